This is an optimization exercise on Yosys and OpenROAD, whose aim is small area, not a production implementation.
At most, simulation tests tie the RTL to the original design; equivalence was not proved.
Order is by start time. A run may have started before the one above it ended, and the first run may already hold edits.
Not every run is shown, and edits may drop behaviour that the tests do not exercise.
Function not checked in run 1: the RTL went through the layout flow alone.

<file path="design/flow/config.mk">
export PLATFORM = sky130hd
export DESIGN_NAME = PHASEMETER_V4
export DESIGN_NICKNAME = PHASEMETER_V4
export VERILOG_FILES = /design/flow/design.v
export SDC_FILE = /design/flow/constraint.sdc
export NUM_CORES = 4
export LEC_CHECK = 0
export CAP_MARGIN = 20
export CORE_MARGIN = 2
export CORE_UTILIZATION = 45
export SLEW_MARGIN = 20
export SYNTH_MEMORY_MAX_BITS = 32768
</file>
<file path="design/flow/constraint.sdc">
create_clock -name core_clock -period 10.0 [get_ports {clk}]
set_input_delay 2.0000 -clock core_clock [delete_from_list [all_inputs] [get_ports {clk}]]
set_output_delay 2.0000 -clock core_clock [all_outputs]
set_load 0.01 [all_outputs]
</file>
<file path="design/flow/design.v">
`timescale 1ns / 1ps
module SINE_LUT_V4 (input [9:0] ADDR, output reg signed [13:0] DATA);
always @(*) begin
    case (ADDR)
    10'd0: DATA = 14'h0000;
    10'd1: DATA = 14'h0032;
    10'd2: DATA = 14'h0065;
    10'd3: DATA = 14'h0097;
    10'd4: DATA = 14'h00c9;
    10'd5: DATA = 14'h00fb;
    10'd6: DATA = 14'h012d;
    10'd7: DATA = 14'h0160;
    10'd8: DATA = 14'h0192;
    10'd9: DATA = 14'h01c4;
    10'd10: DATA = 14'h01f6;
    10'd11: DATA = 14'h0228;
    10'd12: DATA = 14'h025b;
    10'd13: DATA = 14'h028d;
    10'd14: DATA = 14'h02bf;
    10'd15: DATA = 14'h02f1;
    10'd16: DATA = 14'h0323;
    10'd17: DATA = 14'h0355;
    10'd18: DATA = 14'h0387;
    10'd19: DATA = 14'h03b9;
    10'd20: DATA = 14'h03eb;
    10'd21: DATA = 14'h041d;
    10'd22: DATA = 14'h044e;
    10'd23: DATA = 14'h0480;
    10'd24: DATA = 14'h04b2;
    10'd25: DATA = 14'h04e4;
    10'd26: DATA = 14'h0515;
    10'd27: DATA = 14'h0547;
    10'd28: DATA = 14'h0578;
    10'd29: DATA = 14'h05aa;
    10'd30: DATA = 14'h05db;
    10'd31: DATA = 14'h060d;
    10'd32: DATA = 14'h063e;
    10'd33: DATA = 14'h066f;
    10'd34: DATA = 14'h06a0;
    10'd35: DATA = 14'h06d2;
    10'd36: DATA = 14'h0703;
    10'd37: DATA = 14'h0734;
    10'd38: DATA = 14'h0765;
    10'd39: DATA = 14'h0795;
    10'd40: DATA = 14'h07c6;
    10'd41: DATA = 14'h07f7;
    10'd42: DATA = 14'h0828;
    10'd43: DATA = 14'h0858;
    10'd44: DATA = 14'h0889;
    10'd45: DATA = 14'h08b9;
    10'd46: DATA = 14'h08e9;
    10'd47: DATA = 14'h091a;
    10'd48: DATA = 14'h094a;
    10'd49: DATA = 14'h097a;
    10'd50: DATA = 14'h09aa;
    10'd51: DATA = 14'h09da;
    10'd52: DATA = 14'h0a09;
    10'd53: DATA = 14'h0a39;
    10'd54: DATA = 14'h0a69;
    10'd55: DATA = 14'h0a98;
    10'd56: DATA = 14'h0ac7;
    10'd57: DATA = 14'h0af7;
    10'd58: DATA = 14'h0b26;
    10'd59: DATA = 14'h0b55;
    10'd60: DATA = 14'h0b84;
    10'd61: DATA = 14'h0bb3;
    10'd62: DATA = 14'h0be1;
    10'd63: DATA = 14'h0c10;
    10'd64: DATA = 14'h0c3f;
    10'd65: DATA = 14'h0c6d;
    10'd66: DATA = 14'h0c9b;
    10'd67: DATA = 14'h0cc9;
    10'd68: DATA = 14'h0cf7;
    10'd69: DATA = 14'h0d25;
    10'd70: DATA = 14'h0d53;
    10'd71: DATA = 14'h0d81;
    10'd72: DATA = 14'h0dae;
    10'd73: DATA = 14'h0ddb;
    10'd74: DATA = 14'h0e09;
    10'd75: DATA = 14'h0e36;
    10'd76: DATA = 14'h0e63;
    10'd77: DATA = 14'h0e90;
    10'd78: DATA = 14'h0ebc;
    10'd79: DATA = 14'h0ee9;
    10'd80: DATA = 14'h0f15;
    10'd81: DATA = 14'h0f41;
    10'd82: DATA = 14'h0f6e;
    10'd83: DATA = 14'h0f9a;
    10'd84: DATA = 14'h0fc5;
    10'd85: DATA = 14'h0ff1;
    10'd86: DATA = 14'h101c;
    10'd87: DATA = 14'h1048;
    10'd88: DATA = 14'h1073;
    10'd89: DATA = 14'h109e;
    10'd90: DATA = 14'h10c9;
    10'd91: DATA = 14'h10f4;
    10'd92: DATA = 14'h111e;
    10'd93: DATA = 14'h1149;
    10'd94: DATA = 14'h1173;
    10'd95: DATA = 14'h119d;
    10'd96: DATA = 14'h11c7;
    10'd97: DATA = 14'h11f0;
    10'd98: DATA = 14'h121a;
    10'd99: DATA = 14'h1243;
    10'd100: DATA = 14'h126c;
    10'd101: DATA = 14'h1295;
    10'd102: DATA = 14'h12be;
    10'd103: DATA = 14'h12e7;
    10'd104: DATA = 14'h130f;
    10'd105: DATA = 14'h1338;
    10'd106: DATA = 14'h1360;
    10'd107: DATA = 14'h1388;
    10'd108: DATA = 14'h13af;
    10'd109: DATA = 14'h13d7;
    10'd110: DATA = 14'h13fe;
    10'd111: DATA = 14'h1425;
    10'd112: DATA = 14'h144c;
    10'd113: DATA = 14'h1473;
    10'd114: DATA = 14'h149a;
    10'd115: DATA = 14'h14c0;
    10'd116: DATA = 14'h14e6;
    10'd117: DATA = 14'h150c;
    10'd118: DATA = 14'h1532;
    10'd119: DATA = 14'h1557;
    10'd120: DATA = 14'h157d;
    10'd121: DATA = 14'h15a2;
    10'd122: DATA = 14'h15c7;
    10'd123: DATA = 14'h15ec;
    10'd124: DATA = 14'h1610;
    10'd125: DATA = 14'h1634;
    10'd126: DATA = 14'h1658;
    10'd127: DATA = 14'h167c;
    10'd128: DATA = 14'h16a0;
    10'd129: DATA = 14'h16c3;
    10'd130: DATA = 14'h16e7;
    10'd131: DATA = 14'h170a;
    10'd132: DATA = 14'h172c;
    10'd133: DATA = 14'h174f;
    10'd134: DATA = 14'h1771;
    10'd135: DATA = 14'h1793;
    10'd136: DATA = 14'h17b5;
    10'd137: DATA = 14'h17d7;
    10'd138: DATA = 14'h17f8;
    10'd139: DATA = 14'h1819;
    10'd140: DATA = 14'h183a;
    10'd141: DATA = 14'h185b;
    10'd142: DATA = 14'h187b;
    10'd143: DATA = 14'h189c;
    10'd144: DATA = 14'h18bc;
    10'd145: DATA = 14'h18db;
    10'd146: DATA = 14'h18fb;
    10'd147: DATA = 14'h191a;
    10'd148: DATA = 14'h1939;
    10'd149: DATA = 14'h1958;
    10'd150: DATA = 14'h1977;
    10'd151: DATA = 14'h1995;
    10'd152: DATA = 14'h19b3;
    10'd153: DATA = 14'h19d1;
    10'd154: DATA = 14'h19ee;
    10'd155: DATA = 14'h1a0c;
    10'd156: DATA = 14'h1a29;
    10'd157: DATA = 14'h1a46;
    10'd158: DATA = 14'h1a62;
    10'd159: DATA = 14'h1a7f;
    10'd160: DATA = 14'h1a9b;
    10'd161: DATA = 14'h1ab6;
    10'd162: DATA = 14'h1ad2;
    10'd163: DATA = 14'h1aed;
    10'd164: DATA = 14'h1b08;
    10'd165: DATA = 14'h1b23;
    10'd166: DATA = 14'h1b3d;
    10'd167: DATA = 14'h1b58;
    10'd168: DATA = 14'h1b72;
    10'd169: DATA = 14'h1b8b;
    10'd170: DATA = 14'h1ba5;
    10'd171: DATA = 14'h1bbe;
    10'd172: DATA = 14'h1bd7;
    10'd173: DATA = 14'h1bf0;
    10'd174: DATA = 14'h1c08;
    10'd175: DATA = 14'h1c20;
    10'd176: DATA = 14'h1c38;
    10'd177: DATA = 14'h1c4f;
    10'd178: DATA = 14'h1c67;
    10'd179: DATA = 14'h1c7e;
    10'd180: DATA = 14'h1c94;
    10'd181: DATA = 14'h1cab;
    10'd182: DATA = 14'h1cc1;
    10'd183: DATA = 14'h1cd7;
    10'd184: DATA = 14'h1ced;
    10'd185: DATA = 14'h1d02;
    10'd186: DATA = 14'h1d17;
    10'd187: DATA = 14'h1d2c;
    10'd188: DATA = 14'h1d40;
    10'd189: DATA = 14'h1d55;
    10'd190: DATA = 14'h1d68;
    10'd191: DATA = 14'h1d7c;
    10'd192: DATA = 14'h1d8f;
    10'd193: DATA = 14'h1da3;
    10'd194: DATA = 14'h1db5;
    10'd195: DATA = 14'h1dc8;
    10'd196: DATA = 14'h1dda;
    10'd197: DATA = 14'h1dec;
    10'd198: DATA = 14'h1dfe;
    10'd199: DATA = 14'h1e0f;
    10'd200: DATA = 14'h1e20;
    10'd201: DATA = 14'h1e31;
    10'd202: DATA = 14'h1e41;
    10'd203: DATA = 14'h1e52;
    10'd204: DATA = 14'h1e62;
    10'd205: DATA = 14'h1e71;
    10'd206: DATA = 14'h1e81;
    10'd207: DATA = 14'h1e90;
    10'd208: DATA = 14'h1e9e;
    10'd209: DATA = 14'h1ead;
    10'd210: DATA = 14'h1ebb;
    10'd211: DATA = 14'h1ec9;
    10'd212: DATA = 14'h1ed6;
    10'd213: DATA = 14'h1ee4;
    10'd214: DATA = 14'h1ef1;
    10'd215: DATA = 14'h1efd;
    10'd216: DATA = 14'h1f0a;
    10'd217: DATA = 14'h1f16;
    10'd218: DATA = 14'h1f21;
    10'd219: DATA = 14'h1f2d;
    10'd220: DATA = 14'h1f38;
    10'd221: DATA = 14'h1f43;
    10'd222: DATA = 14'h1f4d;
    10'd223: DATA = 14'h1f58;
    10'd224: DATA = 14'h1f62;
    10'd225: DATA = 14'h1f6b;
    10'd226: DATA = 14'h1f75;
    10'd227: DATA = 14'h1f7e;
    10'd228: DATA = 14'h1f86;
    10'd229: DATA = 14'h1f8f;
    10'd230: DATA = 14'h1f97;
    10'd231: DATA = 14'h1f9f;
    10'd232: DATA = 14'h1fa6;
    10'd233: DATA = 14'h1fae;
    10'd234: DATA = 14'h1fb4;
    10'd235: DATA = 14'h1fbb;
    10'd236: DATA = 14'h1fc1;
    10'd237: DATA = 14'h1fc7;
    10'd238: DATA = 14'h1fcd;
    10'd239: DATA = 14'h1fd2;
    10'd240: DATA = 14'h1fd8;
    10'd241: DATA = 14'h1fdc;
    10'd242: DATA = 14'h1fe1;
    10'd243: DATA = 14'h1fe5;
    10'd244: DATA = 14'h1fe9;
    10'd245: DATA = 14'h1fec;
    10'd246: DATA = 14'h1ff0;
    10'd247: DATA = 14'h1ff3;
    10'd248: DATA = 14'h1ff5;
    10'd249: DATA = 14'h1ff7;
    10'd250: DATA = 14'h1ff9;
    10'd251: DATA = 14'h1ffb;
    10'd252: DATA = 14'h1ffd;
    10'd253: DATA = 14'h1ffe;
    10'd254: DATA = 14'h1ffe;
    10'd255: DATA = 14'h1fff;
    10'd256: DATA = 14'h1fff;
    10'd257: DATA = 14'h1fff;
    10'd258: DATA = 14'h1ffe;
    10'd259: DATA = 14'h1ffe;
    10'd260: DATA = 14'h1ffd;
    10'd261: DATA = 14'h1ffb;
    10'd262: DATA = 14'h1ff9;
    10'd263: DATA = 14'h1ff7;
    10'd264: DATA = 14'h1ff5;
    10'd265: DATA = 14'h1ff3;
    10'd266: DATA = 14'h1ff0;
    10'd267: DATA = 14'h1fec;
    10'd268: DATA = 14'h1fe9;
    10'd269: DATA = 14'h1fe5;
    10'd270: DATA = 14'h1fe1;
    10'd271: DATA = 14'h1fdc;
    10'd272: DATA = 14'h1fd8;
    10'd273: DATA = 14'h1fd2;
    10'd274: DATA = 14'h1fcd;
    10'd275: DATA = 14'h1fc7;
    10'd276: DATA = 14'h1fc1;
    10'd277: DATA = 14'h1fbb;
    10'd278: DATA = 14'h1fb4;
    10'd279: DATA = 14'h1fae;
    10'd280: DATA = 14'h1fa6;
    10'd281: DATA = 14'h1f9f;
    10'd282: DATA = 14'h1f97;
    10'd283: DATA = 14'h1f8f;
    10'd284: DATA = 14'h1f86;
    10'd285: DATA = 14'h1f7e;
    10'd286: DATA = 14'h1f75;
    10'd287: DATA = 14'h1f6b;
    10'd288: DATA = 14'h1f62;
    10'd289: DATA = 14'h1f58;
    10'd290: DATA = 14'h1f4d;
    10'd291: DATA = 14'h1f43;
    10'd292: DATA = 14'h1f38;
    10'd293: DATA = 14'h1f2d;
    10'd294: DATA = 14'h1f21;
    10'd295: DATA = 14'h1f16;
    10'd296: DATA = 14'h1f0a;
    10'd297: DATA = 14'h1efd;
    10'd298: DATA = 14'h1ef1;
    10'd299: DATA = 14'h1ee4;
    10'd300: DATA = 14'h1ed6;
    10'd301: DATA = 14'h1ec9;
    10'd302: DATA = 14'h1ebb;
    10'd303: DATA = 14'h1ead;
    10'd304: DATA = 14'h1e9e;
    10'd305: DATA = 14'h1e90;
    10'd306: DATA = 14'h1e81;
    10'd307: DATA = 14'h1e71;
    10'd308: DATA = 14'h1e62;
    10'd309: DATA = 14'h1e52;
    10'd310: DATA = 14'h1e41;
    10'd311: DATA = 14'h1e31;
    10'd312: DATA = 14'h1e20;
    10'd313: DATA = 14'h1e0f;
    10'd314: DATA = 14'h1dfe;
    10'd315: DATA = 14'h1dec;
    10'd316: DATA = 14'h1dda;
    10'd317: DATA = 14'h1dc8;
    10'd318: DATA = 14'h1db5;
    10'd319: DATA = 14'h1da3;
    10'd320: DATA = 14'h1d8f;
    10'd321: DATA = 14'h1d7c;
    10'd322: DATA = 14'h1d68;
    10'd323: DATA = 14'h1d55;
    10'd324: DATA = 14'h1d40;
    10'd325: DATA = 14'h1d2c;
    10'd326: DATA = 14'h1d17;
    10'd327: DATA = 14'h1d02;
    10'd328: DATA = 14'h1ced;
    10'd329: DATA = 14'h1cd7;
    10'd330: DATA = 14'h1cc1;
    10'd331: DATA = 14'h1cab;
    10'd332: DATA = 14'h1c94;
    10'd333: DATA = 14'h1c7e;
    10'd334: DATA = 14'h1c67;
    10'd335: DATA = 14'h1c4f;
    10'd336: DATA = 14'h1c38;
    10'd337: DATA = 14'h1c20;
    10'd338: DATA = 14'h1c08;
    10'd339: DATA = 14'h1bf0;
    10'd340: DATA = 14'h1bd7;
    10'd341: DATA = 14'h1bbe;
    10'd342: DATA = 14'h1ba5;
    10'd343: DATA = 14'h1b8b;
    10'd344: DATA = 14'h1b72;
    10'd345: DATA = 14'h1b58;
    10'd346: DATA = 14'h1b3d;
    10'd347: DATA = 14'h1b23;
    10'd348: DATA = 14'h1b08;
    10'd349: DATA = 14'h1aed;
    10'd350: DATA = 14'h1ad2;
    10'd351: DATA = 14'h1ab6;
    10'd352: DATA = 14'h1a9b;
    10'd353: DATA = 14'h1a7f;
    10'd354: DATA = 14'h1a62;
    10'd355: DATA = 14'h1a46;
    10'd356: DATA = 14'h1a29;
    10'd357: DATA = 14'h1a0c;
    10'd358: DATA = 14'h19ee;
    10'd359: DATA = 14'h19d1;
    10'd360: DATA = 14'h19b3;
    10'd361: DATA = 14'h1995;
    10'd362: DATA = 14'h1977;
    10'd363: DATA = 14'h1958;
    10'd364: DATA = 14'h1939;
    10'd365: DATA = 14'h191a;
    10'd366: DATA = 14'h18fb;
    10'd367: DATA = 14'h18db;
    10'd368: DATA = 14'h18bc;
    10'd369: DATA = 14'h189c;
    10'd370: DATA = 14'h187b;
    10'd371: DATA = 14'h185b;
    10'd372: DATA = 14'h183a;
    10'd373: DATA = 14'h1819;
    10'd374: DATA = 14'h17f8;
    10'd375: DATA = 14'h17d7;
    10'd376: DATA = 14'h17b5;
    10'd377: DATA = 14'h1793;
    10'd378: DATA = 14'h1771;
    10'd379: DATA = 14'h174f;
    10'd380: DATA = 14'h172c;
    10'd381: DATA = 14'h170a;
    10'd382: DATA = 14'h16e7;
    10'd383: DATA = 14'h16c3;
    10'd384: DATA = 14'h16a0;
    10'd385: DATA = 14'h167c;
    10'd386: DATA = 14'h1658;
    10'd387: DATA = 14'h1634;
    10'd388: DATA = 14'h1610;
    10'd389: DATA = 14'h15ec;
    10'd390: DATA = 14'h15c7;
    10'd391: DATA = 14'h15a2;
    10'd392: DATA = 14'h157d;
    10'd393: DATA = 14'h1557;
    10'd394: DATA = 14'h1532;
    10'd395: DATA = 14'h150c;
    10'd396: DATA = 14'h14e6;
    10'd397: DATA = 14'h14c0;
    10'd398: DATA = 14'h149a;
    10'd399: DATA = 14'h1473;
    10'd400: DATA = 14'h144c;
    10'd401: DATA = 14'h1425;
    10'd402: DATA = 14'h13fe;
    10'd403: DATA = 14'h13d7;
    10'd404: DATA = 14'h13af;
    10'd405: DATA = 14'h1388;
    10'd406: DATA = 14'h1360;
    10'd407: DATA = 14'h1338;
    10'd408: DATA = 14'h130f;
    10'd409: DATA = 14'h12e7;
    10'd410: DATA = 14'h12be;
    10'd411: DATA = 14'h1295;
    10'd412: DATA = 14'h126c;
    10'd413: DATA = 14'h1243;
    10'd414: DATA = 14'h121a;
    10'd415: DATA = 14'h11f0;
    10'd416: DATA = 14'h11c7;
    10'd417: DATA = 14'h119d;
    10'd418: DATA = 14'h1173;
    10'd419: DATA = 14'h1149;
    10'd420: DATA = 14'h111e;
    10'd421: DATA = 14'h10f4;
    10'd422: DATA = 14'h10c9;
    10'd423: DATA = 14'h109e;
    10'd424: DATA = 14'h1073;
    10'd425: DATA = 14'h1048;
    10'd426: DATA = 14'h101c;
    10'd427: DATA = 14'h0ff1;
    10'd428: DATA = 14'h0fc5;
    10'd429: DATA = 14'h0f9a;
    10'd430: DATA = 14'h0f6e;
    10'd431: DATA = 14'h0f41;
    10'd432: DATA = 14'h0f15;
    10'd433: DATA = 14'h0ee9;
    10'd434: DATA = 14'h0ebc;
    10'd435: DATA = 14'h0e90;
    10'd436: DATA = 14'h0e63;
    10'd437: DATA = 14'h0e36;
    10'd438: DATA = 14'h0e09;
    10'd439: DATA = 14'h0ddb;
    10'd440: DATA = 14'h0dae;
    10'd441: DATA = 14'h0d81;
    10'd442: DATA = 14'h0d53;
    10'd443: DATA = 14'h0d25;
    10'd444: DATA = 14'h0cf7;
    10'd445: DATA = 14'h0cc9;
    10'd446: DATA = 14'h0c9b;
    10'd447: DATA = 14'h0c6d;
    10'd448: DATA = 14'h0c3f;
    10'd449: DATA = 14'h0c10;
    10'd450: DATA = 14'h0be1;
    10'd451: DATA = 14'h0bb3;
    10'd452: DATA = 14'h0b84;
    10'd453: DATA = 14'h0b55;
    10'd454: DATA = 14'h0b26;
    10'd455: DATA = 14'h0af7;
    10'd456: DATA = 14'h0ac7;
    10'd457: DATA = 14'h0a98;
    10'd458: DATA = 14'h0a69;
    10'd459: DATA = 14'h0a39;
    10'd460: DATA = 14'h0a09;
    10'd461: DATA = 14'h09da;
    10'd462: DATA = 14'h09aa;
    10'd463: DATA = 14'h097a;
    10'd464: DATA = 14'h094a;
    10'd465: DATA = 14'h091a;
    10'd466: DATA = 14'h08e9;
    10'd467: DATA = 14'h08b9;
    10'd468: DATA = 14'h0889;
    10'd469: DATA = 14'h0858;
    10'd470: DATA = 14'h0828;
    10'd471: DATA = 14'h07f7;
    10'd472: DATA = 14'h07c6;
    10'd473: DATA = 14'h0795;
    10'd474: DATA = 14'h0765;
    10'd475: DATA = 14'h0734;
    10'd476: DATA = 14'h0703;
    10'd477: DATA = 14'h06d2;
    10'd478: DATA = 14'h06a0;
    10'd479: DATA = 14'h066f;
    10'd480: DATA = 14'h063e;
    10'd481: DATA = 14'h060d;
    10'd482: DATA = 14'h05db;
    10'd483: DATA = 14'h05aa;
    10'd484: DATA = 14'h0578;
    10'd485: DATA = 14'h0547;
    10'd486: DATA = 14'h0515;
    10'd487: DATA = 14'h04e4;
    10'd488: DATA = 14'h04b2;
    10'd489: DATA = 14'h0480;
    10'd490: DATA = 14'h044e;
    10'd491: DATA = 14'h041d;
    10'd492: DATA = 14'h03eb;
    10'd493: DATA = 14'h03b9;
    10'd494: DATA = 14'h0387;
    10'd495: DATA = 14'h0355;
    10'd496: DATA = 14'h0323;
    10'd497: DATA = 14'h02f1;
    10'd498: DATA = 14'h02bf;
    10'd499: DATA = 14'h028d;
    10'd500: DATA = 14'h025b;
    10'd501: DATA = 14'h0228;
    10'd502: DATA = 14'h01f6;
    10'd503: DATA = 14'h01c4;
    10'd504: DATA = 14'h0192;
    10'd505: DATA = 14'h0160;
    10'd506: DATA = 14'h012d;
    10'd507: DATA = 14'h00fb;
    10'd508: DATA = 14'h00c9;
    10'd509: DATA = 14'h0097;
    10'd510: DATA = 14'h0065;
    10'd511: DATA = 14'h0032;
    10'd512: DATA = 14'h0000;
    10'd513: DATA = 14'h3fce;
    10'd514: DATA = 14'h3f9b;
    10'd515: DATA = 14'h3f69;
    10'd516: DATA = 14'h3f37;
    10'd517: DATA = 14'h3f05;
    10'd518: DATA = 14'h3ed3;
    10'd519: DATA = 14'h3ea0;
    10'd520: DATA = 14'h3e6e;
    10'd521: DATA = 14'h3e3c;
    10'd522: DATA = 14'h3e0a;
    10'd523: DATA = 14'h3dd8;
    10'd524: DATA = 14'h3da5;
    10'd525: DATA = 14'h3d73;
    10'd526: DATA = 14'h3d41;
    10'd527: DATA = 14'h3d0f;
    10'd528: DATA = 14'h3cdd;
    10'd529: DATA = 14'h3cab;
    10'd530: DATA = 14'h3c79;
    10'd531: DATA = 14'h3c47;
    10'd532: DATA = 14'h3c15;
    10'd533: DATA = 14'h3be3;
    10'd534: DATA = 14'h3bb2;
    10'd535: DATA = 14'h3b80;
    10'd536: DATA = 14'h3b4e;
    10'd537: DATA = 14'h3b1c;
    10'd538: DATA = 14'h3aeb;
    10'd539: DATA = 14'h3ab9;
    10'd540: DATA = 14'h3a88;
    10'd541: DATA = 14'h3a56;
    10'd542: DATA = 14'h3a25;
    10'd543: DATA = 14'h39f3;
    10'd544: DATA = 14'h39c2;
    10'd545: DATA = 14'h3991;
    10'd546: DATA = 14'h3960;
    10'd547: DATA = 14'h392e;
    10'd548: DATA = 14'h38fd;
    10'd549: DATA = 14'h38cc;
    10'd550: DATA = 14'h389b;
    10'd551: DATA = 14'h386b;
    10'd552: DATA = 14'h383a;
    10'd553: DATA = 14'h3809;
    10'd554: DATA = 14'h37d8;
    10'd555: DATA = 14'h37a8;
    10'd556: DATA = 14'h3777;
    10'd557: DATA = 14'h3747;
    10'd558: DATA = 14'h3717;
    10'd559: DATA = 14'h36e6;
    10'd560: DATA = 14'h36b6;
    10'd561: DATA = 14'h3686;
    10'd562: DATA = 14'h3656;
    10'd563: DATA = 14'h3626;
    10'd564: DATA = 14'h35f7;
    10'd565: DATA = 14'h35c7;
    10'd566: DATA = 14'h3597;
    10'd567: DATA = 14'h3568;
    10'd568: DATA = 14'h3539;
    10'd569: DATA = 14'h3509;
    10'd570: DATA = 14'h34da;
    10'd571: DATA = 14'h34ab;
    10'd572: DATA = 14'h347c;
    10'd573: DATA = 14'h344d;
    10'd574: DATA = 14'h341f;
    10'd575: DATA = 14'h33f0;
    10'd576: DATA = 14'h33c1;
    10'd577: DATA = 14'h3393;
    10'd578: DATA = 14'h3365;
    10'd579: DATA = 14'h3337;
    10'd580: DATA = 14'h3309;
    10'd581: DATA = 14'h32db;
    10'd582: DATA = 14'h32ad;
    10'd583: DATA = 14'h327f;
    10'd584: DATA = 14'h3252;
    10'd585: DATA = 14'h3225;
    10'd586: DATA = 14'h31f7;
    10'd587: DATA = 14'h31ca;
    10'd588: DATA = 14'h319d;
    10'd589: DATA = 14'h3170;
    10'd590: DATA = 14'h3144;
    10'd591: DATA = 14'h3117;
    10'd592: DATA = 14'h30eb;
    10'd593: DATA = 14'h30bf;
    10'd594: DATA = 14'h3092;
    10'd595: DATA = 14'h3066;
    10'd596: DATA = 14'h303b;
    10'd597: DATA = 14'h300f;
    10'd598: DATA = 14'h2fe4;
    10'd599: DATA = 14'h2fb8;
    10'd600: DATA = 14'h2f8d;
    10'd601: DATA = 14'h2f62;
    10'd602: DATA = 14'h2f37;
    10'd603: DATA = 14'h2f0c;
    10'd604: DATA = 14'h2ee2;
    10'd605: DATA = 14'h2eb7;
    10'd606: DATA = 14'h2e8d;
    10'd607: DATA = 14'h2e63;
    10'd608: DATA = 14'h2e39;
    10'd609: DATA = 14'h2e10;
    10'd610: DATA = 14'h2de6;
    10'd611: DATA = 14'h2dbd;
    10'd612: DATA = 14'h2d94;
    10'd613: DATA = 14'h2d6b;
    10'd614: DATA = 14'h2d42;
    10'd615: DATA = 14'h2d19;
    10'd616: DATA = 14'h2cf1;
    10'd617: DATA = 14'h2cc8;
    10'd618: DATA = 14'h2ca0;
    10'd619: DATA = 14'h2c78;
    10'd620: DATA = 14'h2c51;
    10'd621: DATA = 14'h2c29;
    10'd622: DATA = 14'h2c02;
    10'd623: DATA = 14'h2bdb;
    10'd624: DATA = 14'h2bb4;
    10'd625: DATA = 14'h2b8d;
    10'd626: DATA = 14'h2b66;
    10'd627: DATA = 14'h2b40;
    10'd628: DATA = 14'h2b1a;
    10'd629: DATA = 14'h2af4;
    10'd630: DATA = 14'h2ace;
    10'd631: DATA = 14'h2aa9;
    10'd632: DATA = 14'h2a83;
    10'd633: DATA = 14'h2a5e;
    10'd634: DATA = 14'h2a39;
    10'd635: DATA = 14'h2a14;
    10'd636: DATA = 14'h29f0;
    10'd637: DATA = 14'h29cc;
    10'd638: DATA = 14'h29a8;
    10'd639: DATA = 14'h2984;
    10'd640: DATA = 14'h2960;
    10'd641: DATA = 14'h293d;
    10'd642: DATA = 14'h2919;
    10'd643: DATA = 14'h28f6;
    10'd644: DATA = 14'h28d4;
    10'd645: DATA = 14'h28b1;
    10'd646: DATA = 14'h288f;
    10'd647: DATA = 14'h286d;
    10'd648: DATA = 14'h284b;
    10'd649: DATA = 14'h2829;
    10'd650: DATA = 14'h2808;
    10'd651: DATA = 14'h27e7;
    10'd652: DATA = 14'h27c6;
    10'd653: DATA = 14'h27a5;
    10'd654: DATA = 14'h2785;
    10'd655: DATA = 14'h2764;
    10'd656: DATA = 14'h2744;
    10'd657: DATA = 14'h2725;
    10'd658: DATA = 14'h2705;
    10'd659: DATA = 14'h26e6;
    10'd660: DATA = 14'h26c7;
    10'd661: DATA = 14'h26a8;
    10'd662: DATA = 14'h2689;
    10'd663: DATA = 14'h266b;
    10'd664: DATA = 14'h264d;
    10'd665: DATA = 14'h262f;
    10'd666: DATA = 14'h2612;
    10'd667: DATA = 14'h25f4;
    10'd668: DATA = 14'h25d7;
    10'd669: DATA = 14'h25ba;
    10'd670: DATA = 14'h259e;
    10'd671: DATA = 14'h2581;
    10'd672: DATA = 14'h2565;
    10'd673: DATA = 14'h254a;
    10'd674: DATA = 14'h252e;
    10'd675: DATA = 14'h2513;
    10'd676: DATA = 14'h24f8;
    10'd677: DATA = 14'h24dd;
    10'd678: DATA = 14'h24c3;
    10'd679: DATA = 14'h24a8;
    10'd680: DATA = 14'h248e;
    10'd681: DATA = 14'h2475;
    10'd682: DATA = 14'h245b;
    10'd683: DATA = 14'h2442;
    10'd684: DATA = 14'h2429;
    10'd685: DATA = 14'h2410;
    10'd686: DATA = 14'h23f8;
    10'd687: DATA = 14'h23e0;
    10'd688: DATA = 14'h23c8;
    10'd689: DATA = 14'h23b1;
    10'd690: DATA = 14'h2399;
    10'd691: DATA = 14'h2382;
    10'd692: DATA = 14'h236c;
    10'd693: DATA = 14'h2355;
    10'd694: DATA = 14'h233f;
    10'd695: DATA = 14'h2329;
    10'd696: DATA = 14'h2313;
    10'd697: DATA = 14'h22fe;
    10'd698: DATA = 14'h22e9;
    10'd699: DATA = 14'h22d4;
    10'd700: DATA = 14'h22c0;
    10'd701: DATA = 14'h22ab;
    10'd702: DATA = 14'h2298;
    10'd703: DATA = 14'h2284;
    10'd704: DATA = 14'h2271;
    10'd705: DATA = 14'h225d;
    10'd706: DATA = 14'h224b;
    10'd707: DATA = 14'h2238;
    10'd708: DATA = 14'h2226;
    10'd709: DATA = 14'h2214;
    10'd710: DATA = 14'h2202;
    10'd711: DATA = 14'h21f1;
    10'd712: DATA = 14'h21e0;
    10'd713: DATA = 14'h21cf;
    10'd714: DATA = 14'h21bf;
    10'd715: DATA = 14'h21ae;
    10'd716: DATA = 14'h219e;
    10'd717: DATA = 14'h218f;
    10'd718: DATA = 14'h217f;
    10'd719: DATA = 14'h2170;
    10'd720: DATA = 14'h2162;
    10'd721: DATA = 14'h2153;
    10'd722: DATA = 14'h2145;
    10'd723: DATA = 14'h2137;
    10'd724: DATA = 14'h212a;
    10'd725: DATA = 14'h211c;
    10'd726: DATA = 14'h210f;
    10'd727: DATA = 14'h2103;
    10'd728: DATA = 14'h20f6;
    10'd729: DATA = 14'h20ea;
    10'd730: DATA = 14'h20df;
    10'd731: DATA = 14'h20d3;
    10'd732: DATA = 14'h20c8;
    10'd733: DATA = 14'h20bd;
    10'd734: DATA = 14'h20b3;
    10'd735: DATA = 14'h20a8;
    10'd736: DATA = 14'h209e;
    10'd737: DATA = 14'h2095;
    10'd738: DATA = 14'h208b;
    10'd739: DATA = 14'h2082;
    10'd740: DATA = 14'h207a;
    10'd741: DATA = 14'h2071;
    10'd742: DATA = 14'h2069;
    10'd743: DATA = 14'h2061;
    10'd744: DATA = 14'h205a;
    10'd745: DATA = 14'h2052;
    10'd746: DATA = 14'h204c;
    10'd747: DATA = 14'h2045;
    10'd748: DATA = 14'h203f;
    10'd749: DATA = 14'h2039;
    10'd750: DATA = 14'h2033;
    10'd751: DATA = 14'h202e;
    10'd752: DATA = 14'h2028;
    10'd753: DATA = 14'h2024;
    10'd754: DATA = 14'h201f;
    10'd755: DATA = 14'h201b;
    10'd756: DATA = 14'h2017;
    10'd757: DATA = 14'h2014;
    10'd758: DATA = 14'h2010;
    10'd759: DATA = 14'h200d;
    10'd760: DATA = 14'h200b;
    10'd761: DATA = 14'h2009;
    10'd762: DATA = 14'h2007;
    10'd763: DATA = 14'h2005;
    10'd764: DATA = 14'h2003;
    10'd765: DATA = 14'h2002;
    10'd766: DATA = 14'h2002;
    10'd767: DATA = 14'h2001;
    10'd768: DATA = 14'h2001;
    10'd769: DATA = 14'h2001;
    10'd770: DATA = 14'h2002;
    10'd771: DATA = 14'h2002;
    10'd772: DATA = 14'h2003;
    10'd773: DATA = 14'h2005;
    10'd774: DATA = 14'h2007;
    10'd775: DATA = 14'h2009;
    10'd776: DATA = 14'h200b;
    10'd777: DATA = 14'h200d;
    10'd778: DATA = 14'h2010;
    10'd779: DATA = 14'h2014;
    10'd780: DATA = 14'h2017;
    10'd781: DATA = 14'h201b;
    10'd782: DATA = 14'h201f;
    10'd783: DATA = 14'h2024;
    10'd784: DATA = 14'h2028;
    10'd785: DATA = 14'h202e;
    10'd786: DATA = 14'h2033;
    10'd787: DATA = 14'h2039;
    10'd788: DATA = 14'h203f;
    10'd789: DATA = 14'h2045;
    10'd790: DATA = 14'h204c;
    10'd791: DATA = 14'h2052;
    10'd792: DATA = 14'h205a;
    10'd793: DATA = 14'h2061;
    10'd794: DATA = 14'h2069;
    10'd795: DATA = 14'h2071;
    10'd796: DATA = 14'h207a;
    10'd797: DATA = 14'h2082;
    10'd798: DATA = 14'h208b;
    10'd799: DATA = 14'h2095;
    10'd800: DATA = 14'h209e;
    10'd801: DATA = 14'h20a8;
    10'd802: DATA = 14'h20b3;
    10'd803: DATA = 14'h20bd;
    10'd804: DATA = 14'h20c8;
    10'd805: DATA = 14'h20d3;
    10'd806: DATA = 14'h20df;
    10'd807: DATA = 14'h20ea;
    10'd808: DATA = 14'h20f6;
    10'd809: DATA = 14'h2103;
    10'd810: DATA = 14'h210f;
    10'd811: DATA = 14'h211c;
    10'd812: DATA = 14'h212a;
    10'd813: DATA = 14'h2137;
    10'd814: DATA = 14'h2145;
    10'd815: DATA = 14'h2153;
    10'd816: DATA = 14'h2162;
    10'd817: DATA = 14'h2170;
    10'd818: DATA = 14'h217f;
    10'd819: DATA = 14'h218f;
    10'd820: DATA = 14'h219e;
    10'd821: DATA = 14'h21ae;
    10'd822: DATA = 14'h21bf;
    10'd823: DATA = 14'h21cf;
    10'd824: DATA = 14'h21e0;
    10'd825: DATA = 14'h21f1;
    10'd826: DATA = 14'h2202;
    10'd827: DATA = 14'h2214;
    10'd828: DATA = 14'h2226;
    10'd829: DATA = 14'h2238;
    10'd830: DATA = 14'h224b;
    10'd831: DATA = 14'h225d;
    10'd832: DATA = 14'h2271;
    10'd833: DATA = 14'h2284;
    10'd834: DATA = 14'h2298;
    10'd835: DATA = 14'h22ab;
    10'd836: DATA = 14'h22c0;
    10'd837: DATA = 14'h22d4;
    10'd838: DATA = 14'h22e9;
    10'd839: DATA = 14'h22fe;
    10'd840: DATA = 14'h2313;
    10'd841: DATA = 14'h2329;
    10'd842: DATA = 14'h233f;
    10'd843: DATA = 14'h2355;
    10'd844: DATA = 14'h236c;
    10'd845: DATA = 14'h2382;
    10'd846: DATA = 14'h2399;
    10'd847: DATA = 14'h23b1;
    10'd848: DATA = 14'h23c8;
    10'd849: DATA = 14'h23e0;
    10'd850: DATA = 14'h23f8;
    10'd851: DATA = 14'h2410;
    10'd852: DATA = 14'h2429;
    10'd853: DATA = 14'h2442;
    10'd854: DATA = 14'h245b;
    10'd855: DATA = 14'h2475;
    10'd856: DATA = 14'h248e;
    10'd857: DATA = 14'h24a8;
    10'd858: DATA = 14'h24c3;
    10'd859: DATA = 14'h24dd;
    10'd860: DATA = 14'h24f8;
    10'd861: DATA = 14'h2513;
    10'd862: DATA = 14'h252e;
    10'd863: DATA = 14'h254a;
    10'd864: DATA = 14'h2565;
    10'd865: DATA = 14'h2581;
    10'd866: DATA = 14'h259e;
    10'd867: DATA = 14'h25ba;
    10'd868: DATA = 14'h25d7;
    10'd869: DATA = 14'h25f4;
    10'd870: DATA = 14'h2612;
    10'd871: DATA = 14'h262f;
    10'd872: DATA = 14'h264d;
    10'd873: DATA = 14'h266b;
    10'd874: DATA = 14'h2689;
    10'd875: DATA = 14'h26a8;
    10'd876: DATA = 14'h26c7;
    10'd877: DATA = 14'h26e6;
    10'd878: DATA = 14'h2705;
    10'd879: DATA = 14'h2725;
    10'd880: DATA = 14'h2744;
    10'd881: DATA = 14'h2764;
    10'd882: DATA = 14'h2785;
    10'd883: DATA = 14'h27a5;
    10'd884: DATA = 14'h27c6;
    10'd885: DATA = 14'h27e7;
    10'd886: DATA = 14'h2808;
    10'd887: DATA = 14'h2829;
    10'd888: DATA = 14'h284b;
    10'd889: DATA = 14'h286d;
    10'd890: DATA = 14'h288f;
    10'd891: DATA = 14'h28b1;
    10'd892: DATA = 14'h28d4;
    10'd893: DATA = 14'h28f6;
    10'd894: DATA = 14'h2919;
    10'd895: DATA = 14'h293d;
    10'd896: DATA = 14'h2960;
    10'd897: DATA = 14'h2984;
    10'd898: DATA = 14'h29a8;
    10'd899: DATA = 14'h29cc;
    10'd900: DATA = 14'h29f0;
    10'd901: DATA = 14'h2a14;
    10'd902: DATA = 14'h2a39;
    10'd903: DATA = 14'h2a5e;
    10'd904: DATA = 14'h2a83;
    10'd905: DATA = 14'h2aa9;
    10'd906: DATA = 14'h2ace;
    10'd907: DATA = 14'h2af4;
    10'd908: DATA = 14'h2b1a;
    10'd909: DATA = 14'h2b40;
    10'd910: DATA = 14'h2b66;
    10'd911: DATA = 14'h2b8d;
    10'd912: DATA = 14'h2bb4;
    10'd913: DATA = 14'h2bdb;
    10'd914: DATA = 14'h2c02;
    10'd915: DATA = 14'h2c29;
    10'd916: DATA = 14'h2c51;
    10'd917: DATA = 14'h2c78;
    10'd918: DATA = 14'h2ca0;
    10'd919: DATA = 14'h2cc8;
    10'd920: DATA = 14'h2cf1;
    10'd921: DATA = 14'h2d19;
    10'd922: DATA = 14'h2d42;
    10'd923: DATA = 14'h2d6b;
    10'd924: DATA = 14'h2d94;
    10'd925: DATA = 14'h2dbd;
    10'd926: DATA = 14'h2de6;
    10'd927: DATA = 14'h2e10;
    10'd928: DATA = 14'h2e39;
    10'd929: DATA = 14'h2e63;
    10'd930: DATA = 14'h2e8d;
    10'd931: DATA = 14'h2eb7;
    10'd932: DATA = 14'h2ee2;
    10'd933: DATA = 14'h2f0c;
    10'd934: DATA = 14'h2f37;
    10'd935: DATA = 14'h2f62;
    10'd936: DATA = 14'h2f8d;
    10'd937: DATA = 14'h2fb8;
    10'd938: DATA = 14'h2fe4;
    10'd939: DATA = 14'h300f;
    10'd940: DATA = 14'h303b;
    10'd941: DATA = 14'h3066;
    10'd942: DATA = 14'h3092;
    10'd943: DATA = 14'h30bf;
    10'd944: DATA = 14'h30eb;
    10'd945: DATA = 14'h3117;
    10'd946: DATA = 14'h3144;
    10'd947: DATA = 14'h3170;
    10'd948: DATA = 14'h319d;
    10'd949: DATA = 14'h31ca;
    10'd950: DATA = 14'h31f7;
    10'd951: DATA = 14'h3225;
    10'd952: DATA = 14'h3252;
    10'd953: DATA = 14'h327f;
    10'd954: DATA = 14'h32ad;
    10'd955: DATA = 14'h32db;
    10'd956: DATA = 14'h3309;
    10'd957: DATA = 14'h3337;
    10'd958: DATA = 14'h3365;
    10'd959: DATA = 14'h3393;
    10'd960: DATA = 14'h33c1;
    10'd961: DATA = 14'h33f0;
    10'd962: DATA = 14'h341f;
    10'd963: DATA = 14'h344d;
    10'd964: DATA = 14'h347c;
    10'd965: DATA = 14'h34ab;
    10'd966: DATA = 14'h34da;
    10'd967: DATA = 14'h3509;
    10'd968: DATA = 14'h3539;
    10'd969: DATA = 14'h3568;
    10'd970: DATA = 14'h3597;
    10'd971: DATA = 14'h35c7;
    10'd972: DATA = 14'h35f7;
    10'd973: DATA = 14'h3626;
    10'd974: DATA = 14'h3656;
    10'd975: DATA = 14'h3686;
    10'd976: DATA = 14'h36b6;
    10'd977: DATA = 14'h36e6;
    10'd978: DATA = 14'h3717;
    10'd979: DATA = 14'h3747;
    10'd980: DATA = 14'h3777;
    10'd981: DATA = 14'h37a8;
    10'd982: DATA = 14'h37d8;
    10'd983: DATA = 14'h3809;
    10'd984: DATA = 14'h383a;
    10'd985: DATA = 14'h386b;
    10'd986: DATA = 14'h389b;
    10'd987: DATA = 14'h38cc;
    10'd988: DATA = 14'h38fd;
    10'd989: DATA = 14'h392e;
    10'd990: DATA = 14'h3960;
    10'd991: DATA = 14'h3991;
    10'd992: DATA = 14'h39c2;
    10'd993: DATA = 14'h39f3;
    10'd994: DATA = 14'h3a25;
    10'd995: DATA = 14'h3a56;
    10'd996: DATA = 14'h3a88;
    10'd997: DATA = 14'h3ab9;
    10'd998: DATA = 14'h3aeb;
    10'd999: DATA = 14'h3b1c;
    10'd1000: DATA = 14'h3b4e;
    10'd1001: DATA = 14'h3b80;
    10'd1002: DATA = 14'h3bb2;
    10'd1003: DATA = 14'h3be3;
    10'd1004: DATA = 14'h3c15;
    10'd1005: DATA = 14'h3c47;
    10'd1006: DATA = 14'h3c79;
    10'd1007: DATA = 14'h3cab;
    10'd1008: DATA = 14'h3cdd;
    10'd1009: DATA = 14'h3d0f;
    10'd1010: DATA = 14'h3d41;
    10'd1011: DATA = 14'h3d73;
    10'd1012: DATA = 14'h3da5;
    10'd1013: DATA = 14'h3dd8;
    10'd1014: DATA = 14'h3e0a;
    10'd1015: DATA = 14'h3e3c;
    10'd1016: DATA = 14'h3e6e;
    10'd1017: DATA = 14'h3ea0;
    10'd1018: DATA = 14'h3ed3;
    10'd1019: DATA = 14'h3f05;
    10'd1020: DATA = 14'h3f37;
    10'd1021: DATA = 14'h3f69;
    10'd1022: DATA = 14'h3f9b;
    10'd1023: DATA = 14'h3fce;
    default: DATA = 14'h0000;
    endcase
end
endmodule
`timescale 1ns / 1ps
module NCO_V4#
(parameter ACCUM_WIDTH = 32,
parameter PHASE_BITS = 10,
parameter AMPLITUDE_BITS = 14
)
(input clk,
input rst,
input [ACCUM_WIDTH-1:0] FREQ_WORD,
output [AMPLITUDE_BITS-1:0] SINE_WAVE,
output [AMPLITUDE_BITS-1:0] COS_WAVE);
localparam integer LUT_LENGTH = 1 << PHASE_BITS;
localparam integer COS_OFFSET = LUT_LENGTH/4;
reg [ACCUM_WIDTH-1:0] ACCUMULATOR;
wire [PHASE_BITS-1:0] PHASE;
wire [PHASE_BITS-1:0] PHASE_COS;
reg signed [AMPLITUDE_BITS-1:0] SINE;
reg signed [AMPLITUDE_BITS-1:0] COS;
wire signed [AMPLITUDE_BITS-1:0] SINE_LOOKUP;
wire signed [AMPLITUDE_BITS-1:0] COS_LOOKUP;
assign SINE_WAVE = SINE;
assign COS_WAVE = COS;
assign PHASE = ACCUMULATOR[ACCUM_WIDTH-1:ACCUM_WIDTH-PHASE_BITS];
assign PHASE_COS = ACCUMULATOR[ACCUM_WIDTH-1:ACCUM_WIDTH-PHASE_BITS]+COS_OFFSET;
SINE_LUT_V4 sine_lut (.ADDR(PHASE), .DATA(SINE_LOOKUP));
SINE_LUT_V4 cos_lut (.ADDR(PHASE_COS), .DATA(COS_LOOKUP));
always @ (posedge clk or posedge rst) begin
    if(rst) begin
        ACCUMULATOR <= 0;
        SINE <= 0;
        COS <= 0;
    end
    else begin
        ACCUMULATOR <= ACCUMULATOR + FREQ_WORD;
        SINE <= SINE_LOOKUP;
        COS <= COS_LOOKUP;
    end
end
endmodule
`timescale 1ns / 1ps
module MIXER_V4#
(parameter OUTPUT_WIDTH = 14,
parameter INPUT_WIDTH = 14
)
(input clk,
input rst,
input signed [INPUT_WIDTH-1:0] INPUT_A,
input signed [INPUT_WIDTH-1:0] INPUT_B,
output signed [OUTPUT_WIDTH-1:0] MIXED_AB);
localparam TRUNCATION_UP = OUTPUT_WIDTH - 2*INPUT_WIDTH;  
localparam TRUNCATION_DOWN = 2*INPUT_WIDTH - OUTPUT_WIDTH;
reg signed [2*INPUT_WIDTH-1:0] MIXED_REG;
reg signed [OUTPUT_WIDTH-1:0] TRUNCATED_REG;
assign MIXED_AB = TRUNCATED_REG;
always @ (posedge clk or posedge rst) begin
        if(rst) begin
            MIXED_REG <= 0;
            TRUNCATED_REG <= 0;
        end
        else begin
            MIXED_REG <= INPUT_A * INPUT_B;
            if(TRUNCATION_UP > 0) TRUNCATED_REG <= MIXED_REG <<< TRUNCATION_UP;
            else if (TRUNCATION_DOWN > 0) TRUNCATED_REG <= MIXED_REG >>> TRUNCATION_DOWN;
            else TRUNCATED_REG <= MIXED_REG;
        end
    end
endmodule
`timescale 1ns / 1ps
module CIC_V4 # (parameter N = 2, parameter R = 32, parameter INPUT_WIDTH = 14, parameter OUTPUT_WIDTH = 14)
(input clk, input rst, input signed [INPUT_WIDTH-1:0] inF, output signed [OUTPUT_WIDTH-1:0] outF, output d_clk);
reg signed [INPUT_WIDTH+N*$clog2(R):0] integratorRegs [2*N:0];
reg signed [INPUT_WIDTH+N*$clog2(R):0] subtractorRegs [2*N:0];
reg [$clog2(R)-1:0] count;
reg [OUTPUT_WIDTH-1:0] outputReg;
reg clk_d;
localparam TRUNCATION_UP = OUTPUT_WIDTH - (INPUT_WIDTH + N*$clog2(R));
localparam TRUNCATION_DOWN = (INPUT_WIDTH + N*$clog2(R)) - OUTPUT_WIDTH;
assign outF = outputReg;
assign d_clk = clk_d;
always @ (posedge clk or posedge rst) begin
    if(rst) begin
        clk_d <= 0;
        count <= 0;
    end
    else begin
        count <= count + 1;
        if(count == R-1) begin
            clk_d <= 1'b1;
            count <= 0;
        end
        else clk_d <= 1'b0;
    end
end
genvar k;
always @ (posedge clk or posedge rst) begin
    if(rst) begin
        integratorRegs[0] <= 0;
        integratorRegs[1] <= 0;
        integratorRegs[2] <= 0;
    end
    else begin
        integratorRegs[0] <= inF;
        integratorRegs[2] <= integratorRegs[1];
        integratorRegs[1] <= integratorRegs[2] + integratorRegs[0];
    end
end
generate
    for(k = 1; k < N; k = k + 1) begin : INTEGRATOR_STAGE
        always @ (posedge clk or posedge rst) begin
            if(rst) begin
                integratorRegs[2*k + 1] <= 0;
                integratorRegs[2*k + 2] <= 0;
            end
            else begin
                integratorRegs[2*k + 1] <= integratorRegs[2*k - 1] + integratorRegs[2*k + 2];
                integratorRegs[2*k + 2] <= integratorRegs[2*k + 1];
            end
        end
    end
endgenerate
always @ (posedge clk or posedge rst) begin
    if(rst) begin
        subtractorRegs[0] <= 0;
        subtractorRegs[1] <= 0;
        subtractorRegs[2] <= 0;
    end
    else if(clk_d) begin
        subtractorRegs[1] <= subtractorRegs[0];
        subtractorRegs[0] <= integratorRegs[2*N];
        subtractorRegs[2] <= subtractorRegs[0] - subtractorRegs[1];
    end
end
generate
    for(k = 1; k < N; k = k + 1) begin : SUBTRACTOR_STAGE
        always @ (posedge clk or posedge rst) begin
            if(rst) begin
                subtractorRegs[2*k + 1] <= 0;
                subtractorRegs[2*k + 2] <= 0;
            end
            else if(clk_d) begin
                subtractorRegs[2*k + 2] <= subtractorRegs[2*k] - subtractorRegs[2*k + 1];
                subtractorRegs[2*k + 1] <= subtractorRegs[2*k];
            end
        end
    end
endgenerate
always @ (posedge rst or posedge clk) begin
    if(rst) outputReg <= 0;
    else begin
        if(TRUNCATION_UP > 0) outputReg <= subtractorRegs[2*N] <<< TRUNCATION_UP;
        else if(TRUNCATION_DOWN > 0) outputReg <= subtractorRegs[2*N] >>> TRUNCATION_DOWN;
        else outputReg <= subtractorRegs[2*N];
    end
end
endmodule
`timescale 1ns / 1ps
module PIG_V4 # (parameter INPUT_WIDTH = 14, parameter OUTPUT_WIDTH = 32)(input clk, input ce, input rst, input signed [7:0] KP, input signed [7:0] KI, input signed [7:0] KG, input KGSign, input signed [INPUT_WIDTH-1:0] PV, output signed [OUTPUT_WIDTH-1:0] action);
reg signed [OUTPUT_WIDTH-1:0] error;
reg signed [OUTPUT_WIDTH-1:0] integrator;
reg signed [OUTPUT_WIDTH-1:0] sum;
reg signed [OUTPUT_WIDTH-1:0] actionReg;  
reg signed [OUTPUT_WIDTH-1:0] negSum;
assign action = actionReg;
always @ (*) begin
    if(KI >= 0) begin
        if(KP >= 0) sum = (error <<< KP) + (integrator <<< KI);
        else sum = (error >>> (~KP+1)) + (integrator <<< KI);
    end
    else begin
        if(KP >= 0) sum = (error <<< KP) + (integrator >>> (~KI+1));
        else sum = (error >>> (~KP+1)) + (integrator >>> (~KI+1));
    end
end
always @ (posedge clk or posedge rst) begin
    if(rst) begin
        integrator <= 0;
        actionReg <= 0;
        negSum <= 0;
        error <= 0;
    end
    else if(ce) begin
        error <= ~PV+1;  
        integrator <= error + integrator;  
        if(KGSign == 0) begin
            if(KG >= 0) actionReg <= sum <<< KG;
            else actionReg <= sum >>> (~KG+1);
        end
        else if(KGSign == 1) begin
            negSum <= ~sum+1;
            if(KG >= 0) actionReg <= negSum <<< KG;
            else actionReg <= negSum >>> (~KG+1);
        end
    end
end
endmodule
`timescale 1ns / 1ps
module OLINT_V4#(parameter INPUT_WIDTH = 32, parameter ACCUMULATOR_WIDTH = 32)(input signed [INPUT_WIDTH-1:0] FERROR, input clk, input ce, input rst, output signed [ACCUMULATOR_WIDTH-1:0] PERROR);
    reg signed [ACCUMULATOR_WIDTH-1:0] phaseAccum;  
    assign PERROR = phaseAccum;
    always @ (posedge clk or posedge rst) begin
        if(rst) phaseAccum <= 0;
        else if(ce) phaseAccum <= phaseAccum + FERROR;
    end
endmodule
`timescale 1ns / 1ps
module PHASEMETER_V4#
(
    parameter AXIS_TDATA_WIDTH = 32,
    parameter integer GUESS = 340161410,
    parameter integer ACCUM_WIDTH = 32,
    parameter integer PHASE_BITS = 10,
    parameter integer AMPLITUDE_BITS = 14,
    parameter MIXER_OUTPUT_WIDTH = 14,
    parameter integer CIC_OUTPUT_WIDTH = 14,
    parameter integer R = 32,
    parameter integer N = 2,
    parameter integer PI_OUTPUT_WIDTH = 32,
    parameter integer CFG_EN = 1
)
(
    input clk,
    input rst,
    input en,
    input [AXIS_TDATA_WIDTH-1:0]        S_AXIS_SOURCE_tdata,
    input                               S_AXIS_SOURCE_tvalid,
    input [AXIS_TDATA_WIDTH-1:0]        S_AXIS_PARAM_tdata,  
    input                               S_AXIS_PARAM_tvalid,
    input [AXIS_TDATA_WIDTH-1:0]        S_AXIS_GUESS_tdata,  
    input                               S_AXIS_GUESS_tvalid,
    output wire [AXIS_TDATA_WIDTH-1:0]  M_AXIS_REF_tdata,
    output wire                         M_AXIS_REF_tvalid,
    output wire [AXIS_TDATA_WIDTH-1:0]  M_AXIS_QUAD_tdata,
    output wire                         M_AXIS_QUAD_tvalid,
    output wire [AXIS_TDATA_WIDTH-1:0]  M_AXIS_MIX_tdata,
    output wire                         M_AXIS_MIX_tvalid,
    output wire [AXIS_TDATA_WIDTH-1:0]  M_AXIS_LPF_tdata,  
    output wire                         M_AXIS_LPF_tvalid,
    output wire [AXIS_TDATA_WIDTH-1:0]  M_AXIS_PI_tdata,  
    output wire                         M_AXIS_PI_tvalid,
    output wire [AXIS_TDATA_WIDTH-1:0]  M_AXIS_PE_tdata,  
    output wire                         M_AXIS_PE_tvalid);
    wire [ACCUM_WIDTH-1:0] guess = GUESS;
    reg [ACCUM_WIDTH-1:0] phase_word;
    wire signed [AMPLITUDE_BITS-1:0] NCO_sine;
    wire signed [AMPLITUDE_BITS-1:0] NCO_cos;
    reg signed [AMPLITUDE_BITS-1:0] source;
    wire signed [MIXER_OUTPUT_WIDTH-1:0] mixerOut;
    wire signed [MIXER_OUTPUT_WIDTH-1:0] mixerQuadOut;
    reg signed [MIXER_OUTPUT_WIDTH-1:0] inF;
    reg signed [MIXER_OUTPUT_WIDTH-1:0] inFQuad;
    wire signed [CIC_OUTPUT_WIDTH-1:0] lpfOut;
    wire signed [CIC_OUTPUT_WIDTH-1:0] lpfQuadOut;
    wire d_clk;
    wire d_clk_quad;
    reg signed [7:0] kp;
    reg signed [7:0] ki;
    reg signed [7:0] kg;
    reg KGSign;
    wire signed [PI_OUTPUT_WIDTH-1:0] action;
    reg signed [CIC_OUTPUT_WIDTH-1:0] PV;
    wire signed [ACCUM_WIDTH-1:0] perror;
    assign M_AXIS_REF_tvalid = 1'b1;
    assign M_AXIS_QUAD_tvalid = 1'b1;
    assign M_AXIS_MIX_tvalid = 1'b1;
    assign M_AXIS_LPF_tvalid = 1'b1;
    assign M_AXIS_PI_tvalid = 1'b1;
    assign M_AXIS_PE_tvalid = 1'b1;
    localparam NCO_TRUNCATION_UP = AXIS_TDATA_WIDTH - AMPLITUDE_BITS;
    localparam NCO_TRUNCATION_DOWN = AMPLITUDE_BITS - AXIS_TDATA_WIDTH;
    localparam MIXER_TRUNCATION_UP = AXIS_TDATA_WIDTH - MIXER_OUTPUT_WIDTH;
    localparam MIXER_TRUNCATION_DOWN = MIXER_OUTPUT_WIDTH - AXIS_TDATA_WIDTH;
    localparam CIC_TRUNCATION_UP = AXIS_TDATA_WIDTH -CIC_OUTPUT_WIDTH;
    localparam CIC_TRUNCATION_DOWN = CIC_OUTPUT_WIDTH - AXIS_TDATA_WIDTH;
    localparam PI_TRUNCATION_UP = AXIS_TDATA_WIDTH - PI_OUTPUT_WIDTH;
    localparam PI_TRUNCATION_DOWN = PI_OUTPUT_WIDTH - AXIS_TDATA_WIDTH;
    localparam PE_TRUNCATION_UP = AXIS_TDATA_WIDTH - ACCUM_WIDTH;
    localparam PE_TRUNCATION_DOWN = ACCUM_WIDTH - AXIS_TDATA_WIDTH;
    if(NCO_TRUNCATION_UP > 0) assign M_AXIS_REF_tdata = NCO_sine <<< NCO_TRUNCATION_UP;
    else if(NCO_TRUNCATION_UP < 0) assign M_AXIS_REF_tdata = NCO_sine >>> NCO_TRUNCATION_DOWN;
    else assign M_AXIS_REF_tdata = NCO_sine;
    if(MIXER_TRUNCATION_UP > 0) assign M_AXIS_MIX_tdata = mixerOut <<< MIXER_TRUNCATION_UP;
    else if(MIXER_TRUNCATION_UP < 0) assign M_AXIS_MIX_tdata = mixerOut >>> MIXER_TRUNCATION_DOWN;
    else assign M_AXIS_MIX_tdata = mixerOut;
    if(CIC_TRUNCATION_UP > 0) assign M_AXIS_LPF_tdata = lpfOut <<< CIC_TRUNCATION_UP;
    else if(CIC_TRUNCATION_UP < 0) assign M_AXIS_LPF_tdata = lpfOut >>> CIC_TRUNCATION_DOWN;
    else assign M_AXIS_LPF_tdata = lpfOut;
    if(PI_TRUNCATION_UP > 0) assign M_AXIS_PI_tdata = action <<< PI_TRUNCATION_UP;
    else if(PI_TRUNCATION_UP < 0) assign M_AXIS_PI_tdata = action >>> PI_TRUNCATION_DOWN;
    else assign M_AXIS_PI_tdata = action;
    if(PE_TRUNCATION_UP > 0) assign M_AXIS_PE_tdata = perror <<< PE_TRUNCATION_UP;
    else if(PE_TRUNCATION_UP < 0) assign M_AXIS_PE_tdata = perror >>> PE_TRUNCATION_DOWN;
    else assign M_AXIS_PE_tdata = perror;
    NCO_V4 # (.ACCUM_WIDTH(ACCUM_WIDTH), .PHASE_BITS(PHASE_BITS), .AMPLITUDE_BITS(AMPLITUDE_BITS)) refGen(.clk(clk), .rst(rst),
    .FREQ_WORD(phase_word), .SINE_WAVE(NCO_sine), .COS_WAVE(NCO_cos));
    MIXER_V4 # (.INPUT_WIDTH(AMPLITUDE_BITS), .OUTPUT_WIDTH(MIXER_OUTPUT_WIDTH)) mixer(.clk(clk),.rst(rst),.INPUT_A(source),
    .INPUT_B(NCO_sine), .MIXED_AB(mixerOut));
    CIC_V4 #(.R(R), .N(N), .INPUT_WIDTH(MIXER_OUTPUT_WIDTH), .OUTPUT_WIDTH(CIC_OUTPUT_WIDTH)) LPF(.inF(inF), .rst(rst),
    .clk(clk), .d_clk(d_clk),.outF(lpfOut));
    PIG_V4 #(.INPUT_WIDTH(CIC_OUTPUT_WIDTH), .OUTPUT_WIDTH(PI_OUTPUT_WIDTH)) controller (.clk(clk), .ce(d_clk), .rst(rst),
    .KP(kp), .KI(ki), .KG(kg), .KGSign(KGSign), .PV(PV), .action(action));
    OLINT_V4 #(.INPUT_WIDTH(PI_OUTPUT_WIDTH), .ACCUMULATOR_WIDTH(ACCUM_WIDTH)) PHASE_SUM(.clk(clk), .ce(d_clk), .rst(rst),
    .FERROR(action), .PERROR(perror));
    MIXER_V4 # (.INPUT_WIDTH(AMPLITUDE_BITS), .OUTPUT_WIDTH(MIXER_OUTPUT_WIDTH)) mixer_quad (.clk(clk),.rst(rst),.INPUT_A(source),
    .INPUT_B(NCO_cos), .MIXED_AB(mixerQuadOut));
    CIC_V4 #(.R(R), .N(N), .INPUT_WIDTH(MIXER_OUTPUT_WIDTH), .OUTPUT_WIDTH(CIC_OUTPUT_WIDTH)) LPF_quad (.inF(inFQuad), .rst(rst),
    .clk(clk), .d_clk(d_clk_quad), .outF(lpfQuadOut));
    if(MIXER_TRUNCATION_UP > 0) assign M_AXIS_QUAD_tdata = lpfQuadOut <<< MIXER_TRUNCATION_UP;
    else if(MIXER_TRUNCATION_UP < 0) assign M_AXIS_QUAD_tdata = lpfQuadOut >>> MIXER_TRUNCATION_DOWN;
    else assign M_AXIS_QUAD_tdata = lpfQuadOut;
    always @ (posedge clk) begin
        if(rst) begin
            kp <= S_AXIS_PARAM_tdata[7:0];
            ki <= S_AXIS_PARAM_tdata[15:8];
            kg <= S_AXIS_PARAM_tdata[22:16];
            KGSign <= S_AXIS_PARAM_tdata[23];
        end
    end
    always @ (posedge clk or posedge rst) begin
        if(rst) begin
            source <= 0;
            inF <= 0;
            inFQuad <= 0;
            PV <= 0;
        end
        else begin
            source <= S_AXIS_SOURCE_tdata[13:0];
            inF <= mixerOut;
            inFQuad <= mixerQuadOut;
            PV <= lpfOut;
        end
    end
    always @ (posedge clk or posedge rst) begin
            if(rst) phase_word <= guess;
            else if(d_clk && (!CFG_EN || en)) phase_word <= guess + action;
    end
endmodule
</file>
<file path="design/flow/run.sh">
#!/bin/bash
# synth_recipe.tcl (not shown) runs the flow's synth.tcl, then flattens the netlist and writes it again
# the make line also repeats each setting of config.mk as NAME=value (left out here)
make -C /OpenROAD-flow-scripts/flow DESIGN_CONFIG=/design/flow/config.mk WORK_HOME=/design/flow/orfs CLKGATE_MAP_FILE= SYNTH_SCRIPT=/design/flow/synth_recipe.tcl finish
</file>
==> flow_summary.ini, run 1 <==
[status]
status = no timing/DRC/antenna violations

[synthesis]
synth_simple_gate_area_frac = 0.1566
ys.flop_type = dfrtp_1
synth.top_cells.by_area = dfrtp_1 27%, fa_1 10%, ha_1 8.1%
synth_top_area_share = 0.2725
synth_fa_ha_area_frac = 0.1854
yosys_warnings = 9
synth.most_common_cell = nand2_1
ys_seq_area_frac = 0.2861
synth_common_cells = 1034 x nand2_1, 832 x dfrtp_1, 675 x o21ai_0
synth-edff-count = 24
synth-seq-cells = 868
syn_area_per_cell_um2 = 8.835
synthMuxAreaShare = 0.07533
synth_compound_area_frac = 0.1923
synth_top_family_by_area = compound AO/OA/AOI/OAI gates
synthArstFlopShare = 0.9724
yosys.area.top_type = dfrtp_1
synthXorXnorAreaFrac = 0.04127
syn-cell-area_um2 = 76400
synth_cells = 8648
synth_cell_types = 105

[global_routing]
track_usage = 0.3188
antenna_found_initial = 10
grt_first_pass_wirelength_um = 419400
grt_max_degree = 154
grt_pass1_vias = 64733
grt_overflow = 0

[detailed_routing]
drt_wl_total_um = 280300
drc = 0
first_pass_iters = 9
via_per_inst = 6.153
ant_nets = 0
via_count = 66804
drt_iter0_drc = 7221
wl_per_cell_um = 25.82

[flow_run]
max-cap-violations = 0

[finish]
nets = 9547
syn_to_final_growth_pct = 9.220
fin_cells = 10858
drive_gt1_frac = 0.08801
final_util = 0.4935

[placed_design]
gp_congestion = 1.042
placed_cells = 10670
io_buffer_count = 160
hpwl_um = 205100

[floorplan]
placementRows = 151
die_area_um2 = 173100
die_y_um = 416.1
start_util = 0.4518
die-width_um = 416.1
core-area_um2 = 169100
ioPinCount = 300

[clock_network]
clk_pin_slew_worst_paths_ns = 0.06
cts_tree = yes
ctsHoldBuffers = 0
post_cts_buffers = 0
cts_buffers = 99
clk_path_buf_depth = 3
cts-resized-gates = 0
insertion_delay_ns = 0.77
cts_max_level = 3
clock-sinks = 868
root_buffer = clkbuf_16

[setup_path]
endpoint_kind = register
start_kind = register
r2r_start = ki[0]
critPathMaxFanout = 14
worstPathArrival_ns = 9.34
worstSetupStartpoint = ki[0]
cpMaxStageDelayCell = a2111oi_4
cp_slowest_stage_delay_ns = 0.79
worst_ep_required_time_ns = 10.65
worstSetupPathType = register to register

[timing]
rsz0062_at_grt = no
finalSetupViolCount = 0
finalHoldViolCount = 0
fin_crit_ns = 8.693
finalMaxSlewViolations = 0
clock.fmax_mhz = 115.0
fin_skew_ns = 0.06128
tightestPinTransition_ns = 1.355
slew-limit-headroom = 0.09049
fin_crit_sh = 0.8693

[worst_hold_path]
min_from = LPF_quad.integratorRegs[3][9]
hp-class = register to register
-- registers in the layout (all words and copies together) (netlist names), 110 cells and up --
name	count
LPF.integratorRegs	110
LPF.subtractorRegs	110
LPF_quad.integratorRegs	110
LPF_quad.subtractorRegs	110
-- cell type report --
cell class / instances / area [um2]
antenna: 5 / 12.51
clock buffer: 122 / 2684
clock inverter: 61 / 800.8
fill: 15848 / 85640
inverter: 601 / 2263
multi-input combinational: 6655 / 50090
sequential: 868 / 21880
tap: 2218 / 2775
timing repair buffer: 328 / 2937
-- worst paths after layout --
kind,end,depth (start not counted),slack [ns]
max,controller.actionReg[17],28,1.31
min,LPF_quad.integratorRegs[4][9],0,0.33
max reg2reg,controller.actionReg[17],28,1.31
min reg2reg,LPF_quad.integratorRegs[4][9],0,0.33
max in group asynchronous,LPF.subtractorRegs[4][15],6,6.14
min in group asynchronous,controller.negSum[18],3,1.57
-- stage by stage --
step                setup slack (ns)  area (um2)  hold WS, ns  TNS [ns]
global route                  0.5246       83440       0.3436         0
global placement               1.388       79950       0.3310         0
detailed placement             1.441       79950       0.3347         0
floorplan                     -3.586       76690       0.3312  -2987.24
CTS                            1.397       83430       0.3317         0
finish                         1.307       83450       0.3301         0
-- placed cells by master (no fill, tap or decap), types with 113 or more instances in the layout --
cell type        instances
fa_1                   400
clkdlybuf4s50_1        159
nor2_1                 568
xnor2_1                256
mux2_2                 212
a21oi_1                552
buf_4                  161
dfrtp_1                823
inv_1                  588
and2_1                 185
mux2i_1                125
ha_1                   489
nand2_1               1033
o21ai_0                672
a211oi_1               113
nand3_1                234
a31oi_1                116
nor3_1                 152
-- worst max-delay path, delay by kind of cell, from the launching register on --
family	cells	cell delay, ns
AOI/OAI and AO/OA	14	3.95
xor gates and xnor gates	1	0.27
adders and majority gates	4	1.38
buffers and inverters	1	0.11
DFF	1	0.47
muxes	1	0.61
and+or+nand+nor	7	1.84
-- per-layer routing --
layer | share of wire | vias to the layer above | track usage
met2 | 0.43 | 2997 | 0.4788
met4 | 0.063 | 12 | 0.1760
met3 | 0.081 | 634 | 0.06154
met1 | 0.42 | 33005 | 0.4328
met5 | 0.00028 | - | 0
li1 | - | 30156 | -
-- kinds of logic after synthesis --
logic type | after synthesis
AOI/OAI and AO/OA | 2296
and+or+nand+nor | 2598
xor gates and xnor gates | 360
other | 2
DFF | 868
buffers and inverters | 1201
muxes | 431
adders and majority gates | 892
Power of run 1 is not shown: default switching activity piles up to over one toggle a cycle in this logic, so the estimate is an artifact.
==> run 2, diff against run 1 <==
==> design/flow/design.v (replaced) <==
`timescale 1ns / 1ps
module SINE_LUT_V4 (input [8:0] ADDR, output reg [12:0] DATA);
always @(*) begin
    case (ADDR)
    9'd0: DATA = 13'h0000;
    9'd1: DATA = 13'h0032;
    9'd2: DATA = 13'h0065;
    9'd3: DATA = 13'h0097;
    9'd4: DATA = 13'h00c9;
    9'd5: DATA = 13'h00fb;
    9'd6: DATA = 13'h012d;
    9'd7: DATA = 13'h0160;
    9'd8: DATA = 13'h0192;
    9'd9: DATA = 13'h01c4;
    9'd10: DATA = 13'h01f6;
    9'd11: DATA = 13'h0228;
    9'd12: DATA = 13'h025b;
    9'd13: DATA = 13'h028d;
    9'd14: DATA = 13'h02bf;
    9'd15: DATA = 13'h02f1;
    9'd16: DATA = 13'h0323;
    9'd17: DATA = 13'h0355;
    9'd18: DATA = 13'h0387;
    9'd19: DATA = 13'h03b9;
    9'd20: DATA = 13'h03eb;
    9'd21: DATA = 13'h041d;
    9'd22: DATA = 13'h044e;
    9'd23: DATA = 13'h0480;
    9'd24: DATA = 13'h04b2;
    9'd25: DATA = 13'h04e4;
    9'd26: DATA = 13'h0515;
    9'd27: DATA = 13'h0547;
    9'd28: DATA = 13'h0578;
    9'd29: DATA = 13'h05aa;
    9'd30: DATA = 13'h05db;
    9'd31: DATA = 13'h060d;
    9'd32: DATA = 13'h063e;
    9'd33: DATA = 13'h066f;
    9'd34: DATA = 13'h06a0;
    9'd35: DATA = 13'h06d2;
    9'd36: DATA = 13'h0703;
    9'd37: DATA = 13'h0734;
    9'd38: DATA = 13'h0765;
    9'd39: DATA = 13'h0795;
    9'd40: DATA = 13'h07c6;
    9'd41: DATA = 13'h07f7;
    9'd42: DATA = 13'h0828;
    9'd43: DATA = 13'h0858;
    9'd44: DATA = 13'h0889;
    9'd45: DATA = 13'h08b9;
    9'd46: DATA = 13'h08e9;
    9'd47: DATA = 13'h091a;
    9'd48: DATA = 13'h094a;
    9'd49: DATA = 13'h097a;
    9'd50: DATA = 13'h09aa;
    9'd51: DATA = 13'h09da;
    9'd52: DATA = 13'h0a09;
    9'd53: DATA = 13'h0a39;
    9'd54: DATA = 13'h0a69;
    9'd55: DATA = 13'h0a98;
    9'd56: DATA = 13'h0ac7;
    9'd57: DATA = 13'h0af7;
    9'd58: DATA = 13'h0b26;
    9'd59: DATA = 13'h0b55;
    9'd60: DATA = 13'h0b84;
    9'd61: DATA = 13'h0bb3;
    9'd62: DATA = 13'h0be1;
    9'd63: DATA = 13'h0c10;
    9'd64: DATA = 13'h0c3f;
    9'd65: DATA = 13'h0c6d;
    9'd66: DATA = 13'h0c9b;
    9'd67: DATA = 13'h0cc9;
    9'd68: DATA = 13'h0cf7;
    9'd69: DATA = 13'h0d25;
    9'd70: DATA = 13'h0d53;
    9'd71: DATA = 13'h0d81;
    9'd72: DATA = 13'h0dae;
    9'd73: DATA = 13'h0ddb;
    9'd74: DATA = 13'h0e09;
    9'd75: DATA = 13'h0e36;
    9'd76: DATA = 13'h0e63;
    9'd77: DATA = 13'h0e90;
    9'd78: DATA = 13'h0ebc;
    9'd79: DATA = 13'h0ee9;
    9'd80: DATA = 13'h0f15;
    9'd81: DATA = 13'h0f41;
    9'd82: DATA = 13'h0f6e;
    9'd83: DATA = 13'h0f9a;
    9'd84: DATA = 13'h0fc5;
    9'd85: DATA = 13'h0ff1;
    9'd86: DATA = 13'h101c;
    9'd87: DATA = 13'h1048;
    9'd88: DATA = 13'h1073;
    9'd89: DATA = 13'h109e;
    9'd90: DATA = 13'h10c9;
    9'd91: DATA = 13'h10f4;
    9'd92: DATA = 13'h111e;
    9'd93: DATA = 13'h1149;
    9'd94: DATA = 13'h1173;
    9'd95: DATA = 13'h119d;
    9'd96: DATA = 13'h11c7;
    9'd97: DATA = 13'h11f0;
    9'd98: DATA = 13'h121a;
    9'd99: DATA = 13'h1243;
    9'd100: DATA = 13'h126c;
    9'd101: DATA = 13'h1295;
    9'd102: DATA = 13'h12be;
    9'd103: DATA = 13'h12e7;
    9'd104: DATA = 13'h130f;
    9'd105: DATA = 13'h1338;
    9'd106: DATA = 13'h1360;
    9'd107: DATA = 13'h1388;
    9'd108: DATA = 13'h13af;
    9'd109: DATA = 13'h13d7;
    9'd110: DATA = 13'h13fe;
    9'd111: DATA = 13'h1425;
    9'd112: DATA = 13'h144c;
    9'd113: DATA = 13'h1473;
    9'd114: DATA = 13'h149a;
    9'd115: DATA = 13'h14c0;
    9'd116: DATA = 13'h14e6;
    9'd117: DATA = 13'h150c;
    9'd118: DATA = 13'h1532;
    9'd119: DATA = 13'h1557;
    9'd120: DATA = 13'h157d;
    9'd121: DATA = 13'h15a2;
    9'd122: DATA = 13'h15c7;
    9'd123: DATA = 13'h15ec;
    9'd124: DATA = 13'h1610;
    9'd125: DATA = 13'h1634;
    9'd126: DATA = 13'h1658;
    9'd127: DATA = 13'h167c;
    9'd128: DATA = 13'h16a0;
    9'd129: DATA = 13'h16c3;
    9'd130: DATA = 13'h16e7;
    9'd131: DATA = 13'h170a;
    9'd132: DATA = 13'h172c;
    9'd133: DATA = 13'h174f;
    9'd134: DATA = 13'h1771;
    9'd135: DATA = 13'h1793;
    9'd136: DATA = 13'h17b5;
    9'd137: DATA = 13'h17d7;
    9'd138: DATA = 13'h17f8;
    9'd139: DATA = 13'h1819;
    9'd140: DATA = 13'h183a;
    9'd141: DATA = 13'h185b;
    9'd142: DATA = 13'h187b;
    9'd143: DATA = 13'h189c;
    9'd144: DATA = 13'h18bc;
    9'd145: DATA = 13'h18db;
    9'd146: DATA = 13'h18fb;
    9'd147: DATA = 13'h191a;
    9'd148: DATA = 13'h1939;
    9'd149: DATA = 13'h1958;
    9'd150: DATA = 13'h1977;
    9'd151: DATA = 13'h1995;
    9'd152: DATA = 13'h19b3;
    9'd153: DATA = 13'h19d1;
    9'd154: DATA = 13'h19ee;
    9'd155: DATA = 13'h1a0c;
    9'd156: DATA = 13'h1a29;
    9'd157: DATA = 13'h1a46;
    9'd158: DATA = 13'h1a62;
    9'd159: DATA = 13'h1a7f;
    9'd160: DATA = 13'h1a9b;
    9'd161: DATA = 13'h1ab6;
    9'd162: DATA = 13'h1ad2;
    9'd163: DATA = 13'h1aed;
    9'd164: DATA = 13'h1b08;
    9'd165: DATA = 13'h1b23;
    9'd166: DATA = 13'h1b3d;
    9'd167: DATA = 13'h1b58;
    9'd168: DATA = 13'h1b72;
    9'd169: DATA = 13'h1b8b;
    9'd170: DATA = 13'h1ba5;
    9'd171: DATA = 13'h1bbe;
    9'd172: DATA = 13'h1bd7;
    9'd173: DATA = 13'h1bf0;
    9'd174: DATA = 13'h1c08;
    9'd175: DATA = 13'h1c20;
    9'd176: DATA = 13'h1c38;
    9'd177: DATA = 13'h1c4f;
    9'd178: DATA = 13'h1c67;
    9'd179: DATA = 13'h1c7e;
    9'd180: DATA = 13'h1c94;
    9'd181: DATA = 13'h1cab;
    9'd182: DATA = 13'h1cc1;
    9'd183: DATA = 13'h1cd7;
    9'd184: DATA = 13'h1ced;
    9'd185: DATA = 13'h1d02;
    9'd186: DATA = 13'h1d17;
    9'd187: DATA = 13'h1d2c;
    9'd188: DATA = 13'h1d40;
    9'd189: DATA = 13'h1d55;
    9'd190: DATA = 13'h1d68;
    9'd191: DATA = 13'h1d7c;
    9'd192: DATA = 13'h1d8f;
    9'd193: DATA = 13'h1da3;
    9'd194: DATA = 13'h1db5;
    9'd195: DATA = 13'h1dc8;
    9'd196: DATA = 13'h1dda;
    9'd197: DATA = 13'h1dec;
    9'd198: DATA = 13'h1dfe;
    9'd199: DATA = 13'h1e0f;
    9'd200: DATA = 13'h1e20;
    9'd201: DATA = 13'h1e31;
    9'd202: DATA = 13'h1e41;
    9'd203: DATA = 13'h1e52;
    9'd204: DATA = 13'h1e62;
    9'd205: DATA = 13'h1e71;
    9'd206: DATA = 13'h1e81;
    9'd207: DATA = 13'h1e90;
    9'd208: DATA = 13'h1e9e;
    9'd209: DATA = 13'h1ead;
    9'd210: DATA = 13'h1ebb;
    9'd211: DATA = 13'h1ec9;
    9'd212: DATA = 13'h1ed6;
    9'd213: DATA = 13'h1ee4;
    9'd214: DATA = 13'h1ef1;
    9'd215: DATA = 13'h1efd;
    9'd216: DATA = 13'h1f0a;
    9'd217: DATA = 13'h1f16;
    9'd218: DATA = 13'h1f21;
    9'd219: DATA = 13'h1f2d;
    9'd220: DATA = 13'h1f38;
    9'd221: DATA = 13'h1f43;
    9'd222: DATA = 13'h1f4d;
    9'd223: DATA = 13'h1f58;
    9'd224: DATA = 13'h1f62;
    9'd225: DATA = 13'h1f6b;
    9'd226: DATA = 13'h1f75;
    9'd227: DATA = 13'h1f7e;
    9'd228: DATA = 13'h1f86;
    9'd229: DATA = 13'h1f8f;
    9'd230: DATA = 13'h1f97;
    9'd231: DATA = 13'h1f9f;
    9'd232: DATA = 13'h1fa6;
    9'd233: DATA = 13'h1fae;
    9'd234: DATA = 13'h1fb4;
    9'd235: DATA = 13'h1fbb;
    9'd236: DATA = 13'h1fc1;
    9'd237: DATA = 13'h1fc7;
    9'd238: DATA = 13'h1fcd;
    9'd239: DATA = 13'h1fd2;
    9'd240: DATA = 13'h1fd8;
    9'd241: DATA = 13'h1fdc;
    9'd242: DATA = 13'h1fe1;
    9'd243: DATA = 13'h1fe5;
    9'd244: DATA = 13'h1fe9;
    9'd245: DATA = 13'h1fec;
    9'd246: DATA = 13'h1ff0;
    9'd247: DATA = 13'h1ff3;
    9'd248: DATA = 13'h1ff5;
    9'd249: DATA = 13'h1ff7;
    9'd250: DATA = 13'h1ff9;
    9'd251: DATA = 13'h1ffb;
    9'd252: DATA = 13'h1ffd;
    9'd253: DATA = 13'h1ffe;
    9'd254: DATA = 13'h1ffe;
    9'd255: DATA = 13'h1fff;
    9'd256: DATA = 13'h1fff;
    default: DATA = 13'h0000;
    endcase
end
endmodule
`timescale 1ns / 1ps
module NCO_V4 (
    input clk,
    input rst,
    input [31:0] FREQ_WORD,
    output [13:0] SINE_WAVE,
    output [12:0] SIN_MAG,
    output SIN_NEG,
    output [12:0] COS_MAG,
    output COS_NEG);
reg [31:0] ACCUMULATOR;
reg [13:0] SINE;
assign SINE_WAVE = SINE;
wire [1:0] q = ACCUMULATOR[31:30];
wire [7:0] r = ACCUMULATOR[29:22];
wire [8:0] r_up = {1'b0, r};
wire [8:0] r_dn;
RCA_V4 #(.W(9)) neg_r (.A({1'b0, ~r}), .B(9'd0), .CI(1'b1), .S(r_dn), .CO());    
SINE_LUT_V4 sine_lut (.ADDR(q[0] ? r_dn : r_up), .DATA(SIN_MAG));
SINE_LUT_V4 cos_lut  (.ADDR(q[0] ? r_up : r_dn), .DATA(COS_MAG));
assign SIN_NEG = q[1];
assign COS_NEG = q[1] ^ q[0];
wire [13:0] sin_val;
RCA_V4 #(.W(14)) neg_s (.A({1'b0, SIN_MAG} ^ {14{SIN_NEG}}), .B(14'd0), .CI(SIN_NEG), .S(sin_val), .CO());
wire [31:0] acc_next;
RCA_V4 #(.W(32)) add (.A(ACCUMULATOR), .B(FREQ_WORD), .CI(1'b0), .S(acc_next), .CO());
always @ (posedge clk or posedge rst) begin
    if(rst) begin
        ACCUMULATOR <= 0;
        SINE <= 0;
    end
    else begin
        ACCUMULATOR <= acc_next;
        SINE <= sin_val;
    end
end
endmodule
`timescale 1ns / 1ps
module MIXER_V4 (input signed [13:0] A, input [12:0] T, input S, output [12:0] P);
wire w1 = T[0] ^ 1'b0;
wire w2 = (T[1] & ~T[0] & ~1'b0) | (~T[1] & T[0] & 1'b0);
wire w3 = T[1] ^ S;
wire w4 = ((w1 & A[0]) | (w2 & 1'b0)) ^ w3;
wire w5 = ((w1 & A[1]) | (w2 & A[0])) ^ w3;
wire w6 = ((w1 & A[2]) | (w2 & A[1])) ^ w3;
wire w7 = ((w1 & A[3]) | (w2 & A[2])) ^ w3;
wire w8 = ((w1 & A[4]) | (w2 & A[3])) ^ w3;
wire w9 = ((w1 & A[5]) | (w2 & A[4])) ^ w3;
wire w10 = ((w1 & A[6]) | (w2 & A[5])) ^ w3;
wire w11 = ((w1 & A[7]) | (w2 & A[6])) ^ w3;
wire w12 = ((w1 & A[8]) | (w2 & A[7])) ^ w3;
wire w13 = ((w1 & A[9]) | (w2 & A[8])) ^ w3;
wire w14 = ((w1 & A[10]) | (w2 & A[9])) ^ w3;
wire w15 = ((w1 & A[11]) | (w2 & A[10])) ^ w3;
wire w16 = ((w1 & A[12]) | (w2 & A[11])) ^ w3;
wire w17 = ((w1 & A[13]) | (w2 & A[12])) ^ w3;
wire w18 = ((w1 & A[13]) | (w2 & A[13])) ^ w3;
wire w19 = ~w18;
wire w20 = T[2] ^ T[1];
wire w21 = (T[3] & ~T[2] & ~T[1]) | (~T[3] & T[2] & T[1]);
wire w22 = T[3] ^ S;
wire w23 = ((w20 & A[0]) | (w21 & 1'b0)) ^ w22;
wire w24 = ((w20 & A[1]) | (w21 & A[0])) ^ w22;
wire w25 = ((w20 & A[2]) | (w21 & A[1])) ^ w22;
wire w26 = ((w20 & A[3]) | (w21 & A[2])) ^ w22;
wire w27 = ((w20 & A[4]) | (w21 & A[3])) ^ w22;
wire w28 = ((w20 & A[5]) | (w21 & A[4])) ^ w22;
wire w29 = ((w20 & A[6]) | (w21 & A[5])) ^ w22;
wire w30 = ((w20 & A[7]) | (w21 & A[6])) ^ w22;
wire w31 = ((w20 & A[8]) | (w21 & A[7])) ^ w22;
wire w32 = ((w20 & A[9]) | (w21 & A[8])) ^ w22;
wire w33 = ((w20 & A[10]) | (w21 & A[9])) ^ w22;
wire w34 = ((w20 & A[11]) | (w21 & A[10])) ^ w22;
wire w35 = ((w20 & A[12]) | (w21 & A[11])) ^ w22;
wire w36 = ((w20 & A[13]) | (w21 & A[12])) ^ w22;
wire w37 = ((w20 & A[13]) | (w21 & A[13])) ^ w22;
wire w38 = ~w37;
wire w39 = T[4] ^ T[3];
wire w40 = (T[5] & ~T[4] & ~T[3]) | (~T[5] & T[4] & T[3]);
wire w41 = T[5] ^ S;
wire w42 = ((w39 & A[0]) | (w40 & 1'b0)) ^ w41;
wire w43 = ((w39 & A[1]) | (w40 & A[0])) ^ w41;
wire w44 = ((w39 & A[2]) | (w40 & A[1])) ^ w41;
wire w45 = ((w39 & A[3]) | (w40 & A[2])) ^ w41;
wire w46 = ((w39 & A[4]) | (w40 & A[3])) ^ w41;
wire w47 = ((w39 & A[5]) | (w40 & A[4])) ^ w41;
wire w48 = ((w39 & A[6]) | (w40 & A[5])) ^ w41;
wire w49 = ((w39 & A[7]) | (w40 & A[6])) ^ w41;
wire w50 = ((w39 & A[8]) | (w40 & A[7])) ^ w41;
wire w51 = ((w39 & A[9]) | (w40 & A[8])) ^ w41;
wire w52 = ((w39 & A[10]) | (w40 & A[9])) ^ w41;
wire w53 = ((w39 & A[11]) | (w40 & A[10])) ^ w41;
wire w54 = ((w39 & A[12]) | (w40 & A[11])) ^ w41;
wire w55 = ((w39 & A[13]) | (w40 & A[12])) ^ w41;
wire w56 = ((w39 & A[13]) | (w40 & A[13])) ^ w41;
wire w57 = ~w56;
wire w58 = T[6] ^ T[5];
wire w59 = (T[7] & ~T[6] & ~T[5]) | (~T[7] & T[6] & T[5]);
wire w60 = T[7] ^ S;
wire w61 = ((w58 & A[0]) | (w59 & 1'b0)) ^ w60;
wire w62 = ((w58 & A[1]) | (w59 & A[0])) ^ w60;
wire w63 = ((w58 & A[2]) | (w59 & A[1])) ^ w60;
wire w64 = ((w58 & A[3]) | (w59 & A[2])) ^ w60;
wire w65 = ((w58 & A[4]) | (w59 & A[3])) ^ w60;
wire w66 = ((w58 & A[5]) | (w59 & A[4])) ^ w60;
wire w67 = ((w58 & A[6]) | (w59 & A[5])) ^ w60;
wire w68 = ((w58 & A[7]) | (w59 & A[6])) ^ w60;
wire w69 = ((w58 & A[8]) | (w59 & A[7])) ^ w60;
wire w70 = ((w58 & A[9]) | (w59 & A[8])) ^ w60;
wire w71 = ((w58 & A[10]) | (w59 & A[9])) ^ w60;
wire w72 = ((w58 & A[11]) | (w59 & A[10])) ^ w60;
wire w73 = ((w58 & A[12]) | (w59 & A[11])) ^ w60;
wire w74 = ((w58 & A[13]) | (w59 & A[12])) ^ w60;
wire w75 = ((w58 & A[13]) | (w59 & A[13])) ^ w60;
wire w76 = ~w75;
wire w77 = T[8] ^ T[7];
wire w78 = (T[9] & ~T[8] & ~T[7]) | (~T[9] & T[8] & T[7]);
wire w79 = T[9] ^ S;
wire w80 = ((w77 & A[0]) | (w78 & 1'b0)) ^ w79;
wire w81 = ((w77 & A[1]) | (w78 & A[0])) ^ w79;
wire w82 = ((w77 & A[2]) | (w78 & A[1])) ^ w79;
wire w83 = ((w77 & A[3]) | (w78 & A[2])) ^ w79;
wire w84 = ((w77 & A[4]) | (w78 & A[3])) ^ w79;
wire w85 = ((w77 & A[5]) | (w78 & A[4])) ^ w79;
wire w86 = ((w77 & A[6]) | (w78 & A[5])) ^ w79;
wire w87 = ((w77 & A[7]) | (w78 & A[6])) ^ w79;
wire w88 = ((w77 & A[8]) | (w78 & A[7])) ^ w79;
wire w89 = ((w77 & A[9]) | (w78 & A[8])) ^ w79;
wire w90 = ((w77 & A[10]) | (w78 & A[9])) ^ w79;
wire w91 = ((w77 & A[11]) | (w78 & A[10])) ^ w79;
wire w92 = ((w77 & A[12]) | (w78 & A[11])) ^ w79;
wire w93 = ((w77 & A[13]) | (w78 & A[12])) ^ w79;
wire w94 = ((w77 & A[13]) | (w78 & A[13])) ^ w79;
wire w95 = ~w94;
wire w96 = T[10] ^ T[9];
wire w97 = (T[11] & ~T[10] & ~T[9]) | (~T[11] & T[10] & T[9]);
wire w98 = T[11] ^ S;
wire w99 = ((w96 & A[0]) | (w97 & 1'b0)) ^ w98;
wire w100 = ((w96 & A[1]) | (w97 & A[0])) ^ w98;
wire w101 = ((w96 & A[2]) | (w97 & A[1])) ^ w98;
wire w102 = ((w96 & A[3]) | (w97 & A[2])) ^ w98;
wire w103 = ((w96 & A[4]) | (w97 & A[3])) ^ w98;
wire w104 = ((w96 & A[5]) | (w97 & A[4])) ^ w98;
wire w105 = ((w96 & A[6]) | (w97 & A[5])) ^ w98;
wire w106 = ((w96 & A[7]) | (w97 & A[6])) ^ w98;
wire w107 = ((w96 & A[8]) | (w97 & A[7])) ^ w98;
wire w108 = ((w96 & A[9]) | (w97 & A[8])) ^ w98;
wire w109 = ((w96 & A[10]) | (w97 & A[9])) ^ w98;
wire w110 = ((w96 & A[11]) | (w97 & A[10])) ^ w98;
wire w111 = ((w96 & A[12]) | (w97 & A[11])) ^ w98;
wire w112 = ((w96 & A[13]) | (w97 & A[12])) ^ w98;
wire w113 = ((w96 & A[13]) | (w97 & A[13])) ^ w98;
wire w114 = ~w113;
wire w115 = T[12] ^ T[11];
wire w116 = (1'b0 & ~T[12] & ~T[11]) | (~1'b0 & T[12] & T[11]);
wire w117 = 1'b0 ^ S;
wire w118 = ((w115 & A[0]) | (w116 & 1'b0)) ^ w117;
wire w119 = ((w115 & A[1]) | (w116 & A[0])) ^ w117;
wire w120 = ((w115 & A[2]) | (w116 & A[1])) ^ w117;
wire w121 = ((w115 & A[3]) | (w116 & A[2])) ^ w117;
wire w122 = ((w115 & A[4]) | (w116 & A[3])) ^ w117;
wire w123 = ((w115 & A[5]) | (w116 & A[4])) ^ w117;
wire w124 = ((w115 & A[6]) | (w116 & A[5])) ^ w117;
wire w125 = ((w115 & A[7]) | (w116 & A[6])) ^ w117;
wire w126 = ((w115 & A[8]) | (w116 & A[7])) ^ w117;
wire w127 = ((w115 & A[9]) | (w116 & A[8])) ^ w117;
wire w128 = ((w115 & A[10]) | (w116 & A[9])) ^ w117;
wire w129 = ((w115 & A[11]) | (w116 & A[10])) ^ w117;
wire w130 = ((w115 & A[12]) | (w116 & A[11])) ^ w117;
wire w131 = ((w115 & A[13]) | (w116 & A[12])) ^ w117;
wire w132 = ((w115 & A[13]) | (w116 & A[13])) ^ w117;
wire w133 = ~w132;
wire w134 = w14 ^ w31;
wire w135 = w14 & w31;
wire w136 = w15 ^ w32;
wire w137 = w15 & w32;
wire w138 = w16 ^ w33 ^ w50;
wire w139 = (w16 & w33) | (w50 & (w16 ^ w33));
wire w140 = w67 ^ w84;
wire w141 = w67 & w84;
wire w142 = w17 ^ w34 ^ w51;
wire w143 = (w17 & w34) | (w51 & (w17 ^ w34));
wire w144 = w68 ^ w85;
wire w145 = w68 & w85;
wire w146 = w19 ^ w35 ^ w52;
wire w147 = (w19 & w35) | (w52 & (w19 ^ w35));
wire w148 = w69 ^ w86 ^ w103;
wire w149 = (w69 & w86) | (w103 & (w69 ^ w86));
wire w150 = w36 ^ w53 ^ w70;
wire w151 = (w36 & w53) | (w70 & (w36 ^ w53));
wire w152 = w87 ^ w104;
wire w153 = w87 & w104;
wire w154 = w38 ^ w54 ^ w71;
wire w155 = (w38 & w54) | (w71 & (w38 ^ w54));
wire w156 = w55 ^ w72;
wire w157 = w55 & w72;
wire w158 = w10 ^ w27;
wire w159 = w10 & w27;
wire w160 = w11 ^ w28;
wire w161 = w11 & w28;
wire w162 = w12 ^ w29 ^ w46;
wire w163 = (w12 & w29) | (w46 & (w12 ^ w29));
wire w164 = w63 ^ w80;
wire w165 = w63 & w80;
wire w166 = w13 ^ w30 ^ w47;
wire w167 = (w13 & w30) | (w47 & (w13 ^ w30));
wire w168 = w64 ^ w81;
wire w169 = w64 & w81;
wire w170 = w134 ^ w48 ^ w65;
wire w171 = (w134 & w48) | (w65 & (w134 ^ w48));
wire w172 = w82 ^ w99 ^ w98;
wire w173 = (w82 & w99) | (w98 & (w82 ^ w99));
wire w174 = w136 ^ w49 ^ w66;
wire w175 = (w136 & w49) | (w66 & (w136 ^ w49));
wire w176 = w83 ^ w100 ^ w135;
wire w177 = (w83 & w100) | (w135 & (w83 ^ w100));
wire w178 = w138 ^ w140 ^ w101;
wire w179 = (w138 & w140) | (w101 & (w138 ^ w140));
wire w180 = w118 ^ w117 ^ w137;
wire w181 = (w118 & w117) | (w137 & (w118 ^ w117));
wire w182 = w142 ^ w144 ^ w102;
wire w183 = (w142 & w144) | (w102 & (w142 ^ w144));
wire w184 = w119 ^ w139 ^ w141;
wire w185 = (w119 & w139) | (w141 & (w119 ^ w139));
wire w186 = w146 ^ w148 ^ w120;
wire w187 = (w146 & w148) | (w120 & (w146 ^ w148));
wire w188 = 1'b1 ^ w143 ^ w145;
wire w189 = (1'b1 & w143) | (w145 & (1'b1 ^ w143));
wire w190 = w150 ^ w152 ^ w121;
wire w191 = (w150 & w152) | (w121 & (w150 ^ w152));
wire w192 = 1'b1 ^ w147 ^ w149;
wire w193 = (1'b1 & w147) | (w149 & (1'b1 ^ w147));
wire w194 = w154 ^ w88 ^ w105;
wire w195 = (w154 & w88) | (w105 & (w154 ^ w88));
wire w196 = w122 ^ w151 ^ w153;
wire w197 = (w122 & w151) | (w153 & (w122 ^ w151));
wire w198 = w156 ^ w89 ^ w106;
wire w199 = (w156 & w89) | (w106 & (w156 ^ w89));
wire w200 = w123 ^ 1'b1 ^ w155;
wire w201 = (w123 & 1'b1) | (w155 & (w123 ^ 1'b1));
wire w202 = w57 ^ w73 ^ w90;
wire w203 = (w57 & w73) | (w90 & (w57 ^ w73));
wire w204 = w107 ^ w124 ^ w157;
wire w205 = (w107 & w124) | (w157 & (w107 ^ w124));
wire w206 = w74 ^ w91 ^ w108;
wire w207 = (w74 & w91) | (w108 & (w74 ^ w91));
wire w208 = w125 ^ 1'b1;
wire w209 = w125 & 1'b1;
wire w210 = w76 ^ w92 ^ w109;
wire w211 = (w76 & w92) | (w109 & (w76 ^ w92));
wire w212 = w93 ^ w110;
wire w213 = w93 & w110;
wire w214 = w8 ^ w25;
wire w215 = w8 & w25;
wire w216 = w9 ^ w26;
wire w217 = w9 & w26;
wire w218 = w158 ^ w44 ^ w61;
wire w219 = (w158 & w44) | (w61 & (w158 ^ w44));
wire w220 = w160 ^ w45 ^ w62;
wire w221 = (w160 & w45) | (w62 & (w160 ^ w45));
wire w222 = w162 ^ w164 ^ w79;
wire w223 = (w162 & w164) | (w79 & (w162 ^ w164));
wire w224 = w166 ^ w168 ^ w163;
wire w225 = (w166 & w168) | (w163 & (w166 ^ w168));
wire w226 = w170 ^ w172 ^ w167;
wire w227 = (w170 & w172) | (w167 & (w170 ^ w172));
wire w228 = w174 ^ w176 ^ w171;
wire w229 = (w174 & w176) | (w171 & (w174 ^ w176));
wire w230 = w178 ^ w180 ^ w175;
wire w231 = (w178 & w180) | (w175 & (w178 ^ w180));
wire w232 = w182 ^ w184 ^ w179;
wire w233 = (w182 & w184) | (w179 & (w182 ^ w184));
wire w234 = w186 ^ w188 ^ w183;
wire w235 = (w186 & w188) | (w183 & (w186 ^ w188));
wire w236 = w190 ^ w192 ^ w187;
wire w237 = (w190 & w192) | (w187 & (w190 ^ w192));
wire w238 = w194 ^ w196 ^ w191;
wire w239 = (w194 & w196) | (w191 & (w194 ^ w196));
wire w240 = w198 ^ w200 ^ w195;
wire w241 = (w198 & w200) | (w195 & (w198 ^ w200));
wire w242 = w202 ^ w204 ^ w199;
wire w243 = (w202 & w204) | (w199 & (w202 ^ w204));
wire w244 = w206 ^ w208 ^ w203;
wire w245 = (w206 & w208) | (w203 & (w206 ^ w208));
wire w246 = w210 ^ w126 ^ w207;
wire w247 = (w210 & w126) | (w207 & (w210 ^ w126));
wire w248 = w212 ^ w127 ^ 1'b1;
wire w249 = (w212 & w127) | (1'b1 & (w212 ^ w127));
wire w250 = w95 ^ w111 ^ w128;
wire w251 = (w95 & w111) | (w128 & (w95 ^ w111));
wire w252 = w112 ^ w129;
wire w253 = w112 & w129;
wire w254 = w6 ^ w23;
wire w255 = w6 & w23;
wire w256 = w7 ^ w24;
wire w257 = w7 & w24;
wire w258 = w214 ^ w42 ^ w41;
wire w259 = (w214 & w42) | (w41 & (w214 ^ w42));
wire w260 = w216 ^ w43 ^ w215;
wire w261 = (w216 & w43) | (w215 & (w216 ^ w43));
wire w262 = w218 ^ w60 ^ w217;
wire w263 = (w218 & w60) | (w217 & (w218 ^ w60));
wire w264 = w220 ^ w159 ^ w219;
wire w265 = (w220 & w159) | (w219 & (w220 ^ w159));
wire w266 = w222 ^ w161 ^ w221;
wire w267 = (w222 & w161) | (w221 & (w222 ^ w161));
wire w268 = w224 ^ w165 ^ w223;
wire w269 = (w224 & w165) | (w223 & (w224 ^ w165));
wire w270 = w226 ^ w169 ^ w225;
wire w271 = (w226 & w169) | (w225 & (w226 ^ w169));
wire w272 = w228 ^ w173 ^ w227;
wire w273 = (w228 & w173) | (w227 & (w228 ^ w173));
wire w274 = w230 ^ w177 ^ w229;
wire w275 = (w230 & w177) | (w229 & (w230 ^ w177));
wire w276 = w232 ^ w181 ^ w231;
wire w277 = (w232 & w181) | (w231 & (w232 ^ w181));
wire w278 = w234 ^ w185 ^ w233;
wire w279 = (w234 & w185) | (w233 & (w234 ^ w185));
wire w280 = w236 ^ w189 ^ w235;
wire w281 = (w236 & w189) | (w235 & (w236 ^ w189));
wire w282 = w238 ^ w193 ^ w237;
wire w283 = (w238 & w193) | (w237 & (w238 ^ w193));
wire w284 = w240 ^ w197 ^ w239;
wire w285 = (w240 & w197) | (w239 & (w240 ^ w197));
wire w286 = w242 ^ w201 ^ w241;
wire w287 = (w242 & w201) | (w241 & (w242 ^ w201));
wire w288 = w244 ^ w205 ^ w243;
wire w289 = (w244 & w205) | (w243 & (w244 ^ w205));
wire w290 = w246 ^ w209 ^ w245;
wire w291 = (w246 & w209) | (w245 & (w246 ^ w209));
wire w292 = w248 ^ w211 ^ w247;
wire w293 = (w248 & w211) | (w247 & (w248 ^ w211));
wire w294 = w250 ^ w213 ^ w249;
wire w295 = (w250 & w213) | (w249 & (w250 ^ w213));
wire w296 = w252 ^ 1'b1 ^ w251;
wire w297 = (w252 & 1'b1) | (w251 & (w252 ^ 1'b1));
wire w298 = w114 ^ w130 ^ w253;
wire w299 = (w114 & w130) | (w253 & (w114 ^ w130));
wire w300 = w131 ^ 1'b1;
wire w301 = w131 & 1'b1;
wire w302 = (w4 & w3) | (1'b0 & (w4 ^ w3));
wire w303 = (w5 & 1'b0) | (w302 & (w5 ^ 1'b0));
wire w304 = (w254 & w22) | (w303 & (w254 ^ w22));
wire w305 = (w256 & w255) | (w304 & (w256 ^ w255));
wire w306 = (w258 & w257) | (w305 & (w258 ^ w257));
wire w307 = (w260 & w259) | (w306 & (w260 ^ w259));
wire w308 = (w262 & w261) | (w307 & (w262 ^ w261));
wire w309 = (w264 & w263) | (w308 & (w264 ^ w263));
wire w310 = (w266 & w265) | (w309 & (w266 ^ w265));
wire w311 = (w268 & w267) | (w310 & (w268 ^ w267));
wire w312 = (w270 & w269) | (w311 & (w270 ^ w269));
wire w313 = (w272 & w271) | (w312 & (w272 ^ w271));
wire w314 = (w274 & w273) | (w313 & (w274 ^ w273));
wire w315 = (w276 & w275) | (w314 & (w276 ^ w275));
wire w316 = w278 ^ w277 ^ w315;
wire w317 = (w278 & w277) | (w315 & (w278 ^ w277));
wire w318 = w280 ^ w279 ^ w317;
wire w319 = (w280 & w279) | (w317 & (w280 ^ w279));
wire w320 = w282 ^ w281 ^ w319;
wire w321 = (w282 & w281) | (w319 & (w282 ^ w281));
wire w322 = w284 ^ w283 ^ w321;
wire w323 = (w284 & w283) | (w321 & (w284 ^ w283));
wire w324 = w286 ^ w285 ^ w323;
wire w325 = (w286 & w285) | (w323 & (w286 ^ w285));
wire w326 = w288 ^ w287 ^ w325;
wire w327 = (w288 & w287) | (w325 & (w288 ^ w287));
wire w328 = w290 ^ w289 ^ w327;
wire w329 = (w290 & w289) | (w327 & (w290 ^ w289));
wire w330 = w292 ^ w291 ^ w329;
wire w331 = (w292 & w291) | (w329 & (w292 ^ w291));
wire w332 = w294 ^ w293 ^ w331;
wire w333 = (w294 & w293) | (w331 & (w294 ^ w293));
wire w334 = w296 ^ w295 ^ w333;
wire w335 = (w296 & w295) | (w333 & (w296 ^ w295));
wire w336 = w298 ^ w297 ^ w335;
wire w337 = (w298 & w297) | (w335 & (w298 ^ w297));
wire w338 = w300 ^ w299 ^ w337;
wire w339 = (w300 & w299) | (w337 & (w300 ^ w299));
wire w340 = w133 ^ w301 ^ w339;
wire w341 = 1'b1 ^ 1'b0 ^ w339;
assign P = {w340, w338, w336, w334, w332, w330, w328, w326, w324, w322, w320, w318, w316};
endmodule
`timescale 1ns / 1ps
module CIC_V4 (
    input clk,
    input rst,
    input [4:0] cnt,
    input [12:0] x,
    output [10:0] outI,
    output [10:0] outQ);
reg [16:0] A1, A2;
reg [20:0] P1, P2;
reg [19:0] Q1, Q2;
reg [10:0] S1a, S1b, S2a, S2b, S3a, S3b;
reg [10:0] oI, oQ;
assign outI = oI;
assign outQ = oQ;
wire bstart = (cnt[4:1] == 4'b1101);    
wire [16:0] asum;
wire [20:0] psum;
RCA_V4 #(.W(17)) addA (.A(A2 & {17{~bstart}}), .B({{4{x[12]}}, x}), .CI(1'b0), .S(asum), .CO());
RCA_V4 #(.W(21)) addP (.A(P2 & {21{~bstart}}), .B({{4{asum[16]}}, asum}), .CI(1'b0), .S(psum), .CO());
wire [19:0] qnext;
RCA_V4 #(.W(20)) addQ (.A({A2[15:0], 4'b0}), .B(~P2[19:0]), .CI(1'b1), .S(qnext), .CO());
wire [20:0] ysum;
RCA_V4 #(.W(21)) addY (.A(P2), .B({Q2[19], Q2}), .CI(1'b0), .S(ysum), .CO());
always @ (posedge clk or posedge rst) begin
    if(rst) begin
        A1 <= 0; A2 <= 0; P1 <= 0; P2 <= 0; Q1 <= 0; Q2 <= 0;
        S1a <= 0; S1b <= 0; S2a <= 0; S2b <= 0; S3a <= 0; S3b <= 0;
        oI <= 0; oQ <= 0;
    end
    else begin
        A1 <= asum; A2 <= A1;
        P1 <= psum; P2 <= P1;
        Q2 <= Q1;
        S1b <= S1a; S2b <= S2a; S3b <= S3a;
        if(bstart) begin
            Q1 <= qnext;
            S1a <= ysum[20:10];
            S2a <= S1b;
            S3a <= S2b;
        end
        else begin
            Q1 <= Q2;
            S1a <= S1b;
            S2a <= S2b;
            S3a <= S3b;
        end
        if(cnt == 5'd0) begin
            oQ <= S3b;
            oI <= S3a;
        end
    end
end
endmodule
`timescale 1ns / 1ps
module PIG_V4 (
    input clk,
    input ce,
    input rst,
    input [4:0] cnt,
    input [31:0] PARAM,
    input [10:0] PV,
    output [31:0] action);
reg kgz;                   
reg [4:0] kg5;             
reg [8:0] dE;              
reg [8:0] dI;              
reg ksign;
wire [8:0] dE_in, dI_in;
RCA_V4 #(.W(9)) addE (.A({2'b00, PARAM[22:16]}), .B({PARAM[7], PARAM[7:0]}), .CI(1'b0), .S(dE_in), .CO());
RCA_V4 #(.W(9)) addI (.A({2'b00, PARAM[22:16]}), .B({PARAM[15], PARAM[15:8]}), .CI(1'b0), .S(dI_in), .CO());
always @ (posedge clk) begin
    if(rst) begin
        kgz <= |PARAM[22:21];
        kg5 <= PARAM[20:16];
        dE <= dE_in;
        dI <= dI_in;
        ksign <= PARAM[23];
    end
end
reg [10:0] pvReg;
reg [10:0] pend;
reg [31:0] integrator;
reg [30:0] SH;
reg carry, seen;
reg [31:0] actionReg;
assign action = actionReg;
wire [11:0] error;
RCA_V4 #(.W(12)) negE (.A(~{pvReg[10], pvReg}), .B(12'd0), .CI(1'b1), .S(error), .CO());
wire cge_c;
RCA_V4 #(.W(5)) cmpG (.A(cnt), .B(~kg5), .CI(1'b1), .S(), .CO(cge_c));      
wire cge = ~kgz & cge_c;
wire [9:0] de, di;
RCA_V4 #(.W(10)) subE (.A({5'b0, cnt}), .B(~{dE[8], dE}), .CI(1'b1), .S(de), .CO());
RCA_V4 #(.W(10)) subI (.A({5'b0, cnt}), .B(~{dI[8], dI}), .CI(1'b1), .S(di), .CO());
wire deBig = (|de[8:4]) | (de[3] & de[2]);    
wire [3:0] deIdx = deBig ? 4'd11 : de[3:0];
wire [4:0] diIdx = (|di[8:5]) ? 5'd31 : di[4:0];
wire abit = cge & ~de[9] & error[deIdx];
wire bbit = cge & ~di[9] & integrator[diIdx];
wire first = (cnt == 5'd0);
wire cin = carry & ~first;
wire sn = seen & ~first;
wire s = abit ^ bbit ^ cin;
wire obit = s ^ (ksign & sn);
always @ (posedge clk) begin
    carry <= (abit & bbit) | (cin & (abit ^ bbit));
    seen <= sn | s;
    SH <= {obit, SH[30:1]};
end
wire [31:0] integ_next;
RCA_V4 #(.W(32)) addInt (.A(integrator), .B({{20{error[11]}}, error} & {32{ce}}), .CI(1'b0), .S(integ_next), .CO());
always @ (posedge clk or posedge rst) begin
    if(rst) begin
        pvReg <= 0;
        pend <= 0;
        integrator <= 0;
        actionReg <= 0;
    end
    else begin
        integrator <= integ_next;
        if(ce) begin
            actionReg <= {obit, SH};
            if(ksign) begin
                pvReg <= pend;
                pend <= PV;
            end
            else pvReg <= PV;
        end
    end
end
endmodule
`timescale 1ns / 1ps
module RCA_V4 #(parameter W = 8) (input [W-1:0] A, input [W-1:0] B, input CI, output [W-1:0] S, output CO);
wire [W:0] c;
assign c[0] = CI;
assign CO = c[W];
genvar i;
generate
    for(i = 0; i < W; i = i + 1) begin : bit_
        assign S[i] = A[i] ^ B[i] ^ c[i];
        assign c[i+1] = (A[i] & B[i]) | (c[i] & (A[i] ^ B[i]));
    end
endgenerate
endmodule
module OLINT_V4 (input [31:0] FERROR, input clk, input ce, input rst, output [31:0] PERROR);
    reg [31:0] phaseAccum;
    wire [31:0] nextAccum;
    assign PERROR = phaseAccum;
    RCA_V4 #(.W(32)) add (.A(phaseAccum), .B(FERROR & {32{ce}}), .CI(1'b0), .S(nextAccum), .CO());
    always @ (posedge clk or posedge rst) begin
        if(rst) phaseAccum <= 0;
        else phaseAccum <= nextAccum;
    end
endmodule
`timescale 1ns / 1ps
module PHASEMETER_V4#
(
    parameter AXIS_TDATA_WIDTH = 32,
    parameter integer GUESS = 340161410
)
(
    input clk,
    input rst,
    input en,
    input [AXIS_TDATA_WIDTH-1:0]        S_AXIS_SOURCE_tdata,
    input                               S_AXIS_SOURCE_tvalid,
    input [AXIS_TDATA_WIDTH-1:0]        S_AXIS_PARAM_tdata,  
    input                               S_AXIS_PARAM_tvalid,
    input [AXIS_TDATA_WIDTH-1:0]        S_AXIS_GUESS_tdata,  
    input                               S_AXIS_GUESS_tvalid,
    output wire [AXIS_TDATA_WIDTH-1:0]  M_AXIS_REF_tdata,
    output wire                         M_AXIS_REF_tvalid,
    output wire [AXIS_TDATA_WIDTH-1:0]  M_AXIS_QUAD_tdata,
    output wire                         M_AXIS_QUAD_tvalid,
    output wire [AXIS_TDATA_WIDTH-1:0]  M_AXIS_MIX_tdata,
    output wire                         M_AXIS_MIX_tvalid,
    output wire [AXIS_TDATA_WIDTH-1:0]  M_AXIS_LPF_tdata,  
    output wire                         M_AXIS_LPF_tvalid,
    output wire [AXIS_TDATA_WIDTH-1:0]  M_AXIS_PI_tdata,  
    output wire                         M_AXIS_PI_tvalid,
    output wire [AXIS_TDATA_WIDTH-1:0]  M_AXIS_PE_tdata,  
    output wire                         M_AXIS_PE_tvalid);
    localparam [31:0] guess = GUESS;
    assign M_AXIS_REF_tvalid = 1'b1;
    assign M_AXIS_QUAD_tvalid = 1'b1;
    assign M_AXIS_MIX_tvalid = 1'b1;
    assign M_AXIS_LPF_tvalid = 1'b1;
    assign M_AXIS_PI_tvalid = 1'b1;
    assign M_AXIS_PE_tvalid = 1'b1;
    reg [4:0] cnt;
    reg first;
    always @ (posedge clk or posedge rst) begin
        if(rst) begin
            cnt <= 5'd31;
            first <= 1'b1;
        end
        else begin
            cnt <= cnt + 5'd1;
            first <= 1'b0;
        end
    end
    wire strobe = (cnt == 5'd31) & ~first;
    reg [31:0] phase_word;
    wire [13:0] NCO_sine;
    wire [12:0] sin_mag, cos_mag;
    wire sin_neg, cos_neg;
    NCO_V4 refGen (.clk(clk), .rst(rst), .FREQ_WORD(phase_word), .SINE_WAVE(NCO_sine),
        .SIN_MAG(sin_mag), .SIN_NEG(sin_neg), .COS_MAG(cos_mag), .COS_NEG(cos_neg));
    wire [13:0] src = S_AXIS_SOURCE_tdata[13:0];
    wire [12:0] prodI, prodQ;
    MIXER_V4 mixer (.A(src), .T(sin_mag), .S(sin_neg), .P(prodI));
    MIXER_V4 mixer_quad (.A(src), .T(cos_mag), .S(cos_neg), .P(prodQ));
    reg [12:0] mixA, mixB, mixOut, mixQ;
    always @ (posedge clk or posedge rst) begin
        if(rst) begin
            mixA <= 0;
            mixB <= 0;
            mixOut <= 0;
        end
        else begin
            mixA <= prodI;
            mixB <= mixA;
            mixOut <= mixB;
        end
    end
    always @ (posedge clk) mixQ <= prodQ;
    wire [10:0] lpfOut, lpfQuadOut;
    CIC_V4 LPF (.clk(clk), .rst(rst), .cnt(cnt), .x(cnt[0] ? mixB : mixQ),
        .outI(lpfOut), .outQ(lpfQuadOut));
    wire [31:0] action, perror;
    PIG_V4 controller (.clk(clk), .ce(strobe), .rst(rst), .cnt(cnt), .PARAM(S_AXIS_PARAM_tdata),
        .PV(lpfOut), .action(action));
    OLINT_V4 PHASE_SUM (.clk(clk), .ce(strobe), .rst(rst), .FERROR(action), .PERROR(perror));
    wire [31:0] pw_next;
    RCA_V4 #(.W(32)) addG (.A(guess), .B(action), .CI(1'b0), .S(pw_next), .CO());
    always @ (posedge clk or posedge rst) begin
        if(rst) phase_word <= guess;
        else if(strobe && en) phase_word <= pw_next;
    end
    assign M_AXIS_REF_tdata = {NCO_sine, 18'b0};
    assign M_AXIS_MIX_tdata = {mixOut[12], mixOut, 18'b0};
    assign M_AXIS_LPF_tdata = {{3{lpfOut[10]}}, lpfOut, 18'b0};
    assign M_AXIS_QUAD_tdata = {{3{lpfQuadOut[10]}}, lpfQuadOut, 18'b0};
    assign M_AXIS_PI_tdata = action;
    assign M_AXIS_PE_tdata = perror;
endmodule
--- a/design/flow/config.mk
+++ b/design/flow/config.mk
@@ -5,6 +5,7 @@
 export SDC_FILE = /design/flow/constraint.sdc
 export NUM_CORES = 4
 export LEC_CHECK = 0
+export ABC_AREA = 1
 export CAP_MARGIN = 20
 export CORE_MARGIN = 2
 export CORE_UTILIZATION = 45
==> run 2 against run 1 <==
Now fails the layout checks on negative setup slack. Highest routed layer is now met4. Non-clock buffer count grew 630. Critical endpoint is now PHASE_SUM.phaseAccum[31]. Clock skew is 0.023 ns higher. Wire length is 60% lower.
==> flow_summary.ini, run 2 <==
[global_routing]
antenna_found_initial = 0
grt_first_pass_wirelength_um = 178600
track_usage = 0.2717
grt_max_degree = 159
grt_overflow = 0
grt_pass1_vias = 32014

[synthesis]
syn_area_per_cell_um2 = 9.034
synth_simple_gate_area_frac = 0.1357
yosys_warnings = 6
synth_top_family_by_area = adder cells
syn-cell-area_um2 = 36710
synth-edff-count = 25
ys_seq_area_frac = 0.3495
synth_common_cells = 805 x nand2_1, 550 x inv_1, 427 x dfrtp_1
synthXorXnorAreaFrac = 0.06053
synth_compound_area_frac = 0.1154
synth.top_cells.by_area = dfrtp_1 29%, fa_1 17%, nand2_1 8.2%
synth_cell_types = 71
yosys.area.top_type = dfrtp_1
synth_top_area_share = 0.2910
synthArstFlopShare = 0.8624
ys.flop_type = dfrtp_1
synthMuxAreaShare = 0.001125
synth_cells = 4064
synth-seq-cells = 516
synth_fa_ha_area_frac = 0.2355
synth.most_common_cell = nand2_1

[detailed_routing]
first_pass_iters = 6
via_per_inst = 5.116
drt_iter0_drc = 2088
via_count = 30659
drc = 0
wl_per_cell_um = 18.59
ant_nets = 0
drt_wl_total_um = 111400

[finish]
final_cell_mix = 759 x nand2_1, 724 x buf_4, 512 x inv_1, 426 x dfrtp_1, 219 x o21ai_0
finalInstanceArea_um2 = 48480
fillers = 7040
syn_to_final_growth_pct = 32.03
drive_gt1_frac = 0.2729
diodes = 0
layout.cells.most_common = nand2_1
nets = 5492

[timing]
fin_crit_sh = 1.217
setup_slack_ns = -2.165
rsz0062_at_grt = yes
finalMaxSlewViolations = 0
finalSetupViolCount = 25
slew-limit-headroom = 0.3914
clock.fmax_mhz = 82.20
finalHoldViolCount = 0
fin_skew_ns = 0.08472
fin_crit_ns = 12.17
tightestPinTransition_ns = 0.9129

[floorplan]
ioPinCount = 300
die_y_um = 289.6
die_area_um2 = 83890
die-width_um = 289.6
start_util = 0.4551
core-area_um2 = 80680
placementRows = 104

[clock_network]
cts_buffers = 57
clk_pin_slew_worst_paths_ns = 0.06
clk_path_buf_depth = 3
root_buffer = clkbuf_16
clock-sinks = 516
cts_tree = yes
insertion_delay_ns = 0.66
ctsHoldBuffers = 0
cts_max_level = 2

[setup_path]
start_kind = register
critPathMostFrequentCell = fa_2
endpoint_kind = register
worstSetupPathType = register to register
cp_slowest_stage_delay_ns = 0.38
cpMaxStageDelayCell = dfstp_2
worst_ep_required_time_ns = 10.46
worstPathArrival_ns = 12.63
critPathMaxFanout = 2

[worst_hold_path]
hp-class = register to register

[placed_design]
hpwl_um = 86600
io_buffer_count = 160
dpl_cell_area_um2 = 44610
gp_congestion = 0.9814

[flow_run]
max-cap-violations = 0

[status]
status = finished with violations
so_faults = negative setup slack
run 2: cell types whose count changed in the layout (fill, tap and decap cells not counted), moves of 274 or more:
cell	delta
ha_1	-308
buf_4	+563
dfrtp_1	-397
nor2_1	-401
o21ai_0	-453
nand2_1	-274
a21oi_1	-431
run 2: per-layer routing:
layer	global-route usage	vias to the layer above	part of all wire
met5	0	-	0
met4	0.08359	0	0.035
met3	0.03014	225	0.054
met2	0.4441	907	0.47
met1	0.3816	14994	0.44
li1	-	14533	-
run 2: logic make-up (layout without fill, tap and decap cells):
kind of cell    count (synthesis)  in the layout
flops                         516            516
other cells                     2             79
xor+xnor                      246            246
mux                             4              4
simple gates                 1221           1221
compound gates                713            713
fa+ha+maj                     505            505
buf+inv                       857           1649
run 2: stage by stage:
stage / std cells / hold slack (ns) / setup TNS, ns / setup WS, ns / utilization
after floorplan: 4141 / 0.3311 / -24.18 / -2.784 / -
after global placement: 5807 / 0.3310 / -28.31 / -2.714 / 0.5530
after CTS: 5976 / 0.2728 / -23.83 / -2.182 / 0.5962
after global routing: 5993 / 0.2780 / -31.70 / -2.512 / 0.6009
after detailed placement: 5807 / 0.3347 / -31.60 / -2.849 / 0.5530
final: 5993 / 0.2730 / -22.76 / -2.165 / 0.6009
run 2: worst paths after layout:
kind,slack [ns],cells past startpoint,end,startpoint
setup reg to reg,-2.17,45,PHASE_SUM.phaseAccum[31],cnt[0]
setup / recovery,-2.17,45,PHASE_SUM.phaseAccum[31],cnt[0]
hold / removal,0.27,0,controller.SH[8],controller.SH[9]
max in group asynchronous,6.26,5,LPF.P2[2],rst
hold reg to reg,0.27,0,controller.SH[8],controller.SH[9]
min in group asynchronous,2.21,4,controller.pvReg[3],rst
run 2: layout make-up:
| cell class | count | area, um2 | area share |
|---|---|---|---|
| Clock buffer | 85 | 1662 | 0.03428 |
| Sequential cell | 516 | 12830 | 0.2647 |
| Clock inverter | 22 | 276.5 | 0.005704 |
| Multi-Input combinational cell | 2768 | 21950 | 0.4528 |
| Timing Repair Buffer | 958 | 8197 | 0.1691 |
| Inverter | 584 | 2235 | 0.04610 |
| Tap cell | 1060 | 1326 | 0.02736 |
run 2: timing repair:
action / CTS / global route
pin swaps: 117 / 26
gates cloned: 2 / 1
gates resized for setup: 257 / 61
setup buffers: 62 / 16
setup endpoints to repair: 31 / 32
run 2: worst max-delay path: cells and delay by family, from the launching register on:
kind	cells	cell delay [ns]
simple gates	4	0.16
flops	1	0.38
buf+inv	6	0.41
fa+ha+maj	33	10.68
xor+xnor	2	0.31
Power of run 2 is left out for the same reason.
==> run 3, diff against run 2 <==
==> design/flow/design.v (replaced) <==
`timescale 1ns / 1ps
module SINE_LUT_V4 (input [8:0] ADDR, output reg [12:0] DATA);
always @(*) begin
    case (ADDR)
    9'd0: DATA = 13'h0000;
    9'd1: DATA = 13'h0032;
    9'd2: DATA = 13'h0065;
    9'd3: DATA = 13'h0097;
    9'd4: DATA = 13'h00c9;
    9'd5: DATA = 13'h00fb;
    9'd6: DATA = 13'h012d;
    9'd7: DATA = 13'h0160;
    9'd8: DATA = 13'h0192;
    9'd9: DATA = 13'h01c4;
    9'd10: DATA = 13'h01f6;
    9'd11: DATA = 13'h0228;
    9'd12: DATA = 13'h025b;
    9'd13: DATA = 13'h028d;
    9'd14: DATA = 13'h02bf;
    9'd15: DATA = 13'h02f1;
    9'd16: DATA = 13'h0323;
    9'd17: DATA = 13'h0355;
    9'd18: DATA = 13'h0387;
    9'd19: DATA = 13'h03b9;
    9'd20: DATA = 13'h03eb;
    9'd21: DATA = 13'h041d;
    9'd22: DATA = 13'h044e;
    9'd23: DATA = 13'h0480;
    9'd24: DATA = 13'h04b2;
    9'd25: DATA = 13'h04e4;
    9'd26: DATA = 13'h0515;
    9'd27: DATA = 13'h0547;
    9'd28: DATA = 13'h0578;
    9'd29: DATA = 13'h05aa;
    9'd30: DATA = 13'h05db;
    9'd31: DATA = 13'h060d;
    9'd32: DATA = 13'h063e;
    9'd33: DATA = 13'h066f;
    9'd34: DATA = 13'h06a0;
    9'd35: DATA = 13'h06d2;
    9'd36: DATA = 13'h0703;
    9'd37: DATA = 13'h0734;
    9'd38: DATA = 13'h0765;
    9'd39: DATA = 13'h0795;
    9'd40: DATA = 13'h07c6;
    9'd41: DATA = 13'h07f7;
    9'd42: DATA = 13'h0828;
    9'd43: DATA = 13'h0858;
    9'd44: DATA = 13'h0889;
    9'd45: DATA = 13'h08b9;
    9'd46: DATA = 13'h08e9;
    9'd47: DATA = 13'h091a;
    9'd48: DATA = 13'h094a;
    9'd49: DATA = 13'h097a;
    9'd50: DATA = 13'h09aa;
    9'd51: DATA = 13'h09da;
    9'd52: DATA = 13'h0a09;
    9'd53: DATA = 13'h0a39;
    9'd54: DATA = 13'h0a69;
    9'd55: DATA = 13'h0a98;
    9'd56: DATA = 13'h0ac7;
    9'd57: DATA = 13'h0af7;
    9'd58: DATA = 13'h0b26;
    9'd59: DATA = 13'h0b55;
    9'd60: DATA = 13'h0b84;
    9'd61: DATA = 13'h0bb3;
    9'd62: DATA = 13'h0be1;
    9'd63: DATA = 13'h0c10;
    9'd64: DATA = 13'h0c3f;
    9'd65: DATA = 13'h0c6d;
    9'd66: DATA = 13'h0c9b;
    9'd67: DATA = 13'h0cc9;
    9'd68: DATA = 13'h0cf7;
    9'd69: DATA = 13'h0d25;
    9'd70: DATA = 13'h0d53;
    9'd71: DATA = 13'h0d81;
    9'd72: DATA = 13'h0dae;
    9'd73: DATA = 13'h0ddb;
    9'd74: DATA = 13'h0e09;
    9'd75: DATA = 13'h0e36;
    9'd76: DATA = 13'h0e63;
    9'd77: DATA = 13'h0e90;
    9'd78: DATA = 13'h0ebc;
    9'd79: DATA = 13'h0ee9;
    9'd80: DATA = 13'h0f15;
    9'd81: DATA = 13'h0f41;
    9'd82: DATA = 13'h0f6e;
    9'd83: DATA = 13'h0f9a;
    9'd84: DATA = 13'h0fc5;
    9'd85: DATA = 13'h0ff1;
    9'd86: DATA = 13'h101c;
    9'd87: DATA = 13'h1048;
    9'd88: DATA = 13'h1073;
    9'd89: DATA = 13'h109e;
    9'd90: DATA = 13'h10c9;
    9'd91: DATA = 13'h10f4;
    9'd92: DATA = 13'h111e;
    9'd93: DATA = 13'h1149;
    9'd94: DATA = 13'h1173;
    9'd95: DATA = 13'h119d;
    9'd96: DATA = 13'h11c7;
    9'd97: DATA = 13'h11f0;
    9'd98: DATA = 13'h121a;
    9'd99: DATA = 13'h1243;
    9'd100: DATA = 13'h126c;
    9'd101: DATA = 13'h1295;
    9'd102: DATA = 13'h12be;
    9'd103: DATA = 13'h12e7;
    9'd104: DATA = 13'h130f;
    9'd105: DATA = 13'h1338;
    9'd106: DATA = 13'h1360;
    9'd107: DATA = 13'h1388;
    9'd108: DATA = 13'h13af;
    9'd109: DATA = 13'h13d7;
    9'd110: DATA = 13'h13fe;
    9'd111: DATA = 13'h1425;
    9'd112: DATA = 13'h144c;
    9'd113: DATA = 13'h1473;
    9'd114: DATA = 13'h149a;
    9'd115: DATA = 13'h14c0;
    9'd116: DATA = 13'h14e6;
    9'd117: DATA = 13'h150c;
    9'd118: DATA = 13'h1532;
    9'd119: DATA = 13'h1557;
    9'd120: DATA = 13'h157d;
    9'd121: DATA = 13'h15a2;
    9'd122: DATA = 13'h15c7;
    9'd123: DATA = 13'h15ec;
    9'd124: DATA = 13'h1610;
    9'd125: DATA = 13'h1634;
    9'd126: DATA = 13'h1658;
    9'd127: DATA = 13'h167c;
    9'd128: DATA = 13'h16a0;
    9'd129: DATA = 13'h16c3;
    9'd130: DATA = 13'h16e7;
    9'd131: DATA = 13'h170a;
    9'd132: DATA = 13'h172c;
    9'd133: DATA = 13'h174f;
    9'd134: DATA = 13'h1771;
    9'd135: DATA = 13'h1793;
    9'd136: DATA = 13'h17b5;
    9'd137: DATA = 13'h17d7;
    9'd138: DATA = 13'h17f8;
    9'd139: DATA = 13'h1819;
    9'd140: DATA = 13'h183a;
    9'd141: DATA = 13'h185b;
    9'd142: DATA = 13'h187b;
    9'd143: DATA = 13'h189c;
    9'd144: DATA = 13'h18bc;
    9'd145: DATA = 13'h18db;
    9'd146: DATA = 13'h18fb;
    9'd147: DATA = 13'h191a;
    9'd148: DATA = 13'h1939;
    9'd149: DATA = 13'h1958;
    9'd150: DATA = 13'h1977;
    9'd151: DATA = 13'h1995;
    9'd152: DATA = 13'h19b3;
    9'd153: DATA = 13'h19d1;
    9'd154: DATA = 13'h19ee;
    9'd155: DATA = 13'h1a0c;
    9'd156: DATA = 13'h1a29;
    9'd157: DATA = 13'h1a46;
    9'd158: DATA = 13'h1a62;
    9'd159: DATA = 13'h1a7f;
    9'd160: DATA = 13'h1a9b;
    9'd161: DATA = 13'h1ab6;
    9'd162: DATA = 13'h1ad2;
    9'd163: DATA = 13'h1aed;
    9'd164: DATA = 13'h1b08;
    9'd165: DATA = 13'h1b23;
    9'd166: DATA = 13'h1b3d;
    9'd167: DATA = 13'h1b58;
    9'd168: DATA = 13'h1b72;
    9'd169: DATA = 13'h1b8b;
    9'd170: DATA = 13'h1ba5;
    9'd171: DATA = 13'h1bbe;
    9'd172: DATA = 13'h1bd7;
    9'd173: DATA = 13'h1bf0;
    9'd174: DATA = 13'h1c08;
    9'd175: DATA = 13'h1c20;
    9'd176: DATA = 13'h1c38;
    9'd177: DATA = 13'h1c4f;
    9'd178: DATA = 13'h1c67;
    9'd179: DATA = 13'h1c7e;
    9'd180: DATA = 13'h1c94;
    9'd181: DATA = 13'h1cab;
    9'd182: DATA = 13'h1cc1;
    9'd183: DATA = 13'h1cd7;
    9'd184: DATA = 13'h1ced;
    9'd185: DATA = 13'h1d02;
    9'd186: DATA = 13'h1d17;
    9'd187: DATA = 13'h1d2c;
    9'd188: DATA = 13'h1d40;
    9'd189: DATA = 13'h1d55;
    9'd190: DATA = 13'h1d68;
    9'd191: DATA = 13'h1d7c;
    9'd192: DATA = 13'h1d8f;
    9'd193: DATA = 13'h1da3;
    9'd194: DATA = 13'h1db5;
    9'd195: DATA = 13'h1dc8;
    9'd196: DATA = 13'h1dda;
    9'd197: DATA = 13'h1dec;
    9'd198: DATA = 13'h1dfe;
    9'd199: DATA = 13'h1e0f;
    9'd200: DATA = 13'h1e20;
    9'd201: DATA = 13'h1e31;
    9'd202: DATA = 13'h1e41;
    9'd203: DATA = 13'h1e52;
    9'd204: DATA = 13'h1e62;
    9'd205: DATA = 13'h1e71;
    9'd206: DATA = 13'h1e81;
    9'd207: DATA = 13'h1e90;
    9'd208: DATA = 13'h1e9e;
    9'd209: DATA = 13'h1ead;
    9'd210: DATA = 13'h1ebb;
    9'd211: DATA = 13'h1ec9;
    9'd212: DATA = 13'h1ed6;
    9'd213: DATA = 13'h1ee4;
    9'd214: DATA = 13'h1ef1;
    9'd215: DATA = 13'h1efd;
    9'd216: DATA = 13'h1f0a;
    9'd217: DATA = 13'h1f16;
    9'd218: DATA = 13'h1f21;
    9'd219: DATA = 13'h1f2d;
    9'd220: DATA = 13'h1f38;
    9'd221: DATA = 13'h1f43;
    9'd222: DATA = 13'h1f4d;
    9'd223: DATA = 13'h1f58;
    9'd224: DATA = 13'h1f62;
    9'd225: DATA = 13'h1f6b;
    9'd226: DATA = 13'h1f75;
    9'd227: DATA = 13'h1f7e;
    9'd228: DATA = 13'h1f86;
    9'd229: DATA = 13'h1f8f;
    9'd230: DATA = 13'h1f97;
    9'd231: DATA = 13'h1f9f;
    9'd232: DATA = 13'h1fa6;
    9'd233: DATA = 13'h1fae;
    9'd234: DATA = 13'h1fb4;
    9'd235: DATA = 13'h1fbb;
    9'd236: DATA = 13'h1fc1;
    9'd237: DATA = 13'h1fc7;
    9'd238: DATA = 13'h1fcd;
    9'd239: DATA = 13'h1fd2;
    9'd240: DATA = 13'h1fd8;
    9'd241: DATA = 13'h1fdc;
    9'd242: DATA = 13'h1fe1;
    9'd243: DATA = 13'h1fe5;
    9'd244: DATA = 13'h1fe9;
    9'd245: DATA = 13'h1fec;
    9'd246: DATA = 13'h1ff0;
    9'd247: DATA = 13'h1ff3;
    9'd248: DATA = 13'h1ff5;
    9'd249: DATA = 13'h1ff7;
    9'd250: DATA = 13'h1ff9;
    9'd251: DATA = 13'h1ffb;
    9'd252: DATA = 13'h1ffd;
    9'd253: DATA = 13'h1ffe;
    9'd254: DATA = 13'h1ffe;
    9'd255: DATA = 13'h1fff;
    9'd256: DATA = 13'h1fff;
    default: DATA = 13'h0000;
    endcase
end
endmodule
`timescale 1ns / 1ps
module NCO_V4 (
    input clk,
    input rst,
    input [31:0] FREQ_WORD,
    output [13:0] SINE_WAVE,
    output [12:0] SIN_MAG,
    output SIN_NEG,
    output [12:0] COS_MAG,
    output COS_NEG);
reg [15:0] ACC_LO;
reg [15:0] ACC_HI;
reg CARRY;
reg [12:0] SINE_M, COS_M;
reg SINE_S, COS_S;
assign SIN_MAG = SINE_M;
assign SIN_NEG = SINE_S;
assign COS_MAG = COS_M;
assign COS_NEG = COS_S;
RCA_V4 #(.W(14)) neg_s (.A({1'b0, SINE_M} ^ {14{SINE_S}}), .B(14'd0), .CI(SINE_S), .S(SINE_WAVE), .CO());
wire c6 = CARRY & (&ACC_HI[5:0]);
wire [9:0] phase;
RCA_V4 #(.W(10)) inc_p (.A(ACC_HI[15:6]), .B(10'd0), .CI(c6), .S(phase), .CO());
wire [1:0] q = phase[9:8];
wire [7:0] r = phase[7:0];
wire [8:0] r_up = {1'b0, r};
wire [8:0] r_dn;
RCA_V4 #(.W(9)) neg_r (.A({1'b0, ~r}), .B(9'd0), .CI(1'b1), .S(r_dn), .CO());    
wire [12:0] sin_mag, cos_mag;
SINE_LUT_V4 sine_lut (.ADDR(q[0] ? r_dn : r_up), .DATA(sin_mag));
SINE_LUT_V4 cos_lut  (.ADDR(q[0] ? r_up : r_dn), .DATA(cos_mag));
wire [15:0] lo_next, hi_next;
wire lo_carry;
RCA_V4 #(.W(16)) add_lo (.A(ACC_LO), .B(FREQ_WORD[15:0]), .CI(1'b0), .S(lo_next), .CO(lo_carry));
RCA_V4 #(.W(16)) add_hi (.A(ACC_HI), .B(FREQ_WORD[31:16]), .CI(CARRY), .S(hi_next), .CO());
always @ (posedge clk or posedge rst) begin
    if(rst) begin
        ACC_LO <= 0;
        ACC_HI <= 0;
        CARRY <= 0;
        SINE_M <= 0;
        SINE_S <= 0;
        COS_M <= 0;
        COS_S <= 0;
    end
    else begin
        ACC_LO <= lo_next;
        ACC_HI <= hi_next;
        CARRY <= lo_carry;
        SINE_M <= sin_mag;
        SINE_S <= q[1];
        COS_M <= cos_mag;
        COS_S <= q[1] ^ q[0];
    end
end
endmodule
`timescale 1ns / 1ps
module MIXER_V4 (input [13:0] A, input [12:0] T1, input S1, input [12:0] T2, input S2,
    output [12:0] P1, output [12:0] P2);
wire w1 = A[0] ^ 1'b0;
wire w2 = (A[1] & ~A[0] & ~1'b0) | (~A[1] & A[0] & 1'b0);
wire w3 = A[2] ^ A[1];
wire w4 = (A[3] & ~A[2] & ~A[1]) | (~A[3] & A[2] & A[1]);
wire w5 = A[4] ^ A[3];
wire w6 = (A[5] & ~A[4] & ~A[3]) | (~A[5] & A[4] & A[3]);
wire w7 = A[6] ^ A[5];
wire w8 = (A[7] & ~A[6] & ~A[5]) | (~A[7] & A[6] & A[5]);
wire w9 = A[8] ^ A[7];
wire w10 = (A[9] & ~A[8] & ~A[7]) | (~A[9] & A[8] & A[7]);
wire w11 = A[10] ^ A[9];
wire w12 = (A[11] & ~A[10] & ~A[9]) | (~A[11] & A[10] & A[9]);
wire w13 = A[12] ^ A[11];
wire w14 = (A[13] & ~A[12] & ~A[11]) | (~A[13] & A[12] & A[11]);
wire w15 = A[1] ^ S1;
wire w16 = ((w1 & T1[0]) | (w2 & 1'b0)) ^ w15;
wire w17 = ((w1 & T1[1]) | (w2 & T1[0])) ^ w15;
wire w18 = ((w1 & T1[2]) | (w2 & T1[1])) ^ w15;
wire w19 = ((w1 & T1[3]) | (w2 & T1[2])) ^ w15;
wire w20 = ((w1 & T1[4]) | (w2 & T1[3])) ^ w15;
wire w21 = ((w1 & T1[5]) | (w2 & T1[4])) ^ w15;
wire w22 = ((w1 & T1[6]) | (w2 & T1[5])) ^ w15;
wire w23 = ((w1 & T1[7]) | (w2 & T1[6])) ^ w15;
wire w24 = ((w1 & T1[8]) | (w2 & T1[7])) ^ w15;
wire w25 = ((w1 & T1[9]) | (w2 & T1[8])) ^ w15;
wire w26 = ((w1 & T1[10]) | (w2 & T1[9])) ^ w15;
wire w27 = ((w1 & T1[11]) | (w2 & T1[10])) ^ w15;
wire w28 = ((w1 & T1[12]) | (w2 & T1[11])) ^ w15;
wire w29 = ((w1 & 1'b0) | (w2 & T1[12])) ^ w15;
wire w30 = ~w15;
wire w31 = A[3] ^ S1;
wire w32 = ((w3 & T1[0]) | (w4 & 1'b0)) ^ w31;
wire w33 = ((w3 & T1[1]) | (w4 & T1[0])) ^ w31;
wire w34 = ((w3 & T1[2]) | (w4 & T1[1])) ^ w31;
wire w35 = ((w3 & T1[3]) | (w4 & T1[2])) ^ w31;
wire w36 = ((w3 & T1[4]) | (w4 & T1[3])) ^ w31;
wire w37 = ((w3 & T1[5]) | (w4 & T1[4])) ^ w31;
wire w38 = ((w3 & T1[6]) | (w4 & T1[5])) ^ w31;
wire w39 = ((w3 & T1[7]) | (w4 & T1[6])) ^ w31;
wire w40 = ((w3 & T1[8]) | (w4 & T1[7])) ^ w31;
wire w41 = ((w3 & T1[9]) | (w4 & T1[8])) ^ w31;
wire w42 = ((w3 & T1[10]) | (w4 & T1[9])) ^ w31;
wire w43 = ((w3 & T1[11]) | (w4 & T1[10])) ^ w31;
wire w44 = ((w3 & T1[12]) | (w4 & T1[11])) ^ w31;
wire w45 = ((w3 & 1'b0) | (w4 & T1[12])) ^ w31;
wire w46 = ~w31;
wire w47 = A[5] ^ S1;
wire w48 = ((w5 & T1[0]) | (w6 & 1'b0)) ^ w47;
wire w49 = ((w5 & T1[1]) | (w6 & T1[0])) ^ w47;
wire w50 = ((w5 & T1[2]) | (w6 & T1[1])) ^ w47;
wire w51 = ((w5 & T1[3]) | (w6 & T1[2])) ^ w47;
wire w52 = ((w5 & T1[4]) | (w6 & T1[3])) ^ w47;
wire w53 = ((w5 & T1[5]) | (w6 & T1[4])) ^ w47;
wire w54 = ((w5 & T1[6]) | (w6 & T1[5])) ^ w47;
wire w55 = ((w5 & T1[7]) | (w6 & T1[6])) ^ w47;
wire w56 = ((w5 & T1[8]) | (w6 & T1[7])) ^ w47;
wire w57 = ((w5 & T1[9]) | (w6 & T1[8])) ^ w47;
wire w58 = ((w5 & T1[10]) | (w6 & T1[9])) ^ w47;
wire w59 = ((w5 & T1[11]) | (w6 & T1[10])) ^ w47;
wire w60 = ((w5 & T1[12]) | (w6 & T1[11])) ^ w47;
wire w61 = ((w5 & 1'b0) | (w6 & T1[12])) ^ w47;
wire w62 = ~w47;
wire w63 = A[7] ^ S1;
wire w64 = ((w7 & T1[0]) | (w8 & 1'b0)) ^ w63;
wire w65 = ((w7 & T1[1]) | (w8 & T1[0])) ^ w63;
wire w66 = ((w7 & T1[2]) | (w8 & T1[1])) ^ w63;
wire w67 = ((w7 & T1[3]) | (w8 & T1[2])) ^ w63;
wire w68 = ((w7 & T1[4]) | (w8 & T1[3])) ^ w63;
wire w69 = ((w7 & T1[5]) | (w8 & T1[4])) ^ w63;
wire w70 = ((w7 & T1[6]) | (w8 & T1[5])) ^ w63;
wire w71 = ((w7 & T1[7]) | (w8 & T1[6])) ^ w63;
wire w72 = ((w7 & T1[8]) | (w8 & T1[7])) ^ w63;
wire w73 = ((w7 & T1[9]) | (w8 & T1[8])) ^ w63;
wire w74 = ((w7 & T1[10]) | (w8 & T1[9])) ^ w63;
wire w75 = ((w7 & T1[11]) | (w8 & T1[10])) ^ w63;
wire w76 = ((w7 & T1[12]) | (w8 & T1[11])) ^ w63;
wire w77 = ((w7 & 1'b0) | (w8 & T1[12])) ^ w63;
wire w78 = ~w63;
wire w79 = A[9] ^ S1;
wire w80 = ((w9 & T1[0]) | (w10 & 1'b0)) ^ w79;
wire w81 = ((w9 & T1[1]) | (w10 & T1[0])) ^ w79;
wire w82 = ((w9 & T1[2]) | (w10 & T1[1])) ^ w79;
wire w83 = ((w9 & T1[3]) | (w10 & T1[2])) ^ w79;
wire w84 = ((w9 & T1[4]) | (w10 & T1[3])) ^ w79;
wire w85 = ((w9 & T1[5]) | (w10 & T1[4])) ^ w79;
wire w86 = ((w9 & T1[6]) | (w10 & T1[5])) ^ w79;
wire w87 = ((w9 & T1[7]) | (w10 & T1[6])) ^ w79;
wire w88 = ((w9 & T1[8]) | (w10 & T1[7])) ^ w79;
wire w89 = ((w9 & T1[9]) | (w10 & T1[8])) ^ w79;
wire w90 = ((w9 & T1[10]) | (w10 & T1[9])) ^ w79;
wire w91 = ((w9 & T1[11]) | (w10 & T1[10])) ^ w79;
wire w92 = ((w9 & T1[12]) | (w10 & T1[11])) ^ w79;
wire w93 = ((w9 & 1'b0) | (w10 & T1[12])) ^ w79;
wire w94 = ~w79;
wire w95 = A[11] ^ S1;
wire w96 = ((w11 & T1[0]) | (w12 & 1'b0)) ^ w95;
wire w97 = ((w11 & T1[1]) | (w12 & T1[0])) ^ w95;
wire w98 = ((w11 & T1[2]) | (w12 & T1[1])) ^ w95;
wire w99 = ((w11 & T1[3]) | (w12 & T1[2])) ^ w95;
wire w100 = ((w11 & T1[4]) | (w12 & T1[3])) ^ w95;
wire w101 = ((w11 & T1[5]) | (w12 & T1[4])) ^ w95;
wire w102 = ((w11 & T1[6]) | (w12 & T1[5])) ^ w95;
wire w103 = ((w11 & T1[7]) | (w12 & T1[6])) ^ w95;
wire w104 = ((w11 & T1[8]) | (w12 & T1[7])) ^ w95;
wire w105 = ((w11 & T1[9]) | (w12 & T1[8])) ^ w95;
wire w106 = ((w11 & T1[10]) | (w12 & T1[9])) ^ w95;
wire w107 = ((w11 & T1[11]) | (w12 & T1[10])) ^ w95;
wire w108 = ((w11 & T1[12]) | (w12 & T1[11])) ^ w95;
wire w109 = ((w11 & 1'b0) | (w12 & T1[12])) ^ w95;
wire w110 = ~w95;
wire w111 = A[13] ^ S1;
wire w112 = ((w13 & T1[0]) | (w14 & 1'b0)) ^ w111;
wire w113 = ((w13 & T1[1]) | (w14 & T1[0])) ^ w111;
wire w114 = ((w13 & T1[2]) | (w14 & T1[1])) ^ w111;
wire w115 = ((w13 & T1[3]) | (w14 & T1[2])) ^ w111;
wire w116 = ((w13 & T1[4]) | (w14 & T1[3])) ^ w111;
wire w117 = ((w13 & T1[5]) | (w14 & T1[4])) ^ w111;
wire w118 = ((w13 & T1[6]) | (w14 & T1[5])) ^ w111;
wire w119 = ((w13 & T1[7]) | (w14 & T1[6])) ^ w111;
wire w120 = ((w13 & T1[8]) | (w14 & T1[7])) ^ w111;
wire w121 = ((w13 & T1[9]) | (w14 & T1[8])) ^ w111;
wire w122 = ((w13 & T1[10]) | (w14 & T1[9])) ^ w111;
wire w123 = ((w13 & T1[11]) | (w14 & T1[10])) ^ w111;
wire w124 = ((w13 & T1[12]) | (w14 & T1[11])) ^ w111;
wire w125 = ((w13 & 1'b0) | (w14 & T1[12])) ^ w111;
wire w126 = ~w111;
wire w127 = w26 ^ w40;
wire w128 = w26 & w40;
wire w129 = w27 ^ w41;
wire w130 = w27 & w41;
wire w131 = w28 ^ w42 ^ w56;
wire w132 = (w28 & w42) | (w56 & (w28 ^ w42));
wire w133 = w70 ^ w84;
wire w134 = w70 & w84;
wire w135 = w29 ^ w43 ^ w57;
wire w136 = (w29 & w43) | (w57 & (w29 ^ w43));
wire w137 = w71 ^ w85;
wire w138 = w71 & w85;
wire w139 = w30 ^ w44 ^ w58;
wire w140 = (w30 & w44) | (w58 & (w30 ^ w44));
wire w141 = w72 ^ w86 ^ w100;
wire w142 = (w72 & w86) | (w100 & (w72 ^ w86));
wire w143 = w45 ^ w59 ^ w73;
wire w144 = (w45 & w59) | (w73 & (w45 ^ w59));
wire w145 = w87 ^ w101;
wire w146 = w87 & w101;
wire w147 = w46 ^ w60 ^ w74;
wire w148 = (w46 & w60) | (w74 & (w46 ^ w60));
wire w149 = w61 ^ w75;
wire w150 = w61 & w75;
wire w151 = w22 ^ w36;
wire w152 = w22 & w36;
wire w153 = w23 ^ w37;
wire w154 = w23 & w37;
wire w155 = w24 ^ w38 ^ w52;
wire w156 = (w24 & w38) | (w52 & (w24 ^ w38));
wire w157 = w66 ^ w80;
wire w158 = w66 & w80;
wire w159 = w25 ^ w39 ^ w53;
wire w160 = (w25 & w39) | (w53 & (w25 ^ w39));
wire w161 = w67 ^ w81;
wire w162 = w67 & w81;
wire w163 = w127 ^ w54 ^ w68;
wire w164 = (w127 & w54) | (w68 & (w127 ^ w54));
wire w165 = w82 ^ w96 ^ w95;
wire w166 = (w82 & w96) | (w95 & (w82 ^ w96));
wire w167 = w129 ^ w55 ^ w69;
wire w168 = (w129 & w55) | (w69 & (w129 ^ w55));
wire w169 = w83 ^ w97 ^ w128;
wire w170 = (w83 & w97) | (w128 & (w83 ^ w97));
wire w171 = w131 ^ w133 ^ w98;
wire w172 = (w131 & w133) | (w98 & (w131 ^ w133));
wire w173 = w112 ^ w111 ^ w130;
wire w174 = (w112 & w111) | (w130 & (w112 ^ w111));
wire w175 = w135 ^ w137 ^ w99;
wire w176 = (w135 & w137) | (w99 & (w135 ^ w137));
wire w177 = w113 ^ w132 ^ w134;
wire w178 = (w113 & w132) | (w134 & (w113 ^ w132));
wire w179 = w139 ^ w141 ^ w114;
wire w180 = (w139 & w141) | (w114 & (w139 ^ w141));
wire w181 = 1'b1 ^ w136 ^ w138;
wire w182 = (1'b1 & w136) | (w138 & (1'b1 ^ w136));
wire w183 = w143 ^ w145 ^ w115;
wire w184 = (w143 & w145) | (w115 & (w143 ^ w145));
wire w185 = 1'b1 ^ w140 ^ w142;
wire w186 = (1'b1 & w140) | (w142 & (1'b1 ^ w140));
wire w187 = w147 ^ w88 ^ w102;
wire w188 = (w147 & w88) | (w102 & (w147 ^ w88));
wire w189 = w116 ^ w144 ^ w146;
wire w190 = (w116 & w144) | (w146 & (w116 ^ w144));
wire w191 = w149 ^ w89 ^ w103;
wire w192 = (w149 & w89) | (w103 & (w149 ^ w89));
wire w193 = w117 ^ 1'b1 ^ w148;
wire w194 = (w117 & 1'b1) | (w148 & (w117 ^ 1'b1));
wire w195 = w62 ^ w76 ^ w90;
wire w196 = (w62 & w76) | (w90 & (w62 ^ w76));
wire w197 = w104 ^ w118 ^ w150;
wire w198 = (w104 & w118) | (w150 & (w104 ^ w118));
wire w199 = w77 ^ w91 ^ w105;
wire w200 = (w77 & w91) | (w105 & (w77 ^ w91));
wire w201 = w119 ^ 1'b1;
wire w202 = w119 & 1'b1;
wire w203 = w78 ^ w92 ^ w106;
wire w204 = (w78 & w92) | (w106 & (w78 ^ w92));
wire w205 = w93 ^ w107;
wire w206 = w93 & w107;
wire w207 = w20 ^ w34;
wire w208 = w20 & w34;
wire w209 = w21 ^ w35;
wire w210 = w21 & w35;
wire w211 = w151 ^ w50 ^ w64;
wire w212 = (w151 & w50) | (w64 & (w151 ^ w50));
wire w213 = w153 ^ w51 ^ w65;
wire w214 = (w153 & w51) | (w65 & (w153 ^ w51));
wire w215 = w155 ^ w157 ^ w79;
wire w216 = (w155 & w157) | (w79 & (w155 ^ w157));
wire w217 = w159 ^ w161 ^ w156;
wire w218 = (w159 & w161) | (w156 & (w159 ^ w161));
wire w219 = w163 ^ w165 ^ w160;
wire w220 = (w163 & w165) | (w160 & (w163 ^ w165));
wire w221 = w167 ^ w169 ^ w164;
wire w222 = (w167 & w169) | (w164 & (w167 ^ w169));
wire w223 = w171 ^ w173 ^ w168;
wire w224 = (w171 & w173) | (w168 & (w171 ^ w173));
wire w225 = w175 ^ w177 ^ w172;
wire w226 = (w175 & w177) | (w172 & (w175 ^ w177));
wire w227 = w179 ^ w181 ^ w176;
wire w228 = (w179 & w181) | (w176 & (w179 ^ w181));
wire w229 = w183 ^ w185 ^ w180;
wire w230 = (w183 & w185) | (w180 & (w183 ^ w185));
wire w231 = w187 ^ w189 ^ w184;
wire w232 = (w187 & w189) | (w184 & (w187 ^ w189));
wire w233 = w191 ^ w193 ^ w188;
wire w234 = (w191 & w193) | (w188 & (w191 ^ w193));
wire w235 = w195 ^ w197 ^ w192;
wire w236 = (w195 & w197) | (w192 & (w195 ^ w197));
wire w237 = w199 ^ w201 ^ w196;
wire w238 = (w199 & w201) | (w196 & (w199 ^ w201));
wire w239 = w203 ^ w120 ^ w200;
wire w240 = (w203 & w120) | (w200 & (w203 ^ w120));
wire w241 = w205 ^ w121 ^ 1'b1;
wire w242 = (w205 & w121) | (1'b1 & (w205 ^ w121));
wire w243 = w94 ^ w108 ^ w122;
wire w244 = (w94 & w108) | (w122 & (w94 ^ w108));
wire w245 = w109 ^ w123;
wire w246 = w109 & w123;
wire w247 = w18 ^ w32;
wire w248 = w18 & w32;
wire w249 = w19 ^ w33;
wire w250 = w19 & w33;
wire w251 = w207 ^ w48 ^ w47;
wire w252 = (w207 & w48) | (w47 & (w207 ^ w48));
wire w253 = w209 ^ w49 ^ w208;
wire w254 = (w209 & w49) | (w208 & (w209 ^ w49));
wire w255 = w211 ^ w63 ^ w210;
wire w256 = (w211 & w63) | (w210 & (w211 ^ w63));
wire w257 = w213 ^ w152 ^ w212;
wire w258 = (w213 & w152) | (w212 & (w213 ^ w152));
wire w259 = w215 ^ w154 ^ w214;
wire w260 = (w215 & w154) | (w214 & (w215 ^ w154));
wire w261 = w217 ^ w158 ^ w216;
wire w262 = (w217 & w158) | (w216 & (w217 ^ w158));
wire w263 = w219 ^ w162 ^ w218;
wire w264 = (w219 & w162) | (w218 & (w219 ^ w162));
wire w265 = w221 ^ w166 ^ w220;
wire w266 = (w221 & w166) | (w220 & (w221 ^ w166));
wire w267 = w223 ^ w170 ^ w222;
wire w268 = (w223 & w170) | (w222 & (w223 ^ w170));
wire w269 = w225 ^ w174 ^ w224;
wire w270 = (w225 & w174) | (w224 & (w225 ^ w174));
wire w271 = w227 ^ w178 ^ w226;
wire w272 = (w227 & w178) | (w226 & (w227 ^ w178));
wire w273 = w229 ^ w182 ^ w228;
wire w274 = (w229 & w182) | (w228 & (w229 ^ w182));
wire w275 = w231 ^ w186 ^ w230;
wire w276 = (w231 & w186) | (w230 & (w231 ^ w186));
wire w277 = w233 ^ w190 ^ w232;
wire w278 = (w233 & w190) | (w232 & (w233 ^ w190));
wire w279 = w235 ^ w194 ^ w234;
wire w280 = (w235 & w194) | (w234 & (w235 ^ w194));
wire w281 = w237 ^ w198 ^ w236;
wire w282 = (w237 & w198) | (w236 & (w237 ^ w198));
wire w283 = w239 ^ w202 ^ w238;
wire w284 = (w239 & w202) | (w238 & (w239 ^ w202));
wire w285 = w241 ^ w204 ^ w240;
wire w286 = (w241 & w204) | (w240 & (w241 ^ w204));
wire w287 = w243 ^ w206 ^ w242;
wire w288 = (w243 & w206) | (w242 & (w243 ^ w206));
wire w289 = w245 ^ 1'b1 ^ w244;
wire w290 = (w245 & 1'b1) | (w244 & (w245 ^ 1'b1));
wire w291 = w110 ^ w124 ^ w246;
wire w292 = (w110 & w124) | (w246 & (w110 ^ w124));
wire w293 = w125 ^ 1'b1;
wire w294 = w125 & 1'b1;
wire w295 = (w16 & w15) | (1'b0 & (w16 ^ w15));
wire w296 = (w17 & 1'b0) | (w295 & (w17 ^ 1'b0));
wire w297 = (w247 & w31) | (w296 & (w247 ^ w31));
wire w298 = (w249 & w248) | (w297 & (w249 ^ w248));
wire w299 = (w251 & w250) | (w298 & (w251 ^ w250));
wire w300 = (w253 & w252) | (w299 & (w253 ^ w252));
wire w301 = (w255 & w254) | (w300 & (w255 ^ w254));
wire w302 = (w257 & w256) | (w301 & (w257 ^ w256));
wire w303 = (w259 & w258) | (w302 & (w259 ^ w258));
wire w304 = (w261 & w260) | (w303 & (w261 ^ w260));
wire w305 = (w263 & w262) | (w304 & (w263 ^ w262));
wire w306 = (w265 & w264) | (w305 & (w265 ^ w264));
wire w307 = (w267 & w266) | (w306 & (w267 ^ w266));
wire w308 = (w269 & w268) | (w307 & (w269 ^ w268));
wire w309 = w271 ^ w270 ^ w308;
wire w310 = (w271 & w270) | (w308 & (w271 ^ w270));
wire w311 = w273 ^ w272 ^ w310;
wire w312 = (w273 & w272) | (w310 & (w273 ^ w272));
wire w313 = w275 ^ w274 ^ w312;
wire w314 = (w275 & w274) | (w312 & (w275 ^ w274));
wire w315 = w277 ^ w276 ^ w314;
wire w316 = (w277 & w276) | (w314 & (w277 ^ w276));
wire w317 = w279 ^ w278 ^ w316;
wire w318 = (w279 & w278) | (w316 & (w279 ^ w278));
wire w319 = w281 ^ w280 ^ w318;
wire w320 = (w281 & w280) | (w318 & (w281 ^ w280));
wire w321 = w283 ^ w282 ^ w320;
wire w322 = (w283 & w282) | (w320 & (w283 ^ w282));
wire w323 = w285 ^ w284 ^ w322;
wire w324 = (w285 & w284) | (w322 & (w285 ^ w284));
wire w325 = w287 ^ w286 ^ w324;
wire w326 = (w287 & w286) | (w324 & (w287 ^ w286));
wire w327 = w289 ^ w288 ^ w326;
wire w328 = (w289 & w288) | (w326 & (w289 ^ w288));
wire w329 = w291 ^ w290 ^ w328;
wire w330 = (w291 & w290) | (w328 & (w291 ^ w290));
wire w331 = w293 ^ w292 ^ w330;
wire w332 = (w293 & w292) | (w330 & (w293 ^ w292));
wire w333 = w126 ^ w294 ^ w332;
wire w334 = 1'b1 ^ 1'b0 ^ w332;
assign P1 = {w333, w331, w329, w327, w325, w323, w321, w319, w317, w315, w313, w311, w309};
wire w335 = A[1] ^ S2;
wire w336 = ((w1 & T2[0]) | (w2 & 1'b0)) ^ w335;
wire w337 = ((w1 & T2[1]) | (w2 & T2[0])) ^ w335;
wire w338 = ((w1 & T2[2]) | (w2 & T2[1])) ^ w335;
wire w339 = ((w1 & T2[3]) | (w2 & T2[2])) ^ w335;
wire w340 = ((w1 & T2[4]) | (w2 & T2[3])) ^ w335;
wire w341 = ((w1 & T2[5]) | (w2 & T2[4])) ^ w335;
wire w342 = ((w1 & T2[6]) | (w2 & T2[5])) ^ w335;
wire w343 = ((w1 & T2[7]) | (w2 & T2[6])) ^ w335;
wire w344 = ((w1 & T2[8]) | (w2 & T2[7])) ^ w335;
wire w345 = ((w1 & T2[9]) | (w2 & T2[8])) ^ w335;
wire w346 = ((w1 & T2[10]) | (w2 & T2[9])) ^ w335;
wire w347 = ((w1 & T2[11]) | (w2 & T2[10])) ^ w335;
wire w348 = ((w1 & T2[12]) | (w2 & T2[11])) ^ w335;
wire w349 = ((w1 & 1'b0) | (w2 & T2[12])) ^ w335;
wire w350 = ~w335;
wire w351 = A[3] ^ S2;
wire w352 = ((w3 & T2[0]) | (w4 & 1'b0)) ^ w351;
wire w353 = ((w3 & T2[1]) | (w4 & T2[0])) ^ w351;
wire w354 = ((w3 & T2[2]) | (w4 & T2[1])) ^ w351;
wire w355 = ((w3 & T2[3]) | (w4 & T2[2])) ^ w351;
wire w356 = ((w3 & T2[4]) | (w4 & T2[3])) ^ w351;
wire w357 = ((w3 & T2[5]) | (w4 & T2[4])) ^ w351;
wire w358 = ((w3 & T2[6]) | (w4 & T2[5])) ^ w351;
wire w359 = ((w3 & T2[7]) | (w4 & T2[6])) ^ w351;
wire w360 = ((w3 & T2[8]) | (w4 & T2[7])) ^ w351;
wire w361 = ((w3 & T2[9]) | (w4 & T2[8])) ^ w351;
wire w362 = ((w3 & T2[10]) | (w4 & T2[9])) ^ w351;
wire w363 = ((w3 & T2[11]) | (w4 & T2[10])) ^ w351;
wire w364 = ((w3 & T2[12]) | (w4 & T2[11])) ^ w351;
wire w365 = ((w3 & 1'b0) | (w4 & T2[12])) ^ w351;
wire w366 = ~w351;
wire w367 = A[5] ^ S2;
wire w368 = ((w5 & T2[0]) | (w6 & 1'b0)) ^ w367;
wire w369 = ((w5 & T2[1]) | (w6 & T2[0])) ^ w367;
wire w370 = ((w5 & T2[2]) | (w6 & T2[1])) ^ w367;
wire w371 = ((w5 & T2[3]) | (w6 & T2[2])) ^ w367;
wire w372 = ((w5 & T2[4]) | (w6 & T2[3])) ^ w367;
wire w373 = ((w5 & T2[5]) | (w6 & T2[4])) ^ w367;
wire w374 = ((w5 & T2[6]) | (w6 & T2[5])) ^ w367;
wire w375 = ((w5 & T2[7]) | (w6 & T2[6])) ^ w367;
wire w376 = ((w5 & T2[8]) | (w6 & T2[7])) ^ w367;
wire w377 = ((w5 & T2[9]) | (w6 & T2[8])) ^ w367;
wire w378 = ((w5 & T2[10]) | (w6 & T2[9])) ^ w367;
wire w379 = ((w5 & T2[11]) | (w6 & T2[10])) ^ w367;
wire w380 = ((w5 & T2[12]) | (w6 & T2[11])) ^ w367;
wire w381 = ((w5 & 1'b0) | (w6 & T2[12])) ^ w367;
wire w382 = ~w367;
wire w383 = A[7] ^ S2;
wire w384 = ((w7 & T2[0]) | (w8 & 1'b0)) ^ w383;
wire w385 = ((w7 & T2[1]) | (w8 & T2[0])) ^ w383;
wire w386 = ((w7 & T2[2]) | (w8 & T2[1])) ^ w383;
wire w387 = ((w7 & T2[3]) | (w8 & T2[2])) ^ w383;
wire w388 = ((w7 & T2[4]) | (w8 & T2[3])) ^ w383;
wire w389 = ((w7 & T2[5]) | (w8 & T2[4])) ^ w383;
wire w390 = ((w7 & T2[6]) | (w8 & T2[5])) ^ w383;
wire w391 = ((w7 & T2[7]) | (w8 & T2[6])) ^ w383;
wire w392 = ((w7 & T2[8]) | (w8 & T2[7])) ^ w383;
wire w393 = ((w7 & T2[9]) | (w8 & T2[8])) ^ w383;
wire w394 = ((w7 & T2[10]) | (w8 & T2[9])) ^ w383;
wire w395 = ((w7 & T2[11]) | (w8 & T2[10])) ^ w383;
wire w396 = ((w7 & T2[12]) | (w8 & T2[11])) ^ w383;
wire w397 = ((w7 & 1'b0) | (w8 & T2[12])) ^ w383;
wire w398 = ~w383;
wire w399 = A[9] ^ S2;
wire w400 = ((w9 & T2[0]) | (w10 & 1'b0)) ^ w399;
wire w401 = ((w9 & T2[1]) | (w10 & T2[0])) ^ w399;
wire w402 = ((w9 & T2[2]) | (w10 & T2[1])) ^ w399;
wire w403 = ((w9 & T2[3]) | (w10 & T2[2])) ^ w399;
wire w404 = ((w9 & T2[4]) | (w10 & T2[3])) ^ w399;
wire w405 = ((w9 & T2[5]) | (w10 & T2[4])) ^ w399;
wire w406 = ((w9 & T2[6]) | (w10 & T2[5])) ^ w399;
wire w407 = ((w9 & T2[7]) | (w10 & T2[6])) ^ w399;
wire w408 = ((w9 & T2[8]) | (w10 & T2[7])) ^ w399;
wire w409 = ((w9 & T2[9]) | (w10 & T2[8])) ^ w399;
wire w410 = ((w9 & T2[10]) | (w10 & T2[9])) ^ w399;
wire w411 = ((w9 & T2[11]) | (w10 & T2[10])) ^ w399;
wire w412 = ((w9 & T2[12]) | (w10 & T2[11])) ^ w399;
wire w413 = ((w9 & 1'b0) | (w10 & T2[12])) ^ w399;
wire w414 = ~w399;
wire w415 = A[11] ^ S2;
wire w416 = ((w11 & T2[0]) | (w12 & 1'b0)) ^ w415;
wire w417 = ((w11 & T2[1]) | (w12 & T2[0])) ^ w415;
wire w418 = ((w11 & T2[2]) | (w12 & T2[1])) ^ w415;
wire w419 = ((w11 & T2[3]) | (w12 & T2[2])) ^ w415;
wire w420 = ((w11 & T2[4]) | (w12 & T2[3])) ^ w415;
wire w421 = ((w11 & T2[5]) | (w12 & T2[4])) ^ w415;
wire w422 = ((w11 & T2[6]) | (w12 & T2[5])) ^ w415;
wire w423 = ((w11 & T2[7]) | (w12 & T2[6])) ^ w415;
wire w424 = ((w11 & T2[8]) | (w12 & T2[7])) ^ w415;
wire w425 = ((w11 & T2[9]) | (w12 & T2[8])) ^ w415;
wire w426 = ((w11 & T2[10]) | (w12 & T2[9])) ^ w415;
wire w427 = ((w11 & T2[11]) | (w12 & T2[10])) ^ w415;
wire w428 = ((w11 & T2[12]) | (w12 & T2[11])) ^ w415;
wire w429 = ((w11 & 1'b0) | (w12 & T2[12])) ^ w415;
wire w430 = ~w415;
wire w431 = A[13] ^ S2;
wire w432 = ((w13 & T2[0]) | (w14 & 1'b0)) ^ w431;
wire w433 = ((w13 & T2[1]) | (w14 & T2[0])) ^ w431;
wire w434 = ((w13 & T2[2]) | (w14 & T2[1])) ^ w431;
wire w435 = ((w13 & T2[3]) | (w14 & T2[2])) ^ w431;
wire w436 = ((w13 & T2[4]) | (w14 & T2[3])) ^ w431;
wire w437 = ((w13 & T2[5]) | (w14 & T2[4])) ^ w431;
wire w438 = ((w13 & T2[6]) | (w14 & T2[5])) ^ w431;
wire w439 = ((w13 & T2[7]) | (w14 & T2[6])) ^ w431;
wire w440 = ((w13 & T2[8]) | (w14 & T2[7])) ^ w431;
wire w441 = ((w13 & T2[9]) | (w14 & T2[8])) ^ w431;
wire w442 = ((w13 & T2[10]) | (w14 & T2[9])) ^ w431;
wire w443 = ((w13 & T2[11]) | (w14 & T2[10])) ^ w431;
wire w444 = ((w13 & T2[12]) | (w14 & T2[11])) ^ w431;
wire w445 = ((w13 & 1'b0) | (w14 & T2[12])) ^ w431;
wire w446 = ~w431;
wire w447 = w346 ^ w360;
wire w448 = w346 & w360;
wire w449 = w347 ^ w361;
wire w450 = w347 & w361;
wire w451 = w348 ^ w362 ^ w376;
wire w452 = (w348 & w362) | (w376 & (w348 ^ w362));
wire w453 = w390 ^ w404;
wire w454 = w390 & w404;
wire w455 = w349 ^ w363 ^ w377;
wire w456 = (w349 & w363) | (w377 & (w349 ^ w363));
wire w457 = w391 ^ w405;
wire w458 = w391 & w405;
wire w459 = w350 ^ w364 ^ w378;
wire w460 = (w350 & w364) | (w378 & (w350 ^ w364));
wire w461 = w392 ^ w406 ^ w420;
wire w462 = (w392 & w406) | (w420 & (w392 ^ w406));
wire w463 = w365 ^ w379 ^ w393;
wire w464 = (w365 & w379) | (w393 & (w365 ^ w379));
wire w465 = w407 ^ w421;
wire w466 = w407 & w421;
wire w467 = w366 ^ w380 ^ w394;
wire w468 = (w366 & w380) | (w394 & (w366 ^ w380));
wire w469 = w381 ^ w395;
wire w470 = w381 & w395;
wire w471 = w342 ^ w356;
wire w472 = w342 & w356;
wire w473 = w343 ^ w357;
wire w474 = w343 & w357;
wire w475 = w344 ^ w358 ^ w372;
wire w476 = (w344 & w358) | (w372 & (w344 ^ w358));
wire w477 = w386 ^ w400;
wire w478 = w386 & w400;
wire w479 = w345 ^ w359 ^ w373;
wire w480 = (w345 & w359) | (w373 & (w345 ^ w359));
wire w481 = w387 ^ w401;
wire w482 = w387 & w401;
wire w483 = w447 ^ w374 ^ w388;
wire w484 = (w447 & w374) | (w388 & (w447 ^ w374));
wire w485 = w402 ^ w416 ^ w415;
wire w486 = (w402 & w416) | (w415 & (w402 ^ w416));
wire w487 = w449 ^ w375 ^ w389;
wire w488 = (w449 & w375) | (w389 & (w449 ^ w375));
wire w489 = w403 ^ w417 ^ w448;
wire w490 = (w403 & w417) | (w448 & (w403 ^ w417));
wire w491 = w451 ^ w453 ^ w418;
wire w492 = (w451 & w453) | (w418 & (w451 ^ w453));
wire w493 = w432 ^ w431 ^ w450;
wire w494 = (w432 & w431) | (w450 & (w432 ^ w431));
wire w495 = w455 ^ w457 ^ w419;
wire w496 = (w455 & w457) | (w419 & (w455 ^ w457));
wire w497 = w433 ^ w452 ^ w454;
wire w498 = (w433 & w452) | (w454 & (w433 ^ w452));
wire w499 = w459 ^ w461 ^ w434;
wire w500 = (w459 & w461) | (w434 & (w459 ^ w461));
wire w501 = 1'b1 ^ w456 ^ w458;
wire w502 = (1'b1 & w456) | (w458 & (1'b1 ^ w456));
wire w503 = w463 ^ w465 ^ w435;
wire w504 = (w463 & w465) | (w435 & (w463 ^ w465));
wire w505 = 1'b1 ^ w460 ^ w462;
wire w506 = (1'b1 & w460) | (w462 & (1'b1 ^ w460));
wire w507 = w467 ^ w408 ^ w422;
wire w508 = (w467 & w408) | (w422 & (w467 ^ w408));
wire w509 = w436 ^ w464 ^ w466;
wire w510 = (w436 & w464) | (w466 & (w436 ^ w464));
wire w511 = w469 ^ w409 ^ w423;
wire w512 = (w469 & w409) | (w423 & (w469 ^ w409));
wire w513 = w437 ^ 1'b1 ^ w468;
wire w514 = (w437 & 1'b1) | (w468 & (w437 ^ 1'b1));
wire w515 = w382 ^ w396 ^ w410;
wire w516 = (w382 & w396) | (w410 & (w382 ^ w396));
wire w517 = w424 ^ w438 ^ w470;
wire w518 = (w424 & w438) | (w470 & (w424 ^ w438));
wire w519 = w397 ^ w411 ^ w425;
wire w520 = (w397 & w411) | (w425 & (w397 ^ w411));
wire w521 = w439 ^ 1'b1;
wire w522 = w439 & 1'b1;
wire w523 = w398 ^ w412 ^ w426;
wire w524 = (w398 & w412) | (w426 & (w398 ^ w412));
wire w525 = w413 ^ w427;
wire w526 = w413 & w427;
wire w527 = w340 ^ w354;
wire w528 = w340 & w354;
wire w529 = w341 ^ w355;
wire w530 = w341 & w355;
wire w531 = w471 ^ w370 ^ w384;
wire w532 = (w471 & w370) | (w384 & (w471 ^ w370));
wire w533 = w473 ^ w371 ^ w385;
wire w534 = (w473 & w371) | (w385 & (w473 ^ w371));
wire w535 = w475 ^ w477 ^ w399;
wire w536 = (w475 & w477) | (w399 & (w475 ^ w477));
wire w537 = w479 ^ w481 ^ w476;
wire w538 = (w479 & w481) | (w476 & (w479 ^ w481));
wire w539 = w483 ^ w485 ^ w480;
wire w540 = (w483 & w485) | (w480 & (w483 ^ w485));
wire w541 = w487 ^ w489 ^ w484;
wire w542 = (w487 & w489) | (w484 & (w487 ^ w489));
wire w543 = w491 ^ w493 ^ w488;
wire w544 = (w491 & w493) | (w488 & (w491 ^ w493));
wire w545 = w495 ^ w497 ^ w492;
wire w546 = (w495 & w497) | (w492 & (w495 ^ w497));
wire w547 = w499 ^ w501 ^ w496;
wire w548 = (w499 & w501) | (w496 & (w499 ^ w501));
wire w549 = w503 ^ w505 ^ w500;
wire w550 = (w503 & w505) | (w500 & (w503 ^ w505));
wire w551 = w507 ^ w509 ^ w504;
wire w552 = (w507 & w509) | (w504 & (w507 ^ w509));
wire w553 = w511 ^ w513 ^ w508;
wire w554 = (w511 & w513) | (w508 & (w511 ^ w513));
wire w555 = w515 ^ w517 ^ w512;
wire w556 = (w515 & w517) | (w512 & (w515 ^ w517));
wire w557 = w519 ^ w521 ^ w516;
wire w558 = (w519 & w521) | (w516 & (w519 ^ w521));
wire w559 = w523 ^ w440 ^ w520;
wire w560 = (w523 & w440) | (w520 & (w523 ^ w440));
wire w561 = w525 ^ w441 ^ 1'b1;
wire w562 = (w525 & w441) | (1'b1 & (w525 ^ w441));
wire w563 = w414 ^ w428 ^ w442;
wire w564 = (w414 & w428) | (w442 & (w414 ^ w428));
wire w565 = w429 ^ w443;
wire w566 = w429 & w443;
wire w567 = w338 ^ w352;
wire w568 = w338 & w352;
wire w569 = w339 ^ w353;
wire w570 = w339 & w353;
wire w571 = w527 ^ w368 ^ w367;
wire w572 = (w527 & w368) | (w367 & (w527 ^ w368));
wire w573 = w529 ^ w369 ^ w528;
wire w574 = (w529 & w369) | (w528 & (w529 ^ w369));
wire w575 = w531 ^ w383 ^ w530;
wire w576 = (w531 & w383) | (w530 & (w531 ^ w383));
wire w577 = w533 ^ w472 ^ w532;
wire w578 = (w533 & w472) | (w532 & (w533 ^ w472));
wire w579 = w535 ^ w474 ^ w534;
wire w580 = (w535 & w474) | (w534 & (w535 ^ w474));
wire w581 = w537 ^ w478 ^ w536;
wire w582 = (w537 & w478) | (w536 & (w537 ^ w478));
wire w583 = w539 ^ w482 ^ w538;
wire w584 = (w539 & w482) | (w538 & (w539 ^ w482));
wire w585 = w541 ^ w486 ^ w540;
wire w586 = (w541 & w486) | (w540 & (w541 ^ w486));
wire w587 = w543 ^ w490 ^ w542;
wire w588 = (w543 & w490) | (w542 & (w543 ^ w490));
wire w589 = w545 ^ w494 ^ w544;
wire w590 = (w545 & w494) | (w544 & (w545 ^ w494));
wire w591 = w547 ^ w498 ^ w546;
wire w592 = (w547 & w498) | (w546 & (w547 ^ w498));
wire w593 = w549 ^ w502 ^ w548;
wire w594 = (w549 & w502) | (w548 & (w549 ^ w502));
wire w595 = w551 ^ w506 ^ w550;
wire w596 = (w551 & w506) | (w550 & (w551 ^ w506));
wire w597 = w553 ^ w510 ^ w552;
wire w598 = (w553 & w510) | (w552 & (w553 ^ w510));
wire w599 = w555 ^ w514 ^ w554;
wire w600 = (w555 & w514) | (w554 & (w555 ^ w514));
wire w601 = w557 ^ w518 ^ w556;
wire w602 = (w557 & w518) | (w556 & (w557 ^ w518));
wire w603 = w559 ^ w522 ^ w558;
wire w604 = (w559 & w522) | (w558 & (w559 ^ w522));
wire w605 = w561 ^ w524 ^ w560;
wire w606 = (w561 & w524) | (w560 & (w561 ^ w524));
wire w607 = w563 ^ w526 ^ w562;
wire w608 = (w563 & w526) | (w562 & (w563 ^ w526));
wire w609 = w565 ^ 1'b1 ^ w564;
wire w610 = (w565 & 1'b1) | (w564 & (w565 ^ 1'b1));
wire w611 = w430 ^ w444 ^ w566;
wire w612 = (w430 & w444) | (w566 & (w430 ^ w444));
wire w613 = w445 ^ 1'b1;
wire w614 = w445 & 1'b1;
wire w615 = (w336 & w335) | (1'b0 & (w336 ^ w335));
wire w616 = (w337 & 1'b0) | (w615 & (w337 ^ 1'b0));
wire w617 = (w567 & w351) | (w616 & (w567 ^ w351));
wire w618 = (w569 & w568) | (w617 & (w569 ^ w568));
wire w619 = (w571 & w570) | (w618 & (w571 ^ w570));
wire w620 = (w573 & w572) | (w619 & (w573 ^ w572));
wire w621 = (w575 & w574) | (w620 & (w575 ^ w574));
wire w622 = (w577 & w576) | (w621 & (w577 ^ w576));
wire w623 = (w579 & w578) | (w622 & (w579 ^ w578));
wire w624 = (w581 & w580) | (w623 & (w581 ^ w580));
wire w625 = (w583 & w582) | (w624 & (w583 ^ w582));
wire w626 = (w585 & w584) | (w625 & (w585 ^ w584));
wire w627 = (w587 & w586) | (w626 & (w587 ^ w586));
wire w628 = (w589 & w588) | (w627 & (w589 ^ w588));
wire w629 = w591 ^ w590 ^ w628;
wire w630 = (w591 & w590) | (w628 & (w591 ^ w590));
wire w631 = w593 ^ w592 ^ w630;
wire w632 = (w593 & w592) | (w630 & (w593 ^ w592));
wire w633 = w595 ^ w594 ^ w632;
wire w634 = (w595 & w594) | (w632 & (w595 ^ w594));
wire w635 = w597 ^ w596 ^ w634;
wire w636 = (w597 & w596) | (w634 & (w597 ^ w596));
wire w637 = w599 ^ w598 ^ w636;
wire w638 = (w599 & w598) | (w636 & (w599 ^ w598));
wire w639 = w601 ^ w600 ^ w638;
wire w640 = (w601 & w600) | (w638 & (w601 ^ w600));
wire w641 = w603 ^ w602 ^ w640;
wire w642 = (w603 & w602) | (w640 & (w603 ^ w602));
wire w643 = w605 ^ w604 ^ w642;
wire w644 = (w605 & w604) | (w642 & (w605 ^ w604));
wire w645 = w607 ^ w606 ^ w644;
wire w646 = (w607 & w606) | (w644 & (w607 ^ w606));
wire w647 = w609 ^ w608 ^ w646;
wire w648 = (w609 & w608) | (w646 & (w609 ^ w608));
wire w649 = w611 ^ w610 ^ w648;
wire w650 = (w611 & w610) | (w648 & (w611 ^ w610));
wire w651 = w613 ^ w612 ^ w650;
wire w652 = (w613 & w612) | (w650 & (w613 ^ w612));
wire w653 = w446 ^ w614 ^ w652;
wire w654 = 1'b1 ^ 1'b0 ^ w652;
assign P2 = {w653, w651, w649, w647, w645, w643, w641, w639, w637, w635, w633, w631, w629};
endmodule
`timescale 1ns / 1ps
module CIC_V4 (
    input clk,
    input rst,
    input [4:0] cnt,
    input [12:0] x,
    output [10:0] outI,
    output [10:0] outQ);
reg [16:0] A1, A2;
reg [20:0] P1, P2;
reg [19:0] Q1, Q2;
reg [10:0] S1a, S1b, S2a, S2b, S3a, S3b;
reg [10:0] oI, oQ;
assign outI = oI;
assign outQ = oQ;
wire bstart = (cnt == 5'd27) | (cnt == 5'd28);    
wire [16:0] asum;
wire [20:0] psum;
RCA_V4 #(.W(17)) addA (.A(A2 & {17{~bstart}}), .B({{4{x[12]}}, x}), .CI(1'b0), .S(asum), .CO());
RCA_V4 #(.W(21)) addP (.A(P2 & {21{~bstart}}), .B({{4{asum[16]}}, asum}), .CI(1'b0), .S(psum), .CO());
wire [19:0] qnext;
RCA_V4 #(.W(20)) addQ (.A({A2[15:0], 4'b0}), .B(~P2[19:0]), .CI(1'b1), .S(qnext), .CO());
wire [20:0] ysum;
RCA_V4 #(.W(21)) addY (.A(P2), .B({Q2[19], Q2}), .CI(1'b0), .S(ysum), .CO());
always @ (posedge clk or posedge rst) begin
    if(rst) begin
        A1 <= 0; A2 <= 0; P1 <= 0; P2 <= 0; Q1 <= 0; Q2 <= 0;
        S1a <= 0; S1b <= 0; S2a <= 0; S2b <= 0; S3a <= 0; S3b <= 0;
        oI <= 0; oQ <= 0;
    end
    else begin
        A1 <= asum; A2 <= A1;
        P1 <= psum; P2 <= P1;
        Q2 <= Q1;
        S1b <= S1a; S2b <= S2a; S3b <= S3a;
        if(bstart) begin
            Q1 <= qnext;
            S1a <= ysum[20:10];
            S2a <= S1b;
            S3a <= S2b;
        end
        else begin
            Q1 <= Q2;
            S1a <= S1b;
            S2a <= S2b;
            S3a <= S3b;
        end
        if(cnt == 5'd0) begin
            oI <= S3b;
            oQ <= S3a;
        end
    end
end
endmodule
`timescale 1ns / 1ps
module PIG_V4 (
    input clk,
    input ce,
    input rst,
    input [4:0] cnt,
    input [31:0] PARAM,
    input [10:0] PV,
    output [31:0] action);
reg kgz;                   
reg [4:0] kg5;             
reg [8:0] dE;              
reg [8:0] dI;              
reg ksign;
wire [8:0] dE_in, dI_in;
RCA_V4 #(.W(9)) addE (.A({2'b00, PARAM[22:16]}), .B({PARAM[7], PARAM[7:0]}), .CI(1'b0), .S(dE_in), .CO());
RCA_V4 #(.W(9)) addI (.A({2'b00, PARAM[22:16]}), .B({PARAM[15], PARAM[15:8]}), .CI(1'b0), .S(dI_in), .CO());
always @ (posedge clk) begin
    if(rst) begin
        kgz <= |PARAM[22:21];
        kg5 <= PARAM[20:16];
        dE <= dE_in;
        dI <= dI_in;
        ksign <= PARAM[23];
    end
end
reg [10:0] pvReg;
reg [10:0] pend;
reg [31:0] integrator;
reg [30:0] SH;
reg carry, seen;
reg [31:0] actionReg;
assign action = actionReg;
wire [11:0] error;
RCA_V4 #(.W(12)) negE (.A(~{pvReg[10], pvReg}), .B(12'd0), .CI(1'b1), .S(error), .CO());
wire cge_c;
RCA_V4 #(.W(5)) cmpG (.A(cnt), .B(~kg5), .CI(1'b1), .S(), .CO(cge_c));      
wire cge = ~kgz & cge_c;
wire [9:0] de, di;
RCA_V4 #(.W(10)) subE (.A({5'b0, cnt}), .B(~{dE[8], dE}), .CI(1'b1), .S(de), .CO());
RCA_V4 #(.W(10)) subI (.A({5'b0, cnt}), .B(~{dI[8], dI}), .CI(1'b1), .S(di), .CO());
wire deBig = (|de[8:4]) | (de[3] & de[2]);    
wire [3:0] deIdx = deBig ? 4'd11 : de[3:0];
wire [4:0] diIdx = (|di[8:5]) ? 5'd31 : di[4:0];
wire abit = cge & ~de[9] & error[deIdx];
wire bbit = cge & ~di[9] & integrator[diIdx];
wire first = (cnt == 5'd0);
wire cin = carry & ~first;
wire sn = seen & ~first;
wire s = abit ^ bbit ^ cin;
wire obit = s ^ (ksign & sn);
always @ (posedge clk) begin
    carry <= (abit & bbit) | (cin & (abit ^ bbit));
    seen <= sn | s;
    SH <= {obit, SH[30:1]};
end
wire [31:0] integ_next;
wire [31:0] eExt = {{20{error[11]}}, error};
wire loCarry;
reg cLo;
RCA_V4 #(.W(16)) addLo (.A(integrator[15:0]), .B(eExt[15:0]), .CI(1'b0), .S(integ_next[15:0]), .CO(loCarry));
RCA_V4 #(.W(16)) addHi (.A(integrator[31:16]), .B(eExt[31:16]), .CI(cLo), .S(integ_next[31:16]), .CO());
always @ (posedge clk) cLo <= loCarry;
always @ (posedge clk or posedge rst) begin
    if(rst) begin
        pvReg <= 0;
        pend <= 0;
        integrator <= 0;
        actionReg <= 0;
    end
    else begin
        if(ce) begin
            integrator <= integ_next;
            actionReg <= {obit, SH};
            if(ksign) begin
                pvReg <= pend;
                pend <= PV;
            end
            else pvReg <= PV;
        end
    end
end
endmodule
`timescale 1ns / 1ps
module RCA_V4 #(parameter W = 8) (input [W-1:0] A, input [W-1:0] B, input CI, output [W-1:0] S, output CO);
wire [W:0] c;
assign c[0] = CI;
assign CO = c[W];
genvar i;
generate
    for(i = 0; i < W; i = i + 1) begin : bit_
        assign S[i] = A[i] ^ B[i] ^ c[i];
        assign c[i+1] = (A[i] & B[i]) | (c[i] & (A[i] ^ B[i]));
    end
endgenerate
endmodule
module OLINT_V4 (input [31:0] FERROR, input clk, input ce, input rst, output [31:0] PERROR);
    reg [31:0] phaseAccum;
    reg cLo;
    wire loCarry;
    wire [31:0] nextAccum;
    assign PERROR = phaseAccum;
    RCA_V4 #(.W(16)) addLo (.A(phaseAccum[15:0]), .B(FERROR[15:0]), .CI(1'b0), .S(nextAccum[15:0]), .CO(loCarry));
    RCA_V4 #(.W(16)) addHi (.A(phaseAccum[31:16]), .B(FERROR[31:16]), .CI(cLo), .S(nextAccum[31:16]), .CO());
    always @ (posedge clk) cLo <= loCarry;
    always @ (posedge clk or posedge rst) begin
        if(rst) phaseAccum <= 0;
        else if(ce) phaseAccum <= nextAccum;
    end
endmodule
`timescale 1ns / 1ps
module PHASEMETER_V4#
(
    parameter AXIS_TDATA_WIDTH = 32,
    parameter integer GUESS = 340161410
)
(
    input clk,
    input rst,
    input en,
    input [AXIS_TDATA_WIDTH-1:0]        S_AXIS_SOURCE_tdata,
    input                               S_AXIS_SOURCE_tvalid,
    input [AXIS_TDATA_WIDTH-1:0]        S_AXIS_PARAM_tdata,  
    input                               S_AXIS_PARAM_tvalid,
    input [AXIS_TDATA_WIDTH-1:0]        S_AXIS_GUESS_tdata,  
    input                               S_AXIS_GUESS_tvalid,
    output wire [AXIS_TDATA_WIDTH-1:0]  M_AXIS_REF_tdata,
    output wire                         M_AXIS_REF_tvalid,
    output wire [AXIS_TDATA_WIDTH-1:0]  M_AXIS_QUAD_tdata,
    output wire                         M_AXIS_QUAD_tvalid,
    output wire [AXIS_TDATA_WIDTH-1:0]  M_AXIS_MIX_tdata,
    output wire                         M_AXIS_MIX_tvalid,
    output wire [AXIS_TDATA_WIDTH-1:0]  M_AXIS_LPF_tdata,  
    output wire                         M_AXIS_LPF_tvalid,
    output wire [AXIS_TDATA_WIDTH-1:0]  M_AXIS_PI_tdata,  
    output wire                         M_AXIS_PI_tvalid,
    output wire [AXIS_TDATA_WIDTH-1:0]  M_AXIS_PE_tdata,  
    output wire                         M_AXIS_PE_tvalid);
    localparam [31:0] guess = GUESS;
    assign M_AXIS_REF_tvalid = 1'b1;
    assign M_AXIS_QUAD_tvalid = 1'b1;
    assign M_AXIS_MIX_tvalid = 1'b1;
    assign M_AXIS_LPF_tvalid = 1'b1;
    assign M_AXIS_PI_tvalid = 1'b1;
    assign M_AXIS_PE_tvalid = 1'b1;
    reg [4:0] cnt;
    reg first;
    always @ (posedge clk or posedge rst) begin
        if(rst) begin
            cnt <= 5'd31;
            first <= 1'b1;
        end
        else begin
            cnt <= cnt + 5'd1;
            first <= 1'b0;
        end
    end
    wire strobe = (cnt == 5'd31) & ~first;
    reg [31:0] phase_word;
    wire [13:0] NCO_sine;
    wire [12:0] sin_mag, cos_mag;
    wire sin_neg, cos_neg;
    NCO_V4 refGen (.clk(clk), .rst(rst), .FREQ_WORD(phase_word), .SINE_WAVE(NCO_sine),
        .SIN_MAG(sin_mag), .SIN_NEG(sin_neg), .COS_MAG(cos_mag), .COS_NEG(cos_neg));
    reg [13:0] source;
    wire [12:0] prodI, prodQ;
    MIXER_V4 mixers (.A(source), .T1(sin_mag), .S1(sin_neg), .T2(cos_mag), .S2(cos_neg),
        .P1(prodI), .P2(prodQ));
    reg [12:0] mixI, mixOut, mixQ;
    always @ (posedge clk or posedge rst) begin
        if(rst) begin
            source <= 0;
            mixI <= 0;
            mixOut <= 0;
            mixQ <= 0;
        end
        else begin
            source <= S_AXIS_SOURCE_tdata[13:0];
            mixI <= prodI;
            mixOut <= mixI;
            mixQ <= prodQ;
        end
    end
    wire [10:0] lpfOut, lpfQuadOut;
    CIC_V4 LPF (.clk(clk), .rst(rst), .cnt(cnt), .x(cnt[0] ? mixQ : mixOut),
        .outI(lpfOut), .outQ(lpfQuadOut));
    wire [31:0] action, perror;
    PIG_V4 controller (.clk(clk), .ce(strobe), .rst(rst), .cnt(cnt), .PARAM(S_AXIS_PARAM_tdata),
        .PV(lpfOut), .action(action));
    OLINT_V4 PHASE_SUM (.clk(clk), .ce(strobe), .rst(rst), .FERROR(action), .PERROR(perror));
    wire [31:0] pw_next;
    RCA_V4 #(.W(32)) addG (.A(guess), .B(action), .CI(1'b0), .S(pw_next), .CO());
    always @ (posedge clk or posedge rst) begin
        if(rst) phase_word <= guess;
        else if(strobe && en) phase_word <= pw_next;
    end
    assign M_AXIS_REF_tdata = {NCO_sine, 18'b0};
    assign M_AXIS_MIX_tdata = {mixOut[12], mixOut, 18'b0};
    assign M_AXIS_LPF_tdata = {{3{lpfOut[10]}}, lpfOut, 18'b0};
    assign M_AXIS_QUAD_tdata = {{3{lpfQuadOut[10]}}, lpfQuadOut, 18'b0};
    assign M_AXIS_PI_tdata = action;
    assign M_AXIS_PE_tdata = perror;
endmodule
==> run 3 against run 2 <==
The run now finishes clean. Die area up 2.2%. Synthesized cell count up 2.5%. Flip-flop and latch count up 18. First-iteration DRC count up 31%. Via count down 5.6%.
==> flow_summary.ini, run 3 <==
[synthesis]
yosys.area.top_type = dfrtp_1
synth_cell_types = 68
yosys_warnings = 6
synth.most_common_cell = nand2_1
ys_seq_area_frac = 0.3553
syn-cell-area_um2 = 37530
synth_top_area_share = 0.3040
synth_cells = 4166
synth_common_cells = 832 x nand2_1, 596 x inv_1, 456 x dfrtp_1
ys.flop_type = dfrtp_1
synth-edff-count = 25
synth.top_cells.by_area = dfrtp_1 30%, fa_1 17%, nand2_1 8.3%
syn_area_per_cell_um2 = 9.010
synth-seq-cells = 534
synthArstFlopShare = 0.8876

[clock_network]
clk_pin_slew_worst_paths_ns = 0.07
cts_tree = yes
insertion_delay_ns = 0.64
post_cts_buffers = 0
clk_path_buf_depth = 3
clock-sinks = 534
cts_max_level = 2
ctsHoldBuffers = 0
cts_buffers = 58
root_buffer = clkbuf_16

[timing]
clock.fmax_mhz = 104.0
finalMaxSlewViolations = 0
setup_slack_ns = 0.3878
finalSetupViolCount = 0
slew-limit-headroom = 0.3598
fin_crit_sh = 0.9612
tightestPinTransition_ns = 0.9603
fin_tns_setup_ns = 0
timing.hold.ws_ns = 0.3193
fin_crit_ns = 9.612
fin_skew_ns = 0.03928
rsz0062_at_grt = no
finalHoldViolCount = 0

[setup_path]
worstPathArrival_ns = 10.12
cpMaxStageDelayCell = dfstp_2
cp_slowest_stage_delay_ns = 0.56
path_buf_inv = 6
crit_family = adder cells
critPathMostFrequentCell = fa_1
critPathMaxFanout = 4
worst_ep_required_time_ns = 10.50
worstSetupPathType = register to register
start_kind = register
endpoint_kind = register

[floorplan]
placementRows = 105
die_area_um2 = 85740
die_y_um = 292.8
die-width_um = 292.8
ioPinCount = 300
start_util = 0.4557
core-area_um2 = 82370

[detailed_routing]
drc = 0
ant_nets = 0
via_per_inst = 5.383
via_count = 28934
first_pass_iters = 6
drt_wl_total_um = 103200
wl_per_cell_um = 19.20
drt_iter0_drc = 2735

[finish]
nets = 4877
final_util = 0.5115
syn_to_final_growth_pct = 12.25
final_cell_mix = 832 x nand2_1, 594 x inv_1, 456 x dfrtp_1, 303 x fa_1, 269 x o21ai_0
layout.cells.most_common = nand2_1
drive_gt1_frac = 0.06504
diodes = 0

[global_routing]
grt_first_pass_wirelength_um = 165900
grt_pass1_vias = 29027
antenna_found_initial = 3
grtUsageMet2 = 0.3775
grt_use_met1 = 0.3539
grt_max_degree = 158
grt_overflow = 0
track_usage = 0.2439
use_met3 = 0.03103
busiest_layer = met2

[flow_run]
max-cap-violations = 0

[placed_design]
hpwl_um = 75090
io_buffer_count = 160
dp_slack_ns = 0.01915
gp_congestion = 0.9701

[worst_hold_path]
hp-class = register to register

[status]
status = no timing/DRC/antenna violations
==> run 3: cell count changes after synthesis, moves of 17 or more <==
cell      before  now
clkbuf_1      82  139
buf_4        107   90
nand3_1      160   76
inv_1        550  596
nand2_1      805  832
dfrtp_1      427  456
nand2_2       21    3
o21ai_0      239  270
==> run 3: what timing repair did <==
item / CTS / global route
gates resized for setup: 1 / 8
pin swaps: 1 / 1
setup endpoints to repair: 1 / 3
==> run 3: final timing paths <==
path | from | end | slack [ns] | depth (start not counted)
setup / recovery | cnt[0] | LPF.P1[20] | 0.39 | 33
hold / removal | controller.SH[14] | controller.SH[13] | 0.32 | 0
setup reg to reg | cnt[0] | LPF.P1[20] | 0.39 | 33
hold reg to reg | controller.SH[14] | controller.SH[13] | 0.32 | 0
max in group asynchronous | rst | mixI[7] | 6.40 | 5
min in group asynchronous | rst | controller.pvReg[2] | 2.23 | 4
==> run 3: cell type report <==
type | instances | area, um2
well taps | 1070 | 1339
multi-input cells | 2791 | 20700
inverters | 634 | 2387
clock buffers | 82 | 1694
fillers | 7609 | 40240
clock inverters | 26 | 454.2
repair buffers | 238 | 2225
flip-flops and latches | 534 | 13340
==> run 3: per-layer routing <==
metal	wire, um	vias up	share of wire
met4	3812	0	0.037
met1	46200	14034	0.45
met2	46180	1230	0.45
li1	-	13414	-
met5	0	-	0
met3	7038	256	0.068
==> run 3: through the flow <==
stage | instances | cell area, um2
after floorplan | 4243 | 37850
after global placement | 5267 | 39960
after detailed placement | 5267 | 39960
after CTS | 5375 | 42110
after global routing | 5375 | 42130
final | 5375 | 42130
==> run 3: cells by family (layout without fill, tap and decap cells) <==
family | count (synthesis) | after routing | share of synthesized area
flops | 534 | 534 | 0.3553
simple gates | 1159 | 1159 | 0.1229
xor+xnor | 235 | 235 | 0.05504
compound gates | 796 | 796 | 0.1275
fa+ha+maj | 518 | 518 | 0.2347
mux | 4 | 4 | 0.001067
other cells | 2 | 79 | 0.0002001
buf+inv | 918 | 980 | 0.1033
==> run 3: worst reg2reg max path: cells and delay by family, from the launching register on <==
family                   cells  cell delay, ns
AND/OR/NAND/NOR              2            0.16
AO/OA/AOI/OAI                1            0.14
adder cells (fa/ha/maj)     22            7.91
XOR/XNOR                     2            0.26
flip-flops                   1            0.56
buffers and inverters        6            0.45
Power of run 3 is left out for the same reason.
==> run 4, diff against run 3 <==
--- a/design/flow/design.v
+++ b/design/flow/design.v
@@ -1,267 +1,683 @@
 `timescale 1ns / 1ps
-module SINE_LUT_V4 (input [8:0] ADDR, output reg [12:0] DATA);
+module SINE_LUT_V4 (input [7:0] ADDR, output [12:0] UP, output [12:0] DN);
+reg [12:0] UP_b; reg [6:0] UP_s; reg [1:0] UP_r;
+always @(*) begin
+    case (ADDR[7:2])
+    6'd0: begin UP_b = 13'd0; UP_s = 7'h32; end
+    6'd1: begin UP_b = 13'd201; UP_s = 7'h32; end
+    6'd2: begin UP_b = 13'd402; UP_s = 7'h32; end
+    6'd3: begin UP_b = 13'd603; UP_s = 7'h32; end
+    6'd4: begin UP_b = 13'd803; UP_s = 7'h32; end
+    6'd5: begin UP_b = 13'd1003; UP_s = 7'h32; end
+    6'd6: begin UP_b = 13'd1202; UP_s = 7'h32; end
+    6'd7: begin UP_b = 13'd1400; UP_s = 7'h32; end
+    6'd8: begin UP_b = 13'd1598; UP_s = 7'h31; end
+    6'd9: begin UP_b = 13'd1795; UP_s = 7'h31; end
+    6'd10: begin UP_b = 13'd1990; UP_s = 7'h31; end
+    6'd11: begin UP_b = 13'd2185; UP_s = 7'h30; end
+    6'd12: begin UP_b = 13'd2378; UP_s = 7'h30; end
+    6'd13: begin UP_b = 13'd2569; UP_s = 7'h30; end
+    6'd14: begin UP_b = 13'd2759; UP_s = 7'h2f; end
+    6'd15: begin UP_b = 13'd2948; UP_s = 7'h2f; end
+    6'd16: begin UP_b = 13'd3135; UP_s = 7'h2e; end
+    6'd17: begin UP_b = 13'd3319; UP_s = 7'h2e; end
+    6'd18: begin UP_b = 13'd3502; UP_s = 7'h2d; end
+    6'd19: begin UP_b = 13'd3683; UP_s = 7'h2d; end
+    6'd20: begin UP_b = 13'd3861; UP_s = 7'h2c; end
+    6'd21: begin UP_b = 13'd4037; UP_s = 7'h2c; end
+    6'd22: begin UP_b = 13'd4211; UP_s = 7'h2b; end
+    6'd23: begin UP_b = 13'd4382; UP_s = 7'h2a; end
+    6'd24: begin UP_b = 13'd4551; UP_s = 7'h29; end
+    6'd25: begin UP_b = 13'd4716; UP_s = 7'h29; end
+    6'd26: begin UP_b = 13'd4879; UP_s = 7'h28; end
+    6'd27: begin UP_b = 13'd5039; UP_s = 7'h27; end
+    6'd28: begin UP_b = 13'd5196; UP_s = 7'h27; end
+    6'd29: begin UP_b = 13'd5350; UP_s = 7'h26; end
+    6'd30: begin UP_b = 13'd5501; UP_s = 7'h25; end
+    6'd31: begin UP_b = 13'd5648; UP_s = 7'h24; end
+    6'd32: begin UP_b = 13'd5792; UP_s = 7'h23; end
+    6'd33: begin UP_b = 13'd5932; UP_s = 7'h22; end
+    6'd34: begin UP_b = 13'd6069; UP_s = 7'h21; end
+    6'd35: begin UP_b = 13'd6202; UP_s = 7'h21; end
+    6'd36: begin UP_b = 13'd6332; UP_s = 7'h1f; end
+    6'd37: begin UP_b = 13'd6457; UP_s = 7'h1f; end
+    6'd38: begin UP_b = 13'd6579; UP_s = 7'h1e; end
+    6'd39: begin UP_b = 13'd6697; UP_s = 7'h1d; end
+    6'd40: begin UP_b = 13'd6811; UP_s = 7'h1b; end
+    6'd41: begin UP_b = 13'd6920; UP_s = 7'h1b; end
+    6'd42: begin UP_b = 13'd7026; UP_s = 7'h19; end
+    6'd43: begin UP_b = 13'd7127; UP_s = 7'h18; end
+    6'd44: begin UP_b = 13'd7224; UP_s = 7'h17; end
+    6'd45: begin UP_b = 13'd7316; UP_s = 7'h16; end
+    6'd46: begin UP_b = 13'd7405; UP_s = 7'h15; end
+    6'd47: begin UP_b = 13'd7488; UP_s = 7'h14; end
+    6'd48: begin UP_b = 13'd7567; UP_s = 7'h13; end
+    6'd49: begin UP_b = 13'd7642; UP_s = 7'h12; end
+    6'd50: begin UP_b = 13'd7712; UP_s = 7'h11; end
+    6'd51: begin UP_b = 13'd7778; UP_s = 7'h0f; end
+    6'd52: begin UP_b = 13'd7838; UP_s = 7'h0e; end
+    6'd53: begin UP_b = 13'd7894; UP_s = 7'h0d; end
+    6'd54: begin UP_b = 13'd7946; UP_s = 7'h0c; end
+    6'd55: begin UP_b = 13'd7992; UP_s = 7'h0b; end
+    6'd56: begin UP_b = 13'd8034; UP_s = 7'h09; end
+    6'd57: begin UP_b = 13'd8070; UP_s = 7'h08; end
+    6'd58: begin UP_b = 13'd8102; UP_s = 7'h07; end
+    6'd59: begin UP_b = 13'd8129; UP_s = 7'h06; end
+    6'd60: begin UP_b = 13'd8152; UP_s = 7'h04; end
+    6'd61: begin UP_b = 13'd8169; UP_s = 7'h03; end
+    6'd62: begin UP_b = 13'd8181; UP_s = 7'h02; end
+    6'd63: begin UP_b = 13'd8189; UP_s = 7'h01; end
+    default: begin UP_b = 13'd0; UP_s = 7'h00; end
+    endcase
+end
+always @(*) begin
+    case (ADDR)
+    8'd0: UP_r = 2'h0;
+    8'd1: UP_r = 2'h0;
+    8'd2: UP_r = 2'h1;
+    8'd3: UP_r = 2'h1;
+    8'd4: UP_r = 2'h0;
+    8'd5: UP_r = 2'h0;
+    8'd6: UP_r = 2'h0;
+    8'd7: UP_r = 2'h1;
+    8'd8: UP_r = 2'h0;
+    8'd9: UP_r = 2'h0;
+    8'd10: UP_r = 2'h0;
+    8'd11: UP_r = 2'h0;
+    8'd12: UP_r = 2'h0;
+    8'd13: UP_r = 2'h0;
+    8'd14: UP_r = 2'h0;
+    8'd15: UP_r = 2'h0;
+    8'd16: UP_r = 2'h0;
+    8'd17: UP_r = 2'h0;
+    8'd18: UP_r = 2'h0;
+    8'd19: UP_r = 2'h0;
+    8'd20: UP_r = 2'h0;
+    8'd21: UP_r = 2'h0;
+    8'd22: UP_r = 2'h3;
+    8'd23: UP_r = 2'h3;
+    8'd24: UP_r = 2'h0;
+    8'd25: UP_r = 2'h0;
+    8'd26: UP_r = 2'h3;
+    8'd27: UP_r = 2'h3;
+    8'd28: UP_r = 2'h0;
+    8'd29: UP_r = 2'h0;
+    8'd30: UP_r = 2'h3;
+    8'd31: UP_r = 2'h3;
+    8'd32: UP_r = 2'h0;
+    8'd33: UP_r = 2'h0;
+    8'd34: UP_r = 2'h0;
+    8'd35: UP_r = 2'h1;
+    8'd36: UP_r = 2'h0;
+    8'd37: UP_r = 2'h0;
+    8'd38: UP_r = 2'h0;
+    8'd39: UP_r = 2'h3;
+    8'd40: UP_r = 2'h0;
+    8'd41: UP_r = 2'h0;
+    8'd42: UP_r = 2'h0;
+    8'd43: UP_r = 2'h3;
+    8'd44: UP_r = 2'h0;
+    8'd45: UP_r = 2'h0;
+    8'd46: UP_r = 2'h0;
+    8'd47: UP_r = 2'h1;
+    8'd48: UP_r = 2'h0;
+    8'd49: UP_r = 2'h0;
+    8'd50: UP_r = 2'h0;
+    8'd51: UP_r = 2'h0;
+    8'd52: UP_r = 2'h0;
+    8'd53: UP_r = 2'h0;
+    8'd54: UP_r = 2'h0;
+    8'd55: UP_r = 2'h3;
+    8'd56: UP_r = 2'h0;
+    8'd57: UP_r = 2'h1;
+    8'd58: UP_r = 2'h1;
+    8'd59: UP_r = 2'h1;
+    8'd60: UP_r = 2'h0;
+    8'd61: UP_r = 2'h0;
+    8'd62: UP_r = 2'h3;
+    8'd63: UP_r = 2'h3;
+    8'd64: UP_r = 2'h0;
+    8'd65: UP_r = 2'h0;
+    8'd66: UP_r = 2'h0;
+    8'd67: UP_r = 2'h0;
+    8'd68: UP_r = 2'h0;
+    8'd69: UP_r = 2'h0;
+    8'd70: UP_r = 2'h0;
+    8'd71: UP_r = 2'h0;
+    8'd72: UP_r = 2'h0;
+    8'd73: UP_r = 2'h0;
+    8'd74: UP_r = 2'h1;
+    8'd75: UP_r = 2'h1;
+    8'd76: UP_r = 2'h0;
+    8'd77: UP_r = 2'h0;
+    8'd78: UP_r = 2'h3;
+    8'd79: UP_r = 2'h3;
+    8'd80: UP_r = 2'h0;
+    8'd81: UP_r = 2'h0;
+    8'd82: UP_r = 2'h1;
+    8'd83: UP_r = 2'h1;
+    8'd84: UP_r = 2'h0;
+    8'd85: UP_r = 2'h0;
+    8'd86: UP_r = 2'h3;
+    8'd87: UP_r = 2'h3;
+    8'd88: UP_r = 2'h0;
+    8'd89: UP_r = 2'h0;
+    8'd90: UP_r = 2'h0;
+    8'd91: UP_r = 2'h0;
+    8'd92: UP_r = 2'h0;
+    8'd93: UP_r = 2'h1;
+    8'd94: UP_r = 2'h1;
+    8'd95: UP_r = 2'h1;
+    8'd96: UP_r = 2'h0;
+    8'd97: UP_r = 2'h0;
+    8'd98: UP_r = 2'h1;
+    8'd99: UP_r = 2'h1;
+    8'd100: UP_r = 2'h0;
+    8'd101: UP_r = 2'h0;
+    8'd102: UP_r = 2'h0;
+    8'd103: UP_r = 2'h0;
+    8'd104: UP_r = 2'h0;
+    8'd105: UP_r = 2'h1;
+    8'd106: UP_r = 2'h1;
+    8'd107: UP_r = 2'h1;
+    8'd108: UP_r = 2'h0;
+    8'd109: UP_r = 2'h1;
+    8'd110: UP_r = 2'h1;
+    8'd111: UP_r = 2'h1;
+    8'd112: UP_r = 2'h0;
+    8'd113: UP_r = 2'h0;
+    8'd114: UP_r = 2'h0;
+    8'd115: UP_r = 2'h3;
+    8'd116: UP_r = 2'h0;
+    8'd117: UP_r = 2'h0;
+    8'd118: UP_r = 2'h0;
+    8'd119: UP_r = 2'h3;
+    8'd120: UP_r = 2'h0;
+    8'd121: UP_r = 2'h0;
+    8'd122: UP_r = 2'h0;
+    8'd123: UP_r = 2'h0;
+    8'd124: UP_r = 2'h0;
+    8'd125: UP_r = 2'h0;
+    8'd126: UP_r = 2'h0;
+    8'd127: UP_r = 2'h0;
+    8'd128: UP_r = 2'h0;
+    8'd129: UP_r = 2'h0;
+    8'd130: UP_r = 2'h1;
+    8'd131: UP_r = 2'h1;
+    8'd132: UP_r = 2'h0;
+    8'd133: UP_r = 2'h1;
+    8'd134: UP_r = 2'h1;
+    8'd135: UP_r = 2'h1;
+    8'd136: UP_r = 2'h0;
+    8'd137: UP_r = 2'h1;
+    8'd138: UP_r = 2'h1;
+    8'd139: UP_r = 2'h1;
+    8'd140: UP_r = 2'h0;
+    8'd141: UP_r = 2'h0;
+    8'd142: UP_r = 2'h3;
+    8'd143: UP_r = 2'h3;
+    8'd144: UP_r = 2'h0;
+    8'd145: UP_r = 2'h0;
+    8'd146: UP_r = 2'h1;
+    8'd147: UP_r = 2'h1;
+    8'd148: UP_r = 2'h0;
+    8'd149: UP_r = 2'h0;
+    8'd150: UP_r = 2'h0;
+    8'd151: UP_r = 2'h3;
+    8'd152: UP_r = 2'h0;
+    8'd153: UP_r = 2'h0;
+    8'd154: UP_r = 2'h3;
+    8'd155: UP_r = 2'h3;
+    8'd156: UP_r = 2'h0;
+    8'd157: UP_r = 2'h0;
+    8'd158: UP_r = 2'h3;
+    8'd159: UP_r = 2'h3;
+    8'd160: UP_r = 2'h0;
+    8'd161: UP_r = 2'h0;
+    8'd162: UP_r = 2'h1;
+    8'd163: UP_r = 2'h1;
+    8'd164: UP_r = 2'h0;
+    8'd165: UP_r = 2'h0;
+    8'd166: UP_r = 2'h3;
+    8'd167: UP_r = 2'h3;
+    8'd168: UP_r = 2'h0;
+    8'd169: UP_r = 2'h0;
+    8'd170: UP_r = 2'h1;
+    8'd171: UP_r = 2'h1;
+    8'd172: UP_r = 2'h0;
+    8'd173: UP_r = 2'h1;
+    8'd174: UP_r = 2'h1;
+    8'd175: UP_r = 2'h1;
+    8'd176: UP_r = 2'h0;
+    8'd177: UP_r = 2'h0;
+    8'd178: UP_r = 2'h1;
+    8'd179: UP_r = 2'h1;
+    8'd180: UP_r = 2'h0;
+    8'd181: UP_r = 2'h1;
+    8'd182: UP_r = 2'h1;
+    8'd183: UP_r = 2'h1;
+    8'd184: UP_r = 2'h0;
+    8'd185: UP_r = 2'h0;
+    8'd186: UP_r = 2'h0;
+    8'd187: UP_r = 2'h0;
+    8'd188: UP_r = 2'h0;
+    8'd189: UP_r = 2'h1;
+    8'd190: UP_r = 2'h0;
+    8'd191: UP_r = 2'h0;
+    8'd192: UP_r = 2'h0;
+    8'd193: UP_r = 2'h1;
+    8'd194: UP_r = 2'h0;
+    8'd195: UP_r = 2'h0;
+    8'd196: UP_r = 2'h0;
+    8'd197: UP_r = 2'h0;
+    8'd198: UP_r = 2'h0;
+    8'd199: UP_r = 2'h3;
+    8'd200: UP_r = 2'h0;
+    8'd201: UP_r = 2'h0;
+    8'd202: UP_r = 2'h3;
+    8'd203: UP_r = 2'h3;
+    8'd204: UP_r = 2'h0;
+    8'd205: UP_r = 2'h0;
+    8'd206: UP_r = 2'h1;
+    8'd207: UP_r = 2'h1;
+    8'd208: UP_r = 2'h0;
+    8'd209: UP_r = 2'h1;
+    8'd210: UP_r = 2'h1;
+    8'd211: UP_r = 2'h1;
+    8'd212: UP_r = 2'h0;
+    8'd213: UP_r = 2'h1;
+    8'd214: UP_r = 2'h1;
+    8'd215: UP_r = 2'h0;
+    8'd216: UP_r = 2'h0;
+    8'd217: UP_r = 2'h0;
+    8'd218: UP_r = 2'h3;
+    8'd219: UP_r = 2'h3;
+    8'd220: UP_r = 2'h0;
+    8'd221: UP_r = 2'h0;
+    8'd222: UP_r = 2'h3;
+    8'd223: UP_r = 2'h3;
+    8'd224: UP_r = 2'h0;
+    8'd225: UP_r = 2'h0;
+    8'd226: UP_r = 2'h1;
+    8'd227: UP_r = 2'h1;
+    8'd228: UP_r = 2'h0;
+    8'd229: UP_r = 2'h1;
+    8'd230: UP_r = 2'h1;
+    8'd231: UP_r = 2'h1;
+    8'd232: UP_r = 2'h0;
+    8'd233: UP_r = 2'h1;
+    8'd234: UP_r = 2'h0;
+    8'd235: UP_r = 2'h0;
+    8'd236: UP_r = 2'h0;
+    8'd237: UP_r = 2'h0;
+    8'd238: UP_r = 2'h0;
+    8'd239: UP_r = 2'h3;
+    8'd240: UP_r = 2'h0;
+    8'd241: UP_r = 2'h0;
+    8'd242: UP_r = 2'h1;
+    8'd243: UP_r = 2'h1;
+    8'd244: UP_r = 2'h0;
+    8'd245: UP_r = 2'h0;
+    8'd246: UP_r = 2'h1;
+    8'd247: UP_r = 2'h1;
+    8'd248: UP_r = 2'h0;
+    8'd249: UP_r = 2'h0;
+    8'd250: UP_r = 2'h0;
+    8'd251: UP_r = 2'h0;
+    8'd252: UP_r = 2'h0;
+    8'd253: UP_r = 2'h0;
+    8'd254: UP_r = 2'h3;
+    8'd255: UP_r = 2'h3;
+    default: UP_r = 2'h0;
+    endcase
+end
+wire [12:0] UP_m0 = ADDR[0] ? {{6{UP_s[6]}}, UP_s} : 13'd0;
+wire [12:0] UP_m1 = ADDR[1] ? {{5{UP_s[6]}}, UP_s, 1'b0} : 13'd0;
+wire [12:0] UP_rx = {{11{UP_r[1]}}, UP_r};
+wire [12:0] UP_cs0 = UP_b ^ UP_m0 ^ UP_m1;
+wire [12:0] UP_cc0 = ((UP_b & UP_m0) | (UP_m1 & (UP_b ^ UP_m0))) << 1;
+wire [12:0] UP_cs1 = UP_rx ^ UP_cs0 ^ UP_cc0;
+wire [12:0] UP_cc1 = ((UP_rx & UP_cs0) | (UP_cc0 & (UP_rx ^ UP_cs0))) << 1;
+RCA_V4 #(.W(13)) UP_add (.A(UP_cs1), .B(UP_cc1), .CI(1'b0), .S(UP), .CO());
+reg [12:0] DN_b; reg [6:0] DN_s; reg [1:0] DN_r;
+always @(*) begin
+    case (ADDR[7:2])
+    6'd0: begin DN_b = 13'd8191; DN_s = 7'h00; end
+    6'd1: begin DN_b = 13'd8189; DN_s = 7'h7e; end
+    6'd2: begin DN_b = 13'd8181; DN_s = 7'h7d; end
+    6'd3: begin DN_b = 13'd8169; DN_s = 7'h7c; end
+    6'd4: begin DN_b = 13'd8152; DN_s = 7'h7a; end
+    6'd5: begin DN_b = 13'd8129; DN_s = 7'h7a; end
+    6'd6: begin DN_b = 13'd8102; DN_s = 7'h78; end
+    6'd7: begin DN_b = 13'd8070; DN_s = 7'h77; end
+    6'd8: begin DN_b = 13'd8034; DN_s = 7'h76; end
+    6'd9: begin DN_b = 13'd7992; DN_s = 7'h75; end
+    6'd10: begin DN_b = 13'd7946; DN_s = 7'h73; end
+    6'd11: begin DN_b = 13'd7894; DN_s = 7'h72; end
+    6'd12: begin DN_b = 13'd7838; DN_s = 7'h71; end
+    6'd13: begin DN_b = 13'd7778; DN_s = 7'h70; end
+    6'd14: begin DN_b = 13'd7712; DN_s = 7'h6f; end
+    6'd15: begin DN_b = 13'd7642; DN_s = 7'h6e; end
+    6'd16: begin DN_b = 13'd7567; DN_s = 7'h6d; end
+    6'd17: begin DN_b = 13'd7488; DN_s = 7'h6b; end
+    6'd18: begin DN_b = 13'd7405; DN_s = 7'h6a; end
+    6'd19: begin DN_b = 13'd7316; DN_s = 7'h69; end
+    6'd20: begin DN_b = 13'd7224; DN_s = 7'h68; end
+    6'd21: begin DN_b = 13'd7127; DN_s = 7'h67; end
+    6'd22: begin DN_b = 13'd7026; DN_s = 7'h66; end
+    6'd23: begin DN_b = 13'd6920; DN_s = 7'h65; end
+    6'd24: begin DN_b = 13'd6811; DN_s = 7'h64; end
+    6'd25: begin DN_b = 13'd6697; DN_s = 7'h63; end
+    6'd26: begin DN_b = 13'd6579; DN_s = 7'h62; end
+    6'd27: begin DN_b = 13'd6457; DN_s = 7'h61; end
+    6'd28: begin DN_b = 13'd6332; DN_s = 7'h60; end
+    6'd29: begin DN_b = 13'd6202; DN_s = 7'h5f; end
+    6'd30: begin DN_b = 13'd6069; DN_s = 7'h5e; end
+    6'd31: begin DN_b = 13'd5932; DN_s = 7'h5d; end
+    6'd32: begin DN_b = 13'd5792; DN_s = 7'h5c; end
+    6'd33: begin DN_b = 13'd5648; DN_s = 7'h5b; end
+    6'd34: begin DN_b = 13'd5501; DN_s = 7'h5a; end
+    6'd35: begin DN_b = 13'd5350; DN_s = 7'h5a; end
+    6'd36: begin DN_b = 13'd5196; DN_s = 7'h59; end
+    6'd37: begin DN_b = 13'd5039; DN_s = 7'h58; end
+    6'd38: begin DN_b = 13'd4879; DN_s = 7'h57; end
+    6'd39: begin DN_b = 13'd4716; DN_s = 7'h57; end
+    6'd40: begin DN_b = 13'd4551; DN_s = 7'h56; end
+    6'd41: begin DN_b = 13'd4382; DN_s = 7'h55; end
+    6'd42: begin DN_b = 13'd4211; DN_s = 7'h55; end
+    6'd43: begin DN_b = 13'd4037; DN_s = 7'h54; end
+    6'd44: begin DN_b = 13'd3861; DN_s = 7'h54; end
+    6'd45: begin DN_b = 13'd3683; DN_s = 7'h53; end
+    6'd46: begin DN_b = 13'd3502; DN_s = 7'h52; end
+    6'd47: begin DN_b = 13'd3319; DN_s = 7'h52; end
+    6'd48: begin DN_b = 13'd3135; DN_s = 7'h51; end
+    6'd49: begin DN_b = 13'd2948; DN_s = 7'h51; end
+    6'd50: begin DN_b = 13'd2759; DN_s = 7'h51; end
+    6'd51: begin DN_b = 13'd2569; DN_s = 7'h50; end
+    6'd52: begin DN_b = 13'd2378; DN_s = 7'h50; end
+    6'd53: begin DN_b = 13'd2185; DN_s = 7'h4f; end
+    6'd54: begin DN_b = 13'd1990; DN_s = 7'h4f; end
+    6'd55: begin DN_b = 13'd1795; DN_s = 7'h4f; end
+    6'd56: begin DN_b = 13'd1598; DN_s = 7'h4f; end
+    6'd57: begin DN_b = 13'd1400; DN_s = 7'h4f; end
+    6'd58: begin DN_b = 13'd1202; DN_s = 7'h4e; end
+    6'd59: begin DN_b = 13'd1003; DN_s = 7'h4e; end
+    6'd60: begin DN_b = 13'd803; DN_s = 7'h4e; end
+    6'd61: begin DN_b = 13'd603; DN_s = 7'h4e; end
+    6'd62: begin DN_b = 13'd402; DN_s = 7'h4e; end
+    6'd63: begin DN_b = 13'd201; DN_s = 7'h4e; end
+    default: begin DN_b = 13'd0; DN_s = 7'h00; end
+    endcase
+end
 always @(*) begin
     case (ADDR)
-    9'd0: DATA = 13'h0000;
-    9'd1: DATA = 13'h0032;
-    9'd2: DATA = 13'h0065;
-    9'd3: DATA = 13'h0097;
-    9'd4: DATA = 13'h00c9;
-    9'd5: DATA = 13'h00fb;
-    9'd6: DATA = 13'h012d;
-    9'd7: DATA = 13'h0160;
-    9'd8: DATA = 13'h0192;
-    9'd9: DATA = 13'h01c4;
-    9'd10: DATA = 13'h01f6;
-    9'd11: DATA = 13'h0228;
-    9'd12: DATA = 13'h025b;
-    9'd13: DATA = 13'h028d;
-    9'd14: DATA = 13'h02bf;
-    9'd15: DATA = 13'h02f1;
-    9'd16: DATA = 13'h0323;
-    9'd17: DATA = 13'h0355;
-    9'd18: DATA = 13'h0387;
-    9'd19: DATA = 13'h03b9;
-    9'd20: DATA = 13'h03eb;
-    9'd21: DATA = 13'h041d;
-    9'd22: DATA = 13'h044e;
-    9'd23: DATA = 13'h0480;
-    9'd24: DATA = 13'h04b2;
-    9'd25: DATA = 13'h04e4;
-    9'd26: DATA = 13'h0515;
-    9'd27: DATA = 13'h0547;
-    9'd28: DATA = 13'h0578;
-    9'd29: DATA = 13'h05aa;
-    9'd30: DATA = 13'h05db;
-    9'd31: DATA = 13'h060d;
-    9'd32: DATA = 13'h063e;
-    9'd33: DATA = 13'h066f;
-    9'd34: DATA = 13'h06a0;
-    9'd35: DATA = 13'h06d2;
-    9'd36: DATA = 13'h0703;
-    9'd37: DATA = 13'h0734;
-    9'd38: DATA = 13'h0765;
-    9'd39: DATA = 13'h0795;
-    9'd40: DATA = 13'h07c6;
-    9'd41: DATA = 13'h07f7;
-    9'd42: DATA = 13'h0828;
-    9'd43: DATA = 13'h0858;
-    9'd44: DATA = 13'h0889;
-    9'd45: DATA = 13'h08b9;
-    9'd46: DATA = 13'h08e9;
-    9'd47: DATA = 13'h091a;
-    9'd48: DATA = 13'h094a;
-    9'd49: DATA = 13'h097a;
-    9'd50: DATA = 13'h09aa;
-    9'd51: DATA = 13'h09da;
-    9'd52: DATA = 13'h0a09;
-    9'd53: DATA = 13'h0a39;
-    9'd54: DATA = 13'h0a69;
-    9'd55: DATA = 13'h0a98;
-    9'd56: DATA = 13'h0ac7;
-    9'd57: DATA = 13'h0af7;
-    9'd58: DATA = 13'h0b26;
-    9'd59: DATA = 13'h0b55;
-    9'd60: DATA = 13'h0b84;
-    9'd61: DATA = 13'h0bb3;
-    9'd62: DATA = 13'h0be1;
-    9'd63: DATA = 13'h0c10;
-    9'd64: DATA = 13'h0c3f;
-    9'd65: DATA = 13'h0c6d;
-    9'd66: DATA = 13'h0c9b;
-    9'd67: DATA = 13'h0cc9;
-    9'd68: DATA = 13'h0cf7;
-    9'd69: DATA = 13'h0d25;
-    9'd70: DATA = 13'h0d53;
-    9'd71: DATA = 13'h0d81;
-    9'd72: DATA = 13'h0dae;
-    9'd73: DATA = 13'h0ddb;
-    9'd74: DATA = 13'h0e09;
-    9'd75: DATA = 13'h0e36;
-    9'd76: DATA = 13'h0e63;
-    9'd77: DATA = 13'h0e90;
-    9'd78: DATA = 13'h0ebc;
-    9'd79: DATA = 13'h0ee9;
-    9'd80: DATA = 13'h0f15;
-    9'd81: DATA = 13'h0f41;
-    9'd82: DATA = 13'h0f6e;
-    9'd83: DATA = 13'h0f9a;
-    9'd84: DATA = 13'h0fc5;
-    9'd85: DATA = 13'h0ff1;
-    9'd86: DATA = 13'h101c;
-    9'd87: DATA = 13'h1048;
-    9'd88: DATA = 13'h1073;
-    9'd89: DATA = 13'h109e;
-    9'd90: DATA = 13'h10c9;
-    9'd91: DATA = 13'h10f4;
-    9'd92: DATA = 13'h111e;
-    9'd93: DATA = 13'h1149;
-    9'd94: DATA = 13'h1173;
-    9'd95: DATA = 13'h119d;
-    9'd96: DATA = 13'h11c7;
-    9'd97: DATA = 13'h11f0;
-    9'd98: DATA = 13'h121a;
-    9'd99: DATA = 13'h1243;
-    9'd100: DATA = 13'h126c;
-    9'd101: DATA = 13'h1295;
-    9'd102: DATA = 13'h12be;
-    9'd103: DATA = 13'h12e7;
-    9'd104: DATA = 13'h130f;
-    9'd105: DATA = 13'h1338;
-    9'd106: DATA = 13'h1360;
-    9'd107: DATA = 13'h1388;
-    9'd108: DATA = 13'h13af;
-    9'd109: DATA = 13'h13d7;
-    9'd110: DATA = 13'h13fe;
-    9'd111: DATA = 13'h1425;
-    9'd112: DATA = 13'h144c;
-    9'd113: DATA = 13'h1473;
-    9'd114: DATA = 13'h149a;
-    9'd115: DATA = 13'h14c0;
-    9'd116: DATA = 13'h14e6;
-    9'd117: DATA = 13'h150c;
-    9'd118: DATA = 13'h1532;
-    9'd119: DATA = 13'h1557;
-    9'd120: DATA = 13'h157d;
-    9'd121: DATA = 13'h15a2;
-    9'd122: DATA = 13'h15c7;
-    9'd123: DATA = 13'h15ec;
-    9'd124: DATA = 13'h1610;
-    9'd125: DATA = 13'h1634;
-    9'd126: DATA = 13'h1658;
-    9'd127: DATA = 13'h167c;
-    9'd128: DATA = 13'h16a0;
-    9'd129: DATA = 13'h16c3;
-    9'd130: DATA = 13'h16e7;
-    9'd131: DATA = 13'h170a;
-    9'd132: DATA = 13'h172c;
-    9'd133: DATA = 13'h174f;
-    9'd134: DATA = 13'h1771;
-    9'd135: DATA = 13'h1793;
-    9'd136: DATA = 13'h17b5;
-    9'd137: DATA = 13'h17d7;
-    9'd138: DATA = 13'h17f8;
-    9'd139: DATA = 13'h1819;
-    9'd140: DATA = 13'h183a;
-    9'd141: DATA = 13'h185b;
-    9'd142: DATA = 13'h187b;
-    9'd143: DATA = 13'h189c;
-    9'd144: DATA = 13'h18bc;
-    9'd145: DATA = 13'h18db;
-    9'd146: DATA = 13'h18fb;
-    9'd147: DATA = 13'h191a;
-    9'd148: DATA = 13'h1939;
-    9'd149: DATA = 13'h1958;
-    9'd150: DATA = 13'h1977;
-    9'd151: DATA = 13'h1995;
-    9'd152: DATA = 13'h19b3;
-    9'd153: DATA = 13'h19d1;
-    9'd154: DATA = 13'h19ee;
-    9'd155: DATA = 13'h1a0c;
-    9'd156: DATA = 13'h1a29;
-    9'd157: DATA = 13'h1a46;
-    9'd158: DATA = 13'h1a62;
-    9'd159: DATA = 13'h1a7f;
-    9'd160: DATA = 13'h1a9b;
-    9'd161: DATA = 13'h1ab6;
-    9'd162: DATA = 13'h1ad2;
-    9'd163: DATA = 13'h1aed;
-    9'd164: DATA = 13'h1b08;
-    9'd165: DATA = 13'h1b23;
-    9'd166: DATA = 13'h1b3d;
-    9'd167: DATA = 13'h1b58;
-    9'd168: DATA = 13'h1b72;
-    9'd169: DATA = 13'h1b8b;
-    9'd170: DATA = 13'h1ba5;
-    9'd171: DATA = 13'h1bbe;
-    9'd172: DATA = 13'h1bd7;
-    9'd173: DATA = 13'h1bf0;
-    9'd174: DATA = 13'h1c08;
-    9'd175: DATA = 13'h1c20;
-    9'd176: DATA = 13'h1c38;
-    9'd177: DATA = 13'h1c4f;
-    9'd178: DATA = 13'h1c67;
-    9'd179: DATA = 13'h1c7e;
-    9'd180: DATA = 13'h1c94;
-    9'd181: DATA = 13'h1cab;
-    9'd182: DATA = 13'h1cc1;
-    9'd183: DATA = 13'h1cd7;
-    9'd184: DATA = 13'h1ced;
-    9'd185: DATA = 13'h1d02;
-    9'd186: DATA = 13'h1d17;
-    9'd187: DATA = 13'h1d2c;
-    9'd188: DATA = 13'h1d40;
-    9'd189: DATA = 13'h1d55;
-    9'd190: DATA = 13'h1d68;
-    9'd191: DATA = 13'h1d7c;
-    9'd192: DATA = 13'h1d8f;
-    9'd193: DATA = 13'h1da3;
-    9'd194: DATA = 13'h1db5;
-    9'd195: DATA = 13'h1dc8;
-    9'd196: DATA = 13'h1dda;
-    9'd197: DATA = 13'h1dec;
-    9'd198: DATA = 13'h1dfe;
-    9'd199: DATA = 13'h1e0f;
-    9'd200: DATA = 13'h1e20;
-    9'd201: DATA = 13'h1e31;
-    9'd202: DATA = 13'h1e41;
-    9'd203: DATA = 13'h1e52;
-    9'd204: DATA = 13'h1e62;
-    9'd205: DATA = 13'h1e71;
-    9'd206: DATA = 13'h1e81;
-    9'd207: DATA = 13'h1e90;
-    9'd208: DATA = 13'h1e9e;
-    9'd209: DATA = 13'h1ead;
-    9'd210: DATA = 13'h1ebb;
-    9'd211: DATA = 13'h1ec9;
-    9'd212: DATA = 13'h1ed6;
-    9'd213: DATA = 13'h1ee4;
-    9'd214: DATA = 13'h1ef1;
-    9'd215: DATA = 13'h1efd;
-    9'd216: DATA = 13'h1f0a;
-    9'd217: DATA = 13'h1f16;
-    9'd218: DATA = 13'h1f21;
-    9'd219: DATA = 13'h1f2d;
-    9'd220: DATA = 13'h1f38;
-    9'd221: DATA = 13'h1f43;
-    9'd222: DATA = 13'h1f4d;
-    9'd223: DATA = 13'h1f58;
-    9'd224: DATA = 13'h1f62;
-    9'd225: DATA = 13'h1f6b;
-    9'd226: DATA = 13'h1f75;
-    9'd227: DATA = 13'h1f7e;
-    9'd228: DATA = 13'h1f86;
-    9'd229: DATA = 13'h1f8f;
-    9'd230: DATA = 13'h1f97;
-    9'd231: DATA = 13'h1f9f;
-    9'd232: DATA = 13'h1fa6;
-    9'd233: DATA = 13'h1fae;
-    9'd234: DATA = 13'h1fb4;
-    9'd235: DATA = 13'h1fbb;
-    9'd236: DATA = 13'h1fc1;
-    9'd237: DATA = 13'h1fc7;
-    9'd238: DATA = 13'h1fcd;
-    9'd239: DATA = 13'h1fd2;
-    9'd240: DATA = 13'h1fd8;
-    9'd241: DATA = 13'h1fdc;
-    9'd242: DATA = 13'h1fe1;
-    9'd243: DATA = 13'h1fe5;
-    9'd244: DATA = 13'h1fe9;
-    9'd245: DATA = 13'h1fec;
-    9'd246: DATA = 13'h1ff0;
-    9'd247: DATA = 13'h1ff3;
-    9'd248: DATA = 13'h1ff5;
-    9'd249: DATA = 13'h1ff7;
-    9'd250: DATA = 13'h1ff9;
-    9'd251: DATA = 13'h1ffb;
-    9'd252: DATA = 13'h1ffd;
-    9'd253: DATA = 13'h1ffe;
-    9'd254: DATA = 13'h1ffe;
-    9'd255: DATA = 13'h1fff;
-    9'd256: DATA = 13'h1fff;
-    default: DATA = 13'h0000;
+    8'd0: DN_r = 2'h0;
+    8'd1: DN_r = 2'h0;
+    8'd2: DN_r = 2'h3;
+    8'd3: DN_r = 2'h3;
+    8'd4: DN_r = 2'h0;
+    8'd5: DN_r = 2'h0;
+    8'd6: DN_r = 2'h0;
+    8'd7: DN_r = 2'h0;
+    8'd8: DN_r = 2'h0;
+    8'd9: DN_r = 2'h1;
+    8'd10: DN_r = 2'h1;
+    8'd11: DN_r = 2'h0;
+    8'd12: DN_r = 2'h0;
+    8'd13: DN_r = 2'h0;
+    8'd14: DN_r = 2'h0;
+    8'd15: DN_r = 2'h3;
+    8'd16: DN_r = 2'h0;
+    8'd17: DN_r = 2'h0;
+    8'd18: DN_r = 2'h1;
+    8'd19: DN_r = 2'h1;
+    8'd20: DN_r = 2'h0;
+    8'd21: DN_r = 2'h0;
+    8'd22: DN_r = 2'h3;
+    8'd23: DN_r = 2'h3;
+    8'd24: DN_r = 2'h0;
+    8'd25: DN_r = 2'h1;
+    8'd26: DN_r = 2'h1;
+    8'd27: DN_r = 2'h1;
+    8'd28: DN_r = 2'h0;
+    8'd29: DN_r = 2'h1;
+    8'd30: DN_r = 2'h1;
+    8'd31: DN_r = 2'h0;
+    8'd32: DN_r = 2'h0;
+    8'd33: DN_r = 2'h0;
+    8'd34: DN_r = 2'h3;
+    8'd35: DN_r = 2'h3;
+    8'd36: DN_r = 2'h0;
+    8'd37: DN_r = 2'h0;
+    8'd38: DN_r = 2'h3;
+    8'd39: DN_r = 2'h3;
+    8'd40: DN_r = 2'h0;
+    8'd41: DN_r = 2'h0;
+    8'd42: DN_r = 2'h1;
+    8'd43: DN_r = 2'h1;
+    8'd44: DN_r = 2'h0;
+    8'd45: DN_r = 2'h1;
+    8'd46: DN_r = 2'h1;
+    8'd47: DN_r = 2'h1;
+    8'd48: DN_r = 2'h0;
+    8'd49: DN_r = 2'h1;
+    8'd50: DN_r = 2'h1;
+    8'd51: DN_r = 2'h0;
+    8'd52: DN_r = 2'h0;
+    8'd53: DN_r = 2'h0;
+    8'd54: DN_r = 2'h3;
+    8'd55: DN_r = 2'h3;
+    8'd56: DN_r = 2'h0;
+    8'd57: DN_r = 2'h0;
+    8'd58: DN_r = 2'h0;
+    8'd59: DN_r = 2'h3;
+    8'd60: DN_r = 2'h0;
+    8'd61: DN_r = 2'h0;
+    8'd62: DN_r = 2'h3;
+    8'd63: DN_r = 2'h3;
+    8'd64: DN_r = 2'h0;
+    8'd65: DN_r = 2'h0;
+    8'd66: DN_r = 2'h3;
+    8'd67: DN_r = 2'h3;
+    8'd68: DN_r = 2'h0;
+    8'd69: DN_r = 2'h1;
+    8'd70: DN_r = 2'h1;
+    8'd71: DN_r = 2'h1;
+    8'd72: DN_r = 2'h0;
+    8'd73: DN_r = 2'h0;
+    8'd74: DN_r = 2'h0;
+    8'd75: DN_r = 2'h0;
+    8'd76: DN_r = 2'h0;
+    8'd77: DN_r = 2'h1;
+    8'd78: DN_r = 2'h1;
+    8'd79: DN_r = 2'h0;
+    8'd80: DN_r = 2'h0;
+    8'd81: DN_r = 2'h0;
+    8'd82: DN_r = 2'h0;
+    8'd83: DN_r = 2'h0;
+    8'd84: DN_r = 2'h0;
+    8'd85: DN_r = 2'h0;
+    8'd86: DN_r = 2'h0;
+    8'd87: DN_r = 2'h3;
+    8'd88: DN_r = 2'h0;
+    8'd89: DN_r = 2'h0;
+    8'd90: DN_r = 2'h3;
+    8'd91: DN_r = 2'h3;
+    8'd92: DN_r = 2'h0;
+    8'd93: DN_r = 2'h0;
+    8'd94: DN_r = 2'h0;
+    8'd95: DN_r = 2'h3;
+    8'd96: DN_r = 2'h0;
+    8'd97: DN_r = 2'h0;
+    8'd98: DN_r = 2'h3;
+    8'd99: DN_r = 2'h3;
+    8'd100: DN_r = 2'h0;
+    8'd101: DN_r = 2'h0;
+    8'd102: DN_r = 2'h3;
+    8'd103: DN_r = 2'h3;
+    8'd104: DN_r = 2'h0;
+    8'd105: DN_r = 2'h0;
+    8'd106: DN_r = 2'h0;
+    8'd107: DN_r = 2'h3;
+    8'd108: DN_r = 2'h0;
+    8'd109: DN_r = 2'h0;
+    8'd110: DN_r = 2'h0;
+    8'd111: DN_r = 2'h3;
+    8'd112: DN_r = 2'h0;
+    8'd113: DN_r = 2'h0;
+    8'd114: DN_r = 2'h3;
+    8'd115: DN_r = 2'h3;
+    8'd116: DN_r = 2'h0;
+    8'd117: DN_r = 2'h0;
+    8'd118: DN_r = 2'h0;
+    8'd119: DN_r = 2'h0;
+    8'd120: DN_r = 2'h0;
+    8'd121: DN_r = 2'h0;
+    8'd122: DN_r = 2'h0;
+    8'd123: DN_r = 2'h0;
+    8'd124: DN_r = 2'h0;
+    8'd125: DN_r = 2'h1;
+    8'd126: DN_r = 2'h1;
+    8'd127: DN_r = 2'h0;
+    8'd128: DN_r = 2'h0;
+    8'd129: DN_r = 2'h0;
+    8'd130: DN_r = 2'h0;
+    8'd131: DN_r = 2'h0;
+    8'd132: DN_r = 2'h0;
+    8'd133: DN_r = 2'h1;
+    8'd134: DN_r = 2'h1;
+    8'd135: DN_r = 2'h1;
+    8'd136: DN_r = 2'h0;
+    8'd137: DN_r = 2'h0;
+    8'd138: DN_r = 2'h1;
+    8'd139: DN_r = 2'h1;
+    8'd140: DN_r = 2'h0;
+    8'd141: DN_r = 2'h0;
+    8'd142: DN_r = 2'h0;
+    8'd143: DN_r = 2'h3;
+    8'd144: DN_r = 2'h0;
+    8'd145: DN_r = 2'h0;
+    8'd146: DN_r = 2'h0;
+    8'd147: DN_r = 2'h0;
+    8'd148: DN_r = 2'h0;
+    8'd149: DN_r = 2'h1;
+    8'd150: DN_r = 2'h1;
+    8'd151: DN_r = 2'h1;
+    8'd152: DN_r = 2'h0;
+    8'd153: DN_r = 2'h1;
+    8'd154: DN_r = 2'h1;
+    8'd155: DN_r = 2'h1;
+    8'd156: DN_r = 2'h0;
+    8'd157: DN_r = 2'h0;
+    8'd158: DN_r = 2'h0;
+    8'd159: DN_r = 2'h3;
+    8'd160: DN_r = 2'h0;
+    8'd161: DN_r = 2'h0;
+    8'd162: DN_r = 2'h0;
+    8'd163: DN_r = 2'h0;
+    8'd164: DN_r = 2'h0;
+    8'd165: DN_r = 2'h1;
+    8'd166: DN_r = 2'h1;
+    8'd167: DN_r = 2'h1;
+    8'd168: DN_r = 2'h0;
+    8'd169: DN_r = 2'h0;
+    8'd170: DN_r = 2'h3;
+    8'd171: DN_r = 2'h3;
+    8'd172: DN_r = 2'h0;
+    8'd173: DN_r = 2'h1;
+    8'd174: DN_r = 2'h1;
+    8'd175: DN_r = 2'h0;
+    8'd176: DN_r = 2'h0;
+    8'd177: DN_r = 2'h0;
+    8'd178: DN_r = 2'h3;
+    8'd179: DN_r = 2'h3;
+    8'd180: DN_r = 2'h0;
+    8'd181: DN_r = 2'h0;
+    8'd182: DN_r = 2'h0;
+    8'd183: DN_r = 2'h3;
+    8'd184: DN_r = 2'h0;
+    8'd185: DN_r = 2'h1;
+    8'd186: DN_r = 2'h1;
+    8'd187: DN_r = 2'h1;
+    8'd188: DN_r = 2'h0;
+    8'd189: DN_r = 2'h0;
+    8'd190: DN_r = 2'h0;
+    8'd191: DN_r = 2'h0;
+    8'd192: DN_r = 2'h0;
+    8'd193: DN_r = 2'h0;
+    8'd194: DN_r = 2'h0;
+    8'd195: DN_r = 2'h1;
+    8'd196: DN_r = 2'h0;
+    8'd197: DN_r = 2'h0;
+    8'd198: DN_r = 2'h0;
+    8'd199: DN_r = 2'h0;
+    8'd200: DN_r = 2'h0;
+    8'd201: DN_r = 2'h0;
+    8'd202: DN_r = 2'h0;
+    8'd203: DN_r = 2'h3;
+    8'd204: DN_r = 2'h0;
+    8'd205: DN_r = 2'h1;
+    8'd206: DN_r = 2'h1;
+    8'd207: DN_r = 2'h1;
+    8'd208: DN_r = 2'h0;
+    8'd209: DN_r = 2'h0;
+    8'd210: DN_r = 2'h3;
+    8'd211: DN_r = 2'h3;
+    8'd212: DN_r = 2'h0;
+    8'd213: DN_r = 2'h0;
+    8'd214: DN_r = 2'h1;
+    8'd215: DN_r = 2'h1;
+    8'd216: DN_r = 2'h0;
+    8'd217: DN_r = 2'h0;
+    8'd218: DN_r = 2'h1;
+    8'd219: DN_r = 2'h1;
+    8'd220: DN_r = 2'h0;
+    8'd221: DN_r = 2'h0;
+    8'd222: DN_r = 2'h3;
+    8'd223: DN_r = 2'h3;
+    8'd224: DN_r = 2'h0;
+    8'd225: DN_r = 2'h0;
+    8'd226: DN_r = 2'h3;
+    8'd227: DN_r = 2'h3;
+    8'd228: DN_r = 2'h0;
+    8'd229: DN_r = 2'h0;
+    8'd230: DN_r = 2'h3;
+    8'd231: DN_r = 2'h3;
+    8'd232: DN_r = 2'h0;
+    8'd233: DN_r = 2'h0;
+    8'd234: DN_r = 2'h0;
+    8'd235: DN_r = 2'h1;
+    8'd236: DN_r = 2'h0;
+    8'd237: DN_r = 2'h0;
+    8'd238: DN_r = 2'h0;
+    8'd239: DN_r = 2'h0;
+    8'd240: DN_r = 2'h0;
+    8'd241: DN_r = 2'h0;
+    8'd242: DN_r = 2'h0;
+    8'd243: DN_r = 2'h0;
+    8'd244: DN_r = 2'h0;
+    8'd245: DN_r = 2'h3;
+    8'd246: DN_r = 2'h3;
+    8'd247: DN_r = 2'h3;
+    8'd248: DN_r = 2'h0;
+    8'd249: DN_r = 2'h0;
+    8'd250: DN_r = 2'h3;
+    8'd251: DN_r = 2'h3;
+    8'd252: DN_r = 2'h0;
+    8'd253: DN_r = 2'h0;
+    8'd254: DN_r = 2'h0;
+    8'd255: DN_r = 2'h3;
+    default: DN_r = 2'h0;
     endcase
 end
+wire [12:0] DN_m0 = ADDR[0] ? {{6{DN_s[6]}}, DN_s} : 13'd0;
+wire [12:0] DN_m1 = ADDR[1] ? {{5{DN_s[6]}}, DN_s, 1'b0} : 13'd0;
+wire [12:0] DN_rx = {{11{DN_r[1]}}, DN_r};
+wire [12:0] DN_cs0 = DN_b ^ DN_m0 ^ DN_m1;
+wire [12:0] DN_cc0 = ((DN_b & DN_m0) | (DN_m1 & (DN_b ^ DN_m0))) << 1;
+wire [12:0] DN_cs1 = DN_rx ^ DN_cs0 ^ DN_cc0;
+wire [12:0] DN_cc1 = ((DN_rx & DN_cs0) | (DN_cc0 & (DN_rx ^ DN_cs0))) << 1;
+RCA_V4 #(.W(13)) DN_add (.A(DN_cs1), .B(DN_cc1), .CI(1'b0), .S(DN), .CO());
 endmodule
 `timescale 1ns / 1ps
 module NCO_V4 (
@@ -288,12 +704,10 @@
 RCA_V4 #(.W(10)) inc_p (.A(ACC_HI[15:6]), .B(10'd0), .CI(c6), .S(phase), .CO());
 wire [1:0] q = phase[9:8];
 wire [7:0] r = phase[7:0];
-wire [8:0] r_up = {1'b0, r};
-wire [8:0] r_dn;
-RCA_V4 #(.W(9)) neg_r (.A({1'b0, ~r}), .B(9'd0), .CI(1'b1), .S(r_dn), .CO());    
-wire [12:0] sin_mag, cos_mag;
-SINE_LUT_V4 sine_lut (.ADDR(q[0] ? r_dn : r_up), .DATA(sin_mag));
-SINE_LUT_V4 cos_lut  (.ADDR(q[0] ? r_up : r_dn), .DATA(cos_mag));
+wire [12:0] up_mag, dn_mag;
+SINE_LUT_V4 tables (.ADDR(r), .UP(up_mag), .DN(dn_mag));
+wire [12:0] sin_mag = q[0] ? dn_mag : up_mag;
+wire [12:0] cos_mag = q[0] ? up_mag : dn_mag;
 wire [15:0] lo_next, hi_next;
 wire lo_carry;
 RCA_V4 #(.W(16)) add_lo (.A(ACC_LO), .B(FREQ_WORD[15:0]), .CI(1'b0), .S(lo_next), .CO(lo_carry));
@@ -1042,20 +1456,15 @@
     input [31:0] PARAM,
     input [10:0] PV,
     output [31:0] action);
-reg kgz;                   
-reg [4:0] kg5;             
-reg [8:0] dE;              
-reg [8:0] dI;              
+reg [7:0] kp;
+reg [7:0] ki;
+reg [6:0] kg;
 reg ksign;
-wire [8:0] dE_in, dI_in;
-RCA_V4 #(.W(9)) addE (.A({2'b00, PARAM[22:16]}), .B({PARAM[7], PARAM[7:0]}), .CI(1'b0), .S(dE_in), .CO());
-RCA_V4 #(.W(9)) addI (.A({2'b00, PARAM[22:16]}), .B({PARAM[15], PARAM[15:8]}), .CI(1'b0), .S(dI_in), .CO());
 always @ (posedge clk) begin
     if(rst) begin
-        kgz <= |PARAM[22:21];
-        kg5 <= PARAM[20:16];
-        dE <= dE_in;
-        dI <= dI_in;
+        kp <= PARAM[7:0];
+        ki <= PARAM[15:8];
+        kg <= PARAM[22:16];
         ksign <= PARAM[23];
     end
 end
@@ -1068,17 +1477,16 @@
 assign action = actionReg;
 wire [11:0] error;
 RCA_V4 #(.W(12)) negE (.A(~{pvReg[10], pvReg}), .B(12'd0), .CI(1'b1), .S(error), .CO());
-wire cge_c;
-RCA_V4 #(.W(5)) cmpG (.A(cnt), .B(~kg5), .CI(1'b1), .S(), .CO(cge_c));      
-wire cge = ~kgz & cge_c;
-wire [9:0] de, di;
-RCA_V4 #(.W(10)) subE (.A({5'b0, cnt}), .B(~{dE[8], dE}), .CI(1'b1), .S(de), .CO());
-RCA_V4 #(.W(10)) subI (.A({5'b0, cnt}), .B(~{dI[8], dI}), .CI(1'b1), .S(di), .CO());
-wire deBig = (|de[8:4]) | (de[3] & de[2]);    
-wire [3:0] deIdx = deBig ? 4'd11 : de[3:0];
-wire [4:0] diIdx = (|di[8:5]) ? 5'd31 : di[4:0];
-wire abit = cge & ~de[9] & error[deIdx];
-wire bbit = cge & ~di[9] & integrator[diIdx];
+wire [7:0] j;
+RCA_V4 #(.W(8)) subG (.A({3'b0, cnt}), .B(~{1'b0, kg}), .CI(1'b1), .S(j), .CO());
+wire cge = ~j[7];                     
+wire [8:0] de, di;
+RCA_V4 #(.W(9)) subE (.A({4'b0, j[4:0]}), .B(~{kp[7], kp}), .CI(1'b1), .S(de), .CO());
+RCA_V4 #(.W(9)) subI (.A({4'b0, j[4:0]}), .B(~{ki[7], ki}), .CI(1'b1), .S(di), .CO());
+wire [3:0] deIdx = ((|de[7:4]) | (de[3] & de[2])) ? 4'd11 : de[3:0];
+wire [4:0] diIdx = (|di[7:5]) ? 5'd31 : di[4:0];
+wire abit = cge & ~de[8] & error[deIdx];
+wire bbit = cge & ~di[8] & integrator[diIdx];
 wire first = (cnt == 5'd0);
 wire cin = carry & ~first;
 wire sn = seen & ~first;
==> run 4 against run 3 <==
First-iteration DRC count down 9.0%. Synthesized area down 4.9%. Wire length shrank 15%. Non-clock buffer count up 21. Via count decreased by 13%. Cell area fell by 3.9%. Clock skew is 0.020 ns lower. Global-route usage shrank 2.4 points. Sequential share of layout area grew 1.2 points.
==> flow_summary.ini, run 4 <==
[timing]
tightestPinTransition_ns = 1.005
finalMaxSlewViolations = 0
rsz0062_at_grt = yes
fin_crit_sh = 0.9753
fin_tns_setup_ns = 0
clock.fmax_mhz = 102.5
slew-limit-headroom = 0.3300
fin_crit_ns = 9.753
setup_slack_ns = 0.2467
fin_skew_ns = 0.01948
finalSetupViolCount = 0
finalHoldViolCount = 0

[synthesis]
yosys_warnings = 6
synth_top_area_share = 0.3198
ys_seq_area_frac = 0.3729
syn_area_per_cell_um2 = 9.634
synth-edff-count = 24
ys.flop_type = dfrtp_1
synth_top_family_by_area = adder cells
synth_simple_gate_area_frac = 0.1008
synth_common_cells = 692 x nand2_1, 572 x inv_1, 456 x dfrtp_1
synthMuxAreaShare = 0.001403
synth-seq-cells = 533
synthArstFlopShare = 0.8893
synth.top_cells.by_area = dfrtp_1 32%, fa_1 20%, nand2_1 7.3%
syn-cell-area_um2 = 35680
synth_cell_types = 59
synth_fa_ha_area_frac = 0.2635
synth_compound_area_frac = 0.1006
yosys.area.top_type = dfrtp_1
synth.most_common_cell = nand2_1
synthXorXnorAreaFrac = 0.06073
synth_cells = 3704

[finish]
syn_to_final_growth_pct = 13.42
final_cell_mix = 692 x nand2_1, 569 x inv_1, 456 x dfrtp_1, 356 x fa_1, 244 x o21ai_0
nets = 4487
finalInstanceArea_um2 = 40470
diodes = 0
fin_cells = 4946
drive_gt1_frac = 0.06982
layout.cells.most_common = nand2_1

[floorplan]
start_util = 0.4532
placementRows = 103
ioPinCount = 300
core-area_um2 = 78740
die_y_um = 285.6
die_area_um2 = 81570
die-width_um = 285.6

[placed_design]
hpwl_um = 65530
placed_cells = 4836
io_buffer_count = 160
dp_slack_ns = -0.06684
dpl_cell_area_um2 = 38440
gp_congestion = 0.9849

[detailed_routing]
drt_wl_total_um = 88100
wl_per_cell_um = 17.81
ant_nets = 0
via_count = 25211
via_per_inst = 5.097
drc = 0
first_pass_iters = 6
drt_iter0_drc = 2488

[setup_path]
worstSetupPathType = register to register
worst_ep_required_time_ns = 10.49
critPathMaxFanout = 3
cpMaxStageDelayCell = dfstp_2
endpoint_kind = register
cp_slowest_stage_delay_ns = 0.53
worstPathArrival_ns = 10.25
crit_family = adder cells
path_buf_inv = 6
critPathMostFrequentCell = fa_1
start_kind = register

[clock_network]
clk_pin_slew_worst_paths_ns = 0.06
insertion_delay_ns = 0.61
post_cts_buffers = 0
cts_max_level = 2
clk_path_buf_depth = 3
root_buffer = clkbuf_16
cts_buffers = 59
cts_tree = yes
ctsHoldBuffers = 0
clock-sinks = 533

[global_routing]
grt_first_pass_wirelength_um = 143300
track_usage = 0.2203
grt_pass1_vias = 25698
grt_overflow = 0
antenna_found_initial = 0
grt_max_degree = 176

[status]
status = no timing/DRC/antenna violations

[worst_hold_path]
hp-class = register to register

[flow_run]
max-cap-violations = 0
## run 4: cell count changes in the layout (fill, tap and decap cells not counted), sizes merged, moves of 36 or more
cell,change
fa,+46
a21oi,-64
nand3,-36
inv,-36
o21ai,-48
nor2,-47
nand2,-138
## run 4: cell type report
cell class	instances	area, um2
Multi-Input combinational cell	2396	19180
Tap cell	1050	1314
Timing Repair Buffer	259	2407
Sequential cell	533	13310
Inverter	598	2250
Clock buffer	90	1838
Clock inverter	20	178.9
Fill cell	7239	38270
## run 4: logic make-up (layout without fill, tap and decap cells)
kind of cell,count (synthesis),after routing
other cells,2,79
fa+ha+maj,538,538
xor+xnor,244,244
buf+inv,852,967
flops,533,533
simple gates,918,918
compound gates,612,612
mux,5,5
## run 4: per-stage QoR
stage          hold WS (ns)    util
3_5_place_dp         0.3347  0.4882
4_1_cts              0.3465  0.5138
2_1_floorplan        0.3311       -
5_1_grt              0.3461  0.5140
3_3_place_gp         0.3314  0.4882
6_report             0.3429  0.5140
## run 4: path summary, 6_finish.rpt
check                      startpoint                       end  slack (ns)  cells past startpoint
min in group asynchronous         rst  controller.integrator[1]        2.22                      4
setup / recovery               cnt[1]                LPF.P1[20]        0.25                     34
hold / removal             LPF.A1[14]                LPF.A2[14]        0.34                      0
setup reg to reg               cnt[1]                LPF.P1[20]        0.25                     34
max in group asynchronous         rst                 LPF.P1[9]        6.32                      5
hold reg to reg            LPF.A1[14]                LPF.A2[14]        0.34                      0
## run 4: repair_timing
action,4_1_cts,5_1_grt
gates resized for setup,1,4
setup endpoints to repair,1,3
cloned,0,0
pin swaps,0,0
endpoints found under the hold margin,0,0
## run 4: layer usage
metal	GRT usage	share of wire	vias to the layer above
li1	-	-	11796
met5	0	0	-
met3	0.03517	0.059	203
met1	0.3107	0.44	12395
met4	0.08037	0.037	0
met2	0.3454	0.46	817
Power of run 4 is left out for the same reason.
==> run 5, diff against run 4 <==
--- a/design/flow/design.v
+++ b/design/flow/design.v
@@ -1409,21 +1409,23 @@
 assign outI = oI;
 assign outQ = oQ;
 wire bstart = (cnt == 5'd27) | (cnt == 5'd28);    
+reg pstart;                                       
 wire [16:0] asum;
 wire [20:0] psum;
 RCA_V4 #(.W(17)) addA (.A(A2 & {17{~bstart}}), .B({{4{x[12]}}, x}), .CI(1'b0), .S(asum), .CO());
-RCA_V4 #(.W(21)) addP (.A(P2 & {21{~bstart}}), .B({{4{asum[16]}}, asum}), .CI(1'b0), .S(psum), .CO());
+RCA_V4 #(.W(21)) addP (.A(P2 & {21{~pstart}}), .B({{4{A1[16]}}, A1}), .CI(1'b0), .S(psum), .CO());
 wire [19:0] qnext;
-RCA_V4 #(.W(20)) addQ (.A({A2[15:0], 4'b0}), .B(~P2[19:0]), .CI(1'b1), .S(qnext), .CO());
+RCA_V4 #(.W(20)) addQ (.A({A2[15:0], 4'b0}), .B(~P1[19:0]), .CI(1'b1), .S(qnext), .CO());
 wire [20:0] ysum;
-RCA_V4 #(.W(21)) addY (.A(P2), .B({Q2[19], Q2}), .CI(1'b0), .S(ysum), .CO());
+RCA_V4 #(.W(21)) addY (.A(P1), .B({Q2[19], Q2}), .CI(1'b0), .S(ysum), .CO());
 always @ (posedge clk or posedge rst) begin
     if(rst) begin
-        A1 <= 0; A2 <= 0; P1 <= 0; P2 <= 0; Q1 <= 0; Q2 <= 0;
+        A1 <= 0; A2 <= 0; P1 <= 0; P2 <= 0; Q1 <= 0; Q2 <= 0; pstart <= 0;
         S1a <= 0; S1b <= 0; S2a <= 0; S2b <= 0; S3a <= 0; S3b <= 0;
         oI <= 0; oQ <= 0;
     end
     else begin
+        pstart <= bstart;
         A1 <= asum; A2 <= A1;
         P1 <= psum; P2 <= P1;
         Q2 <= Q1;
@@ -1470,7 +1472,6 @@
 end
 reg [10:0] pvReg;
 reg [10:0] pend;
-reg [31:0] integrator;
 reg [30:0] SH;
 reg carry, seen;
 reg [31:0] actionReg;
@@ -1482,11 +1483,10 @@
 wire cge = ~j[7];                     
 wire [8:0] de, di;
 RCA_V4 #(.W(9)) subE (.A({4'b0, j[4:0]}), .B(~{kp[7], kp}), .CI(1'b1), .S(de), .CO());
-RCA_V4 #(.W(9)) subI (.A({4'b0, j[4:0]}), .B(~{ki[7], ki}), .CI(1'b1), .S(di), .CO());
+RCA_V4 #(.W(9)) subI (.A({j[7], j}), .B(~{ki[7], ki}), .CI(1'b1), .S(di), .CO());    
 wire [3:0] deIdx = ((|de[7:4]) | (de[3] & de[2])) ? 4'd11 : de[3:0];
-wire [4:0] diIdx = (|di[7:5]) ? 5'd31 : di[4:0];
 wire abit = cge & ~de[8] & error[deIdx];
-wire bbit = cge & ~di[8] & integrator[diIdx];
+wire bbit = cge & ~di[8] & ibit;
 wire first = (cnt == 5'd0);
 wire cin = carry & ~first;
 wire sn = seen & ~first;
@@ -1497,23 +1497,37 @@
     seen <= sn | s;
     SH <= {obit, SH[30:1]};
 end
-wire [31:0] integ_next;
-wire [31:0] eExt = {{20{error[11]}}, error};
-wire loCarry;
-reg cLo;
-RCA_V4 #(.W(16)) addLo (.A(integrator[15:0]), .B(eExt[15:0]), .CI(1'b0), .S(integ_next[15:0]), .CO(loCarry));
-RCA_V4 #(.W(16)) addHi (.A(integrator[31:16]), .B(eExt[31:16]), .CI(cLo), .S(integ_next[31:16]), .CO());
-always @ (posedge clk) cLo <= loCarry;
+reg [31:0] R;
+reg icarry;
+reg isign;                                
+wire iAhead = di[8] | (~|di[7:5] & (di[4:0] <= cnt));    
+wire [4:0] k = iAhead ? di[4:0] : cnt;
+wire [3:0] keIdx = ((|k[4:4]) | (k[3] & k[2])) ? 4'd11 : k[3:0];
+wire icin = icarry & (|k);
+wire ebit = error[keIdx];
+wire nb = R[0] ^ ebit ^ icin;
+wire [4:0] pos = di[4:0] - cnt;           
+wire ibit = iAhead ? R[0] : ((|di[7:5]) ? isign : R[pos]);
+always @ (posedge clk or posedge rst) begin
+    if(rst) begin
+        R <= 0;
+        icarry <= 0;
+        isign <= 0;
+    end
+    else begin
+        R <= {nb, R[31:1]};
+        icarry <= (R[0] & ebit) | (icin & (R[0] ^ ebit));
+        if(k == 5'd31) isign <= nb;
+    end
+end
 always @ (posedge clk or posedge rst) begin
     if(rst) begin
         pvReg <= 0;
         pend <= 0;
-        integrator <= 0;
         actionReg <= 0;
     end
     else begin
         if(ce) begin
-            integrator <= integ_next;
             actionReg <= {obit, SH};
             if(ksign) begin
                 pvReg <= pend;
--- a/design/flow/config.mk
+++ b/design/flow/config.mk
@@ -8,6 +8,9 @@
 export ABC_AREA = 1
 export CAP_MARGIN = 20
 export CORE_MARGIN = 2
-export CORE_UTILIZATION = 45
+export CORE_UTILIZATION = 65
+export CTS_CLUSTER_DIAMETER = 60
+export CTS_CLUSTER_SIZE = 25
+export PLACE_DENSITY = 0.75
 export SLEW_MARGIN = 20
 export SYNTH_MEMORY_MAX_BITS = 32768
==> run 5 against run 4 <==
Register-to-register slack improved by 0.20 ns. Maximum frequency rose by 2.0%. Utilization grew 20 points. Worst hold slack worse by 0.039 ns. Cell area decreased by 4.8%. Global-route usage is 11 points higher. Flip-flop and latch count is 2 higher. Setup slack better by 0.20 ns. Count of clock-buffer cells in the layout down 50. Synthesized area shrank 1.4%. Final cell count fell by 9.5%. First-iteration DRC count up 9.9%. Highest routed layer unchanged.
==> flow_summary.ini, run 5 <==
[worst_hold_path]
min_path_cells = 0
hp-class = register to register

[clock_network]
cts_buffers = 36
clk_path_buf_depth = 3
cts-resized-gates = 0
insertion_delay_ns = 0.58
cts_tree = yes
root_buffer = clkbuf_16
clock-sinks = 535
cts_max_level = 2
ctsHoldBuffers = 0
post_cts_buffers = 0
clk_pin_slew_worst_paths_ns = 0.09

[setup_path]
critPathMostFrequentCell = fa_1
endpoint_kind = register
worstRegToRegCells = 26
worstSetupPathType = register to register
critPathMaxFanout = 11
path_depth = 26
crit_family = adder cells
worst_ep_required_time_ns = 10.52
cpMaxStageDelayCell = xnor2_1
cp_slowest_stage_delay_ns = 0.67
path_buf_inv = 3
start_kind = register
worstPathArrival_ns = 10.07

[timing]
fin_tns_setup_ns = 0
finalHoldViolCount = 0
fin_skew_ns = 0.05130
slew-limit-headroom = 0.2277
finalSetupViolCount = 0
clock.fmax_mhz = 104.6
tightestPinTransition_ns = 1.144
fin_crit_ns = 9.558
finalMaxSlewViolations = 0
fin_crit_sh = 0.9558
rsz0062_at_grt = no

[finish]
multi_input_area_um2 = 18640
diodes = 0
seqCellArea_um2 = 13360
final_cell_mix = 667 x nand2_1, 564 x inv_1, 459 x dfrtp_1, 331 x fa_1, 230 x o21ai_0
drive_gt1_frac = 0.05160
nets = 4373
fillers = 3801
syn_to_final_growth_pct = 9.516
layout.cells.most_common = nand2_1

[detailed_routing]
via_per_inst = 5.767
ant_nets = 0
wl_per_cell_um = 20.06
first_pass_iters = 6
drt_iter0_drc = 2734
drc = 0
drt_wl_total_um = 89790
via_count = 25809

[placed_design]
hpwl_um = 67290
io_buffer_count = 160
gp_congestion = 1.022

[synthesis]
syn-cell-area_um2 = 35180
ys_seq_area_frac = 0.3797
yosys.area.top_type = dfrtp_1
synthArstFlopShare = 0.8916
synth.top_cells.by_area = dfrtp_1 33%, fa_1 19%, nand2_1 7.1%
syn_area_per_cell_um2 = 9.631
synth-seq-cells = 535
synth_cells = 3653
yosys_warnings = 6
synth-edff-count = 24
synth_cell_types = 60
synth_common_cells = 667 x nand2_1, 565 x inv_1, 459 x dfrtp_1
synth_top_area_share = 0.3265
synth.most_common_cell = nand2_1
ys.flop_type = dfrtp_1

[global_routing]
grt_pass1_vias = 26771
track_usage = 0.3297
grt_overflow = 0
antenna_found_initial = 1
grt_first_pass_wirelength_um = 145600
grt_max_degree = 148

[floorplan]
die_y_um = 236.7
core-area_um2 = 53710
ioPinCount = 300
start_util = 0.6551
die_area_um2 = 56010
placementRows = 85
die-width_um = 236.7

[status]
status = no timing/DRC/antenna violations

[flow_run]
max-cap-violations = 0
## run 5: path summary, 6_finish.rpt
check | startpoint | end | slack [ns]
worst min-delay path | mixI[1] | mixOut[1] | 0.30
worst max register to register | source[5] | mixQ[11] | 0.44
min in group asynchronous | rst | controller.R[29] | 2.21
worst min register to register | mixI[1] | mixOut[1] | 0.30
worst max-delay path | source[5] | mixQ[11] | 0.44
max in group asynchronous | rst | LPF.S2b[0] | 6.03
## run 5: cell families (layout without fill, tap and decap cells)
family,Yosys count,after routing,share of synthesized area
muxes,14,14,0.003983
and+or+nand+nor,903,903,0.1004
other,2,79,0.0002135
buffers and inverters,838,887,0.09957
adders and majority gates,516,516,0.2541
AOI/OAI and AO/OA,601,601,0.1008
xor gates and xnor gates,244,244,0.06117
DFF,535,535,0.3797
## run 5: worst register-to-register path: cells and delay by family, from the launching register on
family | cells | cell delay, ns
adders and majority gates | 17 | 7.13
and+or+nand+nor | 4 | 0.26
xor gates and xnor gates | 2 | 0.99
buffers and inverters | 3 | 0.66
DFF | 1 | 0.52
## run 5: through the flow
stage          hold WS [ns]  setup WS (ns)    util  instances  instance area [um2]
2_1_floorplan        0.3311         0.6537       -       3730                35480
3_3_place_gp         0.3310         0.6747  0.6946       4413                37310
3_5_place_dp         0.3347         0.4789  0.6946       4413                37310
4_1_cts              0.3078         0.5095  0.7174       4475                38530
5_1_grt              0.3054        0.01737  0.7174       4475                38530
6_report             0.3036         0.4422  0.7174       4475                38530
## run 5: cell type report
class	instances	area share
clock buffers	40	0.02403
clock inverters	22	0.007761
inverters	587	0.05728
multi-input cells	2357	0.4839
flip-flops and latches	535	0.3467
well taps	696	0.02260
repair buffers	238	0.05773
## run 5: metal layers
layer,routed length (um),vias up,part of all wire,global-route usage
met5,0,-,0,0
met4,3585,0,0.040,0.1197
met3,5422,230,0.060,0.03521
met2,43950,1079,0.49,0.5499
met1,36830,12942,0.41,0.4540
li1,-,11558,-,-
Power of run 5 is left out for the same reason.
==> run 6, diff against run 5 <==
--- a/design/flow/config.mk
+++ b/design/flow/config.mk
@@ -8,9 +8,6 @@
 export ABC_AREA = 1
 export CAP_MARGIN = 20
 export CORE_MARGIN = 2
-export CORE_UTILIZATION = 65
-export CTS_CLUSTER_DIAMETER = 60
-export CTS_CLUSTER_SIZE = 25
-export PLACE_DENSITY = 0.75
+export CORE_UTILIZATION = 45
 export SLEW_MARGIN = 20
 export SYNTH_MEMORY_MAX_BITS = 32768
==> run 6 against run 5 <==
Final cell count increased by 9.1%. Non-clock buffer count increased by 23. Synthesized cell count unchanged. Register-to-register slack improved by 0.17 ns. Wire length decreased by 1.9%. First-iteration DRC count decreased by 29%. Setup slack improved by 0.17 ns. Largest cell class unchanged. Still clean. Via count decreased by 4.3%. Sequential share of layout area decreased by 1.2 points. Critical path type unchanged.
==> flow_summary.ini, run 6 <==
[detailed_routing]
wl_per_cell_um = 18.04
first_pass_iters = 6
via_count = 24709
drc = 0
drt_wl_total_um = 88120
via_per_inst = 5.059
drt_iter0_drc = 1940
ant_nets = 0

[finish]
final_util = 0.5153
layout.cells.most_common = nand2_1
multi_input_area_um2 = 18670
seqCellArea_um2 = 13360
drive_gt1_frac = 0.06714
syn_to_final_growth_pct = 13.47
final_cell_mix = 667 x nand2_1, 564 x inv_1, 459 x dfrtp_1, 331 x fa_1, 230 x o21ai_0
fillers = 7173
nets = 4415
fin_cells = 4884

[setup_path]
critPathMostFrequentCell = fa_1
worst_ep_required_time_ns = 10.54
worstSetupPathType = register to register
worstRegToRegCells = 33
path_buf_inv = 5
r2r_start = refGen.SINE_S
cpMaxStageDelayCell = dfrtp_1
r2r-end = mixI[11]
critPathMaxFanout = 15
worstPathArrival_ns = 9.93
start_kind = register
endpoint_kind = register
cp_slowest_stage_delay_ns = 0.64
crit_family = adder cells
reg2reg_slack_ns = 0.61

[synthesis]
synthArstFlopShare = 0.8916
synth.top_cells.by_area = dfrtp_1 33%, fa_1 19%, nand2_1 7.1%
synth-seq-cells = 535
ys.flop_type = dfrtp_1
synth_top_area_share = 0.3265
syn-cell-area_um2 = 35180
ys_seq_area_frac = 0.3797
synth_cells = 3653
yosys_warnings = 6
syn_area_per_cell_um2 = 9.631
yosys.area.top_type = dfrtp_1
synth-edff-count = 24
synth.most_common_cell = nand2_1
synth_common_cells = 667 x nand2_1, 565 x inv_1, 459 x dfrtp_1
synth_cell_types = 60

[global_routing]
busiest_layer = met2
grt_overflow = 0
grt_first_pass_wirelength_um = 143300
grt_use_met1 = 0.3160
use_met3 = 0.02596
antenna_found_initial = 1
grt_max_degree = 184
grt_pass1_vias = 25204
grtUsageMet2 = 0.3581
track_usage = 0.2239

[flow_run]
max-cap-violations = 0

[worst_hold_path]
hp-class = register to register
min_from = LPF.S1a[9]
hold_end = LPF.S1b[9]
min_path_cells = 0

[timing]
clock.fmax_mhz = 106.5
tightestPinTransition_ns = 1.001
fin_tns_setup_ns = 0
finalSetupViolCount = 0
fin_crit_sh = 0.9389
finalMaxSlewViolations = 0
finalHoldViolCount = 0
fin_crit_ns = 9.389
slew-limit-headroom = 0.3326
fin_skew_ns = 0.03147
rsz0062_at_grt = no

[placed_design]
gp_congestion = 0.9629
placed_cells = 4779
hpwl_um = 66070
io_buffer_count = 160

[clock_network]
cts-resized-gates = 0
insertion_delay_ns = 0.62
clk_path_buf_depth = 3
post_cts_buffers = 0
cts_max_level = 2
cts_buffers = 55
clock-sinks = 535
root_buffer = clkbuf_16
clk_pin_slew_worst_paths_ns = 0.07
cts_tree = yes
ctsHoldBuffers = 0

[floorplan]
die-width_um = 283.6
die_area_um2 = 80440
core-area_um2 = 77470
start_util = 0.4542
placementRows = 102
ioPinCount = 300
die_y_um = 283.6

[status]
status = no timing/DRC/antenna violations
==> run 6: kinds of logic after synthesis <==
kind of cell,synth area share
xor+xnor,0.06117
other cells,0.0002135
buf+inv,0.09957
compound gates,0.1008
fa+ha+maj,0.2541
flops,0.3797
simple gates,0.1004
mux,0.003983
==> run 6: per-layer routing <==
layer  wire length (um)  up-vias
met5                  0        -
li1                   -    11666
met4               3252        0
met1              38960    12134
met3               4637      185
met2              41270      724
==> run 6: final cells by class <==
type	count	share of cell area
Clock buffer	77	0.03980
Clock inverter	26	0.009246
Sequential cell	535	0.3347
Tap cell	1040	0.03259
Inverter	587	0.05529
Timing Repair Buffer	261	0.06068
Antenna cell	1	0.00006268
Multi-Input combinational cell	2357	0.4677
==> run 6: how the worst max path moves through the flow <==
stage | startpoint | endpoint | slack, ns | depth (start not counted)
floorplan | LPF.pstart | LPF.P1[20] | 0.65 | 27
global placement | refGen.COS_S | mixQ[11] | 0.46 | 32
detailed placement | refGen.COS_S | mixQ[11] | 0.42 | 25
CTS | refGen.COS_S | mixQ[11] | 0.38 | 32
global route | refGen.SINE_S | mixI[11] | 0.06 | 41
finish | refGen.SINE_S | mixI[11] | 0.61 | 33
==> run 6: per-stage QoR <==
| step | setup WS (ns) | cell area [um2] | hold WS, ns |
|---|---|---|---|
| after global placement | 0.4621 | 37930 | 0.3313 |
| after detailed placement | 0.4207 | 37930 | 0.3347 |
| after floorplan | 0.6537 | 35480 | 0.3311 |
| after global routing | 0.06291 | 39920 | 0.3414 |
| after CTS | 0.3792 | 39880 | 0.3299 |
| final | 0.6107 | 39920 | 0.3386 |
Power of run 6 is left out for the same reason.
==> run 7, diff against run 6 <==
--- a/design/flow/design.v
+++ b/design/flow/design.v
@@ -1460,13 +1460,15 @@
     output [31:0] action);
 reg [7:0] kp;
 reg [7:0] ki;
-reg [6:0] kg;
+reg [4:0] kg;               
+reg kgz;                    
 reg ksign;
 always @ (posedge clk) begin
     if(rst) begin
         kp <= PARAM[7:0];
         ki <= PARAM[15:8];
-        kg <= PARAM[22:16];
+        kg <= PARAM[20:16];
+        kgz <= |PARAM[22:21];
         ksign <= PARAM[23];
     end
 end
@@ -1479,8 +1481,8 @@
 wire [11:0] error;
 RCA_V4 #(.W(12)) negE (.A(~{pvReg[10], pvReg}), .B(12'd0), .CI(1'b1), .S(error), .CO());
 wire [7:0] j;
-RCA_V4 #(.W(8)) subG (.A({3'b0, cnt}), .B(~{1'b0, kg}), .CI(1'b1), .S(j), .CO());
-wire cge = ~j[7];                     
+RCA_V4 #(.W(8)) subG (.A({3'b0, cnt}), .B(~{3'b0, kg}), .CI(1'b1), .S(j), .CO());
+wire cge = ~j[7] & ~kgz;              
 wire [8:0] de, di;
 RCA_V4 #(.W(9)) subE (.A({4'b0, j[4:0]}), .B(~{kp[7], kp}), .CI(1'b1), .S(de), .CO());
 RCA_V4 #(.W(9)) subI (.A({j[7], j}), .B(~{ki[7], ki}), .CI(1'b1), .S(di), .CO());    
@@ -1624,15 +1626,14 @@
     MIXER_V4 mixers (.A(source), .T1(sin_mag), .S1(sin_neg), .T2(cos_mag), .S2(cos_neg),
         .P1(prodI), .P2(prodQ));
     reg [12:0] mixI, mixOut, mixQ;
+    always @ (posedge clk) source <= S_AXIS_SOURCE_tdata[13:0];
     always @ (posedge clk or posedge rst) begin
         if(rst) begin
-            source <= 0;
             mixI <= 0;
             mixOut <= 0;
             mixQ <= 0;
         end
         else begin
-            source <= S_AXIS_SOURCE_tdata[13:0];
             mixI <= prodI;
             mixOut <= mixI;
             mixQ <= prodQ;
==> design/flow/flow/run.sh (new file) <==
#!/bin/bash
# Standard layout (standard.sh, the standard flow's own ORFS run) with two settings given
# to ORFS through its environment:
# - port buffers are the smallest buffer, sky130_fd_sc_hd__buf_1 (every input
#   and output port still gets one);
# - clock tree synthesis clusters up to 25 sinks per leaf buffer within 60 um
#   and inserts no dummy loads.
set -euo pipefail
export BUFFER_PORTS_ARGS="-buffer_cell sky130_fd_sc_hd__buf_1"
export CTS_ARGS="-sink_clustering_enable -repair_clock_nets -dont_use_dummy_load -sink_clustering_size 25 -sink_clustering_max_diameter 60"
bash standard.sh > flow_make.log 2>&1
==> design/flow/standard.sh (new file) <==
#!/bin/bash
# synth_recipe.tcl (not shown) runs the flow's synth.tcl, then flattens the netlist and writes it again
# the make line also repeats each setting of config.mk as NAME=value (left out here)
make -C /OpenROAD-flow-scripts/flow DESIGN_CONFIG=/design/flow/config.mk WORK_HOME=/design/flow/orfs CLKGATE_MAP_FILE= SYNTH_SCRIPT=/design/flow/synth_recipe.tcl "${@:-finish}"
--- a/design/flow/config.mk
+++ b/design/flow/config.mk
@@ -8,6 +8,7 @@
 export ABC_AREA = 1
 export CAP_MARGIN = 20
 export CORE_MARGIN = 2
-export CORE_UTILIZATION = 45
+export CORE_UTILIZATION = 65
+export PLACE_DENSITY = 0.75
 export SLEW_MARGIN = 20
 export SYNTH_MEMORY_MAX_BITS = 32768
removed: design/flow/run.sh
==> run 7 against run 6 <==
Wire length shrank 7.4%. Worst hold slack lost 0.068 ns. Critical path depth grew 1. First-iteration DRC count grew 15%. Cell area shrank 7.1%. Utilization grew 18 points. Critical endpoint unchanged.
==> flow_summary.ini, run 7 <==
[detailed_routing]
wl_per_cell_um = 18.41
drt_wl_total_um = 81580
via_per_inst = 5.649
drt_iter0_drc = 2240
ant_nets = 0
first_pass_iters = 6
via_count = 25031
drc = 0

[timing]
clock.fmax_mhz = 105.9
tightestPinTransition_ns = 1.008
slew-limit-headroom = 0.3278
finalSetupViolCount = 0
fin_tns_setup_ns = 0
fin_skew_ns = 0.07175
fin_crit_sh = 0.9447
finalMaxSlewViolations = 0
finalHoldViolCount = 0
fin_crit_ns = 9.447
rsz0062_at_grt = no

[setup_path]
critPathMaxFanout = 21
endpoint_kind = register
r2r_start = refGen.SINE_S
start_kind = register
worstRegToRegCells = 34
reg2reg_slack_ns = 0.55
r2r-end = mixI[11]
path_buf_inv = 6
cpMaxStageDelayCell = fa_1
critPathMostFrequentCell = fa_1
cp_slowest_stage_delay_ns = 0.57
worstPathArrival_ns = 9.95
worstSetupPathType = register to register
worst_ep_required_time_ns = 10.50
crit_family = adder cells

[placed_design]
hpwl_um = 61730
io_buffer_count = 160
gp_congestion = 0.9887

[floorplan]
start_util = 0.6552
core-area_um2 = 53600
die-width_um = 236.5
die_area_um2 = 55910
placementRows = 85
die_y_um = 236.5
ioPinCount = 300

[clock_network]
clk_path_buf_depth = 3
cts_buffers = 34
ctsHoldBuffers = 0
cts_max_level = 2
root_buffer = clkbuf_16
clk_pin_slew_worst_paths_ns = 0.09
insertion_delay_ns = 0.57
clock-sinks = 534
cts_tree = yes

[synthesis]
synth.most_common_cell = nand2_1
syn_area_per_cell_um2 = 9.651
synth_cell_types = 62
ys_seq_area_frac = 0.3776
synthArstFlopShare = 0.8670
ys.flop_type = dfrtp_1
synth_common_cells = 656 x nand2_1, 555 x inv_1, 445 x dfrtp_1
yosys.area.top_type = dfrtp_1
synth_cells = 3639
syn-cell-area_um2 = 35120
synth_top_area_share = 0.3171
synth-seq-cells = 534
synth-edff-count = 23
yosys_warnings = 6
synth.top_cells.by_area = dfrtp_1 32%, fa_1 19%, nand2_1 7.0%

[finish]
drive_gt1_frac = 0.05114
diodes = 0
layout.cells.most_common = nand2_1
final_util = 0.6920
syn_to_final_growth_pct = 5.618
nets = 4353
final_cell_mix = 656 x nand2_1, 554 x inv_1, 445 x dfrtp_1, 331 x fa_1, 206 x o21ai_0

[global_routing]
track_usage = 0.3007
grt_pass1_vias = 25065
grt_overflow = 0
grt_first_pass_wirelength_um = 134000
antenna_found_initial = 0
grt_max_degree = 180

[status]
status = no timing/DRC/antenna violations

[worst_hold_path]
min_path_cells = 0
min_from = LPF.Q1[19]
hp-class = register to register
hold_end = LPF.Q2[19]

[flow_run]
max-cap-violations = 0
-- run 7: changes by cell type after synthesis, sizes merged, moves of 8 or more --
cell	delta
a31oi	-10
nand2	-9
nor3	+8
o21ai	-23
nand3	+9
dfrtp	-14
dfxtp	+14
-- run 7: worst max path at each step --
stage | depth (start not counted) | to | slack, ns | start
after global routing | 38 | mixQ[11] | 0.13 | source[3]
after global placement | 36 | mixQ[11] | 0.55 | refGen.COS_S
after detailed placement | 32 | mixQ[11] | 0.45 | refGen.COS_S
after floorplan | 27 | LPF.P1[20] | 0.65 | LPF.pstart
after CTS | 32 | mixQ[11] | 0.40 | refGen.COS_S
final | 34 | mixI[11] | 0.55 | refGen.SINE_S
-- run 7: kinds of logic after synthesis --
kind of cell,Yosys count,synth area share
buf+inv,833,0.09929
compound gates,586,0.1006
simple gates,912,0.1030
other cells,2,0.0002138
xor+xnor,245,0.06174
mux,13,0.003705
fa+ha+maj,514,0.2539
flops,534,0.3776
-- run 7: through the flow --
step	cell area, um2	std cells	hold slack [ns]	setup slack [ns]
4_1_cts	37090	4431	0.2738	0.3959
3_5_place_dp	36240	4397	0.3347	0.4501
2_1_floorplan	35410	3716	0.3311	0.6535
5_1_grt	37090	4431	0.2790	0.1296
3_3_place_gp	36240	4397	0.3316	0.5495
6_report	37090	4431	0.2710	0.5528
-- run 7: routing by layer --
metal	track usage	wire length (um)	vias to the layer above
met5	0	0	-
met4	0.09570	2801	0
met3	0.03929	5780	186
met2	0.4734	37880	1066
met1	0.4405	35120	12283
li1	-	-	11496
-- run 7: timing repair --
item	CTS	global route
resized for setup	0	1
endpoints found under the hold margin	0	0
setup buffers	0	0
endpoints found under the setup margin	0	2
-- run 7: final cells by class --
cell class                 count  area (um2)
tap                          696       870.8
multi-input combinational   2349       18720
inverter                     580        2181
timing repair buffer         238        1211
fill                        4121       16510
clock buffer                  34       850.8
sequential                   534       13260
-- run 7: worst register-to-register path, delay by kind of cell (launching register included) --
kind	cells	cell delay, ns
flip-flops	1	0.37
adder cells (fa/ha/maj)	17	7.14
buffers and inverters	6	0.76
AND/OR/NAND/NOR	10	0.85
XOR/XNOR	1	0.28
Power of run 7 is left out for the same reason.
==> run 8, diff against run 7 <==
==> design/flow/run.sh (new file) <==
#!/bin/bash
# synth_recipe.tcl (not shown) runs the flow's synth.tcl, then flattens the netlist and writes it again
# the make line also repeats each setting of config.mk as NAME=value (left out here)
make -C /OpenROAD-flow-scripts/flow DESIGN_CONFIG=/design/flow/config.mk WORK_HOME=/design/flow/orfs CLKGATE_MAP_FILE= SYNTH_SCRIPT=/design/flow/synth_recipe.tcl finish
--- a/design/flow/config.mk
+++ b/design/flow/config.mk
@@ -9,6 +9,8 @@
 export CAP_MARGIN = 20
 export CORE_MARGIN = 2
 export CORE_UTILIZATION = 65
+export CTS_CLUSTER_DIAMETER = 60
+export CTS_CLUSTER_SIZE = 25
 export PLACE_DENSITY = 0.75
 export SLEW_MARGIN = 20
 export SYNTH_MEMORY_MAX_BITS = 32768
removed: design/flow/flow/run.sh
removed: design/flow/standard.sh
==> run 8 against run 7 <==
Synthesized cell count did not move. Critical path depth fell by 6. Largest cell class unchanged. Setup slack got worse by 0.16 ns. Register-to-register slack got worse by 0.16 ns. Still clean on timing, DRC and antenna. Non-clock buffer count rose by 1. Wire length rose by 13%. Sequential share of layout area fell by 1.4 points. Flip-flop and latch count did not move. First-iteration DRC count rose by 13%. Critical path type unchanged.
==> flow_summary.ini, run 8 <==
[clock_network]
cts-resized-gates = 0
insertion_delay_ns = 0.59
root_buffer = clkbuf_16
cts_buffers = 36
clk_pin_slew_worst_paths_ns = 0.09
clk_path_buf_depth = 3
cts_max_level = 2
cts_tree = yes
post_cts_buffers = 0
ctsHoldBuffers = 0
clock-sinks = 534

[detailed_routing]
wl_per_cell_um = 20.62
ant_nets = 0
drt_iter0_drc = 2540
via_per_inst = 5.827
via_count = 26001
drt_wl_total_um = 92020
first_pass_iters = 6
drc = 0

[timing]
fin_crit_sh = 0.9603
fin_crit_ns = 9.603
rsz0062_at_grt = no
fin_skew_ns = 0.03874
fin_tns_setup_ns = 0
timing.hold.ws_ns = 0.3375
slew-limit-headroom = 0.3573
finalHoldViolCount = 0
tightestPinTransition_ns = 0.9640
clock.fmax_mhz = 104.1
finalSetupViolCount = 0
finalMaxSlewViolations = 0

[setup_path]
cpMaxStageDelayCell = dfxtp_1
start_kind = register
critPathMaxFanout = 19
endpoint_kind = register
worstPathArrival_ns = 10.15
cp_slowest_stage_delay_ns = 0.64
worst_ep_required_time_ns = 10.54
worstSetupPathType = register to register
critPathMostFrequentCell = fa_1

[finish]
nets = 4356
multi_input_area_um2 = 18730
syn_to_final_growth_pct = 9.786
layout.cells.most_common = nand2_1
final_cell_mix = 656 x nand2_1, 554 x inv_1, 445 x dfrtp_1, 331 x fa_1, 206 x o21ai_0
fillers = 3797
seqCellArea_um2 = 13260
drive_gt1_frac = 0.05817

[synthesis]
synth-edff-count = 23
synth_top_area_share = 0.3171
synth_common_cells = 656 x nand2_1, 555 x inv_1, 445 x dfrtp_1
synth-seq-cells = 534
synth_cell_types = 62
ys_seq_area_frac = 0.3776
syn-cell-area_um2 = 35120
synth.top_cells.by_area = dfrtp_1 32%, fa_1 19%, nand2_1 7.0%
yosys.area.top_type = dfrtp_1
synth.most_common_cell = nand2_1
ys.flop_type = dfrtp_1
synthArstFlopShare = 0.8670
synth_cells = 3639
yosys_warnings = 6
syn_area_per_cell_um2 = 9.651

[status]
status = no timing/DRC/antenna violations

[global_routing]
grt_max_degree = 190
antenna_found_initial = 2
grt_first_pass_wirelength_um = 146700
grt_pass1_vias = 26856
grt_overflow = 0
track_usage = 0.3345

[floorplan]
placementRows = 85
die_y_um = 236.5
ioPinCount = 300
start_util = 0.6552
die-width_um = 236.5
die_area_um2 = 55910
core-area_um2 = 53600

[placed_design]
io_buffer_count = 160
gp_congestion = 1.008
hpwl_um = 67820

[worst_hold_path]
hp-class = register to register

[flow_run]
max-cap-violations = 0
run 8: cell counts after synthesis:
Identical to the previous run, type by type.
run 8: layer usage:
layer | global-route usage | vias to the layer above | part of all wire
met4 | 0.1367 | 2 | 0.043
li1 | - | 11516 | -
met3 | 0.04080 | 240 | 0.073
met2 | 0.5502 | 1300 | 0.49
met5 | 0 | - | 0.000098
met1 | 0.4574 | 12943 | 0.40
run 8: cells by family after synthesis:
group | count (synthesis) | share of synthesized area
simple gates | 912 | 0.1030
compound gates | 586 | 0.1006
flops | 534 | 0.3776
buf+inv | 833 | 0.09929
xor+xnor | 245 | 0.06174
mux | 13 | 0.003705
other cells | 2 | 0.0002138
fa+ha+maj | 514 | 0.2539
run 8: cell type report:
cell class / instances / area share
antenna: 1 / 0.00006490
clock buffer: 39 / 0.02392
clock inverter: 24 / 0.009573
inverter: 580 / 0.05656
multi-input combinational: 2349 / 0.4856
sequential: 534 / 0.3439
tap: 696 / 0.02258
timing repair buffer: 239 / 0.05776
run 8: path summary, 6_finish.rpt:
check | start | to | slack [ns] | cells past startpoint
setup reg to reg | source[5] | mixI[11] | 0.40 | 28
max in group asynchronous | rst | LPF.Q2[8] | 6.36 | 4
hold / removal | controller.SH[25] | controller.SH[24] | 0.34 | 0
hold reg to reg | controller.SH[25] | controller.SH[24] | 0.34 | 0
min in group asynchronous | rst | controller.R[0] | 1.85 | 2
setup / recovery | source[5] | mixI[11] | 0.40 | 28
run 8: critical path, delay by kind of cell (launching register included):
family                   cells  cell delay [ns]
adder cells (fa/ha/maj)     17             7.07
XOR/XNOR                     1             0.10
flip-flops                   1             0.64
AO/OA/AOI/OAI                1             0.34
AND/OR/NAND/NOR              6             0.76
buffers and inverters        3             0.62
run 8: per-stage QoR:
stage	area [um2]	cells	util	setup WS, ns
2_1_floorplan	35410	3716	-	0.6535
3_3_place_gp	37250	4398	0.6949	0.4430
3_5_place_dp	37250	4398	0.6949	0.3863
4_1_cts	38540	4461	0.7190	0.2730
5_1_grt	38560	4461	0.7193	0.03568
6_report	38560	4462	0.7194	0.3973
Power of run 8 is left out for the same reason.
==> run 9, diff against run 8 <==
==> design/flow/flow/run.sh (new file) <==
#!/bin/bash
# Standard layout (standard.sh, the standard flow's own ORFS run) with these settings given
# to ORFS through its environment:
# - port buffers are the smallest buffer, sky130_fd_sc_hd__buf_1 (every input
#   and output port still gets one);
# - the buffers abc put into the synthesized netlist are removed at
#   floorplan; the placer's repair_design buffers what still needs it;
# - after global routing, gates on the less critical half of the paths with
#   positive slack are downsized (ORFS RECOVER_POWER);
# - clock tree synthesis clusters up to 25 sinks per leaf buffer within 60 um
#   and inserts no dummy loads.
set -euo pipefail
export BUFFER_PORTS_ARGS="-buffer_cell sky130_fd_sc_hd__buf_1"
export REMOVE_ABC_BUFFERS=1
export RECOVER_POWER=50
export CTS_ARGS="-sink_clustering_enable -repair_clock_nets -dont_use_dummy_load -sink_clustering_size 25 -sink_clustering_max_diameter 60"
bash standard.sh > flow_make.log 2>&1
==> design/flow/standard.sh (new file) <==
#!/bin/bash
# synth_recipe.tcl (not shown) runs the flow's synth.tcl, then flattens the netlist and writes it again
# the make line also repeats each setting of config.mk as NAME=value (left out here)
make -C /OpenROAD-flow-scripts/flow DESIGN_CONFIG=/design/flow/config.mk WORK_HOME=/design/flow/orfs CLKGATE_MAP_FILE= SYNTH_SCRIPT=/design/flow/synth_recipe.tcl "${@:-finish}"
--- a/design/flow/config.mk
+++ b/design/flow/config.mk
@@ -9,8 +9,6 @@
 export CAP_MARGIN = 20
 export CORE_MARGIN = 2
 export CORE_UTILIZATION = 65
-export CTS_CLUSTER_DIAMETER = 60
-export CTS_CLUSTER_SIZE = 25
 export PLACE_DENSITY = 0.75
 export SLEW_MARGIN = 20
 export SYNTH_MEMORY_MAX_BITS = 32768
removed: design/flow/run.sh
==> run 9 against run 8 <==
The layout now fails its checks (max-capacitance violations, max-slew violations). Register-to-register slack improved by 0.03 ns. Via count decreased by 4.2%. Wire length decreased by 9.3%. Clock skew increased by 0.037 ns. Non-clock buffer count increased by 2. First-iteration DRC count decreased by 2.8%. Synthesized area unchanged. Worst hold slack got worse by 0.033 ns.
==> flow_summary.ini, run 9 <==
[status]
status = finished with violations
so_faults = max-capacitance violations, max-slew violations

[synthesis]
ys_seq_area_frac = 0.3776
synth.top_cells.by_area = dfrtp_1 32%, fa_1 19%, nand2_1 7.0%
synth-edff-count = 23
syn-cell-area_um2 = 35120
synthArstFlopShare = 0.8670
syn_area_per_cell_um2 = 9.651
synth_top_area_share = 0.3171
synth_cells = 3639
synth-seq-cells = 534
ys.flop_type = dfrtp_1
synth_common_cells = 656 x nand2_1, 555 x inv_1, 445 x dfrtp_1
yosys.area.top_type = dfrtp_1
synth.most_common_cell = nand2_1
yosys_warnings = 6
synth_cell_types = 62

[setup_path]
cp_slowest_stage_delay_ns = 0.56
critPathMaxFanout = 24
r2r-end = mixI[11]
start_kind = register
reg2reg_slack_ns = 0.42
worstSetupPathType = register to register
worst_ep_required_time_ns = 10.45
endpoint_kind = register
r2r_start = source[5]
endpoint = mixI[11]
cpMaxStageDelayCell = fa_1
worstRegToRegCells = 33
worstSetupStartpoint = source[5]
worstPathArrival_ns = 10.02
critPathMostFrequentCell = fa_1

[placed_design]
placed_cells = 4400
hpwl_um = 61980
gp_congestion = 1.018
io_buffer_count = 160
dp_slack_ns = 0.3125

[timing]
finalSetupViolCount = 0
fin_skew_ns = 0.07544
clock.fmax_mhz = 104.4
slew-limit-headroom = -2.559
setup_slack_ns = 0.4237
fin_crit_sh = 0.9576
fin_crit_ns = 9.576
tightestPinTransition_ns = 5.310
finalHoldViolCount = 0
finalMaxSlewViolations = 252
fin_tns_setup_ns = 0
rsz0062_at_grt = no

[clock_network]
clock-sinks = 534
clk_pin_slew_worst_paths_ns = 0.07
cts_max_level = 2
ctsHoldBuffers = 0
root_buffer = clkbuf_16
insertion_delay_ns = 0.56
cts_tree = yes
clk_path_buf_depth = 3
cts_buffers = 37

[global_routing]
antenna_found_initial = 0
track_usage = 0.3070
grt_use_met1 = 0.4405
grt_pass1_vias = 24943
grt_overflow = 0
busiest_layer = met2
use_met3 = 0.03800
grt_max_degree = 178
grt_first_pass_wirelength_um = 135500
grtUsageMet2 = 0.4905

[detailed_routing]
first_pass_iters = 7
drt_wl_total_um = 83420
drc = 0
wl_per_cell_um = 18.80
drt_iter0_drc = 2468
via_per_inst = 5.616
ant_nets = 0
via_count = 24916

[flow_run]
max-cap-violations = 4

[finish]
fin_cells = 4437
fillers = 4137
final_cell_mix = 656 x nand2_1, 555 x inv_1, 445 x dfrtp_1, 331 x fa_1, 206 x o21ai_0
nets = 4359
diodes = 0
syn_to_final_growth_pct = 5.864
drive_gt1_frac = 0.05132
layout.cells.most_common = nand2_1
final_util = 0.6937

[floorplan]
placementRows = 85
die_y_um = 236.5
core-area_um2 = 53600
ioPinCount = 300
start_util = 0.6552
die_area_um2 = 55910
die-width_um = 236.5

[worst_hold_path]
hp-class = register to register
[run 9: cell counts after synthesis]
Identical to the previous run, type by type.
[run 9: critical path, delay by kind of cell (launching register included)]
kind | cells | cell delay (ns)
XOR/XNOR | 1 | 0.17
AND/OR/NAND/NOR | 10 | 0.91
flip-flops | 1 | 0.55
AO/OA/AOI/OAI | 1 | 0.37
adder cells (fa/ha/maj) | 16 | 6.74
buffers and inverters | 5 | 0.76
[run 9: cells by family (layout without fill, tap and decap cells)]
group / after synthesis / after routing / synth area share
and+or+nand+nor: 912 / 912 / 0.1030
other: 2 / 79 / 0.0002138
muxes: 13 / 13 / 0.003705
DFF: 534 / 534 / 0.3776
buffers and inverters: 833 / 858 / 0.09929
AOI/OAI and AO/OA: 586 / 586 / 0.1006
xor gates and xnor gates: 245 / 245 / 0.06174
adders and majority gates: 514 / 514 / 0.2539
[run 9: how the worst min path moves through the flow]
stage	cells after the start	endpoint	slack, ns	from
2_1_floorplan	0	controller.SH[0]	0.33	controller.SH[1]
3_3_place_gp	0	mixOut[7]	0.33	mixI[7]
3_5_place_dp	0	LPF.S1b[3]	0.33	LPF.S1a[3]
4_1_cts	0	controller.SH[23]	0.30	controller.SH[24]
5_1_grt	0	controller.SH[23]	0.30	controller.SH[24]
6_report	0	mixOut[9]	0.30	mixI[9]
[run 9: layer usage]
layer | up-vias | part of all wire
met1 | 12252 | 0.42
met3 | 194 | 0.064
met5 | - | 0
met4 | 0 | 0.037
li1 | 11497 | -
met2 | 973 | 0.47
[run 9: through the flow]
stage	cell area [um2]	hold WS [ns]
after floorplan	34100	0.3311
after global placement	36270	0.3321
after detailed placement	36270	0.3347
after CTS	37190	0.2990
after global routing	37180	0.3020
final	37180	0.3044
[run 9: area by class of cell]
class	instances	area (um2)	share of cell area
Multi-Input combinational cell	2349	18730	0.5037
Timing Repair Buffer	241	1219	0.03278
Inverter	580	2178	0.05859
Sequential cell	534	13260	0.3566
Clock buffer	37	925.9	0.02490
Tap cell	696	870.8	0.02342
[run 9: what timing repair did]
| item | CTS | global route |
|---|---|---|
| endpoints found under the setup margin | 0 | 3 |
| resized for setup | 0 | 3 |
| buffers inserted | 0 | 0 |
Power of run 9 is left out for the same reason.
==> run 10, diff against run 9 <==
==> design/flow/flow/run.sh (replaced) <==
#!/bin/bash
# Standard layout (standard.sh, the standard flow's own ORFS run) with these settings given
# to ORFS through its environment:
# - port buffers are the smallest buffer, sky130_fd_sc_hd__buf_1 (every input
#   and output port still gets one);
# - the buffers abc put into the synthesized netlist are removed at
#   floorplan; the placer's repair_design buffers what still needs it;
# - clock tree synthesis clusters up to 25 sinks per leaf buffer within 60 um
#   and inserts no dummy loads.
set -euo pipefail
export BUFFER_PORTS_ARGS="-buffer_cell sky130_fd_sc_hd__buf_1"
export REMOVE_ABC_BUFFERS=1
export CTS_ARGS="-sink_clustering_enable -repair_clock_nets -dont_use_dummy_load -sink_clustering_size 25 -sink_clustering_max_diameter 60"
bash standard.sh > flow_make.log 2>&1
==> run 10 against run 9 <==
Now clean on timing, DRC and antenna. Highest routed layer unchanged. Flip-flop and latch count did not move. Maximum frequency down 0.12%. Critical path depth is the same. Largest cell class unchanged.
==> flow_summary.ini, run 10 <==
[status]
status = no timing/DRC/antenna violations

[finish]
diodes = 0
finalInstanceArea_um2 = 37210
syn_to_final_growth_pct = 5.960
fillers = 4131
drive_gt1_frac = 0.05346
nets = 4359
layout.cells.most_common = nand2_1
final_cell_mix = 656 x nand2_1, 554 x inv_1, 445 x dfrtp_1, 331 x fa_1, 206 x o21ai_0

[setup_path]
critPathMaxFanout = 24
cpMaxStageDelayCell = fa_1
critPathMostFrequentCell = fa_1
path_buf_inv = 5
cp_slowest_stage_delay_ns = 0.56
worstPathArrival_ns = 10.03
endpoint_kind = register
worst_ep_required_time_ns = 10.45
start_kind = register
crit_family = adder cells
worstSetupPathType = register to register

[detailed_routing]
drt_wl_total_um = 83340
via_count = 24970
drc = 0
wl_per_cell_um = 18.78
ant_nets = 0
drt_iter0_drc = 2493
via_per_inst = 5.628
first_pass_iters = 7

[timing]
finalSetupViolCount = 0
clock.fmax_mhz = 104.3
fin_skew_ns = 0.07425
fin_tns_setup_ns = 0
fin_crit_ns = 9.588
slew-limit-headroom = 0.3422
setup_slack_ns = 0.4124
fin_crit_sh = 0.9588
finalMaxSlewViolations = 0
finalHoldViolCount = 0
rsz0062_at_grt = no
tightestPinTransition_ns = 0.9868

[global_routing]
grt_pass1_vias = 24943
track_usage = 0.3070
grt_first_pass_wirelength_um = 135500
grt_overflow = 0
antenna_found_initial = 0
grt_max_degree = 178

[synthesis]
ys_seq_area_frac = 0.3776
synth-seq-cells = 534
yosys_warnings = 6
syn-cell-area_um2 = 35120
synth_top_area_share = 0.3171
synth_cell_types = 62
synthArstFlopShare = 0.8670
synth_cells = 3639
synth_common_cells = 656 x nand2_1, 555 x inv_1, 445 x dfrtp_1
syn_area_per_cell_um2 = 9.651
synth-edff-count = 23
synth.top_cells.by_area = dfrtp_1 32%, fa_1 19%, nand2_1 7.0%
synth.most_common_cell = nand2_1
ys.flop_type = dfrtp_1
yosys.area.top_type = dfrtp_1

[floorplan]
ioPinCount = 300
die_area_um2 = 55910
core-area_um2 = 53600
placementRows = 85
die-width_um = 236.5
start_util = 0.6552
die_y_um = 236.5

[clock_network]
cts_tree = yes
clk_pin_slew_worst_paths_ns = 0.08
insertion_delay_ns = 0.56
cts_buffers = 37
cts_max_level = 2
root_buffer = clkbuf_16
clk_path_buf_depth = 3
clock-sinks = 534

[placed_design]
hpwl_um = 61980
io_buffer_count = 160
dp_slack_ns = 0.3125
gp_congestion = 1.018
dpl_cell_area_um2 = 36270

[flow_run]
max-cap-violations = 0

[worst_hold_path]
hp-class = register to register
## run 10: area by class of cell
type | instances | area [um2] | area share
sequential | 534 | 13260 | 0.3563
timing repair buffer | 241 | 1234 | 0.03315
inverter | 580 | 2185 | 0.05870
clock buffer | 37 | 925.9 | 0.02488
tap | 696 | 870.8 | 0.02340
multi-input combinational | 2349 | 18740 | 0.5035
## run 10: timing repair
item                                   in CTS  in global routing
gates resized for setup                     0                  3
setup buffers                               0                  0
setup endpoints to repair                   0                  3
hold buffers                                0                  0
endpoints found under the hold margin       0                  0
## run 10: final timing paths
path	start	to	slack (ns)	depth (start not counted)
min	controller.SH[24]	controller.SH[23]	0.30	0
min in group asynchronous	rst	PHASE_SUM.phaseAccum[28]	1.84	3
min reg2reg	controller.SH[24]	controller.SH[23]	0.30	0
max reg2reg	source[5]	mixI[11]	0.41	33
max	source[5]	mixI[11]	0.41	33
max in group asynchronous	rst	LPF.S3b[3]	6.24	5
## run 10: metrics by stage
step,cells,utilization,hold WS [ns]
2_1_floorplan,3463,-,0.3311
3_3_place_gp,4400,0.6766,0.3321
3_5_place_dp,4400,0.6766,0.3347
4_1_cts,4437,0.6939,0.2990
5_1_grt,4437,0.6943,0.3020
6_report,4437,0.6943,0.3030
## run 10: cell families (layout without fill, tap and decap cells)
family	count (synthesis)	in the layout	share of synthesized area
AND/OR/NAND/NOR	912	912	0.1030
buffers and inverters	833	858	0.09929
AO/OA/AOI/OAI	586	586	0.1006
flip-flops	534	534	0.3776
adder cells (fa/ha/maj)	514	514	0.2539
XOR/XNOR	245	245	0.06174
multiplexers	13	13	0.003705
other	2	79	0.0002138
## run 10: layer usage
metal	share of wire	GRT usage
met2	0.47	0.4905
met5	0	0
met3	0.069	0.03800
met1	0.42	0.4405
met4	0.038	0.1068
Power of run 10 is left out for the same reason.
==> run 11, diff against run 10 <==
--- a/design/flow/design.v
+++ b/design/flow/design.v
@@ -1,6 +1,6 @@
 `timescale 1ns / 1ps
 module SINE_LUT_V4 (input [7:0] ADDR, output [12:0] UP, output [12:0] DN);
-reg [12:0] UP_b; reg [6:0] UP_s; reg [1:0] UP_r;
+reg [12:0] UP_b; reg [6:0] UP_s; reg UP_r;
 always @(*) begin
     case (ADDR[7:2])
     6'd0: begin UP_b = 13'd0; UP_s = 7'h32; end
@@ -8,43 +8,43 @@
     6'd2: begin UP_b = 13'd402; UP_s = 7'h32; end
     6'd3: begin UP_b = 13'd603; UP_s = 7'h32; end
     6'd4: begin UP_b = 13'd803; UP_s = 7'h32; end
-    6'd5: begin UP_b = 13'd1003; UP_s = 7'h32; end
-    6'd6: begin UP_b = 13'd1202; UP_s = 7'h32; end
-    6'd7: begin UP_b = 13'd1400; UP_s = 7'h32; end
+    6'd5: begin UP_b = 13'd1002; UP_s = 7'h32; end
+    6'd6: begin UP_b = 13'd1201; UP_s = 7'h32; end
+    6'd7: begin UP_b = 13'd1399; UP_s = 7'h32; end
     6'd8: begin UP_b = 13'd1598; UP_s = 7'h31; end
-    6'd9: begin UP_b = 13'd1795; UP_s = 7'h31; end
-    6'd10: begin UP_b = 13'd1990; UP_s = 7'h31; end
+    6'd9: begin UP_b = 13'd1794; UP_s = 7'h31; end
+    6'd10: begin UP_b = 13'd1989; UP_s = 7'h31; end
     6'd11: begin UP_b = 13'd2185; UP_s = 7'h30; end
     6'd12: begin UP_b = 13'd2378; UP_s = 7'h30; end
-    6'd13: begin UP_b = 13'd2569; UP_s = 7'h30; end
+    6'd13: begin UP_b = 13'd2568; UP_s = 7'h30; end
     6'd14: begin UP_b = 13'd2759; UP_s = 7'h2f; end
-    6'd15: begin UP_b = 13'd2948; UP_s = 7'h2f; end
+    6'd15: begin UP_b = 13'd2947; UP_s = 7'h2f; end
     6'd16: begin UP_b = 13'd3135; UP_s = 7'h2e; end
     6'd17: begin UP_b = 13'd3319; UP_s = 7'h2e; end
     6'd18: begin UP_b = 13'd3502; UP_s = 7'h2d; end
-    6'd19: begin UP_b = 13'd3683; UP_s = 7'h2d; end
+    6'd19: begin UP_b = 13'd3682; UP_s = 7'h2d; end
     6'd20: begin UP_b = 13'd3861; UP_s = 7'h2c; end
-    6'd21: begin UP_b = 13'd4037; UP_s = 7'h2c; end
+    6'd21: begin UP_b = 13'd4036; UP_s = 7'h2c; end
     6'd22: begin UP_b = 13'd4211; UP_s = 7'h2b; end
     6'd23: begin UP_b = 13'd4382; UP_s = 7'h2a; end
     6'd24: begin UP_b = 13'd4551; UP_s = 7'h29; end
     6'd25: begin UP_b = 13'd4716; UP_s = 7'h29; end
     6'd26: begin UP_b = 13'd4879; UP_s = 7'h28; end
     6'd27: begin UP_b = 13'd5039; UP_s = 7'h27; end
-    6'd28: begin UP_b = 13'd5196; UP_s = 7'h27; end
-    6'd29: begin UP_b = 13'd5350; UP_s = 7'h26; end
+    6'd28: begin UP_b = 13'd5195; UP_s = 7'h27; end
+    6'd29: begin UP_b = 13'd5349; UP_s = 7'h26; end
     6'd30: begin UP_b = 13'd5501; UP_s = 7'h25; end
     6'd31: begin UP_b = 13'd5648; UP_s = 7'h24; end
     6'd32: begin UP_b = 13'd5792; UP_s = 7'h23; end
     6'd33: begin UP_b = 13'd5932; UP_s = 7'h22; end
     6'd34: begin UP_b = 13'd6069; UP_s = 7'h21; end
-    6'd35: begin UP_b = 13'd6202; UP_s = 7'h21; end
+    6'd35: begin UP_b = 13'd6201; UP_s = 7'h21; end
     6'd36: begin UP_b = 13'd6332; UP_s = 7'h1f; end
-    6'd37: begin UP_b = 13'd6457; UP_s = 7'h1f; end
-    6'd38: begin UP_b = 13'd6579; UP_s = 7'h1e; end
-    6'd39: begin UP_b = 13'd6697; UP_s = 7'h1d; end
+    6'd37: begin UP_b = 13'd6456; UP_s = 7'h1f; end
+    6'd38: begin UP_b = 13'd6578; UP_s = 7'h1e; end
+    6'd39: begin UP_b = 13'd6696; UP_s = 7'h1d; end
     6'd40: begin UP_b = 13'd6811; UP_s = 7'h1b; end
-    6'd41: begin UP_b = 13'd6920; UP_s = 7'h1b; end
+    6'd41: begin UP_b = 13'd6919; UP_s = 7'h1b; end
     6'd42: begin UP_b = 13'd7026; UP_s = 7'h19; end
     6'd43: begin UP_b = 13'd7127; UP_s = 7'h18; end
     6'd44: begin UP_b = 13'd7224; UP_s = 7'h17; end
@@ -52,632 +52,626 @@
     6'd46: begin UP_b = 13'd7405; UP_s = 7'h15; end
     6'd47: begin UP_b = 13'd7488; UP_s = 7'h14; end
     6'd48: begin UP_b = 13'd7567; UP_s = 7'h13; end
-    6'd49: begin UP_b = 13'd7642; UP_s = 7'h12; end
-    6'd50: begin UP_b = 13'd7712; UP_s = 7'h11; end
+    6'd49: begin UP_b = 13'd7641; UP_s = 7'h12; end
+    6'd50: begin UP_b = 13'd7711; UP_s = 7'h11; end
     6'd51: begin UP_b = 13'd7778; UP_s = 7'h0f; end
     6'd52: begin UP_b = 13'd7838; UP_s = 7'h0e; end
     6'd53: begin UP_b = 13'd7894; UP_s = 7'h0d; end
-    6'd54: begin UP_b = 13'd7946; UP_s = 7'h0c; end
-    6'd55: begin UP_b = 13'd7992; UP_s = 7'h0b; end
+    6'd54: begin UP_b = 13'd7945; UP_s = 7'h0c; end
+    6'd55: begin UP_b = 13'd7991; UP_s = 7'h0b; end
     6'd56: begin UP_b = 13'd8034; UP_s = 7'h09; end
     6'd57: begin UP_b = 13'd8070; UP_s = 7'h08; end
     6'd58: begin UP_b = 13'd8102; UP_s = 7'h07; end
-    6'd59: begin UP_b = 13'd8129; UP_s = 7'h06; end
+    6'd59: begin UP_b = 13'd8128; UP_s = 7'h06; end
     6'd60: begin UP_b = 13'd8152; UP_s = 7'h04; end
     6'd61: begin UP_b = 13'd8169; UP_s = 7'h03; end
     6'd62: begin UP_b = 13'd8181; UP_s = 7'h02; end
-    6'd63: begin UP_b = 13'd8189; UP_s = 7'h01; end
+    6'd63: begin UP_b = 13'd8188; UP_s = 7'h01; end
     default: begin UP_b = 13'd0; UP_s = 7'h00; end
     endcase
 end
 always @(*) begin
     case (ADDR)
-    8'd0: UP_r = 2'h0;
-    8'd1: UP_r = 2'h0;
-    8'd2: UP_r = 2'h1;
-    8'd3: UP_r = 2'h1;
-    8'd4: UP_r = 2'h0;
-    8'd5: UP_r = 2'h0;
-    8'd6: UP_r = 2'h0;
-    8'd7: UP_r = 2'h1;
-    8'd8: UP_r = 2'h0;
-    8'd9: UP_r = 2'h0;
-    8'd10: UP_r = 2'h0;
-    8'd11: UP_r = 2'h0;
-    8'd12: UP_r = 2'h0;
-    8'd13: UP_r = 2'h0;
-    8'd14: UP_r = 2'h0;
-    8'd15: UP_r = 2'h0;
-    8'd16: UP_r = 2'h0;
-    8'd17: UP_r = 2'h0;
-    8'd18: UP_r = 2'h0;
-    8'd19: UP_r = 2'h0;
-    8'd20: UP_r = 2'h0;
-    8'd21: UP_r = 2'h0;
-    8'd22: UP_r = 2'h3;
-    8'd23: UP_r = 2'h3;
-    8'd24: UP_r = 2'h0;
-    8'd25: UP_r = 2'h0;
-    8'd26: UP_r = 2'h3;
-    8'd27: UP_r = 2'h3;
-    8'd28: UP_r = 2'h0;
-    8'd29: UP_r = 2'h0;
-    8'd30: UP_r = 2'h3;
-    8'd31: UP_r = 2'h3;
-    8'd32: UP_r = 2'h0;
-    8'd33: UP_r = 2'h0;
-    8'd34: UP_r = 2'h0;
-    8'd35: UP_r = 2'h1;
-    8'd36: UP_r = 2'h0;
-    8'd37: UP_r = 2'h0;
-    8'd38: UP_r = 2'h0;
-    8'd39: UP_r = 2'h3;
-    8'd40: UP_r = 2'h0;
-    8'd41: UP_r = 2'h0;
-    8'd42: UP_r = 2'h0;
-    8'd43: UP_r = 2'h3;
-    8'd44: UP_r = 2'h0;
-    8'd45: UP_r = 2'h0;
-    8'd46: UP_r = 2'h0;
-    8'd47: UP_r = 2'h1;
-    8'd48: UP_r = 2'h0;
-    8'd49: UP_r = 2'h0;
-    8'd50: UP_r = 2'h0;
-    8'd51: UP_r = 2'h0;
-    8'd52: UP_r = 2'h0;
-    8'd53: UP_r = 2'h0;
-    8'd54: UP_r = 2'h0;
-    8'd55: UP_r = 2'h3;
-    8'd56: UP_r = 2'h0;
-    8'd57: UP_r = 2'h1;
-    8'd58: UP_r = 2'h1;
-    8'd59: UP_r = 2'h1;
-    8'd60: UP_r = 2'h0;
-    8'd61: UP_r = 2'h0;
-    8'd62: UP_r = 2'h3;
-    8'd63: UP_r = 2'h3;
-    8'd64: UP_r = 2'h0;
-    8'd65: UP_r = 2'h0;
-    8'd66: UP_r = 2'h0;
-    8'd67: UP_r = 2'h0;
-    8'd68: UP_r = 2'h0;
-    8'd69: UP_r = 2'h0;
-    8'd70: UP_r = 2'h0;
-    8'd71: UP_r = 2'h0;
-    8'd72: UP_r = 2'h0;
-    8'd73: UP_r = 2'h0;
-    8'd74: UP_r = 2'h1;
-    8'd75: UP_r = 2'h1;
-    8'd76: UP_r = 2'h0;
-    8'd77: UP_r = 2'h0;
-    8'd78: UP_r = 2'h3;
-    8'd79: UP_r = 2'h3;
-    8'd80: UP_r = 2'h0;
-    8'd81: UP_r = 2'h0;
-    8'd82: UP_r = 2'h1;
-    8'd83: UP_r = 2'h1;
-    8'd84: UP_r = 2'h0;
-    8'd85: UP_r = 2'h0;
-    8'd86: UP_r = 2'h3;
-    8'd87: UP_r = 2'h3;
-    8'd88: UP_r = 2'h0;
-    8'd89: UP_r = 2'h0;
-    8'd90: UP_r = 2'h0;
-    8'd91: UP_r = 2'h0;
-    8'd92: UP_r = 2'h0;
-    8'd93: UP_r = 2'h1;
-    8'd94: UP_r = 2'h1;
-    8'd95: UP_r = 2'h1;
-    8'd96: UP_r = 2'h0;
-    8'd97: UP_r = 2'h0;
-    8'd98: UP_r = 2'h1;
-    8'd99: UP_r = 2'h1;
-    8'd100: UP_r = 2'h0;
-    8'd101: UP_r = 2'h0;
-    8'd102: UP_r = 2'h0;
-    8'd103: UP_r = 2'h0;
-    8'd104: UP_r = 2'h0;
-    8'd105: UP_r = 2'h1;
-    8'd106: UP_r = 2'h1;
-    8'd107: UP_r = 2'h1;
-    8'd108: UP_r = 2'h0;
-    8'd109: UP_r = 2'h1;
-    8'd110: UP_r = 2'h1;
-    8'd111: UP_r = 2'h1;
-    8'd112: UP_r = 2'h0;
-    8'd113: UP_r = 2'h0;
-    8'd114: UP_r = 2'h0;
-    8'd115: UP_r = 2'h3;
-    8'd116: UP_r = 2'h0;
-    8'd117: UP_r = 2'h0;
-    8'd118: UP_r = 2'h0;
-    8'd119: UP_r = 2'h3;
-    8'd120: UP_r = 2'h0;
-    8'd121: UP_r = 2'h0;
-    8'd122: UP_r = 2'h0;
-    8'd123: UP_r = 2'h0;
-    8'd124: UP_r = 2'h0;
-    8'd125: UP_r = 2'h0;
-    8'd126: UP_r = 2'h0;
-    8'd127: UP_r = 2'h0;
-    8'd128: UP_r = 2'h0;
-    8'd129: UP_r = 2'h0;
-    8'd130: UP_r = 2'h1;
-    8'd131: UP_r = 2'h1;
-    8'd132: UP_r = 2'h0;
-    8'd133: UP_r = 2'h1;
-    8'd134: UP_r = 2'h1;
-    8'd135: UP_r = 2'h1;
-    8'd136: UP_r = 2'h0;
-    8'd137: UP_r = 2'h1;
-    8'd138: UP_r = 2'h1;
-    8'd139: UP_r = 2'h1;
-    8'd140: UP_r = 2'h0;
-    8'd141: UP_r = 2'h0;
-    8'd142: UP_r = 2'h3;
-    8'd143: UP_r = 2'h3;
-    8'd144: UP_r = 2'h0;
-    8'd145: UP_r = 2'h0;
-    8'd146: UP_r = 2'h1;
-    8'd147: UP_r = 2'h1;
-    8'd148: UP_r = 2'h0;
-    8'd149: UP_r = 2'h0;
-    8'd150: UP_r = 2'h0;
-    8'd151: UP_r = 2'h3;
-    8'd152: UP_r = 2'h0;
-    8'd153: UP_r = 2'h0;
-    8'd154: UP_r = 2'h3;
-    8'd155: UP_r = 2'h3;
-    8'd156: UP_r = 2'h0;
-    8'd157: UP_r = 2'h0;
-    8'd158: UP_r = 2'h3;
-    8'd159: UP_r = 2'h3;
-    8'd160: UP_r = 2'h0;
-    8'd161: UP_r = 2'h0;
-    8'd162: UP_r = 2'h1;
-    8'd163: UP_r = 2'h1;
-    8'd164: UP_r = 2'h0;
-    8'd165: UP_r = 2'h0;
-    8'd166: UP_r = 2'h3;
-    8'd167: UP_r = 2'h3;
-    8'd168: UP_r = 2'h0;
-    8'd169: UP_r = 2'h0;
-    8'd170: UP_r = 2'h1;
-    8'd171: UP_r = 2'h1;
-    8'd172: UP_r = 2'h0;
-    8'd173: UP_r = 2'h1;
-    8'd174: UP_r = 2'h1;
-    8'd175: UP_r = 2'h1;
-    8'd176: UP_r = 2'h0;
-    8'd177: UP_r = 2'h0;
-    8'd178: UP_r = 2'h1;
-    8'd179: UP_r = 2'h1;
-    8'd180: UP_r = 2'h0;
-    8'd181: UP_r = 2'h1;
-    8'd182: UP_r = 2'h1;
-    8'd183: UP_r = 2'h1;
-    8'd184: UP_r = 2'h0;
-    8'd185: UP_r = 2'h0;
-    8'd186: UP_r = 2'h0;
-    8'd187: UP_r = 2'h0;
-    8'd188: UP_r = 2'h0;
-    8'd189: UP_r = 2'h1;
-    8'd190: UP_r = 2'h0;
-    8'd191: UP_r = 2'h0;
-    8'd192: UP_r = 2'h0;
-    8'd193: UP_r = 2'h1;
-    8'd194: UP_r = 2'h0;
-    8'd195: UP_r = 2'h0;
-    8'd196: UP_r = 2'h0;
-    8'd197: UP_r = 2'h0;
-    8'd198: UP_r = 2'h0;
-    8'd199: UP_r = 2'h3;
-    8'd200: UP_r = 2'h0;
-    8'd201: UP_r = 2'h0;
-    8'd202: UP_r = 2'h3;
-    8'd203: UP_r = 2'h3;
-    8'd204: UP_r = 2'h0;
-    8'd205: UP_r = 2'h0;
-    8'd206: UP_r = 2'h1;
-    8'd207: UP_r = 2'h1;
-    8'd208: UP_r = 2'h0;
-    8'd209: UP_r = 2'h1;
-    8'd210: UP_r = 2'h1;
-    8'd211: UP_r = 2'h1;
-    8'd212: UP_r = 2'h0;
-    8'd213: UP_r = 2'h1;
-    8'd214: UP_r = 2'h1;
-    8'd215: UP_r = 2'h0;
-    8'd216: UP_r = 2'h0;
-    8'd217: UP_r = 2'h0;
-    8'd218: UP_r = 2'h3;
-    8'd219: UP_r = 2'h3;
-    8'd220: UP_r = 2'h0;
-    8'd221: UP_r = 2'h0;
-    8'd222: UP_r = 2'h3;
-    8'd223: UP_r = 2'h3;
-    8'd224: UP_r = 2'h0;
-    8'd225: UP_r = 2'h0;
-    8'd226: UP_r = 2'h1;
-    8'd227: UP_r = 2'h1;
-    8'd228: UP_r = 2'h0;
-    8'd229: UP_r = 2'h1;
-    8'd230: UP_r = 2'h1;
-    8'd231: UP_r = 2'h1;
-    8'd232: UP_r = 2'h0;
-    8'd233: UP_r = 2'h1;
-    8'd234: UP_r = 2'h0;
-    8'd235: UP_r = 2'h0;
-    8'd236: UP_r = 2'h0;
-    8'd237: UP_r = 2'h0;
-    8'd238: UP_r = 2'h0;
-    8'd239: UP_r = 2'h3;
-    8'd240: UP_r = 2'h0;
-    8'd241: UP_r = 2'h0;
-    8'd242: UP_r = 2'h1;
-    8'd243: UP_r = 2'h1;
-    8'd244: UP_r = 2'h0;
-    8'd245: UP_r = 2'h0;
-    8'd246: UP_r = 2'h1;
-    8'd247: UP_r = 2'h1;
-    8'd248: UP_r = 2'h0;
-    8'd249: UP_r = 2'h0;
-    8'd250: UP_r = 2'h0;
-    8'd251: UP_r = 2'h0;
-    8'd252: UP_r = 2'h0;
-    8'd253: UP_r = 2'h0;
-    8'd254: UP_r = 2'h3;
-    8'd255: UP_r = 2'h3;
-    default: UP_r = 2'h0;
+    8'd0: UP_r = 1'b0;
+    8'd1: UP_r = 1'b0;
+    8'd2: UP_r = 1'b1;
+    8'd3: UP_r = 1'b1;
+    8'd4: UP_r = 1'b0;
+    8'd5: UP_r = 1'b0;
+    8'd6: UP_r = 1'b0;
+    8'd7: UP_r = 1'b1;
+    8'd8: UP_r = 1'b0;
+    8'd9: UP_r = 1'b0;
+    8'd10: UP_r = 1'b0;
+    8'd11: UP_r = 1'b0;
+    8'd12: UP_r = 1'b0;
+    8'd13: UP_r = 1'b0;
+    8'd14: UP_r = 1'b0;
+    8'd15: UP_r = 1'b0;
+    8'd16: UP_r = 1'b0;
+    8'd17: UP_r = 1'b0;
+    8'd18: UP_r = 1'b0;
+    8'd19: UP_r = 1'b0;
+    8'd20: UP_r = 1'b1;
+    8'd21: UP_r = 1'b1;
+    8'd22: UP_r = 1'b0;
+    8'd23: UP_r = 1'b0;
+    8'd24: UP_r = 1'b1;
+    8'd25: UP_r = 1'b1;
+    8'd26: UP_r = 1'b0;
+    8'd27: UP_r = 1'b0;
+    8'd28: UP_r = 1'b1;
+    8'd29: UP_r = 1'b1;
+    8'd30: UP_r = 1'b0;
+    8'd31: UP_r = 1'b0;
+    8'd32: UP_r = 1'b0;
+    8'd33: UP_r = 1'b0;
+    8'd34: UP_r = 1'b0;
+    8'd35: UP_r = 1'b1;
+    8'd36: UP_r = 1'b1;
+    8'd37: UP_r = 1'b1;
+    8'd38: UP_r = 1'b1;
+    8'd39: UP_r = 1'b0;
+    8'd40: UP_r = 1'b1;
+    8'd41: UP_r = 1'b1;
+    8'd42: UP_r = 1'b1;
+    8'd43: UP_r = 1'b0;
+    8'd44: UP_r = 1'b0;
+    8'd45: UP_r = 1'b0;
+    8'd46: UP_r = 1'b0;
+    8'd47: UP_r = 1'b1;
+    8'd48: UP_r = 1'b0;
+    8'd49: UP_r = 1'b0;
+    8'd50: UP_r = 1'b0;
+    8'd51: UP_r = 1'b0;
+    8'd52: UP_r = 1'b1;
+    8'd53: UP_r = 1'b1;
+    8'd54: UP_r = 1'b1;
+    8'd55: UP_r = 1'b0;
+    8'd56: UP_r = 1'b0;
+    8'd57: UP_r = 1'b1;
+    8'd58: UP_r = 1'b1;
+    8'd59: UP_r = 1'b1;
+    8'd60: UP_r = 1'b1;
+    8'd61: UP_r = 1'b1;
+    8'd62: UP_r = 1'b0;
+    8'd63: UP_r = 1'b0;
+    8'd64: UP_r = 1'b0;
+    8'd65: UP_r = 1'b0;
+    8'd66: UP_r = 1'b0;
+    8'd67: UP_r = 1'b0;
+    8'd68: UP_r = 1'b0;
+    8'd69: UP_r = 1'b0;
+    8'd70: UP_r = 1'b0;
+    8'd71: UP_r = 1'b0;
+    8'd72: UP_r = 1'b0;
+    8'd73: UP_r = 1'b0;
+    8'd74: UP_r = 1'b1;
+    8'd75: UP_r = 1'b1;
+    8'd76: UP_r = 1'b1;
+    8'd77: UP_r = 1'b1;
+    8'd78: UP_r = 1'b0;
+    8'd79: UP_r = 1'b0;
+    8'd80: UP_r = 1'b0;
+    8'd81: UP_r = 1'b0;
+    8'd82: UP_r = 1'b1;
+    8'd83: UP_r = 1'b1;
+    8'd84: UP_r = 1'b1;
+    8'd85: UP_r = 1'b1;
+    8'd86: UP_r = 1'b0;
+    8'd87: UP_r = 1'b0;
+    8'd88: UP_r = 1'b0;
+    8'd89: UP_r = 1'b0;
+    8'd90: UP_r = 1'b0;
+    8'd91: UP_r = 1'b0;
+    8'd92: UP_r = 1'b0;
+    8'd93: UP_r = 1'b1;
+    8'd94: UP_r = 1'b1;
+    8'd95: UP_r = 1'b1;
+    8'd96: UP_r = 1'b0;
+    8'd97: UP_r = 1'b0;
+    8'd98: UP_r = 1'b1;
+    8'd99: UP_r = 1'b1;
+    8'd100: UP_r = 1'b0;
+    8'd101: UP_r = 1'b0;
+    8'd102: UP_r = 1'b0;
+    8'd103: UP_r = 1'b0;
+    8'd104: UP_r = 1'b0;
+    8'd105: UP_r = 1'b1;
+    8'd106: UP_r = 1'b1;
+    8'd107: UP_r = 1'b1;
+    8'd108: UP_r = 1'b0;
+    8'd109: UP_r = 1'b1;
+    8'd110: UP_r = 1'b1;
+    8'd111: UP_r = 1'b1;
+    8'd112: UP_r = 1'b1;
+    8'd113: UP_r = 1'b1;
+    8'd114: UP_r = 1'b1;
+    8'd115: UP_r = 1'b0;
+    8'd116: UP_r = 1'b1;
+    8'd117: UP_r = 1'b1;
+    8'd118: UP_r = 1'b1;
+    8'd119: UP_r = 1'b0;
+    8'd120: UP_r = 1'b0;
+    8'd121: UP_r = 1'b0;
+    8'd122: UP_r = 1'b0;
+    8'd123: UP_r = 1'b0;
+    8'd124: UP_r = 1'b0;
+    8'd125: UP_r = 1'b0;
+    8'd126: UP_r = 1'b0;
+    8'd127: UP_r = 1'b0;
+    8'd128: UP_r = 1'b0;
+    8'd129: UP_r = 1'b0;
+    8'd130: UP_r = 1'b1;
+    8'd131: UP_r = 1'b1;
+    8'd132: UP_r = 1'b0;
+    8'd133: UP_r = 1'b1;
+    8'd134: UP_r = 1'b1;
+    8'd135: UP_r = 1'b1;
+    8'd136: UP_r = 1'b0;
+    8'd137: UP_r = 1'b1;
+    8'd138: UP_r = 1'b1;
+    8'd139: UP_r = 1'b1;
+    8'd140: UP_r = 1'b1;
+    8'd141: UP_r = 1'b1;
+    8'd142: UP_r = 1'b0;
+    8'd143: UP_r = 1'b0;
+    8'd144: UP_r = 1'b0;
+    8'd145: UP_r = 1'b0;
+    8'd146: UP_r = 1'b1;
+    8'd147: UP_r = 1'b1;
+    8'd148: UP_r = 1'b1;
+    8'd149: UP_r = 1'b1;
+    8'd150: UP_r = 1'b1;
+    8'd151: UP_r = 1'b0;
+    8'd152: UP_r = 1'b1;
+    8'd153: UP_r = 1'b1;
+    8'd154: UP_r = 1'b0;
+    8'd155: UP_r = 1'b0;
+    8'd156: UP_r = 1'b1;
+    8'd157: UP_r = 1'b1;
+    8'd158: UP_r = 1'b0;
+    8'd159: UP_r = 1'b0;
+    8'd160: UP_r = 1'b0;
+    8'd161: UP_r = 1'b0;
+    8'd162: UP_r = 1'b1;
+    8'd163: UP_r = 1'b1;
+    8'd164: UP_r = 1'b1;
+    8'd165: UP_r = 1'b1;
+    8'd166: UP_r = 1'b0;
+    8'd167: UP_r = 1'b0;
+    8'd168: UP_r = 1'b0;
+    8'd169: UP_r = 1'b0;
+    8'd170: UP_r = 1'b1;
+    8'd171: UP_r = 1'b1;
+    8'd172: UP_r = 1'b0;
+    8'd173: UP_r = 1'b1;
+    8'd174: UP_r = 1'b1;
+    8'd175: UP_r = 1'b1;
+    8'd176: UP_r = 1'b0;
+    8'd177: UP_r = 1'b0;
+    8'd178: UP_r = 1'b1;
+    8'd179: UP_r = 1'b1;
+    8'd180: UP_r = 1'b0;
+    8'd181: UP_r = 1'b1;
+    8'd182: UP_r = 1'b1;
+    8'd183: UP_r = 1'b1;
+    8'd184: UP_r = 1'b0;
+    8'd185: UP_r = 1'b0;
+    8'd186: UP_r = 1'b0;
+    8'd187: UP_r = 1'b0;
+    8'd188: UP_r = 1'b0;
+    8'd189: UP_r = 1'b1;
+    8'd190: UP_r = 1'b0;
+    8'd191: UP_r = 1'b0;
+    8'd192: UP_r = 1'b0;
+    8'd193: UP_r = 1'b1;
+    8'd194: UP_r = 1'b0;
+    8'd195: UP_r = 1'b0;
+    8'd196: UP_r = 1'b1;
+    8'd197: UP_r = 1'b1;
+    8'd198: UP_r = 1'b1;
+    8'd199: UP_r = 1'b0;
+    8'd200: UP_r = 1'b1;
+    8'd201: UP_r = 1'b1;
+    8'd202: UP_r = 1'b0;
+    8'd203: UP_r = 1'b0;
+    8'd204: UP_r = 1'b0;
+    8'd205: UP_r = 1'b0;
+    8'd206: UP_r = 1'b1;
+    8'd207: UP_r = 1'b1;
+    8'd208: UP_r = 1'b0;
+    8'd209: UP_r = 1'b1;
+    8'd210: UP_r = 1'b1;
+    8'd211: UP_r = 1'b1;
+    8'd212: UP_r = 1'b0;
+    8'd213: UP_r = 1'b1;
+    8'd214: UP_r = 1'b1;
+    8'd215: UP_r = 1'b0;
+    8'd216: UP_r = 1'b1;
+    8'd217: UP_r = 1'b1;
+    8'd218: UP_r = 1'b0;
+    8'd219: UP_r = 1'b0;
+    8'd220: UP_r = 1'b1;
+    8'd221: UP_r = 1'b1;
+    8'd222: UP_r = 1'b0;
+    8'd223: UP_r = 1'b0;
+    8'd224: UP_r = 1'b0;
+    8'd225: UP_r = 1'b0;
+    8'd226: UP_r = 1'b1;
+    8'd227: UP_r = 1'b1;
+    8'd228: UP_r = 1'b0;
+    8'd229: UP_r = 1'b1;
+    8'd230: UP_r = 1'b1;
+    8'd231: UP_r = 1'b1;
+    8'd232: UP_r = 1'b0;
+    8'd233: UP_r = 1'b1;
+    8'd234: UP_r = 1'b0;
+    8'd235: UP_r = 1'b0;
+    8'd236: UP_r = 1'b1;
+    8'd237: UP_r = 1'b1;
+    8'd238: UP_r = 1'b1;
+    8'd239: UP_r = 1'b0;
+    8'd240: UP_r = 1'b0;
+    8'd241: UP_r = 1'b0;
+    8'd242: UP_r = 1'b1;
+    8'd243: UP_r = 1'b1;
+    8'd244: UP_r = 1'b0;
+    8'd245: UP_r = 1'b0;
+    8'd246: UP_r = 1'b1;
+    8'd247: UP_r = 1'b1;
+    8'd248: UP_r = 1'b0;
+    8'd249: UP_r = 1'b0;
+    8'd250: UP_r = 1'b0;
+    8'd251: UP_r = 1'b0;
+    8'd252: UP_r = 1'b1;
+    8'd253: UP_r = 1'b1;
+    8'd254: UP_r = 1'b0;
+    8'd255: UP_r = 1'b0;
+    default: UP_r = 1'b0;
     endcase
 end
 wire [12:0] UP_m0 = ADDR[0] ? {{6{UP_s[6]}}, UP_s} : 13'd0;
 wire [12:0] UP_m1 = ADDR[1] ? {{5{UP_s[6]}}, UP_s, 1'b0} : 13'd0;
-wire [12:0] UP_rx = {{11{UP_r[1]}}, UP_r};
-wire [12:0] UP_cs0 = UP_b ^ UP_m0 ^ UP_m1;
-wire [12:0] UP_cc0 = ((UP_b & UP_m0) | (UP_m1 & (UP_b ^ UP_m0))) << 1;
-wire [12:0] UP_cs1 = UP_rx ^ UP_cs0 ^ UP_cc0;
-wire [12:0] UP_cc1 = ((UP_rx & UP_cs0) | (UP_cc0 & (UP_rx ^ UP_cs0))) << 1;
-RCA_V4 #(.W(13)) UP_add (.A(UP_cs1), .B(UP_cc1), .CI(1'b0), .S(UP), .CO());
-reg [12:0] DN_b; reg [6:0] DN_s; reg [1:0] DN_r;
+wire [12:0] UP_cs = UP_b ^ UP_m0 ^ UP_m1;
+wire [12:0] UP_cc = {((UP_b[11:0] & UP_m0[11:0]) | (UP_m1[11:0] & (UP_b[11:0] ^ UP_m0[11:0]))), UP_r};
+RCA_V4 #(.W(13)) UP_add (.A(UP_cs), .B(UP_cc), .CI(1'b0), .S(UP), .CO());
+reg [12:0] DN_b; reg [6:0] DN_s; reg DN_r;
 always @(*) begin
     case (ADDR[7:2])
-    6'd0: begin DN_b = 13'd8191; DN_s = 7'h00; end
+    6'd0: begin DN_b = 13'd8190; DN_s = 7'h00; end
     6'd1: begin DN_b = 13'd8189; DN_s = 7'h7e; end
     6'd2: begin DN_b = 13'd8181; DN_s = 7'h7d; end
-    6'd3: begin DN_b = 13'd8169; DN_s = 7'h7c; end
+    6'd3: begin DN_b = 13'd8168; DN_s = 7'h7c; end
     6'd4: begin DN_b = 13'd8152; DN_s = 7'h7a; end
-    6'd5: begin DN_b = 13'd8129; DN_s = 7'h7a; end
+    6'd5: begin DN_b = 13'd8128; DN_s = 7'h7a; end
     6'd6: begin DN_b = 13'd8102; DN_s = 7'h78; end
     6'd7: begin DN_b = 13'd8070; DN_s = 7'h77; end
-    6'd8: begin DN_b = 13'd8034; DN_s = 7'h76; end
-    6'd9: begin DN_b = 13'd7992; DN_s = 7'h75; end
+    6'd8: begin DN_b = 13'd8033; DN_s = 7'h76; end
+    6'd9: begin DN_b = 13'd7991; DN_s = 7'h75; end
     6'd10: begin DN_b = 13'd7946; DN_s = 7'h73; end
     6'd11: begin DN_b = 13'd7894; DN_s = 7'h72; end
     6'd12: begin DN_b = 13'd7838; DN_s = 7'h71; end
-    6'd13: begin DN_b = 13'd7778; DN_s = 7'h70; end
-    6'd14: begin DN_b = 13'd7712; DN_s = 7'h6f; end
-    6'd15: begin DN_b = 13'd7642; DN_s = 7'h6e; end
-    6'd16: begin DN_b = 13'd7567; DN_s = 7'h6d; end
+    6'd13: begin DN_b = 13'd7777; DN_s = 7'h70; end
+    6'd14: begin DN_b = 13'd7711; DN_s = 7'h6f; end
+    6'd15: begin DN_b = 13'd7641; DN_s = 7'h6e; end
+    6'd16: begin DN_b = 13'd7566; DN_s = 7'h6d; end
     6'd17: begin DN_b = 13'd7488; DN_s = 7'h6b; end
     6'd18: begin DN_b = 13'd7405; DN_s = 7'h6a; end
     6'd19: begin DN_b = 13'd7316; DN_s = 7'h69; end
     6'd20: begin DN_b = 13'd7224; DN_s = 7'h68; end
-    6'd21: begin DN_b = 13'd7127; DN_s = 7'h67; end
-    6'd22: begin DN_b = 13'd7026; DN_s = 7'h66; end
-    6'd23: begin DN_b = 13'd6920; DN_s = 7'h65; end
-    6'd24: begin DN_b = 13'd6811; DN_s = 7'h64; end
-    6'd25: begin DN_b = 13'd6697; DN_s = 7'h63; end
-    6'd26: begin DN_b = 13'd6579; DN_s = 7'h62; end
-    6'd27: begin DN_b = 13'd6457; DN_s = 7'h61; end
-    6'd28: begin DN_b = 13'd6332; DN_s = 7'h60; end
+    6'd21: begin DN_b = 13'd7126; DN_s = 7'h67; end
+    6'd22: begin DN_b = 13'd7025; DN_s = 7'h66; end
+    6'd23: begin DN_b = 13'd6919; DN_s = 7'h65; end
+    6'd24: begin DN_b = 13'd6810; DN_s = 7'h64; end
+    6'd25: begin DN_b = 13'd6696; DN_s = 7'h63; end
+    6'd26: begin DN_b = 13'd6578; DN_s = 7'h62; end
+    6'd27: begin DN_b = 13'd6456; DN_s = 7'h61; end
+    6'd28: begin DN_b = 13'd6331; DN_s = 7'h60; end
     6'd29: begin DN_b = 13'd6202; DN_s = 7'h5f; end
     6'd30: begin DN_b = 13'd6069; DN_s = 7'h5e; end
     6'd31: begin DN_b = 13'd5932; DN_s = 7'h5d; end
     6'd32: begin DN_b = 13'd5792; DN_s = 7'h5c; end
     6'd33: begin DN_b = 13'd5648; DN_s = 7'h5b; end
     6'd34: begin DN_b = 13'd5501; DN_s = 7'h5a; end
-    6'd35: begin DN_b = 13'd5350; DN_s = 7'h5a; end
+    6'd35: begin DN_b = 13'd5349; DN_s = 7'h5a; end
     6'd36: begin DN_b = 13'd5196; DN_s = 7'h59; end
     6'd37: begin DN_b = 13'd5039; DN_s = 7'h58; end
     6'd38: begin DN_b = 13'd4879; DN_s = 7'h57; end
-    6'd39: begin DN_b = 13'd4716; DN_s = 7'h57; end
+    6'd39: begin DN_b = 13'd4715; DN_s = 7'h57; end
     6'd40: begin DN_b = 13'd4551; DN_s = 7'h56; end
     6'd41: begin DN_b = 13'd4382; DN_s = 7'h55; end
-    6'd42: begin DN_b = 13'd4211; DN_s = 7'h55; end
+    6'd42: begin DN_b = 13'd4210; DN_s = 7'h55; end
     6'd43: begin DN_b = 13'd4037; DN_s = 7'h54; end
-    6'd44: begin DN_b = 13'd3861; DN_s = 7'h54; end
-    6'd45: begin DN_b = 13'd3683; DN_s = 7'h53; end
+    6'd44: begin DN_b = 13'd3860; DN_s = 7'h54; end
+    6'd45: begin DN_b = 13'd3682; DN_s = 7'h53; end
     6'd46: begin DN_b = 13'd3502; DN_s = 7'h52; end
     6'd47: begin DN_b = 13'd3319; DN_s = 7'h52; end
     6'd48: begin DN_b = 13'd3135; DN_s = 7'h51; end
     6'd49: begin DN_b = 13'd2948; DN_s = 7'h51; end
-    6'd50: begin DN_b = 13'd2759; DN_s = 7'h51; end
+    6'd50: begin DN_b = 13'd2758; DN_s = 7'h51; end
     6'd51: begin DN_b = 13'd2569; DN_s = 7'h50; end
-    6'd52: begin DN_b = 13'd2378; DN_s = 7'h50; end
+    6'd52: begin DN_b = 13'd2377; DN_s = 7'h50; end
     6'd53: begin DN_b = 13'd2185; DN_s = 7'h4f; end
     6'd54: begin DN_b = 13'd1990; DN_s = 7'h4f; end
-    6'd55: begin DN_b = 13'd1795; DN_s = 7'h4f; end
-    6'd56: begin DN_b = 13'd1598; DN_s = 7'h4f; end
-    6'd57: begin DN_b = 13'd1400; DN_s = 7'h4f; end
+    6'd55: begin DN_b = 13'd1794; DN_s = 7'h4f; end
+    6'd56: begin DN_b = 13'd1597; DN_s = 7'h4f; end
+    6'd57: begin DN_b = 13'd1399; DN_s = 7'h4f; end
     6'd58: begin DN_b = 13'd1202; DN_s = 7'h4e; end
     6'd59: begin DN_b = 13'd1003; DN_s = 7'h4e; end
     6'd60: begin DN_b = 13'd803; DN_s = 7'h4e; end
-    6'd61: begin DN_b = 13'd603; DN_s = 7'h4e; end
-    6'd62: begin DN_b = 13'd402; DN_s = 7'h4e; end
-    6'd63: begin DN_b = 13'd201; DN_s = 7'h4e; end
+    6'd61: begin DN_b = 13'd602; DN_s = 7'h4e; end
+    6'd62: begin DN_b = 13'd401; DN_s = 7'h4e; end
+    6'd63: begin DN_b = 13'd200; DN_s = 7'h4e; end
     default: begin DN_b = 13'd0; DN_s = 7'h00; end
     endcase
 end
 always @(*) begin
     case (ADDR)
-    8'd0: DN_r = 2'h0;
-    8'd1: DN_r = 2'h0;
-    8'd2: DN_r = 2'h3;
-    8'd3: DN_r = 2'h3;
-    8'd4: DN_r = 2'h0;
-    8'd5: DN_r = 2'h0;
-    8'd6: DN_r = 2'h0;
-    8'd7: DN_r = 2'h0;
-    8'd8: DN_r = 2'h0;
-    8'd9: DN_r = 2'h1;
-    8'd10: DN_r = 2'h1;
-    8'd11: DN_r = 2'h0;
-    8'd12: DN_r = 2'h0;
-    8'd13: DN_r = 2'h0;
-    8'd14: DN_r = 2'h0;
-    8'd15: DN_r = 2'h3;
-    8'd16: DN_r = 2'h0;
-    8'd17: DN_r = 2'h0;
-    8'd18: DN_r = 2'h1;
-    8'd19: DN_r = 2'h1;
-    8'd20: DN_r = 2'h0;
-    8'd21: DN_r = 2'h0;
-    8'd22: DN_r = 2'h3;
-    8'd23: DN_r = 2'h3;
-    8'd24: DN_r = 2'h0;
-    8'd25: DN_r = 2'h1;
-    8'd26: DN_r = 2'h1;
-    8'd27: DN_r = 2'h1;
-    8'd28: DN_r = 2'h0;
-    8'd29: DN_r = 2'h1;
-    8'd30: DN_r = 2'h1;
-    8'd31: DN_r = 2'h0;
-    8'd32: DN_r = 2'h0;
-    8'd33: DN_r = 2'h0;
-    8'd34: DN_r = 2'h3;
-    8'd35: DN_r = 2'h3;
-    8'd36: DN_r = 2'h0;
-    8'd37: DN_r = 2'h0;
-    8'd38: DN_r = 2'h3;
-    8'd39: DN_r = 2'h3;
-    8'd40: DN_r = 2'h0;
-    8'd41: DN_r = 2'h0;
-    8'd42: DN_r = 2'h1;
-    8'd43: DN_r = 2'h1;
-    8'd44: DN_r = 2'h0;
-    8'd45: DN_r = 2'h1;
-    8'd46: DN_r = 2'h1;
-    8'd47: DN_r = 2'h1;
-    8'd48: DN_r = 2'h0;
-    8'd49: DN_r = 2'h1;
-    8'd50: DN_r = 2'h1;
-    8'd51: DN_r = 2'h0;
-    8'd52: DN_r = 2'h0;
-    8'd53: DN_r = 2'h0;
-    8'd54: DN_r = 2'h3;
-    8'd55: DN_r = 2'h3;
-    8'd56: DN_r = 2'h0;
-    8'd57: DN_r = 2'h0;
-    8'd58: DN_r = 2'h0;
-    8'd59: DN_r = 2'h3;
-    8'd60: DN_r = 2'h0;
-    8'd61: DN_r = 2'h0;
-    8'd62: DN_r = 2'h3;
-    8'd63: DN_r = 2'h3;
-    8'd64: DN_r = 2'h0;
-    8'd65: DN_r = 2'h0;
-    8'd66: DN_r = 2'h3;
-    8'd67: DN_r = 2'h3;
-    8'd68: DN_r = 2'h0;
-    8'd69: DN_r = 2'h1;
-    8'd70: DN_r = 2'h1;
-    8'd71: DN_r = 2'h1;
-    8'd72: DN_r = 2'h0;
-    8'd73: DN_r = 2'h0;
-    8'd74: DN_r = 2'h0;
-    8'd75: DN_r = 2'h0;
-    8'd76: DN_r = 2'h0;
-    8'd77: DN_r = 2'h1;
-    8'd78: DN_r = 2'h1;
-    8'd79: DN_r = 2'h0;
-    8'd80: DN_r = 2'h0;
-    8'd81: DN_r = 2'h0;
-    8'd82: DN_r = 2'h0;
-    8'd83: DN_r = 2'h0;
-    8'd84: DN_r = 2'h0;
-    8'd85: DN_r = 2'h0;
-    8'd86: DN_r = 2'h0;
-    8'd87: DN_r = 2'h3;
-    8'd88: DN_r = 2'h0;
-    8'd89: DN_r = 2'h0;
-    8'd90: DN_r = 2'h3;
-    8'd91: DN_r = 2'h3;
-    8'd92: DN_r = 2'h0;
-    8'd93: DN_r = 2'h0;
-    8'd94: DN_r = 2'h0;
-    8'd95: DN_r = 2'h3;
-    8'd96: DN_r = 2'h0;
-    8'd97: DN_r = 2'h0;
-    8'd98: DN_r = 2'h3;
-    8'd99: DN_r = 2'h3;
-    8'd100: DN_r = 2'h0;
-    8'd101: DN_r = 2'h0;
-    8'd102: DN_r = 2'h3;
-    8'd103: DN_r = 2'h3;
-    8'd104: DN_r = 2'h0;
-    8'd105: DN_r = 2'h0;
-    8'd106: DN_r = 2'h0;
-    8'd107: DN_r = 2'h3;
-    8'd108: DN_r = 2'h0;
-    8'd109: DN_r = 2'h0;
-    8'd110: DN_r = 2'h0;
-    8'd111: DN_r = 2'h3;
-    8'd112: DN_r = 2'h0;
-    8'd113: DN_r = 2'h0;
-    8'd114: DN_r = 2'h3;
-    8'd115: DN_r = 2'h3;
-    8'd116: DN_r = 2'h0;
-    8'd117: DN_r = 2'h0;
-    8'd118: DN_r = 2'h0;
-    8'd119: DN_r = 2'h0;
-    8'd120: DN_r = 2'h0;
-    8'd121: DN_r = 2'h0;
-    8'd122: DN_r = 2'h0;
-    8'd123: DN_r = 2'h0;
-    8'd124: DN_r = 2'h0;
-    8'd125: DN_r = 2'h1;
-    8'd126: DN_r = 2'h1;
-    8'd127: DN_r = 2'h0;
-    8'd128: DN_r = 2'h0;
-    8'd129: DN_r = 2'h0;
-    8'd130: DN_r = 2'h0;
-    8'd131: DN_r = 2'h0;
-    8'd132: DN_r = 2'h0;
-    8'd133: DN_r = 2'h1;
-    8'd134: DN_r = 2'h1;
-    8'd135: DN_r = 2'h1;
-    8'd136: DN_r = 2'h0;
-    8'd137: DN_r = 2'h0;
-    8'd138: DN_r = 2'h1;
-    8'd139: DN_r = 2'h1;
-    8'd140: DN_r = 2'h0;
-    8'd141: DN_r = 2'h0;
-    8'd142: DN_r = 2'h0;
-    8'd143: DN_r = 2'h3;
-    8'd144: DN_r = 2'h0;
-    8'd145: DN_r = 2'h0;
-    8'd146: DN_r = 2'h0;
-    8'd147: DN_r = 2'h0;
-    8'd148: DN_r = 2'h0;
-    8'd149: DN_r = 2'h1;
-    8'd150: DN_r = 2'h1;
-    8'd151: DN_r = 2'h1;
-    8'd152: DN_r = 2'h0;
-    8'd153: DN_r = 2'h1;
-    8'd154: DN_r = 2'h1;
-    8'd155: DN_r = 2'h1;
-    8'd156: DN_r = 2'h0;
-    8'd157: DN_r = 2'h0;
-    8'd158: DN_r = 2'h0;
-    8'd159: DN_r = 2'h3;
-    8'd160: DN_r = 2'h0;
-    8'd161: DN_r = 2'h0;
-    8'd162: DN_r = 2'h0;
-    8'd163: DN_r = 2'h0;
-    8'd164: DN_r = 2'h0;
-    8'd165: DN_r = 2'h1;
-    8'd166: DN_r = 2'h1;
-    8'd167: DN_r = 2'h1;
-    8'd168: DN_r = 2'h0;
-    8'd169: DN_r = 2'h0;
-    8'd170: DN_r = 2'h3;
-    8'd171: DN_r = 2'h3;
-    8'd172: DN_r = 2'h0;
-    8'd173: DN_r = 2'h1;
-    8'd174: DN_r = 2'h1;
-    8'd175: DN_r = 2'h0;
-    8'd176: DN_r = 2'h0;
-    8'd177: DN_r = 2'h0;
-    8'd178: DN_r = 2'h3;
-    8'd179: DN_r = 2'h3;
-    8'd180: DN_r = 2'h0;
-    8'd181: DN_r = 2'h0;
-    8'd182: DN_r = 2'h0;
-    8'd183: DN_r = 2'h3;
-    8'd184: DN_r = 2'h0;
-    8'd185: DN_r = 2'h1;
-    8'd186: DN_r = 2'h1;
-    8'd187: DN_r = 2'h1;
-    8'd188: DN_r = 2'h0;
-    8'd189: DN_r = 2'h0;
-    8'd190: DN_r = 2'h0;
-    8'd191: DN_r = 2'h0;
-    8'd192: DN_r = 2'h0;
-    8'd193: DN_r = 2'h0;
-    8'd194: DN_r = 2'h0;
-    8'd195: DN_r = 2'h1;
-    8'd196: DN_r = 2'h0;
-    8'd197: DN_r = 2'h0;
-    8'd198: DN_r = 2'h0;
-    8'd199: DN_r = 2'h0;
-    8'd200: DN_r = 2'h0;
-    8'd201: DN_r = 2'h0;
-    8'd202: DN_r = 2'h0;
-    8'd203: DN_r = 2'h3;
-    8'd204: DN_r = 2'h0;
-    8'd205: DN_r = 2'h1;
-    8'd206: DN_r = 2'h1;
-    8'd207: DN_r = 2'h1;
-    8'd208: DN_r = 2'h0;
-    8'd209: DN_r = 2'h0;
-    8'd210: DN_r = 2'h3;
-    8'd211: DN_r = 2'h3;
-    8'd212: DN_r = 2'h0;
-    8'd213: DN_r = 2'h0;
-    8'd214: DN_r = 2'h1;
-    8'd215: DN_r = 2'h1;
-    8'd216: DN_r = 2'h0;
-    8'd217: DN_r = 2'h0;
-    8'd218: DN_r = 2'h1;
-    8'd219: DN_r = 2'h1;
-    8'd220: DN_r = 2'h0;
-    8'd221: DN_r = 2'h0;
-    8'd222: DN_r = 2'h3;
-    8'd223: DN_r = 2'h3;
-    8'd224: DN_r = 2'h0;
-    8'd225: DN_r = 2'h0;
-    8'd226: DN_r = 2'h3;
-    8'd227: DN_r = 2'h3;
-    8'd228: DN_r = 2'h0;
-    8'd229: DN_r = 2'h0;
-    8'd230: DN_r = 2'h3;
-    8'd231: DN_r = 2'h3;
-    8'd232: DN_r = 2'h0;
-    8'd233: DN_r = 2'h0;
-    8'd234: DN_r = 2'h0;
-    8'd235: DN_r = 2'h1;
-    8'd236: DN_r = 2'h0;
-    8'd237: DN_r = 2'h0;
-    8'd238: DN_r = 2'h0;
-    8'd239: DN_r = 2'h0;
-    8'd240: DN_r = 2'h0;
-    8'd241: DN_r = 2'h0;
-    8'd242: DN_r = 2'h0;
-    8'd243: DN_r = 2'h0;
-    8'd244: DN_r = 2'h0;
-    8'd245: DN_r = 2'h3;
-    8'd246: DN_r = 2'h3;
-    8'd247: DN_r = 2'h3;
-    8'd248: DN_r = 2'h0;
-    8'd249: DN_r = 2'h0;
-    8'd250: DN_r = 2'h3;
-    8'd251: DN_r = 2'h3;
-    8'd252: DN_r = 2'h0;
-    8'd253: DN_r = 2'h0;
-    8'd254: DN_r = 2'h0;
-    8'd255: DN_r = 2'h3;
-    default: DN_r = 2'h0;
+    8'd0: DN_r = 1'b1;
+    8'd1: DN_r = 1'b1;
+    8'd2: DN_r = 1'b0;
+    8'd3: DN_r = 1'b0;
+    8'd4: DN_r = 1'b0;
+    8'd5: DN_r = 1'b0;
+    8'd6: DN_r = 1'b0;
+    8'd7: DN_r = 1'b0;
+    8'd8: DN_r = 1'b0;
+    8'd9: DN_r = 1'b1;
+    8'd10: DN_r = 1'b1;
+    8'd11: DN_r = 1'b0;
+    8'd12: DN_r = 1'b1;
+    8'd13: DN_r = 1'b1;
+    8'd14: DN_r = 1'b1;
+    8'd15: DN_r = 1'b0;
+    8'd16: DN_r = 1'b0;
+    8'd17: DN_r = 1'b0;
+    8'd18: DN_r = 1'b1;
+    8'd19: DN_r = 1'b1;
+    8'd20: DN_r = 1'b1;
+    8'd21: DN_r = 1'b1;
+    8'd22: DN_r = 1'b0;
+    8'd23: DN_r = 1'b0;
+    8'd24: DN_r = 1'b0;
+    8'd25: DN_r = 1'b1;
+    8'd26: DN_r = 1'b1;
+    8'd27: DN_r = 1'b1;
+    8'd28: DN_r = 1'b0;
+    8'd29: DN_r = 1'b1;
+    8'd30: DN_r = 1'b1;
+    8'd31: DN_r = 1'b0;
+    8'd32: DN_r = 1'b1;
+    8'd33: DN_r = 1'b1;
+    8'd34: DN_r = 1'b0;
+    8'd35: DN_r = 1'b0;
+    8'd36: DN_r = 1'b1;
+    8'd37: DN_r = 1'b1;
+    8'd38: DN_r = 1'b0;
+    8'd39: DN_r = 1'b0;
+    8'd40: DN_r = 1'b0;
+    8'd41: DN_r = 1'b0;
+    8'd42: DN_r = 1'b1;
+    8'd43: DN_r = 1'b1;
+    8'd44: DN_r = 1'b0;
+    8'd45: DN_r = 1'b1;
+    8'd46: DN_r = 1'b1;
+    8'd47: DN_r = 1'b1;
+    8'd48: DN_r = 1'b0;
+    8'd49: DN_r = 1'b1;
+    8'd50: DN_r = 1'b1;
+    8'd51: DN_r = 1'b0;
+    8'd52: DN_r = 1'b1;
+    8'd53: DN_r = 1'b1;
+    8'd54: DN_r = 1'b0;
+    8'd55: DN_r = 1'b0;
+    8'd56: DN_r = 1'b1;
+    8'd57: DN_r = 1'b1;
+    8'd58: DN_r = 1'b1;
+    8'd59: DN_r = 1'b0;
+    8'd60: DN_r = 1'b1;
+    8'd61: DN_r = 1'b1;
+    8'd62: DN_r = 1'b0;
+    8'd63: DN_r = 1'b0;
+    8'd64: DN_r = 1'b1;
+    8'd65: DN_r = 1'b1;
+    8'd66: DN_r = 1'b0;
+    8'd67: DN_r = 1'b0;
+    8'd68: DN_r = 1'b0;
+    8'd69: DN_r = 1'b1;
+    8'd70: DN_r = 1'b1;
+    8'd71: DN_r = 1'b1;
+    8'd72: DN_r = 1'b0;
+    8'd73: DN_r = 1'b0;
+    8'd74: DN_r = 1'b0;
+    8'd75: DN_r = 1'b0;
+    8'd76: DN_r = 1'b0;
+    8'd77: DN_r = 1'b1;
+    8'd78: DN_r = 1'b1;
+    8'd79: DN_r = 1'b0;
+    8'd80: DN_r = 1'b0;
+    8'd81: DN_r = 1'b0;
+    8'd82: DN_r = 1'b0;
+    8'd83: DN_r = 1'b0;
+    8'd84: DN_r = 1'b1;
+    8'd85: DN_r = 1'b1;
+    8'd86: DN_r = 1'b1;
+    8'd87: DN_r = 1'b0;
+    8'd88: DN_r = 1'b1;
+    8'd89: DN_r = 1'b1;
+    8'd90: DN_r = 1'b0;
+    8'd91: DN_r = 1'b0;
+    8'd92: DN_r = 1'b1;
+    8'd93: DN_r = 1'b1;
+    8'd94: DN_r = 1'b1;
+    8'd95: DN_r = 1'b0;
+    8'd96: DN_r = 1'b1;
+    8'd97: DN_r = 1'b1;
+    8'd98: DN_r = 1'b0;
+    8'd99: DN_r = 1'b0;
+    8'd100: DN_r = 1'b1;
+    8'd101: DN_r = 1'b1;
+    8'd102: DN_r = 1'b0;
+    8'd103: DN_r = 1'b0;
+    8'd104: DN_r = 1'b1;
+    8'd105: DN_r = 1'b1;
+    8'd106: DN_r = 1'b1;
+    8'd107: DN_r = 1'b0;
+    8'd108: DN_r = 1'b1;
+    8'd109: DN_r = 1'b1;
+    8'd110: DN_r = 1'b1;
+    8'd111: DN_r = 1'b0;
+    8'd112: DN_r = 1'b1;
+    8'd113: DN_r = 1'b1;
+    8'd114: DN_r = 1'b0;
+    8'd115: DN_r = 1'b0;
+    8'd116: DN_r = 1'b0;
+    8'd117: DN_r = 1'b0;
+    8'd118: DN_r = 1'b0;
+    8'd119: DN_r = 1'b0;
+    8'd120: DN_r = 1'b0;
+    8'd121: DN_r = 1'b0;
+    8'd122: DN_r = 1'b0;
+    8'd123: DN_r = 1'b0;
+    8'd124: DN_r = 1'b0;
+    8'd125: DN_r = 1'b1;
+    8'd126: DN_r = 1'b1;
+    8'd127: DN_r = 1'b0;
+    8'd128: DN_r = 1'b0;
+    8'd129: DN_r = 1'b0;
+    8'd130: DN_r = 1'b0;
+    8'd131: DN_r = 1'b0;
+    8'd132: DN_r = 1'b0;
+    8'd133: DN_r = 1'b1;
+    8'd134: DN_r = 1'b1;
+    8'd135: DN_r = 1'b1;
+    8'd136: DN_r = 1'b0;
+    8'd137: DN_r = 1'b0;
+    8'd138: DN_r = 1'b1;
+    8'd139: DN_r = 1'b1;
+    8'd140: DN_r = 1'b1;
+    8'd141: DN_r = 1'b1;
+    8'd142: DN_r = 1'b1;
+    8'd143: DN_r = 1'b0;
+    8'd144: DN_r = 1'b0;
+    8'd145: DN_r = 1'b0;
+    8'd146: DN_r = 1'b0;
+    8'd147: DN_r = 1'b0;
+    8'd148: DN_r = 1'b0;
+    8'd149: DN_r = 1'b1;
+    8'd150: DN_r = 1'b1;
+    8'd151: DN_r = 1'b1;
+    8'd152: DN_r = 1'b0;
+    8'd153: DN_r = 1'b1;
+    8'd154: DN_r = 1'b1;
+    8'd155: DN_r = 1'b1;
+    8'd156: DN_r = 1'b1;
+    8'd157: DN_r = 1'b1;
+    8'd158: DN_r = 1'b1;
+    8'd159: DN_r = 1'b0;
+    8'd160: DN_r = 1'b0;
+    8'd161: DN_r = 1'b0;
+    8'd162: DN_r = 1'b0;
+    8'd163: DN_r = 1'b0;
+    8'd164: DN_r = 1'b0;
+    8'd165: DN_r = 1'b1;
+    8'd166: DN_r = 1'b1;
+    8'd167: DN_r = 1'b1;
+    8'd168: DN_r = 1'b1;
+    8'd169: DN_r = 1'b1;
+    8'd170: DN_r = 1'b0;
+    8'd171: DN_r = 1'b0;
+    8'd172: DN_r = 1'b0;
+    8'd173: DN_r = 1'b1;
+    8'd174: DN_r = 1'b1;
+    8'd175: DN_r = 1'b0;
+    8'd176: DN_r = 1'b1;
+    8'd177: DN_r = 1'b1;
+    8'd178: DN_r = 1'b0;
+    8'd179: DN_r = 1'b0;
+    8'd180: DN_r = 1'b1;
+    8'd181: DN_r = 1'b1;
+    8'd182: DN_r = 1'b1;
+    8'd183: DN_r = 1'b0;
+    8'd184: DN_r = 1'b0;
+    8'd185: DN_r = 1'b1;
+    8'd186: DN_r = 1'b1;
+    8'd187: DN_r = 1'b1;
+    8'd188: DN_r = 1'b0;
+    8'd189: DN_r = 1'b0;
+    8'd190: DN_r = 1'b0;
+    8'd191: DN_r = 1'b0;
+    8'd192: DN_r = 1'b0;
+    8'd193: DN_r = 1'b0;
+    8'd194: DN_r = 1'b0;
+    8'd195: DN_r = 1'b1;
+    8'd196: DN_r = 1'b0;
+    8'd197: DN_r = 1'b0;
+    8'd198: DN_r = 1'b0;
+    8'd199: DN_r = 1'b0;
+    8'd200: DN_r = 1'b1;
+    8'd201: DN_r = 1'b1;
+    8'd202: DN_r = 1'b1;
+    8'd203: DN_r = 1'b0;
+    8'd204: DN_r = 1'b0;
+    8'd205: DN_r = 1'b1;
+    8'd206: DN_r = 1'b1;
+    8'd207: DN_r = 1'b1;
+    8'd208: DN_r = 1'b1;
+    8'd209: DN_r = 1'b1;
+    8'd210: DN_r = 1'b0;
+    8'd211: DN_r = 1'b0;
+    8'd212: DN_r = 1'b0;
+    8'd213: DN_r = 1'b0;
+    8'd214: DN_r = 1'b1;
+    8'd215: DN_r = 1'b1;
+    8'd216: DN_r = 1'b0;
+    8'd217: DN_r = 1'b0;
+    8'd218: DN_r = 1'b1;
+    8'd219: DN_r = 1'b1;
+    8'd220: DN_r = 1'b1;
+    8'd221: DN_r = 1'b1;
+    8'd222: DN_r = 1'b0;
+    8'd223: DN_r = 1'b0;
+    8'd224: DN_r = 1'b1;
+    8'd225: DN_r = 1'b1;
+    8'd226: DN_r = 1'b0;
+    8'd227: DN_r = 1'b0;
+    8'd228: DN_r = 1'b1;
+    8'd229: DN_r = 1'b1;
+    8'd230: DN_r = 1'b0;
+    8'd231: DN_r = 1'b0;
+    8'd232: DN_r = 1'b0;
+    8'd233: DN_r = 1'b0;
+    8'd234: DN_r = 1'b0;
+    8'd235: DN_r = 1'b1;
+    8'd236: DN_r = 1'b0;
+    8'd237: DN_r = 1'b0;
+    8'd238: DN_r = 1'b0;
+    8'd239: DN_r = 1'b0;
+    8'd240: DN_r = 1'b0;
+    8'd241: DN_r = 1'b0;
+    8'd242: DN_r = 1'b0;
+    8'd243: DN_r = 1'b0;
+    8'd244: DN_r = 1'b1;
+    8'd245: DN_r = 1'b0;
+    8'd246: DN_r = 1'b0;
+    8'd247: DN_r = 1'b0;
+    8'd248: DN_r = 1'b1;
+    8'd249: DN_r = 1'b1;
+    8'd250: DN_r = 1'b0;
+    8'd251: DN_r = 1'b0;
+    8'd252: DN_r = 1'b1;
+    8'd253: DN_r = 1'b1;
+    8'd254: DN_r = 1'b1;
+    8'd255: DN_r = 1'b0;
+    default: DN_r = 1'b0;
     endcase
 end
 wire [12:0] DN_m0 = ADDR[0] ? {{6{DN_s[6]}}, DN_s} : 13'd0;
 wire [12:0] DN_m1 = ADDR[1] ? {{5{DN_s[6]}}, DN_s, 1'b0} : 13'd0;
-wire [12:0] DN_rx = {{11{DN_r[1]}}, DN_r};
-wire [12:0] DN_cs0 = DN_b ^ DN_m0 ^ DN_m1;
-wire [12:0] DN_cc0 = ((DN_b & DN_m0) | (DN_m1 & (DN_b ^ DN_m0))) << 1;
-wire [12:0] DN_cs1 = DN_rx ^ DN_cs0 ^ DN_cc0;
-wire [12:0] DN_cc1 = ((DN_rx & DN_cs0) | (DN_cc0 & (DN_rx ^ DN_cs0))) << 1;
-RCA_V4 #(.W(13)) DN_add (.A(DN_cs1), .B(DN_cc1), .CI(1'b0), .S(DN), .CO());
+wire [12:0] DN_cs = DN_b ^ DN_m0 ^ DN_m1;
+wire [12:0] DN_cc = {((DN_b[11:0] & DN_m0[11:0]) | (DN_m1[11:0] & (DN_b[11:0] ^ DN_m0[11:0]))), DN_r};
+RCA_V4 #(.W(13)) DN_add (.A(DN_cs), .B(DN_cc), .CI(1'b0), .S(DN), .CO());
 endmodule
 `timescale 1ns / 1ps
 module NCO_V4 (
==> design/flow/flow/run.sh (replaced) <==
#!/bin/bash
# Standard layout (standard.sh, the standard flow's own ORFS run) with two settings given
# to ORFS through its environment:
# - port buffers are the smallest buffer, sky130_fd_sc_hd__buf_1 (every input
#   and output port still gets one);
# - clock tree synthesis clusters up to 25 sinks per leaf buffer within 60 um
#   and inserts no dummy loads.
set -euo pipefail
export BUFFER_PORTS_ARGS="-buffer_cell sky130_fd_sc_hd__buf_1"
export CTS_ARGS="-sink_clustering_enable -repair_clock_nets -dont_use_dummy_load -sink_clustering_size 25 -sink_clustering_max_diameter 60"
bash standard.sh > flow_make.log 2>&1
==> run 11 against run 10 <==
Clock skew is 0.0071 ns higher. Cell area is 1.2% lower. Worst hold slack better by 0.017 ns. Non-clock buffer count is 17 higher. Die area is 1.6% lower. Global-route usage is 2.4 points higher.
==> flow_summary.ini, run 11 <==
[global_routing]
grt_max_degree = 82
antenna_found_initial = 0
grt_first_pass_wirelength_um = 141200
track_usage = 0.3307
grt_pass1_vias = 25714
grt_overflow = 0

[setup_path]
worstPathArrival_ns = 9.98
critPathMaxFanout = 20
worst_ep_required_time_ns = 10.50
cp_slowest_stage_delay_ns = 0.56
worstSetupPathType = register to register
start_kind = register
critPathMostFrequentCell = fa_1
path_buf_inv = 3
cpMaxStageDelayCell = fa_1
crit_family = adder cells
endpoint_kind = register

[detailed_routing]
via_count = 25357
ant_nets = 0
drt_wl_total_um = 89580
first_pass_iters = 6
drt_iter0_drc = 2476
drc = 0
wl_per_cell_um = 20.33
via_per_inst = 5.754

[finish]
multi_input_area_um2 = 18240
final_util = 0.6995
final_cell_mix = 641 x nand2_1, 542 x inv_1, 445 x dfrtp_1, 311 x fa_1, 224 x o21ai_0
drive_gt1_frac = 0.05163
nets = 4328
diodes = 0
syn_to_final_growth_pct = 6.365
seqCellArea_um2 = 13260
fillers = 3902
layout.cells.most_common = nand2_1
fin_cells = 4407

[placed_design]
placed_cells = 4369
hpwl_um = 67750
io_buffer_count = 160
gp_congestion = 1.003

[synthesis]
synth_common_cells = 641 x nand2_1, 543 x inv_1, 445 x dfrtp_1
synth_top_area_share = 0.3222
syn_area_per_cell_um2 = 9.618
synthArstFlopShare = 0.8670
synth.most_common_cell = nand2_1
synth_cells = 3593
yosys.area.top_type = dfrtp_1
synth_cell_types = 62
ys_seq_area_frac = 0.3837
synth-seq-cells = 534
syn-cell-area_um2 = 34560
synth-edff-count = 23
ys.flop_type = dfrtp_1
yosys_warnings = 6
synth.top_cells.by_area = dfrtp_1 32%, fa_1 18%, ha_1 7.0%

[flow_run]
max-cap-violations = 0

[clock_network]
clock-sinks = 534
clk_path_buf_depth = 3
cts_max_level = 2
post_cts_buffers = 0
cts_tree = yes
root_buffer = clkbuf_16
clk_pin_slew_worst_paths_ns = 0.09
insertion_delay_ns = 0.58
cts_buffers = 36
ctsHoldBuffers = 0
cts-resized-gates = 0

[floorplan]
start_util = 0.6576
die-width_um = 234.6
ioPinCount = 300
core-area_um2 = 52550
die_area_um2 = 55030
die_y_um = 234.6
placementRows = 84

[timing]
finalSetupViolCount = 0
fin_crit_ns = 9.478
fin_tns_setup_ns = 0
finalMaxSlewViolations = 0
finalHoldViolCount = 0
rsz0062_at_grt = no
clock.fmax_mhz = 105.5
fin_crit_sh = 0.9478
tightestPinTransition_ns = 1.084
fin_skew_ns = 0.08137
slew-limit-headroom = 0.2722

[status]
status = no timing/DRC/antenna violations

[worst_hold_path]
hp-class = register to register
==> run 11: per-stage QoR <==
step	hold slack [ns]	setup slack, ns	area, um2
after CTS	0.3207	0.4081	36710
after floorplan	0.3311	0.6537	34850
after global routing	0.3253	0.1236	36760
after global placement	0.3320	0.5749	35810
final	0.3196	0.5218	36760
after detailed placement	0.3347	0.4480	35810
==> run 11: final cells by class <==
cell class                      count  share of cell area
Tap cell                          688             0.02342
Sequential cell                   534              0.3607
Multi-Input combinational cell   2329              0.4963
Clock buffer                       36             0.02451
Inverter                          562             0.05780
Timing Repair Buffer              258             0.03724
==> run 11: worst register-to-register path, delay by kind of cell, from the launching register on <==
family / cells / cell delay, ns
flip-flops: 1 / 0.50
AO/OA/AOI/OAI: 1 / 0.35
AND/OR/NAND/NOR: 6 / 0.59
adder cells (fa/ha/maj): 17 / 7.23
buffers and inverters: 3 / 0.56
XOR/XNOR: 1 / 0.21
==> run 11: cell families after synthesis <==
group,after synthesis,synth area share
xor gates and xnor gates,241,0.06173
AOI/OAI and AO/OA,575,0.09797
DFF,534,0.3837
buffers and inverters,807,0.09808
muxes,15,0.004345
adders and majority gates,505,0.2504
other,2,0.0002173
and+or+nand+nor,914,0.1035
==> run 11: final timing paths <==
kind,startpoint,end,slack [ns],cells past startpoint
worst max-delay path,source[3],mixI[11],0.52,28
worst min-delay path,mixI[3],mixOut[3],0.32,0
worst max register to register,source[3],mixI[11],0.52,28
worst min register to register,mixI[3],mixOut[3],0.32,0
max in group asynchronous,rst,controller.actionReg[17],5.95,5
min in group asynchronous,rst,LPF.S3a[6],1.88,3
==> run 11: per-layer routing <==
layer | GRT usage | wire, um | up-vias
met3 | 0.03270 | 5904 | 227
met1 | 0.4563 | 36540 | 12576
met4 | 0.1268 | 3818 | 0
met2 | 0.5473 | 43320 | 1145
li1 | - | - | 11409
met5 | 0 | 0 | -
Power of run 11 is left out for the same reason.
==> run 12, diff against run 11 <==
==> design/flow/run.sh (new file) <==
#!/bin/bash
# synth_recipe.tcl (not shown) runs the flow's synth.tcl, then flattens the netlist and writes it again
# the make line also repeats each setting of config.mk as NAME=value (left out here)
make -C /OpenROAD-flow-scripts/flow DESIGN_CONFIG=/design/flow/config.mk WORK_HOME=/design/flow/orfs CLKGATE_MAP_FILE= SYNTH_SCRIPT=/design/flow/synth_recipe.tcl finish
--- a/design/flow/config.mk
+++ b/design/flow/config.mk
@@ -9,6 +9,8 @@
 export CAP_MARGIN = 20
 export CORE_MARGIN = 2
 export CORE_UTILIZATION = 65
+export CTS_CLUSTER_DIAMETER = 60
+export CTS_CLUSTER_SIZE = 25
 export PLACE_DENSITY = 0.75
 export SLEW_MARGIN = 20
 export SYNTH_MEMORY_MAX_BITS = 32768
removed: design/flow/flow/run.sh
removed: design/flow/standard.sh
==> run 12 against run 11 <==
Critical path depth decreased by 1. Non-clock buffer count increased by 3. Utilization increased by 2.8 points. Cell area increased by 4.0%. Setup slack got worse by 0.21 ns. Final cell count increased by 0.77%. Maximum frequency decreased by 2.2%. Flip-flop and latch count unchanged. First-iteration DRC count increased by 8.8%. Register-to-register slack got worse by 0.21 ns. Clock skew decreased by 0.039 ns.
==> flow_summary.ini, run 12 <==
[status]
status = no timing/DRC/antenna violations

[detailed_routing]
via_per_inst = 5.843
drc = 0
wl_met3_um = 7013
via_count = 25948
drt_wl_total_um = 95300
ant_nets = 0
m1WireLength_um = 37090
dr_wl_met2_um = 46520
first_pass_iters = 6
top_layer_used = met5
drt_iter0_drc = 2694
wl_per_cell_um = 21.46

[global_routing]
grt_first_pass_wirelength_um = 150600
track_usage = 0.3568
grt_pass1_vias = 27166
grt_max_degree = 179
antenna_found_initial = 1
grt_overflow = 0

[finish]
syn_to_final_growth_pct = 10.64
diodes = 0
nets = 4332
fin_cells = 4441
final_cell_mix = 641 x nand2_1, 541 x inv_1, 445 x dfrtp_1, 311 x fa_1, 224 x o21ai_0
layout.cells.most_common = nand2_1
drive_gt1_frac = 0.05862

[synthesis]
synth.most_common_cell = nand2_1
synth_cell_types = 62
ys.flop_type = dfrtp_1
synth_cells = 3593
synth.top_cells.by_area = dfrtp_1 32%, fa_1 18%, ha_1 7.0%
yosys.area.top_type = dfrtp_1
synth_top_area_share = 0.3222
syn_area_per_cell_um2 = 9.618
synth_common_cells = 641 x nand2_1, 543 x inv_1, 445 x dfrtp_1
ys_seq_area_frac = 0.3837
synth_top_family_by_area = adder cells
synth-edff-count = 23
synth_compound_area_frac = 0.09797
synthArstFlopShare = 0.8670
synth_simple_gate_area_frac = 0.1035
synth_fa_ha_area_frac = 0.2504
synth-seq-cells = 534
synthXorXnorAreaFrac = 0.06173
synthMuxAreaShare = 0.004345
syn-cell-area_um2 = 34560
yosys_warnings = 6

[timing]
finalMaxSlewViolations = 0
finalHoldViolCount = 0
setup_slack_ns = 0.3109
fin_skew_ns = 0.04201
finalSetupViolCount = 0
rsz0062_at_grt = yes
fin_crit_sh = 0.9689
clock.fmax_mhz = 103.2
tightestPinTransition_ns = 1.072
timing.hold.ws_ns = 0.3322
slew-limit-headroom = 0.2802
fin_crit_ns = 9.689

[setup_path]
worst_ep_required_time_ns = 10.52
worstSetupPathType = register to register
cp_slowest_stage_delay_ns = 0.66
path_depth = 27
endpoint_kind = register
path_buf_inv = 4
worstRegToRegCells = 27
crit_family = adder cells
critPathMaxFanout = 16
start_kind = register
critPathMostFrequentCell = fa_1
worstPathArrival_ns = 10.21
cpMaxStageDelayCell = dfrtp_1

[floorplan]
die_area_um2 = 55030
core-area_um2 = 52550
start_util = 0.6576
die-width_um = 234.6
placementRows = 84
ioPinCount = 300
die_y_um = 234.6

[placed_design]
placed_cells = 4369
io_buffer_count = 160
hpwl_um = 69500
gp_congestion = 1.003
dp_slack_ns = 0.3540

[clock_network]
cts_max_level = 2
cts_buffers = 36
clk_path_buf_depth = 3
cts_tree = yes
insertion_delay_ns = 0.59
clock-sinks = 534
clk_pin_slew_worst_paths_ns = 0.08
ctsHoldBuffers = 0
root_buffer = clkbuf_16

[worst_hold_path]
min_path_cells = 0
hp-class = register to register

[flow_run]
max-cap-violations = 0
## run 12: cell counts after synthesis
No cell type changed its count.
## run 12: layout make-up
class | instances | area [um2]
tap | 688 | 860.8
inverter | 562 | 2128
timing repair buffer | 261 | 2430
clock buffer | 43 | 957.2
sequential | 534 | 13260
clock inverter | 23 | 355.3
multi-input combinational | 2329 | 18240
timing repair inverter | 1 | 7.507
fill | 3516 | 14310
## run 12: worst reg2reg max path: stages (launching register included)
cell     delay [ns]
dfrtp_1        0.66
buf_4          0.37
xnor2_1        0.14
inv_1          0.51
xor2_1         0.24
fa_1           0.49
fa_1           0.53
fa_1           0.56
fa_1           0.51
ha_1           0.31
nand2_1        0.07
nand2_1        0.05
nand2_1        0.05
nand2_1        0.07
fa_1           0.46
fa_1           0.41
fa_1           0.40
fa_1           0.41
fa_1           0.43
fa_1           0.40
fa_1           0.41
fa_1           0.41
fa_1           0.39
fa_1           0.40
fa_1           0.38
inv_1          0.08
fa_1           0.41
inv_1          0.08
## run 12: cells by family after synthesis
logic type,count (synthesis)
XOR/XNOR,241
AO/OA/AOI/OAI,575
AND/OR/NAND/NOR,914
other,2
adder cells (fa/ha/maj),505
flip-flops,534
buffers and inverters,807
multiplexers,15
## run 12: repair_timing
item	CTS	global route
resized for setup	0	5
endpoints found under the setup margin	0	3
buffers inserted	0	3
## run 12: path summary, 6_finish.rpt
check	startpoint	endpoint	slack (ns)
setup reg to reg	refGen.SINE_S	mixI[11]	0.31
max in group asynchronous	rst	LPF.A1[2]	6.41
hold reg to reg	mixI[10]	mixOut[10]	0.33
hold / removal	mixI[10]	mixOut[10]	0.33
setup / recovery	refGen.SINE_S	mixI[11]	0.31
min in group asynchronous	rst	controller.pvReg[7]	2.08
## run 12: per-stage QoR
step	TNS (ns)	util	area, um2
5_1_grt	-0.08772	0.7276	38240
3_3_place_gp	0	0.7008	36830
3_5_place_dp	0	0.7008	36830
2_1_floorplan	0	-	34850
6_report	0	0.7276	38240
4_1_cts	0	0.7258	38140
## run 12: metal layers
layer	vias to the layer above	GRT usage
met3	280	0.04264
met5	-	0
met4	2	0.1574
met2	1287	0.5914
li1	11466	-
met1	12913	0.4781
Power of run 12 is left out for the same reason.
==> run 13, diff against run 12 <==
--- a/design/flow/design.v
+++ b/design/flow/design.v
@@ -1,73 +1,73 @@
 `timescale 1ns / 1ps
 module SINE_LUT_V4 (input [7:0] ADDR, output [12:0] UP, output [12:0] DN);
-reg [12:0] UP_b; reg [6:0] UP_s; reg UP_r;
+reg [12:0] UP_b; reg [5:0] UP_s; reg UP_r;
 always @(*) begin
     case (ADDR[7:2])
-    6'd0: begin UP_b = 13'd0; UP_s = 7'h32; end
-    6'd1: begin UP_b = 13'd201; UP_s = 7'h32; end
-    6'd2: begin UP_b = 13'd402; UP_s = 7'h32; end
-    6'd3: begin UP_b = 13'd603; UP_s = 7'h32; end
-    6'd4: begin UP_b = 13'd803; UP_s = 7'h32; end
-    6'd5: begin UP_b = 13'd1002; UP_s = 7'h32; end
-    6'd6: begin UP_b = 13'd1201; UP_s = 7'h32; end
-    6'd7: begin UP_b = 13'd1399; UP_s = 7'h32; end
-    6'd8: begin UP_b = 13'd1598; UP_s = 7'h31; end
-    6'd9: begin UP_b = 13'd1794; UP_s = 7'h31; end
-    6'd10: begin UP_b = 13'd1989; UP_s = 7'h31; end
-    6'd11: begin UP_b = 13'd2185; UP_s = 7'h30; end
-    6'd12: begin UP_b = 13'd2378; UP_s = 7'h30; end
-    6'd13: begin UP_b = 13'd2568; UP_s = 7'h30; end
-    6'd14: begin UP_b = 13'd2759; UP_s = 7'h2f; end
-    6'd15: begin UP_b = 13'd2947; UP_s = 7'h2f; end
-    6'd16: begin UP_b = 13'd3135; UP_s = 7'h2e; end
-    6'd17: begin UP_b = 13'd3319; UP_s = 7'h2e; end
-    6'd18: begin UP_b = 13'd3502; UP_s = 7'h2d; end
-    6'd19: begin UP_b = 13'd3682; UP_s = 7'h2d; end
-    6'd20: begin UP_b = 13'd3861; UP_s = 7'h2c; end
-    6'd21: begin UP_b = 13'd4036; UP_s = 7'h2c; end
-    6'd22: begin UP_b = 13'd4211; UP_s = 7'h2b; end
-    6'd23: begin UP_b = 13'd4382; UP_s = 7'h2a; end
-    6'd24: begin UP_b = 13'd4551; UP_s = 7'h29; end
-    6'd25: begin UP_b = 13'd4716; UP_s = 7'h29; end
-    6'd26: begin UP_b = 13'd4879; UP_s = 7'h28; end
-    6'd27: begin UP_b = 13'd5039; UP_s = 7'h27; end
-    6'd28: begin UP_b = 13'd5195; UP_s = 7'h27; end
-    6'd29: begin UP_b = 13'd5349; UP_s = 7'h26; end
-    6'd30: begin UP_b = 13'd5501; UP_s = 7'h25; end
-    6'd31: begin UP_b = 13'd5648; UP_s = 7'h24; end
-    6'd32: begin UP_b = 13'd5792; UP_s = 7'h23; end
-    6'd33: begin UP_b = 13'd5932; UP_s = 7'h22; end
-    6'd34: begin UP_b = 13'd6069; UP_s = 7'h21; end
-    6'd35: begin UP_b = 13'd6201; UP_s = 7'h21; end
-    6'd36: begin UP_b = 13'd6332; UP_s = 7'h1f; end
-    6'd37: begin UP_b = 13'd6456; UP_s = 7'h1f; end
-    6'd38: begin UP_b = 13'd6578; UP_s = 7'h1e; end
-    6'd39: begin UP_b = 13'd6696; UP_s = 7'h1d; end
-    6'd40: begin UP_b = 13'd6811; UP_s = 7'h1b; end
-    6'd41: begin UP_b = 13'd6919; UP_s = 7'h1b; end
-    6'd42: begin UP_b = 13'd7026; UP_s = 7'h19; end
-    6'd43: begin UP_b = 13'd7127; UP_s = 7'h18; end
-    6'd44: begin UP_b = 13'd7224; UP_s = 7'h17; end
-    6'd45: begin UP_b = 13'd7316; UP_s = 7'h16; end
-    6'd46: begin UP_b = 13'd7405; UP_s = 7'h15; end
-    6'd47: begin UP_b = 13'd7488; UP_s = 7'h14; end
-    6'd48: begin UP_b = 13'd7567; UP_s = 7'h13; end
-    6'd49: begin UP_b = 13'd7641; UP_s = 7'h12; end
-    6'd50: begin UP_b = 13'd7711; UP_s = 7'h11; end
-    6'd51: begin UP_b = 13'd7778; UP_s = 7'h0f; end
-    6'd52: begin UP_b = 13'd7838; UP_s = 7'h0e; end
-    6'd53: begin UP_b = 13'd7894; UP_s = 7'h0d; end
-    6'd54: begin UP_b = 13'd7945; UP_s = 7'h0c; end
-    6'd55: begin UP_b = 13'd7991; UP_s = 7'h0b; end
-    6'd56: begin UP_b = 13'd8034; UP_s = 7'h09; end
-    6'd57: begin UP_b = 13'd8070; UP_s = 7'h08; end
-    6'd58: begin UP_b = 13'd8102; UP_s = 7'h07; end
-    6'd59: begin UP_b = 13'd8128; UP_s = 7'h06; end
-    6'd60: begin UP_b = 13'd8152; UP_s = 7'h04; end
-    6'd61: begin UP_b = 13'd8169; UP_s = 7'h03; end
-    6'd62: begin UP_b = 13'd8181; UP_s = 7'h02; end
-    6'd63: begin UP_b = 13'd8188; UP_s = 7'h01; end
-    default: begin UP_b = 13'd0; UP_s = 7'h00; end
+    6'd0: begin UP_b = 13'd0; UP_s = 6'd50; end
+    6'd1: begin UP_b = 13'd201; UP_s = 6'd50; end
+    6'd2: begin UP_b = 13'd402; UP_s = 6'd50; end
+    6'd3: begin UP_b = 13'd603; UP_s = 6'd50; end
+    6'd4: begin UP_b = 13'd803; UP_s = 6'd50; end
+    6'd5: begin UP_b = 13'd1002; UP_s = 6'd50; end
+    6'd6: begin UP_b = 13'd1201; UP_s = 6'd50; end
+    6'd7: begin UP_b = 13'd1399; UP_s = 6'd50; end
+    6'd8: begin UP_b = 13'd1598; UP_s = 6'd49; end
+    6'd9: begin UP_b = 13'd1794; UP_s = 6'd49; end
+    6'd10: begin UP_b = 13'd1989; UP_s = 6'd49; end
+    6'd11: begin UP_b = 13'd2185; UP_s = 6'd48; end
+    6'd12: begin UP_b = 13'd2378; UP_s = 6'd48; end
+    6'd13: begin UP_b = 13'd2568; UP_s = 6'd48; end
+    6'd14: begin UP_b = 13'd2759; UP_s = 6'd47; end
+    6'd15: begin UP_b = 13'd2947; UP_s = 6'd47; end
+    6'd16: begin UP_b = 13'd3135; UP_s = 6'd46; end
+    6'd17: begin UP_b = 13'd3319; UP_s = 6'd46; end
+    6'd18: begin UP_b = 13'd3502; UP_s = 6'd45; end
+    6'd19: begin UP_b = 13'd3682; UP_s = 6'd45; end
+    6'd20: begin UP_b = 13'd3861; UP_s = 6'd44; end
+    6'd21: begin UP_b = 13'd4036; UP_s = 6'd44; end
+    6'd22: begin UP_b = 13'd4211; UP_s = 6'd43; end
+    6'd23: begin UP_b = 13'd4382; UP_s = 6'd42; end
+    6'd24: begin UP_b = 13'd4551; UP_s = 6'd41; end
+    6'd25: begin UP_b = 13'd4716; UP_s = 6'd41; end
+    6'd26: begin UP_b = 13'd4879; UP_s = 6'd40; end
+    6'd27: begin UP_b = 13'd5039; UP_s = 6'd39; end
+    6'd28: begin UP_b = 13'd5195; UP_s = 6'd39; end
+    6'd29: begin UP_b = 13'd5349; UP_s = 6'd38; end
+    6'd30: begin UP_b = 13'd5501; UP_s = 6'd37; end
+    6'd31: begin UP_b = 13'd5648; UP_s = 6'd36; end
+    6'd32: begin UP_b = 13'd5792; UP_s = 6'd35; end
+    6'd33: begin UP_b = 13'd5932; UP_s = 6'd34; end
+    6'd34: begin UP_b = 13'd6069; UP_s = 6'd33; end
+    6'd35: begin UP_b = 13'd6201; UP_s = 6'd33; end
+    6'd36: begin UP_b = 13'd6332; UP_s = 6'd31; end
+    6'd37: begin UP_b = 13'd6456; UP_s = 6'd31; end
+    6'd38: begin UP_b = 13'd6578; UP_s = 6'd30; end
+    6'd39: begin UP_b = 13'd6696; UP_s = 6'd29; end
+    6'd40: begin UP_b = 13'd6811; UP_s = 6'd27; end
+    6'd41: begin UP_b = 13'd6919; UP_s = 6'd27; end
+    6'd42: begin UP_b = 13'd7026; UP_s = 6'd25; end
+    6'd43: begin UP_b = 13'd7127; UP_s = 6'd24; end
+    6'd44: begin UP_b = 13'd7224; UP_s = 6'd23; end
+    6'd45: begin UP_b = 13'd7316; UP_s = 6'd22; end
+    6'd46: begin UP_b = 13'd7405; UP_s = 6'd21; end
+    6'd47: begin UP_b = 13'd7488; UP_s = 6'd20; end
+    6'd48: begin UP_b = 13'd7567; UP_s = 6'd19; end
+    6'd49: begin UP_b = 13'd7641; UP_s = 6'd18; end
+    6'd50: begin UP_b = 13'd7711; UP_s = 6'd17; end
+    6'd51: begin UP_b = 13'd7778; UP_s = 6'd15; end
+    6'd52: begin UP_b = 13'd7838; UP_s = 6'd14; end
+    6'd53: begin UP_b = 13'd7894; UP_s = 6'd13; end
+    6'd54: begin UP_b = 13'd7945; UP_s = 6'd12; end
+    6'd55: begin UP_b = 13'd7991; UP_s = 6'd11; end
+    6'd56: begin UP_b = 13'd8034; UP_s = 6'd9; end
+    6'd57: begin UP_b = 13'd8070; UP_s = 6'd8; end
+    6'd58: begin UP_b = 13'd8102; UP_s = 6'd7; end
+    6'd59: begin UP_b = 13'd8128; UP_s = 6'd6; end
+    6'd60: begin UP_b = 13'd8152; UP_s = 6'd4; end
+    6'd61: begin UP_b = 13'd8169; UP_s = 6'd3; end
+    6'd62: begin UP_b = 13'd8181; UP_s = 6'd2; end
+    6'd63: begin UP_b = 13'd8188; UP_s = 6'd1; end
+    default: begin UP_b = 13'd0; UP_s = 6'd0; end
     endcase
 end
 always @(*) begin
@@ -331,79 +331,79 @@
     default: UP_r = 1'b0;
     endcase
 end
-wire [12:0] UP_m0 = ADDR[0] ? {{6{UP_s[6]}}, UP_s} : 13'd0;
-wire [12:0] UP_m1 = ADDR[1] ? {{5{UP_s[6]}}, UP_s, 1'b0} : 13'd0;
+wire [12:0] UP_m0 = (ADDR[0] ^ 1'b0) ? {7'b0, UP_s} : 13'd0;
+wire [12:0] UP_m1 = (ADDR[1] ^ 1'b0) ? {6'b0, UP_s, 1'b0} : 13'd0;
 wire [12:0] UP_cs = UP_b ^ UP_m0 ^ UP_m1;
 wire [12:0] UP_cc = {((UP_b[11:0] & UP_m0[11:0]) | (UP_m1[11:0] & (UP_b[11:0] ^ UP_m0[11:0]))), UP_r};
 RCA_V4 #(.W(13)) UP_add (.A(UP_cs), .B(UP_cc), .CI(1'b0), .S(UP), .CO());
-reg [12:0] DN_b; reg [6:0] DN_s; reg DN_r;
+reg [12:0] DN_b; reg [5:0] DN_s; reg DN_r;
 always @(*) begin
     case (ADDR[7:2])
-    6'd0: begin DN_b = 13'd8190; DN_s = 7'h00; end
-    6'd1: begin DN_b = 13'd8189; DN_s = 7'h7e; end
-    6'd2: begin DN_b = 13'd8181; DN_s = 7'h7d; end
-    6'd3: begin DN_b = 13'd8168; DN_s = 7'h7c; end
-    6'd4: begin DN_b = 13'd8152; DN_s = 7'h7a; end
-    6'd5: begin DN_b = 13'd8128; DN_s = 7'h7a; end
-    6'd6: begin DN_b = 13'd8102; DN_s = 7'h78; end
-    6'd7: begin DN_b = 13'd8070; DN_s = 7'h77; end
-    6'd8: begin DN_b = 13'd8033; DN_s = 7'h76; end
-    6'd9: begin DN_b = 13'd7991; DN_s = 7'h75; end
-    6'd10: begin DN_b = 13'd7946; DN_s = 7'h73; end
-    6'd11: begin DN_b = 13'd7894; DN_s = 7'h72; end
-    6'd12: begin DN_b = 13'd7838; DN_s = 7'h71; end
-    6'd13: begin DN_b = 13'd7777; DN_s = 7'h70; end
-    6'd14: begin DN_b = 13'd7711; DN_s = 7'h6f; end
-    6'd15: begin DN_b = 13'd7641; DN_s = 7'h6e; end
-    6'd16: begin DN_b = 13'd7566; DN_s = 7'h6d; end
-    6'd17: begin DN_b = 13'd7488; DN_s = 7'h6b; end
-    6'd18: begin DN_b = 13'd7405; DN_s = 7'h6a; end
-    6'd19: begin DN_b = 13'd7316; DN_s = 7'h69; end
-    6'd20: begin DN_b = 13'd7224; DN_s = 7'h68; end
-    6'd21: begin DN_b = 13'd7126; DN_s = 7'h67; end
-    6'd22: begin DN_b = 13'd7025; DN_s = 7'h66; end
-    6'd23: begin DN_b = 13'd6919; DN_s = 7'h65; end
-    6'd24: begin DN_b = 13'd6810; DN_s = 7'h64; end
-    6'd25: begin DN_b = 13'd6696; DN_s = 7'h63; end
-    6'd26: begin DN_b = 13'd6578; DN_s = 7'h62; end
-    6'd27: begin DN_b = 13'd6456; DN_s = 7'h61; end
-    6'd28: begin DN_b = 13'd6331; DN_s = 7'h60; end
-    6'd29: begin DN_b = 13'd6202; DN_s = 7'h5f; end
-    6'd30: begin DN_b = 13'd6069; DN_s = 7'h5e; end
-    6'd31: begin DN_b = 13'd5932; DN_s = 7'h5d; end
-    6'd32: begin DN_b = 13'd5792; DN_s = 7'h5c; end
-    6'd33: begin DN_b = 13'd5648; DN_s = 7'h5b; end
-    6'd34: begin DN_b = 13'd5501; DN_s = 7'h5a; end
-    6'd35: begin DN_b = 13'd5349; DN_s = 7'h5a; end
-    6'd36: begin DN_b = 13'd5196; DN_s = 7'h59; end
-    6'd37: begin DN_b = 13'd5039; DN_s = 7'h58; end
-    6'd38: begin DN_b = 13'd4879; DN_s = 7'h57; end
-    6'd39: begin DN_b = 13'd4715; DN_s = 7'h57; end
-    6'd40: begin DN_b = 13'd4551; DN_s = 7'h56; end
-    6'd41: begin DN_b = 13'd4382; DN_s = 7'h55; end
-    6'd42: begin DN_b = 13'd4210; DN_s = 7'h55; end
-    6'd43: begin DN_b = 13'd4037; DN_s = 7'h54; end
-    6'd44: begin DN_b = 13'd3860; DN_s = 7'h54; end
-    6'd45: begin DN_b = 13'd3682; DN_s = 7'h53; end
-    6'd46: begin DN_b = 13'd3502; DN_s = 7'h52; end
-    6'd47: begin DN_b = 13'd3319; DN_s = 7'h52; end
-    6'd48: begin DN_b = 13'd3135; DN_s = 7'h51; end
-    6'd49: begin DN_b = 13'd2948; DN_s = 7'h51; end
-    6'd50: begin DN_b = 13'd2758; DN_s = 7'h51; end
-    6'd51: begin DN_b = 13'd2569; DN_s = 7'h50; end
-    6'd52: begin DN_b = 13'd2377; DN_s = 7'h50; end
-    6'd53: begin DN_b = 13'd2185; DN_s = 7'h4f; end
-    6'd54: begin DN_b = 13'd1990; DN_s = 7'h4f; end
-    6'd55: begin DN_b = 13'd1794; DN_s = 7'h4f; end
-    6'd56: begin DN_b = 13'd1597; DN_s = 7'h4f; end
-    6'd57: begin DN_b = 13'd1399; DN_s = 7'h4f; end
-    6'd58: begin DN_b = 13'd1202; DN_s = 7'h4e; end
-    6'd59: begin DN_b = 13'd1003; DN_s = 7'h4e; end
-    6'd60: begin DN_b = 13'd803; DN_s = 7'h4e; end
-    6'd61: begin DN_b = 13'd602; DN_s = 7'h4e; end
-    6'd62: begin DN_b = 13'd401; DN_s = 7'h4e; end
-    6'd63: begin DN_b = 13'd200; DN_s = 7'h4e; end
-    default: begin DN_b = 13'd0; DN_s = 7'h00; end
+    6'd0: begin DN_b = 13'd8190; DN_s = 6'd0; end
+    6'd1: begin DN_b = 13'd8183; DN_s = 6'd2; end
+    6'd2: begin DN_b = 13'd8172; DN_s = 6'd3; end
+    6'd3: begin DN_b = 13'd8156; DN_s = 6'd4; end
+    6'd4: begin DN_b = 13'd8134; DN_s = 6'd6; end
+    6'd5: begin DN_b = 13'd8110; DN_s = 6'd6; end
+    6'd6: begin DN_b = 13'd8078; DN_s = 6'd8; end
+    6'd7: begin DN_b = 13'd8043; DN_s = 6'd9; end
+    6'd8: begin DN_b = 13'd8003; DN_s = 6'd10; end
+    6'd9: begin DN_b = 13'd7958; DN_s = 6'd11; end
+    6'd10: begin DN_b = 13'd7907; DN_s = 6'd13; end
+    6'd11: begin DN_b = 13'd7852; DN_s = 6'd14; end
+    6'd12: begin DN_b = 13'd7793; DN_s = 6'd15; end
+    6'd13: begin DN_b = 13'd7729; DN_s = 6'd16; end
+    6'd14: begin DN_b = 13'd7660; DN_s = 6'd17; end
+    6'd15: begin DN_b = 13'd7587; DN_s = 6'd18; end
+    6'd16: begin DN_b = 13'd7509; DN_s = 6'd19; end
+    6'd17: begin DN_b = 13'd7425; DN_s = 6'd21; end
+    6'd18: begin DN_b = 13'd7339; DN_s = 6'd22; end
+    6'd19: begin DN_b = 13'd7247; DN_s = 6'd23; end
+    6'd20: begin DN_b = 13'd7152; DN_s = 6'd24; end
+    6'd21: begin DN_b = 13'd7051; DN_s = 6'd25; end
+    6'd22: begin DN_b = 13'd6947; DN_s = 6'd26; end
+    6'd23: begin DN_b = 13'd6838; DN_s = 6'd27; end
+    6'd24: begin DN_b = 13'd6726; DN_s = 6'd28; end
+    6'd25: begin DN_b = 13'd6609; DN_s = 6'd29; end
+    6'd26: begin DN_b = 13'd6488; DN_s = 6'd30; end
+    6'd27: begin DN_b = 13'd6363; DN_s = 6'd31; end
+    6'd28: begin DN_b = 13'd6235; DN_s = 6'd32; end
+    6'd29: begin DN_b = 13'd6103; DN_s = 6'd33; end
+    6'd30: begin DN_b = 13'd5967; DN_s = 6'd34; end
+    6'd31: begin DN_b = 13'd5827; DN_s = 6'd35; end
+    6'd32: begin DN_b = 13'd5684; DN_s = 6'd36; end
+    6'd33: begin DN_b = 13'd5537; DN_s = 6'd37; end
+    6'd34: begin DN_b = 13'd5387; DN_s = 6'd38; end
+    6'd35: begin DN_b = 13'd5235; DN_s = 6'd38; end
+    6'd36: begin DN_b = 13'd5079; DN_s = 6'd39; end
+    6'd37: begin DN_b = 13'd4919; DN_s = 6'd40; end
+    6'd38: begin DN_b = 13'd4756; DN_s = 6'd41; end
+    6'd39: begin DN_b = 13'd4592; DN_s = 6'd41; end
+    6'd40: begin DN_b = 13'd4425; DN_s = 6'd42; end
+    6'd41: begin DN_b = 13'd4253; DN_s = 6'd43; end
+    6'd42: begin DN_b = 13'd4081; DN_s = 6'd43; end
+    6'd43: begin DN_b = 13'd3905; DN_s = 6'd44; end
+    6'd44: begin DN_b = 13'd3728; DN_s = 6'd44; end
+    6'd45: begin DN_b = 13'd3547; DN_s = 6'd45; end
+    6'd46: begin DN_b = 13'd3364; DN_s = 6'd46; end
+    6'd47: begin DN_b = 13'd3181; DN_s = 6'd46; end
+    6'd48: begin DN_b = 13'd2994; DN_s = 6'd47; end
+    6'd49: begin DN_b = 13'd2807; DN_s = 6'd47; end
+    6'd50: begin DN_b = 13'd2617; DN_s = 6'd47; end
+    6'd51: begin DN_b = 13'd2425; DN_s = 6'd48; end
+    6'd52: begin DN_b = 13'd2233; DN_s = 6'd48; end
+    6'd53: begin DN_b = 13'd2038; DN_s = 6'd49; end
+    6'd54: begin DN_b = 13'd1843; DN_s = 6'd49; end
+    6'd55: begin DN_b = 13'd1647; DN_s = 6'd49; end
+    6'd56: begin DN_b = 13'd1450; DN_s = 6'd49; end
+    6'd57: begin DN_b = 13'd1252; DN_s = 6'd49; end
+    6'd58: begin DN_b = 13'd1052; DN_s = 6'd50; end
+    6'd59: begin DN_b = 13'd853; DN_s = 6'd50; end
+    6'd60: begin DN_b = 13'd653; DN_s = 6'd50; end
+    6'd61: begin DN_b = 13'd452; DN_s = 6'd50; end
+    6'd62: begin DN_b = 13'd251; DN_s = 6'd50; end
+    6'd63: begin DN_b = 13'd50; DN_s = 6'd50; end
+    default: begin DN_b = 13'd0; DN_s = 6'd0; end
     endcase
 end
 always @(*) begin
@@ -667,8 +667,8 @@
     default: DN_r = 1'b0;
     endcase
 end
-wire [12:0] DN_m0 = ADDR[0] ? {{6{DN_s[6]}}, DN_s} : 13'd0;
-wire [12:0] DN_m1 = ADDR[1] ? {{5{DN_s[6]}}, DN_s, 1'b0} : 13'd0;
+wire [12:0] DN_m0 = (ADDR[0] ^ 1'b1) ? {7'b0, DN_s} : 13'd0;
+wire [12:0] DN_m1 = (ADDR[1] ^ 1'b1) ? {6'b0, DN_s, 1'b0} : 13'd0;
 wire [12:0] DN_cs = DN_b ^ DN_m0 ^ DN_m1;
 wire [12:0] DN_cc = {((DN_b[11:0] & DN_m0[11:0]) | (DN_m1[11:0] & (DN_b[11:0] ^ DN_m0[11:0]))), DN_r};
 RCA_V4 #(.W(13)) DN_add (.A(DN_cs), .B(DN_cc), .CI(1'b0), .S(DN), .CO());
==> design/flow/flow/run.sh (new file) <==
#!/bin/bash
# Standard layout (standard.sh, the standard flow's own ORFS run) with these settings given
# to ORFS through its environment:
# - port buffers are the smallest buffer, sky130_fd_sc_hd__buf_1 (every input
#   and output port still gets one);
# - the constant outputs share the tie cells synthesis made (one tie-high,
#   one tie-low) instead of one tie cell per port;
# - clock tree synthesis clusters up to 25 sinks per leaf buffer within 60 um
#   and inserts no dummy loads.
set -euo pipefail
export BUFFER_PORTS_ARGS="-buffer_cell sky130_fd_sc_hd__buf_1"
export SKIP_REPAIR_TIE_FANOUT=1
export CTS_ARGS="-sink_clustering_enable -repair_clock_nets -dont_use_dummy_load -sink_clustering_size 25 -sink_clustering_max_diameter 60"
bash standard.sh > flow_make.log 2>&1
==> design/flow/standard.sh (new file) <==
#!/bin/bash
# synth_recipe.tcl (not shown) runs the flow's synth.tcl, then flattens the netlist and writes it again
# the make line also repeats each setting of config.mk as NAME=value (left out here)
make -C /OpenROAD-flow-scripts/flow DESIGN_CONFIG=/design/flow/config.mk WORK_HOME=/design/flow/orfs CLKGATE_MAP_FILE= SYNTH_SCRIPT=/design/flow/synth_recipe.tcl "${@:-finish}"
--- a/design/flow/config.mk
+++ b/design/flow/config.mk
@@ -9,8 +9,6 @@
 export CAP_MARGIN = 20
 export CORE_MARGIN = 2
 export CORE_UTILIZATION = 65
-export CTS_CLUSTER_DIAMETER = 60
-export CTS_CLUSTER_SIZE = 25
 export PLACE_DENSITY = 0.75
 export SLEW_MARGIN = 20
 export SYNTH_MEMORY_MAX_BITS = 32768
removed: design/flow/run.sh
==> run 13 against run 12 <==
Die area is 0.64% lower. Maximum frequency is 1.8% higher. Flip-flop and latch count is the same. Final cell count is 4.6% lower. First-iteration DRC count shrank 13%. Count of clock-buffer cells in the layout down 7. Wire length decreased by 13%. Critical endpoint unchanged.
==> flow_summary.ini, run 13 <==
[global_routing]
grt_overflow = 0
grt_use_met1 = 0.4376
grt_max_degree = 168
grtUsageMet2 = 0.5043
track_usage = 0.3150
busiest_layer = met2
grt_pass1_vias = 25416
grt_first_pass_wirelength_um = 135300
antenna_found_initial = 1
use_met3 = 0.04390

[synthesis]
synth.most_common_cell = nand2_1
synth_cell_types = 60
synth_top_area_share = 0.3243
synth-seq-cells = 534
synth_fa_ha_area_frac = 0.2473
synth_simple_gate_area_frac = 0.09464
synth_cells = 3522
synth_compound_area_frac = 0.1049
synth_common_cells = 582 x nand2_1, 520 x inv_1, 445 x dfrtp_1
ys.flop_type = dfrtp_1
yosys_warnings = 6
synthArstFlopShare = 0.8670
synth_top_family_by_area = adder cells
synth-edff-count = 23
synthMuxAreaShare = 0.009038
synth.top_cells.by_area = dfrtp_1 32%, fa_1 18%, ha_1 7.2%
yosys.area.top_type = dfrtp_1
syn-cell-area_um2 = 34330
synthXorXnorAreaFrac = 0.06184
syn_area_per_cell_um2 = 9.748
ys_seq_area_frac = 0.3862

[setup_path]
worstPathArrival_ns = 10.00
worst_ep_required_time_ns = 10.48
worstSetupPathType = register to register
critPathMostFrequentCell = fa_1
r2r_start = refGen.SINE_S
r2r-end = mixI[11]
cp_slowest_stage_delay_ns = 0.61
reg2reg_slack_ns = 0.48
critPathMaxFanout = 13
start_kind = register
cpMaxStageDelayCell = xnor2_1
worstRegToRegCells = 33
endpoint_kind = register

[flow_run]
max-cap-violations = 0

[timing]
clock.fmax_mhz = 105.1
fin_tns_setup_ns = 0
fin_crit_ns = 9.517
fin_skew_ns = 0.07458
tightestPinTransition_ns = 0.9243
finalSetupViolCount = 0
slew-limit-headroom = 0.3679
fin_crit_sh = 0.9517
finalHoldViolCount = 0
rsz0062_at_grt = no
finalMaxSlewViolations = 0

[floorplan]
die-width_um = 233.8
die_area_um2 = 54680
start_util = 0.6560
ioPinCount = 300
placementRows = 84
core-area_um2 = 52340
die_y_um = 233.8

[status]
status = no timing/DRC/antenna violations

[placed_design]
dpl_cell_area_um2 = 35130
hpwl_um = 61990
gp_congestion = 0.9715
io_buffer_count = 160

[worst_hold_path]
hp-class = register to register
min_from = controller.R[31]
min_path_cells = 0
hold_end = controller.R[30]

[clock_network]
cts_buffers = 36
clk_path_buf_depth = 3
ctsHoldBuffers = 0
cts_tree = yes
cts_max_level = 2
cts-resized-gates = 0
root_buffer = clkbuf_16
insertion_delay_ns = 0.58
clk_pin_slew_worst_paths_ns = 0.09
post_cts_buffers = 0
clock-sinks = 534

[detailed_routing]
ant_nets = 0
drt_wl_total_um = 83260
via_count = 24600
drt_iter0_drc = 2352
via_per_inst = 5.807
drc = 0
wl_per_cell_um = 19.65
first_pass_iters = 6

[finish]
nets = 4150
diodes = 0
layout.cells.most_common = nand2_1
finalInstanceArea_um2 = 36040
drive_gt1_frac = 0.05355
final_cell_mix = 582 x nand2_1, 519 x inv_1, 445 x dfrtp_1, 301 x fa_1, 220 x o21ai_0
syn_to_final_growth_pct = 4.956
run 13: changes by cell type in the layout (fill, tap and decap cells not counted), moves of 7 or more:
| cell | before | now |
|---|---|---|
| nor2_1 | 186 | 174 |
| inv_1 | 541 | 519 |
| nand2_1 | 641 | 582 |
| conb_1 | 79 | 2 |
| fa_1 | 311 | 301 |
| buf_4 | 96 | 69 |
| inv_2 | 6 | 13 |
| mux2_2 | 0 | 16 |
| a21oi_1 | 81 | 107 |
| nand3_1 | 49 | 32 |
| buf_1 | 0 | 160 |
| clkdlybuf4s50_1 | 160 | 0 |
run 13: critical path, delay by kind of cell (launching register included):
family	cells	cell delay, ns
adder cells (fa/ha/maj)	17	7.02
XOR/XNOR	2	0.79
buffers and inverters	6	0.63
flip-flops	1	0.58
AND/OR/NAND/NOR	8	0.44
run 13: metal layers:
layer	part of all wire	vias up	wire length, um
met3	0.074	238	6168
met1	0.41	12192	34280
met5	0	-	0
met2	0.47	1052	39230
li1	-	11118	-
met4	0.043	0	3586
run 13: logic make-up after synthesis:
kind of cell	count (synthesis)
buf+inv	786
fa+ha+maj	498
xor+xnor	239
other cells	2
simple gates	825
mux	29
compound gates	609
flops	534
run 13: stage by stage:
step	cells	worst slack (ns)	hold WS [ns]	utilization
after floorplan	3522	0.6537	0.3311	-
after global placement	4200	0.6021	0.3323	0.6711
after detailed placement	4200	0.4646	0.3347	0.6711
after CTS	4236	0.4643	0.3000	0.6883
after global routing	4236	0.02934	0.2984	0.6885
final	4236	0.4826	0.2999	0.6885
run 13: worst max path at each step:
stage	from	to	slack, ns	depth (start not counted)
final	refGen.SINE_S	mixI[11]	0.48	33
after global routing	refGen.SINE_S	mixI[11]	0.03	33
after CTS	refGen.COS_S	mixQ[11]	0.46	32
after detailed placement	refGen.COS_S	mixQ[11]	0.46	25
after global placement	refGen.COS_S	mixQ[11]	0.60	32
after floorplan	LPF.pstart	LPF.P1[20]	0.65	27
run 13: area by class of cell:
cell class,instances,area [um2]
clock buffers,36,900.9
fillers,3969,16300
inverters,546,2053
multi-input cells,2202,17820
flip-flops and latches,534,13260
well taps,688,860.8
repair buffers,230,1139
Power of run 13 is left out for the same reason.
==> run 14, diff against run 13 <==
==> design/flow/flow/run.sh (replaced) <==
#!/bin/bash
# Standard layout (standard.sh, the standard flow's own ORFS run) with two settings given
# to ORFS through its environment:
# - port buffers are the smallest buffer, sky130_fd_sc_hd__buf_1 (every input
#   and output port still gets one);
# - clock tree synthesis clusters up to 25 sinks per leaf buffer within 60 um
#   and inserts no dummy loads.
set -euo pipefail
export BUFFER_PORTS_ARGS="-buffer_cell sky130_fd_sc_hd__buf_1"
export CTS_ARGS="-sink_clustering_enable -repair_clock_nets -dont_use_dummy_load -sink_clustering_size 25 -sink_clustering_max_diameter 60"
bash standard.sh > flow_make.log 2>&1
==> run 14 against run 13 <==
Maximum frequency rose by 0.27%. Utilization rose by 0.47 points. Critical path type unchanged. Sequential share of layout area fell by 0.25 points. Die area did not move. Final cell count rose by 1.8%. Wire length rose by 0.18%. Synthesized area did not move. Highest routed layer unchanged. Clock skew fell by 0.023 ns. Global-route usage fell by 0.30 points. Critical path depth did not move. Still clean on timing, DRC and antenna. Flip-flop and latch count did not move. Via count rose by 0.41%.
==> flow_summary.ini, run 14 <==
[worst_hold_path]
min_from = controller.SH[5]
hp-class = register to register

[placed_design]
dpl_cell_area_um2 = 35400
io_buffer_count = 160
gp_congestion = 0.9790
dp_slack_ns = 0.5424
hpwl_um = 61770

[clock_network]
cts-resized-gates = 0
clk_pin_slew_worst_paths_ns = 0.09
clk_path_buf_depth = 3
cts_tree = yes
insertion_delay_ns = 0.57
clock-sinks = 534
ctsHoldBuffers = 0
post_cts_buffers = 0
cts_max_level = 2
cts_buffers = 35
root_buffer = clkbuf_16

[timing]
finalMaxSlewViolations = 0
clock.fmax_mhz = 105.4
finalHoldViolCount = 0
rsz0062_at_grt = no
slew-limit-headroom = 0.2743
fin_crit_ns = 9.492
finalSetupViolCount = 0
fin_crit_sh = 0.9492
tightestPinTransition_ns = 1.089
setup_slack_ns = 0.5081
fin_tns_setup_ns = 0
fin_skew_ns = 0.05157

[detailed_routing]
ant_nets = 0
drt_iter0_drc = 2541
via_per_inst = 5.730
first_pass_iters = 12
drt_wl_total_um = 83410
via_count = 24701
wl_per_cell_um = 19.35
drc = 0

[floorplan]
placementRows = 84
start_util = 0.6560
die_area_um2 = 54680
core-area_um2 = 52340
ioPinCount = 300
die-width_um = 233.8
die_y_um = 233.8

[synthesis]
synth-seq-cells = 534
synth_common_cells = 582 x nand2_1, 520 x inv_1, 445 x dfrtp_1
synthArstFlopShare = 0.8670
syn-cell-area_um2 = 34330
synth.most_common_cell = nand2_1
yosys_warnings = 6
synth-edff-count = 23
synth.top_cells.by_area = dfrtp_1 32%, fa_1 18%, ha_1 7.2%
synth_cells = 3522
ys.flop_type = dfrtp_1
synth_cell_types = 60
synth_top_area_share = 0.3243
syn_area_per_cell_um2 = 9.748
yosys.area.top_type = dfrtp_1
ys_seq_area_frac = 0.3862

[setup_path]
r2r_start = refGen.SINE_S
worstPathArrival_ns = 9.97
critPathMostFrequentCell = fa_1
critPathMaxFanout = 13
path_buf_inv = 6
worstSetupPathType = register to register
cpMaxStageDelayCell = dfrtp_1
endpoint_kind = register
worstSetupStartpoint = refGen.SINE_S
worst_ep_required_time_ns = 10.48
crit_family = adder cells
cp_slowest_stage_delay_ns = 0.57
start_kind = register

[status]
status = no timing/DRC/antenna violations

[global_routing]
use_met3 = 0.03478
grt_first_pass_wirelength_um = 134000
grt_use_met1 = 0.4435
grt_pass1_vias = 25111
grt_max_degree = 190
busiest_layer = met2
antenna_found_initial = 0
track_usage = 0.3120
grt_overflow = 0
grtUsageMet2 = 0.5028

[finish]
final_cell_mix = 582 x nand2_1, 519 x inv_1, 445 x dfrtp_1, 301 x fa_1, 220 x o21ai_0
layout.cells.most_common = nand2_1
syn_to_final_growth_pct = 5.677
nets = 4224
drive_gt1_frac = 0.05135
finalInstanceArea_um2 = 36280

[flow_run]
max-cap-violations = 0
==> run 14: cell types whose count changed in the layout (fill, tap and decap cells not counted) <==
cell and delta:
conb_1 +77, buf_4 -3, buf_6 +1, clkbuf_16 -1, diode_2 +1, xnor2_1 +1
xnor2_2 -1
==> run 14: layout make-up <==
type	count	area [um2]
fill	4014	16060
antenna	1	2.502
clock buffer	35	875.8
multi-input combinational	2279	18100
tap	688	860.8
timing repair buffer	228	1127
sequential	534	13260
inverter	546	2053
==> run 14: cells by family after synthesis <==
group	Yosys count	synth area share
AOI/OAI and AO/OA	609	0.1049
other	2	0.0002187
adders and majority gates	498	0.2473
xor gates and xnor gates	239	0.06184
and+or+nand+nor	825	0.09464
buffers and inverters	786	0.09584
DFF	534	0.3862
muxes	29	0.009037
==> run 14: worst paths after layout <==
path / endpoint / slack [ns] / cells past startpoint
min in group asynchronous: phase_word[4] / 1.93 / 4
worst max register to register: mixI[11] / 0.51 / 33
worst min register to register: controller.SH[4] / 0.32 / 0
worst max-delay path: mixI[11] / 0.51 / 33
worst min-delay path: controller.SH[4] / 0.32 / 0
max in group asynchronous: LPF.P1[14] / 6.44 / 5
==> run 14: through the flow <==
step | utilization | hold slack [ns] | std cells
after detailed placement | 0.6764 | 0.3347 | 4275
after global routing | 0.6932 | 0.3222 | 4310
after global placement | 0.6764 | 0.3315 | 4275
after floorplan | - | 0.3311 | 3599
after CTS | 0.6931 | 0.3260 | 4310
final | 0.6932 | 0.3235 | 4311
==> run 14: metal layers <==
layer	vias up	wire length [um]
li1	11194	-
met1	12338	35330
met2	979	39990
met3	190	5209
met4	0	2886
met5	-	0
Power of run 14 is left out for the same reason.
==> run 15, diff against run 14 <==
==> design/flow/flow/run.sh (replaced) <==
#!/bin/bash
# Standard layout (standard.sh, the standard flow's own ORFS run) with these settings given
# to ORFS through its environment:
# - port buffers are the smallest buffer, sky130_fd_sc_hd__buf_1 (every input
#   and output port still gets one);
# - the constant outputs share the tie cells synthesis made (one tie-high,
#   one tie-low) instead of one tie cell per port;
# - clock tree synthesis clusters up to 30 sinks per leaf buffer within 60 um
#   and inserts no dummy loads.
set -euo pipefail
export BUFFER_PORTS_ARGS="-buffer_cell sky130_fd_sc_hd__buf_1"
export SKIP_REPAIR_TIE_FANOUT=1
export CTS_ARGS="-sink_clustering_enable -repair_clock_nets -dont_use_dummy_load -sink_clustering_size 30 -sink_clustering_max_diameter 60"
bash standard.sh > flow_make.log 2>&1
==> run 15 against run 14 <==
Still clean. Maximum frequency down 0.12%. Non-clock buffer count grew 2. Synthesized cell count is the same.
==> flow_summary.ini, run 15 <==
[status]
status = no timing/DRC/antenna violations

[synthesis]
synth-seq-cells = 534
synth_simple_gate_area_frac = 0.09464
syn-cell-area_um2 = 34330
synth_cell_types = 60
synthXorXnorAreaFrac = 0.06184
synth_top_family_by_area = adder cells
ys.flop_type = dfrtp_1
synth_common_cells = 582 x nand2_1, 520 x inv_1, 445 x dfrtp_1
synth.top_cells.by_area = dfrtp_1 32%, fa_1 18%, ha_1 7.2%
synth.most_common_cell = nand2_1
ys_seq_area_frac = 0.3862
synth_fa_ha_area_frac = 0.2473
yosys_warnings = 6
yosys.area.top_type = dfrtp_1
synth_cells = 3522
synth_compound_area_frac = 0.1049
synthMuxAreaShare = 0.009038
synthArstFlopShare = 0.8670
syn_area_per_cell_um2 = 9.748
synth_top_area_share = 0.3243
synth-edff-count = 23

[clock_network]
clk_pin_slew_worst_paths_ns = 0.09
cts_tree = yes
cts-resized-gates = 0
cts_buffers = 36
insertion_delay_ns = 0.59
root_buffer = clkbuf_16
clock-sinks = 534
post_cts_buffers = 0
cts_max_level = 2
ctsHoldBuffers = 0
clk_path_buf_depth = 3

[finish]
diodes = 0
nets = 4150
final_cell_mix = 582 x nand2_1, 519 x inv_1, 445 x dfrtp_1, 301 x fa_1, 220 x o21ai_0
syn_to_final_growth_pct = 4.956
drive_gt1_frac = 0.05355
layout.cells.most_common = nand2_1
fin_cells = 4236

[timing]
rsz0062_at_grt = no
fin_crit_ns = 9.503
slew-limit-headroom = 0.3661
finalHoldViolCount = 0
fin_skew_ns = 0.1043
setup_slack_ns = 0.4969
finalMaxSlewViolations = 0
finalSetupViolCount = 0
tightestPinTransition_ns = 0.9269
clock.fmax_mhz = 105.2
timing.hold.ws_ns = 0.3217
fin_crit_sh = 0.9503
fin_tns_setup_ns = 0

[floorplan]
core-area_um2 = 52340
die-width_um = 233.8
placementRows = 84
start_util = 0.6560
die_y_um = 233.8
ioPinCount = 300
die_area_um2 = 54680

[placed_design]
hpwl_um = 61990
dp_slack_ns = 0.4646
gp_congestion = 0.9715
io_buffer_count = 160
placed_cells = 4200

[detailed_routing]
drc = 0
via_per_inst = 5.805
wl_per_cell_um = 19.60
first_pass_iters = 6
via_count = 24591
drt_iter0_drc = 2278
drt_wl_total_um = 83040
ant_nets = 0

[global_routing]
grt_max_degree = 168
grt_overflow = 0
track_usage = 0.3150
grt_first_pass_wirelength_um = 135300
antenna_found_initial = 1
grt_pass1_vias = 25410

[setup_path]
cp_slowest_stage_delay_ns = 0.59
worstPathArrival_ns = 9.98
start_kind = register
worst_ep_required_time_ns = 10.48
endpoint_kind = register
worstSetupPathType = register to register
cpMaxStageDelayCell = xnor2_1
critPathMaxFanout = 13
critPathMostFrequentCell = fa_1

[flow_run]
max-cap-violations = 0

[worst_hold_path]
hp-class = register to register
[run 15: cell counts after synthesis]
No cell type changed its count.
[run 15: area by class of cell]
cell class	count	area [um2]
well taps	688	860.8
flip-flops and latches	534	13260
fillers	3968	16300
inverters	546	2053
repair buffers	230	1139
clock buffers	36	900.9
multi-input cells	2202	17820
[run 15: kinds of logic (layout without fill, tap and decap cells)]
logic type               after synthesis  after routing
AO/OA/AOI/OAI                        609            609
adder cells (fa/ha/maj)              498            498
buffers and inverters                786            812
other                                  2              2
multiplexers                          29             29
AND/OR/NAND/NOR                      825            825
flip-flops                           534            534
XOR/XNOR                             239            239
[run 15: worst paths after layout]
check                           slack, ns  cells after the start        startpoint               end
worst max-delay path                 0.50                     33     refGen.SINE_S          mixI[11]
worst min-delay path                 0.32                      0  controller.R[31]  controller.R[30]
worst max register to register       0.50                     33     refGen.SINE_S          mixI[11]
worst min register to register       0.32                      0  controller.R[31]  controller.R[30]
max in group asynchronous            6.07                      5               rst   refGen.COS_M[7]
min in group asynchronous            1.67                      3               rst     phase_word[2]
[run 15: layer usage]
layer  part of all wire  vias up  wire (um)  track usage
met5                  0        -          0            0
met4              0.043        0       3556       0.1286
met3              0.068      235       5673      0.04268
met2               0.47      986      39250       0.5051
met1               0.42    12241      34560       0.4382
li1                   -    11129          -            -
[run 15: metrics by stage]
step	util	instance area (um2)
after floorplan	-	34340
after global placement	0.6711	35130
after detailed placement	0.6711	35130
after CTS	0.6883	36030
after global routing	0.6885	36040
final	0.6885	36040
[run 15: worst max-delay path: cells and delay by family, from the launching register on]
family / cells / cell delay (ns)
DFF: 1 / 0.58
adders and majority gates: 17 / 7.02
and+or+nand+nor: 8 / 0.44
xor gates and xnor gates: 2 / 0.77
buffers and inverters: 6 / 0.62
Power of run 15 is left out for the same reason.
==> run 16, diff against run 15 <==
==> design/flow/flow/run.sh (replaced) <==
#!/bin/bash
# Standard layout (standard.sh, the standard flow's own ORFS run) with these settings given
# to ORFS through its environment:
# - port buffers are the smallest buffer, sky130_fd_sc_hd__buf_1 (every input
#   and output port still gets one);
# - the constant outputs share the tie cells synthesis made (one tie-high,
#   one tie-low) instead of one tie cell per port;
# - clock tree synthesis clusters up to 25 sinks per leaf buffer within 60 um
#   and inserts no dummy loads.
set -euo pipefail
export BUFFER_PORTS_ARGS="-buffer_cell sky130_fd_sc_hd__buf_1"
export SKIP_REPAIR_TIE_FANOUT=1
export CTS_ARGS="-sink_clustering_enable -repair_clock_nets -dont_use_dummy_load -sink_clustering_size 25 -sink_clustering_max_diameter 60"
bash standard.sh > flow_make.log 2>&1
--- a/design/flow/config.mk
+++ b/design/flow/config.mk
@@ -8,7 +8,7 @@
 export ABC_AREA = 1
 export CAP_MARGIN = 20
 export CORE_MARGIN = 2
-export CORE_UTILIZATION = 65
-export PLACE_DENSITY = 0.75
+export CORE_UTILIZATION = 72
+export PLACE_DENSITY = 0.82
 export SLEW_MARGIN = 20
 export SYNTH_MEMORY_MAX_BITS = 32768
==> run 16 against run 15 <==
Synthesized area is the same. Setup slack lost 0.037 ns. Via count grew 3.1%. Flip-flop and latch count is the same. Cell area shrank 0.40%. Sequential share of layout area grew 0.15 points. Worst hold slack lost 0.041 ns. Clock skew shrank 0.013 ns. Count of clock-buffer cells in the layout shrank 1. Non-clock buffer count shrank 7. Synthesized cell count is the same. Global-route usage grew 5.3 points. Critical path type unchanged. Critical endpoint unchanged.
==> flow_summary.ini, run 16 <==
[status]
status = no timing/DRC/antenna violations

[clock_network]
root_buffer = clkbuf_16
post_cts_buffers = 0
clk_pin_slew_worst_paths_ns = 0.07
insertion_delay_ns = 0.58
cts_tree = yes
clk_path_buf_depth = 3
cts_buffers = 35
clock-sinks = 534
cts_max_level = 2

[timing]
setup_slack_ns = 0.4595
slew-limit-headroom = 0.3162
fin_crit_sh = 0.9541
finalSetupViolCount = 0
finalHoldViolCount = 0
fin_skew_ns = 0.09110
rsz0062_at_grt = no
fin_crit_ns = 9.541
timing.hold.ws_ns = 0.2805
finalMaxSlewViolations = 0
tightestPinTransition_ns = 1.022
fin_tns_setup_ns = 0
clock.fmax_mhz = 104.8

[flow_run]
max-cap-violations = 0

[synthesis]
synth.most_common_cell = nand2_1
syn_area_per_cell_um2 = 9.748
yosys.area.top_type = dfrtp_1
ys.flop_type = dfrtp_1
syn-cell-area_um2 = 34330
synth_fa_ha_area_frac = 0.2473
synth.top_cells.by_area = dfrtp_1 32%, fa_1 18%, ha_1 7.2%
synth_top_area_share = 0.3243
synth_top_family_by_area = adder cells
synth_cells = 3522
synth_simple_gate_area_frac = 0.09464
synth-edff-count = 23
synth_common_cells = 582 x nand2_1, 520 x inv_1, 445 x dfrtp_1
synth_compound_area_frac = 0.1049
yosys_warnings = 6
ys_seq_area_frac = 0.3862
synthXorXnorAreaFrac = 0.06184
synthMuxAreaShare = 0.009038
synthArstFlopShare = 0.8670
synth_cell_types = 60
synth-seq-cells = 534

[detailed_routing]
first_pass_iters = 7
ant_nets = 0
drt_wl_total_um = 88230
wl_per_cell_um = 21.23
drt_iter0_drc = 2776
via_count = 25346
via_per_inst = 6.099
drc = 0

[finish]
finalInstanceArea_um2 = 35890
fillers = 3121
syn_to_final_growth_pct = 4.541
final_cell_mix = 582 x nand2_1, 519 x inv_1, 445 x dfrtp_1, 301 x fa_1, 220 x o21ai_0
layout.cells.most_common = nand2_1
drive_gt1_frac = 0.05141
nets = 4142

[placed_design]
dp_slack_ns = 0.4597
dpl_cell_area_um2 = 34980
io_buffer_count = 160
gp_congestion = 1.009
hpwl_um = 64180

[floorplan]
core-area_um2 = 47450
die_area_um2 = 49450
ioPinCount = 300
die-width_um = 222.4
placementRows = 80
die_y_um = 222.4
start_util = 0.7237

[setup_path]
endpoint = mixI[11]
worstRegToRegCells = 33
worst_ep_required_time_ns = 10.49
critPathMostFrequentCell = fa_1
cpMaxStageDelayCell = dfrtp_1
reg2reg_slack_ns = 0.46
worstSetupStartpoint = refGen.SINE_S
r2r-end = mixI[11]
cp_slowest_stage_delay_ns = 0.58
r2r_start = refGen.SINE_S
endpoint_kind = register
worstSetupPathType = register to register
critPathMaxFanout = 13
worstPathArrival_ns = 10.03
start_kind = register

[global_routing]
grt_overflow = 0
grt_first_pass_wirelength_um = 142700
grt_max_degree = 204
grt_pass1_vias = 26656
track_usage = 0.3679
antenna_found_initial = 1

[worst_hold_path]
min_path_cells = 0
hp-class = register to register
-- run 16: cell counts after synthesis --
No cell type changed its count.
-- run 16: logic make-up after synthesis --
| logic type | after synthesis |
|---|---|
| multiplexers | 29 |
| other | 2 |
| AO/OA/AOI/OAI | 609 |
| buffers and inverters | 786 |
| AND/OR/NAND/NOR | 825 |
| adder cells (fa/ha/maj) | 498 |
| flip-flops | 534 |
| XOR/XNOR | 239 |
-- run 16: cell type report --
| class | count | area, um2 | share of cell area |
|---|---|---|---|
| Sequential cell | 534 | 13260 | 0.3694 |
| Tap cell | 615 | 769.5 | 0.02144 |
| Antenna cell | 1 | 2.502 | 0.00006972 |
| Multi-Input combinational cell | 2202 | 17820 | 0.4965 |
| Clock buffer | 35 | 875.8 | 0.02440 |
| Timing Repair Buffer | 223 | 1110 | 0.03092 |
| Inverter | 546 | 2053 | 0.05720 |
-- run 16: critical path, delay by kind of cell (launching register included) --
kind / cells / cell delay (ns)
buf+inv: 6 / 0.64
xor+xnor: 2 / 0.74
flops: 1 / 0.58
simple gates: 8 / 0.42
fa+ha+maj: 17 / 7.10
-- run 16: worst min-delay path by stage --
stage / from / slack (ns) / endpoint
floorplan: controller.SH[1] / 0.33 / controller.SH[0]
global placement: mixI[0] / 0.33 / mixOut[0]
detailed placement: mixI[4] / 0.33 / mixOut[4]
CTS: controller.SH[17] / 0.29 / controller.SH[16]
global route: controller.SH[17] / 0.29 / controller.SH[16]
finish: controller.SH[17] / 0.28 / controller.SH[16]
-- run 16: what timing repair did --
item	4_1_cts	5_1_grt
hold buffers	0	0
endpoints found under the setup margin	0	1
resized for setup	0	1
-- run 16: layer usage --
layer / track usage / part of all wire / vias to the layer above
met4: 0.1522 / 0.045 / 0
met2: 0.6152 / 0.49 / 1252
met3: 0.05223 / 0.072 / 284
met1: 0.4902 / 0.39 / 12704
met5: 0 / 0 / -
li1: - / - / 11106
-- run 16: through the flow --
step | cells | util
finish | 4156 | 0.7565
global route | 4155 | 0.7565
CTS | 4154 | 0.7556
detailed placement | 4119 | 0.7372
global placement | 4119 | 0.7372
floorplan | 3522 | -
Power of run 16 is left out for the same reason.
==> run 17, diff against run 16 <==
==> design/flow/flow/run.sh (replaced) <==
#!/bin/bash
# Standard layout (standard.sh, the standard flow's own ORFS run) with these settings given
# to ORFS through its environment:
# - port buffers are the smallest buffer, sky130_fd_sc_hd__buf_1 (every input
#   and output port still gets one);
# - the constant outputs share the tie cells synthesis made (one tie-high,
#   one tie-low) instead of one tie cell per port;
# - clock tree synthesis clusters up to 30 sinks per leaf buffer within 80 um
#   and inserts no dummy loads.
set -euo pipefail
export BUFFER_PORTS_ARGS="-buffer_cell sky130_fd_sc_hd__buf_1"
export SKIP_REPAIR_TIE_FANOUT=1
export CTS_ARGS="-sink_clustering_enable -repair_clock_nets -dont_use_dummy_load -sink_clustering_size 30 -sink_clustering_max_diameter 80"
bash standard.sh > flow_make.log 2>&1
==> run 17 against run 16 <==
Flip-flop and latch count is the same. Wire length is 0.61% lower. Register-to-register slack lost 0.04 ns. Critical path type unchanged. Critical endpoint unchanged. Highest routed layer unchanged.
==> flow_summary.ini, run 17 <==
[status]
status = no timing/DRC/antenna violations

[finish]
nets = 4134
fillers = 3160
final_cell_mix = 582 x nand2_1, 519 x inv_1, 445 x dfrtp_1, 301 x fa_1, 220 x o21ai_0
syn_to_final_growth_pct = 3.950
layout.cells.most_common = nand2_1
diodes = 0
drive_gt1_frac = 0.04926

[synthesis]
syn_area_per_cell_um2 = 9.748
synth_cell_types = 60
synth_simple_gate_area_frac = 0.09464
synthArstFlopShare = 0.8670
syn-cell-area_um2 = 34330
synth_compound_area_frac = 0.1049
synth-seq-cells = 534
synth_cells = 3522
yosys.area.top_type = dfrtp_1
synth_fa_ha_area_frac = 0.2473
synthMuxAreaShare = 0.009038
synthXorXnorAreaFrac = 0.06184
synth_common_cells = 582 x nand2_1, 520 x inv_1, 445 x dfrtp_1
ys.flop_type = dfrtp_1
yosys_warnings = 6
synth_top_area_share = 0.3243
ys_seq_area_frac = 0.3862
synth.most_common_cell = nand2_1
synth-edff-count = 23
synth.top_cells.by_area = dfrtp_1 32%, fa_1 18%, ha_1 7.2%
synth_top_family_by_area = adder cells

[timing]
finalSetupViolCount = 0
tightestPinTransition_ns = 1.001
fin_crit_ns = 9.584
fin_crit_sh = 0.9584
fin_skew_ns = 0.09548
fin_tns_setup_ns = 0
clock.fmax_mhz = 104.3
finalHoldViolCount = 0
slew-limit-headroom = 0.3320
finalMaxSlewViolations = 0
rsz0062_at_grt = no

[worst_hold_path]
hp-class = register to register
min_from = controller.SH[17]
min_path_cells = 0
hold_end = controller.SH[16]

[detailed_routing]
wl_per_cell_um = 21.15
first_pass_iters = 8
via_per_inst = 6.080
via_count = 25214
ant_nets = 0
drt_wl_total_um = 87700
drt_iter0_drc = 2697
drc = 0

[floorplan]
die_area_um2 = 49450
die-width_um = 222.4
core-area_um2 = 47450
placementRows = 80
start_util = 0.7237
ioPinCount = 300
die_y_um = 222.4

[global_routing]
grt_max_degree = 204
grt_overflow = 0
grt_pass1_vias = 26295
track_usage = 0.3621
antenna_found_initial = 1
grt_first_pass_wirelength_um = 141100

[setup_path]
cp_slowest_stage_delay_ns = 0.60
start_kind = register
critPathMaxFanout = 13
endpoint_kind = register
reg2reg_slack_ns = 0.42
worstPathArrival_ns = 10.08
critPathMostFrequentCell = fa_1
worst_ep_required_time_ns = 10.50
worstRegToRegCells = 33
r2r-end = mixI[11]
r2r_start = refGen.SINE_S
cpMaxStageDelayCell = dfrtp_1
worstSetupPathType = register to register

[clock_network]
clock-sinks = 534
cts_max_level = 1
root_buffer = clkbuf_16
clk_path_buf_depth = 3
cts_tree = yes
cts_buffers = 27
clk_pin_slew_worst_paths_ns = 0.10
insertion_delay_ns = 0.63

[placed_design]
io_buffer_count = 160
hpwl_um = 64180
gp_congestion = 1.009

[flow_run]
max-cap-violations = 0
run 17: worst max path at each step:
| stage | startpoint | to | slack (ns) |
|---|---|---|---|
| finish | refGen.SINE_S | mixI[11] | 0.42 |
| global route | source[3] | mixQ[11] | 0.04 |
| CTS | refGen.COS_S | mixQ[11] | 0.39 |
| detailed placement | refGen.COS_S | mixQ[11] | 0.46 |
| global placement | refGen.SINE_S | mixI[11] | 0.67 |
| floorplan | LPF.pstart | LPF.P1[20] | 0.65 |
run 17: cell type report:
cell class	count	area (um2)	area share
multi-input combinational	2202	17820	0.4994
sequential	534	13260	0.3715
inverter	546	2053	0.05753
timing repair buffer	223	1110	0.03110
tap	615	769.5	0.02156
clock buffer	27	675.6	0.01893
run 17: through the flow:
stage / hold slack [ns] / std cells / util / setup WS (ns) / area [um2]
finish: 0.2575 / 4147 / 0.7522 / 0.4162 / 35690
global route: 0.2513 / 4147 / 0.7522 / 0.03879 / 35690
CTS: 0.2592 / 4146 / 0.7514 / 0.3885 / 35650
global placement: 0.3317 / 4119 / 0.7372 / 0.6732 / 34980
floorplan: 0.3311 / 3522 / - / 0.6537 / 34340
detailed placement: 0.3347 / 4119 / 0.7372 / 0.4597 / 34980
run 17: worst max-delay path: cells and delay by family, from the launching register on:
family / cells / cell delay (ns)
adder cells (fa/ha/maj): 17 / 7.10
XOR/XNOR: 2 / 0.75
buffers and inverters: 6 / 0.63
flip-flops: 1 / 0.60
AND/OR/NAND/NOR: 8 / 0.43
run 17: kinds of logic after synthesis:
logic type               count (synthesis)
AND/OR/NAND/NOR                        825
buffers and inverters                  786
AO/OA/AOI/OAI                          609
adder cells (fa/ha/maj)                498
multiplexers                            29
flip-flops                             534
XOR/XNOR                               239
other                                    2
run 17: timing repair:
| action | in CTS | in global routing |
|---|---|---|
| endpoints found under the setup margin | 0 | 1 |
| setup buffers | 0 | 0 |
| hold buffers | 0 | 0 |
| resized for setup | 0 | 1 |
run 17: metal layers:
layer	routed length (um)	GRT usage
met2	43310	0.6102
met4	3908	0.1373
met5	0	0
met3	6453	0.04655
met1	34020	0.4872
Power of run 17 is left out for the same reason.
==> run 18, diff against run 17 <==
==> design/flow/flow/run.sh (replaced) <==
#!/bin/bash
# Standard layout (standard.sh, the standard flow's own ORFS run) with these settings given
# to ORFS through its environment:
# - port buffers are the smallest buffer, sky130_fd_sc_hd__buf_1 (every input
#   and output port still gets one);
# - the constant outputs share the tie cells synthesis made (one tie-high,
#   one tie-low) instead of one tie cell per port;
# - clock tree synthesis clusters up to 28 sinks per leaf buffer within 70 um
#   and inserts no dummy loads.
set -euo pipefail
export BUFFER_PORTS_ARGS="-buffer_cell sky130_fd_sc_hd__buf_1"
export SKIP_REPAIR_TIE_FANOUT=1
export CTS_ARGS="-sink_clustering_enable -repair_clock_nets -dont_use_dummy_load -sink_clustering_size 28 -sink_clustering_max_diameter 70"
bash standard.sh > flow_make.log 2>&1
==> run 18 against run 17 <==
Still clean on timing, DRC and antenna. Clock skew about the same. Die area unchanged. Cell area up 0.15%.
==> flow_summary.ini, run 18 <==
[status]
status = no timing/DRC/antenna violations

[synthesis]
synth_common_cells = 582 x nand2_1, 520 x inv_1, 445 x dfrtp_1
synth_cell_types = 60
synth.top_cells.by_area = dfrtp_1 32%, fa_1 18%, ha_1 7.2%
synth_cells = 3522
yosys.area.top_type = dfrtp_1
synth_top_area_share = 0.3243
yosys_warnings = 6
ys_seq_area_frac = 0.3862
syn-cell-area_um2 = 34330
ys.flop_type = dfrtp_1
synth.most_common_cell = nand2_1
synthArstFlopShare = 0.8670
synth-seq-cells = 534
synth-edff-count = 23
syn_area_per_cell_um2 = 9.748

[setup_path]
path_buf_inv = 6
worstSetupPathType = register to register
critPathMostFrequentCell = fa_1
cpMaxStageDelayCell = dfrtp_1
start_kind = register
worstPathArrival_ns = 10.07
critPathMaxFanout = 13
crit_family = adder cells
cp_slowest_stage_delay_ns = 0.60
endpoint_kind = register
worst_ep_required_time_ns = 10.51

[clock_network]
clk_path_buf_depth = 3
cts_buffers = 29
insertion_delay_ns = 0.63
ctsHoldBuffers = 0
post_cts_buffers = 0
cts-resized-gates = 0
clock-sinks = 534
cts_tree = yes
cts_max_level = 1
clk_pin_slew_worst_paths_ns = 0.11
root_buffer = clkbuf_16

[placed_design]
io_buffer_count = 160
hpwl_um = 64180
gp_congestion = 1.009

[timing]
tightestPinTransition_ns = 0.9961
rsz0062_at_grt = no
fin_crit_sh = 0.9560
fin_tns_setup_ns = 0
clock.fmax_mhz = 104.6
fin_crit_ns = 9.560
finalMaxSlewViolations = 0
finalSetupViolCount = 0
finalHoldViolCount = 0
fin_skew_ns = 0.09536
slew-limit-headroom = 0.3352

[finish]
final_cell_mix = 582 x nand2_1, 519 x inv_1, 445 x dfrtp_1, 301 x fa_1, 220 x o21ai_0
nets = 4136
layout.cells.most_common = nand2_1
drive_gt1_frac = 0.04980
syn_to_final_growth_pct = 4.103

[detailed_routing]
wl_per_cell_um = 21.06
ant_nets = 0
via_per_inst = 6.064
via_count = 25166
drc = 0
drt_wl_total_um = 87380
drt_iter0_drc = 2800
first_pass_iters = 7

[floorplan]
ioPinCount = 300
die_area_um2 = 49450
core-area_um2 = 47450
placementRows = 80
die_y_um = 222.4
start_util = 0.7237
die-width_um = 222.4

[global_routing]
grt_first_pass_wirelength_um = 140100
grt_max_degree = 204
antenna_found_initial = 1
track_usage = 0.3584
grt_pass1_vias = 26212
grt_overflow = 0

[worst_hold_path]
hp-class = register to register

[flow_run]
max-cap-violations = 0
==> run 18: cell count changes in the layout (fill, tap and decap cells not counted) <==
cell,previous run,this run
clkbuf_16,27,29
diode_2,0,1
==> run 18: logic make-up (layout without fill, tap and decap cells) <==
kind of cell             count (synthesis)  after routing  synth area share
other                                    2              3         0.0002187
buffers and inverters                  786            798           0.09584
adder cells (fa/ha/maj)                498            498            0.2473
XOR/XNOR                               239            239           0.06184
AO/OA/AOI/OAI                          609            609            0.1049
multiplexers                            29             29          0.009037
flip-flops                             534            534            0.3862
AND/OR/NAND/NOR                        825            825           0.09464
==> run 18: layout make-up <==
class                   instances  area (um2)
multi-input cells            2202       17820
diodes                          1       2.502
clock buffers                  29       725.7
repair buffers                223        1110
well taps                     615       769.5
flip-flops and latches        534       13260
fillers                      3133       11700
inverters                     546        2053
==> run 18: worst paths after layout <==
path                                     from                       to  slack [ns]  cells past startpoint
worst max-delay path            refGen.SINE_S                 mixI[11]        0.44                     33
worst min-delay path                  mixI[6]                mixOut[6]        0.29                      0
worst max register to register  refGen.SINE_S                 mixI[11]        0.44                     33
worst min register to register        mixI[6]                mixOut[6]        0.29                      0
max in group asynchronous                 rst         refGen.SINE_M[2]        6.71                      4
min in group asynchronous                 rst  controller.actionReg[3]        1.77                      3
==> run 18: per-stage QoR <==
stage | area (um2) | hold slack [ns] | instances | utilization | setup WS, ns
2_1_floorplan | 34340 | 0.3311 | 3522 | - | 0.6537
3_3_place_gp | 34980 | 0.3317 | 4119 | 0.7372 | 0.6732
3_5_place_dp | 34980 | 0.3347 | 4119 | 0.7372 | 0.4597
4_1_cts | 35700 | 0.3005 | 4148 | 0.7525 | 0.4020
5_1_grt | 35740 | 0.3035 | 4149 | 0.7533 | 0.008784
6_report | 35740 | 0.2930 | 4150 | 0.7533 | 0.4403
==> run 18: metal layers <==
metal / GRT usage / routed length (um) / vias up
li1: - / - / 11095
met1: 0.4854 / 34470 / 12571
met2: 0.6051 / 43180 / 1233
met3: 0.04271 / 5998 / 267
met4: 0.1314 / 3738 / 0
met5: 0 / 0 / -
Power of run 18 is left out for the same reason.
==> run 19, diff against run 18 <==
==> design/flow/flow/run.sh (replaced) <==
#!/bin/bash
# Standard layout (standard.sh, the standard flow's own ORFS run) with these settings given
# to ORFS through its environment:
# - port buffers are the smallest buffer, sky130_fd_sc_hd__buf_1 (every input
#   and output port still gets one);
# - the constant outputs share the tie cells synthesis made (one tie-high,
#   one tie-low) instead of one tie cell per port;
# - clock tree synthesis clusters up to 30 sinks per leaf buffer within 80 um
#   and inserts no dummy loads.
set -euo pipefail
export BUFFER_PORTS_ARGS="-buffer_cell sky130_fd_sc_hd__buf_1"
export SKIP_REPAIR_TIE_FANOUT=1
export CTS_ARGS="-sink_clustering_enable -repair_clock_nets -dont_use_dummy_load -sink_clustering_size 30 -sink_clustering_max_diameter 80"
bash standard.sh > flow_make.log 2>&1
--- a/design/flow/config.mk
+++ b/design/flow/config.mk
@@ -8,7 +8,7 @@
 export ABC_AREA = 1
 export CAP_MARGIN = 20
 export CORE_MARGIN = 2
-export CORE_UTILIZATION = 72
-export PLACE_DENSITY = 0.82
+export CORE_UTILIZATION = 78
+export PLACE_DENSITY = 0.86
 export SLEW_MARGIN = 20
 export SYNTH_MEMORY_MAX_BITS = 32768
==> run 19 against run 18 <==
The flow now stops in global routing (5_1_grt). Synthesized cell count did not move. Synthesized area did not move.
==> flow_summary.ini, run 19 <==
[synthesis]
synth.most_common_cell = nand2_1
synth_cells = 3522
synth.top_cells.by_area = dfrtp_1 32%, fa_1 18%, ha_1 7.2%
syn_area_per_cell_um2 = 9.748
yosys_warnings = 6
synth_cell_types = 60
syn-cell-area_um2 = 34330
synth-seq-cells = 534
yosys.area.top_type = dfrtp_1
synth_top_area_share = 0.3243
ys.flop_type = dfrtp_1
synth-edff-count = 23
ys_seq_area_frac = 0.3862
synth_common_cells = 582 x nand2_1, 520 x inv_1, 445 x dfrtp_1
synthArstFlopShare = 0.8670

[global_routing]
grt_max_degree = 168
track_usage = 0.7291
grt_overflow = 38
antenna_found_initial = 22

[placed_design]
hpwl_um = 71740
placed_cells = 4095
io_buffer_count = 160
gp_congestion = 1.023
dpl_cell_area_um2 = 34980

[timing]
postGrtWorstEndpoint = mixI[11]$_DFF_PP0_/D
worstEpCategory = register input

[clock_network]
cts_buffers = 27
clk_path_buf_depth = 3
ctsHoldBuffers = 0
post_cts_buffers = 0
cts-resized-gates = 0
clock-sinks = 534
cts_max_level = 1
root_buffer = clkbuf_16

[status]
error = [ERROR GRT-0232] Routing congestion too high. Check the congestion heatmap in the GUI.
status = stopped before the end
lastStage = global routing (5_1_grt)

[floorplan]
die-width_um = 213.8
start_util = 0.7936
ioPinCount = 300
placementRows = 76
die_y_um = 213.8
-- run 19: cell counts after synthesis --
Identical to the previous run, type by type.
-- run 19: how the worst min path moves through the flow --
| stage | to | slack [ns] | cells after the start |
|---|---|---|---|
| after CTS | LPF.S2b[8] | 0.32 | 0 |
| after detailed placement | LPF.S2b[1] | 0.33 | 0 |
| after floorplan | controller.SH[0] | 0.33 | 0 |
| after global placement | controller.SH[0] | 0.33 | 0 |
-- run 19: cell families after synthesis --
| group | share of synthesized area |
|---|---|
| and+or+nand+nor | 0.09464 |
| buffers and inverters | 0.09584 |
| AOI/OAI and AO/OA | 0.1049 |
| DFF | 0.3862 |
| adders and majority gates | 0.2473 |
| xor gates and xnor gates | 0.06184 |
| muxes | 0.009037 |
| other | 0.0002187 |
-- run 19: stage by stage --
stage	setup slack [ns]	util
detailed placement	0.2595	0.8086
global placement	0.5823	0.8086
CTS	0.02085	0.8242
floorplan	0.6537	-
-- run 19: layer usage --
layer  global-route usage  GRT overflow
met5               0.4397             0
met3               0.6248            11
met4               0.6372            13
met2               0.8715            10
met1               0.7386             4

[what the ideal ports hide]
In the flow no input, the clock included, has a driving cell. The finished layouts below were timed again as built, in two steps.
Step 1 assumes that a clkbuf_16 drives the clock port and a buf_2 every other input.
Step 2 moves the port delays by t, midway between the first and last clock arrival at a register: inputs arrive t later, outputs are due t later. That takes back most of the time a late clock gives input paths.
a / b / c = ideal ports / drivers / drivers and shift; a / b = the first two.
run | shift t [ns] | setup WS [ns] | slew at the worst register clock pin (ns) | worst data-port slew with drivers (ns)
run 1 | 0.829 | 1.307 / 1.307 / 1.307 | 0.07 / 0.07 | 0.09
run 2 | 0.677 | -2.165 / -2.165 / -2.165 | 0.06 / 0.06 | 0.05
run 3 | 0.678 | 0.388 / 0.388 / 0.388 | 0.07 / 0.07 | 0.07
run 4 | 0.661 | 0.247 / 0.247 / 0.247 | 0.06 / 0.06 | 0.06
run 5 | 0.605 | 0.442 / 0.442 / 0.442 | 0.10 / 0.10 | 0.05
run 6 | 0.668 | 0.611 / 0.611 / 0.611 | 0.07 / 0.07 | 0.05
run 7 | 0.590 | 0.553 / 0.553 / 0.553 | 0.09 / 0.09 | 0.05
run 8 | 0.621 | 0.397 / 0.397 / 0.397 | 0.10 / 0.10 | 0.05
run 9 | 0.589 | 0.424 / 0.424 / 0.424 | 0.10 / 0.10 | 0.06
run 10 | 0.588 | 0.412 / 0.412 / 0.412 | 0.10 / 0.10 | 0.06
run 11 | 0.584 | 0.522 / 0.522 / 0.522 | 0.10 / 0.10 | 0.05
run 12 | 0.625 | 0.311 / 0.311 / 0.311 | 0.10 / 0.10 | 0.05
run 13 | 0.603 | 0.483 / 0.483 / 0.483 | 0.09 / 0.09 | 0.04
run 14 | 0.597 | 0.508 / 0.508 / 0.508 | 0.10 / 0.10 | 0.07
run 15 | 0.603 | 0.497 / 0.497 / 0.497 | 0.10 / 0.10 | 0.04
run 16 | 0.598 | 0.459 / 0.459 / 0.459 | 0.09 / 0.09 | 0.06
run 17 | 0.639 | 0.416 / 0.416 / 0.416 | 0.12 / 0.12 | 0.06
run 18 | 0.652 | 0.440 / 0.440 / 0.440 | 0.11 / 0.11 | 0.06
